This is an optimization exercise on Yosys and OpenROAD, whose aim is a short achievable clock period and few clock cycles, not a production implementation. At most, simulation tests tie the RTL to the original design; equivalence was not proved. Order is by start time. A run may have started before the one above it ended, and the first run may already hold edits. Not every run is shown, and edits may drop behaviour that the tests do not exercise. No functional check of the RTL was part of runs 2 to 5, 9 to 25, 27, 28, 32 to 44, 47, 49 to 55 and 58. The clock port is modelled as an ideal driver; clocking choices that lean on that would not hold on a real chip. Power is estimated from default activity; no workload was simulated.

[design/flow/config.mk]
export PLATFORM = sky130hd
export DESIGN_NAME = rv32i_core
export DESIGN_NICKNAME = rv32i_core
export VERILOG_FILES = /design/flow/design.v
export SDC_FILE = /design/flow/constraint.sdc
export NUM_CORES = 8
export LEC_CHECK = 0
export CAP_MARGIN = 30
export CORE_MARGIN = 2
export CORE_UTILIZATION = 40
export GPL_TIMING_DRIVEN = 1
export SETUP_SLACK_MARGIN = 1.0
export SLEW_MARGIN = 20
[design/flow/constraint.sdc]
create_clock -name core_clock -period 12.0 [get_ports {Clk}]
set_input_delay 2.4000 -clock core_clock [delete_from_list [all_inputs] [get_ports {Clk}]]
set_output_delay 2.4000 -clock core_clock [all_outputs]
set_load 0.01 [all_outputs]
[design/flow/design.v]
module ALU (
    input logic [31:0] inA,
    input logic [31:0] inB,
    input logic [3:0] ALUCtrlOut,
    output logic [31:0] ALUOut,
    output logic Zero
);
    logic signed [31:0] sa, sb;
    always_comb begin
        sa = $signed(inA);
        sb = $signed(inB);
        ALUOut = 0;
        case(ALUCtrlOut)
            4'b0000: ALUOut = sa + sb;
            4'b0001: ALUOut = sa - sb;
            4'b0010: ALUOut = inA & inB;
            4'b0011: ALUOut = inA | inB;
            4'b0100: ALUOut = inA ^ inB;
            4'b0101: ALUOut = inA << inB[4:0];
            4'b0110: ALUOut = inA >> inB[4:0];
            4'b0111: ALUOut = sa >>> inB[4:0];
            4'b1000: ALUOut = (sa < sb) ? 32'h1 : 32'h0;
            4'b1001: ALUOut = (inA < inB) ? 32'h1 : 32'h0;
            default begin end
        endcase
        Zero = (inA - inB == 32'h0) ? 1'b1 : 1'b0;
    end
endmodule
module ALUCtrl (
    input logic [1:0] ALUOp,
    input logic [2:0] funct3,
    input logic [6:0] funct7,
    output logic [3:0] ALUCtrlOut
);
    always_comb begin
        ALUCtrlOut = 4'b0000;
        case(ALUOp)
            2'b00: ALUCtrlOut = 4'b0000;
            2'b01: begin
                case(funct3)
                    3'b000: ALUCtrlOut = 4'b0001;
                    3'b100: ALUCtrlOut = 4'b1000;
                    3'b101: ALUCtrlOut = 4'b1000;
                    3'b110: ALUCtrlOut = 4'b1001;
                    3'b111: ALUCtrlOut = 4'b1001;
                    default begin
                    end
                endcase
            end
            2'b10: begin
                case(funct3)
                    3'b000: ALUCtrlOut = (funct7 == 7'b0100000) ? 4'b0001 : 4'b0000;
                    3'b111: ALUCtrlOut = 4'b0010;
                    3'b110: ALUCtrlOut = 4'b0011;
                    3'b100: ALUCtrlOut = 4'b0100;
                    3'b001: ALUCtrlOut = 4'b0101;
                    3'b101: ALUCtrlOut = (funct7 == 7'b0100000) ? 4'b0111 : 4'b0110;
                    3'b010: ALUCtrlOut = 4'b1000;
                    3'b011: ALUCtrlOut = 4'b1001;
                    default begin
                    end
                endcase
            end
            2'b11: begin
                case(funct3)
                    3'b000: ALUCtrlOut = 4'b0000;
                    3'b111: ALUCtrlOut = 4'b0010;
                    3'b110: ALUCtrlOut = 4'b0011;
                    3'b100: ALUCtrlOut = 4'b0100;
                    3'b001: ALUCtrlOut = 4'b0101;
                    3'b101: ALUCtrlOut = (funct7 == 7'b0100000) ? 4'b0111 : 4'b0110;
                    3'b010: ALUCtrlOut = 4'b1000;
                    3'b011: ALUCtrlOut = 4'b1001;
                    default begin
                    end
                endcase
            end
            default begin
            end
        endcase
    end
endmodule
module BranchConditionUnit (
    input logic Zero, Branch,
    input logic [31:0] ALUResult,
    input logic [2:0] funct3,
    output logic TakeBranch
);
    always_comb begin
        TakeBranch = 1'b0;
        case(funct3)
            3'b000: TakeBranch = Zero & Branch;
            3'b001: TakeBranch = ~Zero & Branch;
            3'b100: TakeBranch = ALUResult[0] & Branch;
            3'b101: TakeBranch = ~ALUResult[0] & Branch;
            3'b110: TakeBranch = ALUResult[0] & Branch;
            3'b111: TakeBranch = ~ALUResult[0] & Branch;
            default begin end
        endcase
    end
endmodule
module CtrlUnit (
    input logic [6:0] OpCode,
    output logic RegWrite, MemRead, MemWrite, Branch, Jump, JumpReg, ALUSrcA, ALUSrcB,
    output logic [1:0] ResultSrc, ALUOp,
    output logic [2:0] immSrc
);
    always_comb begin
        RegWrite = 1'b0;
        MemRead = 1'b0;
        MemWrite = 1'b0;
        Branch = 1'b0;
        Jump = 1'b0;
        JumpReg = 1'b0;
        ALUSrcA = 1'b0;
        ALUSrcB = 1'b0;
        ResultSrc = 2'b00; 
        ALUOp = 2'b00;
        immSrc = 3'b000;
        case(OpCode)
            7'h33: begin
                RegWrite = 1'b1;
                ALUSrcB = 1'b1;
                ALUOp = 2'b10;
            end
            7'h13: begin
                RegWrite = 1'b1;
                ALUOp = 2'b11;
            end
            7'h03: begin
                RegWrite = 1'b1;
                MemRead = 1'b1;
                ResultSrc = 2'b01;
            end
            7'h23: begin
                MemWrite = 1'b1;
                immSrc = 3'b001;
            end
            7'h63: begin
                Branch = 1'b1;
                ALUSrcB = 1'b1;
                ALUOp = 2'b01;
                immSrc = 3'b010;
            end
            7'h6f: begin
                RegWrite = 1'b1;
                Jump = 1'b1;
                ALUSrcA = 1'b1;
                ResultSrc = 2'b10;
                immSrc = 3'b100;
            end
            7'h67: begin
                RegWrite = 1'b1;
                JumpReg = 1'b1;
                ResultSrc = 2'b10;
            end
            7'h37: begin
                RegWrite = 1'b1;
                ResultSrc = 2'b11;
                immSrc = 3'b011;
            end
            7'h17: begin
                RegWrite = 1'b1;
                ALUSrcA = 1'b1;
                immSrc = 3'b011;
            end
            default begin
            end
        endcase
    end
endmodule
module Decoder1 (
    input logic [31:0] Inst,
    output logic [6:0] OpCode,
    output logic [4:0] rd,
    output logic [2:0] funct3,
    output logic [4:0] rs1,
    output logic [4:0] rs2,
    output logic [6:0] funct7,
    output logic [31:0] immI,
    output logic [31:0] immS,
    output logic [31:0] immB,
    output logic [31:0] immU,
    output logic [31:0] immJ
);
    assign OpCode = Inst[6:0];
    assign rd = Inst[11:7];
    assign funct3 = Inst[14:12];
    assign rs1 = Inst[19:15];
    assign rs2 = Inst[24:20];
    assign funct7 = Inst[31:25];
    assign immI = {{20{Inst[31]}}, Inst[31:20]};
    assign immS = {{20{Inst[31]}}, Inst[31:25], Inst[11:7]};
    assign immB = {{19{Inst[31]}}, Inst[31], Inst[7], Inst[30:25], Inst[11:8], 1'b0};
    assign immU = {Inst[31:12], {12{1'b0}}};
    assign immJ = {{11{Inst[31]}}, Inst[31], Inst[19:12], Inst[20], Inst[30:21], 1'b0};
endmodule
module LoadStoreUnit (
    input logic [31:0] rs,
    input logic [1:0] size, whichbit,
    output logic [3:0] wmask,
    output logic [31:0] WMemData
);
    always_comb begin
        WMemData = {4{rs[7:0]}};
        wmask = 4'b0000;
        case(size)
            2'b00: begin
                WMemData = {4{rs[7:0]}};
                case(whichbit)
                    2'b00: wmask = 4'b0001;
                    2'b01: wmask = 4'b0010;
                    2'b10: wmask = 4'b0100;
                    2'b11: wmask = 4'b1000;
                endcase
            end
            2'b01: begin
                WMemData = {2{rs[15:8], rs[7:0]}};
                case(whichbit[1])
                    1'b0: wmask = 4'b0011;
                    1'b1: wmask = 4'b1100;
                endcase
            end
            2'b10: begin
                WMemData = rs;
                wmask = 4'b1111;
            end
            default begin end
        endcase
    end
endmodule
module LoadExtend (
    input  logic SiUned,
    input  logic MemRead,
    input  logic [1:0]  size,
    input  logic [31:0] RawData,
    output logic [31:0] DataRead
);
    always_comb begin
        DataRead = 32'b0;
        if (MemRead) begin
            case(size)
                2'b00: begin
                    case(SiUned)
                        1'b0: DataRead = { {24{RawData[7]}}, RawData[7:0] };
                        1'b1: DataRead = { 24'b0, RawData[7:0] };
                    endcase
                end
                2'b01: begin
                    case(SiUned)
                        1'b0: DataRead = { {16{RawData[15]}}, RawData[15:0] };
                        1'b1: DataRead = { 16'b0, RawData[15:0] };
                    endcase
                end
                2'b10: DataRead = RawData;
                default: DataRead = 32'b0;
            endcase
        end
    end
endmodule
module PC32Bit (
    input logic Clk,
    input logic Rst,
    input logic [31:0] NewPC,
    output logic [31:0] CurPC
);
    always_ff @(posedge Clk or posedge Rst) begin
        if (Rst) begin
            CurPC <= 32'h0;
        end
        else begin
            CurPC <= NewPC;
        end
    end
endmodule
module PCCtrl (
    input logic [31:0] CurPC, immB, immJ, immI, ReadVal1,
    input logic Branch, Jump, JumpReg,
    output logic [31:0] CurPC4, NewPC
);
    logic [1:0] sel;
    always_comb begin
        if (JumpReg)
            sel = 2'b11;
        else if (Jump)
            sel = 2'b10;
        else if (Branch)
            sel = 2'b01;
        else
            sel = 2'b00;
        case(sel)
            2'b00: NewPC = CurPC + 32'h4;
            2'b01: NewPC = CurPC + (immB);
            2'b10: NewPC = CurPC + (immJ);
            2'b11: NewPC = (ReadVal1) + (immI);
            default begin end
        endcase
        CurPC4 = CurPC + 32'h4;
    end
endmodule
module RegisterFile (
    input logic Clk, Rst, RegWrite,
    input logic [31:0] wdata,
    input logic [4:0] rd, rs1, rs2,
    output logic [31:0] ReadVal1, ReadVal2
);
    logic [31:0] regs [31:0];
    assign ReadVal1 = (rs1 != 0) ? regs[rs1] : 32'b0;  
    assign ReadVal2 = (rs2 != 0) ? regs[rs2] : 32'b0;
    always_ff @(posedge Clk or posedge Rst) begin
        if (Rst) begin
            for (int i = 0; i < 32; i++) begin
                regs[i] <= 32'b0;
            end
        end else if (RegWrite && (rd != 0)) begin
            regs[rd] <= wdata;
        end
    end
endmodule
module rv32i_core (
    input  logic Rst,
    input  logic Clk,
    output logic [31:0] imem_addr,
    input  logic [31:0] imem_rdata,
    output logic        dmem_re,
    output logic        dmem_we,
    output logic [1:0]  dmem_size,
    output logic [31:0] dmem_addr,
    output logic [31:0] dmem_wdata,
    input  logic [31:0] dmem_rdata,
    output logic        retire_valid,
    output logic [31:0] retire_pc,
    output logic        retire_we,
    output logic [4:0]  retire_rd,
    output logic [31:0] retire_wdata
);
    logic [31:0] tNewPC, tCurPC, tCurPC4, tInst, timmI, timmB, timmJ, timmU, timmS, tReadVal1, tReadVal2, tA, tB;
    logic [31:0] tALUOut;
    logic [31:0] tWMemData, tDataRead, timm, twdata;
    logic [6:0] tOpCode, tfunct7;
    logic [4:0] trd, trs1, trs2;
    logic [3:0] tALUCtrlOut, twmask;
    logic [2:0] tfunct3, timmSrc;
    logic [1:0] tResultSrc, tALUOp;
    logic tBranch, tJump, tJumpReg, tRegWrite, tMemWrite, tMemRead, tALUSrcA, tALUSrcB, tZero, tTakeBranch;
    always_comb begin
        timm  = 32'b0;
        tA    = 32'b0;
        tB    = 32'b0;
        twdata = 32'b0;
        case(timmSrc)
            3'b000: timm = timmI;
            3'b001: timm = timmS;
            3'b010: timm = timmB;
            3'b011: timm = timmU;
            3'b100: timm = timmJ;
            default: timm = 32'b0;
        endcase
        case(tResultSrc)
            2'b00: twdata = tALUOut;
            2'b01: twdata = tDataRead;
            2'b10: twdata = tCurPC4;
            2'b11: twdata = timm;
            default: twdata = 32'b0;
        endcase
        case(tALUSrcA)
            1'b0: tA = tReadVal1;
            1'b1: tA = tCurPC;
            default: tA = 32'b0;
        endcase
        case(tALUSrcB)
            1'b0: tB = timm;
            1'b1: tB = tReadVal2;
            default: tB = 32'b0;
        endcase
    end
    assign imem_addr = tCurPC;
    assign tInst     = imem_rdata;
    assign dmem_re    = tMemRead & ~Rst;
    assign dmem_we    = tMemWrite & ~Rst;
    assign dmem_size  = tfunct3[1:0];
    assign dmem_addr  = tALUOut;
    assign dmem_wdata = tWMemData;
    assign retire_valid = ~Rst;
    assign retire_pc    = tCurPC;
    assign retire_we    = tRegWrite && (trd != 0);
    assign retire_rd    = trd;
    assign retire_wdata = twdata;
    PC32Bit Programm_Counter(
        .Clk(Clk),
        .Rst(Rst),
        .NewPC(tNewPC),
        .CurPC(tCurPC)
    );
    PCCtrl Next_PC(
        .CurPC(tCurPC),
        .immI(timmI),
        .immB(timmB),
        .immJ(timmJ),
        .ReadVal1(tReadVal1),
        .Branch(tTakeBranch),
        .Jump(tJump),
        .JumpReg(tJumpReg),
        .NewPC(tNewPC),
        .CurPC4(tCurPC4)
    );
    Decoder1 Decode1(
        .Inst(tInst),
        .OpCode(tOpCode),
        .rd(trd),
        .funct3(tfunct3),
        .rs1(trs1),
        .rs2(trs2),
        .funct7(tfunct7),
        .immI(timmI),
        .immS(timmS),
        .immB(timmB),
        .immU(timmU),
        .immJ(timmJ)
    );
    RegisterFile RegFile(
        .Clk(Clk),
        .Rst(Rst),
        .RegWrite(tRegWrite),
        .wdata(twdata),
        .rd(trd),
        .rs1(trs1),
        .rs2(trs2),
        .ReadVal1(tReadVal1),
        .ReadVal2(tReadVal2)
    );
    CtrlUnit CtrlU(
        .OpCode(tOpCode),
        .RegWrite(tRegWrite),
        .MemWrite(tMemWrite),
        .MemRead(tMemRead),
        .Branch(tBranch),
        .Jump(tJump),
        .JumpReg(tJumpReg),
        .ALUSrcA(tALUSrcA),
        .ALUSrcB(tALUSrcB),
        .ResultSrc(tResultSrc),
        .immSrc(timmSrc),
        .ALUOp(tALUOp)
    );
    ALUCtrl ALUControl(
        .ALUOp(tALUOp),
        .funct3(tfunct3),
        .funct7(tfunct7),
        .ALUCtrlOut(tALUCtrlOut)
    );
    ALU ALU1(
        .inA(tA),
        .inB(tB),
        .ALUCtrlOut(tALUCtrlOut),
        .ALUOut(tALUOut),
        .Zero(tZero)
    );
    BranchConditionUnit BCU(
        .Zero(tZero),
        .Branch(tBranch),
        .ALUResult(tALUOut),
        .funct3(tfunct3),
        .TakeBranch(tTakeBranch)
    );
    LoadStoreUnit LSU(
        .rs(tReadVal2),
        .size(tfunct3[1:0]),
        .whichbit(tALUOut[1:0]),
        .wmask(twmask),
        .WMemData(tWMemData)
    );
    LoadExtend LoadExt(
        .SiUned(tfunct3[2]),
        .MemRead(tMemRead),
        .size(tfunct3[1:0]),
        .RawData(dmem_rdata),
        .DataRead(tDataRead)
    );
endmodule
[design/flow/run.sh]
#!/bin/bash
# synth_recipe.tcl (not shown) runs the flow's synth.tcl, then flattens the netlist and writes it again
# the make line also repeats each setting of config.mk as NAME=value (left out here)
make -C /OpenROAD-flow-scripts/flow DESIGN_CONFIG=/design/flow/config.mk WORK_HOME=/design/flow/orfs CLKGATE_MAP_FILE= SYNTH_SCRIPT=/design/flow/synth_recipe.tcl finish
==> results of run 1 <==
[how the worst max path moves through the flow]
stage | start | to | slack, ns | cells after the start
final | imem_rdata[18] | retire_wdata[27] | 0.88 | 24
after global placement | imem_rdata[18] | retire_wdata[25] | -0.63 | 26
after CTS | imem_rdata[18] | retire_wdata[19] | 0.89 | 31
after floorplan | Rst | retire_valid | -5.01 | 1
after global routing | imem_rdata[22] | retire_wdata[15] | 0.92 | 31
after detailed placement | imem_rdata[18] | retire_wdata[25] | -0.27 | 26
[layout make-up]
cell class                      instances  area (sq um)  area share, %
Sequential cell                      1024         25600           30.3
Clock buffer                          161          3280           3.88
Clock inverter                         51           667          0.787
Antenna cell                           35          87.6          0.103
Inverter                              154           582          0.687
Tap cell                             2233          2790           3.30
Timing Repair Buffer                 1181         10800           12.8
Multi-Input combinational cell       5950         40800           48.2
[cells in the final DEF, fill, tap and decap left out, types with 322 or more instances in the layout]
master / count
a21oi_1: 329
a22oi_1: 351
and3_1: 548
buf_4: 816
dfrtp_1: 1024
mux2_2: 322
nand2_1: 829
nand3_1: 399
nor2_1: 335
o21ai_0: 476
[per-stage QoR]
step / hold WS [ns] / util, %
floorplan: 0.455 / -
global placement: 0.475 / 46.1
detailed placement: 0.485 / 46.1
CTS: 0.498 / 49.0
global route: 0.525 / 49.4
finish: 0.500 / 49.5
[power breakdown]
| group | total, mW | leakage (nW) | internal (mW) | switching, mW |
|---|---|---|---|---|
| registers | 4.05 | 14.1 | 3.68 | 0.374 |
| logic | 2.95 | 23.0 | 1.06 | 1.89 |
| clock network | 3.79 | 1.91 | 2.13 | 1.66 |
| total | 10.8 | 39.0 | 6.88 | 3.92 |
[metal layers]
metal	up-vias	global-route usage, %	routed length (microns)
li1	31000	-	-
met4	22	40.6	46700
met5	-	1.22	307
met3	2084	18.8	63900
met2	6723	70.6	181000
met1	38100	60.7	161000
[critical path: cells and delay by family]
family | cells | cell delay [ns]
AO/OA/AOI/OAI | 7 | 1.65
XOR/XNOR | 1 | 0.24
adder cells (fa/ha/maj) | 1 | 0.32
buffers and inverters | 9 | 2.19
AND/OR/NAND/NOR | 6 | 1.86
[state kept, by name, summed over array words and instances (netlist names)]
| register | flops |
|---|---|
| RegFile.regs | 992 |
| Programm_Counter.CurPC | 32 |
[what timing repair did]
| action | CTS | global route |
|---|---|---|
| cloned | 4 | 5 |
| buffers inserted | 35 | 24 |
| resized for setup | 171 | 117 |
| hold endpoints to repair | 0 | 0 |
| endpoints found under the setup margin | 52 | 47 |
| pin swaps | 53 | 40 |
[cell families (layout without fill, tap and decap cells)]
logic type / after synthesis / after routing / synth area share, %
AOI/OAI and AO/OA: 2499 / 2499 / 25.4
xor gates and xnor gates: 120 / 120 / 1.53
adders and majority gates: 169 / 169 / 3.12
buffers and inverters: 998 / 1547 / 6.04
DFF: 1024 / 1024 / 37.3
muxes: 391 / 391 / 6.48
other: 0 / 35 / 0
and+or+nand+nor: 2767 / 2771 / 20.2
==> impl_metrics.ini, run 1 <==
[setup_path]
cp_common_cell = buf_4
worstReg2RegEnd = Programm_Counter.CurPC[29]$_DFF_PP0_
rrSetupSlack_ns = 3.91
crit_type = in2out
r2r_start = RegFile.regs[10][6]$_DFFE_PP0P_
r2r_cells = 30
crit_required_ns = 9.60
cp_slowest_cell = nor4_1
path_max_fanout = 37
slowest_delay_ns = 0.91
crit_path_cell_trace = clkbuf_2 > bufbuf_16 > buf_4 > and2_4 > buf_4 > and3_1 > a2111o_1 > nor4_1 > buf_4 > a31oi_1 > ha_1 > buf_4 > inv_1 > a21oi_1 > buf_4 > nor2_1 > nor2_1 > o21bai_1 > or2_2 > xnor2_1 > o22ai_1 > a211o_1 > o211a_4 > clkdlybuf4s50_1
arrival_ns = 8.72
crit_path_start_kind = input port
end_kind = primary output

[floorplan]
start_util_pct = 40.2
num_rows = 152
dieWidth_microns = 419
dieArea_sq_um = 175000
core_sq_um = 171000
fp.dieH_microns = 419
io_pins = 237

[synth]
synth_ff_type = dfrtp_1
yosys_warnings = 11
synth_cells = 7968
synth.avg_cell_area_sq_um = 8.63
async_reset_ff_share_pct = 100
synth-seq-cells = 1024
yosysTopAreaCell = dfrtp_1
yosysMostFrequentCell = dfrtp_1
netlist_top_cells_count = dfrtp_1, nand2_1, clkbuf_1, and3_1, o21ai_0
yosysUniqueCellTypes = 100
synthDominantCellAreaShare_pct = 37.3
synth_edf_count = 0
synth_area_leaders = dfrtp_1, mux2_2, and3_1
ys_seq_area_share_pct = 37.3
synthesis.nets = 8203
synth.cell_area_sq_um = 68700

[layout]
nets = 8663
fill_cells = 16400
finish.instance_area_sq_um = 84700
syn_to_final_growth_pct = 23.2
drive_gt1_share_pct = 21.7
layout.cells.non_filler = 10800

[power_and_ir_drop]
p_leak_nw = 39.0
power.density_nw_per_um2 = 128
max-vdd-ir-drop_uv = 122
power_mw = 10.8

[global_route]
grt_pass1_vias = 71800
gr-usage-all-layers_pct = 50.1
grt-ovfl-total = 0
grt_max_degree = 175
antenna_found_initial = 36
grt_pass1_wl_microns = 611000

[clock_network]
cts_hold_buf = 0
cts_made_buffers = 117
cts_tree = built
root_buffer = clkbuf_16
clk_latency_ns = 0.83
clk_pin_slew_worst_paths_ns = 0.06
clock_sinks = 1024
clockBufferDepth = 3
htreeDepth = 3

[placed_design]
placed_area_sq_um = 79000
place_inst = 10500
dp_worst_setup_slack_ns = -0.268
dp_hpwl_microns = 325000
gp_congestion = 1.10
port-buffer-count = 236

[routing]
antenna_left = 0
route.vias.total = 77900
drt-initial-drc-count = 12300
first_pass_iters = 9
vias_per_cell = 7.22
drt_wl_total_microns = 454000
wl_per_cell_microns = 42.0
drc_errors = 0

[timing]
skew_ns = 0.0744
hold_viol = 0
period_share_pct = 92.6
period_needed_ns = 11.12
max_freq_mhz = 89.9
relSlewSlack_pct = 24.2
tightest_slew_ns = 1.13
tns_ns = 0
drv_slew = 0
setup_viol = 0
rsz0062_at_grt = false
setup_ws_ns = 0.883

[min_path]
whs_path_depth = 2
min_path_type = reg2reg
worstHoldStart = RegFile.regs[13][25]$_DFFE_PP0P_
min_to = RegFile.regs[13][25]$_DFFE_PP0P_

[run]
cap_violations = 0

[run_status]
status = timing/DRC/antenna clean
Testbench counts, summed over its fixed seeds: cycles 805,042.
## Run 2: large edit since run 1, in outline
design/flow/design.v: 480 -> 296 lines; modules unchanged: 0
  rv32i_core: edited, 161 -> 296 lines, shown in part
  removed: ALU, ALUCtrl, BranchConditionUnit, CtrlUnit, Decoder1, LoadStoreUnit, LoadExtend, PC32Bit, PCCtrl, RegisterFile
==> module rv32i_core, changes in run 2, first 44 of 425 lines <==
@@ -15,147 +15,282 @@
     output logic [4:0]  retire_rd,
     output logic [31:0] retire_wdata
 );
-    logic [31:0] tNewPC, tCurPC, tCurPC4, tInst, timmI, timmB, timmJ, timmU, timmS, tReadVal1, tReadVal2, tA, tB;
-    logic [31:0] tALUOut;
-    logic [31:0] tWMemData, tDataRead, timm, twdata;
-    logic [6:0] tOpCode, tfunct7;
-    logic [4:0] trd, trs1, trs2;
-    logic [3:0] tALUCtrlOut, twmask;
-    logic [2:0] tfunct3, timmSrc;
-    logic [1:0] tResultSrc, tALUOp;
-    logic tBranch, tJump, tJumpReg, tRegWrite, tMemWrite, tMemRead, tALUSrcA, tALUSrcB, tZero, tTakeBranch;
+    localparam int BI   = 4;             
+    localparam int BN   = 1 << BI;       
+    localparam int TH   = 15;            
+    localparam int TW   = TH - BI - 1;
+    logic        stall, redirect;
+    logic [31:0] redirect_pc;
+    logic [31:0] pc_f;
+    logic        v_d;
+    logic [31:0] ir_d, pc_d;
+    logic        pt_d;
+    logic [31:2] ptgt_d;
+    logic        v_e;
+    logic [31:0] pc_e, pc4_e, tgt_e;
+    logic [31:0] a_e, b_e, sd_e;
+    logic        fa_m_e, fa_w_e, fb_m_e, fb_w_e, fs_m_e, fs_w_e;
+    logic        sub_e, sra_e;
+    logic        s_add_e, s_sll_e, s_slt_e, s_sltu_e, s_xor_e, s_srx_e, s_or_e, s_and_e, s_link_e;
+    logic        is_br_e, is_jalr_e, is_ld_e, is_st_e, is_ctl_e, we_e;
+    logic        c_eq_e, c_lt_e, c_ltu_e, c_inv_e;
+    logic        force_tk_e, m_tk_e, m_nt_e;
+    logic [4:0]  rd_e;
+    logic [2:0]  f3_e;
+    logic        v_m, re_m, st_m, we_m, is_ld_m, upd_m, tk_m;
+    logic [31:0] pc_m, res_m, addr_m, sd_m, tgt_m;
+    logic [4:0]  rd_m;
+    logic [2:0]  f3_m;
+    logic        v_w, we_w;
+    logic [31:0] pc_w, res_w;
+    logic [4:0]  rd_w;
+    logic [BN-1:0] btb_v;
+    logic [TW-1:0] btb_tag [BN];
--- a/design/flow/config.mk
+++ b/design/flow/config.mk
@@ -5,9 +5,10 @@
 export SDC_FILE = /design/flow/constraint.sdc
 export NUM_CORES = 8
 export LEC_CHECK = 0
+export ABC_CLOCK_PERIOD_IN_PS = 3500
 export CAP_MARGIN = 30
 export CORE_MARGIN = 2
 export CORE_UTILIZATION = 40
 export GPL_TIMING_DRIVEN = 1
-export SETUP_SLACK_MARGIN = 1.0
+export SETUP_SLACK_MARGIN = 5
 export SLEW_MARGIN = 20
==> run 2 against run 1 <==
Power is 140% higher. Via count down 14%. Global-route usage fell by 23 points.
==> impl_metrics.ini, run 2 <==
[run_status]
status = timing/DRC/antenna clean

[timing]
period_needed_ns = 6.85
hold_slack_ns = 0.325
skew_ns = 0.112
max_freq_mhz = 146
tns_ns = 0
hold_viol = 0
setup_viol = 0
relSlewSlack_pct = 16.8
rsz0062_at_grt = false
drv_slew = 0
tightest_slew_ns = 1.25
period_share_pct = 57.1

[synth]
synth-seq-cells = 2350
ys_seq_area_share_pct = 60.9
yosys_warnings = 1
synthesis.nets = 6961
synthDominantCellAreaShare_pct = 50.0
synth.cell_area_sq_um = 107000
synth_area_leaders = edfxtp_1, mux4_2, dfxtp_1
synth_cells = 6722
netlist_top_cells_count = edfxtp_1, mux4_2, dfxtp_1, nand2_1, nor2_1
synth.avg_cell_area_sq_um = 16.0
yosysTopAreaCell = edfxtp_1
yosysUniqueCellTypes = 87
async_reset_ff_share_pct = 3.66
synth_ff_type = edfxtp_1
yosysMostFrequentCell = edfxtp_1
synth_edf_count = 1789

[global_route]
grt-ovfl-total = 0
antenna_found_initial = 23
gr-usage-all-layers_pct = 26.7
grt_pass1_vias = 66100
grt_max_degree = 147
grt_pass1_wl_microns = 513000

[clock_network]
cts_setup_buffers = 0
cts_resized = 0
clock_sinks = 2350
cts_hold_buf = 0
cts_made_buffers = 243
cts_tree = built
htreeDepth = 4
clockBufferDepth = 4
clk_pin_slew_worst_paths_ns = 0.06
clk_latency_ns = 0.97
root_buffer = clkbuf_16

[floorplan]
num_rows = 190
core_sq_um = 268000
fp.dieH_microns = 522
dieWidth_microns = 522
dieArea_sq_um = 273000
io_pins = 237
start_util_pct = 40.1

[layout]
drive_gt1_share_pct = 24.2
seqCellArea_sq_um = 65400
largest_register_ffs = 1024
multi_input_area_sq_um = 40300
fill_cells = 23200
nets = 7239
finish.instance_area_sq_um = 123000
syn_to_final_growth_pct = 14.7
top_regs = rf: 1024 flops, btb_tgt: 480 flops, btb_tag: 160 flops
mostFrequentLayoutCells = edfxtp_1, mux4_2, dfxtp_1
max_flop_register = rf
layout_commonest_cell = edfxtp_1

[power_and_ir_drop]
p_leak_nw = 41.3
p_switching_mw = 8.81
p_sw_share_pct = 33.6
p_seq_mw = 11.8
power.density_nw_per_um2 = 213
power_mw = 26.2
power_frac_comb_pct = 26.0
p_comb_mw = 6.83
max-vdd-ir-drop_uv = 168
power.internal_mw = 17.4
seqPwrFrac_pct = 45.0
maxPowerGroup = sequential cells
clock_power_mw = 7.59
clkPwrFrac_pct = 28.9

[setup_path]
slowest_delay_ns = 0.60
arrival_ns = 7.60
path_max_fanout = 42
cp_num_buf_inv = 3
end_kind = register
crit_family = compound AO/OA/AOI/OAI gates
crit_path_start_kind = register
crit_type = reg2reg
cp_slowest_cell = mux2i_1
crit_path_cell_trace = buf_4 > mux2_2 > mux2i_1 > ha_1 > or4_1 > nor4_1 > o311ai_0 > a31o_1 > a311oi_2 > a21oi_1 > nor3b_4 > buf_4 > mux2_2 > buf_12 > a211oi_1 > a21oi_1
crit_required_ns = 12.75

[routing]
drt-initial-drc-count = 9133
antenna_left = 0
drc_errors = 0
drt_wl_total_microns = 372000
vias_per_cell = 6.21
wl_per_cell_microns = 34.5
route.vias.total = 67000
first_pass_iters = 8

[run]
cap_violations = 0

[placed_design]
dp_hpwl_microns = 244000
gp_congestion = 0.975
placed_area_sq_um = 115000
port-buffer-count = 234

[min_path]
min_path_type = reg2reg
[run 2: cell types whose count changed after synthesis, moves of 450 or more]
| cell | delta |
|---|---|
| and3_1 | -518 |
| mux4_2 | +904 |
| dfrtp_1 | -938 |
| dfxtp_1 | +475 |
| edfxtp_1 | +1789 |
| nand2_1 | -450 |
[run 2: layer usage]
layer | global-route usage, % | part of all wire [%] | wire length (microns)
met1 | 35.2 | 39 | 144000
met2 | 42.2 | 47 | 173000
met3 | 5.12 | 8.7 | 32300
met4 | 13.8 | 5.9 | 21900
met5 | 0 | 0.019 | 72
[run 2: logic make-up after synthesis]
group                      Yosys count  synth area share [%]
DFF                               2350                  60.9
muxes                             1229                  22.2
and+or+nand+nor                   1185                  5.01
AOI/OAI and AO/OA                 1025                  6.21
buffers and inverters              563                  2.05
xor gates and xnor gates           197                  1.67
adders and majority gates          173                  2.02
[run 2: stage by stage]
| step | instances | utilization, % | setup WS (ns) |
|---|---|---|---|
| 3_5_place_dp | 10300 | 42.9 | 5.32 |
| 5_1_grt | 10800 | 46.0 | 5.07 |
| 4_1_cts | 10800 | 45.9 | 5.23 |
| 2_1_floorplan | 6722 | - | 6.59 |
| 6_report | 10800 | 46.0 | 5.15 |
| 3_3_place_gp | 10300 | 42.8 | 5.00 |
[run 2: worst paths after layout]
check | startpoint | endpoint | slack [ns] | depth (start not counted)
max | fa_w_e$_DFF_P_ | pc_f[20]$_DFFE_PP0P_ | 5.15 | 16
max in group asynchronous | Rst | pc_f[4]$_DFFE_PP0P_ | 8.79 | 3
min reg2reg | pc_m[31]$_DFF_P_ | pc_w[31]$_DFF_P_ | 0.32 | 0
max reg2reg | fa_w_e$_DFF_P_ | pc_f[20]$_DFFE_PP0P_ | 5.15 | 16
min in group asynchronous | Rst | rv[7]$_DFFE_PP0P_ | 1.85 | 2
min | pc_m[31]$_DFF_P_ | pc_w[31]$_DFF_P_ | 0.32 | 0
[run 2: layout make-up]
cell class,instances,share of cell area [%]
antenna,17,0.0345
clock buffer,324,5.50
tap,3552,3.61
inverter,115,0.357
clock inverter,133,1.00
multi-input combinational,3809,32.7
timing repair buffer,481,3.65
sequential,2350,53.1
==> inputs of run 3 (changes only) <==
==> design/flow/flow/run.sh (new file) <==
#!/bin/bash
set -euo pipefail
bash standard.sh SETUP_SLACK_MARGIN=8.5 TNS_END_PERCENT=100 finish > standard_flow.log 2>&1
==> design/flow/standard.sh (new file) <==
#!/bin/bash
# synth_recipe.tcl (not shown) runs the flow's synth.tcl, then flattens the netlist and writes it again
# the make line also repeats each setting of config.mk as NAME=value (left out here)
make -C /OpenROAD-flow-scripts/flow DESIGN_CONFIG=/design/flow/config.mk WORK_HOME=/design/flow/orfs CLKGATE_MAP_FILE= SYNTH_SCRIPT=/design/flow/synth_recipe.tcl "${@:-finish}"
--- a/design/flow/config.mk
+++ b/design/flow/config.mk
@@ -10,5 +10,4 @@
 export CORE_MARGIN = 2
 export CORE_UTILIZATION = 40
 export GPL_TIMING_DRIVEN = 1
-export SETUP_SLACK_MARGIN = 5
 export SLEW_MARGIN = 20
removed: design/flow/run.sh
==> run 3 against run 2 <==
Critical path depth grew 1. Die area did not move. Clock-buffer cell count decreased by 5. Critical endpoint is now pc_f[2]$_DFFE_PP0P_. Largest power group unchanged.
==> impl_metrics.ini, run 3 <==
[floorplan]
io_pins = 237
core_sq_um = 268000
start_util_pct = 40.1
dieArea_sq_um = 273000
num_rows = 190
dieWidth_microns = 522
fp.dieH_microns = 522

[routing]
wl_met2_microns = 185000
vias_per_cell = 6.36
route.vias.total = 71600
highest_layer = met5
antenna_left = 0
first_pass_iters = 8
drt_wl_total_microns = 405000
drt-initial-drc-count = 9992
drc_errors = 0
met3_length_microns = 40400
wl_per_cell_microns = 36.0
wl_met1_microns = 149000

[timing]
period_share_pct = 39.3
tightest_slew_ns = 1.03
rsz0062_at_grt = true
hold_viol = 0
relSlewSlack_pct = 31.7
period_needed_ns = 4.72
skew_ns = 0.108
setup_viol = 0
drv_slew = 0
tns_ns = 0
setup_ws_ns = 7.28
max_freq_mhz = 212

[setup_path]
r2r_cells = 17
crit_path_start_kind = register
arrival_ns = 5.52
worstReg2RegEnd = pc_f[2]$_DFFE_PP0P_
cp_slowest_cell = or4_4
crit_required_ns = 12.79
end_kind = register
rrSetupSlack_ns = 7.28
crit_end = pc_f[2]$_DFFE_PP0P_
cp_num_cells = 17
crit_path_cell_trace = buf_16 > mux2i_4 > nor2_2 > a21oi_4 > ha_4 > or4_4 > nor4_4 > buf_4 > o311ai_4 > a31o_4 > a311oi_4 > a21oi_2 > nor3b_4 > buf_12 > mux2_8 > a211oi_4 > a21oi_1
path_max_fanout = 8
critPathLaunch = fb_w_e$_DFF_P_
slowest_delay_ns = 0.57
r2r_start = fb_w_e$_DFF_P_
crit_family = compound AO/OA/AOI/OAI gates
crit_type = reg2reg
cp_num_buf_inv = 3

[synth]
synth.cell_area_sq_um = 107000
ys_seq_area_share_pct = 60.9
synth_edf_count = 1789
yosys_warnings = 1
yosysMostFrequentCell = edfxtp_1
synth.avg_cell_area_sq_um = 16.0
yosysUniqueCellTypes = 87
synth-seq-cells = 2350
synth_ff_type = edfxtp_1
netlist_top_cells_count = edfxtp_1, mux4_2, dfxtp_1, nand2_1, nor2_1
synth_cells = 6722
synth_area_leaders = edfxtp_1, mux4_2, dfxtp_1
synthesis.nets = 6961
synthDominantCellAreaShare_pct = 50.0
yosysTopAreaCell = edfxtp_1
async_reset_ff_share_pct = 3.66

[run]
cap_violations = 0

[placed_design]
port-buffer-count = 234
dp_worst_setup_slack_ns = 5.68
dp_hpwl_microns = 243000
gp_congestion = 0.976

[power_and_ir_drop]
power.density_nw_per_um2 = 216
p_leak_nw = 45.7
max-vdd-ir-drop_uv = 154

[clock_network]
clk_pin_slew_worst_paths_ns = 0.06
clockBufferDepth = 4
cts_tree = built
clk_latency_ns = 0.95
cts_made_buffers = 248
root_buffer = clkbuf_16
clock_sinks = 2350
htreeDepth = 4

[min_path]
min_to = pc_w[0]$_DFF_P_
whs_path_depth = 0
worstHoldStart = tgt_m[0]$_DFF_P_
min_path_type = reg2reg

[global_route]
grt-ovfl-total = 0
use_met2_pct = 44.8
grt_util_met3_pct = 5.81
grt_pass1_vias = 69700
gr-usage-all-layers_pct = 29.1
gr-max-usage-layer = met2
grtUsageMet1_pct = 37.8
grt_max_degree = 109
grt_pass1_wl_microns = 553000
antenna_found_initial = 46

[layout]
top_regs = rf: 1024 flops, btb_tgt: 480 flops, btb_tag: 160 flops
fill_cells = 22200
layout_commonest_cell = edfxtp_1
seqCellArea_sq_um = 65700
max_flop_register = rf
nets = 7700
drive_gt1_share_pct = 37.8
multi_input_area_sq_um = 43400
mostFrequentLayoutCells = edfxtp_1, mux4_2, buf_4
syn_to_final_growth_pct = 23.9
largest_register_ffs = 1024

[run_status]
status = timing/DRC/antenna clean
## run 3: cell count changes in the layout (fill, tap and decap cells not counted), moves of 37 or more
| cell | delta |
|---|---|
| o21ai_0 | -39 |
| dfxtp_4 | +47 |
| clkdlybuf4s50_1 | -171 |
| nor2_4 | +37 |
| buf_6 | +213 |
| dfxtp_2 | +56 |
| a21oi_1 | -58 |
| buf_4 | +210 |
| dfxtp_1 | -103 |
| buf_12 | +88 |
## run 3: per-stage QoR
stage / cell area (sq um) / power [mW] / util (%) / instances / hold WS [ns]
2_1_floorplan: 108000 / 15.1 / - / 6722 / 0.310
3_3_place_gp: 115000 / 18.6 / 42.9 / 10300 / 0.311
3_5_place_dp: 115000 / 18.7 / 43.0 / 10300 / 0.312
4_1_cts: 131000 / 28.2 / 48.8 / 11100 / 0.321
5_1_grt: 133000 / 29.4 / 49.7 / 11200 / 0.327
6_report: 133000 / 28.7 / 49.7 / 11300 / 0.321
## run 3: cell families (layout without fill, tap and decap cells)
logic type,count (synthesis),in the layout,synth area share (%)
simple gates,1185,1185,5.01
compound gates,1025,1026,6.21
buf+inv,563,1503,2.05
other cells,0,31,0
fa+ha+maj,173,173,2.02
xor+xnor,197,197,1.67
mux,1229,1236,22.2
flops,2350,2350,60.9
## run 3: what timing repair did
item,CTS,global route
endpoints found under the hold margin,0,0
endpoints found under the setup margin,730,574
gates resized for setup,1643,244
cloned,48,13
setup buffers,319,101
pin swaps,109,111
hold buffers,0,0
## run 3: power breakdown
| part | switching, mW | total, mW | internal, mW |
|---|---|---|---|
| clock network | 3.30 | 7.78 | 4.48 |
| registers | 1.27 | 11.7 | 10.5 |
| logic | 5.14 | 9.19 | 4.05 |
| total | 9.71 | 28.7 | 19.0 |
## run 3: final cells by class
type | count | share of cell area, %
diodes | 31 | 0.0583
repair buffers | 929 | 8.09
clock buffers | 319 | 5.15
inverters | 115 | 0.348
clock inverters | 140 | 0.992
well taps | 3552 | 3.34
multi-input cells | 3817 | 32.6
flip-flops and latches | 2350 | 49.4
==> inputs of run 4 (changes only) <==
--- a/design/flow/design.v
+++ b/design/flow/design.v
@@ -19,22 +19,24 @@
     localparam int BN   = 1 << BI;       
     localparam int TH   = 15;            
     localparam int TW   = TH - BI - 1;
+    localparam int GH   = 15;            
     logic        stall, redirect;
-    logic [31:0] redirect_pc;
     logic [31:0] pc_f;
     logic        v_d;
     logic [31:0] ir_d, pc_d;
     logic        pt_d;
-    logic [31:2] ptgt_d;
+    logic [GH:2] ptgt_d;
     logic        v_e;
     logic [31:0] pc_e, pc4_e, tgt_e;
+    logic [GH:2] ptgt_e;
+    logic        pt_e;
     logic [31:0] a_e, b_e, sd_e;
     logic        fa_m_e, fa_w_e, fb_m_e, fb_w_e, fs_m_e, fs_w_e;
     logic        sub_e, sra_e;
     logic        s_add_e, s_sll_e, s_slt_e, s_sltu_e, s_xor_e, s_srx_e, s_or_e, s_and_e, s_link_e;
     logic        is_br_e, is_jalr_e, is_ld_e, is_st_e, is_ctl_e, we_e;
     logic        c_eq_e, c_lt_e, c_ltu_e, c_inv_e;
-    logic        force_tk_e, m_tk_e, m_nt_e;
+    logic        force_tk_e, m_nt_e;
     logic [4:0]  rd_e;
     logic [2:0]  f3_e;
     logic        v_m, re_m, st_m, we_m, is_ld_m, upd_m, tk_m;
@@ -46,21 +48,21 @@
     logic [4:0]  rd_w;
     logic [BN-1:0] btb_v;
     logic [TW-1:0] btb_tag [BN];
-    logic [31:2]   btb_tgt [BN];
+    logic [GH:2]   btb_tgt [BN];
     logic [1:0]    btb_ctr [BN];
     logic [BI-1:0] fidx;
     logic          f_hit;
-    logic [31:2]   f_tgt;
+    logic [GH:2]   f_tgt;
     logic [31:0]   pc_f4, pc_next;
     assign fidx  = pc_f[BI+1:2];
     assign f_hit = btb_v[fidx] && (btb_tag[fidx] == pc_f[TH:BI+2]) && btb_ctr[fidx][1];
     assign f_tgt = btb_tgt[fidx];
     assign pc_f4 = pc_f + 32'd4;
+    logic [31:0] pc_seq;
     always_comb begin
-        if (redirect)   pc_next = redirect_pc;
-        else if (stall) pc_next = pc_f;
-        else if (f_hit) pc_next = {f_tgt, 2'b00};
-        else            pc_next = pc_f4;
+        if (stall)      pc_seq = pc_f;
+        else if (f_hit) pc_seq = {pc_f[31:GH+1], f_tgt, 2'b00};
+        else            pc_seq = pc_f4;
     end
     always_ff @(posedge Clk or posedge Rst) begin
         if (Rst) pc_f <= 32'd0;
@@ -68,9 +70,8 @@
     end
     assign imem_addr = pc_f;
     always_ff @(posedge Clk or posedge Rst) begin
-        if (Rst)           v_d <= 1'b0;
-        else if (redirect) v_d <= 1'b0;
-        else if (!stall)   v_d <= 1'b1;
+        if (Rst) v_d <= 1'b0;
+        else     v_d <= !redirect && (stall ? v_d : 1'b1);
     end
     always_ff @(posedge Clk) begin
         if (!stall) begin
@@ -137,9 +138,7 @@
     assign h2m = v_m && we_m && (rd_m == rs2);
     assign stall = v_d && v_e && is_ld_e && ((use1 && h1e) || (use2 && h2e));
     logic [31:0] tgt_d;
-    logic        tgt_ok;
     assign tgt_d  = pc_d + (is_jal ? immJ : immB);
-    assign tgt_ok = (tgt_d == {ptgt_d, 2'b00});
     always_ff @(posedge Clk or posedge Rst) begin
         if (Rst) v_e <= 1'b0;
         else     v_e <= v_d && !stall && !redirect;
@@ -181,8 +180,9 @@
         c_ltu_e <= (f3[2:1] == 2'b11);
         c_inv_e <= f3[0];
         force_tk_e <= is_jal | is_jalr;
-        m_tk_e     <= is_jalr | !(pt_d && tgt_ok);
         m_nt_e     <= pt_d;
+        pt_e       <= pt_d && !is_jalr;
+        ptgt_e     <= ptgt_d;
     end
     logic [31:0] a, b, sd;
     assign a  = fa_m_e ? res_m : fa_w_e ? res_w : a_e;
@@ -214,8 +214,15 @@
                | ({32{s_link_e}} & pc4_e);
     logic taken;
     assign taken = is_br_e ? (((c_eq_e & eq) | (c_lt_e & lt) | (c_ltu_e & ltu)) ^ c_inv_e) : force_tk_e;
-    assign redirect    = v_e && (taken ? m_tk_e : m_nt_e);
-    assign redirect_pc = taken ? (is_jalr_e ? sum : tgt_e) : pc4_e;
+    logic tgt_ok, red_t, red_n;
+    assign tgt_ok = pt_e && (tgt_e == {pc_e[31:GH+1], ptgt_e, 2'b00});
+    assign red_t  = v_e && !tgt_ok;
+    assign red_n  = v_e && m_nt_e;
+    logic [31:0] next_t, next_n;
+    assign next_t = red_t ? (is_jalr_e ? sum : tgt_e) : pc_seq;
+    assign next_n = red_n ? pc4_e : pc_seq;
+    assign pc_next  = taken ? next_t : next_n;
+    assign redirect = taken ? red_t : red_n;
     always_ff @(posedge Clk or posedge Rst) begin
         if (Rst) begin
             v_m  <= 1'b0;
@@ -267,13 +274,13 @@
             if (m_hit) begin
                 if (tk_m) begin
                     if (btb_ctr[midx] != 2'b11) btb_ctr[midx] <= btb_ctr[midx] + 2'b01;
-                    btb_tgt[midx] <= tgt_m[31:2];
+                    btb_tgt[midx] <= tgt_m[GH:2];
                 end else begin
                     if (btb_ctr[midx] != 2'b00) btb_ctr[midx] <= btb_ctr[midx] - 2'b01;
                 end
             end else if (tk_m) begin
                 btb_tag[midx] <= pc_m[TH:BI+2];
-                btb_tgt[midx] <= tgt_m[31:2];
+                btb_tgt[midx] <= tgt_m[GH:2];
                 btb_ctr[midx] <= 2'b10;
             end
         end
==> run 4 against run 3 <==
Via count is 10% lower. Synthesized cell count fell by 8.2%. Flip-flop and latch count fell by 274. Sequential power shrank 11%. First-iteration DRC count decreased by 16%. Utilization grew 0.24 points. Combinational power is 16% lower. Critical endpoint is now pc_f[31]$_DFF_PP0_. Largest power group unchanged.
==> impl_metrics.ini, run 4 <==
[run_status]
status = timing/DRC/antenna clean

[routing]
wl_met1_microns = 134000
met3_length_microns = 32600
drt_wl_total_microns = 356000
highest_layer = met5
wl_per_cell_microns = 34.7
antenna_left = 0
drt-initial-drc-count = 8397
wl_met2_microns = 163000
first_pass_iters = 6
drc_errors = 0
vias_per_cell = 6.26
route.vias.total = 64300

[timing]
max_freq_mhz = 226
period_share_pct = 36.9
period_needed_ns = 4.43
skew_ns = 0.0676
rsz0062_at_grt = true
setup_ws_ns = 7.57
tightest_slew_ns = 1.01
drv_slew = 0
setup_viol = 0
relSlewSlack_pct = 31.0
hold_slack_ns = 0.315
hold_viol = 0
tns_ns = 0

[global_route]
antenna_found_initial = 36
grt_pass1_wl_microns = 492000
grt-ovfl-total = 0
grt_max_degree = 73
grt_pass1_vias = 64100
gr-usage-all-layers_pct = 28.7

[synth]
synth-compound-area-share_pct = 6.43
synth_area_leaders = edfxtp_1, mux4_2, dfxtp_1
synth_ff_type = edfxtp_1
synth_cells = 6172
netlist_top_cells_count = edfxtp_1, mux4_2, dfxtp_1, nor2_1, nand2_1
synth_xor_area_share_pct = 2.05
synth.avg_cell_area_sq_um = 15.6
synthSimpleGateAreaFrac_pct = 4.94
synth_edf_count = 1517
async_reset_ff_share_pct = 4.14
yosysTopAreaCell = edfxtp_1
synthesis.nets = 6408
yosysUniqueCellTypes = 92
ys_seq_area_share_pct = 59.4
synthAdderAreaFrac_pct = 2.22
synth_mux_area_share_pct = 22.8
synth_top_family_by_area = multiplexers
synth.cell_area_sq_um = 96200
synthDominantCellAreaShare_pct = 47.4
yosys_warnings = 1
yosysMostFrequentCell = edfxtp_1
synth-seq-cells = 2076

[min_path]
min_path_type = reg2reg
min_to = pc_m[13]$_DFF_P_
whs_path_depth = 0
worstHoldStart = pc_e[13]$_DFF_P_

[clock_network]
clock_sinks = 2076
root_buffer = clkbuf_16
htreeDepth = 4
clk_pin_slew_worst_paths_ns = 0.06
clk_latency_ns = 0.89
cts_tree = built
cts_made_buffers = 214
cts_hold_buf = 0
clockBufferDepth = 3

[floorplan]
dieWidth_microns = 494
start_util_pct = 40.1
dieArea_sq_um = 244000
num_rows = 180
core_sq_um = 240000
fp.dieH_microns = 494
io_pins = 237

[placed_design]
gp_congestion = 0.972
dp_worst_setup_slack_ns = 6.15
placed_area_sq_um = 103000
port-buffer-count = 234
place_inst = 9381
dp_hpwl_microns = 210000

[layout]
max_flop_register = rf
top_regs = rf: 1024 flops, btb_tgt: 224 flops, btb_tag: 160 flops
layout_commonest_cell = edfxtp_1
fill_cells = 19800
finish.instance_area_sq_um = 120000
drive_gt1_share_pct = 38.0
mostFrequentLayoutCells = edfxtp_1, mux4_2, buf_4
syn_to_final_growth_pct = 24.6
fin_util_pct = 50.0
largest_register_ffs = 1024
layout.cells.non_filler = 10300
nets = 7115

[setup_path]
crit_type = reg2reg
crit_path_start_kind = register
arrival_ns = 5.20
critPathLaunch = fb_w_e$_DFF_P_
path_max_fanout = 8
crit_required_ns = 12.77
end_kind = register
crit_end = pc_f[31]$_DFF_PP0_
r2r_start = fb_w_e$_DFF_P_
worstReg2RegEnd = pc_f[31]$_DFF_PP0_
rrSetupSlack_ns = 7.57
r2r_cells = 17

[power_and_ir_drop]
power.density_nw_per_um2 = 209
max-vdd-ir-drop_uv = 164
p_leak_nw = 41.6
power_mw = 25.1

[run]
cap_violations = 0
## run 4: cell types whose count changed in the layout (fill, tap and decap cells not counted), moves of 18 or more
| cell | change |
|---|---|
| mux4_2 | -78 |
| a21oi_1 | -35 |
| xnor2_1 | +21 |
| clkbuf_16 | -44 |
| nand3_1 | -18 |
| o211ai_1 | +21 |
| nor2_1 | +43 |
| nand2b_1 | -29 |
| diode_2 | -20 |
| buf_6 | -18 |
| clkinv_2 | -19 |
| mux2i_1 | -18 |
| o22ai_1 | -28 |
| edfxtp_1 | -272 |
## run 4: area by class of cell
| class | instances | area [sq um] | share of cell area [%] |
|---|---|---|---|
| diodes | 11 | 27.5 | 0.0230 |
| clock buffers | 263 | 5730 | 4.78 |
| clock inverters | 141 | 1700 | 1.41 |
| inverters | 116 | 464 | 0.387 |
| multi-input cells | 3573 | 40100 | 33.5 |
| flip-flops and latches | 2076 | 57500 | 48.0 |
| well taps | 3185 | 3990 | 3.33 |
| repair buffers | 897 | 10300 | 8.61 |
| repair inverters | 1 | 5.00 | 0.00418 |
## run 4: where the power goes
part,internal (mW),total [mW],switching [mW]
Sequential,9.20,10.4,1.16
Clock,4.06,7.01,2.96
Combinational,3.54,7.72,4.18
Total,16.8,25.1,8.30
## run 4: worst max-delay path: stages (launching register included)
cell	delay (ns)
dfxtp_4	0.46
buf_12	0.17
buf_4	0.11
mux2i_1	0.34
nor2_1	0.13
a21oi_4	0.27
ha_2	0.43
nor4_2	0.29
nand3_2	0.24
a221oi_4	0.30
a211oi_4	0.10
a311oi_2	0.26
mux2i_2	0.11
buf_6	0.16
a21oi_4	0.22
nand2b_4	0.32
nor2_2	0.05
a311o_1	0.31
## run 4: what timing repair did
| action | in CTS | in global routing |
|---|---|---|
| pin swaps | 148 | 116 |
| resized for setup | 1594 | 217 |
| gates cloned | 52 | 4 |
| endpoints found under the setup margin | 658 | 520 |
| buffers inserted | 353 | 57 |
## run 4: routing by layer
metal  track usage, %  vias up
met5                0        -
met4             18.3       20
met2             43.9     3721
met1             37.5    33700
li1                 -    26000
met3             5.64      865
==> inputs of run 5 (changes only) <==
--- a/design/flow/design.v
+++ b/design/flow/design.v
@@ -155,13 +155,13 @@
         is_ld_e   <= is_ld;
         is_st_e   <= is_st;
         is_ctl_e  <= is_br | is_jal;
-        a_e    <= is_auipc ? pc_d : is_lui ? 32'd0 : r1;
+        a_e    <= (use1 && (h1e || h1m)) ? 32'd0 : is_auipc ? pc_d : is_lui ? 32'd0 : r1;
         fa_m_e <= use1 && h1e;
         fa_w_e <= use1 && !h1e && h1m;
-        b_e    <= use_imm ? imm : r2;
+        b_e    <= use_imm ? imm : (h2e || h2m) ? 32'd0 : r2;
         fb_m_e <= !use_imm && h2e;
         fb_w_e <= !use_imm && !h2e && h2m;
-        sd_e   <= r2;
+        sd_e   <= (h2e || h2m) ? 32'd0 : r2;
         fs_m_e <= is_st && h2e;
         fs_w_e <= is_st && !h2e && h2m;
         sub_e    <= (is_alur && f3 == 3'b000 && i30);
@@ -185,9 +185,9 @@
         ptgt_e     <= ptgt_d;
     end
     logic [31:0] a, b, sd;
-    assign a  = fa_m_e ? res_m : fa_w_e ? res_w : a_e;
-    assign b  = fb_m_e ? res_m : fb_w_e ? res_w : b_e;
-    assign sd = fs_m_e ? res_m : fs_w_e ? res_w : sd_e;
+    assign a  = ({32{fa_m_e}} & res_m) | ({32{fa_w_e}} & res_w) | a_e;
+    assign b  = ({32{fb_m_e}} & res_m) | ({32{fb_w_e}} & res_w) | b_e;
+    assign sd = ({32{fs_m_e}} & res_m) | ({32{fs_w_e}} & res_w) | sd_e;
     logic [32:0] sum33;
     logic [31:0] sum;
     assign sum33 = {a, 1'b1} + {b ^ {32{sub_e}}, sub_e};
==> run 5 against run 4 <==
Still clean. Die area fell by 0.26%. Combinational power rose by 5.3%. Register-to-register slack improved by 0.33 ns. Flip-flop and latch count unchanged. First-iteration DRC count grew 8.7%. Final cell count decreased by 0.17%. Clock-buffer cell count up 14. Sequential power about the same. Synthesized cell count is 0.41% lower. Critical path type unchanged. Critical endpoint is now pc_f[4]$_DFF_PP0_. Largest cell class unchanged. Largest power group unchanged.
==> impl_metrics.ini, run 5 <==
[placed_design]
dp_worst_setup_slack_ns = 6.52
place_inst = 9317
dp_hpwl_microns = 215000
gp_congestion = 1.00
port-buffer-count = 234

[synth]
synth_area_leaders = edfxtp_1, mux4_2, dfxtp_1
synthDominantCellAreaShare_pct = 47.5
yosysUniqueCellTypes = 86
synth_cells = 6147
synth.cell_area_sq_um = 95900
netlist_top_cells_count = edfxtp_1, mux4_2, dfxtp_1, nor2_1, nand2_1
synth-compound-area-share_pct = 7.46
synth_xor_area_share_pct = 2.00
yosysTopAreaCell = edfxtp_1
ys_seq_area_share_pct = 59.6
yosys_warnings = 1
synth_mux_area_share_pct = 21.4
synthSimpleGateAreaFrac_pct = 5.13
synth_top_family_by_area = multiplexers
synth_edf_count = 1517
synth.avg_cell_area_sq_um = 15.6
synthAdderAreaFrac_pct = 2.22
synth-seq-cells = 2076
synthesis.nets = 6383
async_reset_ff_share_pct = 4.14
yosysMostFrequentCell = edfxtp_1
synth_ff_type = edfxtp_1

[layout]
top_regs = rf: 1024 flops, btb_tgt: 224 flops, btb_tag: 160 flops
max_flop_register = rf
largest_register_ffs = 1024
syn_to_final_growth_pct = 25.6
layout.cells.non_filler = 10200
layout_commonest_cell = edfxtp_1
nets = 7113
drive_gt1_share_pct = 38.1
fill_cells = 19600
mostFrequentLayoutCells = edfxtp_1, mux4_2, buf_4

[floorplan]
dieArea_sq_um = 244000
start_util_pct = 40.3
fp.dieH_microns = 494
dieWidth_microns = 494
io_pins = 237
core_sq_um = 238000
num_rows = 179

[timing]
period_share_pct = 34.1
period_needed_ns = 4.09
rsz0062_at_grt = true
setup_ws_ns = 7.91
tightest_slew_ns = 0.998
tns_ns = 0
setup_viol = 0
max_freq_mhz = 244
skew_ns = 0.0921
hold_viol = 0
relSlewSlack_pct = 33.5
drv_slew = 0

[setup_path]
slowest_delay_ns = 0.42
cp_num_buf_inv = 9
crit_family = buffers and inverters
path_max_fanout = 6
crit_path_start_kind = register
cp_common_cell = buf_6
rrSetupSlack_ns = 7.91
crit_path_cell_trace = buf_6 > buf_4 > buf_6 > a221oi_4 > buf_6 > inv_2 > ha_4 > nor4_4 > nand4_1 > a21oi_2 > o21bai_1 > o2111ai_2 > and4_4 > nor3_4 > buf_12 > clkinv_8 > nor2_4 > buf_6 > buf_8 > a221o_1
crit_type = reg2reg
cp_slowest_cell = dfxtp_4
arrival_ns = 4.82
end_kind = register
crit_required_ns = 12.73

[power_and_ir_drop]
p_leak_nw = 42.1
power.density_nw_per_um2 = 210
max-vdd-ir-drop_uv = 178

[clock_network]
clock_sinks = 2076
cts_tree = built
clk_latency_ns = 0.88
cts_made_buffers = 213
clk_pin_slew_worst_paths_ns = 0.07
clockBufferDepth = 3
htreeDepth = 4
root_buffer = clkbuf_16
cts_hold_buf = 0

[min_path]
min_path_type = reg2reg

[global_route]
antenna_found_initial = 30
grt-ovfl-total = 0
grt_pass1_vias = 64500
gr-usage-all-layers_pct = 29.7
grt_pass1_wl_microns = 506000
grt_max_degree = 84

[routing]
wl_per_cell_microns = 36.0
drt-initial-drc-count = 9129
first_pass_iters = 8
route.vias.total = 66000
drt_wl_total_microns = 369000
drc_errors = 0
antenna_left = 0
vias_per_cell = 6.44

[run]
cap_violations = 0

[run_status]
status = timing/DRC/antenna clean
run 5: cell count changes after synthesis, sizes merged, moves of 39 or more:
cell,previous run,this run
nand2,399,292
nor3,38,118
mux2i,218,141
a221o,37,112
o21ai,258,189
a31oi,26,65
run 5: final timing paths:
kind,from,to,cells past startpoint
setup reg to reg,fb_m_e$_DFF_P_,pc_f[4]$_DFF_PP0_,20
hold / removal,pc_e[8]$_DFF_P_,pc_m[8]$_DFF_P_,0
setup / recovery,fb_m_e$_DFF_P_,pc_f[4]$_DFF_PP0_,20
hold reg to reg,pc_e[8]$_DFF_P_,pc_m[8]$_DFF_P_,0
max in group asynchronous,Rst,pc_f[29]$_DFF_PP0_,4
min in group asynchronous,Rst,btb_v[9]$_DFFE_PP0P_,2
run 5: metrics by stage:
step / util [%] / hold WS, ns / instance area [sq um] / total power, mW
after global routing: 50.5 / 0.324 / 120000 / 25.9
after global placement: 43.2 / 0.312 / 103000 / 16.1
after floorplan: - / 0.310 / 96900 / 13.3
after CTS: 49.7 / 0.318 / 119000 / 24.7
final: 50.6 / 0.314 / 120000 / 25.3
after detailed placement: 43.3 / 0.312 / 103000 / 16.2
run 5: final cells by class:
type	instances	area, sq um	share of cell area [%]
diodes	16	40.0	0.0332
clock inverters	124	1260	1.05
clock buffers	277	5890	4.89
well taps	3167	3960	3.29
inverters	121	502	0.416
repair buffers	932	11000	9.15
multi-input cells	3533	40300	33.5
flip-flops and latches	2076	57500	47.7
run 5: where the power goes:
part / internal [mW] / switching (mW)
clock network: 3.82 / 2.94
registers: 9.18 / 1.18
logic: 3.64 / 4.49
total: 16.7 / 8.60
run 5: layer usage:
metal / part of all wire (%) / track usage (%) / routed length, microns / vias to the layer above
met5: 0.040 / 0 / 149 / -
met4: 8.6 / 21.1 / 31600 / 16
met3: 11 / 6.93 / 38900 / 1053
met2: 45 / 44.5 / 165000 / 4350
met1: 36 / 38.0 / 134000 / 34200
li1: - / - / - / 26400
run 5: timing repair:
action	CTS	global route
pin swaps	163	115
setup endpoints to repair	692	505
gates cloned	59	4
gates resized for setup	1597	270
buffers inserted	381	66
==> inputs of run 6 (changes only) <==
--- a/design/flow/design.v
+++ b/design/flow/design.v
@@ -21,6 +21,8 @@
     localparam int TW   = TH - BI - 1;
     localparam int GH   = 15;            
     logic        stall, redirect;
+    logic        rdr_m;              
+    logic [31:0] rpc_m;              
     logic [31:0] pc_f;
     logic        v_d;
     logic [31:0] ir_d, pc_d;
@@ -71,7 +73,7 @@
     assign imem_addr = pc_f;
     always_ff @(posedge Clk or posedge Rst) begin
         if (Rst) v_d <= 1'b0;
-        else     v_d <= !redirect && (stall ? v_d : 1'b1);
+        else     v_d <= !rdr_m && (stall ? v_d : 1'b1);
     end
     always_ff @(posedge Clk) begin
         if (!stall) begin
@@ -141,7 +143,7 @@
     assign tgt_d  = pc_d + (is_jal ? immJ : immB);
     always_ff @(posedge Clk or posedge Rst) begin
         if (Rst) v_e <= 1'b0;
-        else     v_e <= v_d && !stall && !redirect;
+        else     v_e <= v_d && !stall && !rdr_m;
     end
     always_ff @(posedge Clk) begin
         pc_e   <= pc_d;
@@ -214,24 +216,29 @@
                | ({32{s_link_e}} & pc4_e);
     logic taken;
     assign taken = is_br_e ? (((c_eq_e & eq) | (c_lt_e & lt) | (c_ltu_e & ltu)) ^ c_inv_e) : force_tk_e;
-    logic tgt_ok, red_t, red_n;
+    logic ve, tgt_ok, red_t, red_n;
+    assign ve     = v_e && !rdr_m;
     assign tgt_ok = pt_e && (tgt_e == {pc_e[31:GH+1], ptgt_e, 2'b00});
-    assign red_t  = v_e && !tgt_ok;
-    assign red_n  = v_e && m_nt_e;
-    logic [31:0] next_t, next_n;
-    assign next_t = red_t ? (is_jalr_e ? sum : tgt_e) : pc_seq;
-    assign next_n = red_n ? pc4_e : pc_seq;
-    assign pc_next  = taken ? next_t : next_n;
+    assign red_t  = ve && !tgt_ok;
+    assign red_n  = ve && m_nt_e;
     assign redirect = taken ? red_t : red_n;
     always_ff @(posedge Clk or posedge Rst) begin
+        if (Rst) rdr_m <= 1'b0;
+        else     rdr_m <= redirect;
+    end
+    always_ff @(posedge Clk) begin
+        rpc_m <= taken ? (is_jalr_e ? sum : tgt_e) : pc4_e;
+    end
+    assign pc_next = rdr_m ? rpc_m : pc_seq;
+    always_ff @(posedge Clk or posedge Rst) begin
         if (Rst) begin
             v_m  <= 1'b0;
             re_m <= 1'b0;
             st_m <= 1'b0;
         end else begin
-            v_m  <= v_e;
-            re_m <= v_e && is_ld_e;
-            st_m <= v_e && is_st_e;
+            v_m  <= ve;
+            re_m <= ve && is_ld_e;
+            st_m <= ve && is_st_e;
         end
     end
     always_ff @(posedge Clk) begin
@@ -244,7 +251,7 @@
         addr_m  <= sum;
         sd_m    <= sd;
         tgt_m   <= tgt_e;
-        upd_m   <= v_e && is_ctl_e;
+        upd_m   <= ve && is_ctl_e;
         tk_m    <= taken;
     end
     assign dmem_re    = re_m;
--- a/design/flow/config.mk
+++ b/design/flow/config.mk
@@ -8,6 +8,6 @@
 export ABC_CLOCK_PERIOD_IN_PS = 3500
 export CAP_MARGIN = 30
 export CORE_MARGIN = 2
-export CORE_UTILIZATION = 40
+export CORE_UTILIZATION = 50
 export GPL_TIMING_DRIVEN = 1
 export SLEW_MARGIN = 20
==> run 6 against run 5 <==
Worst setup slack gained 0.036 ns. Sequential power is essentially flat. Flip-flop and latch count grew 33. Via count grew 0.65%. Wire length shrank 0.49%. Global-route usage grew 6.7 points. Non-clock buffer count grew 23. First-iteration DRC count grew 5.9%. Critical endpoint is now imem_addr[4]. Highest routed layer unchanged.
==> impl_metrics.ini, run 6 <==
[run_status]
status = timing/DRC/antenna clean

[layout]
layout.cells.non_filler = 9689
top_regs = rf: 1024 flops, btb_tgt: 224 flops, btb_tag: 160 flops
finish.instance_area_sq_um = 121000
fill_cells = 13900
fin_util_pct = 62.8
syn_to_final_growth_pct = 24.6
layout_commonest_cell = edfxtp_1
mostFrequentLayoutCells = edfxtp_1, mux4_2, buf_4
largest_register_ffs = 1024
max_flop_register = rf
drive_gt1_share_pct = 38.3
nets = 7199

[setup_path]
end_kind = primary output
crit_required_ns = 9.60
cp_num_buf_inv = 2
crit_path_start_kind = register
path_max_fanout = 2
crit_path_cell_trace = buf_16 > buf_6
crit_type = reg2out
slowest_delay_ns = 0.51
arrival_ns = 1.66
cp_slowest_cell = dfrtp_4
crit_family = flip-flops

[synth]
synth_cells = 6217
synth_ff_type = edfxtp_1
yosys_warnings = 1
synthDominantCellAreaShare_pct = 46.9
synth_area_leaders = edfxtp_1, mux4_2, dfxtp_1
synth_edf_count = 1517
ys_seq_area_share_pct = 59.5
synth.avg_cell_area_sq_um = 15.6
yosysMostFrequentCell = edfxtp_1
synthesis.nets = 6453
yosysUniqueCellTypes = 90
async_reset_ff_share_pct = 4.13
netlist_top_cells_count = edfxtp_1, mux4_2, dfxtp_1, nor2_1, nand2_1
synth-seq-cells = 2109
synth.cell_area_sq_um = 97200
yosysTopAreaCell = edfxtp_1

[clock_network]
htreeDepth = 4
clock_sinks = 2109
cts_hold_buf = 0
clockBufferDepth = 3
cts_tree = built
clk_pin_slew_worst_paths_ns = 0.06
cts_made_buffers = 214
root_buffer = clkbuf_16
clk_latency_ns = 0.89

[timing]
setup_viol = 0
relSlewSlack_pct = 31.0
max_freq_mhz = 247
drv_slew = 0
period_share_pct = 33.8
hold_viol = 0
skew_ns = 0.0414
tightest_slew_ns = 1.03
period_needed_ns = 4.06
rsz0062_at_grt = true
setup_ws_ns = 7.94
tns_ns = 0
hold_slack_ns = 0.313

[routing]
drc_errors = 0
wl_met1_microns = 138000
drt-initial-drc-count = 9665
first_pass_iters = 9
vias_per_cell = 6.86
antenna_left = 0
wl_met2_microns = 163000
route.vias.total = 66400
highest_layer = met5
met3_length_microns = 41000
wl_per_cell_microns = 37.9
drt_wl_total_microns = 367000

[floorplan]
dieWidth_microns = 445
num_rows = 161
fp.dieH_microns = 445
start_util_pct = 50.4
dieArea_sq_um = 198000
core_sq_um = 193000
io_pins = 237

[min_path]
min_path_type = reg2reg

[power_and_ir_drop]
power_mw = 24.6
p_sw_share_pct = 32.6
clock_power_mw = 6.87
clkPwrFrac_pct = 27.9
seqPwrFrac_pct = 41.1
p_leak_nw = 42.8
max-vdd-ir-drop_uv = 162
power_frac_comb_pct = 31.0
maxPowerGroup = sequential cells
p_comb_mw = 7.62
p_seq_mw = 10.1
power.internal_mw = 16.6
p_switching_mw = 8.02
power.density_nw_per_um2 = 203

[placed_design]
dp_worst_setup_slack_ns = 6.48
port-buffer-count = 234
gp_congestion = 1.00
placed_area_sq_um = 103000
dp_hpwl_microns = 215000
place_inst = 8740

[global_route]
antenna_found_initial = 24
grt-ovfl-total = 0
use_met2_pct = 54.0
gr-usage-all-layers_pct = 36.4
grt_max_degree = 85
grt_util_met3_pct = 7.63
grtUsageMet1_pct = 50.3
grt_pass1_vias = 64200
grt_pass1_wl_microns = 500000
gr-max-usage-layer = met2

[run]
cap_violations = 0
[run 6: cell types whose count changed after synthesis, moves of 14 or more]
cell,previous run,this run
dfxtp_1,473,505
buf_1,100,81
o21ai_0,186,172
nor2_1,403,382
or3_1,7,25
buf_2,18,38
mux2_2,40,26
mux2i_1,141,208
[run 6: worst paths after layout]
check                      slack, ns                 from                    to  cells after the start
min                             0.31      f3_e[2]$_DFF_P_       f3_m[2]$_DFF_P_                      0
max in group asynchronous       8.97                  Rst  pc_f[28]$_DFFE_PP0P_                      4
min reg2reg                     0.31      f3_e[2]$_DFF_P_       f3_m[2]$_DFF_P_                      0
max reg2reg                     8.08       fb_m_e$_DFF_P_     rpc_m[28]$_DFF_P_                     17
max                             7.94  pc_f[4]$_DFFE_PP0P_          imem_addr[4]                      2
min in group asynchronous       1.95                  Rst     rv[4]$_DFFE_PP0P_                      2
[run 6: area by class of cell]
cell class / count / area, sq um / area share, %
Antenna cell: 15 / 37.5 / 0.0310
Inverter: 122 / 513 / 0.424
Clock buffer: 301 / 6080 / 5.02
Clock inverter: 100 / 1130 / 0.936
Sequential cell: 2109 / 58200 / 48.0
Tap cell: 2526 / 3160 / 2.61
Multi-Input combinational cell: 3559 / 40900 / 33.8
Timing Repair inverter: 2 / 20.0 / 0.0165
Timing Repair Buffer: 955 / 11100 / 9.17
[run 6: worst reg2reg max path, delay by kind of cell, from the launching register on]
| kind | cells | cell delay [ns] |
|---|---|---|
| AOI/OAI and AO/OA | 7 | 1.97 |
| adders and majority gates | 1 | 0.30 |
| buffers and inverters | 6 | 0.92 |
| and+or+nand+nor | 3 | 0.22 |
| DFF | 1 | 0.42 |
[run 6: timing repair]
| action | in CTS | in global routing |
|---|---|---|
| buffers inserted | 352 | 100 |
| gates resized for setup | 1521 | 396 |
| gates cloned | 57 | 22 |
| setup endpoints to repair | 685 | 511 |
| pin swaps | 135 | 178 |
[run 6: kinds of logic after synthesis]
group           Yosys count  synth area share (%)
buf+inv                 555                  2.31
xor+xnor                210                  1.89
flops                  2109                  59.5
compound gates          959                  6.75
simple gates           1144                  5.47
mux                    1070                  21.9
fa+ha+maj               170                  2.20
Testbench counts for the RTL of run 6, summed over its fixed seeds: cycles 870,632.
==> inputs of run 7 (changes only) <==
--- a/design/flow/config.mk
+++ b/design/flow/config.mk
@@ -8,6 +8,8 @@
 export ABC_CLOCK_PERIOD_IN_PS = 3500
 export CAP_MARGIN = 30
 export CORE_MARGIN = 2
-export CORE_UTILIZATION = 50
+export CORE_UTILIZATION = 40
+export CTS_CLUSTER_DIAMETER = 100
+export CTS_CLUSTER_SIZE = 30
 export GPL_TIMING_DRIVEN = 1
 export SLEW_MARGIN = 20
==> run 7 against run 6 <==
Sequential share of layout area rose by 1.6 points. Die area rose by 25%. Power fell by 13%. Wire length fell by 1.2%. Design area fell by 3.2%. Final cell count rose by 4.7%. Maximum frequency rose by 1.4%. Largest power group unchanged. First-iteration DRC count fell by 2.2%. Utilization fell by 14 points.
==> impl_metrics.ini, run 7 <==
[run_status]
status = timing/DRC/antenna clean

[routing]
first_pass_iters = 9
vias_per_cell = 6.38
drc_errors = 0
wl_per_cell_microns = 35.7
antenna_left = 0
route.vias.total = 64800
drt_wl_total_microns = 363000
drt-initial-drc-count = 9449

[synth]
yosysTopAreaCell = edfxtp_1
synth_cells = 6217
yosys_warnings = 1
synthDominantCellAreaShare_pct = 46.9
netlist_top_cells_count = edfxtp_1, mux4_2, dfxtp_1, nor2_1, nand2_1
synth_mux_area_share_pct = 21.9
synth_ff_type = edfxtp_1
synth-compound-area-share_pct = 6.75
synthesis.nets = 6453
synth.avg_cell_area_sq_um = 15.6
async_reset_ff_share_pct = 4.13
ys_seq_area_share_pct = 59.5
synth_xor_area_share_pct = 1.89
synth_area_leaders = edfxtp_1, mux4_2, dfxtp_1
synth-seq-cells = 2109
yosysUniqueCellTypes = 90
synthAdderAreaFrac_pct = 2.20
synth_edf_count = 1517
synth.cell_area_sq_um = 97200
synth_top_family_by_area = multiplexers
yosysMostFrequentCell = edfxtp_1
synthSimpleGateAreaFrac_pct = 5.47

[global_route]
grt_max_degree = 85
grt_pass1_vias = 63100
gr-usage-all-layers_pct = 28.6
grt_util_met3_pct = 6.07
antenna_found_initial = 26
use_met2_pct = 43.5
grtUsageMet1_pct = 38.3
gr-max-usage-layer = met2
grt_pass1_wl_microns = 498000
grt-ovfl-total = 0

[clock_network]
htreeDepth = 3
cts_made_buffers = 89
cts_tree = built
clock_sinks = 2109
clk_pin_slew_worst_paths_ns = 0.12
root_buffer = clkbuf_16
clk_latency_ns = 0.82
cts_hold_buf = 0
clockBufferDepth = 3

[layout]
mostFrequentLayoutCells = edfxtp_1, mux4_2, buf_4
syn_to_final_growth_pct = 20.7
drive_gt1_share_pct = 36.6
fin_util_pct = 48.7
layout_commonest_cell = edfxtp_1
largest_register_ffs = 1024
max_flop_register = rf
finish.instance_area_sq_um = 117000
layout.cells.non_filler = 10100
top_regs = rf: 1024 flops, btb_tgt: 224 flops, btb_tag: 160 flops
nets = 7093

[min_path]
min_path_type = reg2reg

[placed_design]
dp_worst_setup_slack_ns = 6.52
port-buffer-count = 234
placed_area_sq_um = 104000
dp_hpwl_microns = 216000
gp_congestion = 0.998
place_inst = 9400

[floorplan]
core_sq_um = 241000
io_pins = 237
num_rows = 180
start_util_pct = 40.3
dieArea_sq_um = 247000
fp.dieH_microns = 497
dieWidth_microns = 497

[timing]
tightest_slew_ns = 1.07
period_share_pct = 33.3
period_needed_ns = 4.00
hold_slack_ns = 0.333
max_freq_mhz = 250
skew_ns = 0.0707
setup_ws_ns = 8.00
hold_viol = 0
rsz0062_at_grt = true
tns_ns = 0
setup_viol = 0
relSlewSlack_pct = 28.3
drv_slew = 0

[setup_path]
crit_path_start_kind = register
slowest_delay_ns = 0.55
crit_path_cell_trace = buf_16 > buf_6
cp_slowest_cell = dfrtp_4
arrival_ns = 1.60
crit_type = reg2out
end_kind = primary output
path_max_fanout = 2
crit_required_ns = 9.60

[power_and_ir_drop]
p_leak_nw = 40.6
power.density_nw_per_um2 = 182
power_mw = 21.4
max-vdd-ir-drop_uv = 164

[run]
cap_violations = 0
## run 7: cell type report
cell class,instances,area (sq um)
Sequential cell,2109,58200
Timing Repair inverter,2,17.5
Inverter,122,517
Fill cell,20300,124000
Timing Repair Buffer,975,10800
Multi-Input combinational cell,3558,40800
Clock inverter,36,465
Clock buffer,130,2490
Tap cell,3185,3990
Antenna cell,30,75.1
## run 7: kinds of logic (layout without fill, tap and decap cells)
kind of cell | Yosys count | in the layout
buf+inv | 555 | 1265
mux | 1070 | 1070
other cells | 0 | 30
flops | 2109 | 2109
xor+xnor | 210 | 210
fa+ha+maj | 170 | 170
compound gates | 959 | 960
simple gates | 1144 | 1148
## run 7: worst max-delay path, delay by kind of cell, from the launching register on
kind	cells	cell delay, ns
flops	1	0.55
buf+inv	2	0.26
## run 7: final timing paths
path,from,to,slack [ns],cells after the start
min,pc_e[7]$_DFF_P_,pc_m[7]$_DFF_P_,0.33,0
max in group asynchronous,Rst,pc_f[23]$_DFFE_PP0P_,8.84,4
max,pc_f[2]$_DFFE_PP0P_,imem_addr[2],8.00,2
min reg2reg,pc_e[7]$_DFF_P_,pc_m[7]$_DFF_P_,0.33,0
max reg2reg,fb_w_e$_DFF_P_,rpc_m[1]$_DFF_P_,8.07,19
min in group asynchronous,Rst,btb_v[14]$_DFFE_PP0P_,2.16,3
## run 7: metal layers
metal / share of wire, % / up-vias / wire, microns
met5: 0.026 / - / 93
met1: 38 / 34000 / 138000
li1: - / 26200 / -
met3: 10 / 722 / 37300
met2: 45 / 3796 / 163000
met4: 6.6 / 12 / 24000
## run 7: timing repair
action / 4_1_cts / 5_1_grt
pin swaps: 138 / 134
cloned: 48 / 7
setup endpoints to repair: 679 / 398
resized for setup: 1578 / 296
setup buffers: 393 / 100
## run 7: report_power, final
part / total [mW] / internal (mW) / switching [mW]
clock: 3.99 / 1.56 / 2.43
combinational: 7.34 / 3.33 / 4.00
sequential: 10.1 / 9.11 / 0.942
total: 21.4 / 14.0 / 7.37
==> inputs of run 8 (changes only) <==
--- a/design/flow/config.mk
+++ b/design/flow/config.mk
@@ -9,7 +9,5 @@
 export CAP_MARGIN = 30
 export CORE_MARGIN = 2
 export CORE_UTILIZATION = 40
-export CTS_CLUSTER_DIAMETER = 100
-export CTS_CLUSTER_SIZE = 30
 export GPL_TIMING_DRIVEN = 1
 export SLEW_MARGIN = 20
==> run 8 against run 7 <==
Largest cell class unchanged. Non-clock buffer count shrank 12. Flip-flop and latch count unchanged. Maximum frequency fell by 1.5%. Combinational power rose by 0.7%. Clock-buffer cell count is 147 higher. Global-route usage is 0.25 points higher. Critical path depth unchanged. Utilization rose by 1.8 points. Highest routed layer unchanged.
==> impl_metrics.ini, run 8 <==
[power_and_ir_drop]
p_leak_nw = 42.7
power.density_nw_per_um2 = 201
max-vdd-ir-drop_uv = 140

[global_route]
grt_pass1_vias = 64300
grt-ovfl-total = 0
grt_max_degree = 85
antenna_found_initial = 27
grt_pass1_wl_microns = 502000
gr-usage-all-layers_pct = 28.8

[clock_network]
root_buffer = clkbuf_16
clockBufferDepth = 3
cts_tree = built
cts_hold_buf = 0
cts_made_buffers = 216
clk_pin_slew_worst_paths_ns = 0.06
clk_latency_ns = 0.89
htreeDepth = 4
clock_sinks = 2109

[routing]
drt-initial-drc-count = 9352
drt_wl_total_microns = 366000
wl_per_cell_microns = 35.3
antenna_left = 0
first_pass_iters = 8
drc_errors = 0
vias_per_cell = 6.36
route.vias.total = 65900

[floorplan]
core_sq_um = 241000
dieWidth_microns = 497
dieArea_sq_um = 247000
num_rows = 180
io_pins = 237
fp.dieH_microns = 497
start_util_pct = 40.3

[placed_design]
dp_worst_setup_slack_ns = 6.52
dp_hpwl_microns = 216000
gp_congestion = 0.998
port-buffer-count = 234

[synth]
synthesis.nets = 6453
yosysMostFrequentCell = edfxtp_1
synth_xor_area_share_pct = 1.89
async_reset_ff_share_pct = 4.13
synth_top_family_by_area = multiplexers
yosysUniqueCellTypes = 90
yosys_warnings = 1
synth_ff_type = edfxtp_1
synthSimpleGateAreaFrac_pct = 5.47
synthAdderAreaFrac_pct = 2.20
synthDominantCellAreaShare_pct = 46.9
ys_seq_area_share_pct = 59.5
synth_area_leaders = edfxtp_1, mux4_2, dfxtp_1
netlist_top_cells_count = edfxtp_1, mux4_2, dfxtp_1, nor2_1, nand2_1
synth_mux_area_share_pct = 21.9
synth-seq-cells = 2109
synth-compound-area-share_pct = 6.75
synth.avg_cell_area_sq_um = 15.6
synth_edf_count = 1517
synth_cells = 6217
synth.cell_area_sq_um = 97200
yosysTopAreaCell = edfxtp_1

[timing]
setup_viol = 0
hold_viol = 0
period_needed_ns = 4.06
setup_ws_ns = 7.94
tns_ns = 0
period_share_pct = 33.8
rsz0062_at_grt = true
tightest_slew_ns = 1.06
relSlewSlack_pct = 29.4
skew_ns = 0.0634
drv_slew = 0
max_freq_mhz = 246

[min_path]
whs_path_depth = 0
min_path_type = reg2reg
worstHoldStart = pc_e[2]$_DFF_P_
min_to = pc_m[2]$_DFF_P_

[setup_path]
crit_path_cell_trace = buf_16 > buf_6
rrSetupSlack_ns = 8.01
r2r_cells = 18
crit_end = imem_addr[2]
arrival_ns = 1.66
crit_type = reg2out
cp_num_buf_inv = 2
critPathLaunch = pc_f[2]$_DFFE_PP0P_
slowest_delay_ns = 0.52
r2r_start = res_w[22]$_DFF_P_
worstReg2RegEnd = rpc_m[23]$_DFF_P_
crit_path_start_kind = register
crit_required_ns = 9.60
end_kind = primary output
path_max_fanout = 2
cp_slowest_cell = dfrtp_4
cp_num_cells = 2
crit_family = flip-flops

[layout]
mostFrequentLayoutCells = edfxtp_1, mux4_2, buf_4
drive_gt1_share_pct = 38.5
layout_commonest_cell = edfxtp_1
max_flop_register = rf
syn_to_final_growth_pct = 25.1
largest_register_ffs = 1024
top_regs = rf: 1024 flops, btb_tgt: 224 flops, btb_tag: 160 flops
fill_cells = 19900
nets = 7208

[run_status]
status = timing/DRC/antenna clean

[run]
cap_violations = 0
## run 8: changes by cell type in the layout (fill, tap and decap cells not counted), sizes merged
cell / previous run / this run
diode: 30 / 18
clkinvlp: 3 / 14
dlymetal6s2s: 1 / 0
buf: 873 / 856
clkdlybuf4s50: 62 / 63
clkinv: 20 / 85
bufinv: 2 / 19
clkbuf: 133 / 285
inv: 135 / 139
## run 8: final cells by class
type                    count  area [sq um]  share of cell area (%)
well taps                3185          3990                    3.28
clock inverters           133          1410                    1.16
repair buffers            963         10800                    8.91
flip-flops and latches   2109         58200                    47.8
repair inverters            2          17.5                  0.0144
diodes                     18          45.0                  0.0371
inverters                 122           513                   0.422
multi-input cells        3558         40600                    33.4
clock buffers             277          5940                    4.89
## run 8: what timing repair did
item / 4_1_cts / 5_1_grt
setup buffers: 366 / 108
gates cloned: 48 / 13
resized for setup: 1514 / 353
endpoints found under the setup margin: 668 / 417
pin swaps: 100 / 125
## run 8: cells by family after synthesis
| logic type | Yosys count |
|---|---|
| flops | 2109 |
| xor+xnor | 210 |
| mux | 1070 |
| buf+inv | 555 |
| simple gates | 1144 |
| compound gates | 959 |
| fa+ha+maj | 170 |
## run 8: metal layers
layer	wire [microns]	vias to the layer above	track usage, %	part of all wire [%]
met4	25100	26	16.0	6.8
met3	38800	819	6.55	11
met5	167	-	0	0.046
li1	-	26600	-	-
met2	165000	4017	44.0	45
met1	137000	34500	38.2	37
## run 8: where the power goes
| part | switching, mW | internal [mW] | total, mW |
|---|---|---|---|
| Clock | 3.00 | 3.94 | 6.95 |
| Combinational | 4.03 | 3.36 | 7.39 |
| Sequential | 0.944 | 9.13 | 10.1 |
| Total | 7.97 | 16.4 | 24.4 |
## run 8: through the flow
stage	util, %	cells	power (mW)	hold slack, ns	area, sq um
3_3_place_gp	43.2	9395	15.3	0.314	104000
2_1_floorplan	-	6217	12.9	0.310	98000
4_1_cts	49.3	10200	23.9	0.327	119000
3_5_place_dp	43.2	9400	15.3	0.312	104000
6_report	50.4	10400	24.4	0.326	122000
5_1_grt	50.4	10400	25.1	0.329	122000
## Run 9: large edit since run 8, in outline
design/flow/design.v: 310 -> 325 lines; modules unchanged: 0
  rv32i_core: edited, 310 -> 325 lines, shown in part
==> module rv32i_core, changes in run 9, first 49 of 259 lines <==
@@ -21,9 +21,7 @@
     localparam int TW   = TH - BI - 1;
     localparam int GH   = 15;            
     logic        stall, redirect;
-    logic        rdr_m;              
-    logic [31:0] rpc_m;              
-    logic [31:0] pc_f;
+    logic [31:0] pc_f, pc_fn, ia_f;
     logic        v_d;
     logic [31:0] ir_d, pc_d;
     logic        pt_d;
@@ -33,7 +31,7 @@
     logic [GH:2] ptgt_e;
     logic        pt_e;
     logic [31:0] a_e, b_e, sd_e;
-    logic        fa_m_e, fa_w_e, fb_m_e, fb_w_e, fs_m_e, fs_w_e;
+    logic        fa_e, fb_e, fs_e;
     logic        sub_e, sra_e;
     logic        s_add_e, s_sll_e, s_slt_e, s_sltu_e, s_xor_e, s_srx_e, s_or_e, s_and_e, s_link_e;
     logic        is_br_e, is_jalr_e, is_ld_e, is_st_e, is_ctl_e, we_e;
@@ -41,13 +39,17 @@
     logic        force_tk_e, m_nt_e;
     logic [4:0]  rd_e;
     logic [2:0]  f3_e;
-    logic        v_m, re_m, st_m, we_m, is_ld_m, upd_m, tk_m;
-    logic [31:0] pc_m, res_m, addr_m, sd_m, tgt_m;
+    logic        v_m, re_m, st_m, we_m, is_ld_m, upd_m, tk_m, rdr_m;
+    logic [31:0] pc_m, res_m, addr_m, sd_m, tgt_m, rpt_m, rpn_m;
     logic [4:0]  rd_m;
     logic [2:0]  f3_m;
-    logic        v_w, we_w;
-    logic [31:0] pc_w, res_w;
-    logic [4:0]  rd_w;
+    logic [1:0]  sz_m;
+    logic        wv_w;
+    logic [4:0]  wrd_w;
+    logic [31:0] res_w;
+    logic        ret_v, ret_we;
+    logic [31:0] ret_pc, ret_wd;
+    logic [4:0]  ret_rd;
     logic [BN-1:0] btb_v;
     logic [TW-1:0] btb_tag [BN];
     logic [GH:2]   btb_tgt [BN];
@@ -60,17 +62,22 @@
     assign f_hit = btb_v[fidx] && (btb_tag[fidx] == pc_f[TH:BI+2]) && btb_ctr[fidx][1];
     assign f_tgt = btb_tgt[fidx];
     assign pc_f4 = pc_f + 32'd4;
-    logic [31:0] pc_seq;
     always_comb begin
==> run 9 against run 8 <==
Still clean on timing, DRC and antenna. Clock skew up 0.028 ns. Sequential share of layout area up 2.5 points. Clock-buffer cell count up 22. Non-clock buffer count decreased by 282. Design area decreased by 0.39%. Flip-flop and latch count is 99 higher. Die area increased by 2.5%. Final cell count fell by 0.32%. Hold slack got worse by 0.019 ns. Power rose by 2.7%. Utilization fell by 1.7 points. Global-route usage down 1.9 points.
==> impl_metrics.ini, run 9 <==
[timing]
skew_ns = 0.0913
period_share_pct = 34.4
tightest_slew_ns = 1.03
period_needed_ns = 4.13
hold_slack_ns = 0.307
max_freq_mhz = 242
relSlewSlack_pct = 31.4
hold_viol = 0
tns_ns = 0
setup_ws_ns = 7.87
drv_slew = 0
rsz0062_at_grt = true
setup_viol = 0

[setup_path]
crit_end = retire_wdata[28]
critPathLaunch = ret_wd[28]$_DFFE_PP_
cp_num_buf_inv = 1
crit_required_ns = 9.60
arrival_ns = 1.73
cp_slowest_cell = edfxtp_1
path_max_fanout = 1
crit_family = flip-flops
worstReg2RegEnd = ia_f[11]$_DFF_PP0_
r2r_start = pc_fn[2]$_DFF_PP1_
rrSetupSlack_ns = 8.19
cp_num_cells = 1
crit_path_cell_trace = buf_2
end_kind = primary output
crit_type = reg2out
r2r_cells = 14
slowest_delay_ns = 0.60
crit_path_start_kind = register

[layout]
max_flop_register = rf
layout_commonest_cell = edfxtp_1
drive_gt1_share_pct = 35.6
top_regs = rf: 1024 flops, btb_tgt: 224 flops, btb_tag: 160 flops
syn_to_final_growth_pct = 21.5
fill_cells = 20700
mostFrequentLayoutCells = edfxtp_1, mux4_2, dfxtp_1
seqCellArea_sq_um = 61000
fin_util_pct = 48.8
finish.instance_area_sq_um = 121000
nets = 7026
multi_input_area_sq_um = 40000
largest_register_ffs = 1024

[routing]
first_pass_iters = 6
drt_wl_total_microns = 348000
drt-initial-drc-count = 8169
antenna_left = 0
drc_errors = 0
route.vias.total = 63600
wl_per_cell_microns = 33.7
vias_per_cell = 6.15

[synth]
synthesis.nets = 6516
synth_area_leaders = edfxtp_1, mux4_2, dfxtp_1
ys_seq_area_share_pct = 61.0
async_reset_ff_share_pct = 5.43
synth-seq-cells = 2208
synth_ff_type = edfxtp_1
synthDominantCellAreaShare_pct = 47.9
yosysMostFrequentCell = edfxtp_1
yosysUniqueCellTypes = 82
synth.avg_cell_area_sq_um = 15.9
netlist_top_cells_count = edfxtp_1, mux4_2, dfxtp_1, nand2_1, nor2_1
synth.cell_area_sq_um = 99600
synth_cells = 6281
synth_edf_count = 1589
yosys_warnings = 1
yosysTopAreaCell = edfxtp_1

[placed_design]
gp_congestion = 0.984
dp_worst_setup_slack_ns = 6.61
placed_area_sq_um = 107000
port-buffer-count = 234
dp_hpwl_microns = 214000

[floorplan]
fp.dieH_microns = 503
dieArea_sq_um = 253000
io_pins = 237
core_sq_um = 248000
dieWidth_microns = 503
start_util_pct = 40.1
num_rows = 183

[clock_network]
cts_tree = built
cts_made_buffers = 228
clk_latency_ns = 0.93
root_buffer = clkbuf_16
cts_hold_buf = 0
htreeDepth = 4
clock_sinks = 2208
clockBufferDepth = 3
clk_pin_slew_worst_paths_ns = 0.06

[global_route]
antenna_found_initial = 13
gr-usage-all-layers_pct = 26.9
grt-ovfl-total = 0
use_met2_pct = 42.5
grt_pass1_vias = 62600
grt_max_degree = 69
gr-max-usage-layer = met2
grtUsageMet1_pct = 35.6
grt_util_met3_pct = 4.74
grt_pass1_wl_microns = 480000

[power_and_ir_drop]
p_leak_nw = 42.4
power_frac_comb_pct = 25.3
clkPwrFrac_pct = 29.8
power.density_nw_per_um2 = 207
p_switching_mw = 8.09
max-vdd-ir-drop_uv = 163
power.internal_mw = 17.0
seqPwrFrac_pct = 44.9
p_sw_share_pct = 32.3

[min_path]
min_to = pc_m[3]$_DFF_P_
min_path_type = reg2reg
worstHoldStart = pc_e[3]$_DFF_P_
whs_path_depth = 0

[run]
cap_violations = 0

[run_status]
status = timing/DRC/antenna clean
-- run 9: cells by family after synthesis --
logic type,count (synthesis),synth area share [%]
AOI/OAI and AO/OA,1061,7.00
xor gates and xnor gates,220,1.93
adders and majority gates,169,2.13
buffers and inverters,589,2.34
DFF,2208,61.0
muxes,1067,21.3
and+or+nand+nor,967,4.37
-- run 9: stage by stage --
stage | power, mW | cells
2_1_floorplan | 13.9 | 6281
3_3_place_gp | 16.5 | 9609
3_5_place_dp | 16.6 | 9627
4_1_cts | 24.7 | 10200
5_1_grt | 25.8 | 10300
6_report | 25.1 | 10300
-- run 9: layout make-up --
cell class	instances	share of cell area, %
diodes	7	0.0145
clock buffers	299	5.19
clock inverters	137	1.38
inverters	184	0.599
multi-input cells	3487	33.0
flip-flops and latches	2208	50.3
well taps	3330	3.44
repair buffers	681	6.00
repair inverters	1	0.00413
-- run 9: power by group through the flow --
stage	combinational, mW	sequential, mW	clock [mW]
2_1_floorplan	3.12	10.7	0
3_3_place_gp	5.08	11.4	0
3_5_place_dp	5.25	11.4	0
4_1_cts	5.87	11.2	7.57
5_1_grt	6.64	11.3	7.85
6_report	6.35	11.3	7.47
-- run 9: repair_timing --
item	CTS	global route
setup buffers	120	95
gates cloned	33	7
pin swaps	71	129
endpoints found under the setup margin	741	398
resized for setup	1280	319
-- run 9: metal layers --
metal,part of all wire (%),routed length (microns)
met5,0.0066,23
met4,6.1,21300
met3,8.7,30300
met2,47,163000
met1,38,134000
==> inputs of run 10 (changes only) <==
--- a/design/flow/design.v
+++ b/design/flow/design.v
@@ -21,7 +21,8 @@
     localparam int TW   = TH - BI - 1;
     localparam int GH   = 15;            
     logic        stall, redirect;
-    logic [31:0] pc_f, pc_fn, ia_f;
+    logic [31:0] pc_f, pcx_f, ia_f;
+    logic        first;
     logic        v_d;
     logic [31:0] ir_d, pc_d;
     logic        pt_d;
@@ -42,11 +43,8 @@
     logic        v_m, re_m, st_m, we_m, is_ld_m, upd_m, tk_m, rdr_m;
     logic [31:0] pc_m, res_m, addr_m, sd_m, tgt_m, rpt_m, rpn_m;
     logic [4:0]  rd_m;
-    logic [2:0]  f3_m;
+    logic        lb_m, lh_m, ls_m;
     logic [1:0]  sz_m;
-    logic        wv_w;
-    logic [4:0]  wrd_w;
-    logic [31:0] res_w;
     logic        ret_v, ret_we;
     logic [31:0] ret_pc, ret_wd;
     logic [4:0]  ret_rd;
@@ -73,10 +71,13 @@
         else     ia_f <= pc_next;
     end
     always_ff @(posedge Clk or posedge Rst) begin
-        if (Rst) pc_fn <= 32'hFFFF_FFFF;
-        else     pc_fn <= ~pc_next;
+        if (Rst) first <= 1'b1;
+        else     first <= 1'b0;
     end
-    assign pc_f      = ~pc_fn;
+    always_ff @(posedge Clk) begin
+        pcx_f <= pc_next;
+    end
+    assign pc_f      = first ? 32'd0 : pcx_f;
     assign imem_addr = ia_f;
     always_ff @(posedge Clk or posedge Rst) begin
         if (Rst) v_d <= 1'b0;
@@ -131,24 +132,22 @@
     logic [31:0] rf1, rf2, r1, r2;
     assign rf1 = rv[rs1] ? rf[rs1] : 32'd0;
     assign rf2 = rv[rs2] ? rf[rs2] : 32'd0;
+    logic [31:0] ld, mv;
+    assign mv = is_ld_m ? ld : res_m;
     always_ff @(posedge Clk) begin
-        if (wv_w) rf[wrd_w] <= res_w;
+        if (v_m && we_m) rf[rd_m] <= mv;
     end
     always_ff @(posedge Clk or posedge Rst) begin
-        if (Rst)       rv <= 32'd0;
-        else if (wv_w) rv[wrd_w] <= 1'b1;
+        if (Rst)              rv <= 32'd0;
+        else if (v_m && we_m) rv[rd_m] <= 1'b1;
     end
-    logic [31:0] ld, mv;
-    assign mv = is_ld_m ? ld : res_m;
-    logic h1e, h1m, h1w, h2e, h2m, h2w;
+    logic h1e, h1m, h2e, h2m;
     assign h1e = v_e && we_e && (rd_e == rs1);
     assign h1m = v_m && we_m && (rd_m == rs1);
-    assign h1w = wv_w && (wrd_w == rs1);
     assign h2e = v_e && we_e && (rd_e == rs2);
     assign h2m = v_m && we_m && (rd_m == rs2);
-    assign h2w = wv_w && (wrd_w == rs2);
-    assign r1 = h1m ? mv : h1w ? res_w : rf1;
-    assign r2 = h2m ? mv : h2w ? res_w : rf2;
+    assign r1 = h1m ? mv : rf1;
+    assign r2 = h2m ? mv : rf2;
     assign stall = v_d && v_e && is_ld_e && ((use1 && h1e) || (use2 && h2e));
     logic [31:0] tgt_d;
     assign tgt_d  = pc_d + (is_jal ? immJ : immB);
@@ -248,7 +247,10 @@
         pc_m    <= pc_e;
         we_m    <= we_e;
         rd_m    <= rd_e;
-        f3_m    <= f3_e;
+        lb_m    <= (f3_e[1:0] == 2'b00);
+        lh_m    <= (f3_e[1:0] == 2'b01);
+        ls_m    <= !f3_e[2];
+        sz_m    <= f3_e[1:0];
         is_ld_m <= is_ld_e;
         res_m   <= alu;
         addr_m  <= sum;
@@ -257,9 +259,6 @@
         upd_m   <= ve && is_ctl_e;
         tk_m    <= taken;
     end
-    always_ff @(posedge Clk) begin
-        if (ve && (is_ld_e || is_st_e)) sz_m <= f3_e[1:0];
-    end
     assign dmem_re    = re_m;
     assign dmem_we    = st_m;
     assign dmem_size  = sz_m;
@@ -267,11 +266,11 @@
     assign dmem_wdata = sd_m;
     always_comb begin
         ld[7:0] = dmem_rdata[7:0];
-        if (f3_m[1:0] == 2'b00) ld[15:8] = {8{dmem_rdata[7] & ~f3_m[2]}};
-        else                    ld[15:8] = dmem_rdata[15:8];
-        if (f3_m[1])            ld[31:16] = dmem_rdata[31:16];
-        else if (f3_m[0])       ld[31:16] = {16{dmem_rdata[15] & ~f3_m[2]}};
-        else                    ld[31:16] = {16{dmem_rdata[7] & ~f3_m[2]}};
+        if (lb_m)      ld[15:8] = {8{dmem_rdata[7] & ls_m}};
+        else           ld[15:8] = dmem_rdata[15:8];
+        if (lb_m)      ld[31:16] = {16{dmem_rdata[7] & ls_m}};
+        else if (lh_m) ld[31:16] = {16{dmem_rdata[15] & ls_m}};
+        else           ld[31:16] = dmem_rdata[31:16];
     end
     logic [BI-1:0] midx;
     logic          m_hit;
@@ -298,24 +297,14 @@
         end
     end
     always_ff @(posedge Clk or posedge Rst) begin
-        if (Rst) wv_w <= 1'b0;
-        else     wv_w <= v_m && we_m;
-    end
-    always_ff @(posedge Clk) begin
-        wrd_w <= rd_m;
-        res_w <= mv;
-    end
-    always_ff @(posedge Clk or posedge Rst) begin
         if (Rst) ret_v <= 1'b0;
         else     ret_v <= v_m;
     end
     always_ff @(posedge Clk) begin
-        if (v_m) begin
-            ret_pc <= pc_m;
-            ret_we <= we_m;
-            ret_rd <= rd_m;
-            ret_wd <= mv;
-        end
+        ret_pc <= pc_m;
+        ret_we <= we_m;
+        ret_rd <= rd_m;
+        ret_wd <= mv;
     end
     assign retire_valid = ret_v;
     assign retire_pc    = ret_pc;
==> run 10 against run 9 <==
Wire length increased by 3.6%. Power decreased by 16%. Sequential share of layout area decreased by 0.92 points. Largest cell class unchanged. Largest power group unchanged.
==> impl_metrics.ini, run 10 <==
[synth]
synthDominantCellAreaShare_pct = 46.4
netlist_top_cells_count = edfxtp_1, mux4_2, dfxtp_1, nor2_1, nand2_1
yosysUniqueCellTypes = 98
synth-seq-cells = 2171
async_reset_ff_share_pct = 4.05
synth_edf_count = 1517
synth_cells = 6462
synth.cell_area_sq_um = 98200
yosysTopAreaCell = edfxtp_1
ys_seq_area_share_pct = 60.2
yosysMostFrequentCell = edfxtp_1
synthesis.nets = 6697
yosys_warnings = 1
synth_ff_type = edfxtp_1
synth.avg_cell_area_sq_um = 15.2
synth_area_leaders = edfxtp_1, mux4_2, dfxtp_1

[routing]
first_pass_iters = 6
wl_per_cell_microns = 34.6
drt-initial-drc-count = 9087
drc_errors = 0
antenna_left = 0
vias_per_cell = 6.30
route.vias.total = 65700
drt_wl_total_microns = 361000

[power_and_ir_drop]
max-vdd-ir-drop_uv = 166
power_mw = 21.0
power.density_nw_per_um2 = 175
p_leak_nw = 42.8

[global_route]
grt_pass1_vias = 63200
grt-ovfl-total = 0
grt_max_degree = 65
grt_pass1_wl_microns = 490000
antenna_found_initial = 35
gr-usage-all-layers_pct = 27.8

[setup_path]
crit_path_start_kind = register
slowest_delay_ns = 0.43
critPathLaunch = ia_f[8]$_DFF_PP0_
crit_family = flip-flops
end_kind = primary output
crit_required_ns = 9.60
crit_path_cell_trace = buf_2
cp_slowest_cell = dfrtp_1
r2r_cells = 15
path_max_fanout = 1
crit_end = imem_addr[8]
r2r_start = fb_e$_DFF_P_
rrSetupSlack_ns = 8.28
cp_num_cells = 1
crit_type = reg2out
worstReg2RegEnd = rpt_m[30]$_DFF_P_
cp_num_buf_inv = 1
arrival_ns = 1.49

[min_path]
worstHoldStart = pc_e[3]$_DFF_P_
whs_path_depth = 0
min_to = pc_m[3]$_DFF_P_
min_path_type = reg2reg

[run_status]
status = timing/DRC/antenna clean

[layout]
drive_gt1_share_pct = 35.7
finish.instance_area_sq_um = 120000
layout_commonest_cell = edfxtp_1
max_flop_register = rf
top_regs = rf: 1024 flops, btb_tgt: 224 flops, btb_tag: 160 flops
nets = 7247
largest_register_ffs = 1024
fin_util_pct = 49.3
syn_to_final_growth_pct = 22.2
mostFrequentLayoutCells = edfxtp_1, mux4_2, dfxtp_1

[run]
cap_violations = 0

[timing]
period_share_pct = 32.4
rsz0062_at_grt = true
tightest_slew_ns = 1.13
max_freq_mhz = 257
hold_viol = 0
drv_slew = 0
period_needed_ns = 3.89
setup_ws_ns = 8.11
relSlewSlack_pct = 24.7
setup_viol = 0
skew_ns = 0.102
tns_ns = 0

[placed_design]
placed_area_sq_um = 105000
port-buffer-count = 234
gp_congestion = 0.959
dp_hpwl_microns = 212000
dp_worst_setup_slack_ns = 6.70

[floorplan]
io_pins = 237
fp.dieH_microns = 500
start_util_pct = 40.3
dieWidth_microns = 500
dieArea_sq_um = 250000
core_sq_um = 244000
num_rows = 181

[clock_network]
cts_tree = built
clk_pin_slew_worst_paths_ns = 0.06
htreeDepth = 4
root_buffer = clkbuf_16
clockBufferDepth = 3
clk_latency_ns = 0.91
clock_sinks = 2171
cts_made_buffers = 222
==> run 10: cell count changes after synthesis, sizes merged, moves of 48 or more <==
cell    before   now
a211oi      84    25
o21ai      251   167
nor2       305   401
mux4       833   737
dfxtp      499   566
nor3        56   104
a31oi       17    67
inv        181   121
a21oi      243   294
mux2i      170   234
edfxtp    1589  1517
==> run 10: final cells by class <==
type | count | area [sq um]
flip-flops and latches | 2171 | 59300
multi-input cells | 3764 | 40800
clock inverters | 141 | 1470
repair buffers | 730 | 7780
diodes | 11 | 27.5
fillers | 20300 | 124000
inverters | 123 | 492
well taps | 3202 | 4010
clock buffers | 285 | 6140
==> run 10: per-layer routing <==
layer	routed length [microns]	track usage [%]	up-vias
met5	61	0	-
met1	137000	37.0	34200
met2	167000	43.7	3910
li1	-	-	26800
met3	37700	6.20	761
met4	18600	11.9	8
==> run 10: timing repair <==
action,4_1_cts,5_1_grt
hold buffers,0,0
pin swaps,125,151
cloned,53,25
endpoints found under the setup margin,1643,591
gates resized for setup,1296,399
setup buffers,171,106
endpoints found under the hold margin,0,0
==> run 10: kinds of logic after synthesis <==
logic type               synth area share [%]
flip-flops                               60.2
AND/OR/NAND/NOR                          5.75
AO/OA/AOI/OAI                            7.48
multiplexers                             20.3
buffers and inverters                    2.30
XOR/XNOR                                 1.85
adder cells (fa/ha/maj)                  2.16
other                                 0.00382
==> run 10: power by group <==
part / switching [mW] / leakage, nW / total, mW / internal [mW]
clock: 3.12 / 3.73 / 7.12 / 4.00
combinational: 2.66 / 19.2 / 4.43 / 1.77
sequential: 0.595 / 19.8 / 9.50 / 8.90
==> run 10: stage by stage <==
stage / std cells / hold slack [ns]
floorplan: 6462 / 0.310
global placement: 9616 / 0.313
detailed placement: 9630 / 0.312
CTS: 10300 / 0.321
global route: 10400 / 0.332
finish: 10400 / 0.327
==> inputs of run 11 (changes only) <==
==> design/flow/flow/run.sh (replaced) <==
#!/bin/bash
set -euo pipefail
bash standard.sh SETUP_SLACK_MARGIN=8.2 TNS_END_PERCENT=100 finish > standard_flow.log 2>&1
==> run 11 against run 10 <==
Sequential share of layout area is 1.8 points higher. Critical path depth stayed put. Critical path type unchanged. Sequential power is 0.4% lower. Wire length is 3.9% lower. Design area is 3.5% lower. Largest cell class unchanged. Hold slack worse by 0.012 ns. Utilization is 1.7 points lower. Clock skew is 0.0084 ns lower. Non-clock buffer count is 174 lower.
==> impl_metrics.ini, run 11 <==
[global_route]
grt-ovfl-total = 0
antenna_found_initial = 32
gr-usage-all-layers_pct = 26.6
grt_max_degree = 84
grt_util_met3_pct = 5.56
grtUsageMet1_pct = 35.2
grt_pass1_wl_microns = 473000
grt_pass1_vias = 61700
gr-max-usage-layer = met2
use_met2_pct = 41.8

[timing]
setup_viol = 0
rsz0062_at_grt = true
period_needed_ns = 3.90
tns_ns = 0
hold_viol = 0
max_freq_mhz = 256
setup_ws_ns = 8.10
period_share_pct = 32.5
drv_slew = 0
skew_ns = 0.0935
tightest_slew_ns = 1.23
relSlewSlack_pct = 17.7

[layout]
nets = 7060
fin_util_pct = 47.5
fill_cells = 20800
finish.instance_area_sq_um = 116000
top_regs = rf: 1024 flops, btb_tgt: 224 flops, btb_tag: 160 flops
max_flop_register = rf
layout_commonest_cell = edfxtp_1
mostFrequentLayoutCells = edfxtp_1, mux4_2, dfxtp_1
largest_register_ffs = 1024
syn_to_final_growth_pct = 17.9
multi_input_area_sq_um = 38900
drive_gt1_share_pct = 29.5
seqCellArea_sq_um = 59300

[power_and_ir_drop]
power.density_nw_per_um2 = 177
max-vdd-ir-drop_uv = 129
power_mw = 20.5
p_leak_nw = 41.1

[synth]
synthesis.nets = 6697
netlist_top_cells_count = edfxtp_1, mux4_2, dfxtp_1, nor2_1, nand2_1
synthDominantCellAreaShare_pct = 46.4
synth-seq-cells = 2171
yosys_warnings = 1
async_reset_ff_share_pct = 4.05
yosysUniqueCellTypes = 98
synth.avg_cell_area_sq_um = 15.2
synth_ff_type = edfxtp_1
synth_edf_count = 1517
synth_area_leaders = edfxtp_1, mux4_2, dfxtp_1
yosysMostFrequentCell = edfxtp_1
synth_cells = 6462
ys_seq_area_share_pct = 60.2
yosysTopAreaCell = edfxtp_1
synth.cell_area_sq_um = 98200

[placed_design]
port-buffer-count = 234
placed_area_sq_um = 105000
dp_hpwl_microns = 214000
dp_worst_setup_slack_ns = 6.26
gp_congestion = 0.999

[min_path]
worstHoldStart = pc_e[2]$_DFF_P_
min_to = pc_m[2]$_DFF_P_
min_path_type = reg2reg
whs_path_depth = 0

[clock_network]
clk_pin_slew_worst_paths_ns = 0.06
root_buffer = clkbuf_16
clock_sinks = 2171
clk_latency_ns = 0.90
cts_tree = built
clockBufferDepth = 3
cts_made_buffers = 224
htreeDepth = 4

[setup_path]
r2r_start = res_m[28]$_DFF_P_
crit_required_ns = 9.60
rrSetupSlack_ns = 8.11
crit_family = flip-flops
arrival_ns = 1.50
cp_num_cells = 1
crit_path_start_kind = register
end_kind = primary output
worstReg2RegEnd = rdr_m$_DFF_PP0_
r2r_cells = 15
crit_path_cell_trace = buf_6
cp_slowest_cell = dfrtp_2
slowest_delay_ns = 0.49
cp_num_buf_inv = 1
critPathLaunch = re_m$_DFF_PP0_
path_max_fanout = 1
crit_end = dmem_re
crit_type = reg2out

[floorplan]
dieWidth_microns = 500
dieArea_sq_um = 250000
start_util_pct = 40.3
io_pins = 237
num_rows = 181
fp.dieH_microns = 500
core_sq_um = 244000

[routing]
wl_per_cell_microns = 33.9
antenna_left = 0
vias_per_cell = 6.24
route.vias.total = 63900
drt_wl_total_microns = 347000
first_pass_iters = 7
drt-initial-drc-count = 8230
drc_errors = 0

[run]
cap_violations = 0

[run_status]
status = timing/DRC/antenna clean
==> run 11: cell counts after synthesis <==
Identical to the previous run, type by type.
==> run 11: layer usage <==
layer,wire length (microns),vias up
met5,400,-
met4,19400,10
met3,33100,739
met2,160000,3468
met1,134000,33300
li1,-,26300
==> run 11: where the power goes <==
part,internal (mW),switching (mW)
Sequential,8.90,0.564
Clock,4.04,3.03
Combinational,1.50,2.49
Total,14.4,6.08
==> run 11: cells by family (layout without fill, tap and decap cells) <==
| family | Yosys count | after routing | share of synthesized area [%] |
|---|---|---|---|
| buffers and inverters | 562 | 1103 | 2.30 |
| flip-flops | 2171 | 2171 | 60.2 |
| AND/OR/NAND/NOR | 1211 | 1215 | 5.75 |
| AO/OA/AOI/OAI | 1082 | 1098 | 7.48 |
| XOR/XNOR | 208 | 208 | 1.85 |
| adder cells (fa/ha/maj) | 169 | 169 | 2.16 |
| multiplexers | 1058 | 1058 | 20.3 |
| other | 1 | 12 | 0.00382 |
==> run 11: repair_timing <==
item / in CTS / in global routing
resized for setup: 1071 / 157
pin swaps: 27 / 47
cloned: 21 / 16
hold buffers: 0 / 0
setup endpoints to repair: 1465 / 279
setup buffers: 52 / 63
==> run 11: cell type report <==
type | instances | share of cell area [%]
Clock inverter | 85 | 0.864
Antenna cell | 11 | 0.0238
Timing Repair Buffer | 556 | 4.79
Multi-Input combinational cell | 3749 | 33.6
Tap cell | 3202 | 3.46
Clock buffer | 339 | 5.68
Inverter | 123 | 0.420
Sequential cell | 2171 | 51.2
==> run 11: through the flow <==
step / hold slack (ns) / instances
4_1_cts: 0.314 / 10100
6_report: 0.315 / 10200
3_3_place_gp: 0.312 / 9626
2_1_floorplan: 0.310 / 6462
5_1_grt: 0.329 / 10200
3_5_place_dp: 0.312 / 9640
==> inputs of run 12 (changes only) <==
==> design/flow/flow/run.sh (replaced) <==
#!/bin/bash
set -euo pipefail
bash standard.sh SETUP_SLACK_MARGIN=8.8 TNS_END_PERCENT=100 finish > standard_flow.log 2>&1
==> run 12 against run 11 <==
Still clean. Worst setup slack got worse by 0.069 ns. Synthesized cell count unchanged. Non-clock buffer count increased by 373.
==> impl_metrics.ini, run 12 <==
[synth]
synth-compound-area-share_pct = 7.48
synth.avg_cell_area_sq_um = 15.2
yosysMostFrequentCell = edfxtp_1
synth_xor_area_share_pct = 1.85
synth_ff_type = edfxtp_1
yosysTopAreaCell = edfxtp_1
ys_seq_area_share_pct = 60.2
synth_edf_count = 1517
synth.cell_area_sq_um = 98200
async_reset_ff_share_pct = 4.05
synthDominantCellAreaShare_pct = 46.4
yosys_warnings = 1
synth_top_family_by_area = multiplexers
synth_mux_area_share_pct = 20.3
yosysUniqueCellTypes = 98
netlist_top_cells_count = edfxtp_1, mux4_2, dfxtp_1, nor2_1, nand2_1
synth_cells = 6462
synthSimpleGateAreaFrac_pct = 5.75
synthAdderAreaFrac_pct = 2.16
synth_area_leaders = edfxtp_1, mux4_2, dfxtp_1
synth-seq-cells = 2171
synthesis.nets = 6697

[global_route]
grt_pass1_wl_microns = 511000
grt_max_degree = 84
grt-ovfl-total = 0
gr-usage-all-layers_pct = 29.1
antenna_found_initial = 37
grt_pass1_vias = 65400

[timing]
max_freq_mhz = 252
relSlewSlack_pct = 31.8
period_needed_ns = 3.97
rsz0062_at_grt = true
skew_ns = 0.100
tns_ns = 0
hold_viol = 0
setup_ws_ns = 8.03
drv_slew = 0
setup_viol = 0
tightest_slew_ns = 1.02
period_share_pct = 33.1

[floorplan]
start_util_pct = 40.3
dieArea_sq_um = 250000
fp.dieH_microns = 500
core_sq_um = 244000
num_rows = 181
dieWidth_microns = 500
io_pins = 237

[layout]
mostFrequentLayoutCells = edfxtp_1, mux4_2, buf_4
syn_to_final_growth_pct = 26.2
multi_input_area_sq_um = 42100
top_regs = rf: 1024 flops, btb_tgt: 224 flops, btb_tag: 160 flops
max_flop_register = rf
finish.instance_area_sq_um = 124000
fin_util_pct = 50.9
seqCellArea_sq_um = 59400
layout_commonest_cell = edfxtp_1
largest_register_ffs = 1024
drive_gt1_share_pct = 39.5
fill_cells = 20000
nets = 7455

[power_and_ir_drop]
power_mw = 21.4
max-vdd-ir-drop_uv = 165
p_leak_nw = 44.4
power.density_nw_per_um2 = 173

[placed_design]
dp_hpwl_microns = 215000
gp_congestion = 0.977
placed_area_sq_um = 105000
port-buffer-count = 234
dp_worst_setup_slack_ns = 6.84

[setup_path]
cp_num_buf_inv = 1
cp_slowest_cell = dfrtp_2
arrival_ns = 1.57
crit_family = flip-flops
slowest_delay_ns = 0.50
crit_path_start_kind = register
crit_required_ns = 9.60
end_kind = primary output
crit_path_cell_trace = buf_6
crit_type = reg2out
path_max_fanout = 1

[routing]
first_pass_iters = 6
wl_per_cell_microns = 35.3
drc_errors = 0
vias_per_cell = 6.33
antenna_left = 0
drt-initial-drc-count = 8184
drt_wl_total_microns = 375000
route.vias.total = 67300

[min_path]
min_path_type = reg2reg

[clock_network]
clock_sinks = 2171
htreeDepth = 4
clk_pin_slew_worst_paths_ns = 0.07
cts_made_buffers = 224
clk_latency_ns = 0.92
root_buffer = clkbuf_16
clockBufferDepth = 3
cts_tree = built
cts_hold_buf = 0

[run]
cap_violations = 0

[run_status]
status = timing/DRC/antenna clean
[run 12: cell counts after synthesis]
Identical to the previous run, type by type.
[run 12: cell families (layout without fill, tap and decap cells)]
logic type	Yosys count	count (layout)
xor+xnor	208	208
simple gates	1211	1219
other cells	1	9
fa+ha+maj	169	169
mux	1058	1065
buf+inv	562	1479
flops	2171	2171
compound gates	1082	1108
[run 12: power breakdown]
part	switching (mW)	total (mW)	internal, mW
Clock	3.10	7.03	3.93
Combinational	2.85	4.90	2.05
Sequential	0.610	9.51	8.90
[run 12: worst paths after layout]
kind,startpoint,endpoint,slack [ns],cells after the start
max reg2reg,pc_m[2]$_DFF_P_,btb_ctr[0][0]$_DFFE_PP_,8.28,12
max,st_m$_DFF_PP0_,dmem_we,8.03,1
min reg2reg,pc4_e[24]$_DFF_P_,rpn_m[24]$_DFF_P_,0.30,0
min in group asynchronous,Rst,rv[17]$_DFFE_PP0P_,1.86,2
max in group asynchronous,Rst,ia_f[7]$_DFF_PP0_,9.01,3
min,pc4_e[24]$_DFF_P_,rpn_m[24]$_DFF_P_,0.30,0
[run 12: final cells by class]
type                    count  share of cell area, %
repair inverters            1                0.00707
repair buffers            929                   8.50
clock buffers             301                   4.95
inverters                 123                  0.413
clock inverters           125                   1.04
flip-flops and latches   2171                   47.9
diodes                      8                 0.0162
multi-input cells        3770                   33.9
well taps                3202                   3.23
[run 12: per-stage QoR]
stage | instances | hold WS (ns)
finish | 10600 | 0.298
detailed placement | 9617 | 0.312
global placement | 9602 | 0.312
global route | 10600 | 0.315
floorplan | 6462 | 0.310
CTS | 10500 | 0.295
[run 12: timing repair]
item	4_1_cts	5_1_grt
resized for setup	1604	364
setup endpoints to repair	2170	739
pin swaps	239	180
cloned	85	13
buffers inserted	339	137
[run 12: per-layer routing]
metal  vias up  GRT usage (%)  part of all wire, %
met1     35100           37.9                   37
li1      27200              -                    -
met2      4060           45.7                   46
met3       928           6.58                   10
met5         -              0                0.028
met4        16           15.2                  6.2
==> inputs of run 13 (changes only) <==
==> design/flow/flow/run.sh (replaced) <==
#!/bin/bash
set -euo pipefail
bash standard.sh SETUP_SLACK_MARGIN=8.5 TNS_END_PERCENT=100 MATCH_CELL_FOOTPRINT=0 finish > standard_flow.log 2>&1
==> run 13 against run 12 <==
Clock-buffer cell count stayed put. Critical path type unchanged. Sequential share of layout area is 1.5 points higher. Maximum frequency grew 2.2%. Combinational power shrank 9.4%.
==> impl_metrics.ini, run 13 <==
[clock_network]
clk_latency_ns = 0.91
htreeDepth = 4
cts_tree = built
clockBufferDepth = 3
clock_sinks = 2171
cts_made_buffers = 224
cts_setup_buffers = 190
cts_hold_buf = 0
root_buffer = clkbuf_16
clk_pin_slew_worst_paths_ns = 0.07
cts_resized = 1119

[layout]
finish.instance_area_sq_um = 120000
largest_class = sequential cells
multi_input_area_sq_um = 40500
signal_buffers = 736
multi_input_area_share_pct = 33.7
sequential_cell_total = 2171
top_regs = rf: 1024 flops, btb_tgt: 224 flops, btb_tag: 160 flops
fill_cells = 20300
clkbuf_count = 301
n_antenna_cell = 8
clock_area_share_pct = 6.59
seq_area_share_pct = 49.4
nets = 7251
buf_share_pct = 6.49
inv_count = 124
layout_commonest_cell = edfxtp_1
multi_input_cells = 3759
mostFrequentLayoutCells = edfxtp_1, mux4_2, dfxtp_1
syn_to_final_growth_pct = 22.3
max_flop_register = rf
drive_gt1_share_pct = 34.9
largest_register_ffs = 1024
seqCellArea_sq_um = 59300

[routing]
drc_errors = 0
first_pass_iters = 6
route.vias.total = 65500
vias_per_cell = 6.28
drt_wl_total_microns = 362000
antenna_left = 0
wl_per_cell_microns = 34.7
drt-initial-drc-count = 8623

[setup_path]
path_max_fanout = 1
crit_path_start_kind = register
arrival_ns = 1.49
crit_end = imem_addr[11]
cp_slowest_cell = dfrtp_1
critPathLaunch = ia_f[11]$_DFF_PP0_
worstReg2RegEnd = rdr_m$_DFF_PP0_
cp_num_cells = 1
r2r_start = fb_e$_DFF_P_
cp_num_buf_inv = 1
crit_path_cell_trace = buf_6
crit_family = flip-flops
rrSetupSlack_ns = 8.20
r2r_cells = 17
crit_required_ns = 9.60
end_kind = primary output
slowest_delay_ns = 0.43
crit_type = reg2out

[synth]
yosysTopAreaCell = edfxtp_1
synth.avg_cell_area_sq_um = 15.2
synth_area_leaders = edfxtp_1, mux4_2, dfxtp_1
async_reset_ff_share_pct = 4.05
netlist_top_cells_count = edfxtp_1, mux4_2, dfxtp_1, nor2_1, nand2_1
synth_cells = 6462
synth.cell_area_sq_um = 98200
synthesis.nets = 6697
yosysMostFrequentCell = edfxtp_1
yosysUniqueCellTypes = 98
synth_edf_count = 1517
synthDominantCellAreaShare_pct = 46.4
yosys_warnings = 1
synth_ff_type = edfxtp_1
ys_seq_area_share_pct = 60.2
synth-seq-cells = 2171

[global_route]
gr-usage-all-layers_pct = 27.9
grt_pass1_vias = 63800
grt_pass1_wl_microns = 491000
grt-ovfl-total = 0
grt_max_degree = 84
antenna_found_initial = 36

[timing]
setup_viol = 0
drv_slew = 0
period_share_pct = 32.4
hold_slack_ns = 0.304
skew_ns = 0.113
relSlewSlack_pct = 21.4
setup_ws_ns = 8.11
hold_viol = 0
period_needed_ns = 3.89
tightest_slew_ns = 1.18
rsz0062_at_grt = true
tns_ns = 0
max_freq_mhz = 257

[placed_design]
dp_worst_setup_slack_ns = 6.49
port-buffer-count = 234
placed_area_sq_um = 105000
dp_hpwl_microns = 215000
gp_congestion = 0.977

[floorplan]
num_rows = 181
dieArea_sq_um = 250000
core_sq_um = 244000
nWellTaps = 3202
io_pins = 237
start_util_pct = 40.3
fp.dieH_microns = 500
dieWidth_microns = 500

[power_and_ir_drop]
power.internal_mw = 14.9
power.density_nw_per_um2 = 178
p_leak_nw = 42.8
p_sw_share_pct = 29.9
seqPwrFrac_pct = 44.4
clkPwrFrac_pct = 34.8
p_switching_mw = 6.39
max-vdd-ir-drop_uv = 188
power_frac_comb_pct = 20.8
power_mw = 21.3

[run]
cap_violations = 0

[run_status]
status = timing/DRC/antenna clean

[min_path]
min_path_type = reg2reg
run 13: changes by cell type in the layout (fill, tap and decap cells not counted), moves of 18 or more:
cell	before	now
a21oi_1	127	209
a21oi_2	110	40
buf_12	81	47
buf_16	39	13
buf_4	422	304
buf_6	206	175
bufbuf_16	26	0
clkbuf_16	238	264
clkbuf_2	3	23
clkinv_1	41	20
dfxtp_1	417	435
dfxtp_2	117	99
xnor2_1	105	125
run 13: how the worst min path moves through the flow:
stage	cells past startpoint	end	slack, ns	startpoint
2_1_floorplan	0	pc_m[10]$_DFF_P_	0.31	pc_e[10]$_DFF_P_
6_report	0	ptgt_e[6]$_DFF_P_	0.30	ptgt_d[6]$_DFFE_PN_
4_1_cts	0	ptgt_e[6]$_DFF_P_	0.30	ptgt_d[6]$_DFFE_PN_
3_5_place_dp	0	ret_pc[28]$_DFF_P_	0.31	pc_m[28]$_DFF_P_
3_3_place_gp	0	pc_m[3]$_DFF_P_	0.31	pc_e[3]$_DFF_P_
5_1_grt	0	ptgt_e[10]$_DFF_P_	0.32	ptgt_d[10]$_DFFE_PN_
run 13: cells by family after synthesis:
group           after synthesis  share of synthesized area, %
simple gates               1211                          5.75
buf+inv                     562                          2.30
xor+xnor                    208                          1.85
flops                      2171                          60.2
mux                        1058                          20.3
fa+ha+maj                   169                          2.16
other cells                   1                       0.00382
compound gates             1082                          7.48
run 13: power by group through the flow:
stage                     sequential, mW  clock, mW  combinational, mW
after floorplan                     9.26          0               2.13
after global placement              9.49          0               3.53
after detailed placement            9.50          0               3.60
after CTS                           9.42       7.48               4.11
after global routing                9.49       7.77               4.62
final                               9.47       7.42               4.44
run 13: routing by layer:
metal  up-vias  track usage [%]  part of all wire, %
met5         -                0                0.054
met4        18             13.0                  5.4
met3       784             5.81                   10
met2      3795             44.0                   46
met1     34100             36.9                   38
li1      26800                -                    -
run 13: stage by stage:
step / std cells / utilization (%)
2_1_floorplan: 6462 / -
3_3_place_gp: 9619 / 43.0
3_5_place_dp: 9638 / 43.1
4_1_cts: 10300 / 48.1
5_1_grt: 10400 / 49.3
6_report: 10400 / 49.3
==> inputs of run 14 (changes only) <==
--- a/design/flow/design.v
+++ b/design/flow/design.v
@@ -20,6 +20,8 @@
     localparam int TH   = 15;            
     localparam int TW   = TH - BI - 1;
     localparam int GH   = 15;            
+    localparam int LW   = 6;             
+    localparam logic [LW-1:0] LMAX = '1;
     logic        stall, redirect;
     logic [31:0] pc_f, pcx_f, ia_f;
     logic        first;
@@ -52,12 +54,16 @@
     logic [TW-1:0] btb_tag [BN];
     logic [GH:2]   btb_tgt [BN];
     logic [1:0]    btb_ctr [BN];
+    logic [LW-1:0] btb_it [BN];
+    logic [LW-1:0] btb_trip [BN];
+    logic [BN-1:0] btb_cf;
+    logic [BN-1:0] btb_p;
     logic [BI-1:0] fidx;
     logic          f_hit;
     logic [GH:2]   f_tgt;
     logic [31:0]   pc_f4, pc_next;
     assign fidx  = pc_f[BI+1:2];
-    assign f_hit = btb_v[fidx] && (btb_tag[fidx] == pc_f[TH:BI+2]) && btb_ctr[fidx][1];
+    assign f_hit = btb_v[fidx] && (btb_tag[fidx] == pc_f[TH:BI+2]) && btb_p[fidx];
     assign f_tgt = btb_tgt[fidx];
     assign pc_f4 = pc_f + 32'd4;
     always_comb begin
@@ -280,20 +286,39 @@
         if (Rst)                   btb_v <= '0;
         else if (upd_m && tk_m)    btb_v[midx] <= 1'b1;
     end
+    logic [1:0]    c_old, c_new;
+    logic [LW-1:0] it_old, tr_old, it_new, tr_new;
+    logic          cf_new;
+    assign c_old  = btb_ctr[midx];
+    assign it_old = btb_it[midx];
+    assign tr_old = btb_trip[midx];
+    always_comb begin
+        if (!m_hit) begin
+            c_new  = 2'b10;
+            it_new = 1;
+            tr_new = '0;
+            cf_new = 1'b0;
+        end else if (tk_m) begin
+            c_new  = (c_old == 2'b11) ? c_old : c_old + 2'b01;
+            it_new = (it_old == LMAX) ? it_old : it_old + 1'b1;
+            tr_new = tr_old;
+            cf_new = btb_cf[midx];
+        end else begin
+            c_new  = (c_old == 2'b00) ? c_old : c_old - 2'b01;
+            it_new = '0;
+            tr_new = it_old;
+            cf_new = (it_old == tr_old) && (it_old != LMAX);
+        end
+    end
     always_ff @(posedge Clk) begin
-        if (upd_m) begin
-            if (m_hit) begin
-                if (tk_m) begin
-                    if (btb_ctr[midx] != 2'b11) btb_ctr[midx] <= btb_ctr[midx] + 2'b01;
-                    btb_tgt[midx] <= tgt_m[GH:2];
-                end else begin
-                    if (btb_ctr[midx] != 2'b00) btb_ctr[midx] <= btb_ctr[midx] - 2'b01;
-                end
-            end else if (tk_m) begin
-                btb_tag[midx] <= pc_m[TH:BI+2];
-                btb_tgt[midx] <= tgt_m[GH:2];
-                btb_ctr[midx] <= 2'b10;
-            end
+        if (upd_m && (m_hit || tk_m)) begin
+            btb_ctr[midx]  <= c_new;
+            btb_it[midx]   <= it_new;
+            btb_trip[midx] <= tr_new;
+            btb_cf[midx]   <= cf_new;
+            btb_p[midx]    <= c_new[1] && !(cf_new && it_new == tr_new);
+            if (tk_m) btb_tgt[midx] <= tgt_m[GH:2];
+            if (!m_hit) btb_tag[midx] <= pc_m[TH:BI+2];
         end
     end
     always_ff @(posedge Clk or posedge Rst) begin
==> design/flow/flow/run.sh (replaced) <==
#!/bin/bash
set -euo pipefail
bash standard.sh SETUP_SLACK_MARGIN=8.5 TNS_END_PERCENT=100 finish > standard_flow.log 2>&1
==> run 14 against run 13 <==
Via count up 11%. Largest cell class unchanged. Combinational power down 4%. Non-clock buffer count up 127. Sequential power up 8%. Die area up 9.4%. Clock-buffer cell count up 62. Global-route usage down 0.17 points. Still clean. Area after synthesis up 9.5%. Power up 7.0%. Flip-flop and latch count up 224. Sequential share of layout area down 0.054 points. First-iteration DRC count up 17%.
==> impl_metrics.ini, run 14 <==
[routing]
wl_met1_microns = 151000
route.vias.total = 72400
vias_per_cell = 6.28
drt_wl_total_microns = 394000
first_pass_iters = 8
wl_per_cell_microns = 34.2
drt-initial-drc-count = 10100
met3_length_microns = 41800
drc_errors = 0
antenna_left = 0
wl_met2_microns = 179000
highest_layer = met5

[setup_path]
crit_required_ns = 12.58
end_kind = register
crit_path_start_kind = register
cp_slowest_cell = mux4_2
slowest_delay_ns = 0.53
crit_type = reg2reg
cp_common_cell = buf_16
arrival_ns = 4.65
crit_path_cell_trace = buf_16 > buf_16 > mux4_2 > a22oi_2 > nand2_2 > ha_4 > nor3b_4 > a32oi_2 > o41ai_4 > nand4_4 > xnor2_2 > o21ai_1 > o31a_1 > o31ai_4 > buf_6 > a21oi_4 > a32o_1
path_max_fanout = 6

[power_and_ir_drop]
seqPwrFrac_pct = 44.6
p_seq_mw = 10.2
power_mw = 22.8
p_leak_nw = 47.7
clock_power_mw = 8.38
p_switching_mw = 6.54
power_frac_comb_pct = 18.6
p_sw_share_pct = 28.7
power.internal_mw = 16.3
p_comb_mw = 4.26
power.density_nw_per_um2 = 170
clkPwrFrac_pct = 36.7
maxPowerGroup = sequential cells
max-vdd-ir-drop_uv = 144

[layout]
nets = 7993
fin_util_pct = 50.0
largest_register_ffs = 1024
top_regs = rf: 1024 flops, btb_tgt: 224 flops, btb_tag: 160 flops
layout_commonest_cell = edfxtp_1
mostFrequentLayoutCells = edfxtp_1, mux4_2, dfxtp_1
layout.cells.non_filler = 11500
finish.instance_area_sq_um = 134000
max_flop_register = rf
syn_to_final_growth_pct = 24.6
drive_gt1_share_pct = 35.5

[synth]
synthAdderAreaFrac_pct = 1.99
synthDominantCellAreaShare_pct = 48.6
synth-seq-cells = 2395
synth_mux_area_share_pct = 19.1
synth-compound-area-share_pct = 7.97
synth.avg_cell_area_sq_um = 15.2
synth.cell_area_sq_um = 108000
yosysUniqueCellTypes = 99
synth_edf_count = 1741
synth_top_family_by_area = multiplexers
synthesis.nets = 7292
synth_cells = 7056
yosys_warnings = 1
async_reset_ff_share_pct = 3.67
synth_xor_area_share_pct = 1.84
yosysTopAreaCell = edfxtp_1
netlist_top_cells_count = edfxtp_1, mux4_2, dfxtp_1, nand2_1, nor2_1
ys_seq_area_share_pct = 61.2
yosysMostFrequentCell = edfxtp_1
synthSimpleGateAreaFrac_pct = 5.61
synth_ff_type = edfxtp_1
synth_area_leaders = edfxtp_1, mux4_2, dfxtp_1

[global_route]
grt_pass1_wl_microns = 537000
antenna_found_initial = 50
grt_max_degree = 66
gr-usage-all-layers_pct = 27.7
grt-ovfl-total = 0
grt_pass1_vias = 70400

[timing]
max_freq_mhz = 246
period_share_pct = 33.9
setup_viol = 0
hold_slack_ns = 0.322
rsz0062_at_grt = true
setup_ws_ns = 7.94
relSlewSlack_pct = 29.6
hold_viol = 0
tightest_slew_ns = 1.06
period_needed_ns = 4.06
drv_slew = 0
tns_ns = 0
skew_ns = 0.0645

[floorplan]
fp.dieH_microns = 522
num_rows = 190
core_sq_um = 268000
dieWidth_microns = 522
dieArea_sq_um = 273000
io_pins = 237
start_util_pct = 40.2

[run]
cap_violations = 0

[placed_design]
place_inst = 10600
dp_worst_setup_slack_ns = 5.87
gp_congestion = 0.943
dp_hpwl_microns = 230000
placed_area_sq_um = 115000
port-buffer-count = 234

[clock_network]
root_buffer = clkbuf_16
clockBufferDepth = 4
clk_latency_ns = 0.86
cts_made_buffers = 273
cts_tree = built
htreeDepth = 5
clock_sinks = 2395
clk_pin_slew_worst_paths_ns = 0.06
cts_hold_buf = 0

[run_status]
status = timing/DRC/antenna clean

[min_path]
min_path_type = reg2reg
run 14: cell types whose count changed in the layout (fill, tap and decap cells not counted), sizes merged, moves of 28 or more:
| cell | before | now |
|---|---|---|
| o21ai | 167 | 210 |
| a221oi | 18 | 46 |
| inv | 123 | 156 |
| o21bai | 19 | 55 |
| a22oi | 21 | 62 |
| a31o | 39 | 3 |
| a21oi | 294 | 331 |
| nand2 | 329 | 423 |
| nor2 | 402 | 372 |
| edfxtp | 1517 | 1741 |
| bufbuf | 0 | 28 |
| buf | 610 | 756 |
run 14: cell type report:
class / count / area (sq um)
Fill cell: 22200 / 134000
Sequential cell: 2395 / 66100
Multi-Input combinational cell: 4078 / 43900
Timing Repair Buffer: 863 / 9900
Clock buffer: 363 / 7680
Tap cell: 3552 / 4440
Clock inverter: 120 / 1210
Inverter: 143 / 609
Antenna cell: 21 / 52.6
Timing Repair inverter: 3 / 25.0
run 14: critical path, delay by kind of cell (launching register included):
kind | cells | cell delay (ns)
buffers and inverters | 3 | 0.45
DFF | 1 | 0.40
muxes | 1 | 0.53
xor gates and xnor gates | 1 | 0.15
and+or+nand+nor | 3 | 0.43
adders and majority gates | 1 | 0.19
AOI/OAI and AO/OA | 8 | 1.61
run 14: what timing repair did:
action | CTS | global route
pin swaps | 170 | 133
resized for setup | 1571 | 354
endpoints found under the setup margin | 1837 | 879
buffers inserted | 264 | 111
cloned | 66 | 28
run 14: routing by layer:
metal | GRT usage [%] | vias to the layer above
met2 | 42.6 | 4453
li1 | - | 29500
met5 | 0 | -
met1 | 37.2 | 37500
met4 | 13.6 | 24
met3 | 6.09 | 948
run 14: final timing paths:
kind,start,end,slack (ns),cells past startpoint
min in group asynchronous,Rst,ret_v$_DFF_PP0_,1.96,3
max reg2reg,pc_m[2]$_DFF_P_,btb_p[2]$_DFFE_PP_,7.94,17
min reg2reg,pc_e[2]$_DFF_P_,pc_m[2]$_DFF_P_,0.32,0
max in group asynchronous,Rst,ia_f[4]$_DFF_PP0_,9.16,4
max,pc_m[2]$_DFF_P_,btb_p[2]$_DFFE_PP_,7.94,17
min,pc_e[2]$_DFF_P_,pc_m[2]$_DFF_P_,0.32,0
==> inputs of run 15 (changes only) <==
--- a/design/flow/design.v
+++ b/design/flow/design.v
@@ -203,14 +203,42 @@
     assign a  = ({32{fa_e}} & res_m) | a_e;
     assign b  = ({32{fb_e}} & res_m) | b_e;
     assign sd = ({32{fs_e}} & res_m) | sd_e;
-    logic [32:0] sum33;
+    logic [31:0] bx_e, bx_m;
+    assign bx_e = b_e ^ {32{sub_e}};
+    assign bx_m = res_m ^ {32{sub_e}};
+    logic [32:0] s00, s10, s01, s11;
+    assign s00 = {a_e,   1'b1} + {bx_e, sub_e};
+    assign s10 = {res_m, 1'b1} + {bx_e, sub_e};
+    assign s01 = {a_e,   1'b1} + {bx_m, sub_e};
+    assign s11 = {res_m, 1'b1} + {bx_m, sub_e};
     logic [31:0] sum;
-    assign sum33 = {a, 1'b1} + {b ^ {32{sub_e}}, sub_e};
-    assign sum   = sum33[32:1];
+    always_comb begin
+        case ({fa_e, fb_e})
+            2'b00:   sum = s00[32:1];
+            2'b10:   sum = s10[32:1];
+            2'b01:   sum = s01[32:1];
+            default: sum = s11[32:1];
+        endcase
+    end
+    logic eq00, eq10, eq01, lt00, lt10, lt01, ltu00, ltu10, ltu01;
+    assign eq00  = (a_e == b_e);
+    assign eq10  = (res_m == b_e);
+    assign eq01  = (a_e == res_m);
+    assign lt00  = ($signed(a_e) < $signed(b_e));
+    assign lt10  = ($signed(res_m) < $signed(b_e));
+    assign lt01  = ($signed(a_e) < $signed(res_m));
+    assign ltu00 = (a_e < b_e);
+    assign ltu10 = (res_m < b_e);
+    assign ltu01 = (a_e < res_m);
     logic eq, lt, ltu;
-    assign eq  = (a == b);
-    assign lt  = ($signed(a) < $signed(b));
-    assign ltu = (a < b);
+    always_comb begin
+        case ({fa_e, fb_e})
+            2'b00:   begin eq = eq00; lt = lt00; ltu = ltu00; end
+            2'b10:   begin eq = eq10; lt = lt10; ltu = ltu10; end
+            2'b01:   begin eq = eq01; lt = lt01; ltu = ltu01; end
+            default: begin eq = 1'b1; lt = 1'b0; ltu = 1'b0; end
+        endcase
+    end
     logic [31:0] sll, srx;
     logic [32:0] sr33;
     assign sll  = a << b[4:0];
==> run 15 against run 14 <==
Final cell count grew 7.7%. Critical path type unchanged. Clock skew up 0.029 ns. Wire length rose by 3.0%. Flip-flop and latch count is the same.
==> impl_metrics.ini, run 15 <==
[routing]
route.vias.total = 77100
highest_layer = met5
antenna_left = 0
first_pass_iters = 6
vias_per_cell = 6.21
wl_per_cell_microns = 32.7
drt-initial-drc-count = 9726
met3_length_microns = 40400
wl_met1_microns = 158000
drc_errors = 0
drt_wl_total_microns = 406000
wl_met2_microns = 182000

[setup_path]
crit_family = compound AO/OA/AOI/OAI gates
crit_path_start_kind = register
cp_num_buf_inv = 8
crit_path_cell_trace = buf_12 > buf_6 > nor2_4 > buf_6 > buf_12 > buf_16 > buf_12 > a21oi_1 > xnor2_1 > ha_2 > a21o_1 > a21o_1 > a21o_1 > a21o_1 > a21o_1 > a21o_1 > a31o_2 > o31ai_4 > xnor2_2 > o221ai_4 > buf_12 > inv_8 > mux2_4
path_max_fanout = 6
crit_required_ns = 12.72
crit_type = reg2reg
cp_common_cell = a21o_1
cp_slowest_cell = dfxtp_4
arrival_ns = 5.03
end_kind = register
slowest_delay_ns = 0.35

[synth]
synth_area_leaders = edfxtp_1, mux4_2, dfxtp_1
yosysUniqueCellTypes = 102
yosys_warnings = 1
synth.avg_cell_area_sq_um = 14.5
synth_ff_type = edfxtp_1
yosysTopAreaCell = edfxtp_1
synthDominantCellAreaShare_pct = 46.6
synth.cell_area_sq_um = 112000
ys_seq_area_share_pct = 58.7
async_reset_ff_share_pct = 3.67
netlist_top_cells_count = edfxtp_1, mux4_2, dfxtp_1, nor2_1, nand2_1
synth-seq-cells = 2395
synth_edf_count = 1741
synthesis.nets = 8070
yosysMostFrequentCell = edfxtp_1
synth_cells = 7736

[timing]
hold_viol = 0
drv_slew = 0
period_needed_ns = 4.30
hold_slack_ns = 0.296
period_share_pct = 35.9
setup_viol = 0
max_freq_mhz = 232
skew_ns = 0.0937
setup_ws_ns = 7.70
relSlewSlack_pct = 24.4
tns_ns = 0
rsz0062_at_grt = true
tightest_slew_ns = 1.13

[floorplan]
io_pins = 237
dieWidth_microns = 533
dieArea_sq_um = 284000
core_sq_um = 279000
num_rows = 194
start_util_pct = 40.2
fp.dieH_microns = 533

[run]
cap_violations = 0

[global_route]
grt_util_met3_pct = 5.39
antenna_found_initial = 27
gr-usage-all-layers_pct = 27.1
use_met2_pct = 41.5
gr-max-usage-layer = met2
grt_pass1_vias = 74200
grt-ovfl-total = 0
grt_pass1_wl_microns = 555000
grtUsageMet1_pct = 36.5
grt_max_degree = 83

[clock_network]
clock_sinks = 2395
clockBufferDepth = 4
clk_pin_slew_worst_paths_ns = 0.07
clk_latency_ns = 0.87
cts_hold_buf = 0
root_buffer = clkbuf_16
htreeDepth = 5
cts_made_buffers = 269
cts_tree = built

[layout]
fill_cells = 23200
multi_input_area_sq_um = 47900
syn_to_final_growth_pct = 24.1
nets = 8809
largest_register_ffs = 1024
max_flop_register = rf
mostFrequentLayoutCells = edfxtp_1, mux4_2, nand2_1
seqCellArea_sq_um = 66200
layout.cells.non_filler = 12400
finish.instance_area_sq_um = 139000
fin_util_pct = 49.8
drive_gt1_share_pct = 34.8
top_regs = rf: 1024 flops, btb_tgt: 224 flops, btb_tag: 160 flops
layout_commonest_cell = edfxtp_1

[power_and_ir_drop]
clkPwrFrac_pct = 34.4
seqPwrFrac_pct = 42.5
p_switching_mw = 7.29
power.internal_mw = 16.8
power_frac_comb_pct = 23.1
p_sw_share_pct = 30.2
p_leak_nw = 49.8
power.density_nw_per_um2 = 173
max-vdd-ir-drop_uv = 117
power_mw = 24.1

[run_status]
status = timing/DRC/antenna clean

[min_path]
min_path_type = reg2reg

[placed_design]
dp_hpwl_microns = 241000
placed_area_sq_um = 120000
dp_worst_setup_slack_ns = 6.07
gp_congestion = 0.984
place_inst = 11400
port-buffer-count = 234
==> run 15: cell types whose count changed after synthesis, moves of 42 or more <==
cell | previous run | this run
xnor2_1 | 148 | 190
nor2_1 | 372 | 516
o21ai_0 | 196 | 297
a21oi_1 | 329 | 438
ha_1 | 169 | 265
inv_1 | 136 | 207
mux2_2 | 97 | 140
nand2_1 | 418 | 470
==> run 15: what timing repair did <==
item / CTS / global route
hold endpoints to repair: 0 / 0
gates resized for setup: 1637 / 491
gates cloned: 57 / 24
endpoints found under the setup margin: 1495 / 1115
pin swaps: 211 / 220
buffers inserted: 279 / 154
==> run 15: layout make-up <==
type	count	share of cell area [%]
repair inverters	3	0.0171
flip-flops and latches	2395	47.6
diodes	12	0.0216
repair buffers	921	7.63
multi-input cells	4671	34.4
clock inverters	119	0.954
inverters	214	0.658
well taps	3724	3.35
clock buffers	362	5.35
==> run 15: power by group through the flow <==
stage	Sequential, mW	Clock, mW	Combinational (mW)
after detailed placement	10.3	0	4.30
after floorplan	10.0	0	2.78
after global routing	10.3	8.71	5.87
final	10.3	8.30	5.57
after global placement	10.3	0	4.21
after CTS	10.2	8.39	4.96
==> run 15: worst paths after layout <==
kind / startpoint / endpoint / slack [ns] / cells after the start
max: fb_e$_DFF_P_ / rpt_m[29]$_DFF_P_ / 7.70 / 23
min: pc_e[11]$_DFF_P_ / pc_m[11]$_DFF_P_ / 0.30 / 0
max reg2reg: fb_e$_DFF_P_ / rpt_m[29]$_DFF_P_ / 7.70 / 23
min reg2reg: pc_e[11]$_DFF_P_ / pc_m[11]$_DFF_P_ / 0.30 / 0
max in group asynchronous: Rst / ia_f[8]$_DFF_PP0_ / 8.84 / 4
min in group asynchronous: Rst / ret_v$_DFF_PP0_ / 2.03 / 3
==> run 15: cell families after synthesis <==
group | after synthesis | share of synthesized area, %
flops | 2395 | 58.7
simple gates | 1490 | 6.06
compound gates | 1472 | 8.54
mux | 1148 | 19.1
buf+inv | 696 | 2.52
fa+ha+maj | 269 | 3.02
xor+xnor | 265 | 2.07
other cells | 1 | 0.00335
==> inputs of run 16 (changes only) <==
--- a/design/flow/design.v
+++ b/design/flow/design.v
@@ -24,7 +24,7 @@
     localparam logic [LW-1:0] LMAX = '1;
     logic        stall, redirect;
     logic [31:0] pc_f, pcx_f, ia_f;
-    logic        first;
+    logic        first, first2;
     logic        v_d;
     logic [31:0] ir_d, pc_d;
     logic        pt_d;
@@ -73,21 +73,23 @@
         else            pc_next = pc_f4;
     end
     always_ff @(posedge Clk or posedge Rst) begin
-        if (Rst) ia_f <= 32'd0;
-        else     ia_f <= pc_next;
-    end
-    always_ff @(posedge Clk or posedge Rst) begin
-        if (Rst) first <= 1'b1;
-        else     first <= 1'b0;
+        if (Rst) begin
+            first  <= 1'b1;
+            first2 <= 1'b1;
+        end else begin
+            first  <= 1'b0;
+            first2 <= first;
+        end
     end
     always_ff @(posedge Clk) begin
+        ia_f  <= first ? 32'd0 : pc_next;
         pcx_f <= pc_next;
     end
-    assign pc_f      = first ? 32'd0 : pcx_f;
+    assign pc_f      = first2 ? 32'd0 : pcx_f;
     assign imem_addr = ia_f;
     always_ff @(posedge Clk or posedge Rst) begin
         if (Rst) v_d <= 1'b0;
-        else     v_d <= !rdr_m && (stall ? v_d : 1'b1);
+        else     v_d <= !rdr_m && !first && (stall ? v_d : 1'b1);
     end
     always_ff @(posedge Clk) begin
         if (!stall) begin
@@ -203,42 +205,14 @@
     assign a  = ({32{fa_e}} & res_m) | a_e;
     assign b  = ({32{fb_e}} & res_m) | b_e;
     assign sd = ({32{fs_e}} & res_m) | sd_e;
-    logic [31:0] bx_e, bx_m;
-    assign bx_e = b_e ^ {32{sub_e}};
-    assign bx_m = res_m ^ {32{sub_e}};
-    logic [32:0] s00, s10, s01, s11;
-    assign s00 = {a_e,   1'b1} + {bx_e, sub_e};
-    assign s10 = {res_m, 1'b1} + {bx_e, sub_e};
-    assign s01 = {a_e,   1'b1} + {bx_m, sub_e};
-    assign s11 = {res_m, 1'b1} + {bx_m, sub_e};
+    logic [32:0] sum33;
     logic [31:0] sum;
-    always_comb begin
-        case ({fa_e, fb_e})
-            2'b00:   sum = s00[32:1];
-            2'b10:   sum = s10[32:1];
-            2'b01:   sum = s01[32:1];
-            default: sum = s11[32:1];
-        endcase
-    end
-    logic eq00, eq10, eq01, lt00, lt10, lt01, ltu00, ltu10, ltu01;
-    assign eq00  = (a_e == b_e);
-    assign eq10  = (res_m == b_e);
-    assign eq01  = (a_e == res_m);
-    assign lt00  = ($signed(a_e) < $signed(b_e));
-    assign lt10  = ($signed(res_m) < $signed(b_e));
-    assign lt01  = ($signed(a_e) < $signed(res_m));
-    assign ltu00 = (a_e < b_e);
-    assign ltu10 = (res_m < b_e);
-    assign ltu01 = (a_e < res_m);
+    assign sum33 = {a, 1'b1} + {b ^ {32{sub_e}}, sub_e};
+    assign sum   = sum33[32:1];
     logic eq, lt, ltu;
-    always_comb begin
-        case ({fa_e, fb_e})
-            2'b00:   begin eq = eq00; lt = lt00; ltu = ltu00; end
-            2'b10:   begin eq = eq10; lt = lt10; ltu = ltu10; end
-            2'b01:   begin eq = eq01; lt = lt01; ltu = ltu01; end
-            default: begin eq = 1'b1; lt = 1'b0; ltu = 1'b0; end
-        endcase
-    end
+    assign eq  = (a == b);
+    assign lt  = ($signed(a) < $signed(b));
+    assign ltu = (a < b);
     logic [31:0] sll, srx;
     logic [32:0] sr33;
     assign sll  = a << b[4:0];
@@ -310,10 +284,6 @@
     logic          m_hit;
     assign midx  = pc_m[BI+1:2];
     assign m_hit = btb_v[midx] && (btb_tag[midx] == pc_m[TH:BI+2]);
-    always_ff @(posedge Clk or posedge Rst) begin
-        if (Rst)                   btb_v <= '0;
-        else if (upd_m && tk_m)    btb_v[midx] <= 1'b1;
-    end
     logic [1:0]    c_old, c_new;
     logic [LW-1:0] it_old, tr_old, it_new, tr_new;
     logic          cf_new;
@@ -338,15 +308,40 @@
             cf_new = (it_old == tr_old) && (it_old != LMAX);
         end
     end
+    logic          bw_en, bw_tk, bw_new, bw_cf;
+    logic [BI-1:0] bw_idx;
+    logic [1:0]    bw_c;
+    logic [LW-1:0] bw_it, bw_tr;
+    logic [GH:2]   bw_tgt;
+    logic [TW-1:0] bw_tag;
+    always_ff @(posedge Clk or posedge Rst) begin
+        if (Rst) bw_en <= 1'b0;
+        else     bw_en <= upd_m && (m_hit || tk_m);
+    end
+    always_ff @(posedge Clk) begin
+        bw_tk  <= tk_m;
+        bw_new <= !m_hit;
+        bw_idx <= midx;
+        bw_c   <= c_new;
+        bw_it  <= it_new;
+        bw_tr  <= tr_new;
+        bw_cf  <= cf_new;
+        bw_tgt <= tgt_m[GH:2];
+        bw_tag <= pc_m[TH:BI+2];
+    end
+    always_ff @(posedge Clk or posedge Rst) begin
+        if (Rst)                 btb_v <= '0;
+        else if (bw_en && bw_tk) btb_v[bw_idx] <= 1'b1;
+    end
     always_ff @(posedge Clk) begin
-        if (upd_m && (m_hit || tk_m)) begin
-            btb_ctr[midx]  <= c_new;
-            btb_it[midx]   <= it_new;
-            btb_trip[midx] <= tr_new;
-            btb_cf[midx]   <= cf_new;
-            btb_p[midx]    <= c_new[1] && !(cf_new && it_new == tr_new);
-            if (tk_m) btb_tgt[midx] <= tgt_m[GH:2];
-            if (!m_hit) btb_tag[midx] <= pc_m[TH:BI+2];
+        if (bw_en) begin
+            btb_ctr[bw_idx]  <= bw_c;
+            btb_it[bw_idx]   <= bw_it;
+            btb_trip[bw_idx] <= bw_tr;
+            btb_cf[bw_idx]   <= bw_cf;
+            btb_p[bw_idx]    <= bw_c[1] && !(bw_cf && bw_it == bw_tr);
+            if (bw_tk)  btb_tgt[bw_idx] <= bw_tgt;
+            if (bw_new) btb_tag[bw_idx] <= bw_tag;
         end
     end
     always_ff @(posedge Clk or posedge Rst) begin
--- a/design/flow/config.mk
+++ b/design/flow/config.mk
@@ -9,5 +9,7 @@
 export CAP_MARGIN = 30
 export CORE_MARGIN = 2
 export CORE_UTILIZATION = 40
+export CTS_CLUSTER_DIAMETER = 70
+export CTS_CLUSTER_SIZE = 24
 export GPL_TIMING_DRIVEN = 1
 export SLEW_MARGIN = 20
==> run 16 against run 15 <==
Still clean. Hold slack improved by 0.013 ns. Final cell count fell by 9.8%. Wire length fell by 4.7%. Die area fell by 3.5%. Area after synthesis fell by 3.6%. Global-route usage barely moved. Power fell by 18%. Utilization fell by 1.7 points. Combinational power fell by 31%. Clock-buffer cell count fell by 175.
==> impl_metrics.ini, run 16 <==
[timing]
rsz0062_at_grt = true
setup_ws_ns = 8.07
relSlewSlack_pct = 14.8
drv_slew = 0
period_needed_ns = 3.93
tightest_slew_ns = 1.28
max_freq_mhz = 254
hold_slack_ns = 0.310
period_share_pct = 32.8
hold_viol = 0
skew_ns = 0.0824
tns_ns = 0
setup_viol = 0

[layout]
fin_util_pct = 48.1
largest_register_ffs = 1024
inv_count = 152
sequential_cell_total = 2428
seqCellArea_sq_um = 66700
layout_commonest_cell = edfxtp_1
syn_to_final_growth_pct = 19.6
multi_input_cells = 4001
signal_buffers = 777
nets = 7745
drive_gt1_share_pct = 33.8
buf_share_pct = 6.80
multi_input_area_sq_um = 43400
n_antenna_cell = 15
multi_input_area_share_pct = 33.6
layout.cells.non_filler = 11200
largest_class = sequential cells
mostFrequentLayoutCells = edfxtp_1, mux4_2, dfxtp_1
top_regs = rf: 1024 flops, btb_tgt: 224 flops, btb_tag: 160 flops
fill_cells = 22600
clkbuf_count = 187
max_flop_register = rf
finish.instance_area_sq_um = 129000
clock_area_share_pct = 4.09
seq_area_share_pct = 51.6

[setup_path]
crit_family = flip-flops
crit_path_cell_trace = buf_6
path_max_fanout = 1
r2r_start = first2$_DFF_PP1_
cp_num_buf_inv = 1
r2r_cells = 15
rrSetupSlack_ns = 8.23
crit_path_start_kind = register
end_kind = primary output
arrival_ns = 1.53
crit_end = dmem_re
crit_type = reg2out
critPathLaunch = re_m$_DFF_PP0_
worstReg2RegEnd = ia_f[29]$_SDFF_PP0_
slowest_delay_ns = 0.52
cp_num_cells = 1
cp_slowest_cell = dfrtp_2
crit_required_ns = 9.60

[routing]
drt_wl_total_microns = 387000
drc_errors = 0
wl_per_cell_microns = 34.6
antenna_left = 0
drt-initial-drc-count = 9415
vias_per_cell = 6.29
route.vias.total = 70500
first_pass_iters = 6

[clock_network]
cts_tree = built
clk_latency_ns = 0.87
htreeDepth = 4
root_buffer = clkbuf_16
cts_made_buffers = 149
clk_pin_slew_worst_paths_ns = 0.09
clockBufferDepth = 3
cts_hold_buf = 0
clock_sinks = 2428

[global_route]
gr-usage-all-layers_pct = 27.1
grt_pass1_vias = 67900
grt_pass1_wl_microns = 524000
antenna_found_initial = 40
grt-ovfl-total = 0
grt_max_degree = 72

[floorplan]
io_pins = 237
num_rows = 190
nWellTaps = 3552
core_sq_um = 268000
dieWidth_microns = 524
dieArea_sq_um = 274000
start_util_pct = 40.3
fp.dieH_microns = 524

[synth]
synth.cell_area_sq_um = 108000
ys_seq_area_share_pct = 61.4
yosys_warnings = 1
synth_cells = 7025
synthesis.nets = 7261
yosysTopAreaCell = edfxtp_1
yosysMostFrequentCell = edfxtp_1
async_reset_ff_share_pct = 2.39
synth_edf_count = 1741
synthDominantCellAreaShare_pct = 48.4
synth_area_leaders = edfxtp_1, mux4_2, dfxtp_1
synth_ff_type = edfxtp_1
synth.avg_cell_area_sq_um = 15.4
synth-seq-cells = 2428
netlist_top_cells_count = edfxtp_1, mux4_2, dfxtp_1, nand2_1, nor2_1
yosysUniqueCellTypes = 88

[power_and_ir_drop]
p_leak_nw = 44.6
max-vdd-ir-drop_uv = 123
power_mw = 19.8
power.density_nw_per_um2 = 153

[run_status]
status = timing/DRC/antenna clean

[min_path]
whs_path_depth = 0
min_path_type = reg2reg

[run]
cap_violations = 0

[placed_design]
dp_hpwl_microns = 229000
place_inst = 10500
dp_worst_setup_slack_ns = 6.47
gp_congestion = 0.949
placed_area_sq_um = 115000
port-buffer-count = 234
## run 16: cell types whose count changed after synthesis, moves of 31 or more
cell | previous run | this run
nand2_1 | 470 | 384
dfxtp_1 | 566 | 629
ha_1 | 265 | 169
inv_1 | 207 | 142
nor2_1 | 516 | 339
xnor2_1 | 190 | 149
dfrtp_1 | 87 | 56
and2_1 | 22 | 60
a21oi_1 | 438 | 334
o21ai_0 | 297 | 232
## run 16: where the power goes
group | switching (mW) | internal [mW]
clock network | 3.22 | 2.65
logic | 2.26 | 1.61
registers | 0.452 | 9.58
total | 5.93 | 13.8
## run 16: cells by family (layout without fill, tap and decap cells)
logic type	count (synthesis)	count (layout)	synth area share, %
other cells	1	16	0.00347
buf+inv	618	1205	2.29
fa+ha+maj	170	170	1.98
flops	2428	2428	61.4
compound gates	1222	1242	7.47
simple gates	1249	1251	5.37
xor+xnor	209	209	1.69
mux	1128	1128	19.8
## run 16: per-layer routing
| layer | GRT usage, % | vias to the layer above | part of all wire [%] |
|---|---|---|---|
| met5 | 0 | - | 0.039 |
| met4 | 12.7 | 24 | 5.6 |
| met3 | 5.60 | 802 | 9.9 |
| met2 | 42.6 | 4031 | 46 |
| met1 | 36.0 | 36800 | 38 |
| li1 | - | 28800 | - |
## run 16: worst min path at each step
stage	start	endpoint	slack [ns]
5_1_grt	pc_e[4]$_DFF_P_	pc_m[4]$_DFF_P_	0.34
2_1_floorplan	tgt_m[10]$_DFF_P_	bw_tgt[10]$_DFF_P_	0.31
3_3_place_gp	pc_e[3]$_DFF_P_	pc_m[3]$_DFF_P_	0.31
6_report	pc_e[14]$_DFF_P_	pc_m[14]$_DFF_P_	0.31
4_1_cts	pc_e[14]$_DFF_P_	pc_m[14]$_DFF_P_	0.32
3_5_place_dp	tgt_m[4]$_DFF_P_	bw_tgt[4]$_DFF_P_	0.31
## run 16: timing repair
| item | 4_1_cts | 5_1_grt |
|---|---|---|
| cloned | 48 | 22 |
| resized for setup | 1513 | 322 |
| pin swaps | 150 | 145 |
| setup endpoints to repair | 956 | 724 |
| setup buffers | 226 | 102 |
==> inputs of run 17 (changes only) <==
--- a/design/flow/config.mk
+++ b/design/flow/config.mk
@@ -9,7 +9,5 @@
 export CAP_MARGIN = 30
 export CORE_MARGIN = 2
 export CORE_UTILIZATION = 40
-export CTS_CLUSTER_DIAMETER = 70
-export CTS_CLUSTER_SIZE = 24
 export GPL_TIMING_DRIVEN = 1
 export SLEW_MARGIN = 20
==> run 17 against run 16 <==
Critical path type unchanged. Worst setup slack improved by 0.00067 ns. Largest cell class unchanged. Still clean. Clock power grew 43%. Critical path depth did not move.
==> impl_metrics.ini, run 17 <==
[placed_design]
port-buffer-count = 234
gp_congestion = 0.949
placed_area_sq_um = 115000
dp_hpwl_microns = 229000

[synth]
synthSimpleGateAreaFrac_pct = 5.37
synth_cells = 7025
synthDominantCellAreaShare_pct = 48.4
yosysTopAreaCell = edfxtp_1
synthAdderAreaFrac_pct = 1.98
yosys_warnings = 1
synth_mux_area_share_pct = 19.8
synth_top_family_by_area = multiplexers
synth-seq-cells = 2428
async_reset_ff_share_pct = 2.39
ys_seq_area_share_pct = 61.4
synth_xor_area_share_pct = 1.69
yosysUniqueCellTypes = 88
synth.cell_area_sq_um = 108000
synth_area_leaders = edfxtp_1, mux4_2, dfxtp_1
synth_edf_count = 1741
synth-compound-area-share_pct = 7.47
synth_ff_type = edfxtp_1
synthesis.nets = 7261
synth.avg_cell_area_sq_um = 15.4
netlist_top_cells_count = edfxtp_1, mux4_2, dfxtp_1, nand2_1, nor2_1
yosysMostFrequentCell = edfxtp_1

[routing]
highest_layer = met5
wl_met1_microns = 149000
met3_length_microns = 39900
drt_wl_total_microns = 393000
drt-initial-drc-count = 9718
antenna_left = 0
wl_per_cell_microns = 34.4
first_pass_iters = 8
drc_errors = 0
route.vias.total = 71700
wl_met2_microns = 181000
vias_per_cell = 6.26

[clock_network]
cts_tree = built
clockBufferDepth = 4
root_buffer = clkbuf_16
clk_pin_slew_worst_paths_ns = 0.06
cts_made_buffers = 268
htreeDepth = 5
clk_latency_ns = 0.91
clock_sinks = 2428

[layout]
largest_register_ffs = 1024
max_flop_register = rf
finish.instance_area_sq_um = 133000
nets = 7891
drive_gt1_share_pct = 35.5
mostFrequentLayoutCells = edfxtp_1, mux4_2, dfxtp_1
layout_commonest_cell = edfxtp_1
fill_cells = 22200
multi_input_area_sq_um = 43600
seqCellArea_sq_um = 66700
syn_to_final_growth_pct = 23.5
top_regs = rf: 1024 flops, btb_tgt: 224 flops, btb_tag: 160 flops

[setup_path]
crit_path_start_kind = register
worstReg2RegEnd = ia_f[23]$_SDFF_PP0_
path_max_fanout = 1
rrSetupSlack_ns = 8.21
r2r_cells = 15
arrival_ns = 1.53
r2r_start = first2$_DFF_PP1_
slowest_delay_ns = 0.51
crit_family = flip-flops
cp_num_buf_inv = 1
cp_slowest_cell = dfrtp_2
end_kind = primary output
crit_path_cell_trace = buf_6
crit_type = reg2out
crit_required_ns = 9.60

[timing]
tns_ns = 0
period_share_pct = 32.7
period_needed_ns = 3.93
drv_slew = 0
setup_viol = 0
relSlewSlack_pct = 10.7
rsz0062_at_grt = true
tightest_slew_ns = 1.34
hold_viol = 0
max_freq_mhz = 254
skew_ns = 0.0666

[global_route]
grt_pass1_wl_microns = 529000
grt_pass1_vias = 69200
gr-usage-all-layers_pct = 27.2
antenna_found_initial = 42
grt-ovfl-total = 0
grt_max_degree = 72

[min_path]
worstHoldStart = pc_e[14]$_DFF_P_
min_to = pc_m[14]$_DFF_P_
whs_path_depth = 0
min_path_type = reg2reg

[floorplan]
fp.dieH_microns = 524
dieArea_sq_um = 274000
start_util_pct = 40.3
num_rows = 190
io_pins = 237
core_sq_um = 268000
dieWidth_microns = 524

[run]
cap_violations = 0

[power_and_ir_drop]
p_leak_nw = 46.6
max-vdd-ir-drop_uv = 122
power_mw = 22.4
power.density_nw_per_um2 = 168

[run_status]
status = timing/DRC/antenna clean
## run 17: cell families (layout without fill, tap and decap cells)
| kind of cell | Yosys count | in the layout |
|---|---|---|
| flops | 2428 | 2428 |
| simple gates | 1249 | 1252 |
| compound gates | 1222 | 1245 |
| mux | 1128 | 1128 |
| buf+inv | 618 | 1439 |
| xor+xnor | 209 | 209 |
| fa+ha+maj | 170 | 170 |
| other cells | 1 | 18 |
## run 17: metal layers
layer	track usage, %	up-vias
met1	36.4	37300
li1	-	29200
met2	42.5	4217
met5	0	-
met3	5.48	946
met4	13.3	28
## run 17: how the worst max path moves through the flow
| stage | from | slack [ns] | endpoint | depth (start not counted) |
|---|---|---|---|---|
| 6_report | re_m$_DFF_PP0_ | 8.07 | dmem_re | 1 |
| 2_1_floorplan | dmem_rdata[7] | 8.38 | b_e[16]$_DFF_P_ | 7 |
| 4_1_cts | re_m$_DFF_PP0_ | 8.04 | dmem_re | 1 |
| 5_1_grt | re_m$_DFF_PP0_ | 8.06 | dmem_re | 1 |
| 3_3_place_gp | first2$_DFF_PP1_ | 6.60 | ia_f[19]$_SDFF_PP0_ | 14 |
| 3_5_place_dp | first2$_DFF_PP1_ | 6.47 | ia_f[17]$_SDFF_PP0_ | 14 |
## run 17: what timing repair did
item                        CTS  global route
cloned                       49            31
hold buffers                  0             0
buffers inserted            215           132
resized for setup          1554           332
pin swaps                   160           170
setup endpoints to repair   852           619
## run 17: stage by stage
step                setup WS [ns]  util, %  hold WS, ns  cells
floorplan                    8.38        -        0.310   7025
global placement             6.60     42.8        0.312  10500
detailed placement           6.47     42.9        0.312  10500
CTS                          8.04     48.5        0.306  11300
global route                 8.06     49.7        0.315  11400
finish                       8.07     49.7        0.299  11400
## run 17: layout make-up
type	count	area share, %
sequential	2428	49.9
multi-input combinational	4005	32.7
timing repair buffer	800	6.91
clock buffer	360	5.59
tap	3552	3.33
clock inverter	127	1.07
inverter	151	0.473
antenna	17	0.0319
timing repair inverter	1	0.00656
## run 17: power by group
group,switching (mW),internal (mW)
clock,3.57,4.81
sequential,0.462,9.59
combinational,2.30,1.67
==> inputs of run 18 (changes only) <==
--- a/design/flow/design.v
+++ b/design/flow/design.v
@@ -24,7 +24,7 @@
     localparam logic [LW-1:0] LMAX = '1;
     logic        stall, redirect;
     logic [31:0] pc_f, pcx_f, ia_f;
-    logic        first, first2;
+    logic        first, firstb;
     logic        v_d;
     logic [31:0] ir_d, pc_d;
     logic        pt_d;
@@ -73,19 +73,18 @@
         else            pc_next = pc_f4;
     end
     always_ff @(posedge Clk or posedge Rst) begin
-        if (Rst) begin
-            first  <= 1'b1;
-            first2 <= 1'b1;
-        end else begin
-            first  <= 1'b0;
-            first2 <= first;
-        end
+        if (Rst) first <= 1'b1;
+        else     first <= 1'b0;
+    end
+    always_ff @(posedge Clk or posedge Rst) begin
+        if (Rst) firstb <= 1'b0;
+        else     firstb <= 1'b1;
     end
     always_ff @(posedge Clk) begin
         ia_f  <= first ? 32'd0 : pc_next;
-        pcx_f <= pc_next;
+        pcx_f <= firstb ? pc_next : 32'd0;
     end
-    assign pc_f      = first2 ? 32'd0 : pcx_f;
+    assign pc_f      = pcx_f;
     assign imem_addr = ia_f;
     always_ff @(posedge Clk or posedge Rst) begin
         if (Rst) v_d <= 1'b0;
==> design/flow/flow/run.sh (replaced) <==
#!/bin/bash
set -euo pipefail
export MOVE_MIN_GAP=0.3
bash standard.sh SETUP_SLACK_MARGIN=8.5 TNS_END_PERCENT=100 \
  POST_GLOBAL_PLACE_TCL=$PWD/flow/post_gpl.tcl finish > standard_flow.log 2>&1
==> design/flow/flow/post_gpl.tcl (new file) <==
# Move each flip-flop that drives only an output port's buffer next to that
# buffer, when its data input has timing slack to spare.
set block [ord::get_db_block]
set moved 0
foreach port [get_ports -filter "direction == output"] {
  set pnet [get_nets [get_full_name $port]]
  foreach drv [get_pins -of_objects $pnet -filter "direction == output"] {
    set buf [get_cells -of_objects $drv]
    set bin [get_pins -of_objects $buf -filter "direction == input"]
    set inet [get_nets -of_objects $bin]
    if {[llength [get_pins -of_objects $inet]] != 2} { continue }
    foreach d2 [get_pins -of_objects $inet -filter "direction == output"] {
      set ff [get_cells -of_objects $d2]
      if {[llength [get_pins -of_objects $ff -filter "name == CLK"]] != 1} { continue }
      set dpin [get_pins -of_objects $ff -filter "name == D"]
      if {[llength $dpin] != 1} { continue }
      set ds [get_property $dpin slack_max]
      set os [get_property $port slack_max]
      if {$ds - $os < $::env(MOVE_MIN_GAP)} { continue }
      set bi [sta::sta_to_db_inst $buf]
      set fi [sta::sta_to_db_inst $ff]
      lassign [$bi getLocation] x y
      $fi setLocation $x $y
      incr moved
    }
  }
}
puts "post_gpl: moved $moved output flip-flops next to their port buffers"
estimate_parasitics -placement
==> run 18 against run 17 <==
Clock power about the same. Hold slack improved by 0.026 ns. Register-to-register slack worse by 0.06 ns. Global-route usage fell by 0.50 points. Largest power group unchanged.
==> impl_metrics.ini, run 18 <==
[floorplan]
io_pins = 237
fp.dieH_microns = 522
dieArea_sq_um = 273000
dieWidth_microns = 522
num_rows = 190
start_util_pct = 40.1
core_sq_um = 267000

[clock_network]
cts_hold_buf = 0
clk_latency_ns = 0.93
cts_tree = built
clock_sinks = 2428
clockBufferDepth = 4
cts_made_buffers = 269
clk_pin_slew_worst_paths_ns = 0.06
htreeDepth = 5
root_buffer = clkbuf_16

[layout]
fin_util_pct = 48.6
finish.instance_area_sq_um = 130000
syn_to_final_growth_pct = 21.2
layout_commonest_cell = edfxtp_1
layout.cells.non_filler = 11000
max_flop_register = rf
fill_cells = 22200
drive_gt1_share_pct = 35.4
top_regs = rf: 1024 flops, btb_tgt: 224 flops, btb_tag: 160 flops
largest_register_ffs = 1024
mostFrequentLayoutCells = edfxtp_1, mux4_2, dfxtp_1
nets = 7446

[routing]
wl_per_cell_microns = 34.1
first_pass_iters = 8
drc_errors = 0
drt_wl_total_microns = 374000
route.vias.total = 68100
drt-initial-drc-count = 8895
vias_per_cell = 6.20
antenna_left = 0

[min_path]
min_path_type = reg2reg
worstHoldStart = pc_e[3]$_DFF_P_

[setup_path]
cp_common_cell = a21o_1
slowest_delay_ns = 0.50
crit_type = reg2reg
crit_family = compound AO/OA/AOI/OAI gates
r2r_start = ir_d[5]$_DFFE_PN_
arrival_ns = 4.60
cp_slowest_cell = edfxtp_1
path_max_fanout = 4
crit_path_start_kind = register
critPathLaunch = ir_d[5]$_DFFE_PN_
crit_required_ns = 12.75
end_kind = register
cp_num_buf_inv = 2
crit_path_cell_trace = nor2b_4 > and3_4 > and2_4 > buf_6 > buf_6 > nand2_4 > nand2_4 > ha_4 > a21o_1 > a21o_1 > a21o_1 > a2111oi_4 > a21oi_2 > o31ai_4 > nand3_2 > a2111oi_4 > nor2_2 > xor2_1

[global_route]
gr-usage-all-layers_pct = 26.7
antenna_found_initial = 38
grt_pass1_wl_microns = 515000
grt_pass1_vias = 66600
grt-ovfl-total = 0
grt_max_degree = 125

[synth]
yosysMostFrequentCell = edfxtp_1
synth_edf_count = 1741
synth-seq-cells = 2428
synthDominantCellAreaShare_pct = 48.7
synth.cell_area_sq_um = 107000
async_reset_ff_share_pct = 2.39
yosys_warnings = 1
synth_top_family_by_area = multiplexers
synth_xor_area_share_pct = 1.85
ys_seq_area_share_pct = 61.8
synth_cells = 6674
synth_mux_area_share_pct = 21.2
yosysUniqueCellTypes = 82
synthSimpleGateAreaFrac_pct = 4.93
netlist_top_cells_count = edfxtp_1, mux4_2, dfxtp_1, nand2_1, nor2_1
synthAdderAreaFrac_pct = 1.99
synth_ff_type = edfxtp_1
synth_area_leaders = edfxtp_1, mux4_2, dfxtp_1
synth-compound-area-share_pct = 6.25
synthesis.nets = 6910
synth.avg_cell_area_sq_um = 16.1
yosysTopAreaCell = edfxtp_1

[power_and_ir_drop]
max-vdd-ir-drop_uv = 125
p_switching_mw = 5.67
power_frac_comb_pct = 14.1
clock_power_mw = 8.35
power.density_nw_per_um2 = 163
p_seq_mw = 9.87
clkPwrFrac_pct = 39.4
seqPwrFrac_pct = 46.5
p_leak_nw = 44.7
power.internal_mw = 15.5
power_mw = 21.2
p_sw_share_pct = 26.7
maxPowerGroup = sequential cells
p_comb_mw = 2.99

[timing]
rsz0062_at_grt = true
period_share_pct = 32.0
hold_viol = 0
hold_slack_ns = 0.325
skew_ns = 0.0731
max_freq_mhz = 260
tightest_slew_ns = 1.13
drv_slew = 0
setup_viol = 0
setup_ws_ns = 8.15
relSlewSlack_pct = 24.6
tns_ns = 0
period_needed_ns = 3.85

[placed_design]
dp_worst_setup_slack_ns = 6.81
placed_area_sq_um = 115000
port-buffer-count = 234
place_inst = 10200
dp_hpwl_microns = 227000

[run]
cap_violations = 0

[run_status]
status = timing/DRC/antenna clean
run 18: cell types whose count changed in the layout (fill, tap and decap cells not counted), sizes merged, moves of 17 or more:
cell,before,now
o21ai,232,186
nor2b,57,36
mux2i,215,156
a211oi,28,51
clkbuf,373,356
buf,695,596
mux4,799,900
a21oi,334,278
nand2,386,352
inv,163,137
a221oi,41,11
nor2,339,319
bufbuf,29,10
mux2,114,76
run 18: worst paths after layout:
path | end | slack (ns) | cells after the start
worst max-delay path | tgt_e[28]$_DFF_P_ | 8.15 | 18
worst min-delay path | pc_m[3]$_DFF_P_ | 0.32 | 0
worst max register to register | tgt_e[28]$_DFF_P_ | 8.15 | 18
worst min register to register | pc_m[3]$_DFF_P_ | 0.32 | 0
max in group asynchronous | rv[15]$_DFFE_PP0P_ | 9.14 | 3
min in group asynchronous | st_m$_DFF_PP0_ | 2.11 | 3
run 18: area by class of cell:
type,instances,area (sq um),area share [%]
flip-flops and latches,2428,66600,51.2
repair buffers,674,7200,5.53
inverters,125,489,0.376
diodes,14,35.0,0.0269
well taps,3552,4440,3.42
multi-input cells,3711,42400,32.6
clock inverters,132,1490,1.14
clock buffers,350,7370,5.66
repair inverters,1,7.51,0.00577
run 18: worst register-to-register path, cell delays in order, from the launching register on:
cell	delay [ns]
edfxtp_1	0.50
nor2b_4	0.18
and3_4	0.17
and2_4	0.18
buf_6	0.11
buf_6	0.11
nand2_4	0.06
nand2_4	0.07
ha_4	0.26
a21o_1	0.16
a21o_1	0.15
a21o_1	0.20
a2111oi_4	0.21
a21oi_2	0.15
o31ai_4	0.38
nand3_2	0.22
a2111oi_4	0.39
nor2_2	0.10
xor2_1	0.15
run 18: repair_timing:
item | 4_1_cts | 5_1_grt
gates cloned | 36 | 7
gates resized for setup | 1341 | 324
pin swaps | 146 | 126
endpoints found under the setup margin | 1319 | 459
buffers inserted | 181 | 64
run 18: per-layer routing:
layer / global-route usage (%) / wire length (microns) / up-vias
li1: - / - / 27800
met1: 35.7 / 143000 / 35800
met2: 41.9 / 174000 / 3726
met3: 5.74 / 37000 / 764
met4: 12.2 / 19500 / 10
met5: 0 / 113 / -
==> inputs of run 19 (changes only) <==
==> design/flow/flow/run.sh (replaced) <==
#!/bin/bash
set -euo pipefail
bash standard.sh SETUP_SLACK_MARGIN=8.5 TNS_END_PERCENT=100 finish > standard_flow.log 2>&1
removed: design/flow/flow/post_gpl.tcl
==> run 19 against run 18 <==
Final cell count is 0.37% higher. Wire length is 0.86% higher. Largest cell class unchanged. Design area is 0.41% higher. Highest routed layer unchanged. Synthesized cell count stayed put. Critical path depth is 17 lower. Clock skew is 0.024 ns lower. Global-route usage is 0.29 points higher. Clock power hardly changed.
==> impl_metrics.ini, run 19 <==
[run_status]
status = timing/DRC/antenna clean

[floorplan]
num_rows = 190
io_pins = 237
core_sq_um = 267000
dieArea_sq_um = 273000
start_util_pct = 40.1
dieWidth_microns = 522
fp.dieH_microns = 522

[timing]
drv_slew = 0
max_freq_mhz = 257
rsz0062_at_grt = true
hold_viol = 0
period_share_pct = 32.5
tns_ns = 0
setup_ws_ns = 8.10
period_needed_ns = 3.90
skew_ns = 0.0496
tightest_slew_ns = 1.17
relSlewSlack_pct = 22.1
setup_viol = 0
hold_slack_ns = 0.323

[layout]
multi_input_area_sq_um = 42500
nets = 7486
fin_util_pct = 48.8
layout_commonest_cell = edfxtp_1
max_flop_register = rf
layout.cells.non_filler = 11000
finish.instance_area_sq_um = 131000
fill_cells = 22200
largest_register_ffs = 1024
drive_gt1_share_pct = 36.1
mostFrequentLayoutCells = edfxtp_1, mux4_2, dfxtp_1
seqCellArea_sq_um = 66600
syn_to_final_growth_pct = 21.7
top_regs = rf: 1024 flops, btb_tgt: 224 flops, btb_tag: 160 flops

[clock_network]
clk_pin_slew_worst_paths_ns = 0.06
clk_latency_ns = 0.85
cts_tree = built
clockBufferDepth = 4
root_buffer = clkbuf_16
cts_made_buffers = 274
cts_hold_buf = 0
htreeDepth = 5
clock_sinks = 2428

[power_and_ir_drop]
power.density_nw_per_um2 = 163
power_frac_comb_pct = 14.2
p_switching_mw = 5.61
power_mw = 21.2
p_leak_nw = 44.9
clkPwrFrac_pct = 39.2
p_sw_share_pct = 26.4
max-vdd-ir-drop_uv = 106
power.internal_mw = 15.6
seqPwrFrac_pct = 46.5

[synth]
yosysMostFrequentCell = edfxtp_1
synth.avg_cell_area_sq_um = 16.1
yosysTopAreaCell = edfxtp_1
synth_cells = 6674
synth_edf_count = 1741
netlist_top_cells_count = edfxtp_1, mux4_2, dfxtp_1, nand2_1, nor2_1
synth_ff_type = edfxtp_1
async_reset_ff_share_pct = 2.39
synthesis.nets = 6910
synthDominantCellAreaShare_pct = 48.7
synth-seq-cells = 2428
yosys_warnings = 1
yosysUniqueCellTypes = 82
synth_area_leaders = edfxtp_1, mux4_2, dfxtp_1
ys_seq_area_share_pct = 61.8
synth.cell_area_sq_um = 107000

[routing]
vias_per_cell = 6.22
drt-initial-drc-count = 8850
first_pass_iters = 8
antenna_left = 0
drt_wl_total_microns = 377000
drc_errors = 0
route.vias.total = 68600
wl_per_cell_microns = 34.2

[setup_path]
cp_num_buf_inv = 1
crit_path_cell_trace = buf_6
crit_path_start_kind = register
crit_family = flip-flops
arrival_ns = 1.50
cp_slowest_cell = dfrtp_2
crit_type = reg2out
slowest_delay_ns = 0.50
path_max_fanout = 1
end_kind = primary output
crit_required_ns = 9.60

[placed_design]
dp_hpwl_microns = 227000
gp_congestion = 0.973
dp_worst_setup_slack_ns = 6.78
place_inst = 10200
port-buffer-count = 234
placed_area_sq_um = 115000

[global_route]
grt_max_degree = 88
gr-usage-all-layers_pct = 27.0
grt_pass1_vias = 66800
grt_pass1_wl_microns = 519000
grt-ovfl-total = 0
antenna_found_initial = 39

[min_path]
min_path_type = reg2reg

[run]
cap_violations = 0
[run 19: final cells by class]
type	instances	area share, %
Sequential cell	2428	51.0
Multi-Input combinational cell	3715	32.5
Clock buffer	377	5.97
Timing Repair Buffer	705	5.87
Tap cell	3552	3.40
Clock inverter	108	0.792
Inverter	125	0.385
Antenna cell	17	0.0326
Timing Repair inverter	1	0.00575
[run 19: logic make-up (layout without fill, tap and decap cells)]
| group | count (synthesis) | after routing | synth area share (%) |
|---|---|---|---|
| and+or+nand+nor | 1141 | 1144 | 4.93 |
| muxes | 1132 | 1132 | 21.2 |
| buffers and inverters | 558 | 1316 | 2.04 |
| AOI/OAI and AO/OA | 1016 | 1040 | 6.25 |
| DFF | 2428 | 2428 | 61.8 |
| xor gates and xnor gates | 227 | 227 | 1.85 |
| other | 2 | 19 | 0.00699 |
| adders and majority gates | 170 | 170 | 1.99 |
[run 19: what timing repair did]
action | CTS | global route
endpoints found under the setup margin | 1324 | 427
pin swaps | 130 | 140
gates resized for setup | 1366 | 338
endpoints found under the hold margin | 0 | 0
buffers inserted | 205 | 71
gates cloned | 43 | 5
[run 19: power groups by stage]
stage	sequential (mW)	combinational, mW	clock, mW
global route	9.89	3.14	8.77
CTS	9.86	2.82	8.42
detailed placement	9.98	2.48	0
global placement	9.97	2.44	0
finish	9.88	3.02	8.33
floorplan	9.82	1.47	0
[run 19: worst paths after layout]
kind / start / end / slack [ns] / cells after the start
max: re_m$_DFF_PP0_ / dmem_re / 8.10 / 1
min: pc_m[24]$_DFF_P_ / ret_pc[24]$_DFF_P_ / 0.32 / 0
max reg2reg: ir_d[5]$_DFFE_PN_ / tgt_e[30]$_DFF_P_ / 8.21 / 17
min reg2reg: pc_m[24]$_DFF_P_ / ret_pc[24]$_DFF_P_ / 0.32 / 0
max in group asynchronous: Rst / st_m$_DFF_PP0_ / 9.10 / 3
min in group asynchronous: Rst / bw_en$_DFF_PP0_ / 2.19 / 3
[run 19: layer usage]
metal / share of wire, % / GRT usage [%]
met1: 38 / 36.2
met5: 0.034 / 0
met4: 5.3 / 12.4
met3: 10 / 5.81
met2: 46 / 42.2
==> inputs of run 20 (changes only) <==
--- a/design/flow/design.v
+++ b/design/flow/design.v
@@ -29,6 +29,7 @@
     logic [31:0] ir_d, pc_d;
     logic        pt_d;
     logic [GH:2] ptgt_d;
+    logic [31:0] imm_d, timm_d;
     logic        v_e;
     logic [31:0] pc_e, pc4_e, tgt_e;
     logic [GH:2] ptgt_e;
@@ -90,12 +91,24 @@
         if (Rst) v_d <= 1'b0;
         else     v_d <= !rdr_m && !first && (stall ? v_d : 1'b1);
     end
+    logic [31:0] pre_imm, pre_timm;
+    logic [31:0] q;
+    assign q = imem_rdata;
+    always_comb begin
+        if (q[6:2] == 5'b01000)                            pre_imm = {{20{q[31]}}, q[31:25], q[11:7]};
+        else if (q[6:2] == 5'b01101 || q[6:2] == 5'b00101) pre_imm = {q[31:12], 12'b0};
+        else                                               pre_imm = {{20{q[31]}}, q[31:20]};
+        if (q[6:2] == 5'b11011) pre_timm = {{11{q[31]}}, q[31], q[19:12], q[20], q[30:21], 1'b0};
+        else                    pre_timm = {{19{q[31]}}, q[31], q[7], q[30:25], q[11:8], 1'b0};
+    end
     always_ff @(posedge Clk) begin
         if (!stall) begin
             ir_d   <= imem_rdata;
             pc_d   <= pc_f;
             pt_d   <= f_hit;
             ptgt_d <= f_tgt;
+            imm_d  <= pre_imm;
+            timm_d <= pre_timm;
         end
     end
     logic [4:0] op;
@@ -123,17 +136,8 @@
     assign use1    = is_jalr | is_br | is_ld | is_st | is_alui | is_alur;
     assign use2    = is_br | is_st | is_alur;
     assign use_imm = ~(is_br | is_alur);
-    logic [31:0] immI, immS, immB, immU, immJ, imm;
-    assign immI = {{20{ir_d[31]}}, ir_d[31:20]};
-    assign immS = {{20{ir_d[31]}}, ir_d[31:25], ir_d[11:7]};
-    assign immB = {{19{ir_d[31]}}, ir_d[31], ir_d[7], ir_d[30:25], ir_d[11:8], 1'b0};
-    assign immU = {ir_d[31:12], 12'b0};
-    assign immJ = {{11{ir_d[31]}}, ir_d[31], ir_d[19:12], ir_d[20], ir_d[30:21], 1'b0};
-    always_comb begin
-        if (is_st)                    imm = immS;
-        else if (is_lui | is_auipc)   imm = immU;
-        else                          imm = immI;
-    end
+    logic [31:0] imm;
+    assign imm = imm_d;
     logic [31:0] rf [32];
     logic [31:0] rv;
     logic [31:0] rf1, rf2, r1, r2;
@@ -157,7 +161,7 @@
     assign r2 = h2m ? mv : rf2;
     assign stall = v_d && v_e && is_ld_e && ((use1 && h1e) || (use2 && h2e));
     logic [31:0] tgt_d;
-    assign tgt_d  = pc_d + (is_jal ? immJ : immB);
+    assign tgt_d  = pc_d + timm_d;
     always_ff @(posedge Clk or posedge Rst) begin
         if (Rst) v_e <= 1'b0;
         else     v_e <= v_d && !stall && !rdr_m;
==> design/flow/flow/run.sh (replaced) <==
#!/bin/bash
set -euo pipefail
export MOVE_MIN_GAP=0.3
bash standard.sh SETUP_SLACK_MARGIN=8.5 TNS_END_PERCENT=100 \
  POST_GLOBAL_PLACE_TCL=$PWD/flow/post_gpl.tcl finish > standard_flow.log 2>&1
==> design/flow/flow/post_gpl.tcl (new file) <==
# Move each flip-flop that drives only an output port's buffer next to that
# buffer, when its data input has timing slack to spare.
set block [ord::get_db_block]
set moved 0
foreach port [get_ports -filter "direction == output"] {
  set pnet [get_nets [get_full_name $port]]
  foreach drv [get_pins -of_objects $pnet -filter "direction == output"] {
    set buf [get_cells -of_objects $drv]
    set bin [get_pins -of_objects $buf -filter "direction == input"]
    set inet [get_nets -of_objects $bin]
    if {[llength [get_pins -of_objects $inet]] != 2} { continue }
    foreach d2 [get_pins -of_objects $inet -filter "direction == output"] {
      set ff [get_cells -of_objects $d2]
      if {[llength [get_pins -of_objects $ff -filter "name == CLK"]] != 1} { continue }
      set dpin [get_pins -of_objects $ff -filter "name == D"]
      if {[llength $dpin] != 1} { continue }
      set ds [get_property $dpin slack_max]
      set os [get_property $port slack_max]
      if {$ds - $os < $::env(MOVE_MIN_GAP)} { continue }
      set bi [sta::sta_to_db_inst $buf]
      set fi [sta::sta_to_db_inst $ff]
      lassign [$bi getLocation] x y
      $fi setLocation $x $y
      incr moved
    }
  }
}
puts "post_gpl: moved $moved output flip-flops next to their port buffers"
estimate_parasitics -placement
==> run 20 against run 19 <==
Clock power rose by 1%. Global-route usage fell by 1.2 points. First-iteration DRC count fell by 1.2%. Clock-buffer cell count fell by 19. Non-clock buffer count fell by 41. Hold slack barely moved. Critical endpoint is now ia_f[30]$_SDFF_PP0_. Power rose by 0.62%. Still clean. Via count rose by 1.1%. Critical path type is now reg2reg. Synthesized cell count rose by 2.8%.
==> impl_metrics.ini, run 20 <==
[layout]
max_flop_register = rf
mostFrequentLayoutCells = edfxtp_1, mux4_2, dfxtp_1
layout.cells.non_filler = 11200
nets = 7636
syn_to_final_growth_pct = 20.8
drive_gt1_share_pct = 34.3
top_regs = rf: 1024 flops, btb_tgt: 224 flops, btb_tag: 160 flops
layout_commonest_cell = edfxtp_1
largest_register_ffs = 1024
finish.instance_area_sq_um = 132000
fin_util_pct = 48.5

[timing]
relSlewSlack_pct = 21.1
tns_ns = 0
rsz0062_at_grt = true
hold_viol = 0
drv_slew = 0
skew_ns = 0.0634
max_freq_mhz = 257
period_share_pct = 32.4
tightest_slew_ns = 1.18
period_needed_ns = 3.89
setup_viol = 0

[clock_network]
cts_hold_buf = 0
root_buffer = clkbuf_16
cts_tree = built
clockBufferDepth = 4
clk_pin_slew_worst_paths_ns = 0.06
clock_sinks = 2472
htreeDepth = 5
cts_made_buffers = 274
clk_latency_ns = 0.87

[floorplan]
io_pins = 237
num_rows = 192
core_sq_um = 273000
start_util_pct = 40.1
dieArea_sq_um = 278000
dieWidth_microns = 527
fp.dieH_microns = 527

[routing]
drc_errors = 0
antenna_left = 0
first_pass_iters = 6
wl_per_cell_microns = 33.4
drt_wl_total_microns = 375000
route.vias.total = 69400
vias_per_cell = 6.18
drt-initial-drc-count = 8740

[setup_path]
crit_type = reg2reg
crit_path_start_kind = register
cp_slowest_cell = or4b_4
end_kind = register
slowest_delay_ns = 0.67
crit_family = multiplexers
crit_required_ns = 12.75
arrival_ns = 4.64
cp_num_buf_inv = 2
path_max_fanout = 7
crit_path_cell_trace = buf_16 > mux4_2 > mux4_2 > a22oi_2 > o21a_1 > o2111ai_4 > or4b_4 > buf_6 > nand4_1 > nor3b_1 > a221o_1 > nor2_1
cp_common_cell = mux4_2

[power_and_ir_drop]
p_switching_mw = 5.58
maxPowerGroup = sequential cells
clock_power_mw = 8.42
power.density_nw_per_um2 = 162
p_seq_mw = 10.1
power.internal_mw = 15.8
clkPwrFrac_pct = 39.4
seqPwrFrac_pct = 47.1
max-vdd-ir-drop_uv = 125
p_leak_nw = 45.6
power_frac_comb_pct = 13.5
p_comb_mw = 2.88
power_mw = 21.4
p_sw_share_pct = 26.1

[global_route]
grt_pass1_wl_microns = 513000
grt_pass1_vias = 67600
grt-ovfl-total = 0
antenna_found_initial = 49
grt_max_degree = 127
gr-usage-all-layers_pct = 25.8

[synth]
synth_area_leaders = edfxtp_1, mux4_2, dfxtp_1
ys_seq_area_share_pct = 61.8
synthesis.nets = 7099
synth.cell_area_sq_um = 109000
synth.avg_cell_area_sq_um = 16.0
yosys_warnings = 1
synthDominantCellAreaShare_pct = 49.0
synth_cells = 6863
yosysMostFrequentCell = edfxtp_1
synth_edf_count = 1785
async_reset_ff_share_pct = 2.35
yosysTopAreaCell = edfxtp_1
synth-seq-cells = 2472
netlist_top_cells_count = edfxtp_1, mux4_2, dfxtp_1, nand2_1, nor2_1
synth_ff_type = edfxtp_1
yosysUniqueCellTypes = 89

[min_path]
min_path_type = reg2reg

[placed_design]
place_inst = 10400
placed_area_sq_um = 117000
dp_hpwl_microns = 224000
port-buffer-count = 234

[run_status]
status = timing/DRC/antenna clean

[run]
cap_violations = 0
run 20: cells by family (layout without fill, tap and decap cells):
logic type	count (synthesis)	in the layout	synth area share, %
adders and majority gates	170	170	1.95
muxes	1177	1178	21.2
AOI/OAI and AO/OA	993	1016	5.94
DFF	2472	2472	61.8
other	2	26	0.00686
buffers and inverters	558	1281	2.00
and+or+nand+nor	1283	1287	5.47
xor gates and xnor gates	208	208	1.66
run 20: final timing paths:
kind / startpoint / to / slack (ns) / cells after the start
worst max-delay path: pcx_f[2]$_SDFF_PN0_ / ia_f[30]$_SDFF_PP0_ / 8.11 / 12
worst min-delay path: pc_e[8]$_DFF_P_ / pc_m[8]$_DFF_P_ / 0.32 / 0
worst max register to register: pcx_f[2]$_SDFF_PN0_ / ia_f[30]$_SDFF_PP0_ / 8.11 / 12
worst min register to register: pc_e[8]$_DFF_P_ / pc_m[8]$_DFF_P_ / 0.32 / 0
max in group asynchronous: Rst / first$_DFF_PP1_ / 9.26 / 4
min in group asynchronous: Rst / rv[26]$_DFFE_PP0P_ / 2.09 / 3
run 20: routing by layer:
metal	routed length [microns]	global-route usage, %	share of wire [%]	vias to the layer above
met5	69	0	0.018	-
met3	35700	4.81	9.5	777
li1	-	-	-	28400
met2	174000	40.9	47	3900
met1	145000	34.5	39	36200
met4	20100	12.2	5.4	10
run 20: cell type report:
cell class                      instances  area, sq um
Antenna cell                           24         60.1
Sequential cell                      2472        67900
Inverter                              122          520
Timing Repair inverter                  5         58.8
Tap cell                             3589         4490
Clock inverter                        132         1240
Timing Repair Buffer                  664         7120
Multi-Input combinational cell       3861        43200
Fill cell                           22700       141000
Clock buffer                          358         7650
run 20: through the flow:
stage          hold slack (ns)  worst slack, ns
2_1_floorplan            0.310             8.05
3_3_place_gp             0.313             6.42
3_5_place_dp             0.312             6.43
4_1_cts                  0.325             8.12
5_1_grt                  0.330             8.06
6_report                 0.323             8.11
run 20: repair_timing:
item | in CTS | in global routing
endpoints found under the setup margin | 1336 | 504
resized for setup | 1365 | 221
buffers inserted | 159 | 95
gates cloned | 38 | 21
pin swaps | 125 | 111
endpoints found under the hold margin | 0 | 0
==> inputs of run 21 (changes only) <==
==> design/flow/flow/run.sh (replaced) <==
#!/bin/bash
set -euo pipefail
export MOVE_MIN_GAP=0.3
bash standard.sh SETUP_SLACK_MARGIN=8.5 TNS_END_PERCENT=100 MATCH_CELL_FOOTPRINT=0 \
  POST_GLOBAL_PLACE_TCL=$PWD/flow/post_gpl.tcl finish > standard_flow.log 2>&1
==> run 21 against run 20 <==
Worst setup slack got worse by 0.10 ns. Critical path depth increased by 6. Design area increased by 0.12%. Hold slack improved by 0.0014 ns. Largest cell class unchanged.
==> impl_metrics.ini, run 21 <==
[run_status]
status = timing/DRC/antenna clean

[layout]
buf_share_pct = 5.49
layout_commonest_cell = edfxtp_1
nets = 7636
multi_input_area_share_pct = 32.6
multi_input_cells = 3860
seqCellArea_sq_um = 67900
clock_area_share_pct = 6.82
syn_to_final_growth_pct = 21.0
largest_class = sequential cells
n_antenna_cell = 41
sequential_cell_total = 2472
mostFrequentLayoutCells = edfxtp_1, mux4_2, dfxtp_1
top_regs = rf: 1024 flops, btb_tgt: 224 flops, btb_tag: 160 flops
inv_count = 124
clkbuf_count = 375
seq_area_share_pct = 51.3
multi_input_area_sq_um = 43100
fin_util_pct = 48.5
drive_gt1_share_pct = 34.2
finish.instance_area_sq_um = 132000
fill_cells = 22700
largest_register_ffs = 1024
max_flop_register = rf
signal_buffers = 670

[placed_design]
dp_hpwl_microns = 224000
placed_area_sq_um = 117000
port-buffer-count = 234

[routing]
met3_length_microns = 35600
highest_layer = met5
route.vias.total = 69700
wl_met1_microns = 145000
first_pass_iters = 5
wl_met2_microns = 174000
drt-initial-drc-count = 9419
drt_wl_total_microns = 376000
wl_per_cell_microns = 33.4
drc_errors = 0
vias_per_cell = 6.19
antenna_left = 0

[global_route]
grt-ovfl-total = 0
grtUsageMet1_pct = 34.6
grt_max_degree = 87
use_met2_pct = 40.9
grt_pass1_wl_microns = 518000
gr-usage-all-layers_pct = 26.1
grt_util_met3_pct = 5.33
grt_pass1_vias = 68400
gr-max-usage-layer = met2
antenna_found_initial = 56

[synth]
synth.cell_area_sq_um = 109000
synth_ff_type = edfxtp_1
synth_edf_count = 1785
netlist_top_cells_count = edfxtp_1, mux4_2, dfxtp_1, nand2_1, nor2_1
synth_cells = 6863
yosysUniqueCellTypes = 89
yosysTopAreaCell = edfxtp_1
async_reset_ff_share_pct = 2.35
synth-seq-cells = 2472
synth.avg_cell_area_sq_um = 16.0
synthDominantCellAreaShare_pct = 49.0
yosys_warnings = 1
synthesis.nets = 7099
yosysMostFrequentCell = edfxtp_1
ys_seq_area_share_pct = 61.8
synth_area_leaders = edfxtp_1, mux4_2, dfxtp_1

[clock_network]
cts_setup_buffers = 175
cts_resized = 1202
clk_pin_slew_worst_paths_ns = 0.06
cts_made_buffers = 272
clockBufferDepth = 4
cts_hold_buf = 0
clock_sinks = 2472
clk_latency_ns = 0.93
root_buffer = clkbuf_16
cts_tree = built
htreeDepth = 5

[run]
cap_violations = 0

[power_and_ir_drop]
clock_power_mw = 8.45
power.internal_mw = 15.7
seqPwrFrac_pct = 47.0
max-vdd-ir-drop_uv = 107
clkPwrFrac_pct = 39.5
p_leak_nw = 45.6
p_seq_mw = 10.1
p_sw_share_pct = 26.4
p_comb_mw = 2.89
power_frac_comb_pct = 13.5
power.density_nw_per_um2 = 162
p_switching_mw = 5.65
maxPowerGroup = sequential cells

[timing]
rsz0062_at_grt = true
period_share_pct = 33.3
hold_viol = 0
skew_ns = 0.0735
period_needed_ns = 3.99
relSlewSlack_pct = 21.5
drv_slew = 0
tightest_slew_ns = 1.17
tns_ns = 0
setup_viol = 0
max_freq_mhz = 250

[floorplan]
dieArea_sq_um = 278000
fp.dieH_microns = 527
nWellTaps = 3589
start_util_pct = 40.1
num_rows = 192
io_pins = 237
core_sq_um = 273000
dieWidth_microns = 527

[setup_path]
end_kind = register
crit_path_start_kind = register
crit_type = reg2reg
crit_required_ns = 12.76
arrival_ns = 4.76
path_max_fanout = 7

[min_path]
min_path_type = reg2reg
## run 21: cell counts after synthesis
No cell type changed its count.
## run 21: logic make-up (layout without fill, tap and decap cells)
logic type / Yosys count / after routing / share of synthesized area, %
AO/OA/AOI/OAI: 993 / 1013 / 5.94
XOR/XNOR: 208 / 208 / 1.66
adder cells (fa/ha/maj): 170 / 170 / 1.95
buffers and inverters: 558 / 1287 / 2.00
flip-flops: 2472 / 2472 / 61.8
multiplexers: 1177 / 1178 / 21.2
other: 2 / 43 / 0.00686
AND/OR/NAND/NOR: 1283 / 1289 / 5.47
## run 21: critical path, cell delays in order (launching register included)
cell	delay, ns
dfxtp_4	0.39
buf_12	0.16
buf_6	0.14
a21oi_4	0.24
xnor2_1	0.16
ha_1	0.28
buf_4	0.15
a221o_1	0.35
a31oi_2	0.18
o211ai_1	0.25
a221oi_2	0.31
buf_4	0.17
buf_4	0.11
buf_6	0.10
buf_6	0.09
o21ai_4	0.06
or2_4	0.27
xor2_4	0.18
mux2_4	0.27
## run 21: through the flow
stage / setup slack, ns / std cells / hold slack, ns / total power [mW]
2_1_floorplan: 8.06 / 6863 / 0.310 / 11.4
3_3_place_gp: 6.17 / 10400 / 0.313 / 12.5
3_5_place_dp: 6.21 / 10400 / 0.312 / 12.5
4_1_cts: 8.06 / 11100 / 0.324 / 21.3
5_1_grt: 7.86 / 11200 / 0.328 / 22.0
6_report: 8.01 / 11200 / 0.324 / 21.4
## run 21: worst paths after layout
kind / startpoint / endpoint / slack (ns) / cells after the start
min: pc_e[3]$_DFF_P_ / pc_m[3]$_DFF_P_ / 0.32 / 0
min reg2reg: pc_e[3]$_DFF_P_ / pc_m[3]$_DFF_P_ / 0.32 / 0
max: fb_e$_DFF_P_ / rpt_m[29]$_DFF_P_ / 8.01 / 18
max reg2reg: fb_e$_DFF_P_ / rpt_m[29]$_DFF_P_ / 8.01 / 18
min in group asynchronous: Rst / btb_v[3]$_DFFE_PP0P_ / 1.99 / 3
max in group asynchronous: Rst / first$_DFF_PP1_ / 9.38 / 4
==> inputs of run 22 (changes only) <==
--- a/design/flow/design.v
+++ b/design/flow/design.v
@@ -44,7 +44,8 @@
     logic [4:0]  rd_e;
     logic [2:0]  f3_e;
     logic        v_m, re_m, st_m, we_m, is_ld_m, upd_m, tk_m, rdr_m;
-    logic [31:0] pc_m, res_m, addr_m, sd_m, tgt_m, rpt_m, rpn_m;
+    logic [31:0] pc_m, res_m, addr_m, sd_m, tgt_m, rpn_m;
+    logic        jalr_m;
     logic [4:0]  rd_m;
     logic        lb_m, lh_m, ls_m;
     logic [1:0]  sz_m;
@@ -68,7 +69,7 @@
     assign f_tgt = btb_tgt[fidx];
     assign pc_f4 = pc_f + 32'd4;
     always_comb begin
-        if (rdr_m)      pc_next = tk_m ? rpt_m : rpn_m;
+        if (rdr_m)      pc_next = !tk_m ? rpn_m : jalr_m ? addr_m : tgt_m;
         else if (stall) pc_next = pc_f;
         else if (f_hit) pc_next = {pc_f[31:GH+1], f_tgt, 2'b00};
         else            pc_next = pc_f4;
@@ -253,7 +254,7 @@
         end
     end
     always_ff @(posedge Clk) begin
-        rpt_m   <= is_jalr_e ? sum : tgt_e;
+        jalr_m  <= is_jalr_e;
         rpn_m   <= pc4_e;
         pc_m    <= pc_e;
         we_m    <= we_e;
==> design/flow/flow/run.sh (replaced) <==
#!/bin/bash
set -euo pipefail
export MOVE_MIN_GAP=0.3
bash standard.sh SETUP_SLACK_MARGIN=8.5 TNS_END_PERCENT=100 MATCH_CELL_FOOTPRINT=0 SETUP_MOVE_SEQUENCE=unbuffer,sizeup,swap,clone \
  POST_GLOBAL_PLACE_TCL=$PWD/flow/post_gpl.tcl finish > standard_flow.log 2>&1
==> run 22 against run 21 <==
Clock power down 2%. Register-to-register slack better by 0.03 ns. Die area down 0.45%. Sequential power about the same. Worst setup slack better by 0.028 ns. Wire length down 2.3%. Via count down 2.3%. Synthesized cell count down 0.39%. Hold slack worse by 0.012 ns. Global-route usage down 0.52 points.
==> impl_metrics.ini, run 22 <==
[routing]
route.vias.total = 68100
met3_length_microns = 31300
wl_per_cell_microns = 33.5
wl_met2_microns = 176000
drc_errors = 0
vias_per_cell = 6.20
antenna_left = 0
highest_layer = met5
first_pass_iters = 6
drt-initial-drc-count = 8198
drt_wl_total_microns = 368000
wl_met1_microns = 141000

[layout]
mostFrequentLayoutCells = edfxtp_1, mux4_2, dfxtp_1
fill_cells = 22800
nets = 7404
multi_input_area_sq_um = 42600
largest_register_ffs = 1024
layout_commonest_cell = edfxtp_1
drive_gt1_share_pct = 31.6
max_flop_register = rf
top_regs = rf: 1024 flops, btb_tgt: 224 flops, btb_tag: 160 flops
syn_to_final_growth_pct = 19.6
seqCellArea_sq_um = 67700

[synth]
ys_seq_area_share_pct = 61.8
synth-seq-cells = 2458
synth.avg_cell_area_sq_um = 15.9
yosysUniqueCellTypes = 87
yosysTopAreaCell = edfxtp_1
synthesis.nets = 7072
synth.cell_area_sq_um = 109000
yosysMostFrequentCell = edfxtp_1
synth_area_leaders = edfxtp_1, mux4_2, dfxtp_1
synth_ff_type = edfxtp_1
yosys_warnings = 1
netlist_top_cells_count = edfxtp_1, mux4_2, dfxtp_1, nand2_1, nor2_1
async_reset_ff_share_pct = 2.36
synth_cells = 6836
synthDominantCellAreaShare_pct = 49.2
synth_edf_count = 1785

[floorplan]
dieArea_sq_um = 277000
dieWidth_microns = 526
core_sq_um = 271000
start_util_pct = 40.2
io_pins = 237
num_rows = 191
fp.dieH_microns = 526

[clock_network]
cts_made_buffers = 273
cts_setup_buffers = 0
clk_latency_ns = 0.94
root_buffer = clkbuf_16
cts_tree = built
cts_hold_buf = 0
clk_pin_slew_worst_paths_ns = 0.06
cts_resized = 1234
clock_sinks = 2458
clockBufferDepth = 4
htreeDepth = 5

[power_and_ir_drop]
power.density_nw_per_um2 = 161
p_leak_nw = 44.4
max-vdd-ir-drop_uv = 129
power_mw = 21.0

[timing]
drv_slew = 0
tightest_slew_ns = 1.29
hold_viol = 0
tns_ns = 0
period_needed_ns = 3.96
skew_ns = 0.0697
max_freq_mhz = 252
relSlewSlack_pct = 14.3
setup_viol = 0
rsz0062_at_grt = true
period_share_pct = 33.0

[global_route]
grt-ovfl-total = 0
grt_pass1_wl_microns = 507000
grtUsageMet1_pct = 33.7
antenna_found_initial = 40
gr-max-usage-layer = met2
use_met2_pct = 41.2
grt_util_met3_pct = 4.42
grt_pass1_vias = 67500
gr-usage-all-layers_pct = 25.6
grt_max_degree = 98

[setup_path]
crit_family = compound AO/OA/AOI/OAI gates
path_max_fanout = 6
crit_required_ns = 12.73
cp_num_buf_inv = 0
slowest_delay_ns = 0.80
arrival_ns = 4.70
crit_path_start_kind = register
cp_slowest_cell = dfxtp_1
end_kind = register
crit_type = reg2reg
crit_path_cell_trace = a21o_2 > ha_4 > nor4_4 > nand4_1 > or4b_4 > a21oi_4 > o22ai_2 > a31o_2 > a311o_2 > mux2i_1

[run]
cap_violations = 0

[run_status]
status = timing/DRC/antenna clean

[placed_design]
port-buffer-count = 234
dp_hpwl_microns = 222000

[min_path]
min_path_type = reg2reg
-- run 22: area by class of cell --
type	count	area share, %
Clock buffer	369	5.71
Clock inverter	125	1.06
Antenna cell	20	0.0384
Timing Repair Buffer	474	4.69
Tap cell	3570	3.43
Multi-Input combinational cell	3834	32.7
Inverter	127	0.380
Sequential cell	2458	52.0
-- run 22: logic make-up after synthesis --
family	after synthesis	share of synthesized area, %
flip-flops	2458	61.8
AND/OR/NAND/NOR	1244	5.36
multiplexers	1136	20.8
AO/OA/AOI/OAI	1042	6.34
buffers and inverters	566	2.02
XOR/XNOR	218	1.75
adder cells (fa/ha/maj)	170	1.96
other	2	0.00689
-- run 22: worst paths after layout --
kind | start | end | slack [ns] | depth (start not counted)
max in group asynchronous | Rst | first$_DFF_PP1_ | 9.47 | 4
worst max-delay path | res_m[30]$_DFF_P_ | rdr_m$_DFF_PP0_ | 8.04 | 10
min in group asynchronous | Rst | re_m$_DFF_PP0_ | 1.90 | 3
worst min register to register | pc_e[3]$_DFF_P_ | pc_m[3]$_DFF_P_ | 0.31 | 0
worst max register to register | res_m[30]$_DFF_P_ | rdr_m$_DFF_PP0_ | 8.04 | 10
worst min-delay path | pc_e[3]$_DFF_P_ | pc_m[3]$_DFF_P_ | 0.31 | 0
-- run 22: through the flow --
step	cells	utilization (%)	hold slack, ns	instance area [sq um]	setup WS, ns
CTS	10900	47.4	0.301	128000	8.02
finish	11000	48.1	0.312	130000	8.04
global route	11000	48.1	0.301	130000	7.97
detailed placement	10400	42.9	0.312	116000	6.72
global placement	10300	42.8	0.312	116000	6.78
floorplan	6836	-	0.310	110000	7.67
-- run 22: report_power, final --
group / leakage (nW) / total (mW) / switching, mW / internal, mW
Sequential: 21.8 / 10.1 / 0.409 / 9.64
Combinational: 18.4 / 2.66 / 1.58 / 1.08
Clock: 4.27 / 8.25 / 3.58 / 4.67
Total: 44.4 / 21.0 / 5.57 / 15.4
==> inputs of run 23 (changes only) <==
==> design/flow/flow/run.sh (replaced) <==
#!/bin/bash
set -euo pipefail
export MOVE_MIN_GAP=0.3
bash standard.sh SETUP_SLACK_MARGIN=8.5 TNS_END_PERCENT=100 MATCH_CELL_FOOTPRINT=0 \
  POST_GLOBAL_PLACE_TCL=$PWD/flow/post_gpl.tcl finish > standard_flow.log 2>&1
==> run 23 against run 22 <==
Final cell count rose by 1.1%. Highest routed layer unchanged. Combinational power rose by 3%. Still clean. Register-to-register slack improved by 0.18 ns. Maximum frequency rose by 3.2%. Clock-buffer cell count did not move. First-iteration DRC count rose by 3.4%. Power rose by 0.33%. Non-clock buffer count rose by 122. Hold slack improved by 0.0018 ns. Synthesized cell count did not move. Via count rose by 0.48%.
==> impl_metrics.ini, run 23 <==
[floorplan]
core_sq_um = 271000
dieArea_sq_um = 277000
dieWidth_microns = 526
io_pins = 237
start_util_pct = 40.2
fp.dieH_microns = 526
num_rows = 191

[placed_design]
place_inst = 10400
placed_area_sq_um = 116000
port-buffer-count = 234
dp_hpwl_microns = 222000

[layout]
mostFrequentLayoutCells = edfxtp_1, mux4_2, dfxtp_1
top_regs = rf: 1024 flops, btb_tgt: 224 flops, btb_tag: 160 flops
syn_to_final_growth_pct = 19.4
largest_register_ffs = 1024
layout.cells.non_filler = 11100
finish.instance_area_sq_um = 130000
fin_util_pct = 48.0
max_flop_register = rf
drive_gt1_share_pct = 31.5
nets = 7532
layout_commonest_cell = edfxtp_1

[setup_path]
worstReg2RegEnd = rdr_m$_DFF_PP0_
crit_required_ns = 9.60
arrival_ns = 1.44
end_kind = primary output
crit_family = flip-flops
cp_slowest_cell = dfxtp_4
slowest_delay_ns = 0.40
crit_path_cell_trace = buf_6
path_max_fanout = 1
crit_type = reg2out
cp_num_buf_inv = 1
crit_path_start_kind = register
critPathLaunch = ret_wd[15]$_DFF_P_
cp_num_cells = 1
crit_end = retire_wdata[15]
r2r_start = res_m[9]$_DFF_P_
r2r_cells = 14
rrSetupSlack_ns = 8.22

[routing]
drt_wl_total_microns = 369000
vias_per_cell = 6.16
first_pass_iters = 6
drc_errors = 0
antenna_left = 0
route.vias.total = 68400
wl_per_cell_microns = 33.2
drt-initial-drc-count = 8476

[timing]
tns_ns = 0
period_needed_ns = 3.84
tightest_slew_ns = 1.09
relSlewSlack_pct = 27.2
rsz0062_at_grt = true
hold_viol = 0
period_share_pct = 32.0
drv_slew = 0
setup_viol = 0
skew_ns = 0.0685
max_freq_mhz = 260

[synth]
synth_cells = 6836
yosys_warnings = 1
synth_ff_type = edfxtp_1
synthDominantCellAreaShare_pct = 49.2
synth.avg_cell_area_sq_um = 15.9
ys_seq_area_share_pct = 61.8
yosysUniqueCellTypes = 87
synth_area_leaders = edfxtp_1, mux4_2, dfxtp_1
synth_edf_count = 1785
synth-seq-cells = 2458
async_reset_ff_share_pct = 2.36
synth.cell_area_sq_um = 109000
netlist_top_cells_count = edfxtp_1, mux4_2, dfxtp_1, nand2_1, nor2_1
yosysTopAreaCell = edfxtp_1
synthesis.nets = 7072
yosysMostFrequentCell = edfxtp_1

[clock_network]
cts_setup_buffers = 136
cts_made_buffers = 273
clk_pin_slew_worst_paths_ns = 0.06
clockBufferDepth = 4
clk_latency_ns = 0.93
cts_tree = built
root_buffer = clkbuf_16
htreeDepth = 5
cts_hold_buf = 0
clock_sinks = 2458
cts_resized = 1188

[run_status]
status = timing/DRC/antenna clean

[power_and_ir_drop]
clkPwrFrac_pct = 39.2
clock_power_mw = 8.25
power.density_nw_per_um2 = 162
power.internal_mw = 15.4
p_leak_nw = 44.7
power_frac_comb_pct = 13.0
p_sw_share_pct = 26.6
p_switching_mw = 5.60
p_seq_mw = 10.0
power_mw = 21.0
p_comb_mw = 2.73
seqPwrFrac_pct = 47.7
maxPowerGroup = sequential cells
max-vdd-ir-drop_uv = 128

[global_route]
antenna_found_initial = 40
grt_pass1_vias = 68200
grt-ovfl-total = 0
grt_max_degree = 98
grt_pass1_wl_microns = 512000
gr-usage-all-layers_pct = 25.9

[run]
cap_violations = 0

[min_path]
min_path_type = reg2reg
run 23: cell count changes in the layout (fill, tap and decap cells not counted), sizes merged, moves of 2 or more:
cell,delta
inv,-2
o22a,+10
clkbuf,-38
nor4,-2
clkinv,+2
diode,-2
buf,+160
run 23: cells by family (layout without fill, tap and decap cells):
group / count (synthesis) / count (layout) / synth area share [%]
XOR/XNOR: 218 / 218 / 1.75
buffers and inverters: 566 / 1217 / 2.02
multiplexers: 1136 / 1137 / 20.8
AND/OR/NAND/NOR: 1244 / 1247 / 5.36
flip-flops: 2458 / 2458 / 61.8
adder cells (fa/ha/maj): 170 / 170 / 1.96
other: 2 / 20 / 0.00689
AO/OA/AOI/OAI: 1042 / 1066 / 6.34
run 23: cell type report:
type	count	area (sq um)
Sequential cell	2458	67700
Tap cell	3570	4470
Inverter	127	508
Fill cell	23000	141000
Antenna cell	18	45.0
Timing Repair Buffer	596	6430
Multi-Input combinational cell	3840	42100
Clock inverter	125	1380
Clock buffer	369	7440
run 23: how the worst min path moves through the flow:
stage                                   to  slack, ns  depth (start not counted)              start
after CTS                  pc_m[3]$_DFF_P_       0.30                          0    pc_e[3]$_DFF_P_
after global routing       pc_m[3]$_DFF_P_       0.30                          0    pc_e[3]$_DFF_P_
after floorplan             jalr_m$_DFF_P_       0.31                          0  is_jalr_e$_DFF_P_
after global placement      jalr_m$_DFF_P_       0.31                          0  is_jalr_e$_DFF_P_
final                      pc_m[3]$_DFF_P_       0.31                          0    pc_e[3]$_DFF_P_
after detailed placement  pc_m[14]$_DFF_P_       0.31                          0   pc_e[14]$_DFF_P_
run 23: through the flow:
step	hold slack, ns	worst slack, ns
finish	0.314	8.16
global route	0.300	8.11
CTS	0.301	8.11
detailed placement	0.312	6.72
global placement	0.312	6.78
floorplan	0.310	7.67
run 23: layer usage:
layer	vias up	wire [microns]	track usage (%)
met4	2	19400	12.4
met3	683	33100	4.71
met5	-	13	0
met1	35900	142000	34.3
li1	28300	-	-
met2	3499	174000	41.4
## Run 24: large edit since run 23, in outline
design/flow/design.v: 366 -> 405 lines; modules unchanged: 0
  rv32i_core: edited, 366 -> 405 lines, shown in part
==> module rv32i_core, changes in run 24, first 27 of 205 lines <==
@@ -15,10 +15,9 @@
     output logic [4:0]  retire_rd,
     output logic [31:0] retire_wdata
 );
-    localparam int BI   = 4;             
-    localparam int BN   = 1 << BI;       
+    localparam int BN   = 8;             
     localparam int TH   = 15;            
-    localparam int TW   = TH - BI - 1;
+    localparam int TW   = TH - 1;
     localparam int GH   = 15;            
     localparam int LW   = 6;             
     localparam logic [LW-1:0] LMAX = '1;
@@ -35,7 +34,7 @@
     logic [GH:2] ptgt_e;
     logic        pt_e;
     logic [31:0] a_e, b_e, sd_e;
-    logic        fa_e, fb_e, fs_e;
+    logic        fa_e, fb_e, fs_e, nf_e;
     logic        sub_e, sra_e;
     logic        s_add_e, s_sll_e, s_slt_e, s_sltu_e, s_xor_e, s_srx_e, s_or_e, s_and_e, s_link_e;
     logic        is_br_e, is_jalr_e, is_ld_e, is_st_e, is_ctl_e, we_e;
@@ -60,19 +59,31 @@
     logic [LW-1:0] btb_trip [BN];
     logic [BN-1:0] btb_cf;
     logic [BN-1:0] btb_p;
-    logic [BI-1:0] fidx;
removed: design/flow/flow/post_gpl.tcl
==> design/flow/flow/run.sh (replaced) <==
#!/bin/bash
set -euo pipefail
export MOVE_PATTERNS='ret_* st_m* re_m* sz_m* sd_m*'
bash standard.sh SETUP_SLACK_MARGIN=8.5 TNS_END_PERCENT=100 MATCH_CELL_FOOTPRINT=0 \
  POST_RESIZE_TCL=$PWD/flow/post_rsz.tcl finish > standard_flow.log 2>&1
==> design/flow/flow/post_rsz.tcl (new file) <==
# Move each flip-flop that drives only an output port's buffer, and whose name
# matches one of MOVE_PATTERNS, next to that buffer (detailed placement then
# legalizes it).
set block [ord::get_db_block]
set moved 0
foreach port [get_ports -filter "direction == output"] {
  set pnet [get_nets [get_full_name $port]]
  foreach drv [get_pins -of_objects $pnet -filter "direction == output"] {
    set buf [get_cells -of_objects $drv]
    set bin [get_pins -of_objects $buf -filter "direction == input"]
    set inet [get_nets -of_objects $bin]
    if {[llength [get_pins -of_objects $inet]] != 2} { continue }
    foreach d2 [get_pins -of_objects $inet -filter "direction == output"] {
      set ff [get_cells -of_objects $d2]
      if {[llength [get_pins -of_objects $ff -filter "name == CLK"]] != 1} { continue }
      set name [get_full_name $ff]
      set hit 0
      foreach pat $::env(MOVE_PATTERNS) { if {[string match $pat $name]} { set hit 1 } }
      if {!$hit} { continue }
      set bi [sta::sta_to_db_inst $buf]
      set fi [sta::sta_to_db_inst $ff]
      lassign [$bi getLocation] x y
      $fi setLocation $x $y
      incr moved
    }
  }
}
puts "post_rsz: moved $moved output flip-flops next to their port buffers"
estimate_parasitics -placement
==> run 24 against run 23 <==
Wire length decreased by 4.3%. Via count decreased by 4.1%. Area after synthesis decreased by 9.3%. Maximum frequency decreased by 0.64%. Highest routed layer unchanged. Clock power decreased by 15%. Sequential share of layout area decreased by 1.9 points. Die area decreased by 9.2%. Global-route usage increased by 1.2 points. Flip-flop and latch count decreased by 265. Non-clock buffer count increased by 47. Hold slack improved by 0.0094 ns.
==> impl_metrics.ini, run 24 <==
[min_path]
worstHoldStart = pc_e[15]$_DFF_P_
whs_path_depth = 0
min_to = pc_m[15]$_DFF_P_
min_path_type = reg2reg

[synth]
synth-compound-area-share_pct = 7.75
synthAdderAreaFrac_pct = 2.51
synth_edf_count = 1511
ys_seq_area_share_pct = 60.0
synth_top_family_by_area = multiplexers
netlist_top_cells_count = edfxtp_1, mux4_2, dfxtp_1, nand2_1, xnor2_1
yosysTopAreaCell = edfxtp_1
synth_mux_area_share_pct = 17.0
synth_xor_area_share_pct = 3.69
synth-seq-cells = 2193
yosys_warnings = 6
yosysUniqueCellTypes = 92
async_reset_ff_share_pct = 2.64
synth_cells = 6754
synthDominantCellAreaShare_pct = 45.9
synth_area_leaders = edfxtp_1, mux4_2, dfxtp_1
yosysMostFrequentCell = edfxtp_1
synthesis.nets = 7017
synth.avg_cell_area_sq_um = 14.6
synth_ff_type = edfxtp_1
synth.cell_area_sq_um = 98900
synthSimpleGateAreaFrac_pct = 6.85

[clock_network]
clock_sinks = 2193
htreeDepth = 4
cts_made_buffers = 222
clockBufferDepth = 3
cts_tree = built
root_buffer = clkbuf_16
clk_pin_slew_worst_paths_ns = 0.06
cts_hold_buf = 0
clk_latency_ns = 0.92

[placed_design]
gp_congestion = 0.968
place_inst = 9936
dp_hpwl_microns = 212000
port-buffer-count = 234

[power_and_ir_drop]
p_sw_share_pct = 27.4
power.density_nw_per_um2 = 157
maxPowerGroup = sequential cells
power.internal_mw = 13.6
max-vdd-ir-drop_uv = 127
seqPwrFrac_pct = 48.6
p_comb_mw = 2.59
p_leak_nw = 41.7
clkPwrFrac_pct = 37.5
clock_power_mw = 7.01
p_switching_mw = 5.11
power_frac_comb_pct = 13.8
p_seq_mw = 9.09

[global_route]
grt_pass1_wl_microns = 483000
antenna_found_initial = 40
grt_pass1_vias = 63900
grtUsageMet1_pct = 35.0
grt_util_met3_pct = 5.43
gr-usage-all-layers_pct = 27.2
grt_max_degree = 67
use_met2_pct = 42.8
gr-max-usage-layer = met2
grt-ovfl-total = 0

[routing]
drt-initial-drc-count = 7908
vias_per_cell = 6.14
antenna_left = 0
wl_per_cell_microns = 33.1
drt_wl_total_microns = 353000
route.vias.total = 65600
drc_errors = 0
first_pass_iters = 6

[layout]
nets = 7497
multi_input_area_sq_um = 40500
layout_commonest_cell = edfxtp_1
fill_cells = 20800
drive_gt1_share_pct = 29.6
mostFrequentLayoutCells = edfxtp_1, mux4_2, dfxtp_1
largest_register_ffs = 1024
seqCellArea_sq_um = 59700
layout.cells.non_filler = 10700
max_flop_register = rf
fin_util_pct = 48.3
syn_to_final_growth_pct = 20.2
top_regs = rf: 1024 flops, btb_tag: 112 flops, btb_tgt: 112 flops

[setup_path]
crit_type = reg2reg
end_kind = register
worstReg2RegEnd = res_m[27]$_DFF_P_
crit_path_start_kind = register
rrSetupSlack_ns = 8.13
r2r_start = fb_e$_DFF_P_
crit_required_ns = 12.74
arrival_ns = 4.60
path_max_fanout = 5
r2r_cells = 17
critPathLaunch = fb_e$_DFF_P_

[floorplan]
dieArea_sq_um = 251000
core_sq_um = 246000
fp.dieH_microns = 501
start_util_pct = 40.2
io_pins = 237
num_rows = 182
dieWidth_microns = 501

[timing]
hold_viol = 0
tns_ns = 0
hold_slack_ns = 0.323
period_needed_ns = 3.87
drv_slew = 0
setup_viol = 0
skew_ns = 0.103
relSlewSlack_pct = 23.4
tightest_slew_ns = 1.15
period_share_pct = 32.2
max_freq_mhz = 259
rsz0062_at_grt = true

[run_status]
status = timing/DRC/antenna clean

[run]
cap_violations = 0
## run 24: cell count changes after synthesis, moves of 30 or more
cell      before   now
a21oi_1      281   324
a22oi_1       35    96
mux2i_1      205   151
nand4_1       38    95
xnor2_1      158   364
buf_2         23    53
edfxtp_1    1785  1511
a31oi_1       53    11
o31ai_1       40    78
mux4_2       896   663
clkbuf_1     309   273
## run 24: worst max-delay path by stage
stage,slack [ns],depth (start not counted),end
floorplan,8.36,4,timm_d[11]$_DFFE_PN_
global placement,6.84,9,b_e[9]$_DFF_P_
detailed placement,6.84,9,b_e[9]$_DFF_P_
CTS,8.10,1,dmem_addr[7]
global route,8.09,17,res_m[27]$_DFF_P_
finish,8.13,17,res_m[27]$_DFF_P_
## run 24: stage by stage
step                      power [mW]  setup WS (ns)  instance area (sq um)
after floorplan                 10.2           8.36                  99200
after detailed placement        11.3           6.84                 105000
after global placement          11.2           6.84                 105000
final                           18.7           8.13                 119000
after CTS                       18.5           8.10                 116000
after global routing            19.2           8.09                 119000
## run 24: worst max-delay path: stages (launching register included)
cell       delay [ns]
dfxtp_4          0.36
buf_12           0.13
buf_6            0.11
clkbuf_16        0.16
buf_12           0.13
a21oi_4          0.28
xnor2_2          0.13
ha_4             0.31
a21o_1           0.12
a21o_1           0.12
a21oi_2          0.05
o21a_1           0.14
o21ai_2          0.21
a31oi_4          0.15
o21a_1           0.22
o31a_1           0.34
or4_1            0.50
nand4_1          0.25
## run 24: final cells by class
class                   instances  share of cell area, %
inverters                     156                  0.534
multi-input cells            4017                   34.1
flip-flops and latches       2193                   50.2
repair inverters                1                0.00737
diodes                         27                 0.0568
clock inverters               134                   1.12
repair buffers                643                   5.50
clock buffers                 289                   5.14
well taps                    3220                   3.39
## run 24: metal layers
metal	wire length, microns	vias to the layer above	part of all wire, %
met3	35500	852	10
li1	-	27400	-
met2	164000	3656	46
met5	111	-	0.031
met1	131000	33700	37
met4	22200	12	6.3
## run 24: what timing repair did
item                        CTS  global route
hold endpoints to repair      0             0
setup endpoints to repair   750           620
resized for setup          1138           276
cloned                       35            11
pin swaps                   112           103
setup buffers               141            98
==> inputs of run 25 (changes only) <==
--- a/design/flow/config.mk
+++ b/design/flow/config.mk
@@ -5,7 +5,7 @@
 export SDC_FILE = /design/flow/constraint.sdc
 export NUM_CORES = 8
 export LEC_CHECK = 0
-export ABC_CLOCK_PERIOD_IN_PS = 3500
+export ABC_CLOCK_PERIOD_IN_PS = 2000
 export CAP_MARGIN = 30
 export CORE_MARGIN = 2
 export CORE_UTILIZATION = 40
==> run 25 against run 24 <==
Maximum frequency unchanged. Clock power is essentially flat. Critical path depth is the same. Design area stayed put. Utilization unchanged. Non-clock buffer count stayed put. Global-route usage unchanged. Still clean on timing, DRC and antenna. Via count stayed put.
==> impl_metrics.ini, run 25 <==
[synth]
yosysMostFrequentCell = edfxtp_1
synthesis.nets = 7017
async_reset_ff_share_pct = 2.64
synth_top_family_by_area = multiplexers
synth.avg_cell_area_sq_um = 14.6
synth_ff_type = edfxtp_1
ys_seq_area_share_pct = 60.0
yosys_warnings = 6
synth_cells = 6754
synth-compound-area-share_pct = 7.75
synthDominantCellAreaShare_pct = 45.9
synth.cell_area_sq_um = 98900
yosysUniqueCellTypes = 92
synthAdderAreaFrac_pct = 2.51
synthSimpleGateAreaFrac_pct = 6.85
synth_mux_area_share_pct = 17.0
synth_xor_area_share_pct = 3.69
synth-seq-cells = 2193
synth_edf_count = 1511
synth_area_leaders = edfxtp_1, mux4_2, dfxtp_1
netlist_top_cells_count = edfxtp_1, mux4_2, dfxtp_1, nand2_1, xnor2_1
yosysTopAreaCell = edfxtp_1

[timing]
period_share_pct = 32.2
tns_ns = 0
rsz0062_at_grt = true
hold_viol = 0
skew_ns = 0.103
max_freq_mhz = 259
relSlewSlack_pct = 23.4
period_needed_ns = 3.87
setup_viol = 0
drv_slew = 0
hold_slack_ns = 0.323
tightest_slew_ns = 1.15
setup_ws_ns = 8.13

[floorplan]
fp.dieH_microns = 501
dieArea_sq_um = 251000
core_sq_um = 246000
io_pins = 237
dieWidth_microns = 501
start_util_pct = 40.2
num_rows = 182

[placed_design]
port-buffer-count = 234
gp_congestion = 0.968
dp_worst_setup_slack_ns = 6.84
placed_area_sq_um = 105000
dp_hpwl_microns = 212000
place_inst = 9936

[setup_path]
crit_type = reg2reg
crit_path_cell_trace = buf_12 > buf_6 > clkbuf_16 > buf_12 > a21oi_4 > xnor2_2 > ha_4 > a21o_1 > a21o_1 > a21oi_2 > o21a_1 > o21ai_2 > a31oi_4 > o21a_1 > o31a_1 > or4_1 > nand4_1
crit_family = compound AO/OA/AOI/OAI gates
end_kind = register
cp_num_buf_inv = 4
arrival_ns = 4.60
path_max_fanout = 5
worstReg2RegEnd = res_m[27]$_DFF_P_
crit_required_ns = 12.74
rrSetupSlack_ns = 8.13
r2r_cells = 17
r2r_start = fb_e$_DFF_P_
crit_path_start_kind = register
slowest_delay_ns = 0.50
cp_slowest_cell = or4_1

[clock_network]
clock_sinks = 2193
clk_pin_slew_worst_paths_ns = 0.06
cts_tree = built
htreeDepth = 4
root_buffer = clkbuf_16
cts_hold_buf = 0
clk_latency_ns = 0.92
clockBufferDepth = 3
cts_made_buffers = 222

[global_route]
grt_pass1_vias = 63900
grt_max_degree = 67
grt_pass1_wl_microns = 483000
gr-usage-all-layers_pct = 27.2
grt-ovfl-total = 0
antenna_found_initial = 40

[run]
cap_violations = 0

[min_path]
min_to = pc_m[15]$_DFF_P_
min_path_type = reg2reg
worstHoldStart = pc_e[15]$_DFF_P_
whs_path_depth = 0

[routing]
route.vias.total = 65600
drt_wl_total_microns = 353000
drc_errors = 0
wl_per_cell_microns = 33.1
drt-initial-drc-count = 7908
first_pass_iters = 6
antenna_left = 0
vias_per_cell = 6.14

[layout]
layout.cells.non_filler = 10700
largest_register_ffs = 1024
top_regs = rf: 1024 flops, btb_tag: 112 flops, btb_tgt: 112 flops
nets = 7497
max_flop_register = rf
mostFrequentLayoutCells = edfxtp_1, mux4_2, dfxtp_1
syn_to_final_growth_pct = 20.2
fin_util_pct = 48.3
layout_commonest_cell = edfxtp_1
drive_gt1_share_pct = 29.6
finish.instance_area_sq_um = 119000

[power_and_ir_drop]
power_frac_comb_pct = 13.8
max-vdd-ir-drop_uv = 127
power.internal_mw = 13.6
seqPwrFrac_pct = 48.6
power.density_nw_per_um2 = 157
power_mw = 18.7
clkPwrFrac_pct = 37.5
p_leak_nw = 41.7
p_sw_share_pct = 27.4
p_switching_mw = 5.11

[run_status]
status = timing/DRC/antenna clean
-- run 25: cell counts after synthesis --
Identical to the previous run, type by type.
-- run 25: cells by family (layout without fill, tap and decap cells) --
family                   Yosys count  after routing
multiplexers                     843            843
AO/OA/AOI/OAI                   1149           1172
buffers and inverters            569           1223
AND/OR/NAND/NOR                 1383           1385
flip-flops                      2193           2193
XOR/XNOR                         417            417
adder cells (fa/ha/maj)          198            198
other                              2             29
-- run 25: final cells by class --
cell class | instances | area, sq um
Tap cell | 3220 | 4030
Clock buffer | 289 | 6110
Timing Repair inverter | 1 | 8.76
Inverter | 156 | 634
Multi-Input combinational cell | 4017 | 40500
Timing Repair Buffer | 643 | 6540
Fill cell | 20800 | 127000
Antenna cell | 27 | 67.6
Clock inverter | 134 | 1340
Sequential cell | 2193 | 59700
-- run 25: routing by layer --
metal	vias to the layer above	share of wire, %	track usage, %
li1	27400	-	-
met1	33700	37	35.0
met2	3656	46	42.8
met3	852	10	5.43
met4	12	6.3	15.4
met5	-	0.031	0
-- run 25: how the worst max path moves through the flow --
stage,from,depth (start not counted),endpoint,slack [ns]
6_report,fb_e$_DFF_P_,17,res_m[27]$_DFF_P_,8.13
5_1_grt,fb_e$_DFF_P_,17,res_m[27]$_DFF_P_,8.09
4_1_cts,addr_m[7]$_DFF_P_,1,dmem_addr[7],8.10
3_5_place_dp,register,9,b_e[9]$_DFF_P_,6.84
3_3_place_gp,register,9,b_e[9]$_DFF_P_,6.84
2_1_floorplan,imem_rdata[4],4,timm_d[11]$_DFFE_PN_,8.36
-- run 25: power groups by stage --
stage	registers (mW)	clock network [mW]	logic (mW)
after floorplan	8.94	0	1.26
after global placement	9.15	0	2.08
after detailed placement	9.13	0	2.14
after CTS	9.05	7.09	2.38
after global routing	9.09	7.38	2.71
final	9.09	7.01	2.59
-- run 25: timing repair --
| item | in CTS | in global routing |
|---|---|---|
| setup buffers | 141 | 98 |
| setup endpoints to repair | 750 | 620 |
| pin swaps | 112 | 103 |
| gates cloned | 35 | 11 |
| gates resized for setup | 1138 | 276 |
==> inputs of run 26 (changes only) <==
--- a/design/flow/design.v
+++ b/design/flow/design.v
@@ -361,9 +361,7 @@
         bw_tr  <= tr_new;
         bw_cf  <= cf_new;
         bw_tgt <= tgt_m[GH:2];
-    end
-    always_ff @(posedge Clk) begin
-        if (upd_m) bw_tag <= pc_m[TH:2];
+        bw_tag <= pc_m[TH:2];
     end
     always_ff @(posedge Clk or posedge Rst) begin
         if (Rst) begin
==> design/flow/flow/run.sh (replaced) <==
#!/bin/bash
set -euo pipefail
export MOVE_MIN_GAP=0.3
bash standard.sh SETUP_SLACK_MARGIN=8.5 TNS_END_PERCENT=100 MATCH_CELL_FOOTPRINT=0 \
  POST_GLOBAL_PLACE_TCL=$PWD/flow/post_gpl.tcl finish > standard_flow.log 2>&1
==> design/flow/flow/post_gpl.tcl (new file) <==
# Move each flip-flop that drives only an output port's buffer next to that
# buffer, when its data input has timing slack to spare.
set block [ord::get_db_block]
set moved 0
foreach port [get_ports -filter "direction == output"] {
  set pnet [get_nets [get_full_name $port]]
  foreach drv [get_pins -of_objects $pnet -filter "direction == output"] {
    set buf [get_cells -of_objects $drv]
    set bin [get_pins -of_objects $buf -filter "direction == input"]
    set inet [get_nets -of_objects $bin]
    if {[llength [get_pins -of_objects $inet]] != 2} { continue }
    foreach d2 [get_pins -of_objects $inet -filter "direction == output"] {
      set ff [get_cells -of_objects $d2]
      if {[llength [get_pins -of_objects $ff -filter "name == CLK"]] != 1} { continue }
      set dpin [get_pins -of_objects $ff -filter "name == D"]
      if {[llength $dpin] != 1} { continue }
      set ds [get_property $dpin slack_max]
      set os [get_property $port slack_max]
      if {$ds - $os < $::env(MOVE_MIN_GAP)} { continue }
      set bi [sta::sta_to_db_inst $buf]
      set fi [sta::sta_to_db_inst $ff]
      lassign [$bi getLocation] x y
      $fi setLocation $x $y
      incr moved
    }
  }
}
puts "post_gpl: moved $moved output flip-flops next to their port buffers"
estimate_parasitics -placement
--- a/design/flow/config.mk
+++ b/design/flow/config.mk
@@ -5,7 +5,7 @@
 export SDC_FILE = /design/flow/constraint.sdc
 export NUM_CORES = 8
 export LEC_CHECK = 0
-export ABC_CLOCK_PERIOD_IN_PS = 2000
+export ABC_CLOCK_PERIOD_IN_PS = 3500
 export CAP_MARGIN = 30
 export CORE_MARGIN = 2
 export CORE_UTILIZATION = 40
removed: design/flow/flow/post_rsz.tcl
==> run 26 against run 25 <==
Still clean on timing, DRC and antenna. Maximum frequency fell by 1.6%. Area after synthesis barely moved. Wire length up 4.4%. Flip-flop and latch count down 14. Worst setup slack worse by 0.062 ns. Largest cell class unchanged.
==> impl_metrics.ini, run 26 <==
[run_status]
status = timing/DRC/antenna clean

[setup_path]
cp_num_buf_inv = 1
crit_type = reg2out
crit_family = flip-flops
end_kind = primary output
slowest_delay_ns = 0.48
crit_required_ns = 9.60
crit_path_cell_trace = buf_6
path_max_fanout = 2
cp_slowest_cell = dfxtp_4
arrival_ns = 1.53
crit_path_start_kind = register

[timing]
period_share_pct = 32.7
relSlewSlack_pct = 28.8
tightest_slew_ns = 1.07
period_needed_ns = 3.93
max_freq_mhz = 255
setup_viol = 0
skew_ns = 0.0589
rsz0062_at_grt = true
drv_slew = 0
tns_ns = 0
hold_viol = 0

[synth]
synthesis.nets = 7014
synth_area_leaders = edfxtp_1, mux4_2, dfxtp_1
synth-seq-cells = 2179
yosysTopAreaCell = edfxtp_1
synth_ff_type = edfxtp_1
yosysUniqueCellTypes = 98
netlist_top_cells_count = edfxtp_1, mux4_2, dfxtp_1, xnor2_1, nand2_1
async_reset_ff_share_pct = 2.66
synth.avg_cell_area_sq_um = 14.6
synth.cell_area_sq_um = 98900
synth_cells = 6751
ys_seq_area_share_pct = 59.6
yosysMostFrequentCell = edfxtp_1
yosys_warnings = 6
synth_edf_count = 1497
synthDominantCellAreaShare_pct = 45.5

[floorplan]
fp.dieH_microns = 501
dieWidth_microns = 501
start_util_pct = 40.2
num_rows = 182
io_pins = 237
nWellTaps = 3220
dieArea_sq_um = 251000
core_sq_um = 246000

[layout]
fin_util_pct = 48.4
multi_input_cells = 4027
buf_share_pct = 5.75
largest_register_ffs = 1024
drive_gt1_share_pct = 30.0
inv_count = 149
clock_area_share_pct = 6.39
multi_input_area_sq_um = 40600
seq_area_share_pct = 49.8
mostFrequentLayoutCells = edfxtp_1, mux4_2, dfxtp_1
multi_input_area_share_pct = 34.1
largest_class = sequential cells
seqCellArea_sq_um = 59300
fill_cells = 20800
top_regs = rf: 1024 flops, btb_tag: 112 flops, btb_tgt: 112 flops
sequential_cell_total = 2179
max_flop_register = rf
syn_to_final_growth_pct = 20.3
clkbuf_count = 322
signal_buffers = 651
nets = 7494
layout_commonest_cell = edfxtp_1
n_antenna_cell = 20

[power_and_ir_drop]
p_sw_share_pct = 27.2
p_leak_nw = 42.2
clkPwrFrac_pct = 38.1
max-vdd-ir-drop_uv = 161
maxPowerGroup = sequential cells
p_comb_mw = 2.64
p_seq_mw = 9.05
power.density_nw_per_um2 = 159
p_switching_mw = 5.14
seqPwrFrac_pct = 47.9
power_frac_comb_pct = 14.0
clock_power_mw = 7.19
power.internal_mw = 13.7

[min_path]
min_path_type = reg2reg

[run]
cap_violations = 0

[clock_network]
cts_hold_buf = 0
clk_pin_slew_worst_paths_ns = 0.07
cts_setup_buffers = 128
clockBufferDepth = 3
cts_made_buffers = 223
cts_tree = built
root_buffer = clkbuf_16
htreeDepth = 4
clk_latency_ns = 0.89
clock_sinks = 2179
cts_resized = 1087

[placed_design]
port-buffer-count = 234
dp_hpwl_microns = 221000

[routing]
drc_errors = 0
wl_met1_microns = 142000
vias_per_cell = 6.29
drt_wl_total_microns = 368000
antenna_left = 0
drt-initial-drc-count = 9581
wl_per_cell_microns = 34.5
first_pass_iters = 6
wl_met2_microns = 166000
met3_length_microns = 38800
highest_layer = met5
route.vias.total = 67100

[global_route]
gr-usage-all-layers_pct = 28.1
use_met2_pct = 42.9
grt_pass1_vias = 63700
grt-ovfl-total = 0
grt_util_met3_pct = 5.74
grt_max_degree = 73
antenna_found_initial = 50
grt_pass1_wl_microns = 496000
grtUsageMet1_pct = 37.9
gr-max-usage-layer = met2
## run 26: cell types whose count changed in the layout (fill, tap and decap cells not counted), moves of 17 or more
cell / change
buf_2: -22
nor3b_1: -30
a21oi_1: -29
clkinv_1: -18
a211oi_1: -20
nand3_1: +28
dfxtp_1: -27
dfxtp_2: +25
nand2_1: -31
o211a_1: +18
o211ai_1: +17
a31oi_1: +39
o31ai_1: -37
o21ai_0: +25
## run 26: kinds of logic (layout without fill, tap and decap cells)
kind of cell / after synthesis / count (layout) / synth area share, %
flops: 2179 / 2179 / 59.6
simple gates: 1354 / 1356 / 6.73
compound gates: 1179 / 1202 / 8.06
mux: 844 / 844 / 16.9
buf+inv: 570 / 1223 / 2.42
xor+xnor: 425 / 425 / 3.76
fa+ha+maj: 198 / 198 / 2.51
other cells: 2 / 22 / 0.00760
## run 26: path summary, 6_finish.rpt
| kind | startpoint | endpoint | slack (ns) | cells after the start |
|---|---|---|---|---|
| max reg2reg | fb_e$_DFF_P_ | res_m[31]$_DFF_P_ | 8.16 | 17 |
| max in group asynchronous | Rst | rv[22]$_DFFE_PP0P_ | 9.32 | 4 |
| max | addr_m[7]$_DFF_P_ | dmem_addr[7] | 8.07 | 1 |
| min reg2reg | pc_m[20]$_DFF_P_ | ret_pc[20]$_DFF_P_ | 0.32 | 0 |
| min in group asynchronous | Rst | btb_v[5]$_DFFE_PP0P_ | 2.04 | 3 |
| min | pc_m[20]$_DFF_P_ | ret_pc[20]$_DFF_P_ | 0.32 | 0 |
## run 26: per-stage QoR
step | power (mW) | instances | hold WS [ns] | setup slack (ns) | instance area, sq um
2_1_floorplan | 10.2 | 6751 | 0.310 | 8.18 | 99300
3_3_place_gp | 11.2 | 9925 | 0.312 | 7.00 | 105000
3_5_place_dp | 11.3 | 9946 | 0.312 | 6.96 | 106000
4_1_cts | 18.7 | 10500 | 0.315 | 8.04 | 116000
5_1_grt | 19.3 | 10700 | 0.323 | 8.06 | 119000
6_report | 18.9 | 10700 | 0.321 | 8.07 | 119000
Testbench counts for the RTL of run 26, summed over its fixed seeds: cycles 843,059.
==> inputs of run 27 (changes only) <==
--- a/design/flow/design.v
+++ b/design/flow/design.v
@@ -35,6 +35,8 @@
     logic        pt_e;
     logic [31:0] a_e, b_e, sd_e;
     logic        fa_e, fb_e, fs_e, nf_e;
+    logic        sel00_e, sel10_e, sel01_e, sel11_e;
+    logic [31:0] bs_e;
     logic        sub_e, sra_e;
     logic        s_add_e, s_sll_e, s_slt_e, s_sltu_e, s_xor_e, s_srx_e, s_or_e, s_and_e, s_link_e;
     logic        is_br_e, is_jalr_e, is_ld_e, is_st_e, is_ctl_e, we_e;
@@ -43,7 +45,7 @@
     logic [4:0]  rd_e;
     logic [2:0]  f3_e;
     logic        v_m, re_m, st_m, we_m, is_ld_m, upd_m, tk_m, rdr_m;
-    logic [31:0] pc_m, res_m, addr_m, sd_m, tgt_m, rpn_m;
+    logic [31:0] pc_m, res_m, addr_m, sd_m, tgt_m, rpn_m, rpt_m;
     logic        jalr_m;
     logic [4:0]  rd_m;
     logic        lb_m, lh_m, ls_m;
@@ -74,7 +76,7 @@
     assign pc_f4 = pc_f + 32'd4;
     logic [31:0] pc_slow;
     always_comb begin
-        if (rdr_m)      pc_slow = !tk_m ? rpn_m : jalr_m ? addr_m : tgt_m;
+        if (rdr_m)      pc_slow = !tk_m ? rpn_m : jalr_m ? rpt_m : tgt_m;
         else if (stall) pc_slow = pc_f;
         else if (f_hit) pc_slow = {pc_f[31:GH+1], f_tgt, 2'b00};
         else            pc_slow = pc_f4;
@@ -195,6 +197,11 @@
         nf_e <= !(use1 && h1e) && !(!use_imm && h2e) && !is_jalr;
         b_e  <= use_imm ? imm : h2e ? 32'd0 : r2;
         fb_e <= !use_imm && h2e;
+        bs_e <= (use_imm ? imm : h2e ? 32'd0 : r2) ^ {32{is_alur && f3 == 3'b000 && i30}};
+        sel00_e <= !(use1 && h1e) && !(!use_imm && h2e);
+        sel10_e <=  (use1 && h1e) && !(!use_imm && h2e);
+        sel01_e <= !(use1 && h1e) &&  (!use_imm && h2e);
+        sel11_e <=  (use1 && h1e) &&  (!use_imm && h2e);
         sd_e <= h2e ? 32'd0 : r2;
         fs_e <= is_st && h2e;
         sub_e    <= (is_alur && f3 == 3'b000 && i30);
@@ -221,14 +228,31 @@
     assign a  = ({32{fa_e}} & res_m) | a_e;
     assign b  = ({32{fb_e}} & res_m) | b_e;
     assign sd = ({32{fs_e}} & res_m) | sd_e;
-    logic [32:0] sum33;
+    logic eqf, ltf, ltuf;
+    assign eqf  = (a_e == b_e);
+    assign ltf  = ($signed(a_e) < $signed(b_e));
+    assign ltuf = (a_e < b_e);
+    logic [31:0] rx;
+    logic [32:0] s00, s10, s01, s11;
     logic [31:0] sum;
-    assign sum33 = {a, 1'b1} + {b ^ {32{sub_e}}, sub_e};
-    assign sum   = sum33[32:1];
+    assign rx  = res_m ^ {32{sub_e}};
+    assign s00 = {a_e,   1'b1} + {bs_e, sub_e};
+    assign s10 = {res_m, 1'b1} + {bs_e, sub_e};
+    assign s01 = {a_e,   1'b1} + {rx,   sub_e};
+    assign s11 = {res_m, 1'b1} + {rx,   sub_e};
+    assign sum = ({32{sel00_e}} & s00[32:1]) | ({32{sel10_e}} & s10[32:1])
+               | ({32{sel01_e}} & s01[32:1]) | ({32{sel11_e}} & s11[32:1]);
+    logic eq10, lt10, ltu10, eq01, lt01, ltu01;
+    assign eq10  = (res_m == b_e);
+    assign lt10  = ($signed(res_m) < $signed(b_e));
+    assign ltu10 = (res_m < b_e);
+    assign eq01  = (a_e == res_m);
+    assign lt01  = ($signed(a_e) < $signed(res_m));
+    assign ltu01 = (a_e < res_m);
     logic eq, lt, ltu;
-    assign eq  = (a == b);
-    assign lt  = ($signed(a) < $signed(b));
-    assign ltu = (a < b);
+    assign eq  = (sel00_e & eqf)  | (sel10_e & eq10)  | (sel01_e & eq01) | sel11_e;
+    assign lt  = (sel00_e & ltf)  | (sel10_e & lt10)  | (sel01_e & lt01);
+    assign ltu = (sel00_e & ltuf) | (sel10_e & ltu10) | (sel01_e & ltu01);
     logic [31:0] sll, srx;
     logic [32:0] sr33;
     assign sll  = a << b[4:0];
@@ -252,10 +276,7 @@
     assign red_t    = ve && !tgt_ok;
     assign red_n    = ve && m_nt_e;
     assign redirect = !nf_e && (taken ? red_t : red_n);
-    logic eqf, ltf, ltuf, takenf;
-    assign eqf    = (a_e == b_e);
-    assign ltf    = ($signed(a_e) < $signed(b_e));
-    assign ltuf   = (a_e < b_e);
+    logic takenf;
     assign takenf = is_br_e ? (((c_eq_e & eqf) | (c_lt_e & ltf) | (c_ltu_e & ltuf)) ^ c_inv_e) : force_tk_e;
     assign fred_t = nf_e && takenf && red_t;
     assign fred_n = nf_e && !takenf && red_n;
@@ -275,6 +296,7 @@
     end
     always_ff @(posedge Clk) begin
         jalr_m  <= is_jalr_e;
+        if (is_jalr_e) rpt_m <= sum;
         rpn_m   <= pc4_e;
         pc_m    <= pc_e;
         we_m    <= we_e;
@@ -361,7 +383,9 @@
         bw_tr  <= tr_new;
         bw_cf  <= cf_new;
         bw_tgt <= tgt_m[GH:2];
-        bw_tag <= pc_m[TH:2];
+    end
+    always_ff @(posedge Clk) begin
+        if (upd_m) bw_tag <= pc_m[TH:2];
     end
     always_ff @(posedge Clk or posedge Rst) begin
         if (Rst) begin
==> design/flow/flow/run.sh (replaced) <==
#!/bin/bash
set -euo pipefail
export MOVE_PATTERNS='ret_* st_m* re_m* sz_m* sd_m*'
bash standard.sh SETUP_SLACK_MARGIN=8.5 TNS_END_PERCENT=100 MATCH_CELL_FOOTPRINT=0 \
  POST_RESIZE_TCL=$PWD/flow/post_rsz.tcl finish > standard_flow.log 2>&1
==> design/flow/flow/post_rsz.tcl (new file) <==
# Move each flip-flop that drives only an output port's buffer, and whose name
# matches one of MOVE_PATTERNS, next to that buffer (detailed placement then
# legalizes it).
set block [ord::get_db_block]
set moved 0
foreach port [get_ports -filter "direction == output"] {
  set pnet [get_nets [get_full_name $port]]
  foreach drv [get_pins -of_objects $pnet -filter "direction == output"] {
    set buf [get_cells -of_objects $drv]
    set bin [get_pins -of_objects $buf -filter "direction == input"]
    set inet [get_nets -of_objects $bin]
    if {[llength [get_pins -of_objects $inet]] != 2} { continue }
    foreach d2 [get_pins -of_objects $inet -filter "direction == output"] {
      set ff [get_cells -of_objects $d2]
      if {[llength [get_pins -of_objects $ff -filter "name == CLK"]] != 1} { continue }
      set name [get_full_name $ff]
      set hit 0
      foreach pat $::env(MOVE_PATTERNS) { if {[string match $pat $name]} { set hit 1 } }
      if {!$hit} { continue }
      set bi [sta::sta_to_db_inst $buf]
      set fi [sta::sta_to_db_inst $ff]
      lassign [$bi getLocation] x y
      $fi setLocation $x $y
      incr moved
    }
  }
}
puts "post_rsz: moved $moved output flip-flops next to their port buffers"
estimate_parasitics -placement
removed: design/flow/flow/post_gpl.tcl
==> run 27 against run 26 <==
First-iteration DRC count down 1.3%. Maximum frequency up 0.87%. Sequential power up 2%. Critical path depth up 16. Die area up 8.1%. Largest cell class unchanged. Critical endpoint is now res_m[16]$_DFF_P_. Power up 12%. Final cell count up 13%. Sequential share of layout area down 2.6 points. Critical path type is now reg2reg. Worst setup slack better by 0.034 ns. Clock-buffer cell count down 1. Still clean. Synthesized cell count up 14%.
==> impl_metrics.ini, run 27 <==
[run_status]
status = timing/DRC/antenna clean

[setup_path]
crit_required_ns = 12.77
r2r_cells = 17
crit_type = reg2reg
end_kind = register
rrSetupSlack_ns = 8.11
r2r_start = sub_e$_DFF_P_
worstReg2RegEnd = res_m[16]$_DFF_P_
crit_end = res_m[16]$_DFF_P_
path_max_fanout = 11
critPathLaunch = sub_e$_DFF_P_
arrival_ns = 4.66
crit_path_start_kind = register

[power_and_ir_drop]
p_seq_mw = 9.25
clkPwrFrac_pct = 37.6
power.density_nw_per_um2 = 162
p_leak_nw = 47.1
p_comb_mw = 3.89
power_frac_comb_pct = 18.5
clock_power_mw = 7.92
power.internal_mw = 15.1
max-vdd-ir-drop_uv = 149
maxPowerGroup = sequential cells
p_switching_mw = 5.99
p_sw_share_pct = 28.4
seqPwrFrac_pct = 43.9

[layout]
nets = 8650
syn_to_final_growth_pct = 21.4
max_flop_register = rf
finish.instance_area_sq_um = 130000
layout_commonest_cell = edfxtp_1
mostFrequentLayoutCells = edfxtp_1, mux4_2, dfxtp_1
largest_register_ffs = 1024
top_regs = rf: 1024 flops, btb_tag: 112 flops, btb_tgt: 112 flops
drive_gt1_share_pct = 30.6

[routing]
vias_per_cell = 6.17
drc_errors = 0
first_pass_iters = 9
drt-initial-drc-count = 9458
antenna_left = 0
drt_wl_total_microns = 395000
wl_per_cell_microns = 32.9
route.vias.total = 74100

[placed_design]
dp_hpwl_microns = 246000
placed_area_sq_um = 114000
gp_congestion = 0.977
port-buffer-count = 234

[synth]
synthAdderAreaFrac_pct = 3.83
synth-seq-cells = 2261
yosysTopAreaCell = edfxtp_1
synth-compound-area-share_pct = 9.22
synth_xor_area_share_pct = 4.48
yosysMostFrequentCell = edfxtp_1
synthSimpleGateAreaFrac_pct = 7.10
synthDominantCellAreaShare_pct = 43.3
synth_cells = 7687
async_reset_ff_share_pct = 2.57
yosysUniqueCellTypes = 109
synth.avg_cell_area_sq_um = 13.9
ys_seq_area_share_pct = 57.0
synthesis.nets = 8078
synth_top_family_by_area = multiplexers
yosys_warnings = 6
synth_edf_count = 1543
synth_mux_area_share_pct = 15.6
synth.cell_area_sq_um = 107000
synth_area_leaders = edfxtp_1, mux4_2, dfxtp_1
synth_ff_type = edfxtp_1
netlist_top_cells_count = edfxtp_1, mux4_2, dfxtp_1, nand2_1, nor2_1

[timing]
tightest_slew_ns = 1.20
max_freq_mhz = 257
tns_ns = 0
hold_viol = 0
skew_ns = 0.0604
period_share_pct = 32.4
setup_viol = 0
relSlewSlack_pct = 19.8
drv_slew = 0
rsz0062_at_grt = true
period_needed_ns = 3.89

[min_path]
whs_path_depth = 0
min_path_type = reg2reg
min_to = ret_pc[29]$_DFF_P_
worstHoldStart = pc_m[29]$_DFF_P_

[clock_network]
cts_setup_buffers = 146
htreeDepth = 4
clk_pin_slew_worst_paths_ns = 0.07
clk_latency_ns = 0.94
cts_made_buffers = 238
cts_hold_buf = 0
cts_tree = built
clock_sinks = 2261
cts_resized = 1077
root_buffer = clkbuf_16
clockBufferDepth = 4

[global_route]
grt-ovfl-total = 0
grt_max_degree = 67
antenna_found_initial = 46
grt_pass1_wl_microns = 542000
gr-usage-all-layers_pct = 27.9
grt_pass1_vias = 72200

[floorplan]
start_util_pct = 40.3
core_sq_um = 266000
num_rows = 189
dieArea_sq_um = 272000
dieWidth_microns = 521
io_pins = 237
fp.dieH_microns = 521

[run]
cap_violations = 0
run 27: cell types whose count changed after synthesis, sizes merged, moves of 16 or more:
cell    change
o211a      -19
edfxtp     +46
a21oi      +53
nor2       +63
inv        +83
dfxtp      +36
a211oi     +16
o21ai      +59
ha        +126
nand2     +110
xor2       +84
xnor2      +37
a21o       +51
clkbuf     +40
run 27: critical path, cell delays in order (launching register included):
cell        delay (ns)
dfxtp_4           0.36
clkinvlp_4        0.09
buf_12            0.16
ha_4              0.30
inv_1             0.04
ha_1              0.29
or2_2             0.30
a21o_1            0.20
o211ai_1          0.12
o211ai_1          0.25
buf_4             0.21
buf_4             0.13
a21o_1            0.18
a21oi_2           0.14
xnor2_1           0.10
a211oi_1          0.21
o211ai_1          0.24
a221o_1           0.39
run 27: area by class of cell:
cell class	count	area, sq um
Antenna cell	15	37.5
Clock inverter	128	1530
Timing Repair Buffer	760	7460
Inverter	232	922
Fill cell	22700	136000
Clock buffer	321	6950
Tap cell	3533	4420
Multi-Input combinational cell	4766	47100
Sequential cell	2261	61400
run 27: logic make-up after synthesis:
family / after synthesis
fa+ha+maj: 326
buf+inv: 692
mux: 840
compound gates: 1455
xor+xnor: 546
flops: 2261
simple gates: 1565
other cells: 2
run 27: metal layers:
layer	GRT usage [%]	vias to the layer above	share of wire, %
li1	-	31100	-
met1	36.2	37900	38
met2	43.9	4223	46
met3	5.98	892	9.9
met4	14.8	16	6.0
met5	0	-	0.026
run 27: through the flow:
| step | utilization (%) | worst slack (ns) | power [mW] | hold slack [ns] | instances |
|---|---|---|---|---|---|
| 6_report | 48.9 | 8.11 | 21.1 | 0.325 | 12000 |
| 5_1_grt | 48.9 | 7.99 | 21.7 | 0.327 | 12000 |
| 4_1_cts | 47.5 | 8.12 | 20.8 | 0.324 | 11800 |
| 3_5_place_dp | 43.1 | 6.83 | 12.6 | 0.312 | 11200 |
| 3_3_place_gp | 43.0 | 6.81 | 12.5 | 0.314 | 11200 |
| 2_1_floorplan | - | 8.34 | 11.2 | 0.310 | 7687 |
==> inputs of run 28 (changes only) <==
--- a/design/flow/design.v
+++ b/design/flow/design.v
@@ -35,8 +35,6 @@
     logic        pt_e;
     logic [31:0] a_e, b_e, sd_e;
     logic        fa_e, fb_e, fs_e, nf_e;
-    logic        sel00_e, sel10_e, sel01_e, sel11_e;
-    logic [31:0] bs_e;
     logic        sub_e, sra_e;
     logic        s_add_e, s_sll_e, s_slt_e, s_sltu_e, s_xor_e, s_srx_e, s_or_e, s_and_e, s_link_e;
     logic        is_br_e, is_jalr_e, is_ld_e, is_st_e, is_ctl_e, we_e;
@@ -197,11 +195,6 @@
         nf_e <= !(use1 && h1e) && !(!use_imm && h2e) && !is_jalr;
         b_e  <= use_imm ? imm : h2e ? 32'd0 : r2;
         fb_e <= !use_imm && h2e;
-        bs_e <= (use_imm ? imm : h2e ? 32'd0 : r2) ^ {32{is_alur && f3 == 3'b000 && i30}};
-        sel00_e <= !(use1 && h1e) && !(!use_imm && h2e);
-        sel10_e <=  (use1 && h1e) && !(!use_imm && h2e);
-        sel01_e <= !(use1 && h1e) &&  (!use_imm && h2e);
-        sel11_e <=  (use1 && h1e) &&  (!use_imm && h2e);
         sd_e <= h2e ? 32'd0 : r2;
         fs_e <= is_st && h2e;
         sub_e    <= (is_alur && f3 == 3'b000 && i30);
@@ -228,31 +221,19 @@
     assign a  = ({32{fa_e}} & res_m) | a_e;
     assign b  = ({32{fb_e}} & res_m) | b_e;
     assign sd = ({32{fs_e}} & res_m) | sd_e;
-    logic eqf, ltf, ltuf;
-    assign eqf  = (a_e == b_e);
-    assign ltf  = ($signed(a_e) < $signed(b_e));
-    assign ltuf = (a_e < b_e);
-    logic [31:0] rx;
-    logic [32:0] s00, s10, s01, s11;
+    logic [31:0] bx;
+    logic [16:0] slo;
+    logic [15:0] shi0, shi1;
     logic [31:0] sum;
-    assign rx  = res_m ^ {32{sub_e}};
-    assign s00 = {a_e,   1'b1} + {bs_e, sub_e};
-    assign s10 = {res_m, 1'b1} + {bs_e, sub_e};
-    assign s01 = {a_e,   1'b1} + {rx,   sub_e};
-    assign s11 = {res_m, 1'b1} + {rx,   sub_e};
-    assign sum = ({32{sel00_e}} & s00[32:1]) | ({32{sel10_e}} & s10[32:1])
-               | ({32{sel01_e}} & s01[32:1]) | ({32{sel11_e}} & s11[32:1]);
-    logic eq10, lt10, ltu10, eq01, lt01, ltu01;
-    assign eq10  = (res_m == b_e);
-    assign lt10  = ($signed(res_m) < $signed(b_e));
-    assign ltu10 = (res_m < b_e);
-    assign eq01  = (a_e == res_m);
-    assign lt01  = ($signed(a_e) < $signed(res_m));
-    assign ltu01 = (a_e < res_m);
+    assign bx   = b ^ {32{sub_e}};
+    assign slo  = {1'b0, a[15:0]} + {1'b0, bx[15:0]} + {16'd0, sub_e};
+    assign shi0 = a[31:16] + bx[31:16];
+    assign shi1 = a[31:16] + bx[31:16] + 16'd1;
+    assign sum  = {({16{slo[16]}} & shi1) | ({16{!slo[16]}} & shi0), slo[15:0]};
     logic eq, lt, ltu;
-    assign eq  = (sel00_e & eqf)  | (sel10_e & eq10)  | (sel01_e & eq01) | sel11_e;
-    assign lt  = (sel00_e & ltf)  | (sel10_e & lt10)  | (sel01_e & lt01);
-    assign ltu = (sel00_e & ltuf) | (sel10_e & ltu10) | (sel01_e & ltu01);
+    assign eq  = (a == b);
+    assign lt  = ($signed(a) < $signed(b));
+    assign ltu = (a < b);
     logic [31:0] sll, srx;
     logic [32:0] sr33;
     assign sll  = a << b[4:0];
@@ -276,7 +257,10 @@
     assign red_t    = ve && !tgt_ok;
     assign red_n    = ve && m_nt_e;
     assign redirect = !nf_e && (taken ? red_t : red_n);
-    logic takenf;
+    logic eqf, ltf, ltuf, takenf;
+    assign eqf    = (a_e == b_e);
+    assign ltf    = ($signed(a_e) < $signed(b_e));
+    assign ltuf   = (a_e < b_e);
     assign takenf = is_br_e ? (((c_eq_e & eqf) | (c_lt_e & ltf) | (c_ltu_e & ltuf)) ^ c_inv_e) : force_tk_e;
     assign fred_t = nf_e && takenf && red_t;
     assign fred_n = nf_e && !takenf && red_n;
==> run 28 against run 27 <==
Via count fell by 12%. Final cell count down 11%. Critical path depth fell by 1. Non-clock buffer count fell by 127. First-iteration DRC count fell by 12%. Clock power fell by 7.8%. Clock-buffer cell count shrank 14. Power shrank 10%. Highest routed layer unchanged.
==> impl_metrics.ini, run 28 <==
[power_and_ir_drop]
power.density_nw_per_um2 = 157
power_frac_comb_pct = 13.4
p_seq_mw = 9.04
p_leak_nw = 42.3
seqPwrFrac_pct = 47.9
p_sw_share_pct = 26.7
maxPowerGroup = sequential cells
max-vdd-ir-drop_uv = 159
p_switching_mw = 5.04
p_comb_mw = 2.53
power.internal_mw = 13.8
clock_power_mw = 7.30
clkPwrFrac_pct = 38.7

[layout]
fill_cells = 21000
drive_gt1_share_pct = 31.0
fin_util_pct = 48.4
multi_input_area_sq_um = 40200
mostFrequentLayoutCells = edfxtp_1, mux4_2, dfxtp_1
nets = 7450
syn_to_final_growth_pct = 20.7
layout_commonest_cell = edfxtp_1
seqCellArea_sq_um = 60600
top_regs = rf: 1024 flops, btb_tag: 112 flops, btb_tgt: 112 flops
max_flop_register = rf
largest_register_ffs = 1024

[clock_network]
clockBufferDepth = 3
cts_hold_buf = 0
htreeDepth = 4
clk_latency_ns = 0.96
clk_pin_slew_worst_paths_ns = 0.07
root_buffer = clkbuf_16
cts_made_buffers = 226
cts_tree = built
clock_sinks = 2225

[synth]
synthesis.nets = 6986
synth.avg_cell_area_sq_um = 14.8
async_reset_ff_share_pct = 2.61
synth-seq-cells = 2225
synth_area_leaders = edfxtp_1, mux4_2, dfxtp_1
synthDominantCellAreaShare_pct = 46.6
yosys_warnings = 6
synth_edf_count = 1543
ys_seq_area_share_pct = 60.6
netlist_top_cells_count = edfxtp_1, mux4_2, dfxtp_1, nor2_1, nand2_1
yosysMostFrequentCell = edfxtp_1
synth.cell_area_sq_um = 99400
yosysTopAreaCell = edfxtp_1
synth_ff_type = edfxtp_1
synth_cells = 6720
yosysUniqueCellTypes = 96

[placed_design]
dp_worst_setup_slack_ns = 6.80
dp_hpwl_microns = 206000
gp_congestion = 0.959
port-buffer-count = 234

[setup_path]
crit_required_ns = 12.69
path_max_fanout = 7
rrSetupSlack_ns = 7.82
arrival_ns = 4.87
critPathLaunch = fb_e$_DFF_P_
crit_path_start_kind = register
r2r_start = fb_e$_DFF_P_
crit_type = reg2reg
r2r_cells = 16
end_kind = register
worstReg2RegEnd = res_m[29]$_DFF_P_
crit_end = res_m[29]$_DFF_P_

[timing]
period_share_pct = 34.8
hold_slack_ns = 0.291
skew_ns = 0.135
setup_ws_ns = 7.82
max_freq_mhz = 239
tightest_slew_ns = 1.11
tns_ns = 0
period_needed_ns = 4.18
rsz0062_at_grt = true
setup_viol = 0
hold_viol = 0
drv_slew = 0
relSlewSlack_pct = 26.3

[global_route]
gr-usage-all-layers_pct = 26.4
grt-ovfl-total = 0
grt_pass1_wl_microns = 474000
grt_max_degree = 76
grt_pass1_vias = 63500
antenna_found_initial = 32

[routing]
route.vias.total = 65000
drt-initial-drc-count = 8283
first_pass_iters = 5
drc_errors = 0
wl_per_cell_microns = 31.7
antenna_left = 0
drt_wl_total_microns = 341000
vias_per_cell = 6.05

[floorplan]
dieWidth_microns = 503
io_pins = 237
start_util_pct = 40.1
num_rows = 183
fp.dieH_microns = 503
core_sq_um = 248000
dieArea_sq_um = 253000

[run]
cap_violations = 0

[min_path]
min_to = pc_m[4]$_DFF_P_
min_path_type = reg2reg
worstHoldStart = pc_e[4]$_DFF_P_
whs_path_depth = 0

[run_status]
status = timing/DRC/antenna clean
## run 28: cell count changes in the layout (fill, tap and decap cells not counted), sizes merged, moves of 55 or more
cell   previous run  this run
buf             675       540
ha              322       197
nand2           476       375
o21ai           266       171
xor2            144        66
inv             231       158
a21o            172       115
a21oi           342       287
## run 28: critical path, cell delays in order, from the launching register on
cell,delay (ns)
dfxtp_4,0.36
buf_12,0.15
buf_12,0.13
a21oi_2,0.38
xnor2_1,0.12
ha_1,0.37
nand4_1,0.09
o21ai_1,0.13
o311ai_2,0.32
a31oi_1,0.16
or2_1,0.26
xor2_1,0.42
and3_4,0.28
buf_4,0.12
nand2_1,0.08
xnor2_2,0.22
a211o_1,0.36
## run 28: layout make-up
cell class / count / area share [%]
clock buffer: 307 / 5.30
timing repair buffer: 633 / 5.53
inverter: 153 / 0.488
sequential: 2225 / 50.5
clock inverter: 123 / 1.22
antenna: 16 / 0.0334
multi-input combinational: 3945 / 33.5
tap: 3330 / 3.47
## run 28: stage by stage
step	power [mW]	cell area [sq um]	std cells
floorplan	10.3	100000	6720
finish	18.9	120000	10700
global placement	11.2	106000	9994
CTS	18.8	118000	10600
detailed placement	11.3	106000	10000
global route	19.4	120000	10700
## run 28: per-layer routing
metal / vias up / track usage (%) / routed length, microns
li1: 27100 / - / -
met1: 33700 / 35.2 / 133000
met2: 3451 / 42.5 / 162000
met3: 706 / 4.35 / 28900
met4: 2 / 11.6 / 16700
met5: - / 0 / 13
## run 28: cell families (layout without fill, tap and decap cells)
kind of cell / Yosys count / in the layout / share of synthesized area (%)
multiplexers: 840 / 840 / 16.8
flip-flops: 2225 / 2225 / 60.6
AO/OA/AOI/OAI: 1110 / 1127 / 7.47
buffers and inverters: 567 / 1216 / 2.29
adder cells (fa/ha/maj): 201 / 201 / 2.55
AND/OR/NAND/NOR: 1343 / 1343 / 6.44
XOR/XNOR: 432 / 432 / 3.81
other: 2 / 18 / 0.00755
## run 28: repair_timing
item / 4_1_cts / 5_1_grt
pin swaps: 128 / 80
setup buffers: 140 / 85
cloned: 36 / 6
endpoints found under the setup margin: 1091 / 485
gates resized for setup: 1096 / 329
==> inputs of run 29 (changes only) <==
--- a/design/flow/design.v
+++ b/design/flow/design.v
@@ -221,15 +221,10 @@
     assign a  = ({32{fa_e}} & res_m) | a_e;
     assign b  = ({32{fb_e}} & res_m) | b_e;
     assign sd = ({32{fs_e}} & res_m) | sd_e;
-    logic [31:0] bx;
-    logic [16:0] slo;
-    logic [15:0] shi0, shi1;
+    logic [32:0] sum33;
     logic [31:0] sum;
-    assign bx   = b ^ {32{sub_e}};
-    assign slo  = {1'b0, a[15:0]} + {1'b0, bx[15:0]} + {16'd0, sub_e};
-    assign shi0 = a[31:16] + bx[31:16];
-    assign shi1 = a[31:16] + bx[31:16] + 16'd1;
-    assign sum  = {({16{slo[16]}} & shi1) | ({16{!slo[16]}} & shi0), slo[15:0]};
+    assign sum33 = {a, 1'b1} + {b ^ {32{sub_e}}, sub_e};
+    assign sum   = sum33[32:1];
     logic eq, lt, ltu;
     assign eq  = (a == b);
     assign lt  = ($signed(a) < $signed(b));
==> run 29 against run 28 <==
Design area increased by 0.76%. Non-clock buffer count increased by 2. Combinational power up 4%. Clock skew fell by 0.031 ns. Final cell count rose by 0.99%. Utilization is 0.19 points higher. Area after synthesis grew 0.78%. Sequential share of layout area down 0.38 points. Wire length grew 5.9%. Largest power group unchanged. Highest routed layer unchanged.
==> impl_metrics.ini, run 29 <==
[timing]
relSlewSlack_pct = 24.0
tightest_slew_ns = 1.13
period_share_pct = 31.4
hold_viol = 0
hold_slack_ns = 0.322
rsz0062_at_grt = true
period_needed_ns = 3.77
setup_ws_ns = 8.23
skew_ns = 0.104
tns_ns = 0
max_freq_mhz = 265
drv_slew = 0
setup_viol = 0

[routing]
drt_wl_total_microns = 361000
drc_errors = 0
first_pass_iters = 9
wl_per_cell_microns = 33.3
vias_per_cell = 6.19
route.vias.total = 67100
antenna_left = 0
drt-initial-drc-count = 8627

[layout]
mostFrequentLayoutCells = edfxtp_1, mux4_2, dfxtp_1
layout_commonest_cell = edfxtp_1
finish.instance_area_sq_um = 121000
fin_util_pct = 48.6
nets = 7541
largest_register_ffs = 1024
layout.cells.non_filler = 10800
drive_gt1_share_pct = 30.3
max_flop_register = rf
top_regs = rf: 1024 flops, btb_tag: 112 flops, btb_tgt: 112 flops
syn_to_final_growth_pct = 20.7

[power_and_ir_drop]
power_mw = 19.2
power.density_nw_per_um2 = 159
p_leak_nw = 42.6
max-vdd-ir-drop_uv = 153

[clock_network]
clk_latency_ns = 0.91
cts_hold_buf = 0
htreeDepth = 4
cts_made_buffers = 230
clockBufferDepth = 3
cts_tree = built
clock_sinks = 2225
root_buffer = clkbuf_16
clk_pin_slew_worst_paths_ns = 0.07

[global_route]
gr-usage-all-layers_pct = 27.5
grt_pass1_wl_microns = 499000
antenna_found_initial = 42
grt_max_degree = 125
grt_pass1_vias = 65600
grt-ovfl-total = 0

[synth]
synthesis.nets = 7068
async_reset_ff_share_pct = 2.61
synth-seq-cells = 2225
synth_ff_type = edfxtp_1
yosys_warnings = 6
netlist_top_cells_count = edfxtp_1, mux4_2, dfxtp_1, nand2_1, xnor2_1
synth_edf_count = 1543
synth_area_leaders = edfxtp_1, mux4_2, dfxtp_1
synth_cells = 6805
synth.avg_cell_area_sq_um = 14.7
synthDominantCellAreaShare_pct = 46.2
yosysMostFrequentCell = edfxtp_1
yosysUniqueCellTypes = 90
synth.cell_area_sq_um = 100000
ys_seq_area_share_pct = 60.2
yosysTopAreaCell = edfxtp_1

[setup_path]
crit_family = flip-flops
crit_path_cell_trace = clkbuf_2
path_max_fanout = 1
crit_type = reg2out
cp_slowest_cell = dfrtp_1
crit_required_ns = 9.60
end_kind = primary output
cp_num_buf_inv = 1
slowest_delay_ns = 0.37
arrival_ns = 1.37
crit_path_start_kind = register

[placed_design]
placed_area_sq_um = 107000
port-buffer-count = 234
place_inst = 10100
dp_hpwl_microns = 216000
dp_worst_setup_slack_ns = 6.68
gp_congestion = 0.963

[floorplan]
io_pins = 237
num_rows = 183
fp.dieH_microns = 504
dieWidth_microns = 504
start_util_pct = 40.3
core_sq_um = 249000
dieArea_sq_um = 254000

[run_status]
status = timing/DRC/antenna clean

[run]
cap_violations = 0

[min_path]
min_path_type = reg2reg
run 29: worst paths after layout:
check                               startpoint                 end  slack (ns)  depth (start not counted)
min in group asynchronous                  Rst     ret_v$_DFF_PP0_        2.14                          3
hold reg to reg            ptgt_d[7]$_DFFE_PN_   ptgt_e[7]$_DFF_P_        0.32                          0
max in group asynchronous                  Rst  rv[18]$_DFFE_PP0P_        9.16                          3
hold / removal             ptgt_d[7]$_DFFE_PN_   ptgt_e[7]$_DFF_P_        0.32                          0
setup reg to reg                  fb_e$_DFF_P_   res_m[26]$_DFF_P_        8.26                         16
setup / recovery               ret_v$_DFF_PP0_        retire_valid        8.23                          1
run 29: power by group:
part	switching (mW)	total (mW)	internal, mW	leakage, nW
sequential	0.406	9.15	8.75	20.3
clock	3.17	7.45	4.29	3.89
combinational	1.61	2.63	1.02	18.4
run 29: final cells by class:
cell class	count	area, sq um
Sequential cell	2225	60500
Timing Repair inverter	1	11.3
Multi-Input combinational cell	4030	41200
Timing Repair Buffer	635	6360
Inverter	155	621
Fill cell	21000	128000
Tap cell	3330	4170
Clock inverter	122	1430
Clock buffer	317	6540
Antenna cell	23	57.6
run 29: what timing repair did:
action / CTS / global route
cloned: 44 / 6
gates resized for setup: 1137 / 279
buffers inserted: 138 / 74
pin swaps: 104 / 92
setup endpoints to repair: 1325 / 541
run 29: logic make-up after synthesis:
| family | count (synthesis) | synth area share [%] |
|---|---|---|
| AO/OA/AOI/OAI | 1159 | 7.73 |
| XOR/XNOR | 430 | 3.76 |
| adder cells (fa/ha/maj) | 198 | 2.48 |
| buffers and inverters | 574 | 2.29 |
| flip-flops | 2225 | 60.2 |
| multiplexers | 850 | 16.8 |
| other | 2 | 0.00750 |
| AND/OR/NAND/NOR | 1367 | 6.75 |
run 29: layer usage:
| layer | share of wire (%) | routed length [microns] | GRT usage (%) |
|---|---|---|---|
| met1 | 38 | 137000 | 35.9 |
| met2 | 46 | 164000 | 42.7 |
| met3 | 10 | 36100 | 5.94 |
| met4 | 6.4 | 23200 | 15.1 |
| met5 | 0.018 | 64 | 0 |
Testbench counts for the RTL of run 29, summed over its fixed seeds: cycles 843,059.
==> inputs of run 30 (changes only) <==
--- a/design/flow/config.mk
+++ b/design/flow/config.mk
@@ -8,6 +8,6 @@
 export ABC_CLOCK_PERIOD_IN_PS = 3500
 export CAP_MARGIN = 30
 export CORE_MARGIN = 2
-export CORE_UTILIZATION = 40
+export CORE_UTILIZATION = 50
 export GPL_TIMING_DRIVEN = 1
 export SLEW_MARGIN = 20
==> run 30 against run 29 <==
Critical path depth did not move. Sequential share of layout area increased by 0.98 points. Still clean on timing, DRC and antenna. Die area decreased by 20%. Largest power group unchanged.
==> impl_metrics.ini, run 30 <==
[timing]
setup_viol = 0
tightest_slew_ns = 1.01
period_share_pct = 31.8
tns_ns = 0
hold_slack_ns = 0.325
period_needed_ns = 3.82
setup_ws_ns = 8.18
drv_slew = 0
relSlewSlack_pct = 32.9
hold_viol = 0
rsz0062_at_grt = true
skew_ns = 0.0590
max_freq_mhz = 262

[clock_network]
clk_latency_ns = 0.92
clockBufferDepth = 3
cts_hold_buf = 0
clk_pin_slew_worst_paths_ns = 0.06
cts_tree = built
clock_sinks = 2225
htreeDepth = 4
cts_made_buffers = 228
root_buffer = clkbuf_16

[setup_path]
crit_family = flip-flops
rrSetupSlack_ns = 8.21
arrival_ns = 1.42
r2r_cells = 17
cp_num_cells = 1
r2r_start = fb_e$_DFF_P_
cp_num_buf_inv = 1
crit_end = dmem_we
crit_required_ns = 9.60
end_kind = primary output
crit_type = reg2out
cp_slowest_cell = dfrtp_1
critPathLaunch = st_m$_DFF_PP0_
crit_path_cell_trace = buf_6
crit_path_start_kind = register
slowest_delay_ns = 0.37
path_max_fanout = 1
worstReg2RegEnd = rdr_m$_DFF_PP0_

[synth]
netlist_top_cells_count = edfxtp_1, mux4_2, dfxtp_1, nand2_1, xnor2_1
synth_ff_type = edfxtp_1
synthDominantCellAreaShare_pct = 46.2
synth.avg_cell_area_sq_um = 14.7
synth_cells = 6805
yosysTopAreaCell = edfxtp_1
synthesis.nets = 7068
synth_edf_count = 1543
yosys_warnings = 6
async_reset_ff_share_pct = 2.61
synth_area_leaders = edfxtp_1, mux4_2, dfxtp_1
yosysUniqueCellTypes = 90
synth.cell_area_sq_um = 100000
ys_seq_area_share_pct = 60.2
yosysMostFrequentCell = edfxtp_1
synth-seq-cells = 2225

[placed_design]
place_inst = 9452
gp_congestion = 0.984
port-buffer-count = 234
dp_worst_setup_slack_ns = 6.79
placed_area_sq_um = 106000
dp_hpwl_microns = 216000

[global_route]
grt_max_degree = 67
antenna_found_initial = 31
grt-ovfl-total = 0
grt_pass1_wl_microns = 486000
gr-usage-all-layers_pct = 33.9
grt_pass1_vias = 63900

[power_and_ir_drop]
power_mw = 18.9
p_leak_nw = 42.0
power_frac_comb_pct = 13.4
seqPwrFrac_pct = 48.3
power.internal_mw = 13.9
max-vdd-ir-drop_uv = 156
clock_power_mw = 7.25
clkPwrFrac_pct = 38.3
p_seq_mw = 9.12
p_switching_mw = 5.04
power.density_nw_per_um2 = 160
p_comb_mw = 2.54
maxPowerGroup = sequential cells
p_sw_share_pct = 26.7

[floorplan]
io_pins = 237
fp.dieH_microns = 452
dieWidth_microns = 452
num_rows = 164
core_sq_um = 199000
dieArea_sq_um = 204000
start_util_pct = 50.2

[routing]
drt_wl_total_microns = 351000
wl_met2_microns = 166000
wl_met1_microns = 134000
first_pass_iters = 6
route.vias.total = 65800
vias_per_cell = 6.51
drc_errors = 0
drt-initial-drc-count = 8337
wl_per_cell_microns = 34.7
antenna_left = 0
met3_length_microns = 30600
highest_layer = met5

[layout]
fin_util_pct = 59.4
finish.instance_area_sq_um = 118000
drive_gt1_share_pct = 28.7
syn_to_final_growth_pct = 18.3
layout.cells.non_filler = 10100
top_regs = rf: 1024 flops, btb_tag: 112 flops, btb_tgt: 112 flops
nets = 7494
mostFrequentLayoutCells = edfxtp_1, mux4_2, dfxtp_1
layout_commonest_cell = edfxtp_1
fill_cells = 15400
max_flop_register = rf
largest_register_ffs = 1024

[min_path]
min_path_type = reg2reg

[run]
cap_violations = 0

[run_status]
status = timing/DRC/antenna clean
-- run 30: cell counts after synthesis --
Identical to the previous run, type by type.
-- run 30: area by class of cell --
class / count / area [sq um] / share of cell area, %
Clock inverter: 100 / 1010 / 0.850
Clock buffer: 329 / 6680 / 5.64
Tap cell: 2656 / 3320 / 2.80
Sequential cell: 2225 / 60500 / 51.1
Timing Repair Buffer: 597 / 5810 / 4.90
Timing Repair inverter: 2 / 17.5 / 0.0148
Antenna cell: 14 / 35.0 / 0.0296
Multi-Input combinational cell: 4022 / 40500 / 34.2
Inverter: 155 / 622 / 0.525
-- run 30: repair_timing --
item                       4_1_cts  5_1_grt
gates cloned                    27        6
pin swaps                       86       82
resized for setup              963      300
setup endpoints to repair     1277      386
buffers inserted                93       75
-- run 30: worst min path at each step --
stage / start / end / slack [ns] / cells after the start
5_1_grt: pc_e[13]$_DFF_P_ / pc_m[13]$_DFF_P_ / 0.33 / 0
3_5_place_dp: pc_m[25]$_DFF_P_ / ret_pc[25]$_DFF_P_ / 0.31 / 0
4_1_cts: pc_e[12]$_DFF_P_ / pc_m[12]$_DFF_P_ / 0.32 / 0
2_1_floorplan: pc_e[10]$_DFF_P_ / pc_m[10]$_DFF_P_ / 0.31 / 0
3_3_place_gp: pc_m[22]$_DFF_P_ / ret_pc[22]$_DFF_P_ / 0.31 / 0
6_report: pc_e[12]$_DFF_P_ / pc_m[12]$_DFF_P_ / 0.33 / 0
-- run 30: logic make-up after synthesis --
family                     after synthesis  synth area share, %
muxes                                  850                 16.8
AOI/OAI and AO/OA                     1159                 7.73
DFF                                   2225                 60.2
and+or+nand+nor                       1367                 6.75
adders and majority gates              198                 2.48
buffers and inverters                  574                 2.29
xor gates and xnor gates               430                 3.76
other                                    2              0.00750
-- run 30: layer usage --
| metal | up-vias | global-route usage, % |
|---|---|---|
| met2 | 3515 | 54.2 |
| met3 | 808 | 5.54 |
| met4 | 8 | 17.4 |
| met1 | 33900 | 44.9 |
| li1 | 27500 | - |
| met5 | - | 0 |
==> inputs of run 31 (changes only) <==
--- a/design/flow/config.mk
+++ b/design/flow/config.mk
@@ -8,6 +8,6 @@
 export ABC_CLOCK_PERIOD_IN_PS = 3500
 export CAP_MARGIN = 30
 export CORE_MARGIN = 2
-export CORE_UTILIZATION = 50
+export CORE_UTILIZATION = 55
 export GPL_TIMING_DRIVEN = 1
 export SLEW_MARGIN = 20
==> run 31 against run 30 <==
Final cell count decreased by 2.9%. Clock-buffer cell count decreased by 15. Register-to-register slack got worse by 0.05 ns. Flip-flop and latch count unchanged. Worst setup slack got worse by 0.025 ns. Area after synthesis unchanged. Sequential share of layout area increased by 0.22 points. Die area decreased by 9.0%. Non-clock buffer count increased by 3. Via count increased by 0.99%. Clock power decreased by 3.7%. Critical path type is now reg2reg. Critical endpoint is now rdr_m$_DFF_PP0_.
==> impl_metrics.ini, run 31 <==
[run_status]
status = timing/DRC/antenna clean

[setup_path]
cp_common_cell = a21oi_1
crit_path_cell_trace = a21oi_1 > buf_4 > inv_1 > ha_1 > nor4_1 > nand2_1 > nor3_4 > o41ai_2 > buf_2 > nand4_1 > buf_6 > a21oi_1 > a311oi_4 > xor2_2 > or2_2 > a21oi_1
cp_num_buf_inv = 4
cp_slowest_cell = dfxtp_1
crit_required_ns = 12.78
path_max_fanout = 7
crit_type = reg2reg
crit_family = simple AND/OR/NAND/NOR gates
arrival_ns = 4.62
end_kind = register
rrSetupSlack_ns = 8.16
slowest_delay_ns = 0.74
crit_path_start_kind = register

[clock_network]
clock_sinks = 2225
clk_latency_ns = 0.88
cts_tree = built
clockBufferDepth = 3
cts_hold_buf = 0
cts_resized = 1032
cts_made_buffers = 222
cts_setup_buffers = 112
root_buffer = clkbuf_16
htreeDepth = 4
clk_pin_slew_worst_paths_ns = 0.06

[synth]
yosysTopAreaCell = edfxtp_1
synthesis.nets = 7068
synth_area_leaders = edfxtp_1, mux4_2, dfxtp_1
synth.avg_cell_area_sq_um = 14.7
yosysUniqueCellTypes = 90
async_reset_ff_share_pct = 2.61
netlist_top_cells_count = edfxtp_1, mux4_2, dfxtp_1, nand2_1, xnor2_1
synth_ff_type = edfxtp_1
synth_edf_count = 1543
ys_seq_area_share_pct = 60.2
yosysMostFrequentCell = edfxtp_1
synthDominantCellAreaShare_pct = 46.2
synth-seq-cells = 2225
synth_cells = 6805
yosys_warnings = 6
synth.cell_area_sq_um = 100000

[timing]
drv_slew = 0
setup_viol = 0
setup_ws_ns = 8.16
rsz0062_at_grt = true
skew_ns = 0.0366
tightest_slew_ns = 1.24
period_needed_ns = 3.84
relSlewSlack_pct = 16.8
period_share_pct = 32.0
max_freq_mhz = 260
tns_ns = 0
hold_viol = 0

[power_and_ir_drop]
power_mw = 18.7
power.density_nw_per_um2 = 158
max-vdd-ir-drop_uv = 140
p_leak_nw = 41.9

[placed_design]
place_inst = 9158
dp_hpwl_microns = 215000
gp_congestion = 1.00
dp_worst_setup_slack_ns = 6.71
port-buffer-count = 234

[routing]
first_pass_iters = 7
antenna_left = 0
vias_per_cell = 6.77
route.vias.total = 66400
drt_wl_total_microns = 352000
wl_per_cell_microns = 35.9
drc_errors = 0
drt-initial-drc-count = 8165

[floorplan]
fp.dieH_microns = 431
num_rows = 156
dieArea_sq_um = 186000
start_util_pct = 55.4
io_pins = 237
dieWidth_microns = 431
core_sq_um = 181000

[global_route]
antenna_found_initial = 18
grt_max_degree = 66
gr-usage-all-layers_pct = 37.4
grt-ovfl-total = 0
grt_pass1_vias = 64300
grt_pass1_wl_microns = 486000

[run]
cap_violations = 0

[layout]
syn_to_final_growth_pct = 17.9
fin_util_pct = 65.3
nets = 7492
top_regs = rf: 1024 flops, btb_tag: 112 flops, btb_tgt: 112 flops
layout.cells.non_filler = 9803
max_flop_register = rf
layout_commonest_cell = edfxtp_1
drive_gt1_share_pct = 28.8
largest_register_ffs = 1024
mostFrequentLayoutCells = edfxtp_1, mux4_2, dfxtp_1

[min_path]
min_path_type = reg2reg
## run 31: changes by cell type in the layout (fill, tap and decap cells not counted), sizes merged
cell	before	now
clkinv	66	70
diode	14	10
clkbuf	350	337
buf	513	514
bufinv	14	15
## run 31: logic make-up after synthesis
logic type / share of synthesized area (%)
compound gates: 7.73
xor+xnor: 3.76
fa+ha+maj: 2.48
buf+inv: 2.29
flops: 60.2
mux: 16.8
other cells: 0.00750
simple gates: 6.75
## run 31: through the flow
step,cell area [sq um],hold WS (ns)
2_1_floorplan,101000,0.310
3_3_place_gp,106000,0.313
3_5_place_dp,106000,0.312
4_1_cts,116000,0.322
5_1_grt,118000,0.323
6_report,118000,0.321
## run 31: per-layer routing
metal / vias up / wire length, microns / global-route usage (%) / share of wire, %
li1: 27500 / - / - / -
met1: 34300 / 130000 / 48.3 / 37
met2: 3702 / 164000 / 59.1 / 47
met3: 962 / 33500 / 8.45 / 9.5
met4: 12 / 24500 / 20.8 / 6.9
met5: - / 121 / 0 / 0.034
## run 31: cell type report
type,count,area [sq um]
fillers,12900,62800
well taps,2370,2970
inverters,155,636
clock inverters,104,1020
diodes,10,25.0
flip-flops and latches,2225,60600
multi-input cells,4022,40600
repair buffers,600,5940
clock buffers,314,6320
repair inverters,3,26.3
## run 31: power breakdown
group | total [mW] | switching (mW) | internal [mW]
Clock | 6.98 | 3.01 | 3.98
Sequential | 9.13 | 0.380 | 8.75
Combinational | 2.57 | 1.59 | 0.981
## run 31: final timing paths
check,start,end,depth (start not counted)
worst min-delay path,pc_e[7]$_DFF_P_,pc_m[7]$_DFF_P_,0
max in group asynchronous,Rst,first$_DFF_PP1_,4
worst min register to register,pc_e[7]$_DFF_P_,pc_m[7]$_DFF_P_,0
worst max register to register,res_m[9]$_DFF_P_,rdr_m$_DFF_PP0_,16
min in group asynchronous,Rst,re_m$_DFF_PP0_,3
worst max-delay path,res_m[9]$_DFF_P_,rdr_m$_DFF_PP0_,16
==> inputs of run 32 (changes only) <==
--- a/design/flow/design.v
+++ b/design/flow/design.v
@@ -39,10 +39,10 @@
     logic        s_add_e, s_sll_e, s_slt_e, s_sltu_e, s_xor_e, s_srx_e, s_or_e, s_and_e, s_link_e;
     logic        is_br_e, is_jalr_e, is_ld_e, is_st_e, is_ctl_e, we_e;
     logic        c_eq_e, c_lt_e, c_ltu_e, c_inv_e;
-    logic        force_tk_e, m_nt_e;
+    logic        force_tk_e, m_nt_e, sk_e;
     logic [4:0]  rd_e;
     logic [2:0]  f3_e;
-    logic        v_m, re_m, st_m, we_m, is_ld_m, upd_m, tk_m, rdr_m;
+    logic        v_m, re_m, st_m, we_m, is_ld_m, upd_m, tk_m, rdr_m, skill_m;
     logic [31:0] pc_m, res_m, addr_m, sd_m, tgt_m, rpn_m, rpt_m;
     logic        jalr_m;
     logic [4:0]  rd_m;
@@ -165,9 +165,9 @@
         else if (v_m && we_m) rv[rd_m] <= 1'b1;
     end
     logic h1e, h1m, h2e, h2m;
-    assign h1e = v_e && we_e && (rd_e == rs1);
+    assign h1e = v_e && !skill_m && we_e && (rd_e == rs1);
     assign h1m = v_m && we_m && (rd_m == rs1);
-    assign h2e = v_e && we_e && (rd_e == rs2);
+    assign h2e = v_e && !skill_m && we_e && (rd_e == rs2);
     assign h2m = v_m && we_m && (rd_m == rs2);
     assign r1 = h1m ? mv : rf1;
     assign r2 = h2m ? mv : rf2;
@@ -176,7 +176,7 @@
     assign tgt_d  = pc_d + timm_d;
     always_ff @(posedge Clk or posedge Rst) begin
         if (Rst) v_e <= 1'b0;
-        else     v_e <= v_d && !stall && !rdr_m && !fred;
+        else     v_e <= v_d && !stall && !rdr_m && !fred && !fkill;
     end
     always_ff @(posedge Clk) begin
         pc_e   <= pc_d;
@@ -214,6 +214,7 @@
         c_inv_e <= f3[0];
         force_tk_e <= is_jal | is_jalr;
         m_nt_e     <= pt_d;
+        sk_e       <= is_br && !pt_d && (timm_d == 32'd8);
         pt_e       <= pt_d && !is_jalr;
         ptgt_e     <= ptgt_d;
     end
@@ -246,10 +247,11 @@
                | ({32{s_link_e}} & pc4_e);
     logic taken;
     assign taken = is_br_e ? (((c_eq_e & eq) | (c_lt_e & lt) | (c_ltu_e & ltu)) ^ c_inv_e) : force_tk_e;
-    logic ve, tgt_ok, red_t, red_n;
-    assign ve       = v_e && !rdr_m;
+    logic ve, skp, tgt_ok, red_t, red_n;
+    assign ve       = v_e && !rdr_m && !skill_m;
+    assign skp      = sk_e && v_d && !pt_d;
     assign tgt_ok   = pt_e && (tgt_e == {pc_e[31:GH+1], ptgt_e, 2'b00});
-    assign red_t    = ve && !tgt_ok;
+    assign red_t    = ve && !tgt_ok && !skp;
     assign red_n    = ve && m_nt_e;
     assign redirect = !nf_e && (taken ? red_t : red_n);
     logic eqf, ltf, ltuf, takenf;
@@ -260,14 +262,19 @@
     assign fred_t = nf_e && takenf && red_t;
     assign fred_n = nf_e && !takenf && red_n;
     assign fred   = fred_t || fred_n;
+    logic fkill, skill;
+    assign fkill  = nf_e && takenf && ve && skp;
+    assign skill  = !nf_e && taken && ve && skp;
     always_ff @(posedge Clk or posedge Rst) begin
         if (Rst) begin
             rdr_m <= 1'b0;
+            skill_m <= 1'b0;
             v_m   <= 1'b0;
             re_m  <= 1'b0;
             st_m  <= 1'b0;
         end else begin
             rdr_m <= redirect;
+            skill_m <= skill;
             v_m   <= ve;
             re_m  <= ve && is_ld_e;
             st_m  <= ve && is_st_e;
--- a/design/flow/config.mk
+++ b/design/flow/config.mk
@@ -8,6 +8,6 @@
 export ABC_CLOCK_PERIOD_IN_PS = 3500
 export CAP_MARGIN = 30
 export CORE_MARGIN = 2
-export CORE_UTILIZATION = 55
+export CORE_UTILIZATION = 40
 export GPL_TIMING_DRIVEN = 1
 export SLEW_MARGIN = 20
==> run 32 against run 31 <==
Utilization decreased by 17 points. Register-to-register slack gained 0.07 ns. Area after synthesis about the same. Critical endpoint is now rpt_m[24]$_DFFE_PP_. Largest cell class unchanged. Highest routed layer unchanged.
==> impl_metrics.ini, run 32 <==
[layout]
top_regs = rf: 1024 flops, btb_tag: 112 flops, btb_tgt: 112 flops
drive_gt1_share_pct = 29.8
syn_to_final_growth_pct = 20.0
finish.instance_area_sq_um = 120000
fin_util_pct = 48.4
mostFrequentLayoutCells = edfxtp_1, mux4_2, dfxtp_1
layout.cells.non_filler = 10800
max_flop_register = rf
layout_commonest_cell = edfxtp_1
largest_register_ffs = 1024
nets = 7534

[placed_design]
place_inst = 10100
dp_worst_setup_slack_ns = 6.67
port-buffer-count = 234
dp_hpwl_microns = 220000
gp_congestion = 0.962
placed_area_sq_um = 107000

[clock_network]
root_buffer = clkbuf_16
clk_latency_ns = 0.89
cts_tree = built
cts_hold_buf = 0
clock_sinks = 2227
cts_made_buffers = 229
htreeDepth = 4
clockBufferDepth = 3
clk_pin_slew_worst_paths_ns = 0.06

[routing]
route.vias.total = 66700
vias_per_cell = 6.17
wl_per_cell_microns = 33.6
drt-initial-drc-count = 8018
drt_wl_total_microns = 364000
drc_errors = 0
antenna_left = 0
first_pass_iters = 7

[setup_path]
worstReg2RegEnd = rpt_m[24]$_DFFE_PP_
crit_required_ns = 12.61
crit_type = reg2reg
arrival_ns = 4.38
rrSetupSlack_ns = 8.23
cp_slowest_cell = dfxtp_4
end_kind = register
r2r_start = fb_e$_DFF_P_
crit_path_cell_trace = clkbuf_16 > a21oi_4 > buf_6 > buf_6 > xnor2_2 > ha_1 > a21o_1 > a21o_1 > a21oi_2 > o21ai_2 > a221o_1 > a31oi_4 > o31ai_4 > buf_4 > o21a_1 > nor2_2 > xnor2_2 > buf_4
crit_path_start_kind = register
path_max_fanout = 7
slowest_delay_ns = 0.39
r2r_cells = 18

[floorplan]
io_pins = 237
core_sq_um = 249000
dieWidth_microns = 505
num_rows = 183
dieArea_sq_um = 255000
fp.dieH_microns = 505
start_util_pct = 40.3

[synth]
async_reset_ff_share_pct = 2.65
synth.avg_cell_area_sq_um = 14.8
yosys_warnings = 6
synthSimpleGateAreaFrac_pct = 6.73
netlist_top_cells_count = edfxtp_1, mux4_2, dfxtp_1, nor2_1, xnor2_1
synth_area_leaders = edfxtp_1, mux4_2, dfxtp_1
synthDominantCellAreaShare_pct = 46.2
synthAdderAreaFrac_pct = 2.48
yosysMostFrequentCell = edfxtp_1
synth_mux_area_share_pct = 16.9
synth.cell_area_sq_um = 100000
synth-seq-cells = 2227
synth_xor_area_share_pct = 3.66
synth_edf_count = 1543
yosysUniqueCellTypes = 100
ys_seq_area_share_pct = 60.2
yosysTopAreaCell = edfxtp_1
synth_top_family_by_area = multiplexers
synth_cells = 6796
synthesis.nets = 7059
synth-compound-area-share_pct = 7.73
synth_ff_type = edfxtp_1

[power_and_ir_drop]
clock_power_mw = 7.53
max-vdd-ir-drop_uv = 171
power.internal_mw = 14.1
p_leak_nw = 42.5
p_comb_mw = 2.54
p_seq_mw = 9.12
seqPwrFrac_pct = 47.5
p_switching_mw = 5.12
p_sw_share_pct = 26.7
maxPowerGroup = sequential cells
power_mw = 19.2
power_frac_comb_pct = 13.2
clkPwrFrac_pct = 39.2
power.density_nw_per_um2 = 159

[timing]
hold_slack_ns = 0.263
tightest_slew_ns = 1.08
hold_viol = 0
tns_ns = 0
rsz0062_at_grt = true
drv_slew = 0
setup_viol = 0
relSlewSlack_pct = 27.7
period_share_pct = 31.4
max_freq_mhz = 265
period_needed_ns = 3.77
skew_ns = 0.0865
setup_ws_ns = 8.23

[global_route]
grt-ovfl-total = 0
grt_max_degree = 98
grt_pass1_vias = 65300
antenna_found_initial = 36
gr-usage-all-layers_pct = 27.7
grt_pass1_wl_microns = 503000

[min_path]
min_to = ret_pc[23]$_DFF_P_
worstHoldStart = pc_m[23]$_DFF_P_
min_path_type = reg2reg
whs_path_depth = 0

[run_status]
status = timing/DRC/antenna clean

[run]
cap_violations = 0
[run 32: cell types whose count changed after synthesis, moves of 16 or more]
cell,previous run,this run
a22oi_1,105,89
nor3_1,90,125
o31ai_1,80,46
clkbuf_1,295,270
nor2_1,330,386
nand2_1,410,318
a31oi_1,18,48
buf_2,31,70
nor3b_1,46,7
a21oi_1,319,294
[run 32: how the worst max path moves through the flow]
| stage | from | end |
|---|---|---|
| finish | fb_e$_DFF_P_ | rpt_m[24]$_DFFE_PP_ |
| global route | fb_e$_DFF_P_ | rpt_m[24]$_DFFE_PP_ |
| CTS | ia_f[13]$_SDFF_PP0_ | imem_addr[13] |
| detailed placement | dmem_rdata[7] | a_e[9]$_SDFF_PP0_ |
| global placement | dmem_rdata[7] | a_e[8]$_SDFF_PP0_ |
| floorplan | imem_rdata[4] | timm_d[11]$_DFFE_PN_ |
[run 32: repair_timing]
item	CTS	global route
endpoints found under the setup margin	1332	468
cloned	44	8
gates resized for setup	957	309
pin swaps	93	93
setup buffers	139	71
[run 32: cells by family (layout without fill, tap and decap cells)]
kind of cell | count (synthesis) | in the layout
AO/OA/AOI/OAI | 1148 | 1173
other | 2 | 12
multiplexers | 863 | 863
adder cells (fa/ha/maj) | 198 | 198
XOR/XNOR | 419 | 419
AND/OR/NAND/NOR | 1364 | 1367
buffers and inverters | 575 | 1225
flip-flops | 2227 | 2227
[run 32: metal layers]
metal	vias up	routed length (microns)	track usage, %
met5	-	68	0
met4	10	22600	14.8
met3	851	34500	5.68
met2	3692	168000	43.4
met1	34600	139000	36.4
li1	27600	-	-
[run 32: cell type report]
cell class	count	area, sq um
Antenna cell	10	25.0
Clock buffer	307	6490
Clock inverter	127	1590
Fill cell	21200	129000
Inverter	155	609
Multi-Input combinational cell	4022	40700
Sequential cell	2227	60500
Tap cell	3330	4170
Timing Repair Buffer	635	6250
Timing Repair inverter	1	8.76
[run 32: critical path, delay by kind of cell, from the launching register on]
family	cells	cell delay, ns
buffers and inverters	5	0.73
AOI/OAI and AO/OA	9	1.76
and+or+nand+nor	1	0.15
xor gates and xnor gates	2	0.14
DFF	1	0.39
adders and majority gates	1	0.31
==> inputs of run 33 (changes only) <==
--- a/design/flow/design.v
+++ b/design/flow/design.v
@@ -43,7 +43,7 @@
     logic [4:0]  rd_e;
     logic [2:0]  f3_e;
     logic        v_m, re_m, st_m, we_m, is_ld_m, upd_m, tk_m, rdr_m, skill_m;
-    logic [31:0] pc_m, res_m, addr_m, sd_m, tgt_m, rpn_m, rpt_m;
+    logic [31:0] pc_m, res_m, addr_m, sd_m, tgt_m, rpn_m, rptn_m;
     logic        jalr_m;
     logic [4:0]  rd_m;
     logic        lb_m, lh_m, ls_m;
@@ -74,7 +74,7 @@
     assign pc_f4 = pc_f + 32'd4;
     logic [31:0] pc_slow;
     always_comb begin
-        if (rdr_m)      pc_slow = !tk_m ? rpn_m : jalr_m ? rpt_m : tgt_m;
+        if (rdr_m)      pc_slow = !tk_m ? rpn_m : jalr_m ? ~rptn_m : tgt_m;
         else if (stall) pc_slow = pc_f;
         else if (f_hit) pc_slow = {pc_f[31:GH+1], f_tgt, 2'b00};
         else            pc_slow = pc_f4;
@@ -282,7 +282,7 @@
     end
     always_ff @(posedge Clk) begin
         jalr_m  <= is_jalr_e;
-        if (is_jalr_e) rpt_m <= sum;
+        rptn_m  <= ~sum;     
         rpn_m   <= pc4_e;
         pc_m    <= pc_e;
         we_m    <= we_e;
==> run 33 against run 32 <==
Utilization is 0.16 points higher. Wire length decreased by 0.86%. Sequential share of layout area is 0.39 points lower. Synthesized cell count is 0.10% higher. Clock-buffer cell count grew 2. Flip-flop and latch count stayed put. Global-route usage decreased by 0.41 points.
==> impl_metrics.ini, run 33 <==
[clock_network]
cts_made_buffers = 229
clockBufferDepth = 3
clock_sinks = 2227
cts_tree = built
root_buffer = clkbuf_16
htreeDepth = 4
cts_hold_buf = 0
clk_latency_ns = 0.90
clk_pin_slew_worst_paths_ns = 0.06

[synth]
synth_edf_count = 1511
synth_area_leaders = edfxtp_1, mux4_2, dfxtp_1
netlist_top_cells_count = edfxtp_1, mux4_2, dfxtp_1, xnor2_1, nand2_1
synthDominantCellAreaShare_pct = 45.3
yosysTopAreaCell = edfxtp_1
synth.avg_cell_area_sq_um = 14.7
async_reset_ff_share_pct = 2.65
synth_cells = 6803
yosysUniqueCellTypes = 101
ys_seq_area_share_pct = 59.9
synth-seq-cells = 2227
synthesis.nets = 7066
yosys_warnings = 6
synth.cell_area_sq_um = 100000
synth_ff_type = edfxtp_1
yosysMostFrequentCell = edfxtp_1

[global_route]
antenna_found_initial = 49
grt_pass1_wl_microns = 493000
grt_max_degree = 113
grt-ovfl-total = 0
grt_pass1_vias = 64600
gr-usage-all-layers_pct = 27.3

[power_and_ir_drop]
p_sw_share_pct = 26.7
power_mw = 19.3
clock_power_mw = 7.57
power.internal_mw = 14.1
seqPwrFrac_pct = 47.4
power.density_nw_per_um2 = 160
p_leak_nw = 42.7
maxPowerGroup = sequential cells
p_comb_mw = 2.57
power_frac_comb_pct = 13.3
p_switching_mw = 5.15
clkPwrFrac_pct = 39.3
p_seq_mw = 9.13
max-vdd-ir-drop_uv = 154

[timing]
tns_ns = 0
setup_viol = 0
max_freq_mhz = 262
skew_ns = 0.0739
hold_viol = 0
rsz0062_at_grt = true
period_share_pct = 31.8
setup_ws_ns = 8.19
relSlewSlack_pct = 29.1
drv_slew = 0
period_needed_ns = 3.81
tightest_slew_ns = 1.06

[placed_design]
gp_congestion = 0.986
dp_worst_setup_slack_ns = 6.94
placed_area_sq_um = 107000
port-buffer-count = 234
dp_hpwl_microns = 219000

[routing]
first_pass_iters = 8
route.vias.total = 66400
wl_per_cell_microns = 33.3
antenna_left = 0
vias_per_cell = 6.12
drt-initial-drc-count = 9045
drc_errors = 0
drt_wl_total_microns = 361000

[setup_path]
crit_type = reg2reg
cp_num_cells = 11
cp_num_buf_inv = 4
arrival_ns = 4.62
crit_family = compound AO/OA/AOI/OAI gates
r2r_start = fb_e$_DFF_P_
cp_slowest_cell = o21ai_0
crit_path_start_kind = register
slowest_delay_ns = 0.58
critPathLaunch = fb_e$_DFF_P_
crit_path_cell_trace = buf_6 > a21o_4 > inv_4 > buf_4 > buf_4 > ha_1 > nand2_1 > o21ai_0 > o21ai_0 > o21ai_0 > a221o_1
r2r_cells = 11
path_max_fanout = 56
cp_common_cell = o21ai_0
end_kind = register
crit_required_ns = 12.81

[min_path]
worstHoldStart = pc_e[13]$_DFF_P_
whs_path_depth = 0
min_path_type = reg2reg

[layout]
largest_register_ffs = 1024
nets = 7538
top_regs = rf: 1024 flops, btb_tag: 112 flops, btb_tgt: 112 flops
finish.instance_area_sq_um = 121000
mostFrequentLayoutCells = edfxtp_1, mux4_2, dfxtp_1
max_flop_register = rf
fin_util_pct = 48.5
layout_commonest_cell = edfxtp_1
syn_to_final_growth_pct = 20.5
fill_cells = 21200
drive_gt1_share_pct = 30.6

[run]
cap_violations = 0

[floorplan]
dieArea_sq_um = 255000
fp.dieH_microns = 505
start_util_pct = 40.3
dieWidth_microns = 505
core_sq_um = 249000
num_rows = 183
io_pins = 237

[run_status]
status = timing/DRC/antenna clean
-- run 33: cell count changes in the layout (fill, tap and decap cells not counted), moves of 33 or more --
cell | previous run | this run
nor3b_1 | 7 | 40
xnor2_1 | 333 | 367
nor2_1 | 347 | 272
nor3_1 | 116 | 66
inv_1 | 135 | 200
-- run 33: layout make-up --
type / instances / area [sq um] / area share (%)
flip-flops and latches: 2227 / 60300 / 49.9
multi-input cells: 3957 / 41000 / 34.0
clock buffers: 309 / 6510 / 5.39
repair buffers: 633 / 6220 / 5.15
well taps: 3330 / 4170 / 3.45
clock inverters: 127 / 1610 / 1.33
inverters: 226 / 876 / 0.725
diodes: 35 / 87.6 / 0.0725
repair inverters: 1 / 8.76 / 0.00725
-- run 33: path summary, 6_finish.rpt --
kind	to	slack [ns]
hold reg to reg	pc_m[13]$_DFF_P_	0.28
setup reg to reg	res_m[28]$_DFF_P_	8.19
min in group asynchronous	ret_v$_DFF_PP0_	1.90
max in group asynchronous	rr[0]$_DFFE_PP1P_	9.51
hold / removal	pc_m[13]$_DFF_P_	0.28
setup / recovery	res_m[28]$_DFF_P_	8.19
-- run 33: logic make-up after synthesis --
group / after synthesis / share of synthesized area (%)
mux: 862 / 16.9
xor+xnor: 431 / 3.77
compound gates: 1142 / 7.75
other cells: 2 / 0.00749
simple gates: 1299 / 6.57
flops: 2227 / 59.9
fa+ha+maj: 198 / 2.48
buf+inv: 642 / 2.62
-- run 33: layer usage --
layer,part of all wire (%),track usage (%),vias to the layer above
li1,-,-,27500
met4,6.1,14.6,2
met2,45,42.1,3899
met3,11,5.99,824
met1,38,36.2,34100
met5,0.0039,0,-
-- run 33: what timing repair did --
action	in CTS	in global routing
buffers inserted	128	89
resized for setup	1041	355
gates cloned	35	11
endpoints found under the setup margin	980	472
pin swaps	103	137
-- run 33: stage by stage --
step                instances  hold slack (ns)
floorplan                6803            0.310
global placement        10100            0.312
detailed placement      10100            0.312
CTS                     10700            0.271
global route            10800            0.281
finish                  10800            0.283
==> inputs of run 34 (changes only) <==
==> design/flow/flow/run.sh (replaced) <==
#!/bin/bash
set -euo pipefail
export MOVE_PATTERNS='ret_* st_m* re_m* sz_m* sd_m*'
bash standard.sh SETUP_SLACK_MARGIN=8.5 TNS_END_PERCENT=100 MATCH_CELL_FOOTPRINT=0 GLOBAL_PLACEMENT_ARGS=-virtual_cts \
  POST_RESIZE_TCL=$PWD/flow/post_rsz.tcl finish > standard_flow.log 2>&1
==> run 34 against run 33 <==
Highest routed layer unchanged. Synthesized cell count stayed put. Die area stayed put. Design area is 0.72% lower. Largest power group unchanged. Register-to-register slack worse by 0.24 ns. Critical path depth is 7 higher. Global-route usage is 0.13 points higher. Clock power is 2.6% lower. Largest cell class unchanged. Clock skew is 0.013 ns lower. Critical path type unchanged. Maximum frequency is 5.8% lower. Clock-buffer cell count is 13 higher.
==> impl_metrics.ini, run 34 <==
[run_status]
status = timing/DRC/antenna clean

[layout]
fill_cells = 21200
clkbuf_count = 322
sequential_cell_total = 2227
n_antenna_cell = 32
top_regs = rf: 1024 flops, btb_tag: 112 flops, btb_tgt: 112 flops
syn_to_final_growth_pct = 19.6
multi_input_cells = 3962
clock_area_share_pct = 6.51
largest_class = sequential cells
mostFrequentLayoutCells = edfxtp_1, mux4_2, dfxtp_1
layout_commonest_cell = edfxtp_1
max_flop_register = rf
seqCellArea_sq_um = 60300
drive_gt1_share_pct = 29.3
seq_area_share_pct = 50.3
fin_util_pct = 48.2
nets = 7526

[setup_path]
rrSetupSlack_ns = 7.95
slowest_delay_ns = 0.56
crit_path_start_kind = register
r2r_cells = 18
cp_num_buf_inv = 6
cp_slowest_cell = or4_4
worstReg2RegEnd = rdr_m$_DFF_PP0_
crit_required_ns = 12.78
r2r_start = fb_e$_DFF_P_
end_kind = register
path_max_fanout = 5
crit_path_cell_trace = buf_12 > buf_12 > buf_8 > a21oi_4 > inv_2 > ha_4 > or4_4 > nor3_4 > nand3_4 > buf_6 > buf_6 > a211o_1 > o21ai_4 > nor4_4 > nor2_4 > nand3_2 > o211ai_4 > mux2i_1
arrival_ns = 4.83

[floorplan]
dieArea_sq_um = 255000
num_rows = 183
io_pins = 237
fp.dieH_microns = 505
core_sq_um = 249000
dieWidth_microns = 505
nWellTaps = 3330
start_util_pct = 40.3

[clock_network]
cts_hold_buf = 0
cts_tree = built
root_buffer = clkbuf_16
clk_pin_slew_worst_paths_ns = 0.06
clock_sinks = 2227
clockBufferDepth = 3
clk_latency_ns = 0.90
htreeDepth = 4
cts_made_buffers = 228

[routing]
vias_per_cell = 6.16
drt-initial-drc-count = 9206
wl_per_cell_microns = 33.5
antenna_left = 0
route.vias.total = 66700
drc_errors = 0
drt_wl_total_microns = 362000

[timing]
rsz0062_at_grt = true
max_freq_mhz = 247
period_share_pct = 33.8
setup_viol = 0
period_needed_ns = 4.05
drv_slew = 0
skew_ns = 0.0606
hold_viol = 0

[power_and_ir_drop]
power_frac_comb_pct = 13.6
p_leak_nw = 42.5
power.internal_mw = 13.9
power.density_nw_per_um2 = 159
p_sw_share_pct = 27.0
seqPwrFrac_pct = 47.8
clkPwrFrac_pct = 38.6
max-vdd-ir-drop_uv = 136
p_switching_mw = 5.16

[synth]
synth_ff_type = edfxtp_1
synthSimpleGateAreaFrac_pct = 6.57
synth-seq-cells = 2227
synth.cell_area_sq_um = 100000
synth_xor_area_share_pct = 3.77
synth_cells = 6803
synthesis.nets = 7066
async_reset_ff_share_pct = 2.65
yosys_warnings = 6
synth_mux_area_share_pct = 16.9
yosysMostFrequentCell = edfxtp_1
synth.avg_cell_area_sq_um = 14.7
yosysUniqueCellTypes = 101
synth_top_family_by_area = multiplexers
synth-compound-area-share_pct = 7.75
synthAdderAreaFrac_pct = 2.48
ys_seq_area_share_pct = 59.9
yosysTopAreaCell = edfxtp_1
synthDominantCellAreaShare_pct = 45.3
synth_area_leaders = edfxtp_1, mux4_2, dfxtp_1

[placed_design]
gp_congestion = 0.975
port-buffer-count = 234

[global_route]
grt_max_degree = 120
grt_pass1_wl_microns = 497000
gr-usage-all-layers_pct = 27.5

[min_path]
whs_path_depth = 0
min_to = pc_m[10]$_DFF_P_
min_path_type = reg2reg
worstHoldStart = pc_e[10]$_DFF_P_

[run]
cap_violations = 0
## run 34: cell count changes in the layout (fill, tap and decap cells not counted), moves of 11 or more
| cell | previous run | this run |
|---|---|---|
| a21oi_1 | 218 | 233 |
| clkbuf_1 | 41 | 56 |
| a21oi_4 | 58 | 36 |
| nor3b_2 | 12 | 1 |
| buf_4 | 266 | 238 |
| buf_2 | 81 | 95 |
| buf_6 | 147 | 136 |
## run 34: through the flow
stage | setup slack [ns] | std cells | instance area, sq um | hold slack (ns) | total power, mW
3_3_place_gp | 7.03 | 10100 | 107000 | 0.313 | 11.4
6_report | 7.95 | 10800 | 120000 | 0.315 | 19.1
3_5_place_dp | 6.93 | 10100 | 107000 | 0.312 | 11.4
5_1_grt | 7.94 | 10800 | 120000 | 0.328 | 19.6
2_1_floorplan | 8.36 | 6803 | 101000 | 0.310 | 10.3
4_1_cts | 8.08 | 10700 | 118000 | 0.324 | 18.9
## run 34: metal layers
metal	wire length (microns)	track usage (%)	share of wire (%)	up-vias
met5	74	0	0.020	-
met2	165000	42.4	46	3915
li1	-	-	-	27500
met3	38000	5.47	10	823
met1	138000	36.6	38	34500
met4	21900	14.6	6.0	12
## run 34: power by group through the flow
stage	Sequential (mW)	Combinational, mW	Clock [mW]
floorplan	9.05	1.26	0
global placement	9.21	2.15	0
detailed placement	9.20	2.21	0
CTS	9.09	2.41	7.45
global route	9.14	2.71	7.75
finish	9.13	2.60	7.37
## run 34: worst max path at each step
stage                        from              endpoint  slack [ns]  cells after the start
global route         fb_e$_DFF_P_       rdr_m$_DFF_PP0_        7.94                     18
finish               fb_e$_DFF_P_       rdr_m$_DFF_PP0_        7.95                     18
CTS                  fb_e$_DFF_P_       rdr_m$_DFF_PP0_        8.08                     15
floorplan           imem_rdata[4]  timm_d[11]$_DFFE_PN_        8.36                      4
detailed placement  dmem_rdata[7]       b_e[10]$_DFF_P_        6.93                      6
global placement    dmem_rdata[7]       b_e[10]$_DFF_P_        7.03                      6
## run 34: timing repair
action                                  4_1_cts  5_1_grt
gates resized for setup                    1004      272
cloned                                       38       11
endpoints found under the setup margin     1207      511
setup buffers                               135       76
pin swaps                                   100       99
==> inputs of run 35 (changes only) <==
==> design/flow/flow/run.sh (replaced) <==
#!/bin/bash
set -euo pipefail
export MOVE_PATTERNS='ret_* st_m* re_m* sz_m* sd_m*'
bash standard.sh SETUP_SLACK_MARGIN=8.3 TNS_END_PERCENT=100 MATCH_CELL_FOOTPRINT=0 \
  POST_RESIZE_TCL=$PWD/flow/post_rsz.tcl finish > standard_flow.log 2>&1
==> run 35 against run 34 <==
Critical endpoint unchanged. Design area shrank 2.0%. Synthesized cell count is the same. Final cell count shrank 1.3%. First-iteration DRC count shrank 9.8%. Still clean on timing, DRC and antenna. Highest routed layer unchanged. Clock skew grew 0.023 ns. Maximum frequency grew 3.9%. Utilization shrank 0.98 points. Flip-flop and latch count is the same. Hold slack lost 0.0014 ns. Register-to-register slack gained 0.15 ns. Clock power shrank 2%.
==> impl_metrics.ini, run 35 <==
[clock_network]
clk_pin_slew_worst_paths_ns = 0.07
clock_sinks = 2227
root_buffer = clkbuf_16
cts_made_buffers = 228
cts_tree = built
clk_latency_ns = 0.92
cts_hold_buf = 0
clockBufferDepth = 3
htreeDepth = 4

[floorplan]
core_sq_um = 249000
dieArea_sq_um = 255000
dieWidth_microns = 505
num_rows = 183
start_util_pct = 40.3
fp.dieH_microns = 505
io_pins = 237

[setup_path]
crit_family = simple AND/OR/NAND/NOR gates
crit_path_cell_trace = a21o_1 > ha_1 > nor3_4 > buf_12 > nand3_4 > or4b_4 > nor3_4 > a31o_2 > nor2_4 > o21a_1 > o211ai_4 > mux2i_1
rrSetupSlack_ns = 8.10
crit_type = reg2reg
r2r_cells = 12
cp_slowest_cell = dfxtp_1
arrival_ns = 4.72
worstReg2RegEnd = rdr_m$_DFF_PP0_
path_max_fanout = 6
crit_required_ns = 12.82
cp_num_buf_inv = 1
slowest_delay_ns = 0.78
r2r_start = res_m[21]$_DFF_P_
cp_common_cell = nor3_4
crit_path_start_kind = register
end_kind = register

[routing]
drt_wl_total_microns = 346000
route.vias.total = 65100
drc_errors = 0
wl_per_cell_microns = 32.4
vias_per_cell = 6.09
drt-initial-drc-count = 8307
antenna_left = 0
first_pass_iters = 6

[layout]
seqCellArea_sq_um = 60200
max_flop_register = rf
syn_to_final_growth_pct = 17.2
fill_cells = 21400
largest_register_ffs = 1024
drive_gt1_share_pct = 26.5
top_regs = rf: 1024 flops, btb_tag: 112 flops, btb_tgt: 112 flops
mostFrequentLayoutCells = edfxtp_1, mux4_2, dfxtp_1
layout_commonest_cell = edfxtp_1
nets = 7393
multi_input_area_sq_um = 39500

[timing]
hold_viol = 0
relSlewSlack_pct = 30.2
tns_ns = 0
setup_ws_ns = 8.10
drv_slew = 0
tightest_slew_ns = 1.04
hold_slack_ns = 0.314
rsz0062_at_grt = true
setup_viol = 0
period_share_pct = 32.5
period_needed_ns = 3.90
max_freq_mhz = 256
skew_ns = 0.0831

[synth]
ys_seq_area_share_pct = 59.9
synth.cell_area_sq_um = 100000
synthesis.nets = 7066
synth_area_leaders = edfxtp_1, mux4_2, dfxtp_1
synth_cells = 6803
netlist_top_cells_count = edfxtp_1, mux4_2, dfxtp_1, xnor2_1, nand2_1
synthDominantCellAreaShare_pct = 45.3
yosys_warnings = 6
synth-seq-cells = 2227
yosysMostFrequentCell = edfxtp_1
async_reset_ff_share_pct = 2.65
yosysUniqueCellTypes = 101
yosysTopAreaCell = edfxtp_1
synth.avg_cell_area_sq_um = 14.7
synth_ff_type = edfxtp_1
synth_edf_count = 1511

[min_path]
worstHoldStart = ptgt_d[6]$_DFFE_PN_
min_path_type = reg2reg
whs_path_depth = 0
min_to = ptgt_e[6]$_DFF_P_

[placed_design]
port-buffer-count = 234
dp_worst_setup_slack_ns = 6.78
gp_congestion = 0.990
dp_hpwl_microns = 218000

[global_route]
gr-usage-all-layers_pct = 26.0
grt-ovfl-total = 0
grt_max_degree = 78
grt_pass1_wl_microns = 475000
grt_pass1_vias = 63300
antenna_found_initial = 45

[power_and_ir_drop]
max-vdd-ir-drop_uv = 153
power.density_nw_per_um2 = 160
power_mw = 18.8
p_leak_nw = 41.5

[run_status]
status = timing/DRC/antenna clean

[run]
cap_violations = 0
==> run 35: cell counts after synthesis <==
No cell type changed its count.
==> run 35: worst max path at each step <==
stage	start	endpoint	slack, ns	depth (start not counted)
after floorplan	fb_e$_DFF_P_	res_m[30]$_DFF_P_	8.30	18
after CTS	fa_e$_DFF_P_	skill_m$_DFF_PP0_	8.13	14
after detailed placement	fb_e$_DFF_P_	skill_m$_DFF_PP0_	6.78	13
after global routing	fb_e$_DFF_P_	res_m[24]$_DFF_P_	8.08	17
final	res_m[21]$_DFF_P_	rdr_m$_DFF_PP0_	8.10	12
after global placement	fb_e$_DFF_P_	addr_m[30]$_DFF_P_	6.72	16
==> run 35: repair_timing <==
item,4_1_cts,5_1_grt
pin swaps,43,47
buffers inserted,58,33
endpoints found under the setup margin,665,367
resized for setup,878,204
gates cloned,9,11
==> run 35: where the power goes <==
part | switching (mW) | internal (mW) | total [mW]
Combinational | 1.51 | 0.899 | 2.41
Clock | 3.11 | 4.15 | 7.25
Sequential | 0.362 | 8.74 | 9.10
==> run 35: per-stage QoR <==
stage | instances | instance area, sq um | util (%)
6_report | 10700 | 117000 | 47.2
5_1_grt | 10700 | 117000 | 47.2
4_1_cts | 10600 | 116000 | 46.6
3_5_place_dp | 10100 | 107000 | 43.0
3_3_place_gp | 10100 | 107000 | 42.9
2_1_floorplan | 6803 | 100000 | -
==> run 35: layout make-up <==
cell class	count	share of cell area, %
clock inverter	116	0.995
inverter	226	0.735
tap	3330	3.55
timing repair buffer	502	4.18
antenna	24	0.0511
sequential	2227	51.3
multi-input combinational	3945	33.6
clock buffer	319	5.63
==> run 35: per-layer routing <==
layer / part of all wire (%) / global-route usage [%] / vias up
met5: 0.040 / 0 / -
met4: 5.5 / 13.5 / 8
met2: 47 / 41.2 / 3507
met3: 9.2 / 5.10 / 771
li1: - / - / 27100
met1: 39 / 34.0 / 33700
==> run 35: logic make-up after synthesis <==
group,synth area share [%]
simple gates,6.57
compound gates,7.75
xor+xnor,3.77
other cells,0.00749
fa+ha+maj,2.48
mux,16.9
buf+inv,2.62
flops,59.9
==> inputs of run 36 (changes only) <==
--- a/design/flow/design.v
+++ b/design/flow/design.v
@@ -197,7 +197,8 @@
         fb_e <= !use_imm && h2e;
         sd_e <= h2e ? 32'd0 : r2;
         fs_e <= is_st && h2e;
-        sub_e    <= (is_alur && f3 == 3'b000 && i30);
+        sub_e    <= (is_alur && f3 == 3'b000 && i30) || is_br
+                    || ((is_alui | is_alur) && f3[2:1] == 2'b01);
         sra_e    <= i30;
         s_add_e  <= !(is_alui | is_alur | is_jal | is_jalr) || ((is_alui | is_alur) && f3 == 3'b000);
         s_sll_e  <= (is_alui | is_alur) && f3 == 3'b001;
@@ -222,14 +223,14 @@
     assign a  = ({32{fa_e}} & res_m) | a_e;
     assign b  = ({32{fb_e}} & res_m) | b_e;
     assign sd = ({32{fs_e}} & res_m) | sd_e;
-    logic [32:0] sum33;
+    logic [33:0] sum34;
     logic [31:0] sum;
-    assign sum33 = {a, 1'b1} + {b ^ {32{sub_e}}, sub_e};
-    assign sum   = sum33[32:1];
+    assign sum34 = {1'b0, a, 1'b1} + {1'b0, b ^ {32{sub_e}}, sub_e};
+    assign sum   = sum34[32:1];
     logic eq, lt, ltu;
     assign eq  = (a == b);
-    assign lt  = ($signed(a) < $signed(b));
-    assign ltu = (a < b);
+    assign ltu = !sum34[33];
+    assign lt  = (a[31] != b[31]) ? a[31] : sum[31];
     logic [31:0] sll, srx;
     logic [32:0] sr33;
     assign sll  = a << b[4:0];
==> design/flow/flow/run.sh (replaced) <==
#!/bin/bash
set -euo pipefail
export MOVE_PATTERNS='ret_* st_m* re_m* sz_m* sd_m*'
bash standard.sh SETUP_SLACK_MARGIN=8.5 TNS_END_PERCENT=100 MATCH_CELL_FOOTPRINT=0 \
  POST_RESIZE_TCL=$PWD/flow/post_rsz.tcl finish > standard_flow.log 2>&1
==> run 36 against run 35 <==
Still clean. Via count rose by 2.9%. Worst setup slack improved by 0.020 ns. Critical path depth rose by 2. Design area rose by 1.9%. Global-route usage rose by 1.2 points. Largest cell class unchanged.
==> impl_metrics.ini, run 36 <==
[layout]
largest_register_ffs = 1024
mostFrequentLayoutCells = edfxtp_1, mux4_2, dfxtp_1
drive_gt1_share_pct = 29.2
finish.instance_area_sq_um = 120000
syn_to_final_growth_pct = 20.1
layout_commonest_cell = edfxtp_1
layout.cells.non_filler = 10800
nets = 7506
fin_util_pct = 48.2
top_regs = rf: 1024 flops, btb_tag: 112 flops, btb_tgt: 112 flops
max_flop_register = rf

[synth]
synth_ff_type = edfxtp_1
synth_top_family_by_area = multiplexers
synth.avg_cell_area_sq_um = 14.7
synth_cells = 6782
yosys_warnings = 6
synthDominantCellAreaShare_pct = 45.5
synth_area_leaders = edfxtp_1, mux4_2, dfxtp_1
synthSimpleGateAreaFrac_pct = 6.76
synth_xor_area_share_pct = 3.69
yosysTopAreaCell = edfxtp_1
synth.cell_area_sq_um = 99600
ys_seq_area_share_pct = 60.2
yosysUniqueCellTypes = 101
synth_edf_count = 1511
yosysMostFrequentCell = edfxtp_1
netlist_top_cells_count = edfxtp_1, mux4_2, dfxtp_1, nand2_1, xnor2_1
synthAdderAreaFrac_pct = 2.11
synth_mux_area_share_pct = 16.7
synthesis.nets = 7015
synth-seq-cells = 2227
synth-compound-area-share_pct = 7.80
async_reset_ff_share_pct = 2.65

[min_path]
min_path_type = reg2reg
worstHoldStart = ptgt_d[15]$_DFFE_PN_
min_to = ptgt_e[15]$_DFF_P_
whs_path_depth = 0

[timing]
period_share_pct = 32.3
hold_slack_ns = 0.323
period_needed_ns = 3.88
drv_slew = 0
tightest_slew_ns = 1.43
skew_ns = 0.101
relSlewSlack_pct = 4.51
hold_viol = 0
setup_ws_ns = 8.12
tns_ns = 0
rsz0062_at_grt = true
setup_viol = 0
max_freq_mhz = 258

[clock_network]
cts_tree = built
cts_setup_buffers = 117
cts_made_buffers = 229
cts_hold_buf = 0
cts_resized = 978
htreeDepth = 4
clk_pin_slew_worst_paths_ns = 0.06
clock_sinks = 2227
clockBufferDepth = 3
clk_latency_ns = 0.91
root_buffer = clkbuf_16

[routing]
route.vias.total = 66900
antenna_left = 0
first_pass_iters = 8
drt_wl_total_microns = 362000
vias_per_cell = 6.18
drt-initial-drc-count = 8456
wl_per_cell_microns = 33.4
drc_errors = 0

[placed_design]
dp_hpwl_microns = 217000
port-buffer-count = 234
gp_congestion = 0.978
dp_worst_setup_slack_ns = 6.78
place_inst = 10100
placed_area_sq_um = 106000

[power_and_ir_drop]
p_leak_nw = 42.7
power_mw = 19.3
max-vdd-ir-drop_uv = 164
p_sw_share_pct = 26.9
p_switching_mw = 5.20
clkPwrFrac_pct = 39.0
power.internal_mw = 14.2
power_frac_comb_pct = 13.6
seqPwrFrac_pct = 47.4
power.density_nw_per_um2 = 162

[setup_path]
cp_num_buf_inv = 2
crit_required_ns = 12.77
worstReg2RegEnd = skill_m$_DFF_PP0_
cp_slowest_cell = dfxtp_2
r2r_cells = 14
crit_type = reg2reg
rrSetupSlack_ns = 8.12
slowest_delay_ns = 0.71
crit_path_cell_trace = a21o_2 > ha_2 > a211oi_2 > o211ai_1 > a41oi_2 > o21ai_1 > a31oi_4 > xnor2_4 > inv_2 > o21ai_4 > mux2i_1 > o211a_4 > buf_4 > nor3_2
arrival_ns = 4.65
crit_path_start_kind = register
crit_family = compound AO/OA/AOI/OAI gates
r2r_start = res_m[24]$_DFF_P_
end_kind = register
path_max_fanout = 6

[global_route]
grt_pass1_vias = 64400
gr-usage-all-layers_pct = 27.2
antenna_found_initial = 41
grt-ovfl-total = 0
grt_max_degree = 120
grt_pass1_wl_microns = 488000

[floorplan]
fp.dieH_microns = 503
start_util_pct = 40.1
num_rows = 183
core_sq_um = 248000
dieWidth_microns = 503
io_pins = 237
dieArea_sq_um = 253000

[run]
cap_violations = 0

[run_status]
status = timing/DRC/antenna clean
[run 36: logic make-up after synthesis]
family	Yosys count
adders and majority gates	168
xor gates and xnor gates	420
muxes	833
other	2
buffers and inverters	642
and+or+nand+nor	1352
DFF	2227
AOI/OAI and AO/OA	1138
[run 36: area by class of cell]
cell class / instances / area (sq um)
Antenna cell: 30 / 75.1
Multi-Input combinational cell: 3939 / 39700
Tap cell: 3330 / 4170
Timing Repair Buffer: 656 / 6600
Clock buffer: 303 / 6460
Inverter: 220 / 843
Fill cell: 21200 / 129000
Sequential cell: 2227 / 60300
Clock inverter: 124 / 1580
[run 36: worst register-to-register path: stages (launching register included)]
cell      delay, ns
dfxtp_2        0.71
a21o_2         0.39
ha_2           0.39
a211oi_2       0.28
o211ai_1       0.15
a41oi_2        0.34
o21ai_1        0.18
a31oi_4        0.24
xnor2_4        0.20
inv_2          0.10
o21ai_4        0.14
mux2i_1        0.24
o211a_4        0.24
buf_4          0.13
nor3_2         0.03
[run 36: per-layer routing]
layer,vias to the layer above,routed length (microns),global-route usage (%)
li1,27500,-,-
met1,34500,134000,35.0
met2,4009,167000,43.1
met3,892,38900,5.75
met4,10,21900,14.9
met5,-,57,0
[run 36: power by group through the flow]
stage / clock network [mW] / logic (mW) / registers, mW
after CTS: 7.63 / 2.39 / 9.09
after global placement: 0 / 2.15 / 9.24
after global routing: 7.93 / 2.75 / 9.17
after floorplan: 0 / 1.26 / 9.08
final: 7.54 / 2.64 / 9.16
after detailed placement: 0 / 2.22 / 9.22
[run 36: worst max path at each step]
stage	end	start	cells past startpoint	slack (ns)
after floorplan	ia_f[2]$_SDFF_PP0_	ir_d[6]$_DFFE_PN_	11	8.05
after global placement	rdr_m$_DFF_PP0_	fb_e$_DFF_P_	19	6.79
after detailed placement	rdr_m$_DFF_PP0_	fb_e$_DFF_P_	19	6.78
after CTS	retire_valid	ret_v$_DFF_PP0_	1	8.16
after global routing	rdr_m$_DFF_PP0_	fb_e$_DFF_P_	18	8.02
final	skill_m$_DFF_PP0_	res_m[24]$_DFF_P_	14	8.12
==> inputs of run 37 (changes only) <==
--- a/design/flow/design.v
+++ b/design/flow/design.v
@@ -43,7 +43,7 @@
     logic [4:0]  rd_e;
     logic [2:0]  f3_e;
     logic        v_m, re_m, st_m, we_m, is_ld_m, upd_m, tk_m, rdr_m, skill_m;
-    logic [31:0] pc_m, res_m, addr_m, sd_m, tgt_m, rpn_m, rptn_m;
+    logic [31:0] pc_m, res_m, reswn_m, addr_m, sd_m, tgt_m, rpn_m, rptn_m;
     logic        jalr_m;
     logic [4:0]  rd_m;
     logic        lb_m, lh_m, ls_m;
@@ -156,7 +156,7 @@
     assign rf1 = rv[rs1] ? rf[rs1] : 32'd0;
     assign rf2 = rv[rs2] ? rf[rs2] : 32'd0;
     logic [31:0] ld, mv;
-    assign mv = is_ld_m ? ld : res_m;
+    assign mv = is_ld_m ? ld : ~reswn_m;
     always_ff @(posedge Clk) begin
         if (v_m && we_m) rf[rd_m] <= mv;
     end
@@ -294,6 +294,7 @@
         sz_m    <= f3_e[1:0];
         is_ld_m <= is_ld_e;
         res_m   <= alu;
+        reswn_m <= ~alu;
         addr_m  <= sum;
         sd_m    <= sd;
         tgt_m   <= tgt_e;
==> run 37 against run 36 <==
Sequential power increased by 1%. Power increased by 0.16%. Register-to-register slack got worse by 0.13 ns. Clock-buffer cell count increased by 30. Non-clock buffer count decreased by 63. Critical path type unchanged. Largest power group unchanged.
==> impl_metrics.ini, run 37 <==
[routing]
route.vias.total = 65600
drt-initial-drc-count = 8064
first_pass_iters = 8
wl_per_cell_microns = 32.5
antenna_left = 0
drt_wl_total_microns = 352000
drc_errors = 0
vias_per_cell = 6.06

[setup_path]
slowest_delay_ns = 0.46
crit_path_cell_trace = buf_12 > nand2_4 > nand2_4 > buf_16 > buf_4 > buf_4 > ha_1 > nor4_2 > nand4_1 > nor4_1 > nand4_1 > nand2_1 > a221oi_2 > xnor2_1 > mux2_4 > mux2i_2
end_kind = register
cp_num_buf_inv = 4
path_max_fanout = 13
crit_family = simple AND/OR/NAND/NOR gates
crit_required_ns = 12.78
crit_type = reg2reg
arrival_ns = 4.79
crit_path_start_kind = register
rrSetupSlack_ns = 8.00
cp_slowest_cell = dfxtp_4

[synth]
synthDominantCellAreaShare_pct = 45.5
netlist_top_cells_count = edfxtp_1, dfxtp_1, mux4_2, nand2_1, xnor2_1
async_reset_ff_share_pct = 2.61
synth_edf_count = 1511
ys_seq_area_share_pct = 60.8
synth.cell_area_sq_um = 99800
synth_cells = 6826
synth_ff_type = edfxtp_1
synth-seq-cells = 2259
yosys_warnings = 6
yosysTopAreaCell = edfxtp_1
synth_top_family_by_area = multiplexers
synth.avg_cell_area_sq_um = 14.6
yosysUniqueCellTypes = 92
synth_mux_area_share_pct = 16.6
synthesis.nets = 7059
synth_area_leaders = edfxtp_1, mux4_2, dfxtp_1
yosysMostFrequentCell = edfxtp_1
synth_xor_area_share_pct = 3.79
synthAdderAreaFrac_pct = 2.11
synthSimpleGateAreaFrac_pct = 6.49
synth-compound-area-share_pct = 7.69

[layout]
largest_register_ffs = 1024
mostFrequentLayoutCells = edfxtp_1, mux4_2, dfxtp_1
layout_commonest_cell = edfxtp_1
max_flop_register = rf
fill_cells = 21000
top_regs = rf: 1024 flops, btb_tag: 112 flops, btb_tgt: 112 flops
nets = 7499
syn_to_final_growth_pct = 20.9
finish.instance_area_sq_um = 121000
drive_gt1_share_pct = 30.2

[timing]
tns_ns = 0
relSlewSlack_pct = 16.2
tightest_slew_ns = 1.26
max_freq_mhz = 250
rsz0062_at_grt = true
skew_ns = 0.0900
period_needed_ns = 4.00
period_share_pct = 33.4
setup_ws_ns = 8.00
setup_viol = 0
drv_slew = 0
hold_slack_ns = 0.307
hold_viol = 0

[min_path]
min_path_type = reg2reg

[global_route]
grt_pass1_vias = 64000
grt_max_degree = 66
gr-usage-all-layers_pct = 27.2
grt-ovfl-total = 0
grt_pass1_wl_microns = 488000
antenna_found_initial = 40

[placed_design]
dp_hpwl_microns = 219000
dp_worst_setup_slack_ns = 6.71
gp_congestion = 0.944
port-buffer-count = 234
placed_area_sq_um = 107000

[clock_network]
cts_hold_buf = 0
clk_pin_slew_worst_paths_ns = 0.06
clk_latency_ns = 0.93
cts_made_buffers = 234
cts_tree = built
clock_sinks = 2259
root_buffer = clkbuf_16
clockBufferDepth = 3
htreeDepth = 4

[power_and_ir_drop]
clock_power_mw = 7.38
power_mw = 19.4
maxPowerGroup = sequential cells
max-vdd-ir-drop_uv = 186
clkPwrFrac_pct = 38.1
p_switching_mw = 5.24
seqPwrFrac_pct = 47.8
power.internal_mw = 14.1
power.density_nw_per_um2 = 161
p_comb_mw = 2.72
p_leak_nw = 42.7
p_seq_mw = 9.27
p_sw_share_pct = 27.0
power_frac_comb_pct = 14.1

[run]
cap_violations = 0

[floorplan]
core_sq_um = 248000
io_pins = 237
start_util_pct = 40.2
dieWidth_microns = 503
num_rows = 183
dieArea_sq_um = 254000
fp.dieH_microns = 503

[run_status]
status = timing/DRC/antenna clean
## run 37: cell count changes after synthesis, sizes merged, moves of 25 or more
cell	change
dfxtp	+32
a31oi	-33
buf	-35
inv	+27
nor3	-48
nand3	-25
nand2	+35
o21ai	+51
o211ai	+39
clkbuf	+25
nand4	-37
## run 37: layout make-up
type | instances | area, sq um | share of cell area (%)
Antenna cell | 24 | 60.1 | 0.0498
Clock buffer | 333 | 6680 | 5.53
Timing Repair inverter | 6 | 42.5 | 0.0353
Sequential cell | 2259 | 60900 | 50.4
Multi-Input combinational cell | 3927 | 40300 | 33.4
Clock inverter | 109 | 1210 | 1.01
Tap cell | 3330 | 4170 | 3.45
Timing Repair Buffer | 593 | 6200 | 5.14
Inverter | 245 | 1150 | 0.953
## run 37: path summary, 6_finish.rpt
kind / startpoint / to / depth (start not counted)
max: fb_e$_DFF_P_ / rdr_m$_DFF_PP0_ / 16
min reg2reg: ptgt_d[5]$_DFFE_PN_ / ptgt_e[5]$_DFF_P_ / 0
max in group asynchronous: Rst / rv[22]$_DFFE_PP0P_ / 4
min: ptgt_d[5]$_DFFE_PN_ / ptgt_e[5]$_DFF_P_ / 0
max reg2reg: fb_e$_DFF_P_ / rdr_m$_DFF_PP0_ / 16
min in group asynchronous: Rst / btb_v[4]$_DFFE_PP0P_ / 3
## run 37: kinds of logic after synthesis
logic type,after synthesis
other,2
DFF,2259
adders and majority gates,168
AOI/OAI and AO/OA,1156
xor gates and xnor gates,432
and+or+nand+nor,1323
buffers and inverters,657
muxes,829
## run 37: routing by layer
metal	track usage (%)	routed length, microns
met1	36.7	139000
met2	42.2	162000
met3	5.12	31400
met4	13.3	18800
met5	0	39
## run 37: through the flow
| stage | utilization [%] | cells |
|---|---|---|
| after floorplan | - | 6826 |
| after detailed placement | 43.0 | 10100 |
| final | 48.6 | 10800 |
| after CTS | 47.6 | 10700 |
| after global routing | 48.6 | 10800 |
| after global placement | 42.9 | 10100 |
## run 37: repair_timing
action,CTS,global route
buffers inserted,125,54
gates resized for setup,1179,383
gates cloned,35,9
setup endpoints to repair,1323,458
pin swaps,73,74
==> inputs of run 38 (changes only) <==
==> design/flow/flow/run.sh (replaced) <==
#!/bin/bash
set -euo pipefail
export MOVE_PATTERNS='ret_* st_m* re_m* sz_m* sd_m*'
bash standard.sh SETUP_SLACK_MARGIN=8.7 TNS_END_PERCENT=100 MATCH_CELL_FOOTPRINT=0 \
  POST_RESIZE_TCL=$PWD/flow/post_rsz.tcl finish > standard_flow.log 2>&1
==> run 38 against run 37 <==
Register-to-register slack improved by 0.09 ns. Clock power decreased by 1%. Maximum frequency increased by 2.2%. Worst setup slack improved by 0.087 ns. Via count increased by 0.91%. Synthesized cell count unchanged. Combinational power increased by 5%. Hold slack improved by 0.0035 ns. Critical path type unchanged. Largest cell class unchanged.
==> impl_metrics.ini, run 38 <==
[run_status]
status = timing/DRC/antenna clean

[synth]
async_reset_ff_share_pct = 2.61
synth_edf_count = 1511
ys_seq_area_share_pct = 60.8
yosysTopAreaCell = edfxtp_1
synthesis.nets = 7059
synth_area_leaders = edfxtp_1, mux4_2, dfxtp_1
synth.avg_cell_area_sq_um = 14.6
synth_cells = 6826
yosys_warnings = 6
synth-seq-cells = 2259
netlist_top_cells_count = edfxtp_1, dfxtp_1, mux4_2, nand2_1, xnor2_1
synth.cell_area_sq_um = 99800
yosysMostFrequentCell = edfxtp_1
yosysUniqueCellTypes = 92
synth_ff_type = edfxtp_1
synthDominantCellAreaShare_pct = 45.5

[floorplan]
start_util_pct = 40.2
num_rows = 183
core_sq_um = 248000
dieArea_sq_um = 254000
fp.dieH_microns = 503
dieWidth_microns = 503
io_pins = 237

[setup_path]
r2r_start = fb_e$_DFF_P_
end_kind = register
crit_path_cell_trace = buf_4 > nand2_4 > nand2_8 > buf_4 > ha_1 > nor4_1 > nand4_1 > nor4_2 > nand4_1 > nand2_1 > a221oi_2 > xnor2_1 > mux2_4 > nor3b_2
crit_path_start_kind = register
critPathLaunch = fb_e$_DFF_P_
cp_num_buf_inv = 2
path_max_fanout = 45
crit_family = simple AND/OR/NAND/NOR gates
rrSetupSlack_ns = 8.08
worstReg2RegEnd = skill_m$_DFF_PP0_
crit_type = reg2reg
cp_slowest_cell = buf_4
slowest_delay_ns = 0.51
crit_required_ns = 12.76
cp_num_cells = 14
arrival_ns = 4.68
r2r_cells = 14
crit_end = skill_m$_DFF_PP0_

[timing]
setup_viol = 0
hold_slack_ns = 0.311
skew_ns = 0.0992
drv_slew = 0
rsz0062_at_grt = true
hold_viol = 0
period_share_pct = 32.6
tns_ns = 0
relSlewSlack_pct = 26.6
max_freq_mhz = 255
tightest_slew_ns = 1.10
period_needed_ns = 3.92
setup_ws_ns = 8.08

[clock_network]
clk_latency_ns = 0.92
cts_tree = built
cts_hold_buf = 0
clk_pin_slew_worst_paths_ns = 0.07
clockBufferDepth = 3
root_buffer = clkbuf_16
clock_sinks = 2259
cts_made_buffers = 232
htreeDepth = 4

[run]
cap_violations = 0

[power_and_ir_drop]
power.internal_mw = 14.1
power_frac_comb_pct = 14.7
p_comb_mw = 2.86
p_leak_nw = 43.0
p_switching_mw = 5.27
seqPwrFrac_pct = 47.8
p_seq_mw = 9.27
max-vdd-ir-drop_uv = 151
p_sw_share_pct = 27.1
power.density_nw_per_um2 = 160
clkPwrFrac_pct = 37.5
power_mw = 19.4
maxPowerGroup = sequential cells
clock_power_mw = 7.29

[routing]
route.vias.total = 66200
antenna_left = 0
vias_per_cell = 6.08
drt_wl_total_microns = 357000
first_pass_iters = 8
wl_per_cell_microns = 32.8
drc_errors = 0
drt-initial-drc-count = 8941

[min_path]
min_path_type = reg2reg

[layout]
top_regs = rf: 1024 flops, btb_tag: 112 flops, btb_tgt: 112 flops
fill_cells = 20900
fin_util_pct = 49.0
syn_to_final_growth_pct = 21.9
largest_register_ffs = 1024
finish.instance_area_sq_um = 122000
drive_gt1_share_pct = 31.6
layout_commonest_cell = edfxtp_1
nets = 7572
layout.cells.non_filler = 10900
max_flop_register = rf
mostFrequentLayoutCells = edfxtp_1, mux4_2, dfxtp_1

[global_route]
grt-ovfl-total = 0
gr-usage-all-layers_pct = 27.6
antenna_found_initial = 40
grt_max_degree = 69
grt_pass1_wl_microns = 492000
grt_pass1_vias = 64000

[placed_design]
port-buffer-count = 234
place_inst = 10100
placed_area_sq_um = 107000
dp_worst_setup_slack_ns = 6.94
gp_congestion = 1.02
dp_hpwl_microns = 222000
## run 38: cell counts after synthesis
No cell type changed its count.
## run 38: worst min-delay path by stage
stage                       from                to  slack (ns)  depth (start not counted)
2_1_floorplan  is_jalr_e$_DFF_P_    jalr_m$_DFF_P_        0.31                          0
3_3_place_gp   is_jalr_e$_DFF_P_    jalr_m$_DFF_P_        0.31                          0
3_5_place_dp   is_jalr_e$_DFF_P_    jalr_m$_DFF_P_        0.31                          0
4_1_cts         pc_e[19]$_DFF_P_  pc_m[19]$_DFF_P_        0.30                          0
5_1_grt         pc_e[19]$_DFF_P_  pc_m[19]$_DFF_P_        0.32                          0
6_report        pc_e[19]$_DFF_P_  pc_m[19]$_DFF_P_        0.31                          0
## run 38: cells by family (layout without fill, tap and decap cells)
kind of cell | count (synthesis) | count (layout) | share of synthesized area, %
compound gates | 1156 | 1168 | 7.69
xor+xnor | 432 | 432 | 3.79
mux | 829 | 829 | 16.6
fa+ha+maj | 168 | 168 | 2.11
other cells | 2 | 17 | 0.00753
simple gates | 1323 | 1330 | 6.49
buf+inv | 657 | 1358 | 2.52
flops | 2259 | 2259 | 60.8
## run 38: layout make-up
cell class	count	area [sq um]	area share, %
timing repair buffer	667	6700	5.51
multi-input combinational	3929	40800	33.5
tap	3330	4170	3.42
sequential	2259	60900	50.0
antenna	15	37.5	0.0309
inverter	245	1270	1.04
timing repair inverter	5	48.8	0.0401
clock buffer	331	6630	5.45
clock inverter	110	1130	0.933
## run 38: per-layer routing
metal / GRT usage (%) / up-vias / routed length, microns
met3: 6.01 / 790 / 35400
met2: 42.6 / 3748 / 165000
li1: - / 27500 / -
met5: 0 / - / 74
met1: 36.6 / 34200 / 137000
met4: 14.5 / 12 / 20200
## run 38: timing repair
action                                   CTS  global route
pin swaps                                 84            99
endpoints found under the setup margin  1421           473
gates cloned                              39             4
hold endpoints to repair                   0             0
gates resized for setup                 1172           358
setup buffers                            115           136
==> inputs of run 39 (changes only) <==
==> design/flow/flow/run.sh (replaced) <==
#!/bin/bash
set -euo pipefail
export MOVE_PATTERNS='ret_* st_m* re_m* sz_m* sd_m*'
export EXTRA_MARGINS='8.0 8.5 8.5'
export GRT_MARGIN=8.5
bash standard.sh SETUP_SLACK_MARGIN=8.5 TNS_END_PERCENT=100 MATCH_CELL_FOOTPRINT=0 \
  POST_RESIZE_TCL=$PWD/flow/post_rsz.tcl POST_CTS_TCL=$PWD/flow/post_cts_rep.tcl \
  POST_GLOBAL_ROUTE_TCL=$PWD/flow/post_grt_rep.tcl \
  finish > standard_flow.log 2>&1
==> design/flow/flow/post_cts_rep.tcl (new file) <==
# More rounds of setup repair after clock tree synthesis, aiming at rising
# margins.
foreach m $::env(EXTRA_MARGINS) {
  repair_timing -setup -setup_margin $m -repair_tns 100 -verbose
  detailed_placement
  estimate_parasitics -placement
}
report_worst_slack -max
==> design/flow/flow/post_grt_rep.tcl (new file) <==
# One more round of setup repair with global-route parasitics; the route
# guides are written again afterwards.
global_route -start_incremental
repair_timing -setup -setup_margin $::env(GRT_MARGIN) -repair_tns 100 -verbose
detailed_placement
global_route -end_incremental
estimate_parasitics -global_routing
report_worst_slack -max
write_guides $::env(RESULTS_DIR)/route.guide
==> run 39 against run 38 <==
Flip-flop and latch count did not move. Critical endpoint is now rdr_m$_DFF_PP0_. Register-to-register slack worse by 0.04 ns. Clock power up 1%. Worst setup slack worse by 0.037 ns. Critical path type unchanged. Sequential power hardly changed. Combinational power decreased by 2%. Maximum frequency is 0.94% lower. Synthesized cell count stayed put. Die area is the same. Final cell count fell by 0.20%.
==> impl_metrics.ini, run 39 <==
[run_status]
status = timing/DRC/antenna clean

[clock_network]
clk_latency_ns = 0.93
cts_tree = built
clock_sinks = 2259
clk_pin_slew_worst_paths_ns = 0.07

[power_and_ir_drop]
p_leak_nw = 43.0
clkPwrFrac_pct = 38.0
p_sw_share_pct = 27.1
p_switching_mw = 5.27
power_frac_comb_pct = 14.4
power.density_nw_per_um2 = 160
power.internal_mw = 14.2
power_mw = 19.5
seqPwrFrac_pct = 47.7
max-vdd-ir-drop_uv = 186

[routing]
drt_wl_total_microns = 353000
vias_per_cell = 6.05
first_pass_iters = 6
wl_per_cell_microns = 32.5
route.vias.total = 65700
drc_errors = 0
antenna_left = 0
drt-initial-drc-count = 8221

[synth]
yosysTopAreaCell = edfxtp_1
async_reset_ff_share_pct = 2.61
synth-seq-cells = 2259
yosysMostFrequentCell = edfxtp_1
netlist_top_cells_count = edfxtp_1, dfxtp_1, mux4_2, nand2_1, xnor2_1
synthDominantCellAreaShare_pct = 45.5
ys_seq_area_share_pct = 60.8
synth.avg_cell_area_sq_um = 14.6
synth_ff_type = edfxtp_1
synth.cell_area_sq_um = 99800
synthesis.nets = 7059
synth_edf_count = 1511
synth_cells = 6826
synth_area_leaders = edfxtp_1, mux4_2, dfxtp_1
yosys_warnings = 6
yosysUniqueCellTypes = 92

[floorplan]
io_pins = 237
dieWidth_microns = 503
fp.dieH_microns = 503
dieArea_sq_um = 254000
start_util_pct = 40.2
core_sq_um = 248000
num_rows = 183

[timing]
hold_viol = 0
drv_slew = 0
tns_ns = 0
hold_slack_ns = 0.305
period_needed_ns = 3.95
setup_ws_ns = 8.05
max_freq_mhz = 253
setup_viol = 0
tightest_slew_ns = 1.32
period_share_pct = 33.0
skew_ns = 0.0891
relSlewSlack_pct = 12.2

[placed_design]
placed_area_sq_um = 107000
dp_worst_setup_slack_ns = 6.71
place_inst = 10100
dp_hpwl_microns = 219000
gp_congestion = 0.944
port-buffer-count = 234

[setup_path]
crit_required_ns = 12.79
crit_path_start_kind = register
crit_path_cell_trace = clkbuf_16 > clkbuf_16 > a21oi_1 > inv_1 > ha_1 > nor4_1 > nand4_1 > nor4_1 > nand4_1 > nand2_1 > a221oi_2 > xnor2_1 > mux2_4 > mux2i_2
rrSetupSlack_ns = 8.05
arrival_ns = 4.74
path_max_fanout = 6
cp_slowest_cell = a21oi_1
slowest_delay_ns = 0.56
crit_type = reg2reg
end_kind = register

[layout]
drive_gt1_share_pct = 30.9
max_flop_register = rf
largest_register_ffs = 1024
fill_cells = 20900
syn_to_final_growth_pct = 21.6
mostFrequentLayoutCells = edfxtp_1, mux4_2, dfxtp_1
layout.cells.non_filler = 10900
top_regs = rf: 1024 flops, btb_tag: 112 flops, btb_tgt: 112 flops
nets = 7542
finish.instance_area_sq_um = 121000
layout_commonest_cell = edfxtp_1
fin_util_pct = 48.8

[global_route]
grt_max_degree = 66
grt_pass1_vias = 64100
grt_pass1_wl_microns = 488000
grt-ovfl-total = 0
antenna_found_initial = 38
gr-usage-all-layers_pct = 27.2

[run]
cap_violations = 0

[min_path]
min_path_type = reg2reg
run 39: cell counts after synthesis:
No cell type changed its count.
run 39: layout make-up:
cell class              instances  area [sq um]  area share (%)
diodes                         24          60.1          0.0495
clock buffers                 333          6680            5.50
clock inverters               109          1210            1.00
inverters                     245          1180           0.973
multi-input cells            3925         40500            33.3
flip-flops and latches       2259         60900            50.2
well taps                    3330          4170            3.43
repair buffers                637          6660            5.48
repair inverters                7          51.3          0.0423
run 39: metal layers:
layer,wire (microns),track usage (%)
met5,43,0
met1,140000,36.8
met3,31300,5.17
met2,163000,42.3
met4,19200,13.0
run 39: final timing paths:
path	cells past startpoint	from	to
setup / recovery	14	fb_e$_DFF_P_	rdr_m$_DFF_PP0_
hold reg to reg	0	ptgt_d[4]$_DFFE_PN_	ptgt_e[4]$_DFF_P_
min in group asynchronous	3	Rst	btb_v[3]$_DFFE_PP0P_
setup reg to reg	14	fb_e$_DFF_P_	rdr_m$_DFF_PP0_
max in group asynchronous	4	Rst	rv[22]$_DFFE_PP0P_
hold / removal	0	ptgt_d[4]$_DFFE_PN_	ptgt_e[4]$_DFF_P_
run 39: worst max-delay path, delay by kind of cell (launching register included):
| kind | cells | cell delay (ns) |
|---|---|---|
| simple gates | 5 | 1.30 |
| compound gates | 2 | 0.62 |
| mux | 2 | 0.56 |
| buf+inv | 3 | 0.45 |
| flops | 1 | 0.41 |
| fa+ha+maj | 1 | 0.37 |
| xor+xnor | 1 | 0.14 |
run 39: cell families (layout without fill, tap and decap cells):
logic type,Yosys count,in the layout,share of synthesized area [%]
adders and majority gates,168,168,2.11
AOI/OAI and AO/OA,1156,1166,7.69
muxes,829,829,16.6
buffers and inverters,657,1331,2.52
xor gates and xnor gates,432,432,3.79
other,2,26,0.00753
DFF,2259,2259,60.8
and+or+nand+nor,1323,1328,6.49
run 39: power groups by stage:
stage	Combinational, mW	Clock (mW)	Sequential [mW]
after floorplan	1.26	0	9.23
after global placement	2.20	0	9.38
final	2.80	7.39	9.27
after detailed placement	2.25	0	9.37
==> inputs of run 40 (changes only) <==
==> design/flow/flow/run.sh (replaced) <==
#!/bin/bash
set -euo pipefail
export MOVE_PATTERNS='ret_* st_m* re_m* sz_m* sd_m*'
export EXTRA_MARGINS='8.0 8.5 8.5'
bash standard.sh SETUP_SLACK_MARGIN=8.5 TNS_END_PERCENT=100 MATCH_CELL_FOOTPRINT=0 \
  POST_RESIZE_TCL=$PWD/flow/post_rsz.tcl POST_CTS_TCL=$PWD/flow/post_cts_rep.tcl \
  finish > standard_flow.log 2>&1
removed: design/flow/flow/post_grt_rep.tcl
==> run 40 against run 39 <==
Via count about the same. Non-clock buffer count down 15. Clock skew decreased by 0.0027 ns. Wire length about the same. Sequential share of layout area is 0.15 points higher. Design area fell by 0.33%. Still clean. Largest power group unchanged. Largest cell class unchanged. Hold slack better by 0.0060 ns. Power fell by 0.11%.
==> impl_metrics.ini, run 40 <==
[synth]
netlist_top_cells_count = edfxtp_1, dfxtp_1, mux4_2, nand2_1, xnor2_1
synth_edf_count = 1511
synthDominantCellAreaShare_pct = 45.5
synthesis.nets = 7059
synth_cells = 6826
yosys_warnings = 6
async_reset_ff_share_pct = 2.61
synth-seq-cells = 2259
synth.cell_area_sq_um = 99800
yosysMostFrequentCell = edfxtp_1
synth_area_leaders = edfxtp_1, mux4_2, dfxtp_1
yosysTopAreaCell = edfxtp_1
ys_seq_area_share_pct = 60.8
yosysUniqueCellTypes = 92
synth.avg_cell_area_sq_um = 14.6
synth_ff_type = edfxtp_1

[routing]
antenna_left = 0
vias_per_cell = 6.06
highest_layer = met5
met3_length_microns = 31900
wl_met2_microns = 163000
wl_per_cell_microns = 32.6
drc_errors = 0
first_pass_iters = 6
drt_wl_total_microns = 353000
drt-initial-drc-count = 8164
route.vias.total = 65700
wl_met1_microns = 139000

[power_and_ir_drop]
p_switching_mw = 5.27
clkPwrFrac_pct = 38.0
power.density_nw_per_um2 = 161
seqPwrFrac_pct = 47.7
power.internal_mw = 14.2
p_leak_nw = 42.9
power_mw = 19.4
power_frac_comb_pct = 14.2
p_sw_share_pct = 27.1
max-vdd-ir-drop_uv = 186

[timing]
max_freq_mhz = 256
rsz0062_at_grt = true
period_share_pct = 32.6
tightest_slew_ns = 1.23
relSlewSlack_pct = 17.7
period_needed_ns = 3.91
tns_ns = 0
hold_viol = 0
setup_viol = 0
drv_slew = 0
skew_ns = 0.0864

[setup_path]
crit_path_start_kind = register
crit_type = reg2reg
crit_path_cell_trace = buf_12 > nand2_8 > nand2_8 > clkinv_8 > buf_12 > xnor2_4 > ha_4 > nand2_4 > a2111oi_4 > o311a_1 > o2111ai_4 > o21ai_4 > a32o_2 > nor2_2 > a221oi_2 > xnor2_1 > mux2_4 > mux2i_2
path_max_fanout = 6
crit_required_ns = 12.78
slowest_delay_ns = 0.46
arrival_ns = 4.70
cp_num_buf_inv = 3
cp_slowest_cell = dfxtp_4
crit_family = compound AO/OA/AOI/OAI gates
end_kind = register

[clock_network]
clk_pin_slew_worst_paths_ns = 0.06
cts_tree = built
clock_sinks = 2259
clk_latency_ns = 0.93

[placed_design]
gp_congestion = 0.944
port-buffer-count = 234
dp_hpwl_microns = 219000

[global_route]
grtUsageMet1_pct = 36.8
grt_pass1_wl_microns = 488000
gr-max-usage-layer = met2
antenna_found_initial = 38
grt_max_degree = 66
grt-ovfl-total = 0
grt_util_met3_pct = 5.17
grt_pass1_vias = 64100
use_met2_pct = 42.3
gr-usage-all-layers_pct = 27.2

[layout]
drive_gt1_share_pct = 30.4
max_flop_register = rf
mostFrequentLayoutCells = edfxtp_1, mux4_2, dfxtp_1
nets = 7527
top_regs = rf: 1024 flops, btb_tag: 112 flops, btb_tgt: 112 flops
syn_to_final_growth_pct = 21.2
layout_commonest_cell = edfxtp_1
fill_cells = 21000
largest_register_ffs = 1024

[min_path]
min_path_type = reg2reg

[floorplan]
dieArea_sq_um = 254000
num_rows = 183
dieWidth_microns = 503
core_sq_um = 248000
fp.dieH_microns = 503
io_pins = 237
start_util_pct = 40.2

[run]
cap_violations = 0

[run_status]
status = timing/DRC/antenna clean
run 40: cell counts after synthesis:
No cell type changed its count.
run 40: logic make-up after synthesis:
kind of cell	after synthesis	synth area share (%)
adders and majority gates	168	2.11
muxes	829	16.6
buffers and inverters	657	2.52
and+or+nand+nor	1323	6.49
DFF	2259	60.8
AOI/OAI and AO/OA	1156	7.69
xor gates and xnor gates	432	3.79
other	2	0.00753
run 40: power groups by stage:
| stage | clock, mW | combinational, mW | sequential [mW] |
|---|---|---|---|
| floorplan | 0 | 1.26 | 9.23 |
| detailed placement | 0 | 2.25 | 9.37 |
| finish | 7.39 | 2.77 | 9.27 |
| global placement | 0 | 2.20 | 9.38 |
| global route | 7.79 | 2.89 | 9.29 |
run 40: final timing paths:
kind	startpoint	endpoint	slack, ns	cells after the start
min	pc_e[15]$_DFF_P_	pc_m[15]$_DFF_P_	0.31	0
max in group asynchronous	Rst	rv[22]$_DFFE_PP0P_	9.50	4
min reg2reg	pc_e[15]$_DFF_P_	pc_m[15]$_DFF_P_	0.31	0
max	fb_e$_DFF_P_	rdr_m$_DFF_PP0_	8.09	18
min in group asynchronous	Rst	btb_v[4]$_DFFE_PP0P_	1.89	3
max reg2reg	fb_e$_DFF_P_	rdr_m$_DFF_PP0_	8.09	18
run 40: per-stage QoR:
stage               hold WS, ns  setup slack (ns)  area, sq um  utilization, %  std cells
finish                    0.311              8.09       121000            48.7      10900
floorplan                 0.310              8.36       100000               -       6826
global route              0.302              7.98       121000            48.7      10800
detailed placement        0.312              6.71       107000            43.0      10100
global placement          0.311              6.79       107000            42.9      10100
run 40: area by class of cell:
| class | count | area, sq um | area share, % |
|---|---|---|---|
| repair inverters | 7 | 51.3 | 0.0424 |
| inverters | 245 | 1180 | 0.976 |
| clock inverters | 109 | 1210 | 1.00 |
| multi-input cells | 3925 | 40300 | 33.3 |
| clock buffers | 333 | 6680 | 5.52 |
| diodes | 21 | 52.6 | 0.0434 |
| well taps | 3330 | 4170 | 3.44 |
| flip-flops and latches | 2259 | 60900 | 50.3 |
| repair buffers | 622 | 6480 | 5.36 |
==> inputs of run 41 (changes only) <==
--- a/design/flow/design.v
+++ b/design/flow/design.v
@@ -197,8 +197,7 @@
         fb_e <= !use_imm && h2e;
         sd_e <= h2e ? 32'd0 : r2;
         fs_e <= is_st && h2e;
-        sub_e    <= (is_alur && f3 == 3'b000 && i30) || is_br
-                    || ((is_alui | is_alur) && f3[2:1] == 2'b01);
+        sub_e    <= (is_alur && f3 == 3'b000 && i30);
         sra_e    <= i30;
         s_add_e  <= !(is_alui | is_alur | is_jal | is_jalr) || ((is_alui | is_alur) && f3 == 3'b000);
         s_sll_e  <= (is_alui | is_alur) && f3 == 3'b001;
@@ -223,14 +222,14 @@
     assign a  = ({32{fa_e}} & res_m) | a_e;
     assign b  = ({32{fb_e}} & res_m) | b_e;
     assign sd = ({32{fs_e}} & res_m) | sd_e;
-    logic [33:0] sum34;
+    logic [32:0] sum33;
     logic [31:0] sum;
-    assign sum34 = {1'b0, a, 1'b1} + {1'b0, b ^ {32{sub_e}}, sub_e};
-    assign sum   = sum34[32:1];
+    assign sum33 = {a, 1'b1} + {b ^ {32{sub_e}}, sub_e};
+    assign sum   = sum33[32:1];
     logic eq, lt, ltu;
     assign eq  = (a == b);
-    assign ltu = !sum34[33];
-    assign lt  = (a[31] != b[31]) ? a[31] : sum[31];
+    assign lt  = ($signed(a) < $signed(b));
+    assign ltu = (a < b);
     logic [31:0] sll, srx;
     logic [32:0] sr33;
     assign sll  = a << b[4:0];
==> design/flow/flow/run.sh (replaced) <==
#!/bin/bash
set -euo pipefail
export MOVE_PATTERNS='ret_* st_m* re_m* sz_m* sd_m*'
bash standard.sh SETUP_SLACK_MARGIN=8.5 TNS_END_PERCENT=100 MATCH_CELL_FOOTPRINT=0 \
  POST_RESIZE_TCL=$PWD/flow/post_rsz.tcl finish > standard_flow.log 2>&1
removed: design/flow/flow/post_cts_rep.tcl
==> run 41 against run 40 <==
Final cell count increased by 1.8%. Maximum frequency increased by 1.4%. Flip-flop and latch count is the same. Worst setup slack gained 0.055 ns. Via count grew 2.2%. Largest power group unchanged.
==> impl_metrics.ini, run 41 <==
[run_status]
status = timing/DRC/antenna clean

[placed_design]
dp_hpwl_microns = 224000
dp_worst_setup_slack_ns = 6.89
placed_area_sq_um = 109000
place_inst = 10300
gp_congestion = 0.955
port-buffer-count = 234

[timing]
tns_ns = 0
hold_slack_ns = 0.298
hold_viol = 0
max_freq_mhz = 259
skew_ns = 0.0929
relSlewSlack_pct = 25.9
setup_ws_ns = 8.14
rsz0062_at_grt = true
period_share_pct = 32.1
setup_viol = 0
tightest_slew_ns = 1.11
period_needed_ns = 3.86
drv_slew = 0

[synth]
synthDominantCellAreaShare_pct = 44.6
synth_edf_count = 1511
ys_seq_area_share_pct = 59.6
yosysMostFrequentCell = edfxtp_1
async_reset_ff_share_pct = 2.61
yosysTopAreaCell = edfxtp_1
synthesis.nets = 7253
synth_ff_type = edfxtp_1
synth.cell_area_sq_um = 102000
synth_cells = 6990
synth-seq-cells = 2259
netlist_top_cells_count = edfxtp_1, dfxtp_1, mux4_2, nand2_1, xnor2_1
synth.avg_cell_area_sq_um = 14.6
synth_area_leaders = edfxtp_1, mux4_2, dfxtp_1
yosysUniqueCellTypes = 110
yosys_warnings = 6

[floorplan]
num_rows = 185
dieWidth_microns = 509
dieArea_sq_um = 259000
start_util_pct = 40.1
fp.dieH_microns = 509
core_sq_um = 254000
io_pins = 237

[setup_path]
rrSetupSlack_ns = 8.14
r2r_cells = 16
crit_required_ns = 12.82
crit_type = reg2reg
path_max_fanout = 6
cp_slowest_cell = or4_4
r2r_start = fa_e$_DFF_P_
crit_path_start_kind = register
crit_family = simple AND/OR/NAND/NOR gates
slowest_delay_ns = 0.55
arrival_ns = 4.68
cp_common_cell = buf_4
crit_end = rdr_m$_DFF_PP0_
worstReg2RegEnd = rdr_m$_DFF_PP0_
crit_path_cell_trace = buf_4 > a21oi_4 > inv_1 > ha_1 > nor2_1 > and3_2 > nand4_1 > buf_4 > a32oi_4 > buf_12 > buf_6 > o211a_1 > or4_4 > a31o_4 > or2_1 > a21oi_2
end_kind = register
cp_num_cells = 16
critPathLaunch = fa_e$_DFF_P_
cp_num_buf_inv = 5

[global_route]
grt-ovfl-total = 0
grt_pass1_vias = 65500
gr-usage-all-layers_pct = 27.2
antenna_found_initial = 46
grt_max_degree = 112
grt_pass1_wl_microns = 498000

[routing]
drc_errors = 0
route.vias.total = 67200
drt_wl_total_microns = 363000
drt-initial-drc-count = 8291
vias_per_cell = 6.08
first_pass_iters = 6
wl_per_cell_microns = 32.8
antenna_left = 0

[min_path]
whs_path_depth = 0
min_path_type = reg2reg
worstHoldStart = pc_e[11]$_DFF_P_
min_to = pc_m[11]$_DFF_P_

[layout]
layout.cells.non_filler = 11000
drive_gt1_share_pct = 30.4
layout_commonest_cell = edfxtp_1
mostFrequentLayoutCells = edfxtp_1, mux4_2, dfxtp_1
nets = 7716
fill_cells = 21700
max_flop_register = rf
syn_to_final_growth_pct = 20.6
fin_util_pct = 48.4
finish.instance_area_sq_um = 123000
top_regs = rf: 1024 flops, btb_tag: 112 flops, btb_tgt: 112 flops
largest_register_ffs = 1024

[clock_network]
cts_hold_buf = 0
clockBufferDepth = 3
clk_latency_ns = 0.92
htreeDepth = 4
cts_tree = built
clock_sinks = 2259
clk_pin_slew_worst_paths_ns = 0.06
cts_made_buffers = 234
root_buffer = clkbuf_16

[run]
cap_violations = 0

[power_and_ir_drop]
p_leak_nw = 43.6
p_sw_share_pct = 26.9
power.density_nw_per_um2 = 159
max-vdd-ir-drop_uv = 163
power_mw = 19.6
power.internal_mw = 14.3
clkPwrFrac_pct = 38.6
seqPwrFrac_pct = 47.3
power_frac_comb_pct = 14.1
p_switching_mw = 5.27
run 41: cell count changes in the layout (fill, tap and decap cells not counted), sizes merged, moves of 17 or more:
| cell | before | now |
|---|---|---|
| ha | 166 | 196 |
| nor2b | 19 | 46 |
| mux2i | 141 | 177 |
| clkbuf | 359 | 340 |
| a21o | 111 | 132 |
| nand4 | 78 | 114 |
| xor2 | 65 | 48 |
| o21ai | 222 | 191 |
| nand3 | 89 | 110 |
| a21oi | 298 | 321 |
run 41: timing repair:
| item | in CTS | in global routing |
|---|---|---|
| setup endpoints to repair | 1317 | 442 |
| pin swaps | 116 | 120 |
| resized for setup | 1082 | 360 |
| cloned | 33 | 9 |
| buffers inserted | 131 | 71 |
run 41: logic make-up (layout without fill, tap and decap cells):
family                   count (synthesis)  count (layout)  share of synthesized area (%)
flip-flops                            2259            2259                           59.6
AND/OR/NAND/NOR                       1413            1414                           7.18
AO/OA/AOI/OAI                         1172            1185                           7.82
multiplexers                           855             855                           16.6
buffers and inverters                  661            1315                           2.70
XOR/XNOR                               430             430                           3.73
adder cells (fa/ha/maj)                198             198                           2.44
other                                    2              27                        0.00738
run 41: layout make-up:
cell class | count | area [sq um] | share of cell area, %
tap | 3366 | 4210 | 3.43
inverter | 240 | 1170 | 0.951
timing repair inverter | 8 | 52.6 | 0.0428
clock inverter | 125 | 1460 | 1.19
timing repair buffer | 626 | 6320 | 5.15
sequential | 2259 | 60900 | 49.6
multi-input combinational | 4084 | 42000 | 34.2
antenna | 25 | 62.6 | 0.0510
clock buffer | 316 | 6610 | 5.38
run 41: layer usage:
| metal | up-vias | track usage, % | routed length (microns) |
|---|---|---|---|
| li1 | 28100 | - | - |
| met1 | 34700 | 35.6 | 140000 |
| met2 | 3592 | 42.3 | 167000 |
| met3 | 792 | 5.85 | 33800 |
| met4 | 10 | 15.1 | 22100 |
| met5 | - | 0 | 57 |
run 41: power groups by stage:
stage	logic, mW	registers, mW	clock network (mW)
final	2.76	9.24	7.56
after global routing	2.89	9.26	7.96
after CTS	2.51	9.21	7.66
after detailed placement	2.25	9.34	0
after global placement	2.19	9.36	0
after floorplan	1.29	9.20	0
==> inputs of run 42 (changes only) <==
==> design/flow/flow/run.sh (replaced) <==
#!/bin/bash
set -euo pipefail
export MOVE_PATTERNS='ret_* st_m* re_m* sz_m* sd_m*'
export EXTRA_MARGINS='8.0 8.5 8.5'
bash standard.sh SETUP_SLACK_MARGIN=8.5 TNS_END_PERCENT=100 MATCH_CELL_FOOTPRINT=0 \
  POST_RESIZE_TCL=$PWD/flow/post_rsz.tcl POST_CTS_TCL=$PWD/flow/post_cts_rep.tcl \
  finish > standard_flow.log 2>&1
==> design/flow/flow/post_cts_rep.tcl (new file) <==
# More rounds of setup repair after clock tree synthesis, aiming at rising
# margins.
foreach m $::env(EXTRA_MARGINS) {
  repair_timing -setup -setup_margin $m -repair_tns 100 -verbose
  detailed_placement
  estimate_parasitics -placement
}
report_worst_slack -max
==> run 42 against run 41 <==
Still clean. Critical path depth increased by 1. Clock-buffer cell count unchanged. Global-route usage increased by 0.12 points. Sequential power about the same. Largest cell class unchanged.
==> impl_metrics.ini, run 42 <==
[floorplan]
dieWidth_microns = 509
fp.dieH_microns = 509
num_rows = 185
io_pins = 237
start_util_pct = 40.1
core_sq_um = 254000
dieArea_sq_um = 259000

[layout]
fin_util_pct = 48.5
nets = 7735
mostFrequentLayoutCells = edfxtp_1, mux4_2, dfxtp_1
max_flop_register = rf
finish.instance_area_sq_um = 123000
layout_commonest_cell = edfxtp_1
syn_to_final_growth_pct = 20.8
layout.cells.non_filler = 11100
top_regs = rf: 1024 flops, btb_tag: 112 flops, btb_tgt: 112 flops
largest_register_ffs = 1024
drive_gt1_share_pct = 30.4

[power_and_ir_drop]
p_switching_mw = 5.29
seqPwrFrac_pct = 47.1
p_leak_nw = 43.8
p_comb_mw = 2.80
power_mw = 19.6
power.density_nw_per_um2 = 159
power.internal_mw = 14.3
power_frac_comb_pct = 14.3
clkPwrFrac_pct = 38.6
p_sw_share_pct = 27.0
max-vdd-ir-drop_uv = 163
p_seq_mw = 9.24
clock_power_mw = 7.56
maxPowerGroup = sequential cells

[placed_design]
dp_worst_setup_slack_ns = 6.89
dp_hpwl_microns = 224000
place_inst = 10300
placed_area_sq_um = 109000
port-buffer-count = 234
gp_congestion = 0.955

[clock_network]
clock_sinks = 2259
cts_tree = built
clk_latency_ns = 0.92
clk_pin_slew_worst_paths_ns = 0.06

[synth]
async_reset_ff_share_pct = 2.61
synth.cell_area_sq_um = 102000
yosysTopAreaCell = edfxtp_1
synth_ff_type = edfxtp_1
yosysMostFrequentCell = edfxtp_1
netlist_top_cells_count = edfxtp_1, dfxtp_1, mux4_2, nand2_1, xnor2_1
synth_cells = 6990
ys_seq_area_share_pct = 59.6
synthDominantCellAreaShare_pct = 44.6
yosys_warnings = 6
synth.avg_cell_area_sq_um = 14.6
yosysUniqueCellTypes = 110
synth_edf_count = 1511
synth_area_leaders = edfxtp_1, mux4_2, dfxtp_1
synthesis.nets = 7253
synth-seq-cells = 2259

[global_route]
gr-usage-all-layers_pct = 27.3
grt_max_degree = 112
grt_pass1_wl_microns = 500000
grt-ovfl-total = 0
grt_pass1_vias = 65800
antenna_found_initial = 45

[setup_path]
path_max_fanout = 4
end_kind = register
worstReg2RegEnd = res_m[24]$_DFF_P_
crit_type = reg2reg
r2r_cells = 17
rrSetupSlack_ns = 8.15
crit_required_ns = 12.77
r2r_start = fb_e$_DFF_P_
crit_path_start_kind = register
arrival_ns = 4.62

[routing]
wl_met1_microns = 141000
drc_errors = 0
wl_per_cell_microns = 32.8
drt_wl_total_microns = 363000
vias_per_cell = 6.10
first_pass_iters = 8
drt-initial-drc-count = 8498
wl_met2_microns = 167000
route.vias.total = 67600
highest_layer = met5
met3_length_microns = 32800
antenna_left = 0

[timing]
drv_slew = 0
period_needed_ns = 3.85
skew_ns = 0.0901
rsz0062_at_grt = true
setup_ws_ns = 8.15
period_share_pct = 32.1
tns_ns = 0
tightest_slew_ns = 1.13
max_freq_mhz = 260
hold_viol = 0
setup_viol = 0
hold_slack_ns = 0.300
relSlewSlack_pct = 24.9

[min_path]
min_path_type = reg2reg
whs_path_depth = 0
min_to = pc_m[11]$_DFF_P_
worstHoldStart = pc_e[11]$_DFF_P_

[run_status]
status = timing/DRC/antenna clean

[run]
cap_violations = 0
run 42: changes by cell type in the layout (fill, tap and decap cells not counted), sizes merged:
| cell | delta |
|---|---|
| clkinv | +2 |
| diode | +3 |
| buf | +17 |
| clkbuf | +2 |
| bufinv | -2 |
run 42: how the worst max path moves through the flow:
stage	slack, ns	end	start
finish	8.15	res_m[24]$_DFF_P_	fb_e$_DFF_P_
global route	8.08	res_m[28]$_DFF_P_	fb_e$_DFF_P_
detailed placement	6.89	b_e[28]$_DFF_P_	dmem_rdata[15]
global placement	6.88	a_e[12]$_SDFF_PP0_	register
floorplan	8.28	res_m[26]$_DFF_P_	fb_e$_DFF_P_
run 42: cells by family (layout without fill, tap and decap cells):
kind of cell | Yosys count | count (layout) | share of synthesized area (%)
muxes | 855 | 855 | 16.6
xor gates and xnor gates | 430 | 430 | 3.73
buffers and inverters | 661 | 1334 | 2.70
and+or+nand+nor | 1413 | 1414 | 7.18
AOI/OAI and AO/OA | 1172 | 1185 | 7.82
DFF | 2259 | 2259 | 59.6
adders and majority gates | 198 | 198 | 2.44
other | 2 | 30 | 0.00738
run 42: critical path, stage by stage (launching register included):
cell	delay [ns]
dfxtp_4	0.40
buf_12	0.15
buf_8	0.12
a21o_4	0.24
inv_6	0.08
xnor2_4	0.11
ha_4	0.23
o211ai_1	0.21
o211ai_1	0.11
buf_4	0.17
a311oi_4	0.28
o311ai_2	0.15
a31o_2	0.32
o21ai_4	0.20
o211a_1	0.20
nor2_4	0.06
mux2i_4	0.23
or4_4	0.44
run 42: final cells by class:
cell class                 count  area, sq um
fill                       21700       131000
sequential                  2259        60900
multi-input combinational   4084        41900
timing repair buffer         645         6630
clock buffer                 316         6610
tap                         3366         4210
clock inverter               125         1460
inverter                     240         1150
antenna                       28         70.1
timing repair inverter         8         52.6
run 42: metal layers:
| layer | GRT usage, % | vias up |
|---|---|---|
| met3 | 5.64 | 844 |
| met1 | 35.8 | 35000 |
| met2 | 42.6 | 3608 |
| met5 | 0 | - |
| met4 | 15.1 | 8 |
| li1 | - | 28100 |
==> inputs of run 43 (changes only) <==
--- a/design/flow/design.v
+++ b/design/flow/design.v
@@ -226,10 +226,26 @@
     logic [31:0] sum;
     assign sum33 = {a, 1'b1} + {b ^ {32{sub_e}}, sub_e};
     assign sum   = sum33[32:1];
+    logic eqf, ltf, ltuf;
+    assign eqf  = (a_e == b_e);
+    assign ltf  = ($signed(a_e) < $signed(b_e));
+    assign ltuf = (a_e < b_e);
+    logic eq10, lt10, ltu10, eq01, lt01, ltu01;
+    assign eq10  = (res_m == b_e);
+    assign lt10  = ($signed(res_m) < $signed(b_e));
+    assign ltu10 = (res_m < b_e);
+    assign eq01  = (a_e == res_m);
+    assign lt01  = ($signed(a_e) < $signed(res_m));
+    assign ltu01 = (a_e < res_m);
+    logic c00, c10, c01, c11;
+    assign c00 = !fa_e && !fb_e;
+    assign c10 =  fa_e && !fb_e;
+    assign c01 = !fa_e &&  fb_e;
+    assign c11 =  fa_e &&  fb_e;
     logic eq, lt, ltu;
-    assign eq  = (a == b);
-    assign lt  = ($signed(a) < $signed(b));
-    assign ltu = (a < b);
+    assign eq  = (c00 & eqf)  | (c10 & eq10)  | (c01 & eq01) | c11;
+    assign lt  = (c00 & ltf)  | (c10 & lt10)  | (c01 & lt01);
+    assign ltu = (c00 & ltuf) | (c10 & ltu10) | (c01 & ltu01);
     logic [31:0] sll, srx;
     logic [32:0] sr33;
     assign sll  = a << b[4:0];
@@ -254,10 +270,7 @@
     assign red_t    = ve && !tgt_ok && !skp;
     assign red_n    = ve && m_nt_e;
     assign redirect = !nf_e && (taken ? red_t : red_n);
-    logic eqf, ltf, ltuf, takenf;
-    assign eqf    = (a_e == b_e);
-    assign ltf    = ($signed(a_e) < $signed(b_e));
-    assign ltuf   = (a_e < b_e);
+    logic takenf;
     assign takenf = is_br_e ? (((c_eq_e & eqf) | (c_lt_e & ltf) | (c_ltu_e & ltuf)) ^ c_inv_e) : force_tk_e;
     assign fred_t = nf_e && takenf && red_t;
     assign fred_n = nf_e && !takenf && red_n;
==> run 43 against run 42 <==
Still clean. Die area up 0.29%. Clock skew up 0.020 ns. Utilization up 0.27 points. Design area up 0.65%. Critical path depth down 1. Register-to-register slack about the same. Combinational power up 7.9%. Sequential share of layout area down 0.21 points. Final cell count up 0.89%. Synthesized cell count up 1.6%. Critical endpoint is now res_m[31]$_DFF_P_. Largest cell class unchanged. Largest power group unchanged.
==> impl_metrics.ini, run 43 <==
[synth]
async_reset_ff_share_pct = 2.61
synth.cell_area_sq_um = 102000
synth_ff_type = edfxtp_1
yosys_warnings = 6
netlist_top_cells_count = edfxtp_1, dfxtp_1, mux4_2, nand2_1, xnor2_1
synthesis.nets = 7397
yosysUniqueCellTypes = 91
synth.avg_cell_area_sq_um = 14.4
synth_edf_count = 1511
yosysTopAreaCell = edfxtp_1
synth-seq-cells = 2259
synth_area_leaders = edfxtp_1, mux4_2, dfxtp_1
yosysMostFrequentCell = edfxtp_1
synthDominantCellAreaShare_pct = 44.4
ys_seq_area_share_pct = 59.4
synth_cells = 7100

[setup_path]
crit_path_start_kind = register
end_kind = register
slowest_delay_ns = 0.43
cp_slowest_cell = o41ai_4
crit_family = compound AO/OA/AOI/OAI gates
path_max_fanout = 6
arrival_ns = 4.64
cp_num_buf_inv = 4
crit_required_ns = 12.78
crit_type = reg2reg
crit_path_cell_trace = buf_12 > clkinv_8 > buf_12 > o21ai_4 > inv_4 > xnor2_4 > ha_4 > nand2_4 > o41ai_4 > a21oi_2 > a211oi_4 > o21ai_4 > a21boi_4 > o2111ai_4 > mux2i_2 > or3_1

[routing]
antenna_left = 0
route.vias.total = 68100
vias_per_cell = 6.10
first_pass_iters = 8
drt_wl_total_microns = 366000
drc_errors = 0
wl_per_cell_microns = 32.8
drt-initial-drc-count = 8379

[layout]
largest_register_ffs = 1024
max_flop_register = rf
nets = 7876
mostFrequentLayoutCells = edfxtp_1, mux4_2, dfxtp_1
layout.cells.non_filler = 11200
layout_commonest_cell = edfxtp_1
top_regs = rf: 1024 flops, btb_tag: 112 flops, btb_tgt: 112 flops
fin_util_pct = 48.8
drive_gt1_share_pct = 30.7
finish.instance_area_sq_um = 124000
syn_to_final_growth_pct = 21.2

[power_and_ir_drop]
p_leak_nw = 44.5
max-vdd-ir-drop_uv = 174
power_mw = 19.9
power.density_nw_per_um2 = 161

[timing]
relSlewSlack_pct = 23.7
period_share_pct = 32.1
skew_ns = 0.110
tightest_slew_ns = 1.13
tns_ns = 0
hold_slack_ns = 0.323
setup_ws_ns = 8.15
period_needed_ns = 3.85
hold_viol = 0
setup_viol = 0
max_freq_mhz = 259
drv_slew = 0
rsz0062_at_grt = true

[global_route]
grt_pass1_vias = 66400
grt-ovfl-total = 0
grt_pass1_wl_microns = 506000
grt_max_degree = 125
gr-usage-all-layers_pct = 27.6
antenna_found_initial = 33

[clock_network]
clock_sinks = 2259
clk_pin_slew_worst_paths_ns = 0.06
clk_latency_ns = 0.93
cts_tree = built

[placed_design]
placed_area_sq_um = 109000
dp_hpwl_microns = 230000
gp_congestion = 1.00
dp_worst_setup_slack_ns = 6.75
place_inst = 10400
port-buffer-count = 234

[floorplan]
core_sq_um = 254000
io_pins = 237
dieArea_sq_um = 259000
dieWidth_microns = 509
num_rows = 185
fp.dieH_microns = 509
start_util_pct = 40.2

[run]
cap_violations = 0

[min_path]
min_path_type = reg2reg

[run_status]
status = timing/DRC/antenna clean
## run 43: cell types whose count changed after synthesis, moves of 14 or more
cell	before	now
xor2_1	48	69
ha_1	196	230
nor3_1	91	106
a21o_1	129	175
xnor2_1	378	364
a21oi_1	305	329
o21bai_1	38	13
or3b_2	17	2
nor4_4	18	1
nor3b_1	24	39
nor2_1	313	327
buf_1	36	85
buf_2	88	53
nor4_1	32	47
## run 43: kinds of logic after synthesis
group           count (synthesis)  synth area share [%]
flops                        2259                  59.4
simple gates                 1432                  6.95
compound gates               1195                  7.82
mux                           867                  16.7
buf+inv                       680                  2.61
xor+xnor                      433                  3.71
fa+ha+maj                     232                  2.85
other cells                     2               0.00736
## run 43: area by class of cell
class / count / area [sq um]
sequential: 2259 / 61000
fill: 21500 / 130000
inverter: 252 / 1130
tap: 3366 / 4210
clock inverter: 117 / 1280
timing repair inverter: 1 / 5.00
timing repair buffer: 649 / 6620
clock buffer: 329 / 6880
antenna: 18 / 45.0
multi-input combinational: 4179 / 42600
## run 43: path summary, 6_finish.rpt
kind / start / to / cells after the start / slack (ns)
max in group asynchronous: Rst / rv[15]$_DFFE_PP0P_ / 4 / 9.41
min in group asynchronous: Rst / btb_v[7]$_DFFE_PP0P_ / 3 / 1.91
worst min-delay path: ptgt_d[10]$_DFFE_PN_ / ptgt_e[10]$_DFF_P_ / 0 / 0.32
worst min register to register: ptgt_d[10]$_DFFE_PN_ / ptgt_e[10]$_DFF_P_ / 0 / 0.32
worst max register to register: fb_e$_DFF_P_ / res_m[31]$_DFF_P_ / 16 / 8.15
worst max-delay path: fb_e$_DFF_P_ / res_m[31]$_DFF_P_ / 16 / 8.15
## run 43: routing by layer
metal | up-vias | track usage (%) | wire length (microns) | share of wire [%]
li1 | 28500 | - | - | -
met4 | 4 | 12.9 | 19500 | 5.3
met1 | 35300 | 37.3 | 145000 | 40
met2 | 3585 | 43.5 | 170000 | 46
met5 | - | 0 | 23 | 0.0063
met3 | 704 | 4.66 | 31600 | 8.6
## run 43: report_power, final
part	internal, mW	switching (mW)	leakage [nW]
logic	1.19	1.83	19.9
registers	8.90	0.429	20.6
clock network	4.33	3.24	3.98
==> inputs of run 44 (changes only) <==
==> design/flow/flow/run.sh (replaced) <==
#!/bin/bash
set -euo pipefail
export MOVE_PATTERNS='ret_* st_m* re_m* sz_m* sd_m*'
bash standard.sh SETUP_SLACK_MARGIN=8.5 TNS_END_PERCENT=100 MATCH_CELL_FOOTPRINT=0 \
  POST_RESIZE_TCL=$PWD/flow/post_rsz.tcl finish > standard_flow.log 2>&1
removed: design/flow/flow/post_cts_rep.tcl
==> run 44 against run 43 <==
Global-route usage down 0.18 points. Flip-flop and latch count did not move. Highest routed layer unchanged. Clock power hardly changed. Maximum frequency down 0.97%. Hold slack worse by 0.00060 ns. Still clean on timing, DRC and antenna.
==> impl_metrics.ini, run 44 <==
[routing]
wl_met1_microns = 145000
first_pass_iters = 8
drt-initial-drc-count = 8161
met3_length_microns = 32000
route.vias.total = 67900
vias_per_cell = 6.09
antenna_left = 0
wl_per_cell_microns = 32.9
wl_met2_microns = 171000
drc_errors = 0
highest_layer = met5
drt_wl_total_microns = 367000

[global_route]
grt_pass1_wl_microns = 503000
grt-ovfl-total = 0
grt_max_degree = 125
antenna_found_initial = 32
gr-usage-all-layers_pct = 27.4
grt_pass1_vias = 65900

[synth]
async_reset_ff_share_pct = 2.61
synth_area_leaders = edfxtp_1, mux4_2, dfxtp_1
synth-seq-cells = 2259
yosys_warnings = 6
synth.avg_cell_area_sq_um = 14.4
synth_ff_type = edfxtp_1
synthesis.nets = 7397
synth_edf_count = 1511
synthDominantCellAreaShare_pct = 44.4
yosysMostFrequentCell = edfxtp_1
yosysTopAreaCell = edfxtp_1
yosysUniqueCellTypes = 91
netlist_top_cells_count = edfxtp_1, dfxtp_1, mux4_2, nand2_1, xnor2_1
synth_cells = 7100
synth.cell_area_sq_um = 102000
ys_seq_area_share_pct = 59.4

[timing]
tightest_slew_ns = 1.22
period_share_pct = 32.4
drv_slew = 0
hold_slack_ns = 0.322
rsz0062_at_grt = true
tns_ns = 0
relSlewSlack_pct = 18.1
period_needed_ns = 3.89
max_freq_mhz = 257
hold_viol = 0
skew_ns = 0.112
setup_viol = 0
setup_ws_ns = 8.11

[clock_network]
clock_sinks = 2259
cts_made_buffers = 237
htreeDepth = 4
cts_tree = built
root_buffer = clkbuf_16
clk_pin_slew_worst_paths_ns = 0.06
clk_latency_ns = 0.92
clockBufferDepth = 3

[min_path]
whs_path_depth = 0
min_path_type = reg2reg
worstHoldStart = ptgt_d[10]$_DFFE_PN_
min_to = ptgt_e[10]$_DFF_P_

[placed_design]
place_inst = 10400
dp_hpwl_microns = 230000
gp_congestion = 1.00
dp_worst_setup_slack_ns = 6.75
port-buffer-count = 234
placed_area_sq_um = 109000

[floorplan]
dieArea_sq_um = 259000
dieWidth_microns = 509
num_rows = 185
start_util_pct = 40.2
core_sq_um = 254000
fp.dieH_microns = 509
io_pins = 237

[power_and_ir_drop]
clock_power_mw = 7.57
power_frac_comb_pct = 15.0
p_comb_mw = 2.98
p_seq_mw = 9.33
power.internal_mw = 14.4
p_leak_nw = 44.5
maxPowerGroup = sequential cells
p_sw_share_pct = 27.6
power.density_nw_per_um2 = 161
max-vdd-ir-drop_uv = 172
p_switching_mw = 5.49
seqPwrFrac_pct = 46.9
power_mw = 19.9
clkPwrFrac_pct = 38.1

[layout]
layout.cells.non_filler = 11200
syn_to_final_growth_pct = 21.1
finish.instance_area_sq_um = 124000
top_regs = rf: 1024 flops, btb_tag: 112 flops, btb_tgt: 112 flops
mostFrequentLayoutCells = edfxtp_1, mux4_2, dfxtp_1
max_flop_register = rf
nets = 7868
largest_register_ffs = 1024
fin_util_pct = 48.7
layout_commonest_cell = edfxtp_1
drive_gt1_share_pct = 30.3

[setup_path]
cp_num_buf_inv = 4
rrSetupSlack_ns = 8.11
crit_path_cell_trace = buf_12 > clkinv_8 > o21ai_4 > inv_4 > buf_12 > xnor2_4 > ha_4 > o21ai_4 > o41ai_4 > a21oi_2 > a211oi_4 > o21ai_4 > a21boi_4 > o2111ai_4 > mux2i_4 > or3_1
slowest_delay_ns = 0.42
cp_common_cell = o21ai_4
worstReg2RegEnd = res_m[31]$_DFF_P_
crit_family = compound AO/OA/AOI/OAI gates
end_kind = register
arrival_ns = 4.67
crit_required_ns = 12.78
crit_path_start_kind = register
path_max_fanout = 6
cp_slowest_cell = o41ai_4
r2r_cells = 16
crit_type = reg2reg
r2r_start = fb_e$_DFF_P_

[run_status]
status = timing/DRC/antenna clean

[run]
cap_violations = 0
run 44: changes by cell type in the layout (fill, tap and decap cells not counted), moves of 4 or more:
cell,change
dfxtp_4,-5
dfxtp_1,+11
dfxtp_2,-6
ha_4,-6
buf_6,-13
inv_2,-4
mux2i_2,-4
inv_1,+4
ha_1,+6
run 44: worst max-delay path by stage:
stage                     cells after the start  slack [ns]         startpoint                   to
after floorplan                              11        7.72  ir_d[6]$_DFFE_PN_  pcx_f[8]$_SDFF_PN0_
after global placement                        7        6.84     dmem_rdata[15]      b_e[20]$_DFF_P_
after detailed placement                      7        6.75     dmem_rdata[15]      b_e[20]$_DFF_P_
after CTS                                     1        8.16    ret_v$_DFF_PP0_         retire_valid
after global routing                         16        8.03       fb_e$_DFF_P_    res_m[31]$_DFF_P_
final                                        16        8.11       fb_e$_DFF_P_    res_m[31]$_DFF_P_
run 44: timing repair:
item,in CTS,in global routing
pin swaps,90,105
hold buffers,0,0
setup buffers,123,93
resized for setup,1161,405
cloned,25,15
endpoints found under the setup margin,1171,428
run 44: layer usage:
metal | vias to the layer above | track usage (%)
li1 | 28500 | -
met1 | 35300 | 37.2
met5 | - | 0
met4 | 2 | 12.4
met3 | 729 | 4.55
met2 | 3489 | 43.4
run 44: area by class of cell:
| class | instances | area [sq um] |
|---|---|---|
| Fill cell | 21600 | 130000 |
| Sequential cell | 2259 | 61000 |
| Multi-Input combinational cell | 4179 | 42600 |
| Clock buffer | 329 | 6880 |
| Timing Repair Buffer | 640 | 6510 |
| Tap cell | 3366 | 4210 |
| Clock inverter | 117 | 1280 |
| Inverter | 252 | 1120 |
| Antenna cell | 16 | 40.0 |
| Timing Repair inverter | 2 | 10.0 |
run 44: cell families after synthesis:
group / count (synthesis) / synth area share, %
flip-flops: 2259 / 59.4
AND/OR/NAND/NOR: 1432 / 6.95
AO/OA/AOI/OAI: 1195 / 7.82
multiplexers: 867 / 16.7
buffers and inverters: 680 / 2.61
XOR/XNOR: 433 / 3.71
adder cells (fa/ha/maj): 232 / 2.85
other: 2 / 0.00736
==> inputs of run 45 (changes only) <==
--- a/design/flow/design.v
+++ b/design/flow/design.v
@@ -35,6 +35,7 @@
     logic        pt_e;
     logic [31:0] a_e, b_e, sd_e;
     logic        fa_e, fb_e, fs_e, nf_e;
+    logic        fan_e, fbn_e;       
     logic        sub_e, sra_e;
     logic        s_add_e, s_sll_e, s_slt_e, s_sltu_e, s_xor_e, s_srx_e, s_or_e, s_and_e, s_link_e;
     logic        is_br_e, is_jalr_e, is_ld_e, is_st_e, is_ctl_e, we_e;
@@ -192,9 +193,11 @@
         is_ctl_e  <= is_br | is_jal;
         a_e  <= (use1 && h1e) ? 32'd0 : is_auipc ? pc_d : is_lui ? 32'd0 : r1;
         fa_e <= use1 && h1e;
+        fan_e <= !(use1 && h1e);
         nf_e <= !(use1 && h1e) && !(!use_imm && h2e) && !is_jalr;
         b_e  <= use_imm ? imm : h2e ? 32'd0 : r2;
         fb_e <= !use_imm && h2e;
+        fbn_e <= !(!use_imm && h2e);
         sd_e <= h2e ? 32'd0 : r2;
         fs_e <= is_st && h2e;
         sub_e    <= (is_alur && f3 == 3'b000 && i30);
@@ -224,7 +227,10 @@
     assign sd = ({32{fs_e}} & res_m) | sd_e;
     logic [32:0] sum33;
     logic [31:0] sum;
-    assign sum33 = {a, 1'b1} + {b ^ {32{sub_e}}, sub_e};
+    logic [31:0] aa, ba;
+    assign aa    = ({32{!fan_e}} & res_m) | a_e;
+    assign ba    = ({32{!fbn_e}} & res_m) | b_e;
+    assign sum33 = {aa, 1'b1} + {ba ^ {32{sub_e}}, sub_e};
     assign sum   = sum33[32:1];
     logic eqf, ltf, ltuf;
     assign eqf  = (a_e == b_e);
==> run 45 against run 44 <==
Critical endpoint is now imem_addr[27]. Critical path type is now reg2out. Sequential share of layout area is 0.38 points higher. Still clean on timing, DRC and antenna. First-iteration DRC count is 2.3% higher. Register-to-register slack gained 0.16 ns. Power decreased by 1.7%.
==> impl_metrics.ini, run 45 <==
[synth]
synth.cell_area_sq_um = 103000
synth_area_leaders = edfxtp_1, mux4_2, dfxtp_1
synth-seq-cells = 2261
synth_cells = 7177
ys_seq_area_share_pct = 59.2
synth_mux_area_share_pct = 16.4
synth-compound-area-share_pct = 8.64
yosysMostFrequentCell = edfxtp_1
synth_edf_count = 1511
synth_ff_type = edfxtp_1
synth_xor_area_share_pct = 3.58
synth_top_family_by_area = multiplexers
synthAdderAreaFrac_pct = 2.84
yosys_warnings = 6
yosysUniqueCellTypes = 99
async_reset_ff_share_pct = 2.61
netlist_top_cells_count = edfxtp_1, dfxtp_1, mux4_2, nand2_1, xnor2_1
synthDominantCellAreaShare_pct = 44.3
synthesis.nets = 7474
synthSimpleGateAreaFrac_pct = 6.70
synth.avg_cell_area_sq_um = 14.3
yosysTopAreaCell = edfxtp_1

[placed_design]
port-buffer-count = 234
dp_hpwl_microns = 229000
gp_congestion = 0.956
place_inst = 10500
placed_area_sq_um = 109000
dp_worst_setup_slack_ns = 6.81

[setup_path]
crit_family = flip-flops
end_kind = primary output
critPathLaunch = ia_f[27]$_SDFF_PP0_
path_max_fanout = 1
cp_num_cells = 1
arrival_ns = 1.37
r2r_start = fbn_e$_DFF_P_
worstReg2RegEnd = rptn_m[25]$_DFF_P_
cp_slowest_cell = dfxtp_1
crit_type = reg2out
r2r_cells = 17
cp_num_buf_inv = 1
rrSetupSlack_ns = 8.27
crit_end = imem_addr[27]
crit_path_start_kind = register
slowest_delay_ns = 0.32
crit_path_cell_trace = buf_2
crit_required_ns = 9.60

[timing]
tns_ns = 0
drv_slew = 0
period_share_pct = 31.4
setup_viol = 0
skew_ns = 0.116
period_needed_ns = 3.77
tightest_slew_ns = 1.03
hold_slack_ns = 0.255
max_freq_mhz = 265
relSlewSlack_pct = 31.3
rsz0062_at_grt = true
setup_ws_ns = 8.23
hold_viol = 0

[layout]
max_flop_register = rf
layout_commonest_cell = edfxtp_1
syn_to_final_growth_pct = 19.6
largest_register_ffs = 1024
mostFrequentLayoutCells = edfxtp_1, mux4_2, dfxtp_1
fin_util_pct = 48.2
top_regs = rf: 1024 flops, btb_tag: 112 flops, btb_tgt: 112 flops
layout.cells.non_filler = 11200
finish.instance_area_sq_um = 123000
nets = 7861
drive_gt1_share_pct = 29.1

[min_path]
min_path_type = reg2reg

[routing]
antenna_left = 0
vias_per_cell = 6.16
drt_wl_total_microns = 365000
wl_per_cell_microns = 32.7
drt-initial-drc-count = 8348
route.vias.total = 68800
first_pass_iters = 6
drc_errors = 0

[clock_network]
cts_tree = built
clock_sinks = 2261
root_buffer = clkbuf_16
cts_made_buffers = 232
clk_latency_ns = 0.92
cts_hold_buf = 0
clockBufferDepth = 3
htreeDepth = 4
clk_pin_slew_worst_paths_ns = 0.06

[run]
cap_violations = 0

[floorplan]
start_util_pct = 40.3
dieArea_sq_um = 260000
dieWidth_microns = 510
io_pins = 237
fp.dieH_microns = 510
core_sq_um = 254000
num_rows = 185

[global_route]
grt-ovfl-total = 0
grt_pass1_wl_microns = 506000
antenna_found_initial = 43
grt_pass1_vias = 66900
gr-usage-all-layers_pct = 27.4
grt_max_degree = 75

[power_and_ir_drop]
power.density_nw_per_um2 = 159
max-vdd-ir-drop_uv = 168
p_leak_nw = 43.6
power_mw = 19.5

[run_status]
status = timing/DRC/antenna clean
[run 45: repair_timing]
| action | in CTS | in global routing |
|---|---|---|
| resized for setup | 1020 | 399 |
| setup endpoints to repair | 1183 | 364 |
| cloned | 31 | 7 |
| setup buffers | 96 | 46 |
| pin swaps | 72 | 118 |
[run 45: power breakdown]
| part | leakage [nW] | switching [mW] | internal (mW) |
|---|---|---|---|
| Clock | 3.94 | 3.24 | 4.27 |
| Combinational | 19.0 | 1.70 | 1.04 |
| Sequential | 20.6 | 0.413 | 8.88 |
| Total | 43.6 | 5.35 | 14.2 |
[run 45: kinds of logic after synthesis]
group,after synthesis
xor gates and xnor gates,419
muxes,849
AOI/OAI and AO/OA,1311
DFF,2261
adders and majority gates,232
other,2
and+or+nand+nor,1403
buffers and inverters,700
[run 45: final cells by class]
cell class	count	area, sq um
clock inverters	128	1500
well taps	3366	4210
repair buffers	562	5610
diodes	19	47.5
multi-input cells	4233	42600
clock buffers	317	6550
flip-flops and latches	2261	61000
repair inverters	1	7.51
inverters	273	1110
fillers	21700	132000
[run 45: worst min-delay path by stage]
stage	start	endpoint	slack, ns	cells past startpoint
after floorplan	is_jalr_e$_DFF_P_	jalr_m$_DFF_P_	0.31	0
after global placement	is_jalr_e$_DFF_P_	jalr_m$_DFF_P_	0.31	0
after detailed placement	pc_e[9]$_DFF_P_	pc_m[9]$_DFF_P_	0.31	0
after CTS	pc_m[29]$_DFF_P_	ret_pc[29]$_DFF_P_	0.26	0
after global routing	pc_m[29]$_DFF_P_	ret_pc[29]$_DFF_P_	0.27	0
final	pc_m[29]$_DFF_P_	ret_pc[29]$_DFF_P_	0.26	0
[run 45: per-layer routing]
layer	routed length (microns)	part of all wire (%)	track usage (%)
met1	143000	39	36.6
met2	172000	47	43.7
met3	31900	8.7	4.90
met4	18700	5.1	12.6
met5	13	0.0036	0
Testbench counts for the RTL of run 45, summed over its fixed seeds: cycles 838,294.
==> inputs of run 46 (changes only) <==
==> design/flow/flow/run.sh (replaced) <==
#!/bin/bash
set -euo pipefail
export MOVE_PATTERNS='ret_* st_m* re_m* sz_m* sd_m*'
export EXTRA_MARGINS='8.0 8.5 8.5'
bash standard.sh SETUP_SLACK_MARGIN=8.5 TNS_END_PERCENT=100 MATCH_CELL_FOOTPRINT=0 \
  POST_RESIZE_TCL=$PWD/flow/post_rsz.tcl POST_CTS_TCL=$PWD/flow/post_cts_rep.tcl \
  finish > standard_flow.log 2>&1
==> design/flow/flow/post_cts_rep.tcl (new file) <==
# More rounds of setup repair after clock tree synthesis, aiming at rising
# margins.
foreach m $::env(EXTRA_MARGINS) {
  repair_timing -setup -setup_margin $m -repair_tns 100 -verbose
  detailed_placement
  estimate_parasitics -placement
}
report_worst_slack -max
==> run 46 against run 45 <==
Still clean on timing, DRC and antenna. Area after synthesis stayed put. Hold slack got worse by 0.0047 ns. Power grew 0.19%. Clock power hardly changed. Design area increased by 0.50%. Via count rose by 0.16%. Non-clock buffer count up 22. Maximum frequency about the same. Clock skew decreased by 0.0071 ns. Clock-buffer cell count unchanged. Highest routed layer is now met4.
==> impl_metrics.ini, run 46 <==
[timing]
rsz0062_at_grt = true
tightest_slew_ns = 1.09
period_needed_ns = 3.77
skew_ns = 0.109
relSlewSlack_pct = 27.0
setup_viol = 0
tns_ns = 0
max_freq_mhz = 265
hold_slack_ns = 0.251
hold_viol = 0
setup_ws_ns = 8.23
drv_slew = 0
period_share_pct = 31.4

[floorplan]
dieArea_sq_um = 260000
fp.dieH_microns = 510
core_sq_um = 254000
io_pins = 237
start_util_pct = 40.3
num_rows = 185
dieWidth_microns = 510

[routing]
route.vias.total = 68900
vias_per_cell = 6.16
first_pass_iters = 6
drt_wl_total_microns = 368000
drt-initial-drc-count = 8408
drc_errors = 0
wl_per_cell_microns = 32.9
antenna_left = 0

[power_and_ir_drop]
power_mw = 19.6
p_leak_nw = 43.8
power.density_nw_per_um2 = 159
max-vdd-ir-drop_uv = 169

[synth]
synth_ff_type = edfxtp_1
synth_area_leaders = edfxtp_1, mux4_2, dfxtp_1
synth_top_family_by_area = multiplexers
synthesis.nets = 7474
netlist_top_cells_count = edfxtp_1, dfxtp_1, mux4_2, nand2_1, xnor2_1
synth.cell_area_sq_um = 103000
synth_edf_count = 1511
synthSimpleGateAreaFrac_pct = 6.70
synth_mux_area_share_pct = 16.4
synth_xor_area_share_pct = 3.58
synth-compound-area-share_pct = 8.64
yosysUniqueCellTypes = 99
yosysTopAreaCell = edfxtp_1
synth_cells = 7177
async_reset_ff_share_pct = 2.61
yosys_warnings = 6
yosysMostFrequentCell = edfxtp_1
ys_seq_area_share_pct = 59.2
synthAdderAreaFrac_pct = 2.84
synthDominantCellAreaShare_pct = 44.3
synth.avg_cell_area_sq_um = 14.3
synth-seq-cells = 2261

[setup_path]
slowest_delay_ns = 0.32
cp_slowest_cell = dfxtp_1
crit_family = flip-flops
arrival_ns = 1.37
path_max_fanout = 1
crit_path_cell_trace = buf_2
end_kind = primary output
crit_required_ns = 9.60
cp_num_buf_inv = 1
crit_type = reg2out
crit_path_start_kind = register

[global_route]
grt-ovfl-total = 0
grt_pass1_wl_microns = 509000
grt_max_degree = 75
grt_pass1_vias = 67400
antenna_found_initial = 38
gr-usage-all-layers_pct = 27.6

[layout]
layout.cells.non_filler = 11200
multi_input_area_sq_um = 43000
fill_cells = 21700
drive_gt1_share_pct = 29.9
seqCellArea_sq_um = 61000
fin_util_pct = 48.4
syn_to_final_growth_pct = 20.2
finish.instance_area_sq_um = 123000
largest_register_ffs = 1024
nets = 7883
layout_commonest_cell = edfxtp_1
top_regs = rf: 1024 flops, btb_tag: 112 flops, btb_tgt: 112 flops
mostFrequentLayoutCells = edfxtp_1, mux4_2, dfxtp_1
max_flop_register = rf

[placed_design]
port-buffer-count = 234
dp_hpwl_microns = 229000
gp_congestion = 0.956
dp_worst_setup_slack_ns = 6.81
place_inst = 10500
placed_area_sq_um = 109000

[min_path]
min_path_type = reg2reg

[run_status]
status = timing/DRC/antenna clean

[run]
cap_violations = 0

[clock_network]
cts_tree = built
clk_latency_ns = 0.92
clock_sinks = 2261
clk_pin_slew_worst_paths_ns = 0.06
## run 46: cell counts after synthesis
Identical to the previous run, type by type.
## run 46: worst register-to-register path, cell delays in order, from the launching register on
cell and delay [ns]:
dfxtp_4 0.37, clkinvlp_4 0.12, buf_12 0.17, a21oi_4 0.16, xnor2_2 0.11, ha_4 0.30, and3_4 0.22, and3_4 0.21
nand2_4 0.07, a211o_4 0.31, a211oi_4 0.33, o311ai_4 0.15, a21oi_2 0.20, buf_6 0.15, a41o_1 0.28, nand4_1 0.17
o311a_1 0.25
## run 46: cell type report
type / instances / share of cell area [%]
well taps: 3366 / 3.42
repair buffers: 584 / 4.78
inverters: 273 / 0.909
clock inverters: 128 / 1.22
clock buffers: 317 / 5.31
diodes: 13 / 0.0264
multi-input cells: 4233 / 34.9
flip-flops and latches: 2261 / 49.5
repair inverters: 1 / 0.00609
## run 46: kinds of logic after synthesis
logic type / count (synthesis)
multiplexers: 849
XOR/XNOR: 419
adder cells (fa/ha/maj): 232
flip-flops: 2261
AND/OR/NAND/NOR: 1403
other: 2
buffers and inverters: 700
AO/OA/AOI/OAI: 1311
## run 46: final timing paths
path,start,endpoint,slack [ns],depth (start not counted)
worst max-delay path,ia_f[27]$_SDFF_PP0_,imem_addr[27],8.23,1
max in group asynchronous,Rst,rv[3]$_DFFE_PP0P_,9.39,4
worst max register to register,fbn_e$_DFF_P_,reswn_m[31]$_DFF_P_,8.30,16
worst min-delay path,pc_m[29]$_DFF_P_,ret_pc[29]$_DFF_P_,0.25,0
worst min register to register,pc_m[29]$_DFF_P_,ret_pc[29]$_DFF_P_,0.25,0
min in group asynchronous,Rst,rr[6]$_DFFE_PP0P_,1.89,3
## run 46: where the power goes
group / internal [mW] / switching, mW
clock: 4.27 / 3.24
combinational: 1.06 / 1.71
sequential: 8.88 / 0.416
## run 46: metal layers
metal | part of all wire, % | GRT usage, % | vias to the layer above
li1 | - | - | 28800
met1 | 39 | 36.7 | 35600
met2 | 47 | 44.1 | 3693
met3 | 8.8 | 4.88 | 765
met4 | 5.4 | 12.9 | 0
met5 | 0 | 0 | -
==> inputs of run 47 (changes only) <==
--- a/design/flow/design.v
+++ b/design/flow/design.v
@@ -36,6 +36,7 @@
     logic [31:0] a_e, b_e, sd_e;
     logic        fa_e, fb_e, fs_e, nf_e;
     logic        fan_e, fbn_e;       
+    logic [31:0] bsx_e;              
     logic        sub_e, sra_e;
     logic        s_add_e, s_sll_e, s_slt_e, s_sltu_e, s_xor_e, s_srx_e, s_or_e, s_and_e, s_link_e;
     logic        is_br_e, is_jalr_e, is_ld_e, is_st_e, is_ctl_e, we_e;
@@ -198,6 +199,8 @@
         b_e  <= use_imm ? imm : h2e ? 32'd0 : r2;
         fb_e <= !use_imm && h2e;
         fbn_e <= !(!use_imm && h2e);
+        bsx_e <= (!use_imm && h2e) ? 32'd0
+               : ((use_imm ? imm : r2) ^ {32{is_alur && f3 == 3'b000 && i30}});
         sd_e <= h2e ? 32'd0 : r2;
         fs_e <= is_st && h2e;
         sub_e    <= (is_alur && f3 == 3'b000 && i30);
@@ -229,8 +232,8 @@
     logic [31:0] sum;
     logic [31:0] aa, ba;
     assign aa    = ({32{!fan_e}} & res_m) | a_e;
-    assign ba    = ({32{!fbn_e}} & res_m) | b_e;
-    assign sum33 = {aa, 1'b1} + {ba ^ {32{sub_e}}, sub_e};
+    assign ba    = ({32{!fbn_e}} & (res_m ^ {32{sub_e}})) | bsx_e;
+    assign sum33 = {aa, 1'b1} + {ba, sub_e};
     assign sum   = sum33[32:1];
     logic eqf, ltf, ltuf;
     assign eqf  = (a_e == b_e);
==> design/flow/flow/run.sh (replaced) <==
#!/bin/bash
set -euo pipefail
export MOVE_PATTERNS='ret_* st_m* re_m* sz_m* sd_m*'
export SPLIT_CLOCK_PORT=Clk
export EXTRA_MARGINS='8.0 8.5 8.5'
bash standard.sh SETUP_SLACK_MARGIN=8.5 TNS_END_PERCENT=100 MATCH_CELL_FOOTPRINT=0 \
  POST_RESIZE_TCL=$PWD/flow/post_rsz.tcl POST_CTS_TCL=$PWD/flow/post_cts_split.tcl \
  finish > standard_flow.log 2>&1
==> design/flow/flow/post_cts_split.tcl (new file) <==
# Split the clock tree's root buffer in two: a second root buffer, also
# driven by the clock port, takes over the half of the root's loads that lie
# on one side; each root is placed at the centre of its loads.
set block [ord::get_db_block]
set db [ord::get_db]
set cport $::env(SPLIT_CLOCK_PORT)
set cnet [$block findNet $cport]
set root ""
foreach it [$cnet getITerms] {
  if {[$it isInputSignal]} { set root [$it getInst] }
}
set rnet [[$root findITerm X] getNet]
set loads {}
foreach it [$rnet getITerms] {
  if {[$it isInputSignal]} {
    lassign [[$it getInst] getLocation] x y
    lappend loads [list $it $x $y]
  }
}
set n [llength $loads]
# split along the longer side of the loads' bounding box, at the median
set xs [lsort -integer [lmap l $loads {lindex $l 1}]]
set ys [lsort -integer [lmap l $loads {lindex $l 2}]]
set dx [expr {[lindex $xs end] - [lindex $xs 0]}]
set dy [expr {[lindex $ys end] - [lindex $ys 0]}]
set k [expr {$dx >= $dy ? 1 : 2}]
set sorted [lsort -integer -index $k $loads]
set half [expr {$n / 2}]
set g1 [lrange $sorted 0 [expr {$half - 1}]]
set g2 [lrange $sorted $half end]
set master [$db findMaster [[$root getMaster] getName]]
set root2 [odb::dbInst_create $block $master "[$root getName]_b"]
set net2 [odb::dbNet_create $block "[$rnet getName]_b"]
$net2 setSigType CLOCK
[$root2 findITerm A] connect $cnet
[$root2 findITerm X] connect $net2
foreach l $g2 { set it [lindex $l 0]; $it disconnect; $it connect $net2 }
proc centre {g} {
  set sx 0; set sy 0
  foreach l $g { set sx [expr {$sx + [lindex $l 1]}]; set sy [expr {$sy + [lindex $l 2]}] }
  list [expr {$sx / [llength $g]}] [expr {$sy / [llength $g]}]
}
lassign [centre $g1] x1 y1
lassign [centre $g2] x2 y2
$root setLocation $x1 $y1
$root2 setLocation $x2 $y2
$root2 setPlacementStatus PLACED
puts "split_root: [$root getName] keeps [llength $g1] loads, [$root2 getName] takes [llength $g2]"
detailed_placement
estimate_parasitics -placement

# More rounds of setup repair after clock tree synthesis, aiming at rising
# margins.
foreach m $::env(EXTRA_MARGINS) {
  repair_timing -setup -setup_margin $m -repair_tns 100 -verbose
  detailed_placement
  estimate_parasitics -placement
}
report_worst_slack -max
removed: design/flow/flow/post_cts_rep.tcl
==> run 47 against run 46 <==
Combinational power rose by 7.9%. Clock skew shrank 0.040 ns. Utilization grew 0.42 points. Power up 1.9%. First-iteration DRC count increased by 1.3%. Synthesized cell count grew 1.2%. Clock power about the same. Worst setup slack got worse by 0.23 ns. Design area grew 1.7%. Critical path depth increased by 23. Critical endpoint is now reswn_m[27]$_DFF_P_. Highest routed layer is now met5.
==> impl_metrics.ini, run 47 <==
[setup_path]
crit_required_ns = 12.61
cp_num_buf_inv = 12
cp_common_cell = buf_6
crit_path_cell_trace = buf_12 > buf_6 > clkbuf_16 > xor2_1 > a21o_1 > ha_4 > o21a_1 > nor2_2 > o41ai_4 > buf_6 > a2111oi_4 > buf_4 > o41ai_4 > a21oi_1 > nor2b_1 > buf_4 > buf_6 > buf_6 > buf_6 > buf_6 > inv_2 > mux2i_1 > a21o_1 > inv_1
end_kind = register
rrSetupSlack_ns = 8.00
cp_num_cells = 24
path_max_fanout = 5
r2r_start = sub_e$_DFF_P_
worstReg2RegEnd = reswn_m[27]$_DFF_P_
crit_path_start_kind = register
cp_slowest_cell = dfxtp_4
r2r_cells = 24
crit_type = reg2reg
slowest_delay_ns = 0.36
crit_family = buffers and inverters
arrival_ns = 4.61

[power_and_ir_drop]
p_leak_nw = 46.0
power.density_nw_per_um2 = 159
max-vdd-ir-drop_uv = 127
seqPwrFrac_pct = 47.4
p_switching_mw = 5.47
power.internal_mw = 14.5
clkPwrFrac_pct = 37.5
power_mw = 19.9
p_sw_share_pct = 27.4
power_frac_comb_pct = 15.1

[layout]
max_flop_register = rf
nets = 8134
layout.cells.non_filler = 11400
largest_register_ffs = 1024
finish.instance_area_sq_um = 125000
drive_gt1_share_pct = 30.7
mostFrequentLayoutCells = edfxtp_1, mux4_2, dfxtp_1
fill_cells = 21700
top_regs = rf: 1024 flops, btb_tag: 112 flops, btb_tgt: 112 flops
layout_commonest_cell = edfxtp_1
fin_util_pct = 48.9
syn_to_final_growth_pct = 21.7

[routing]
drt-initial-drc-count = 8519
antenna_left = 0
first_pass_iters = 6
drc_errors = 0
route.vias.total = 68900
drt_wl_total_microns = 369000
wl_per_cell_microns = 32.2
vias_per_cell = 6.02

[synth]
synthDominantCellAreaShare_pct = 44.1
synth_area_leaders = edfxtp_1, mux4_2, dfxtp_1
yosysUniqueCellTypes = 92
synth_mux_area_share_pct = 16.3
synthAdderAreaFrac_pct = 2.84
synth-seq-cells = 2293
async_reset_ff_share_pct = 2.57
synth-compound-area-share_pct = 7.72
synth.avg_cell_area_sq_um = 14.2
yosysTopAreaCell = edfxtp_1
synth_ff_type = edfxtp_1
synth.cell_area_sq_um = 103000
ys_seq_area_share_pct = 59.6
synth_cells = 7261
yosysMostFrequentCell = edfxtp_1
synthesis.nets = 7559
synth_xor_area_share_pct = 3.98
yosys_warnings = 6
synth_edf_count = 1511
synth_top_family_by_area = multiplexers
netlist_top_cells_count = edfxtp_1, dfxtp_1, mux4_2, nor2_1, nand2_1
synthSimpleGateAreaFrac_pct = 6.84

[floorplan]
start_util_pct = 40.1
io_pins = 237
num_rows = 186
dieArea_sq_um = 261000
core_sq_um = 256000
fp.dieH_microns = 511
dieWidth_microns = 511

[timing]
max_freq_mhz = 250
hold_slack_ns = 0.325
hold_viol = 0
period_needed_ns = 4.00
drv_slew = 0
skew_ns = 0.0694
period_share_pct = 33.4
relSlewSlack_pct = 21.2
tightest_slew_ns = 1.17
tns_ns = 0
rsz0062_at_grt = true
setup_ws_ns = 8.00
setup_viol = 0

[placed_design]
dp_hpwl_microns = 224000
port-buffer-count = 234
dp_worst_setup_slack_ns = 6.55
place_inst = 10600
gp_congestion = 0.963
placed_area_sq_um = 110000

[global_route]
grt-ovfl-total = 0
grt_max_degree = 85
grt_pass1_wl_microns = 511000
antenna_found_initial = 35
gr-usage-all-layers_pct = 27.4
grt_pass1_vias = 67500

[clock_network]
clock_sinks = 2293
clk_latency_ns = 0.75
cts_tree = built
clk_pin_slew_worst_paths_ns = 0.06

[min_path]
min_to = pc_m[2]$_DFF_P_
min_path_type = reg2reg
whs_path_depth = 0
worstHoldStart = pc_e[2]$_DFF_P_

[run]
cap_violations = 0

[run_status]
status = timing/DRC/antenna clean
==> run 47: cell types whose count changed in the layout (fill, tap and decap cells not counted), sizes merged, moves of 28 or more <==
| cell | before | now |
|---|---|---|
| dfxtp | 691 | 723 |
| nor2 | 332 | 497 |
| a21oi | 349 | 377 |
| nand3 | 134 | 103 |
| nor3b | 8 | 38 |
| nor3 | 142 | 46 |
| a21o | 139 | 200 |
| nand2 | 358 | 448 |
| buf | 495 | 653 |
| xor2 | 67 | 135 |
==> run 47: routing by layer <==
metal / global-route usage [%] / wire length [microns]
met3: 4.90 / 33000
met2: 44.2 / 174000
met5: 0 / 70
met1: 35.9 / 142000
met4: 12.6 / 19900
==> run 47: logic make-up after synthesis <==
logic type                 Yosys count
buffers and inverters              721
muxes                              846
xor gates and xnor gates           468
DFF                               2293
and+or+nand+nor                   1489
AOI/OAI and AO/OA                 1209
adders and majority gates          233
other                                2
==> run 47: power by group through the flow <==
stage | clock network [mW] | logic, mW | registers [mW]
detailed placement | 0 | 2.45 | 9.52
global placement | 0 | 2.38 | 9.54
global route | 7.85 | 3.16 | 9.48
floorplan | 0 | 1.43 | 9.37
finish | 7.48 | 3.00 | 9.46
==> run 47: how the worst max path moves through the flow <==
stage / start / endpoint / slack, ns
floorplan: dmem_rdata[7] / bsx_e[31]$_SDFF_PP0_ / 8.17
global placement: dmem_rdata[7] / bsx_e[9]$_SDFF_PP0_ / 6.68
detailed placement: dmem_rdata[7] / bsx_e[10]$_SDFF_PP0_ / 6.55
global route: sub_e$_DFF_P_ / reswn_m[27]$_DFF_P_ / 7.87
finish: sub_e$_DFF_P_ / reswn_m[27]$_DFF_P_ / 8.00
==> run 47: area by class of cell, clock buffers not listed <==
cell class | count | area [sq um] | area share (%)
antenna | 20 | 50.0 | 0.0399
buffer | 1 | 25.0 | 0.0200
clock inverter | 111 | 1340 | 1.07
inverter | 285 | 1100 | 0.879
multi-input combinational | 4280 | 42800 | 34.2
sequential | 2293 | 61600 | 49.2
tap | 3384 | 4230 | 3.38
timing repair buffer | 743 | 7540 | 6.02
==> inputs of run 48 (changes only) <==
--- a/design/flow/design.v
+++ b/design/flow/design.v
@@ -36,7 +36,6 @@
     logic [31:0] a_e, b_e, sd_e;
     logic        fa_e, fb_e, fs_e, nf_e;
     logic        fan_e, fbn_e;       
-    logic [31:0] bsx_e;              
     logic        sub_e, sra_e;
     logic        s_add_e, s_sll_e, s_slt_e, s_sltu_e, s_xor_e, s_srx_e, s_or_e, s_and_e, s_link_e;
     logic        is_br_e, is_jalr_e, is_ld_e, is_st_e, is_ctl_e, we_e;
@@ -199,8 +198,6 @@
         b_e  <= use_imm ? imm : h2e ? 32'd0 : r2;
         fb_e <= !use_imm && h2e;
         fbn_e <= !(!use_imm && h2e);
-        bsx_e <= (!use_imm && h2e) ? 32'd0
-               : ((use_imm ? imm : r2) ^ {32{is_alur && f3 == 3'b000 && i30}});
         sd_e <= h2e ? 32'd0 : r2;
         fs_e <= is_st && h2e;
         sub_e    <= (is_alur && f3 == 3'b000 && i30);
@@ -232,8 +229,8 @@
     logic [31:0] sum;
     logic [31:0] aa, ba;
     assign aa    = ({32{!fan_e}} & res_m) | a_e;
-    assign ba    = ({32{!fbn_e}} & (res_m ^ {32{sub_e}})) | bsx_e;
-    assign sum33 = {aa, 1'b1} + {ba, sub_e};
+    assign ba    = ({32{!fbn_e}} & res_m) | b_e;
+    assign sum33 = {aa, 1'b1} + {ba ^ {32{sub_e}}, sub_e};
     assign sum   = sum33[32:1];
     logic eqf, ltf, ltuf;
     assign eqf  = (a_e == b_e);
==> run 48 against run 47 <==
Still clean. First-iteration DRC count decreased by 1.4%. Final cell count decreased by 2.2%. Clock power increased by 0.8%. Wire length decreased by 0.17%. Worst setup slack improved by 0.31 ns. Critical path depth decreased by 8.
==> impl_metrics.ini, run 48 <==
[power_and_ir_drop]
p_leak_nw = 43.9
max-vdd-ir-drop_uv = 156
power_mw = 19.6
power.density_nw_per_um2 = 159

[global_route]
grt_pass1_wl_microns = 510000
grt-ovfl-total = 0
antenna_found_initial = 35
grt_pass1_vias = 67500
grt_max_degree = 75
gr-usage-all-layers_pct = 27.6

[placed_design]
dp_hpwl_microns = 229000
placed_area_sq_um = 109000
gp_congestion = 0.956
port-buffer-count = 234

[setup_path]
crit_type = reg2reg
cp_slowest_cell = ha_1
rrSetupSlack_ns = 8.31
slowest_delay_ns = 0.37
path_max_fanout = 6
crit_required_ns = 12.57
crit_path_cell_trace = clkinvlp_4 > buf_12 > a21oi_2 > xnor2_1 > ha_1 > a21oi_1 > o21ai_2 > a22oi_2 > nor3b_4 > a211oi_4 > o311ai_4 > a21oi_2 > buf_6 > a41o_1 > a21o_4 > xor2_1
end_kind = register
arrival_ns = 4.27
cp_common_cell = a21oi_2
crit_path_start_kind = register

[layout]
max_flop_register = rf
top_regs = rf: 1024 flops, btb_tag: 112 flops, btb_tgt: 112 flops
finish.instance_area_sq_um = 123000
layout_commonest_cell = edfxtp_1
seqCellArea_sq_um = 61000
drive_gt1_share_pct = 29.9
largest_register_ffs = 1024
mostFrequentLayoutCells = edfxtp_1, mux4_2, dfxtp_1
fin_util_pct = 48.5
multi_input_area_sq_um = 42900
nets = 7894
fill_cells = 21600
syn_to_final_growth_pct = 20.4

[floorplan]
dieWidth_microns = 510
core_sq_um = 254000
fp.dieH_microns = 510
dieArea_sq_um = 260000
num_rows = 185
start_util_pct = 40.3
io_pins = 237

[timing]
period_needed_ns = 3.69
skew_ns = 0.106
max_freq_mhz = 271
setup_viol = 0
rsz0062_at_grt = true
hold_viol = 0
tns_ns = 0
relSlewSlack_pct = 28.4
tightest_slew_ns = 1.07
drv_slew = 0
period_share_pct = 30.8

[routing]
drt-initial-drc-count = 8402
drt_wl_total_microns = 368000
wl_per_cell_microns = 32.9
drc_errors = 0
vias_per_cell = 6.17
antenna_left = 0
route.vias.total = 69100
first_pass_iters = 6

[synth]
yosysUniqueCellTypes = 99
synth_cells = 7177
netlist_top_cells_count = edfxtp_1, dfxtp_1, mux4_2, nand2_1, xnor2_1
synth_edf_count = 1511
synth.avg_cell_area_sq_um = 14.3
synthesis.nets = 7474
ys_seq_area_share_pct = 59.2
yosysMostFrequentCell = edfxtp_1
synth.cell_area_sq_um = 103000
yosysTopAreaCell = edfxtp_1
yosys_warnings = 6
synth-seq-cells = 2261
synthDominantCellAreaShare_pct = 44.3
synth_ff_type = edfxtp_1
synth_area_leaders = edfxtp_1, mux4_2, dfxtp_1
async_reset_ff_share_pct = 2.61

[clock_network]
clk_latency_ns = 0.76
clk_pin_slew_worst_paths_ns = 0.06
cts_tree = built
clock_sinks = 2261

[run]
cap_violations = 0

[run_status]
status = timing/DRC/antenna clean

[min_path]
min_path_type = reg2reg
## run 48: layout make-up, clock buffers not listed
type                    count  share of cell area, %
flip-flops and latches   2261                   49.4
diodes                     21                 0.0426
plain buffers               1                 0.0203
inverters                 273                  0.950
multi-input cells        4233                   34.8
well taps                3366                   3.41
clock inverters           128                   1.21
repair buffers            594                   4.87
repair inverters            1                0.00608
## run 48: kinds of logic after synthesis
logic type,after synthesis,synth area share [%]
buffers and inverters,700,2.66
other,2,0.00732
adder cells (fa/ha/maj),232,2.84
multiplexers,849,16.4
XOR/XNOR,419,3.58
flip-flops,2261,59.2
AND/OR/NAND/NOR,1403,6.70
AO/OA/AOI/OAI,1311,8.64
## run 48: layer usage
layer  part of all wire, %  GRT usage (%)  vias up  routed length, microns
met4                   5.2           13.0        2                   19100
li1                      -              -    28900                       -
met3                   8.7           4.80      761                   32100
met2                    47           44.1     3580                  173000
met1                    39           36.6    35900                  143000
met5                0.0035              0        -                      13
## run 48: final timing paths
path | endpoint | depth (start not counted) | startpoint
max | rptn_m[31]$_DFF_P_ | 16 | fbn_e$_DFF_P_
min | ret_pc[29]$_DFF_P_ | 0 | pc_m[29]$_DFF_P_
max reg2reg | rptn_m[31]$_DFF_P_ | 16 | fbn_e$_DFF_P_
min reg2reg | ret_pc[29]$_DFF_P_ | 0 | pc_m[29]$_DFF_P_
max in group asynchronous | rv[3]$_DFFE_PP0P_ | 4 | Rst
min in group asynchronous | rr[6]$_DFFE_PP0P_ | 3 | Rst
## run 48: critical path: cells and delay by family (launching register included)
family          cells  cell delay [ns]
fa+ha+maj           1             0.37
buf+inv             3             0.44
simple gates        1             0.29
compound gates      9             1.84
xor+xnor            2             0.22
flops               1             0.36
## run 48: metrics by stage
stage	hold WS [ns]	setup WS [ns]	instances
finish	0.256	8.31	11200
floorplan	0.310	8.36	7177
detailed placement	0.312	6.81	10500
global route	0.275	8.21	11200
global placement	0.311	6.89	10500
## run 48: power breakdown
part	internal (mW)	leakage, nW	total [mW]	switching (mW)
clock network	4.29	3.95	7.54	3.25
registers	8.88	20.6	9.30	0.416
logic	1.07	19.4	2.78	1.71
total	14.2	43.9	19.6	5.37
Testbench counts for the RTL of run 48, summed over its fixed seeds: cycles 838,294.
==> inputs of run 49 (changes only) <==
--- a/design/flow/design.v
+++ b/design/flow/design.v
@@ -35,7 +35,8 @@
     logic        pt_e;
     logic [31:0] a_e, b_e, sd_e;
     logic        fa_e, fb_e, fs_e, nf_e;
-    logic        fan_e, fbn_e;       
+    logic        a00_e, a10_e, a01_e, a11_e;   
+    logic [31:0] bs_e;               
     logic        sub_e, sra_e;
     logic        s_add_e, s_sll_e, s_slt_e, s_sltu_e, s_xor_e, s_srx_e, s_or_e, s_and_e, s_link_e;
     logic        is_br_e, is_jalr_e, is_ld_e, is_st_e, is_ctl_e, we_e;
@@ -44,7 +45,7 @@
     logic [4:0]  rd_e;
     logic [2:0]  f3_e;
     logic        v_m, re_m, st_m, we_m, is_ld_m, upd_m, tk_m, rdr_m, skill_m;
-    logic [31:0] pc_m, res_m, reswn_m, addr_m, sd_m, tgt_m, rpn_m, rptn_m;
+    logic [31:0] pc_m, res_m, reswn_m, rescn_m, addr_m, sd_m, tgt_m, rpn_m, rptn_m;
     logic        jalr_m;
     logic [4:0]  rd_m;
     logic        lb_m, lh_m, ls_m;
@@ -193,11 +194,14 @@
         is_ctl_e  <= is_br | is_jal;
         a_e  <= (use1 && h1e) ? 32'd0 : is_auipc ? pc_d : is_lui ? 32'd0 : r1;
         fa_e <= use1 && h1e;
-        fan_e <= !(use1 && h1e);
+        a00_e <= !(use1 && h1e) && !(!use_imm && h2e);
+        a10_e <=  (use1 && h1e) && !(!use_imm && h2e);
+        a01_e <= !(use1 && h1e) &&  (!use_imm && h2e);
+        a11_e <=  (use1 && h1e) &&  (!use_imm && h2e);
         nf_e <= !(use1 && h1e) && !(!use_imm && h2e) && !is_jalr;
         b_e  <= use_imm ? imm : h2e ? 32'd0 : r2;
         fb_e <= !use_imm && h2e;
-        fbn_e <= !(!use_imm && h2e);
+        bs_e  <= (use_imm ? imm : r2) ^ {32{is_alur && f3 == 3'b000 && i30}};
         sd_e <= h2e ? 32'd0 : r2;
         fs_e <= is_st && h2e;
         sub_e    <= (is_alur && f3 == 3'b000 && i30);
@@ -227,22 +231,28 @@
     assign sd = ({32{fs_e}} & res_m) | sd_e;
     logic [32:0] sum33;
     logic [31:0] sum;
-    logic [31:0] aa, ba;
-    assign aa    = ({32{!fan_e}} & res_m) | a_e;
-    assign ba    = ({32{!fbn_e}} & res_m) | b_e;
-    assign sum33 = {aa, 1'b1} + {ba ^ {32{sub_e}}, sub_e};
-    assign sum   = sum33[32:1];
+    logic [31:0] rx;
+    logic [32:0] s00, s10, s01, s11;
+    assign rx    = res_m ^ {32{sub_e}};
+    assign s00   = {a_e,   1'b1} + {bs_e, sub_e};
+    assign s10   = {res_m, 1'b1} + {bs_e, sub_e};
+    assign s01   = {a_e,   1'b1} + {rx,   sub_e};
+    assign s11   = {res_m, 1'b1} + {rx,   sub_e};
+    assign sum   = ({32{a00_e}} & s00[32:1]) | ({32{a10_e}} & s10[32:1])
+                 | ({32{a01_e}} & s01[32:1]) | ({32{a11_e}} & s11[32:1]);
     logic eqf, ltf, ltuf;
     assign eqf  = (a_e == b_e);
     assign ltf  = ($signed(a_e) < $signed(b_e));
     assign ltuf = (a_e < b_e);
     logic eq10, lt10, ltu10, eq01, lt01, ltu01;
-    assign eq10  = (res_m == b_e);
-    assign lt10  = ($signed(res_m) < $signed(b_e));
-    assign ltu10 = (res_m < b_e);
-    assign eq01  = (a_e == res_m);
-    assign lt01  = ($signed(a_e) < $signed(res_m));
-    assign ltu01 = (a_e < res_m);
+    logic [31:0] rc;
+    assign rc    = ~rescn_m;
+    assign eq10  = (rc == b_e);
+    assign lt10  = ($signed(rc) < $signed(b_e));
+    assign ltu10 = (rc < b_e);
+    assign eq01  = (a_e == rc);
+    assign lt01  = ($signed(a_e) < $signed(rc));
+    assign ltu01 = (a_e < rc);
     logic c00, c10, c01, c11;
     assign c00 = !fa_e && !fb_e;
     assign c10 =  fa_e && !fb_e;
@@ -299,6 +309,10 @@
             st_m  <= ve && is_st_e;
         end
     end
+    always_ff @(posedge Clk or posedge Rst) begin
+        if (Rst) rescn_m <= '0;
+        else     rescn_m <= ~alu;
+    end
     always_ff @(posedge Clk) begin
         jalr_m  <= is_jalr_e;
         rptn_m  <= ~sum;     
==> run 49 against run 48 <==
Still clean. Sequential share of layout area is 2.6 points lower. Die area increased by 6.9%. Worst setup slack got worse by 0.18 ns. Power rose by 10%. Critical path depth rose by 6. Global-route usage grew 1.1 points. Design area grew 8.2%. Flip-flop and latch count rose by 66. Hold slack better by 0.059 ns. Sequential power grew 3.7%. Combinational power grew 46%. Critical endpoint is now rescn_m[18]$_DFF_PP0_.
==> impl_metrics.ini, run 49 <==
[run_status]
status = timing/DRC/antenna clean

[routing]
drt_wl_total_microns = 410000
highest_layer = met5
wl_per_cell_microns = 32.9
met3_length_microns = 36900
route.vias.total = 76800
wl_met2_microns = 191000
antenna_left = 0
drc_errors = 0
drt-initial-drc-count = 9432
first_pass_iters = 8
vias_per_cell = 6.16
wl_met1_microns = 160000

[power_and_ir_drop]
power.internal_mw = 15.3
power_mw = 21.6
power_frac_comb_pct = 18.8
max-vdd-ir-drop_uv = 138
seqPwrFrac_pct = 44.6
clkPwrFrac_pct = 36.5
power.density_nw_per_um2 = 162
p_switching_mw = 6.25
p_leak_nw = 48.3
p_sw_share_pct = 28.9

[clock_network]
clk_pin_slew_worst_paths_ns = 0.07
cts_tree = built
clk_latency_ns = 0.90
clock_sinks = 2327

[setup_path]
crit_end = rescn_m[18]$_DFF_PP0_
r2r_cells = 22
crit_type = reg2reg
r2r_start = sub_e$_DFF_P_
worstReg2RegEnd = rescn_m[18]$_DFF_PP0_
critPathLaunch = sub_e$_DFF_P_
crit_required_ns = 12.74
path_max_fanout = 14
arrival_ns = 4.61
crit_path_start_kind = register
end_kind = register
rrSetupSlack_ns = 8.13

[global_route]
grt_max_degree = 80
grt_pass1_vias = 75200
grt_util_met3_pct = 4.92
antenna_found_initial = 29
use_met2_pct = 45.9
gr-max-usage-layer = met2
grt-ovfl-total = 0
grt_pass1_wl_microns = 570000
grtUsageMet1_pct = 38.1
gr-usage-all-layers_pct = 28.7

[floorplan]
dieWidth_microns = 527
dieArea_sq_um = 278000
fp.dieH_microns = 527
num_rows = 192
io_pins = 237
core_sq_um = 273000
start_util_pct = 40.1

[synth]
netlist_top_cells_count = edfxtp_1, dfxtp_1, mux4_2, nor2_1, nand2_1
synth_cells = 8129
yosysTopAreaCell = edfxtp_1
synthSimpleGateAreaFrac_pct = 7.73
synthDominantCellAreaShare_pct = 41.4
synthesis.nets = 8517
synth_xor_area_share_pct = 4.08
synth-seq-cells = 2327
synth.avg_cell_area_sq_um = 13.5
async_reset_ff_share_pct = 3.91
synth_ff_type = edfxtp_1
ys_seq_area_share_pct = 56.7
yosys_warnings = 6
synth.cell_area_sq_um = 110000
yosysUniqueCellTypes = 111
yosysMostFrequentCell = edfxtp_1
synth_mux_area_share_pct = 15.5
synth_edf_count = 1511
synth_area_leaders = edfxtp_1, mux4_2, dfxtp_1
synth-compound-area-share_pct = 9.48
synth_top_family_by_area = multiplexers
synthAdderAreaFrac_pct = 3.71

[timing]
tightest_slew_ns = 1.12
setup_ws_ns = 8.13
max_freq_mhz = 258
rsz0062_at_grt = true
hold_slack_ns = 0.315
relSlewSlack_pct = 25.2
drv_slew = 0
period_share_pct = 32.3
setup_viol = 0
tns_ns = 0
hold_viol = 0
skew_ns = 0.130
period_needed_ns = 3.87

[layout]
largest_register_ffs = 1024
syn_to_final_growth_pct = 21.8
top_regs = rf: 1024 flops, btb_tag: 112 flops, btb_tgt: 112 flops
max_flop_register = rf
fin_util_pct = 48.9
nets = 9032
drive_gt1_share_pct = 29.4
layout_commonest_cell = edfxtp_1
finish.instance_area_sq_um = 134000
layout.cells.non_filler = 12500
mostFrequentLayoutCells = edfxtp_1, mux4_2, dfxtp_1
fill_cells = 23200

[run]
cap_violations = 0

[placed_design]
place_inst = 11700
dp_hpwl_microns = 264000
port-buffer-count = 234
gp_congestion = 0.962
dp_worst_setup_slack_ns = 6.22
placed_area_sq_um = 117000

[min_path]
min_path_type = reg2reg
==> run 49: cell types whose count changed after synthesis, moves of 29 or more <==
cell,change
nand2_1,+152
o31ai_1,-29
inv_1,+45
dfxtp_1,+34
nor2_1,+207
nor3_1,-81
ha_1,+89
nor3b_1,+33
a21oi_1,+85
dfrtp_1,+32
o21ai_0,+48
xnor2_1,+49
xor2_1,+42
==> run 49: power by group through the flow <==
stage	clock network (mW)	registers, mW	logic [mW]
6_report	7.88	9.64	4.06
2_1_floorplan	0	9.51	2.06
3_5_place_dp	0	9.73	3.29
3_3_place_gp	0	9.75	3.21
5_1_grt	8.29	9.65	4.30
==> run 49: layout make-up, clock buffers not listed <==
cell class,instances,area [sq um],share of cell area [%]
Sequential cell,2327,62500,46.8
Multi-Input combinational cell,5048,49400,37.0
Timing Repair Buffer,704,7340,5.50
Tap cell,3589,4490,3.36
Clock inverter,114,1410,1.05
Inverter,319,1390,1.04
Antenna cell,23,57.6,0.0431
Buffer,1,25.0,0.0187
Timing Repair inverter,1,11.3,0.00843
==> run 49: worst min path at each step <==
stage | from | end | slack, ns | cells past startpoint
after floorplan | is_jalr_e$_DFF_P_ | jalr_m$_DFF_P_ | 0.31 | 0
after global placement | is_jalr_e$_DFF_P_ | jalr_m$_DFF_P_ | 0.31 | 0
after detailed placement | pc_m[31]$_DFF_P_ | ret_pc[31]$_DFF_P_ | 0.31 | 0
after global routing | pc_e[15]$_DFF_P_ | pc_m[15]$_DFF_P_ | 0.31 | 0
final | pc_e[15]$_DFF_P_ | pc_m[15]$_DFF_P_ | 0.31 | 0
==> run 49: worst max-delay path: stages (launching register included) <==
cell      delay, ns
dfxtp_4        0.36
buf_12         0.14
inv_16         0.06
buf_12         0.15
ha_4           0.33
inv_4          0.06
ha_4           0.28
buf_4          0.12
o21ai_4        0.05
a31oi_4        0.21
o21ai_4        0.10
o21ai_4        0.31
buf_6          0.16
o211ai_1       0.14
buf_4          0.18
buf_4          0.13
o21ai_2        0.13
xor2_1         0.18
a22oi_1        0.11
o211ai_1       0.11
buf_4          0.19
a21oi_4        0.06
buf_6          0.16
==> inputs of run 50 (changes only) <==
==> design/flow/design.v: back to that of run 43 <==
==> run 50 against run 49 <==
Final cell count decreased by 10%. Register-to-register slack about the same. Flip-flop and latch count fell by 68. Via count shrank 11%. Hold slack better by 0.0076 ns. Utilization about the same. Clock skew decreased by 0.014 ns. Die area decreased by 6.8%. Worst setup slack got worse by 0.0069 ns. Design area decreased by 7.0%. Combinational power fell by 24%.
==> impl_metrics.ini, run 50 <==
[run_status]
status = timing/DRC/antenna clean

[power_and_ir_drop]
p_seq_mw = 9.33
power.internal_mw = 14.5
clock_power_mw = 7.59
power.density_nw_per_um2 = 161
p_switching_mw = 5.51
maxPowerGroup = sequential cells
p_sw_share_pct = 27.6
power_frac_comb_pct = 15.4
max-vdd-ir-drop_uv = 130
power_mw = 20.0
clkPwrFrac_pct = 38.0
p_leak_nw = 44.7
seqPwrFrac_pct = 46.7
p_comb_mw = 3.07

[layout]
fill_cells = 21500
drive_gt1_share_pct = 30.7
layout_commonest_cell = edfxtp_1
top_regs = rf: 1024 flops, btb_tag: 112 flops, btb_tgt: 112 flops
fin_util_pct = 48.9
max_flop_register = rf
nets = 7888
largest_register_ffs = 1024
mostFrequentLayoutCells = edfxtp_1, mux4_2, dfxtp_1
syn_to_final_growth_pct = 21.6

[routing]
route.vias.total = 68100
antenna_left = 0
drt_wl_total_microns = 367000
drt-initial-drc-count = 8105
first_pass_iters = 6
wl_per_cell_microns = 32.8
drc_errors = 0
vias_per_cell = 6.10

[synth]
synth_cells = 7100
synthesis.nets = 7397
synth_area_leaders = edfxtp_1, mux4_2, dfxtp_1
yosysTopAreaCell = edfxtp_1
yosys_warnings = 6
synth_edf_count = 1511
async_reset_ff_share_pct = 2.61
synth-seq-cells = 2259
yosysUniqueCellTypes = 91
synth.avg_cell_area_sq_um = 14.4
synth.cell_area_sq_um = 102000
netlist_top_cells_count = edfxtp_1, dfxtp_1, mux4_2, nand2_1, xnor2_1
synth_ff_type = edfxtp_1
ys_seq_area_share_pct = 59.4
synthDominantCellAreaShare_pct = 44.4
yosysMostFrequentCell = edfxtp_1

[setup_path]
cp_num_buf_inv = 4
crit_path_start_kind = register
crit_family = compound AO/OA/AOI/OAI gates
arrival_ns = 4.54
crit_type = reg2reg
crit_path_cell_trace = buf_12 > clkinv_8 > o21ai_4 > inv_4 > buf_12 > xnor2_4 > ha_4 > o21ai_4 > o41ai_4 > a21oi_2 > a211oi_4 > o21ai_4 > a21boi_4 > o2111ai_4 > mux2i_2 > or3_1
cp_slowest_cell = o41ai_4
cp_common_cell = o21ai_4
path_max_fanout = 6
crit_required_ns = 12.66
end_kind = register
slowest_delay_ns = 0.43

[floorplan]
dieArea_sq_um = 259000
num_rows = 185
io_pins = 237
dieWidth_microns = 509
core_sq_um = 254000
fp.dieH_microns = 509
start_util_pct = 40.2

[global_route]
grt_pass1_vias = 66500
grt_pass1_wl_microns = 506000
antenna_found_initial = 32
grt_max_degree = 125
gr-usage-all-layers_pct = 27.5
grt-ovfl-total = 0

[timing]
hold_slack_ns = 0.322
max_freq_mhz = 258
tns_ns = 0
skew_ns = 0.116
period_share_pct = 32.3
period_needed_ns = 3.88
tightest_slew_ns = 1.11
relSlewSlack_pct = 25.3
rsz0062_at_grt = true
setup_viol = 0
drv_slew = 0
hold_viol = 0

[clock_network]
clock_sinks = 2259
clk_latency_ns = 0.80
cts_tree = built
clk_pin_slew_worst_paths_ns = 0.06

[run]
cap_violations = 0

[placed_design]
port-buffer-count = 234
dp_hpwl_microns = 230000
gp_congestion = 1.00

[min_path]
min_path_type = reg2reg
==> run 50: final cells by class, clock buffers not listed <==
cell class / instances / area [sq um] / area share (%)
flip-flops and latches: 2259 / 61000 / 49.1
clock inverters: 117 / 1280 / 1.03
inverters: 252 / 1220 / 0.985
plain buffers: 1 / 25.0 / 0.0202
repair buffers: 659 / 6770 / 5.45
well taps: 3366 / 4210 / 3.39
multi-input cells: 4178 / 42700 / 34.4
diodes: 13 / 32.5 / 0.0262
repair inverters: 3 / 18.8 / 0.0151
==> run 50: path summary, 6_finish.rpt <==
kind	startpoint	to	slack (ns)	depth (start not counted)
min in group asynchronous	Rst	btb_v[7]$_DFFE_PP0P_	2.04	3
setup / recovery	fb_e$_DFF_P_	res_m[31]$_DFF_P_	8.12	16
max in group asynchronous	Rst	rv[15]$_DFFE_PP0P_	9.28	4
hold reg to reg	ptgt_d[10]$_DFFE_PN_	ptgt_e[10]$_DFF_P_	0.32	0
setup reg to reg	fb_e$_DFF_P_	res_m[31]$_DFF_P_	8.12	16
hold / removal	ptgt_d[10]$_DFFE_PN_	ptgt_e[10]$_DFF_P_	0.32	0
==> run 50: metrics by stage <==
stage	instance area [sq um]	instances	worst slack, ns
finish	124000	11200	8.12
detailed placement	109000	10400	6.75
global route	124000	11200	8.03
global placement	109000	10400	6.84
floorplan	103000	7100	7.72
==> run 50: routing by layer <==
metal | up-vias | part of all wire (%) | global-route usage, %
met5 | - | 0.0074 | 0
met4 | 4 | 5.7 | 13.5
met3 | 737 | 8.9 | 4.33
met2 | 3575 | 46 | 43.2
met1 | 35300 | 39 | 37.3
li1 | 28500 | - | -
==> run 50: kinds of logic after synthesis <==
kind of cell	count (synthesis)	synth area share, %
AO/OA/AOI/OAI	1195	7.82
XOR/XNOR	433	3.71
adder cells (fa/ha/maj)	232	2.85
buffers and inverters	680	2.61
flip-flops	2259	59.4
multiplexers	867	16.7
other	2	0.00736
AND/OR/NAND/NOR	1432	6.95
==> inputs of run 51 (changes only) <==
--- a/design/flow/design.v
+++ b/design/flow/design.v
@@ -34,7 +34,9 @@
     logic [GH:2] ptgt_e;
     logic        pt_e;
     logic [31:0] a_e, b_e, sd_e;
+    logic [31:0] im_e;               
     logic        fa_e, fb_e, fs_e, nf_e;
+    logic        fan_e, fbn_e;       
     logic        sub_e, sra_e;
     logic        s_add_e, s_sll_e, s_slt_e, s_sltu_e, s_xor_e, s_srx_e, s_or_e, s_and_e, s_link_e;
     logic        is_br_e, is_jalr_e, is_ld_e, is_st_e, is_ctl_e, we_e;
@@ -192,9 +194,12 @@
         is_ctl_e  <= is_br | is_jal;
         a_e  <= (use1 && h1e) ? 32'd0 : is_auipc ? pc_d : is_lui ? 32'd0 : r1;
         fa_e <= use1 && h1e;
+        fan_e <= !(use1 && h1e);
         nf_e <= !(use1 && h1e) && !(!use_imm && h2e) && !is_jalr;
         b_e  <= use_imm ? imm : h2e ? 32'd0 : r2;
+        im_e <= imm;
         fb_e <= !use_imm && h2e;
+        fbn_e <= !(!use_imm && h2e);
         sd_e <= h2e ? 32'd0 : r2;
         fs_e <= is_st && h2e;
         sub_e    <= (is_alur && f3 == 3'b000 && i30);
@@ -224,8 +229,13 @@
     assign sd = ({32{fs_e}} & res_m) | sd_e;
     logic [32:0] sum33;
     logic [31:0] sum;
-    assign sum33 = {a, 1'b1} + {b ^ {32{sub_e}}, sub_e};
+    logic [31:0] aa, ba;
+    assign aa    = ({32{!fan_e}} & res_m) | a_e;
+    assign ba    = ({32{!fbn_e}} & res_m) | b_e;
+    assign sum33 = {aa, 1'b1} + {ba ^ {32{sub_e}}, sub_e};
     assign sum   = sum33[32:1];
+    logic [31:0] asum;
+    assign asum  = aa + im_e;
     logic eqf, ltf, ltuf;
     assign eqf  = (a_e == b_e);
     assign ltf  = ($signed(a_e) < $signed(b_e));
@@ -295,7 +305,7 @@
     end
     always_ff @(posedge Clk) begin
         jalr_m  <= is_jalr_e;
-        rptn_m  <= ~sum;     
+        rptn_m  <= ~asum;    
         rpn_m   <= pc4_e;
         pc_m    <= pc_e;
         we_m    <= we_e;
@@ -307,7 +317,7 @@
         is_ld_m <= is_ld_e;
         res_m   <= alu;
         reswn_m <= ~alu;
-        addr_m  <= sum;
+        addr_m  <= asum;
         sd_m    <= sd;
         tgt_m   <= tgt_e;
         upd_m   <= ve && is_ctl_e;
==> run 51 against run 50 <==
Register-to-register slack barely moved. Die area rose by 1.4%. Clock power rose by 3.2%. Combinational power fell by 7.2%. Global-route usage fell by 0.13 points. Hold slack got worse by 0.039 ns. Power rose by 0.61%. Area after synthesis rose by 1.4%. Wire length rose by 1.4%. Synthesized cell count rose by 2.6%. Worst setup slack improved by 0.0086 ns. Via count rose by 1.8%. Critical endpoint is now ia_f[8]$_SDFF_PP0_. Highest routed layer unchanged.
==> impl_metrics.ini, run 51 <==
[routing]
drt-initial-drc-count = 9088
vias_per_cell = 6.09
antenna_left = 0
drt_wl_total_microns = 372000
wl_per_cell_microns = 32.6
drc_errors = 0
route.vias.total = 69400
first_pass_iters = 5

[clock_network]
clk_pin_slew_worst_paths_ns = 0.06
clock_sinks = 2293
clk_latency_ns = 0.79
cts_tree = built

[synth]
synth_area_leaders = edfxtp_1, mux4_2, dfxtp_1
synth.avg_cell_area_sq_um = 14.2
yosysTopAreaCell = edfxtp_1
synth.cell_area_sq_um = 104000
synth_ff_type = edfxtp_1
yosysUniqueCellTypes = 97
synth_cells = 7285
synth-seq-cells = 2293
synth_edf_count = 1511
async_reset_ff_share_pct = 2.57
synthDominantCellAreaShare_pct = 43.8
yosysMostFrequentCell = edfxtp_1
synthesis.nets = 7613
yosys_warnings = 6
netlist_top_cells_count = edfxtp_1, dfxtp_1, mux4_2, xnor2_1, nor2_1
ys_seq_area_share_pct = 59.2

[global_route]
grt_max_degree = 133
grt-ovfl-total = 0
gr-usage-all-layers_pct = 27.4
grt_pass1_vias = 67700
grt_pass1_wl_microns = 513000
antenna_found_initial = 40

[layout]
layout_commonest_cell = edfxtp_1
syn_to_final_growth_pct = 21.3
fill_cells = 21800
drive_gt1_share_pct = 30.3
nets = 8088
layout.cells.non_filler = 11400
mostFrequentLayoutCells = edfxtp_1, mux4_2, dfxtp_1
top_regs = rf: 1024 flops, btb_tag: 112 flops, btb_tgt: 112 flops
largest_register_ffs = 1024
max_flop_register = rf

[placed_design]
port-buffer-count = 234
gp_congestion = 0.965
dp_worst_setup_slack_ns = 6.48
place_inst = 10600
dp_hpwl_microns = 234000

[timing]
drv_slew = 0
period_share_pct = 32.2
tightest_slew_ns = 1.16
setup_viol = 0
hold_viol = 0
skew_ns = 0.102
rsz0062_at_grt = true
period_needed_ns = 3.87
max_freq_mhz = 258
setup_ws_ns = 8.13
tns_ns = 0
hold_slack_ns = 0.284
relSlewSlack_pct = 22.9

[setup_path]
r2r_cells = 16
crit_path_start_kind = register
cp_num_buf_inv = 6
rrSetupSlack_ns = 8.13
arrival_ns = 4.48
slowest_delay_ns = 0.57
r2r_start = b_e[16]$_DFF_P_
path_max_fanout = 5
crit_type = reg2reg
worstReg2RegEnd = ia_f[8]$_SDFF_PP0_
cp_num_cells = 16
crit_required_ns = 12.61
critPathLaunch = b_e[16]$_DFF_P_
cp_slowest_cell = or4_4
end_kind = register
crit_family = simple AND/OR/NAND/NOR gates
crit_end = ia_f[8]$_SDFF_PP0_
crit_path_cell_trace = inv_1 > ha_1 > nand4_1 > or4_4 > a311oi_4 > a211o_4 > mux2i_4 > buf_4 > and4_4 > nor3_4 > buf_4 > buf_8 > buf_12 > buf_12 > a211oi_4 > nor3_2

[floorplan]
fp.dieH_microns = 513
start_util_pct = 40.3
num_rows = 186
dieArea_sq_um = 263000
io_pins = 237
core_sq_um = 257000
dieWidth_microns = 513

[power_and_ir_drop]
power.density_nw_per_um2 = 160
power.internal_mw = 14.6
p_leak_nw = 45.6
seqPwrFrac_pct = 46.9
p_seq_mw = 9.43
p_switching_mw = 5.48
p_comb_mw = 2.85
clkPwrFrac_pct = 38.9
maxPowerGroup = sequential cells
clock_power_mw = 7.83
p_sw_share_pct = 27.2
max-vdd-ir-drop_uv = 144
power_frac_comb_pct = 14.2

[min_path]
min_path_type = reg2reg
whs_path_depth = 0

[run]
cap_violations = 0

[run_status]
status = timing/DRC/antenna clean
## run 51: changes by cell type in the layout (fill, tap and decap cells not counted), sizes merged, moves of 27 or more
cell and delta:
a211oi +39, nand4 -32, xnor2 +27, nor2b -32, dfxtp +34, inv +28
nor3b -34, nor2 +60, buf -30, ha +30, o21ai +63, mux2i -38
## run 51: per-layer routing
metal	vias to the layer above	track usage, %	wire (microns)	share of wire [%]
met2	3525	43.6	174000	47
met1	35900	36.4	146000	39
met3	773	4.03	30200	8.1
met4	2	14.2	22000	5.9
li1	29200	-	-	-
met5	-	0	13	0.0035
## run 51: area by class of cell, clock buffers not listed
| class | instances | area [sq um] | area share, % |
|---|---|---|---|
| Buffer | 1 | 25.0 | 0.0199 |
| Sequential cell | 2293 | 61700 | 49.1 |
| Multi-Input combinational cell | 4309 | 43400 | 34.6 |
| Timing Repair Buffer | 633 | 6390 | 5.08 |
| Antenna cell | 37 | 92.6 | 0.0737 |
| Timing Repair inverter | 3 | 18.8 | 0.0149 |
| Tap cell | 3384 | 4230 | 3.37 |
| Clock inverter | 141 | 1730 | 1.38 |
| Inverter | 283 | 1240 | 0.986 |
## run 51: logic make-up after synthesis
logic type	count (synthesis)	synth area share (%)
flops	2293	59.2
simple gates	1401	6.50
compound gates	1331	8.54
mux	833	16.1
buf+inv	701	2.60
xor+xnor	461	3.90
fa+ha+maj	263	3.19
other cells	2	0.00725
## run 51: stage by stage
step           power [mW]  area, sq um  util [%]
3_3_place_gp         11.9       110000      42.9
6_report             20.1       126000      48.8
2_1_floorplan        10.8       104000         -
3_5_place_dp         12.0       111000      43.0
5_1_grt              20.7       126000      48.8
## run 51: worst min-delay path by stage
stage	startpoint	to	slack, ns
floorplan	is_jalr_e$_DFF_P_	jalr_m$_DFF_P_	0.31
global placement	is_jalr_e$_DFF_P_	jalr_m$_DFF_P_	0.31
detailed placement	pc_e[10]$_DFF_P_	pc_m[10]$_DFF_P_	0.31
global route	pc_e[6]$_DFF_P_	pc_m[6]$_DFF_P_	0.30
finish	pc_e[6]$_DFF_P_	pc_m[6]$_DFF_P_	0.28
==> inputs of run 52 (changes only) <==
==> design/flow/flow/run.sh (replaced) <==
#!/bin/bash
set -euo pipefail
export MOVE_PATTERNS='ret_* st_m* re_m* sz_m* sd_m*'
export EXTRA_MARGINS='8.0 8.5 8.5'
bash standard.sh SETUP_SLACK_MARGIN=8.5 TNS_END_PERCENT=100 MATCH_CELL_FOOTPRINT=0 \
  POST_RESIZE_TCL=$PWD/flow/post_rsz.tcl POST_CTS_TCL=$PWD/flow/post_cts_rep.tcl \
  finish > standard_flow.log 2>&1
==> design/flow/flow/post_cts_rep.tcl (new file) <==
# More rounds of setup repair after clock tree synthesis, aiming at rising
# margins.
foreach m $::env(EXTRA_MARGINS) {
  repair_timing -setup -setup_margin $m -repair_tns 100 -verbose
  detailed_placement
  estimate_parasitics -placement
}
report_worst_slack -max
removed: design/flow/flow/post_cts_split.tcl
==> run 52 against run 51 <==
Still clean on timing, DRC and antenna. Utilization decreased by 0.095 points. Area after synthesis unchanged. Flip-flop and latch count unchanged. Maximum frequency is 1.6% higher. Clock power about the same. Final cell count down 0.18%. Critical path type is now reg2out. Critical endpoint is now imem_addr[13].
==> impl_metrics.ini, run 52 <==
[synth]
synthSimpleGateAreaFrac_pct = 6.50
synthesis.nets = 7613
synthDominantCellAreaShare_pct = 43.8
synth.cell_area_sq_um = 104000
yosysUniqueCellTypes = 97
ys_seq_area_share_pct = 59.2
synth_cells = 7285
synth.avg_cell_area_sq_um = 14.2
synth_ff_type = edfxtp_1
async_reset_ff_share_pct = 2.57
synth_edf_count = 1511
synth_mux_area_share_pct = 16.1
synth_area_leaders = edfxtp_1, mux4_2, dfxtp_1
netlist_top_cells_count = edfxtp_1, dfxtp_1, mux4_2, xnor2_1, nor2_1
synth-seq-cells = 2293
synth_xor_area_share_pct = 3.90
synth_top_family_by_area = multiplexers
yosys_warnings = 6
synthAdderAreaFrac_pct = 3.19
yosysTopAreaCell = edfxtp_1
yosysMostFrequentCell = edfxtp_1
synth-compound-area-share_pct = 8.54

[layout]
nets = 8076
layout.cells.non_filler = 11400
drive_gt1_share_pct = 30.2
fill_cells = 21800
top_regs = rf: 1024 flops, btb_tag: 112 flops, btb_tgt: 112 flops
largest_register_ffs = 1024
max_flop_register = rf
layout_commonest_cell = edfxtp_1
syn_to_final_growth_pct = 21.0
fin_util_pct = 48.7
finish.instance_area_sq_um = 125000
mostFrequentLayoutCells = edfxtp_1, mux4_2, dfxtp_1

[placed_design]
place_inst = 10600
gp_congestion = 0.965
placed_area_sq_um = 111000
dp_hpwl_microns = 234000
dp_worst_setup_slack_ns = 6.48
port-buffer-count = 234

[clock_network]
cts_tree = built
clock_sinks = 2293
clk_latency_ns = 0.92
clk_pin_slew_worst_paths_ns = 0.06

[timing]
hold_viol = 0
relSlewSlack_pct = 28.8
tns_ns = 0
rsz0062_at_grt = true
skew_ns = 0.113
setup_ws_ns = 8.19
period_needed_ns = 3.81
max_freq_mhz = 263
tightest_slew_ns = 1.07
drv_slew = 0
period_share_pct = 31.7
hold_slack_ns = 0.283
setup_viol = 0

[global_route]
grt_max_degree = 133
grt_pass1_vias = 67800
gr-usage-all-layers_pct = 27.4
grt_pass1_wl_microns = 512000
antenna_found_initial = 41
grt-ovfl-total = 0

[floorplan]
start_util_pct = 40.3
fp.dieH_microns = 513
num_rows = 186
io_pins = 237
dieArea_sq_um = 263000
dieWidth_microns = 513
core_sq_um = 257000

[power_and_ir_drop]
power.internal_mw = 14.6
p_sw_share_pct = 27.2
p_leak_nw = 45.5
clkPwrFrac_pct = 38.9
max-vdd-ir-drop_uv = 169
power.density_nw_per_um2 = 160
seqPwrFrac_pct = 47.1
p_switching_mw = 5.45
power_mw = 20.0
power_frac_comb_pct = 14.0

[setup_path]
crit_path_cell_trace = buf_6
crit_required_ns = 9.60
arrival_ns = 1.41
path_max_fanout = 1
crit_path_start_kind = register
cp_num_buf_inv = 1
slowest_delay_ns = 0.39
cp_slowest_cell = dfxtp_4
crit_family = flip-flops
crit_type = reg2out
end_kind = primary output

[routing]
drt_wl_total_microns = 371000
vias_per_cell = 6.10
antenna_left = 0
first_pass_iters = 6
drt-initial-drc-count = 8711
drc_errors = 0
wl_per_cell_microns = 32.6
route.vias.total = 69400

[min_path]
min_path_type = reg2reg

[run_status]
status = timing/DRC/antenna clean

[run]
cap_violations = 0
==> run 52: path summary, 6_finish.rpt <==
path	startpoint	to	slack [ns]	cells past startpoint
worst max-delay path	ia_f[13]$_SDFF_PP0_	imem_addr[13]	8.19	1
min in group asynchronous	Rst	rv[10]$_DFFE_PP0P_	1.95	2
worst max register to register	b_e[25]$_DFF_P_	ia_f[3]$_SDFF_PP0_	8.22	15
worst min register to register	pc_e[6]$_DFF_P_	pc_m[6]$_DFF_P_	0.28	0
max in group asynchronous	Rst	rdr_m$_DFF_PP0_	8.93	3
worst min-delay path	pc_e[6]$_DFF_P_	pc_m[6]$_DFF_P_	0.28	0
==> run 52: cell families (layout without fill, tap and decap cells) <==
kind of cell	after synthesis	in the layout
AO/OA/AOI/OAI	1331	1348
XOR/XNOR	461	461
adder cells (fa/ha/maj)	263	263
buffers and inverters	701	1362
flip-flops	2293	2293
multiplexers	833	833
other	2	31
AND/OR/NAND/NOR	1401	1401
==> run 52: power groups by stage <==
| stage | registers [mW] | logic, mW | clock network (mW) |
|---|---|---|---|
| final | 9.43 | 2.80 | 7.80 |
| after global routing | 9.44 | 2.97 | 8.19 |
| after detailed placement | 9.52 | 2.44 | 0 |
| after global placement | 9.53 | 2.39 | 0 |
| after floorplan | 9.33 | 1.43 | 0 |
==> run 52: layout make-up <==
class | count | area (sq um) | area share (%)
Sequential cell | 2293 | 61700 | 49.2
Clock buffer | 312 | 6730 | 5.37
Clock inverter | 141 | 1730 | 1.38
Timing Repair inverter | 1 | 11.3 | 0.00898
Inverter | 283 | 1190 | 0.949
Multi-Input combinational cell | 4308 | 43400 | 34.6
Antenna cell | 29 | 72.6 | 0.0579
Tap cell | 3384 | 4230 | 3.38
Timing Repair Buffer | 625 | 6320 | 5.05
==> run 52: metal layers <==
layer / up-vias / track usage (%) / part of all wire (%)
met5: - / 0 / 0.012
met4: 6 / 14.1 / 5.8
met3: 747 / 4.53 / 8.5
met2: 3666 / 43.7 / 47
met1: 35800 / 36.2 / 39
li1: 29100 / - / -
==> run 53: too many edits to list; what changed since run 52 <==
design/flow/design.v: 437 -> 400 lines; modules unchanged: 0
  rv32i_core: edited, 437 -> 400 lines, not shown
removed: design/flow/flow/post_cts_rep.tcl
==> design/flow/flow/run.sh (replaced) <==
#!/bin/bash
set -euo pipefail
export MOVE_PATTERNS='ret_* st_m* re_m* sz_m* sd_m*'
export SPLIT_CLOCK_PORT=Clk
export EXTRA_MARGINS='8.0 8.5 8.5'
bash standard.sh SETUP_SLACK_MARGIN=8.5 TNS_END_PERCENT=100 MATCH_CELL_FOOTPRINT=0 \
  POST_RESIZE_TCL=$PWD/flow/post_rsz.tcl POST_CTS_TCL=$PWD/flow/post_cts_split.tcl \
  finish > standard_flow.log 2>&1
==> design/flow/flow/post_cts_split.tcl (new file) <==
# Split the clock tree's root buffer in two: a second root buffer, also
# driven by the clock port, takes over the half of the root's loads that lie
# on one side; each root is placed at the centre of its loads.
set block [ord::get_db_block]
set db [ord::get_db]
set cport $::env(SPLIT_CLOCK_PORT)
set cnet [$block findNet $cport]
set root ""
foreach it [$cnet getITerms] {
  if {[$it isInputSignal]} { set root [$it getInst] }
}
set rnet [[$root findITerm X] getNet]
set loads {}
foreach it [$rnet getITerms] {
  if {[$it isInputSignal]} {
    lassign [[$it getInst] getLocation] x y
    lappend loads [list $it $x $y]
  }
}
set n [llength $loads]
# split along the longer side of the loads' bounding box, at the median
set xs [lsort -integer [lmap l $loads {lindex $l 1}]]
set ys [lsort -integer [lmap l $loads {lindex $l 2}]]
set dx [expr {[lindex $xs end] - [lindex $xs 0]}]
set dy [expr {[lindex $ys end] - [lindex $ys 0]}]
set k [expr {$dx >= $dy ? 1 : 2}]
set sorted [lsort -integer -index $k $loads]
set half [expr {$n / 2}]
set g1 [lrange $sorted 0 [expr {$half - 1}]]
set g2 [lrange $sorted $half end]
set master [$db findMaster [[$root getMaster] getName]]
set root2 [odb::dbInst_create $block $master "[$root getName]_b"]
set net2 [odb::dbNet_create $block "[$rnet getName]_b"]
$net2 setSigType CLOCK
[$root2 findITerm A] connect $cnet
[$root2 findITerm X] connect $net2
foreach l $g2 { set it [lindex $l 0]; $it disconnect; $it connect $net2 }
proc centre {g} {
  set sx 0; set sy 0
  foreach l $g { set sx [expr {$sx + [lindex $l 1]}]; set sy [expr {$sy + [lindex $l 2]}] }
  list [expr {$sx / [llength $g]}] [expr {$sy / [llength $g]}]
}
lassign [centre $g1] x1 y1
lassign [centre $g2] x2 y2
$root setLocation $x1 $y1
$root2 setLocation $x2 $y2
$root2 setPlacementStatus PLACED
puts "split_root: [$root getName] keeps [llength $g1] loads, [$root2 getName] takes [llength $g2]"
detailed_placement
estimate_parasitics -placement

# More rounds of setup repair after clock tree synthesis, aiming at rising
# margins.
foreach m $::env(EXTRA_MARGINS) {
  repair_timing -setup -setup_margin $m -repair_tns 100 -verbose
  detailed_placement
  estimate_parasitics -placement
}
report_worst_slack -max
==> run 53 against run 52 <==
Largest power group unchanged. Die area fell by 3.8%. Flip-flop and latch count down 71. Final cell count is 5.9% lower. Clock power decreased by 4.5%. Critical path type is now reg2reg.
==> impl_metrics.ini, run 53 <==
[placed_design]
gp_congestion = 0.962
port-buffer-count = 234
place_inst = 9935
dp_hpwl_microns = 215000

[synth]
netlist_top_cells_count = edfxtp_1, mux4_2, dfxtp_1, xnor2_1, nor2_1
synthesis.nets = 6837
yosysTopAreaCell = edfxtp_1
yosysMostFrequentCell = edfxtp_1
synth_mux_area_share_pct = 18.7
synth_edf_count = 1511
synth.cell_area_sq_um = 99600
synth.avg_cell_area_sq_um = 15.1
async_reset_ff_share_pct = 2.61
synth_ff_type = edfxtp_1
synthSimpleGateAreaFrac_pct = 6.08
yosysUniqueCellTypes = 94
ys_seq_area_share_pct = 60.1
synth_xor_area_share_pct = 3.68
synth_top_family_by_area = multiplexers
synth-seq-cells = 2222
synth_cells = 6605
synthAdderAreaFrac_pct = 2.10
synthDominantCellAreaShare_pct = 45.6
synth_area_leaders = edfxtp_1, mux4_2, dfxtp_1
synth-compound-area-share_pct = 6.75
yosys_warnings = 6

[layout]
largest_register_ffs = 1024
fin_util_pct = 48.6
top_regs = rf: 1024 flops, btb_tag: 112 flops, btb_tgt: 112 flops
drive_gt1_share_pct = 32.8
fill_cells = 21100
mostFrequentLayoutCells = edfxtp_1, mux4_2, dfxtp_1
max_flop_register = rf
layout_commonest_cell = edfxtp_1
layout.cells.non_filler = 10700
nets = 7378
syn_to_final_growth_pct = 21.2

[timing]
skew_ns = 0.0838
period_needed_ns = 3.72
tns_ns = 0
period_share_pct = 31.0
max_freq_mhz = 269
hold_slack_ns = 0.286
hold_viol = 0
setup_viol = 0
drv_slew = 0
rsz0062_at_grt = true
tightest_slew_ns = 1.04
relSlewSlack_pct = 30.8

[routing]
drc_errors = 0
vias_per_cell = 6.18
route.vias.total = 66200
wl_per_cell_microns = 33.9
antenna_left = 0
drt_wl_total_microns = 363000
drt-initial-drc-count = 8150
first_pass_iters = 5

[setup_path]
cp_num_cells = 19
cp_slowest_cell = dfxtp_4
crit_path_start_kind = register
arrival_ns = 4.30
slowest_delay_ns = 0.36
r2r_cells = 19
cp_num_buf_inv = 8
worstReg2RegEnd = b_e[26]$_DFF_P_
r2r_start = sub_e$_DFF_P_
rrSetupSlack_ns = 8.28
crit_path_cell_trace = buf_12 > buf_12 > xor2_1 > ha_1 > buf_4 > buf_6 > buf_6 > buf_6 > buf_6 > nor3_2 > nor2_1 > nand3_2 > a21boi_4 > buf_6 > nor3_4 > or2_4 > a32oi_4 > a31oi_4 > mux2_4
crit_type = reg2reg
crit_required_ns = 12.58
path_max_fanout = 8
end_kind = register
cp_common_cell = buf_6
crit_family = buffers and inverters

[power_and_ir_drop]
power.density_nw_per_um2 = 159
power_mw = 19.2
p_seq_mw = 9.06
max-vdd-ir-drop_uv = 143
p_leak_nw = 42.2
maxPowerGroup = sequential cells
clock_power_mw = 7.45
p_sw_share_pct = 26.6
seqPwrFrac_pct = 47.3
p_comb_mw = 2.65
power.internal_mw = 14.1
power_frac_comb_pct = 13.8
clkPwrFrac_pct = 38.9
p_switching_mw = 5.11

[global_route]
grt_pass1_wl_microns = 499000
use_met2_pct = 44.6
grt_util_met3_pct = 6.01
grt_pass1_vias = 64500
grt-ovfl-total = 0
grtUsageMet1_pct = 36.4
antenna_found_initial = 42
gr-usage-all-layers_pct = 28.0
grt_max_degree = 77
gr-max-usage-layer = met2

[floorplan]
dieWidth_microns = 503
start_util_pct = 40.1
fp.dieH_microns = 503
io_pins = 237
core_sq_um = 248000
dieArea_sq_um = 253000
num_rows = 183

[min_path]
min_to = pc_m[5]$_DFF_P_
worstHoldStart = pc_e[5]$_DFF_P_
min_path_type = reg2reg
whs_path_depth = 0

[clock_network]
clock_sinks = 2222
clk_latency_ns = 0.77
cts_tree = built
clk_pin_slew_worst_paths_ns = 0.06

[run_status]
status = timing/DRC/antenna clean

[run]
cap_violations = 0
==> run 53: cell types whose count changed in the layout (fill, tap and decap cells not counted), moves of 41 or more <==
cell	delta
o21ai_0	-54
mux2_2	+56
nor2_1	-41
buf_4	+62
dfxtp_1	-45
mux4_2	+60
nand2_1	-79
ha_1	-84
a21o_1	-113
a21oi_1	-80
nor3_1	-67
xnor2_1	-50
==> run 53: cell type report, clock buffers not listed <==
class | count | area (sq um) | area share, %
Antenna cell | 26 | 65.1 | 0.0539
Buffer | 1 | 25.0 | 0.0207
Clock inverter | 119 | 1430 | 1.19
Inverter | 223 | 871 | 0.721
Multi-Input combinational cell | 3791 | 40800 | 33.8
Sequential cell | 2222 | 60200 | 49.9
Tap cell | 3330 | 4170 | 3.45
Timing Repair Buffer | 678 | 6700 | 5.55
Timing Repair inverter | 1 | 8.76 | 0.00725
==> run 53: cells by family after synthesis <==
kind of cell / count (synthesis)
DFF: 2222
and+or+nand+nor: 1228
AOI/OAI and AO/OA: 989
muxes: 952
buffers and inverters: 627
xor gates and xnor gates: 418
adders and majority gates: 167
other: 2
==> run 53: through the flow <==
stage | instance area [sq um] | setup slack (ns)
6_report | 121000 | 8.28
3_5_place_dp | 107000 | 6.66
5_1_grt | 121000 | 8.24
2_1_floorplan | 100000 | 8.29
3_3_place_gp | 107000 | 6.69
==> run 53: routing by layer <==
layer	vias to the layer above	wire [microns]
met3	791	35800
li1	27000	-
met5	-	66
met2	3762	170000
met1	34600	137000
met4	10	20700
==> run 53: worst max path at each step <==
stage                     from                   end  slack (ns)
2_1_floorplan   dmem_rdata[15]       b_e[30]$_DFF_P_        8.29
3_3_place_gp   a_e[31]$_DFF_P_   ia_f[16]$_SDFF_PP0_        6.69
3_5_place_dp   a_e[31]$_DFF_P_  pcx_f[16]$_SDFF_PN0_        6.66
5_1_grt          sub_e$_DFF_P_       b_e[23]$_DFF_P_        8.24
6_report         sub_e$_DFF_P_       b_e[26]$_DFF_P_        8.28
==> inputs of run 54 (changes only) <==
==> design/flow/flow/run.sh (replaced) <==
#!/bin/bash
set -euo pipefail
export MOVE_PATTERNS='ret_* st_m* re_m* sz_m* sd_m*'
export EXTRA_MARGINS='8.0 8.5 8.5'
bash standard.sh SETUP_SLACK_MARGIN=8.5 TNS_END_PERCENT=100 MATCH_CELL_FOOTPRINT=0 \
  POST_RESIZE_TCL=$PWD/flow/post_rsz.tcl POST_CTS_TCL=$PWD/flow/post_cts_rep.tcl \
  finish > standard_flow.log 2>&1
==> design/flow/flow/post_cts_rep.tcl (new file) <==
# More rounds of setup repair after clock tree synthesis, aiming at rising
# margins.
foreach m $::env(EXTRA_MARGINS) {
  repair_timing -setup -setup_margin $m -repair_tns 100 -verbose
  detailed_placement
  estimate_parasitics -placement
}
report_worst_slack -max
removed: design/flow/flow/post_cts_split.tcl
==> run 54 against run 53 <==
Maximum frequency shrank 2.7%. Critical endpoint is now imem_addr[16]. Largest cell class unchanged. Utilization rose by 0.083 points. Sequential share of layout area fell by 0.065 points. Synthesized cell count did not move.
==> impl_metrics.ini, run 54 <==
[synth]
synth_cells = 6605
synth_top_family_by_area = multiplexers
synth-compound-area-share_pct = 6.75
synthDominantCellAreaShare_pct = 45.6
yosys_warnings = 6
yosysUniqueCellTypes = 94
synth-seq-cells = 2222
synthAdderAreaFrac_pct = 2.10
synthesis.nets = 6837
yosysTopAreaCell = edfxtp_1
synth_mux_area_share_pct = 18.7
async_reset_ff_share_pct = 2.61
synth_ff_type = edfxtp_1
synth.avg_cell_area_sq_um = 15.1
yosysMostFrequentCell = edfxtp_1
synth.cell_area_sq_um = 99600
synth_edf_count = 1511
synth_xor_area_share_pct = 3.68
ys_seq_area_share_pct = 60.1
synth_area_leaders = edfxtp_1, mux4_2, dfxtp_1
synthSimpleGateAreaFrac_pct = 6.08
netlist_top_cells_count = edfxtp_1, mux4_2, dfxtp_1, xnor2_1, nor2_1

[routing]
drt-initial-drc-count = 8159
wl_met2_microns = 170000
route.vias.total = 66000
wl_per_cell_microns = 33.8
met3_length_microns = 35700
first_pass_iters = 6
antenna_left = 0
drt_wl_total_microns = 362000
vias_per_cell = 6.17
wl_met1_microns = 136000
highest_layer = met5
drc_errors = 0

[timing]
relSlewSlack_pct = 25.4
rsz0062_at_grt = true
tns_ns = 0
skew_ns = 0.0843
max_freq_mhz = 262
period_share_pct = 31.9
hold_viol = 0
hold_slack_ns = 0.285
drv_slew = 0
tightest_slew_ns = 1.12
setup_viol = 0
period_needed_ns = 3.82

[setup_path]
cp_slowest_cell = dfxtp_2
crit_family = flip-flops
end_kind = primary output
crit_type = reg2out
crit_path_cell_trace = buf_6
crit_path_start_kind = register
cp_num_buf_inv = 1
arrival_ns = 1.42
path_max_fanout = 1
slowest_delay_ns = 0.38
crit_required_ns = 9.60

[floorplan]
dieArea_sq_um = 253000
start_util_pct = 40.1
dieWidth_microns = 503
io_pins = 237
num_rows = 183
core_sq_um = 248000
fp.dieH_microns = 503

[layout]
nets = 7378
mostFrequentLayoutCells = edfxtp_1, mux4_2, dfxtp_1
syn_to_final_growth_pct = 21.4
top_regs = rf: 1024 flops, btb_tag: 112 flops, btb_tgt: 112 flops
layout_commonest_cell = edfxtp_1
max_flop_register = rf
drive_gt1_share_pct = 33.4
largest_register_ffs = 1024
fill_cells = 21000

[global_route]
grt_pass1_vias = 64300
grt_pass1_wl_microns = 497000
grtUsageMet1_pct = 36.3
gr-max-usage-layer = met2
grt_util_met3_pct = 5.97
gr-usage-all-layers_pct = 27.9
antenna_found_initial = 48
grt-ovfl-total = 0
use_met2_pct = 44.7
grt_max_degree = 77

[placed_design]
gp_congestion = 0.962
port-buffer-count = 234
dp_hpwl_microns = 215000

[clock_network]
clk_pin_slew_worst_paths_ns = 0.06
clock_sinks = 2222
cts_tree = built
clk_latency_ns = 0.93

[power_and_ir_drop]
p_leak_nw = 42.3
power.density_nw_per_um2 = 158
max-vdd-ir-drop_uv = 178

[run_status]
status = timing/DRC/antenna clean

[min_path]
min_path_type = reg2reg

[run]
cap_violations = 0
==> run 54: power breakdown <==
part	internal (mW)	switching (mW)	leakage (nW)
combinational	1.07	1.58	18.1
sequential	8.71	0.353	20.3
clock	4.26	3.17	3.88
total	14.0	5.10	42.3
==> run 54: final cells by class <==
type / instances / area [sq um] / share of cell area [%]
Tap cell: 3330 / 4170 / 3.45
Clock inverter: 119 / 1430 / 1.19
Clock buffer: 317 / 6520 / 5.39
Timing Repair inverter: 1 / 8.76 / 0.00724
Multi-Input combinational cell: 3789 / 40900 / 33.8
Inverter: 223 / 871 / 0.720
Timing Repair Buffer: 681 / 6760 / 5.59
Sequential cell: 2222 / 60200 / 49.8
Antenna cell: 21 / 52.6 / 0.0435
==> run 54: worst paths after layout <==
kind / from / end / slack (ns) / cells after the start
setup / recovery: ia_f[16]$_SDFF_PP0_ / imem_addr[16] / 8.18 / 1
min in group asynchronous: Rst / btb_v[1]$_DFFE_PP0P_ / 1.89 / 3
max in group asynchronous: Rst / first$_DFF_PP1_ / 9.47 / 4
hold reg to reg: pc_e[5]$_DFF_P_ / pc_m[5]$_DFF_P_ / 0.29 / 0
setup reg to reg: sub_e$_DFF_P_ / b_e[23]$_DFF_P_ / 8.24 / 16
hold / removal: pc_e[5]$_DFF_P_ / pc_m[5]$_DFF_P_ / 0.29 / 0
==> run 54: cell families (layout without fill, tap and decap cells) <==
logic type / count (synthesis) / after routing
AND/OR/NAND/NOR: 1228 / 1232
XOR/XNOR: 418 / 418
flip-flops: 2222 / 2222
multiplexers: 952 / 956
buffers and inverters: 627 / 1341
other: 2 / 23
AO/OA/AOI/OAI: 989 / 1014
adder cells (fa/ha/maj): 167 / 167
==> run 54: through the flow <==
| stage | total power, mW | instance area [sq um] | worst slack [ns] | utilization, % | cells |
|---|---|---|---|---|---|
| after global placement | 11.3 | 107000 | 6.69 | 42.9 | 9916 |
| after global routing | 19.7 | 121000 | 8.16 | 48.7 | 10700 |
| final | 19.1 | 121000 | 8.18 | 48.7 | 10700 |
| after detailed placement | 11.3 | 107000 | 6.66 | 43.0 | 9935 |
| after floorplan | 10.3 | 100000 | 8.29 | - | 6605 |
==> inputs of run 55 (changes only) <==
==> design/flow/flow/run.sh (replaced) <==
#!/bin/bash
set -euo pipefail
export MOVE_PATTERNS='ret_* st_m* re_m* sz_m* sd_m*'
export SPLIT_CLOCK_PORT=Clk
export EXTRA_MARGINS='8.0 8.5 8.5'
bash standard.sh SETUP_SLACK_MARGIN=8.5 TNS_END_PERCENT=100 MATCH_CELL_FOOTPRINT=0 \
  POST_RESIZE_TCL=$PWD/flow/post_rsz.tcl POST_CTS_TCL=$PWD/flow/post_cts_c.tcl \
  POST_GLOBAL_ROUTE_TCL=$PWD/flow/post_grt_c.tcl \
  finish > standard_flow.log 2>&1
==> design/flow/flow/post_cts_c.tcl (new file) <==
# Split the clock tree's root buffer in two: a second root buffer, also
# driven by the clock port, takes over the half of the root's loads that lie
# on one side; each root is placed at the centre of its loads.
set block [ord::get_db_block]
set db [ord::get_db]
set cport $::env(SPLIT_CLOCK_PORT)
set cnet [$block findNet $cport]
set root ""
foreach it [$cnet getITerms] {
  if {[$it isInputSignal]} { set root [$it getInst] }
}
set rnet [[$root findITerm X] getNet]
set loads {}
foreach it [$rnet getITerms] {
  if {[$it isInputSignal]} {
    lassign [[$it getInst] getLocation] x y
    lappend loads [list $it $x $y]
  }
}
set n [llength $loads]
# split along the longer side of the loads' bounding box, at the median
set xs [lsort -integer [lmap l $loads {lindex $l 1}]]
set ys [lsort -integer [lmap l $loads {lindex $l 2}]]
set dx [expr {[lindex $xs end] - [lindex $xs 0]}]
set dy [expr {[lindex $ys end] - [lindex $ys 0]}]
set k [expr {$dx >= $dy ? 1 : 2}]
set sorted [lsort -integer -index $k $loads]
set half [expr {$n / 2}]
set g1 [lrange $sorted 0 [expr {$half - 1}]]
set g2 [lrange $sorted $half end]
set master [$db findMaster [[$root getMaster] getName]]
set root2 [odb::dbInst_create $block $master "[$root getName]_b"]
set net2 [odb::dbNet_create $block "[$rnet getName]_b"]
$net2 setSigType CLOCK
[$root2 findITerm A] connect $cnet
[$root2 findITerm X] connect $net2
foreach l $g2 { set it [lindex $l 0]; $it disconnect; $it connect $net2 }
proc centre {g} {
  set sx 0; set sy 0
  foreach l $g { set sx [expr {$sx + [lindex $l 1]}]; set sy [expr {$sy + [lindex $l 2]}] }
  list [expr {$sx / [llength $g]}] [expr {$sy / [llength $g]}]
}
lassign [centre $g1] x1 y1
lassign [centre $g2] x2 y2
$root setLocation $x1 $y1
$root2 setLocation $x2 $y2
$root2 setPlacementStatus PLACED
puts "split_root: [$root getName] keeps [llength $g1] loads, [$root2 getName] takes [llength $g2]"
detailed_placement
estimate_parasitics -placement

# Remove buffers (named rebuffer*) in the middle of chains: fed by another
# such buffer of single fanout, and driving a single load themselves.  Such
# chains only add delay.
proc clean_buffer_chains {} {
  set removed {}
  foreach inst [get_cells rebuffer*] {
    set inpin [get_pins -of_objects $inst -filter "direction == input"]
    if {[llength $inpin] != 1} { continue }
    set innet [get_nets -of_objects $inpin]
    if {[llength [get_pins -of_objects $innet]] != 2} { continue }
    set drv [get_pins -of_objects $innet -filter "direction == output"]
    if {[llength $drv] != 1} { continue }
    set dcell [get_cells -of_objects $drv]
    if {![string match rebuffer* [get_full_name $dcell]]} { continue }
    set outpin [get_pins -of_objects $inst -filter "direction == output"]
    set outnet [get_nets -of_objects $outpin]
    if {[llength [get_pins -of_objects $outnet]] != 2} { continue }
    lappend removed $inst
  }
  puts "clean_buffer_chains: removing [llength $removed] buffers"
  if {[llength $removed]} { remove_buffers {*}[lmap i $removed {get_full_name $i}] }
}

# More rounds of setup repair after clock tree synthesis, aiming at rising
# margins, then the buffer chains they left are removed.
foreach m $::env(EXTRA_MARGINS) {
  repair_timing -setup -setup_margin $m -repair_tns 100 -verbose
  detailed_placement
  estimate_parasitics -placement
}
clean_buffer_chains
repair_design_helper
repair_timing -setup -setup_margin $::env(SETUP_SLACK_MARGIN) -sequence "sizeup,swap" -repair_tns 100
detailed_placement
estimate_parasitics -placement
report_worst_slack -max
==> design/flow/flow/post_grt_c.tcl (new file) <==
# Remove buffers (named rebuffer*) in the middle of chains: fed by another
# such buffer of single fanout, and driving a single load themselves.  Such
# chains only add delay.
proc clean_buffer_chains {} {
  set removed {}
  foreach inst [get_cells rebuffer*] {
    set inpin [get_pins -of_objects $inst -filter "direction == input"]
    if {[llength $inpin] != 1} { continue }
    set innet [get_nets -of_objects $inpin]
    if {[llength [get_pins -of_objects $innet]] != 2} { continue }
    set drv [get_pins -of_objects $innet -filter "direction == output"]
    if {[llength $drv] != 1} { continue }
    set dcell [get_cells -of_objects $drv]
    if {![string match rebuffer* [get_full_name $dcell]]} { continue }
    set outpin [get_pins -of_objects $inst -filter "direction == output"]
    set outnet [get_nets -of_objects $outpin]
    if {[llength [get_pins -of_objects $outnet]] != 2} { continue }
    lappend removed $inst
  }
  puts "clean_buffer_chains: removing [llength $removed] buffers"
  if {[llength $removed]} { remove_buffers {*}[lmap i $removed {get_full_name $i}] }
}

# After the timing repair with global-route parasitics: remove the buffer
# chains it left, repair slew and capacitance, size cells up for setup, and
# write the route guides again.
global_route -start_incremental
clean_buffer_chains
repair_design_helper
repair_timing -setup -setup_margin $::env(SETUP_SLACK_MARGIN) -sequence "sizeup,swap" -repair_tns 100
detailed_placement
global_route -end_incremental
estimate_parasitics -global_routing
report_worst_slack -max
write_guides $::env(RESULTS_DIR)/route.guide
removed: design/flow/flow/post_cts_rep.tcl
==> run 55 against run 54 <==
Sequential share of layout area shrank 0.064 points. Sequential power is essentially flat. First-iteration DRC count shrank 2.0%. Clock skew shrank 0.0061 ns. Largest cell class unchanged. Area after synthesis is the same. Die area is the same. Maximum frequency grew 2.4%. Hold slack gained 0.0034 ns. Utilization grew 0.069 points. Critical endpoint is now b_e[23]$_DFF_P_. Synthesized cell count is the same.
==> impl_metrics.ini, run 55 <==
[global_route]
grt-ovfl-total = 0
grt_pass1_vias = 64500
grt_pass1_wl_microns = 499000
antenna_found_initial = 41
gr-usage-all-layers_pct = 28.0
grt_max_degree = 77

[power_and_ir_drop]
power.density_nw_per_um2 = 158
power_mw = 19.2
p_leak_nw = 42.3
max-vdd-ir-drop_uv = 143

[run]
cap_violations = 0

[min_path]
min_path_type = reg2reg
worstHoldStart = pc_e[5]$_DFF_P_
min_to = pc_m[5]$_DFF_P_
whs_path_depth = 0

[clock_network]
cts_tree = built
clk_latency_ns = 0.77
clk_pin_slew_worst_paths_ns = 0.06
clock_sinks = 2222

[placed_design]
dp_hpwl_microns = 215000
dp_worst_setup_slack_ns = 6.66
gp_congestion = 0.962
port-buffer-count = 234

[floorplan]
num_rows = 183
dieArea_sq_um = 253000
fp.dieH_microns = 503
start_util_pct = 40.1
core_sq_um = 248000
io_pins = 237
dieWidth_microns = 503

[setup_path]
crit_required_ns = 12.58
crit_family = compound AO/OA/AOI/OAI gates
cp_num_buf_inv = 5
r2r_cells = 16
crit_type = reg2reg
path_max_fanout = 8
slowest_delay_ns = 0.45
worstReg2RegEnd = b_e[23]$_DFF_P_
end_kind = register
rrSetupSlack_ns = 8.27
r2r_start = sub_e$_DFF_P_
crit_path_cell_trace = buf_12 > buf_12 > xor2_1 > ha_1 > inv_2 > o22ai_4 > o41a_1 > o31ai_4 > buf_6 > buf_6 > nand2_4 > o21ba_4 > xor2_4 > a221o_2 > a2bb2oi_2 > mux2_4
arrival_ns = 4.31
crit_path_start_kind = register
cp_slowest_cell = a221o_2

[routing]
route.vias.total = 66100
first_pass_iters = 6
wl_per_cell_microns = 34.0
drt_wl_total_microns = 363000
vias_per_cell = 6.19
antenna_left = 0
drc_errors = 0
drt-initial-drc-count = 7992

[synth]
yosys_warnings = 6
synth-seq-cells = 2222
synth.avg_cell_area_sq_um = 15.1
synth_edf_count = 1511
yosysUniqueCellTypes = 94
netlist_top_cells_count = edfxtp_1, mux4_2, dfxtp_1, xnor2_1, nor2_1
yosysMostFrequentCell = edfxtp_1
synth_area_leaders = edfxtp_1, mux4_2, dfxtp_1
synthesis.nets = 6837
ys_seq_area_share_pct = 60.1
yosysTopAreaCell = edfxtp_1
synth.cell_area_sq_um = 99600
synth_cells = 6605
async_reset_ff_share_pct = 2.61
synth_ff_type = edfxtp_1
synthDominantCellAreaShare_pct = 45.6

[run_status]
status = timing/DRC/antenna clean

[layout]
fill_cells = 21000
nets = 7367
mostFrequentLayoutCells = edfxtp_1, mux4_2, dfxtp_1
max_flop_register = rf
drive_gt1_share_pct = 33.6
top_regs = rf: 1024 flops, btb_tag: 112 flops, btb_tgt: 112 flops
largest_register_ffs = 1024
fin_util_pct = 48.8
syn_to_final_growth_pct = 21.6
layout_commonest_cell = edfxtp_1
multi_input_area_sq_um = 41100
seqCellArea_sq_um = 60200

[timing]
tns_ns = 0
hold_viol = 0
period_share_pct = 31.1
relSlewSlack_pct = 25.4
setup_ws_ns = 8.27
tightest_slew_ns = 1.12
max_freq_mhz = 268
setup_viol = 0
period_needed_ns = 3.73
hold_slack_ns = 0.289
skew_ns = 0.0782
drv_slew = 0
==> run 55: cell counts after synthesis <==
No cell type changed its count.
==> run 55: cells by family (layout without fill, tap and decap cells) <==
| logic type | after synthesis | count (layout) | synth area share [%] |
|---|---|---|---|
| fa+ha+maj | 167 | 167 | 2.10 |
| buf+inv | 627 | 1328 | 2.50 |
| flops | 2222 | 2222 | 60.1 |
| simple gates | 1228 | 1233 | 6.08 |
| xor+xnor | 418 | 418 | 3.68 |
| other cells | 2 | 23 | 0.00754 |
| compound gates | 989 | 1014 | 6.75 |
| mux | 952 | 957 | 18.7 |
==> run 55: per-layer routing <==
metal	wire, microns	part of all wire [%]	global-route usage [%]
met1	137000	38	36.4
met2	170000	47	44.6
met3	36000	9.9	5.92
met4	20600	5.7	14.0
met5	59	0.016	0
==> run 55: worst max path at each step <==
stage | from | cells past startpoint | end | slack (ns)
after global placement | a_e[31]$_DFF_P_ | 13 | ia_f[16]$_SDFF_PP0_ | 6.69
final | sub_e$_DFF_P_ | 16 | b_e[23]$_DFF_P_ | 8.27
after detailed placement | a_e[31]$_DFF_P_ | 13 | pcx_f[16]$_SDFF_PN0_ | 6.66
after floorplan | dmem_rdata[15] | 7 | b_e[30]$_DFF_P_ | 8.29
==> run 55: cell type report, clock buffers not listed <==
cell class / count / area share (%)
flip-flops and latches: 2222 / 49.7
multi-input cells: 3791 / 33.9
repair buffers: 667 / 5.54
well taps: 3330 / 3.44
clock inverters: 119 / 1.18
inverters: 223 / 0.724
diodes: 21 / 0.0434
plain buffers: 1 / 0.0207
repair inverters: 1 / 0.00723
==> run 55: power by group <==
part           total [mW]  switching, mW  internal [mW]
clock network        7.45           3.17           4.28
registers            9.06          0.355           8.71
logic                2.66           1.59           1.08
==> run 55: stage by stage <==
stage               area [sq um]  std cells
detailed placement        107000       9935
global placement          107000       9916
floorplan                 100000       6605
finish                    121000      10700
==> inputs of run 56 (changes only) <==
==> design/flow/design.v: back to that of run 45 <==
==> run 56 against run 55 <==
Critical path depth is 2 lower. Hold slack worse by 0.023 ns. Wire length is 1.3% higher. Via count is 4.3% higher. Still clean on timing, DRC and antenna. Clock power is 1% higher. Sequential power is 2.6% higher. Maximum frequency is 2.1% higher. Sequential share of layout area is 0.41 points lower. Combinational power is 6% higher. Synthesized cell count is 8.7% higher.
==> impl_metrics.ini, run 56 <==
[power_and_ir_drop]
power.density_nw_per_um2 = 159
p_sw_share_pct = 27.4
power.internal_mw = 14.3
seqPwrFrac_pct = 47.3
power_mw = 19.7
clkPwrFrac_pct = 38.4
power_frac_comb_pct = 14.3
max-vdd-ir-drop_uv = 156
p_leak_nw = 44.0
p_switching_mw = 5.39

[floorplan]
core_sq_um = 254000
io_pins = 237
num_rows = 185
fp.dieH_microns = 510
start_util_pct = 40.3
dieWidth_microns = 510
dieArea_sq_um = 260000

[clock_network]
clock_sinks = 2261
cts_tree = built
clk_pin_slew_worst_paths_ns = 0.06
clk_latency_ns = 0.76

[synth]
yosysUniqueCellTypes = 99
synthDominantCellAreaShare_pct = 44.3
yosys_warnings = 6
synthesis.nets = 7474
synth.avg_cell_area_sq_um = 14.3
ys_seq_area_share_pct = 59.2
yosysMostFrequentCell = edfxtp_1
async_reset_ff_share_pct = 2.61
synth.cell_area_sq_um = 103000
yosysTopAreaCell = edfxtp_1
netlist_top_cells_count = edfxtp_1, dfxtp_1, mux4_2, nand2_1, xnor2_1
synth_ff_type = edfxtp_1
synth_edf_count = 1511
synth-seq-cells = 2261
synth_cells = 7177
synth_area_leaders = edfxtp_1, mux4_2, dfxtp_1

[timing]
tns_ns = 0
hold_slack_ns = 0.266
drv_slew = 0
setup_viol = 0
tightest_slew_ns = 1.11
period_share_pct = 30.5
skew_ns = 0.107
relSlewSlack_pct = 25.2
period_needed_ns = 3.65
hold_viol = 0
setup_ws_ns = 8.35
max_freq_mhz = 274

[routing]
drc_errors = 0
first_pass_iters = 6
drt-initial-drc-count = 8386
drt_wl_total_microns = 368000
route.vias.total = 69000
antenna_left = 0
vias_per_cell = 6.16
wl_per_cell_microns = 32.9

[placed_design]
gp_congestion = 0.956
place_inst = 10500
dp_hpwl_microns = 229000
port-buffer-count = 234
dp_worst_setup_slack_ns = 6.81
placed_area_sq_um = 109000

[global_route]
grt_max_degree = 75
grt_pass1_vias = 67500
use_met2_pct = 44.2
antenna_found_initial = 35
gr-max-usage-layer = met2
gr-usage-all-layers_pct = 27.6
grtUsageMet1_pct = 36.6
grt_util_met3_pct = 4.79
grt-ovfl-total = 0
grt_pass1_wl_microns = 510000

[setup_path]
rrSetupSlack_ns = 8.35
crit_path_start_kind = register
arrival_ns = 4.30
path_max_fanout = 7
end_kind = register
worstReg2RegEnd = ia_f[2]$_SDFF_PP0_
crit_required_ns = 12.65
critPathLaunch = b_e[1]$_DFF_P_
r2r_cells = 14
crit_type = reg2reg
crit_end = ia_f[2]$_SDFF_PP0_
r2r_start = b_e[1]$_DFF_P_

[layout]
fin_util_pct = 48.6
max_flop_register = rf
top_regs = rf: 1024 flops, btb_tag: 112 flops, btb_tgt: 112 flops
nets = 7890
syn_to_final_growth_pct = 20.6
layout.cells.non_filler = 11200
mostFrequentLayoutCells = edfxtp_1, mux4_2, dfxtp_1
finish.instance_area_sq_um = 124000
layout_commonest_cell = edfxtp_1
drive_gt1_share_pct = 30.2
largest_register_ffs = 1024

[run_status]
status = timing/DRC/antenna clean

[run]
cap_violations = 0

[min_path]
min_path_type = reg2reg
## run 56: worst min path at each step
stage                       from                 end  cells after the start
2_1_floorplan  is_jalr_e$_DFF_P_      jalr_m$_DFF_P_                      0
3_3_place_gp   is_jalr_e$_DFF_P_      jalr_m$_DFF_P_                      0
3_5_place_dp     pc_e[9]$_DFF_P_     pc_m[9]$_DFF_P_                      0
6_report        pc_m[29]$_DFF_P_  ret_pc[29]$_DFF_P_                      0
## run 56: critical path, stage by stage, from the launching register on
cell	delay, ns
dfxtp_4	0.41
inv_4	0.05
ha_4	0.23
nor2b_4	0.12
o211ai_1	0.27
a21boi_4	0.12
o41ai_4	0.45
a21oi_4	0.13
buf_6	0.15
nor4_4	0.45
or3_4	0.36
buf_12	0.19
o211ai_1	0.09
a21boi_4	0.19
a211oi_4	0.31
## run 56: cell families (layout without fill, tap and decap cells)
kind of cell / Yosys count / after routing / share of synthesized area, %
multiplexers: 849 / 849 / 16.4
adder cells (fa/ha/maj): 232 / 232 / 2.84
AND/OR/NAND/NOR: 1403 / 1404 / 6.70
XOR/XNOR: 419 / 419 / 3.58
AO/OA/AOI/OAI: 1311 / 1327 / 8.64
other: 2 / 23 / 0.00732
buffers and inverters: 700 / 1310 / 2.66
flip-flops: 2261 / 2261 / 59.2
## run 56: cell type report, clock buffers not listed
type / count / area [sq um]
Tap cell: 3366 / 4210
Timing Repair inverter: 1 / 7.51
Buffer: 1 / 25.0
Antenna cell: 21 / 52.6
Multi-Input combinational cell: 4233 / 43200
Inverter: 273 / 1180
Clock inverter: 128 / 1500
Timing Repair Buffer: 590 / 5970
Fill cell: 21600 / 131000
Sequential cell: 2261 / 61000
## run 56: layer usage
layer  up-vias  share of wire [%]
met5         -                  0
met4         0                5.2
met3       779                8.7
met2      3617                 47
met1     35700                 39
li1      28900                  -
## run 56: power by group through the flow
stage / combinational [mW] / sequential [mW] / clock (mW)
after floorplan: 1.39 / 9.22 / 0
after global placement: 2.33 / 9.40 / 0
after detailed placement: 2.38 / 9.39 / 0
final: 2.81 / 9.30 / 7.54
Testbench counts for the RTL of run 56, summed over its fixed seeds: cycles 838,294.
==> inputs of run 57 (changes only) <==
--- a/design/flow/design.v
+++ b/design/flow/design.v
@@ -80,12 +80,11 @@
         else if (f_hit) pc_slow = {pc_f[31:GH+1], f_tgt, 2'b00};
         else            pc_slow = pc_f4;
     end
-    logic fred_t, fred_n, fred;
-    always_comb begin
-        if (fred_t)      pc_next = tgt_e;
-        else if (fred_n) pc_next = pc4_e;
-        else             pc_next = pc_slow;
-    end
+    logic fred_t, fred_n, fred, fr_t, fr_n, takenf;
+    logic [31:0] nx_t, nx_n;
+    assign nx_t    = fr_t ? tgt_e : pc_slow;
+    assign nx_n    = fr_n ? pc4_e : pc_slow;
+    assign pc_next = takenf ? nx_t : nx_n;
     always_ff @(posedge Clk or posedge Rst) begin
         if (Rst) first <= 1'b1;
         else     first <= 1'b0;
@@ -276,10 +275,11 @@
     assign red_t    = ve && !tgt_ok && !skp;
     assign red_n    = ve && m_nt_e;
     assign redirect = !nf_e && (taken ? red_t : red_n);
-    logic takenf;
     assign takenf = is_br_e ? (((c_eq_e & eqf) | (c_lt_e & ltf) | (c_ltu_e & ltuf)) ^ c_inv_e) : force_tk_e;
-    assign fred_t = nf_e && takenf && red_t;
-    assign fred_n = nf_e && !takenf && red_n;
+    assign fr_t   = nf_e && red_t;
+    assign fr_n   = nf_e && red_n;
+    assign fred_t = takenf && fr_t;
+    assign fred_n = !takenf && fr_n;
     assign fred   = fred_t || fred_n;
     logic fkill, skill;
     assign fkill  = nf_e && takenf && ve && skp;
==> run 57 against run 56 <==
Register-to-register slack is essentially flat. Still clean on timing, DRC and antenna. Design area is essentially flat. Wire length shrank 1.4%. Highest routed layer is now met5. Global-route usage shrank 0.61 points. Die area shrank 0.12%. Hold slack gained 0.057 ns. Flip-flop and latch count is the same.
==> impl_metrics.ini, run 57 <==
[run_status]
status = timing/DRC/antenna clean

[floorplan]
dieArea_sq_um = 260000
io_pins = 237
start_util_pct = 40.3
fp.dieH_microns = 510
dieWidth_microns = 510
num_rows = 185
core_sq_um = 254000

[layout]
nets = 7861
layout_commonest_cell = edfxtp_1
fin_util_pct = 48.6
largest_register_ffs = 1024
syn_to_final_growth_pct = 20.7
layout.cells.non_filler = 11200
top_regs = rf: 1024 flops, btb_tag: 112 flops, btb_tgt: 112 flops
max_flop_register = rf
mostFrequentLayoutCells = edfxtp_1, mux4_2, dfxtp_1
fill_cells = 21300
drive_gt1_share_pct = 30.2
finish.instance_area_sq_um = 124000

[run]
cap_violations = 0

[setup_path]
r2r_start = b_e[20]$_DFF_P_
arrival_ns = 4.33
cp_num_cells = 16
critPathLaunch = b_e[20]$_DFF_P_
crit_end = ia_f[2]$_SDFF_PP0_
crit_path_start_kind = register
worstReg2RegEnd = ia_f[2]$_SDFF_PP0_
cp_common_cell = buf_4
cp_slowest_cell = dfxtp_1
cp_num_buf_inv = 6
end_kind = register
crit_required_ns = 12.68
slowest_delay_ns = 0.43
crit_family = simple AND/OR/NAND/NOR gates
path_max_fanout = 8
rrSetupSlack_ns = 8.34
crit_path_cell_trace = inv_1 > ha_1 > nand3_1 > nor4_4 > buf_4 > buf_4 > and4_4 > a31o_2 > or3_4 > and3_4 > buf_12 > a21o_4 > clkbuf_16 > o31ai_4 > buf_6 > nor2b_4
crit_type = reg2reg
r2r_cells = 16

[power_and_ir_drop]
max-vdd-ir-drop_uv = 128
p_leak_nw = 44.1
clkPwrFrac_pct = 38.1
seqPwrFrac_pct = 47.1
power_mw = 19.8
power_frac_comb_pct = 14.8
power.internal_mw = 14.4
power.density_nw_per_um2 = 160
p_switching_mw = 5.40
p_sw_share_pct = 27.3

[synth]
synth_edf_count = 1511
yosys_warnings = 6
synth_area_leaders = edfxtp_1, mux4_2, dfxtp_1
synth_ff_type = edfxtp_1
synthDominantCellAreaShare_pct = 44.3
async_reset_ff_share_pct = 2.61
synth.avg_cell_area_sq_um = 14.3
synthesis.nets = 7438
synth.cell_area_sq_um = 102000
synth_cells = 7141
synth-seq-cells = 2261
yosysTopAreaCell = edfxtp_1
yosysUniqueCellTypes = 100
yosysMostFrequentCell = edfxtp_1
ys_seq_area_share_pct = 59.3
netlist_top_cells_count = edfxtp_1, dfxtp_1, mux4_2, nand2_1, xnor2_1

[routing]
wl_per_cell_microns = 32.4
first_pass_iters = 8
vias_per_cell = 6.15
drc_errors = 0
route.vias.total = 68800
drt-initial-drc-count = 8732
antenna_left = 0
drt_wl_total_microns = 363000

[timing]
period_needed_ns = 3.66
period_share_pct = 30.5
drv_slew = 0
max_freq_mhz = 274
tightest_slew_ns = 1.02
setup_viol = 0
tns_ns = 0
hold_viol = 0
hold_slack_ns = 0.324
relSlewSlack_pct = 31.5
setup_ws_ns = 8.34
skew_ns = 0.0750

[global_route]
grt_max_degree = 66
gr-usage-all-layers_pct = 27.0
grt_pass1_vias = 66700
grt_pass1_wl_microns = 500000
grt-ovfl-total = 0
antenna_found_initial = 67

[placed_design]
dp_hpwl_microns = 228000
port-buffer-count = 234
placed_area_sq_um = 110000
gp_congestion = 1.01
dp_worst_setup_slack_ns = 6.75
place_inst = 10500

[clock_network]
clk_latency_ns = 0.77
clock_sinks = 2261
cts_tree = built
clk_pin_slew_worst_paths_ns = 0.06

[min_path]
min_path_type = reg2reg
==> run 57: routing by layer <==
layer	share of wire, %	vias up	global-route usage [%]	wire length, microns
li1	-	28600	-	-
met1	39	35800	35.9	142000
met2	46	3626	42.4	169000
met3	8.6	748	4.40	31300
met4	5.9	2	14.7	21400
met5	0.0047	-	0	17
==> run 57: how the worst min path moves through the flow <==
stage / from / to / slack [ns] / depth (start not counted)
6_report: pc_e[5]$_DFF_P_ / pc_m[5]$_DFF_P_ / 0.32 / 0
2_1_floorplan: is_jalr_e$_DFF_P_ / jalr_m$_DFF_P_ / 0.31 / 0
3_3_place_gp: is_jalr_e$_DFF_P_ / jalr_m$_DFF_P_ / 0.31 / 0
3_5_place_dp: pc_e[11]$_DFF_P_ / pc_m[11]$_DFF_P_ / 0.31 / 0
==> run 57: layout make-up, clock buffers not listed <==
class,instances,area [sq um],share of cell area (%)
multi-input combinational,4205,42900,34.7
tap,3366,4210,3.41
inverter,268,1280,1.04
timing repair inverter,9,57.6,0.0466
antenna,48,120,0.0972
timing repair buffer,584,5910,4.78
buffer,1,25.0,0.0202
sequential,2261,61000,49.4
clock inverter,126,1470,1.19
==> run 57: power by group through the flow <==
| stage | registers (mW) | clock network (mW) | logic, mW |
|---|---|---|---|
| after detailed placement | 9.40 | 0 | 2.39 |
| final | 9.32 | 7.55 | 2.93 |
| after global placement | 9.43 | 0 | 2.30 |
| after floorplan | 9.23 | 0 | 1.39 |
==> run 57: logic make-up after synthesis <==
| group | Yosys count | synth area share [%] |
|---|---|---|
| XOR/XNOR | 430 | 3.68 |
| AND/OR/NAND/NOR | 1442 | 7.02 |
| adder cells (fa/ha/maj) | 232 | 2.84 |
| AO/OA/AOI/OAI | 1236 | 8.14 |
| other | 2 | 0.00733 |
| multiplexers | 848 | 16.5 |
| buffers and inverters | 690 | 2.59 |
| flip-flops | 2261 | 59.3 |
Testbench counts for the RTL of run 57, summed over its fixed seeds: cycles 838,294.
==> inputs of run 58 (changes only) <==
--- a/design/flow/design.v
+++ b/design/flow/design.v
@@ -34,6 +34,7 @@
     logic [GH:2] ptgt_e;
     logic        pt_e;
     logic [31:0] a_e, b_e, sd_e;
+    logic [31:0] acn_e, bcn_e;       
     logic        fa_e, fb_e, fs_e, nf_e;
     logic        fan_e, fbn_e;       
     logic        sub_e, sra_e;
@@ -191,10 +192,12 @@
         is_st_e   <= is_st;
         is_ctl_e  <= is_br | is_jal;
         a_e  <= (use1 && h1e) ? 32'd0 : is_auipc ? pc_d : is_lui ? 32'd0 : r1;
+        acn_e <= ~((use1 && h1e) ? 32'd0 : is_auipc ? pc_d : is_lui ? 32'd0 : r1);
         fa_e <= use1 && h1e;
         fan_e <= !(use1 && h1e);
         nf_e <= !(use1 && h1e) && !(!use_imm && h2e) && !is_jalr;
         b_e  <= use_imm ? imm : h2e ? 32'd0 : r2;
+        bcn_e <= ~(use_imm ? imm : h2e ? 32'd0 : r2);
         fb_e <= !use_imm && h2e;
         fbn_e <= !(!use_imm && h2e);
         sd_e <= h2e ? 32'd0 : r2;
@@ -232,16 +235,19 @@
     assign sum33 = {aa, 1'b1} + {ba ^ {32{sub_e}}, sub_e};
     assign sum   = sum33[32:1];
     logic eqf, ltf, ltuf;
-    assign eqf  = (a_e == b_e);
-    assign ltf  = ($signed(a_e) < $signed(b_e));
-    assign ltuf = (a_e < b_e);
+    logic [31:0] ac, bc;
+    assign ac   = ~acn_e;
+    assign bc   = ~bcn_e;
+    assign eqf  = (ac == bc);
+    assign ltf  = ($signed(ac) < $signed(bc));
+    assign ltuf = (ac < bc);
     logic eq10, lt10, ltu10, eq01, lt01, ltu01;
-    assign eq10  = (res_m == b_e);
-    assign lt10  = ($signed(res_m) < $signed(b_e));
-    assign ltu10 = (res_m < b_e);
-    assign eq01  = (a_e == res_m);
-    assign lt01  = ($signed(a_e) < $signed(res_m));
-    assign ltu01 = (a_e < res_m);
+    assign eq10  = (res_m == bc);
+    assign lt10  = ($signed(res_m) < $signed(bc));
+    assign ltu10 = (res_m < bc);
+    assign eq01  = (ac == res_m);
+    assign lt01  = ($signed(ac) < $signed(res_m));
+    assign ltu01 = (ac < res_m);
     logic c00, c10, c01, c11;
     assign c00 = !fa_e && !fb_e;
     assign c10 =  fa_e && !fb_e;
==> run 58 against run 57 <==
Largest power group unchanged. Wire length rose by 1.0%. Die area rose by 1.3%. Still clean on timing, DRC and antenna. Clock power rose by 3.7%.
==> impl_metrics.ini, run 58 <==
[run_status]
status = timing/DRC/antenna clean

[layout]
nets = 8023
mostFrequentLayoutCells = edfxtp_1, mux4_2, dfxtp_1
largest_register_ffs = 1024
layout.cells.non_filler = 11300
drive_gt1_share_pct = 30.3
fin_util_pct = 49.0
top_regs = rf: 1024 flops, btb_tag: 112 flops, btb_tgt: 112 flops
layout_commonest_cell = edfxtp_1
syn_to_final_growth_pct = 21.5
finish.instance_area_sq_um = 126000
max_flop_register = rf

[setup_path]
crit_path_start_kind = register
crit_required_ns = 12.69
cp_slowest_cell = o41a_1
worstReg2RegEnd = pcx_f[11]$_SDFF_PN0_
cp_num_cells = 14
r2r_cells = 14
arrival_ns = 4.49
crit_family = compound AO/OA/AOI/OAI gates
end_kind = register
slowest_delay_ns = 0.52
r2r_start = acn_e[3]$_DFF_P_
rrSetupSlack_ns = 8.19
crit_path_cell_trace = inv_2 > ha_4 > and2_4 > o311a_1 > o41a_1 > buf_4 > o211a_1 > or4_4 > and3_4 > buf_12 > a21o_4 > clkbuf_16 > o31a_1 > nor2b_1
crit_end = pcx_f[11]$_SDFF_PN0_
cp_num_buf_inv = 4
path_max_fanout = 7
critPathLaunch = acn_e[3]$_DFF_P_
crit_type = reg2reg

[global_route]
gr-usage-all-layers_pct = 27.1
grt_pass1_wl_microns = 510000
antenna_found_initial = 44
grt_pass1_vias = 68000
grt-ovfl-total = 0
grt_max_degree = 69

[routing]
drc_errors = 0
first_pass_iters = 7
route.vias.total = 69100
drt-initial-drc-count = 7910
antenna_left = 0
drt_wl_total_microns = 367000
wl_per_cell_microns = 32.3
vias_per_cell = 6.09

[floorplan]
dieWidth_microns = 513
num_rows = 186
core_sq_um = 257000
start_util_pct = 40.3
fp.dieH_microns = 513
dieArea_sq_um = 264000
io_pins = 237

[min_path]
min_path_type = reg2reg

[run]
cap_violations = 0

[clock_network]
clock_sinks = 2325
clk_latency_ns = 0.77
clk_pin_slew_worst_paths_ns = 0.06
cts_tree = built

[placed_design]
place_inst = 10600
dp_hpwl_microns = 231000
gp_congestion = 0.949
dp_worst_setup_slack_ns = 6.57
port-buffer-count = 234
placed_area_sq_um = 111000

[synth]
netlist_top_cells_count = edfxtp_1, dfxtp_1, mux4_2, xnor2_1, inv_1
synth.cell_area_sq_um = 104000
yosys_warnings = 6
yosysTopAreaCell = edfxtp_1
synth-seq-cells = 2325
ys_seq_area_share_pct = 59.7
synth_edf_count = 1511
yosysMostFrequentCell = edfxtp_1
synth.avg_cell_area_sq_um = 14.3
synth_cells = 7243
async_reset_ff_share_pct = 2.54
synth_ff_type = edfxtp_1
synth_area_leaders = edfxtp_1, dfxtp_1, mux4_2
yosysUniqueCellTypes = 83
synthesis.nets = 7539
synthDominantCellAreaShare_pct = 43.7

[timing]
hold_viol = 0
tns_ns = 0
skew_ns = 0.0919
setup_viol = 0
drv_slew = 0
max_freq_mhz = 263
tightest_slew_ns = 1.07
period_needed_ns = 3.81
setup_ws_ns = 8.19
relSlewSlack_pct = 28.2
hold_slack_ns = 0.312
period_share_pct = 31.7

[power_and_ir_drop]
p_leak_nw = 45.8
power_mw = 20.3
power.density_nw_per_um2 = 161
max-vdd-ir-drop_uv = 156
-- run 58: changes by cell type in the layout (fill, tap and decap cells not counted), moves of 28 or more --
cell	change
dfxtp_1	+85
inv_1	+81
nand2_1	-65
nor2_1	-54
o31ai_1	-51
buf_4	+42
nand3b_1	+30
diode_2	-29
nor2b_1	+28
-- run 58: final cells by class, clock buffers not listed --
class | instances | area, sq um
tap | 3384 | 4230
clock inverter | 125 | 1600
antenna | 19 | 47.5
inverter | 343 | 1450
sequential | 2325 | 62300
timing repair buffer | 639 | 6560
timing repair inverter | 3 | 22.5
fill | 21600 | 131000
multi-input combinational | 4177 | 43100
buffer | 1 | 25.0
-- run 58: power by group --
part / switching [mW] / internal [mW]
registers: 0.423 / 9.11
logic: 1.76 / 1.19
clock network: 3.31 / 4.53
total: 5.49 / 14.8
-- run 58: per-layer routing --
| layer | vias to the layer above | part of all wire [%] | GRT usage, % |
|---|---|---|---|
| met3 | 819 | 8.9 | 4.79 |
| met4 | 6 | 5.7 | 13.6 |
| met1 | 35600 | 39 | 35.6 |
| met2 | 3734 | 47 | 43.1 |
| met5 | - | 0.013 | 0 |
| li1 | 28900 | - | - |
-- run 58: cells by family (layout without fill, tap and decap cells) --
group | Yosys count | count (layout) | synth area share [%]
AOI/OAI and AO/OA | 1226 | 1243 | 7.85
buffers and inverters | 759 | 1436 | 2.81
muxes | 878 | 878 | 16.5
and+or+nand+nor | 1393 | 1394 | 6.71
other | 2 | 21 | 0.00724
DFF | 2325 | 2325 | 59.7
xor gates and xnor gates | 429 | 429 | 3.62
adders and majority gates | 231 | 231 | 2.79
-- run 58: worst min path at each step --
stage                      startpoint               end  slack [ns]  depth (start not counted)
detailed placement  is_jalr_e$_DFF_P_    jalr_m$_DFF_P_        0.31                          0
finish               pc_e[14]$_DFF_P_  pc_m[14]$_DFF_P_        0.31                          0
floorplan           is_jalr_e$_DFF_P_    jalr_m$_DFF_P_        0.31                          0
global placement    is_jalr_e$_DFF_P_    jalr_m$_DFF_P_        0.31                          0

## what the ideal ports hide
The flow's constraints put no driver on any port. The routed layouts listed below were extracted and timed again, unchanged, in two steps.
Step 1, drivers: a clkbuf_16 drives Clk and a buf_2 each remaining input, both assumed.
Step 2 also shifts input and output timing later by t, the mid clock arrival at the registers, as if the neighbouring blocks saw the same clock.
Slacks: ideal ports / drivers / drivers and shift; pairs: ideal ports / drivers.
run	t, ns	setup WS [ns]	worst hold slack (ns)	clock arrival spread, ns	slew at the worst register clock pin (ns)
run 1	0.886	0.883 / 0.857 / 0.857	0.500 / 0.500 / 0.500	0.074 / 0.074	0.07 / 0.07
run 2	1.014	5.147 / 5.147 / 5.147	0.325 / 0.325 / 0.325	0.113 / 0.113	0.07 / 0.07
run 3	0.992	7.280 / 7.280 / 7.280	0.321 / 0.321 / 0.321	0.115 / 0.115	0.07 / 0.07
run 4	0.962	7.574 / 7.574 / 7.574	0.315 / 0.315 / 0.315	0.073 / 0.073	0.07 / 0.07
run 5	0.926	7.908 / 7.870 / 7.689	0.314 / 0.314 / 0.314	0.096 / 0.096	0.07 / 0.07
run 6	0.966	7.944 / 7.845 / 7.623	0.313 / 0.313 / 0.313	0.042 / 0.041	0.07 / 0.07
run 7	0.875	8.001 / 7.911 / 7.892	0.333 / 0.333 / 0.333	0.071 / 0.071	0.12 / 0.12
run 8	0.969	7.939 / 7.831 / 7.582	0.326 / 0.326 / 0.326	0.063 / 0.063	0.08 / 0.08
run 9	0.966	7.875 / 7.785 / 7.644	0.307 / 0.307 / 0.307	0.102 / 0.103	0.07 / 0.07
run 10	0.945	8.108 / 8.017 / 7.563	0.327 / 0.327 / 0.327	0.107 / 0.106	0.07 / 0.07
run 11	0.939	8.096 / 8.010 / 7.278	0.315 / 0.315 / 0.315	0.097 / 0.097	0.07 / 0.07
run 12	0.961	8.028 / 7.937 / 7.851	0.298 / 0.298 / 0.298	0.111 / 0.111	0.07 / 0.07
run 13	0.952	8.111 / 8.022 / 7.531	0.304 / 0.304 / 0.304	0.136 / 0.135	0.07 / 0.07
run 14	0.928	7.938 / 7.938 / 7.496	0.322 / 0.322 / 0.322	0.068 / 0.068	0.07 / 0.07
run 15	0.919	7.697 / 7.697 / 7.620	0.296 / 0.296 / 0.296	0.101 / 0.101	0.08 / 0.08
run 16	0.948	8.070 / 7.957 / 7.500	0.310 / 0.310 / 0.310	0.089 / 0.089	0.11 / 0.11
run 17	0.984	8.070 / 7.966 / 7.545	0.299 / 0.299 / 0.299	0.069 / 0.069	0.07 / 0.07
run 18	0.974	8.155 / 8.081 / 7.464	0.325 / 0.325 / 0.325	0.096 / 0.095	0.07 / 0.07
run 19	0.926	8.103 / 8.014 / 7.582	0.323 / 0.323 / 0.323	0.074 / 0.075	0.07 / 0.07
run 20	0.941	8.111 / 8.087 / 7.491	0.323 / 0.323 / 0.323	0.069 / 0.069	0.07 / 0.07
run 21	0.981	8.008 / 8.008 / 7.434	0.324 / 0.324 / 0.324	0.088 / 0.088	0.07 / 0.07
run 22	1.012	8.036 / 7.942 / 7.427	0.312 / 0.312 / 0.312	0.078 / 0.077	0.07 / 0.07
run 23	1.004	8.159 / 8.050 / 7.389	0.314 / 0.314 / 0.314	0.076 / 0.075	0.07 / 0.07
run 24	0.978	8.134 / 8.045 / 7.501	0.323 / 0.323 / 0.323	0.105 / 0.105	0.07 / 0.07
run 25	0.978	8.134 / 8.045 / 7.501	0.323 / 0.323 / 0.323	0.105 / 0.105	0.07 / 0.07
run 26	0.958	8.072 / 7.981 / 7.613	0.321 / 0.321 / 0.321	0.071 / 0.072	0.07 / 0.07
run 27	1.003	8.106 / 8.072 / 7.498	0.325 / 0.325 / 0.325	0.063 / 0.063	0.07 / 0.07
run 28	0.985	7.824 / 7.824 / 7.535	0.291 / 0.291 / 0.291	0.136 / 0.136	0.08 / 0.08
run 29	0.954	8.231 / 8.134 / 7.547	0.322 / 0.322 / 0.322	0.111 / 0.111	0.07 / 0.07
run 30	0.969	8.185 / 8.107 / 7.406	0.325 / 0.325 / 0.325	0.064 / 0.063	0.07 / 0.07
run 31	0.943	8.160 / 8.131 / 7.447	0.321 / 0.321 / 0.321	0.038 / 0.038	0.08 / 0.08
run 32	0.962	8.226 / 8.146 / 7.454	0.263 / 0.263 / 0.263	0.117 / 0.117	0.07 / 0.07
run 33	0.956	8.186 / 8.136 / 7.354	0.283 / 0.283 / 0.283	0.079 / 0.079	0.07 / 0.07
run 34	0.962	7.950 / 7.950 / 7.482	0.315 / 0.315 / 0.315	0.061 / 0.061	0.08 / 0.08
run 35	0.984	8.101 / 8.101 / 7.261	0.314 / 0.314 / 0.314	0.084 / 0.083	0.07 / 0.07
run 36	0.971	8.122 / 8.111 / 7.494	0.323 / 0.323 / 0.323	0.126 / 0.127	0.07 / 0.07
run 37	0.982	7.996 / 7.996 / 7.648	0.307 / 0.307 / 0.307	0.090 / 0.090	0.07 / 0.07
run 38	0.954	8.083 / 8.083 / 7.645	0.311 / 0.311 / 0.311	0.102 / 0.102	0.07 / 0.07
run 39	0.984	8.046 / 8.046 / 7.548	0.305 / 0.305 / 0.305	0.089 / 0.089	0.07 / 0.07
run 40	0.983	8.087 / 8.087 / 7.580	0.311 / 0.311 / 0.311	0.087 / 0.086	0.07 / 0.07
run 41	0.963	8.142 / 8.117 / 7.529	0.298 / 0.298 / 0.298	0.095 / 0.095	0.09 / 0.09
run 42	0.966	8.149 / 8.119 / 7.515	0.300 / 0.300 / 0.300	0.093 / 0.093	0.09 / 0.09
run 43	0.967	8.146 / 8.133 / 7.535	0.323 / 0.323 / 0.323	0.119 / 0.119	0.08 / 0.08
run 44	0.964	8.109 / 8.109 / 7.552	0.322 / 0.322 / 0.322	0.123 / 0.122	0.07 / 0.07
run 45	0.960	8.230 / 8.147 / 7.572	0.255 / 0.255 / 0.255	0.146 / 0.146	0.07 / 0.07
run 46	0.964	8.228 / 8.145 / 7.520	0.251 / 0.251 / 0.251	0.149 / 0.148	0.07 / 0.07
run 47	0.853	7.995 / 7.995 / 7.697	0.325 / 0.325 / 0.325	0.078 / 0.077	0.07 / 0.07
run 48	0.846	8.310 / 8.264 / 7.678	0.256 / 0.256 / 0.256	0.136 / 0.137	0.07 / 0.07
run 49	0.966	8.128 / 8.128 / 7.649	0.315 / 0.315 / 0.315	0.136 / 0.136	0.07 / 0.07
run 50	0.853	8.122 / 8.122 / 7.682	0.322 / 0.322 / 0.322	0.123 / 0.122	0.08 / 0.08
run 51	0.858	8.130 / 8.130 / 7.617	0.284 / 0.284 / 0.284	0.103 / 0.102	0.07 / 0.07
run 52	0.960	8.191 / 8.098 / 7.554	0.283 / 0.283 / 0.283	0.112 / 0.112	0.07 / 0.07
run 53	0.855	8.279 / 8.216 / 7.586	0.286 / 0.286 / 0.286	0.084 / 0.083	0.08 / 0.08
run 54	0.978	8.176 / 8.087 / 7.521	0.285 / 0.285 / 0.285	0.085 / 0.084	0.08 / 0.08
run 55	0.859	8.268 / 8.214 / 7.597	0.289 / 0.289 / 0.289	0.080 / 0.081	0.08 / 0.08
run 56	0.849	8.346 / 8.265 / 7.677	0.266 / 0.266 / 0.266	0.145 / 0.145	0.07 / 0.07
run 57	0.865	8.345 / 8.210 / 7.669	0.324 / 0.324 / 0.324	0.080 / 0.081	0.07 / 0.07
run 58	0.853	8.193 / 8.193 / 7.650	0.312 / 0.312 / 0.312	0.100 / 0.100	0.07 / 0.07
After both steps setup and hold are still met in every run listed. The setup slack of run 35, which loses most, moves by 0.000 ns with the drivers and by -0.840 ns with both steps.
